This is an optimization exercise on Yosys and OpenROAD, whose aim is small area and a short achievable clock period, not a production implementation. At most, simulation tests tie the RTL to the original design; equivalence was not proved. The runs stand in the order in which they began. Some may have run side by side, so a run need not build on the results above it, and the first need not be the original design. The series may have gaps, and a smaller design here may also do less where the tests do not look. For runs 5, 6, 14, 15, 20 and 21, only the layout was checked, not whether the RTL still works. Power and IR drop assume default switching activity.

[flow/run.sh]
#!/bin/bash
# synth_recipe.tcl (not shown) runs the flow's synth.tcl, then flattens the netlist and writes it again
# the make line also repeats each setting of config.mk as NAME=value (left out here)
make -C /OpenROAD-flow-scripts/flow DESIGN_CONFIG=/design/flow/config.mk WORK_HOME=/design/flow/orfs CLKGATE_MAP_FILE= SYNTH_SCRIPT=/design/flow/synth_recipe.tcl finish
[flow/config.mk]
export PLATFORM = sky130hd
export DESIGN_NAME = median_3x3
export DESIGN_NICKNAME = median_3x3
export VERILOG_FILES = /design/flow/design.v
export SDC_FILE = /design/flow/constraint.sdc
export NUM_CORES = 4
export LEC_CHECK = 0
export ABC_AREA = 1
export CAP_MARGIN = 20
export CORE_MARGIN = 2
export CORE_UTILIZATION = 60
export SETUP_SLACK_MARGIN = 2.8
export SLEW_MARGIN = 20
[flow/constraint.sdc]
create_clock -name core_clock -period 6.0 [get_ports {clk}]
set_input_delay 1.2000 -clock core_clock [delete_from_list [all_inputs] [get_ports {clk}]]
set_output_delay 1.2000 -clock core_clock [all_outputs]
set_load 0.01 [all_outputs]
[flow/design.v]
module find_min_max(
	input [8 - 1 : 0] a,
	input [8 - 1 : 0] b,
	output [8 - 1 : 0] min,
	output [8 - 1 : 0] max
);
	assign min = (a > b) ? b : a;
	assign max = (a > b) ? a : b;
endmodule
module find_min_mid_max(
	input [8 - 1 : 0] a,
	input [8 - 1 : 0] b,
	input [8 - 1 : 0] c,
	output [8 - 1 : 0] min,
	output [8 - 1 : 0] mid,
	output [8 - 1 : 0] max
);
	wire [8 - 1 : 0] ab_min;
	wire [8 - 1 : 0] ab_max;
	wire [8 - 1 : 0] mid_temp;
	find_min_max u1(.a(a), .b(b), .min(ab_min), .max(ab_max));
	find_min_max u2(.a(ab_max), .b(c), .min(mid_temp), .max(max));
	find_min_max u3(.a(ab_min), .b(mid_temp), .min(min), .max(mid));
endmodule
module median_3x3(
	input clk,
	input [8 - 1 : 0] i_p0, i_p1, i_p2,
	input [8 - 1 : 0] i_p3, i_p4, i_p5,
	input [8 - 1 : 0] i_p6, i_p7, i_p8,
	output reg [8 - 1 : 0] o_median
);
	wire m7_g0_1 = i_p0[7] | i_p1[7] | i_p2[7];
	wire m7_g0_2 = (i_p0[7] & i_p1[7]) | (i_p0[7] & i_p2[7]) | (i_p1[7] & i_p2[7]);
	wire m7_g0_3 = i_p0[7] & i_p1[7] & i_p2[7];
	wire m7_g1_1 = i_p3[7] | i_p4[7] | i_p5[7];
	wire m7_g1_2 = (i_p3[7] & i_p4[7]) | (i_p3[7] & i_p5[7]) | (i_p4[7] & i_p5[7]);
	wire m7_g1_3 = i_p3[7] & i_p4[7] & i_p5[7];
	wire m7_g2_1 = i_p6[7] | i_p7[7] | i_p8[7];
	wire m7_g2_2 = (i_p6[7] & i_p7[7]) | (i_p6[7] & i_p8[7]) | (i_p7[7] & i_p8[7]);
	wire m7_g2_3 = i_p6[7] & i_p7[7] & i_p8[7];
	wire m7_s2 = (m7_g1_2) | (m7_g0_1 & m7_g1_1) | (m7_g0_2);
	wire m7_s3 = (m7_g1_3) | (m7_g0_1 & m7_g1_2) | (m7_g0_2 & m7_g1_1) | (m7_g0_3);
	wire m7_s4 = (m7_g0_1 & m7_g1_3) | (m7_g0_2 & m7_g1_2) | (m7_g0_3 & m7_g1_1);
	wire m7_s5 = (m7_g0_2 & m7_g1_3) | (m7_g0_3 & m7_g1_2);
	wire m7 = m7_s5 | (m7_s4 & m7_g2_1) | (m7_s3 & m7_g2_2) | (m7_s2 & m7_g2_3);
	wire e6_0_0 = i_p0[7] | i_p0[6];
	wire e6_0_1 = (i_p0[6] & i_p0[7]);
	wire e6_1_0 = i_p1[7] | i_p1[6];
	wire e6_1_1 = (i_p1[6] & i_p1[7]);
	wire e6_2_0 = i_p2[7] | i_p2[6];
	wire e6_2_1 = (i_p2[6] & i_p2[7]);
	wire e6_3_0 = i_p3[7] | i_p3[6];
	wire e6_3_1 = (i_p3[6] & i_p3[7]);
	wire e6_4_0 = i_p4[7] | i_p4[6];
	wire e6_4_1 = (i_p4[6] & i_p4[7]);
	wire e6_5_0 = i_p5[7] | i_p5[6];
	wire e6_5_1 = (i_p5[6] & i_p5[7]);
	wire e6_6_0 = i_p6[7] | i_p6[6];
	wire e6_6_1 = (i_p6[6] & i_p6[7]);
	wire e6_7_0 = i_p7[7] | i_p7[6];
	wire e6_7_1 = (i_p7[6] & i_p7[7]);
	wire e6_8_0 = i_p8[7] | i_p8[6];
	wire e6_8_1 = (i_p8[6] & i_p8[7]);
	wire m6_0_g0_1 = e6_0_0 | e6_1_0 | e6_2_0;
	wire m6_0_g0_2 = (e6_0_0 & e6_1_0) | (e6_0_0 & e6_2_0) | (e6_1_0 & e6_2_0);
	wire m6_0_g0_3 = e6_0_0 & e6_1_0 & e6_2_0;
	wire m6_0_g1_1 = e6_3_0 | e6_4_0 | e6_5_0;
	wire m6_0_g1_2 = (e6_3_0 & e6_4_0) | (e6_3_0 & e6_5_0) | (e6_4_0 & e6_5_0);
	wire m6_0_g1_3 = e6_3_0 & e6_4_0 & e6_5_0;
	wire m6_0_g2_1 = e6_6_0 | e6_7_0 | e6_8_0;
	wire m6_0_g2_2 = (e6_6_0 & e6_7_0) | (e6_6_0 & e6_8_0) | (e6_7_0 & e6_8_0);
	wire m6_0_g2_3 = e6_6_0 & e6_7_0 & e6_8_0;
	wire m6_0_s2 = (m6_0_g1_2) | (m6_0_g0_1 & m6_0_g1_1) | (m6_0_g0_2);
	wire m6_0_s3 = (m6_0_g1_3) | (m6_0_g0_1 & m6_0_g1_2) | (m6_0_g0_2 & m6_0_g1_1) | (m6_0_g0_3);
	wire m6_0_s4 = (m6_0_g0_1 & m6_0_g1_3) | (m6_0_g0_2 & m6_0_g1_2) | (m6_0_g0_3 & m6_0_g1_1);
	wire m6_0_s5 = (m6_0_g0_2 & m6_0_g1_3) | (m6_0_g0_3 & m6_0_g1_2);
	wire m6_0 = m6_0_s5 | (m6_0_s4 & m6_0_g2_1) | (m6_0_s3 & m6_0_g2_2) | (m6_0_s2 & m6_0_g2_3);
	wire m6_1_g0_1 = e6_0_1 | e6_1_1 | e6_2_1;
	wire m6_1_g0_2 = (e6_0_1 & e6_1_1) | (e6_0_1 & e6_2_1) | (e6_1_1 & e6_2_1);
	wire m6_1_g0_3 = e6_0_1 & e6_1_1 & e6_2_1;
	wire m6_1_g1_1 = e6_3_1 | e6_4_1 | e6_5_1;
	wire m6_1_g1_2 = (e6_3_1 & e6_4_1) | (e6_3_1 & e6_5_1) | (e6_4_1 & e6_5_1);
	wire m6_1_g1_3 = e6_3_1 & e6_4_1 & e6_5_1;
	wire m6_1_g2_1 = e6_6_1 | e6_7_1 | e6_8_1;
	wire m6_1_g2_2 = (e6_6_1 & e6_7_1) | (e6_6_1 & e6_8_1) | (e6_7_1 & e6_8_1);
	wire m6_1_g2_3 = e6_6_1 & e6_7_1 & e6_8_1;
	wire m6_1_s2 = (m6_1_g1_2) | (m6_1_g0_1 & m6_1_g1_1) | (m6_1_g0_2);
	wire m6_1_s3 = (m6_1_g1_3) | (m6_1_g0_1 & m6_1_g1_2) | (m6_1_g0_2 & m6_1_g1_1) | (m6_1_g0_3);
	wire m6_1_s4 = (m6_1_g0_1 & m6_1_g1_3) | (m6_1_g0_2 & m6_1_g1_2) | (m6_1_g0_3 & m6_1_g1_1);
	wire m6_1_s5 = (m6_1_g0_2 & m6_1_g1_3) | (m6_1_g0_3 & m6_1_g1_2);
	wire m6_1 = m6_1_s5 | (m6_1_s4 & m6_1_g2_1) | (m6_1_s3 & m6_1_g2_2) | (m6_1_s2 & m6_1_g2_3);
	wire m6 = ~m7 ? m6_0 : m6_1;
	wire lt7_0 = (~i_p0[7] & m7);
	wire gt7_0 = (i_p0[7] & ~m7);
	wire lt7_1 = (~i_p1[7] & m7);
	wire gt7_1 = (i_p1[7] & ~m7);
	wire lt7_2 = (~i_p2[7] & m7);
	wire gt7_2 = (i_p2[7] & ~m7);
	wire lt7_3 = (~i_p3[7] & m7);
	wire gt7_3 = (i_p3[7] & ~m7);
	wire lt7_4 = (~i_p4[7] & m7);
	wire gt7_4 = (i_p4[7] & ~m7);
	wire lt7_5 = (~i_p5[7] & m7);
	wire gt7_5 = (i_p5[7] & ~m7);
	wire lt7_6 = (~i_p6[7] & m7);
	wire gt7_6 = (i_p6[7] & ~m7);
	wire lt7_7 = (~i_p7[7] & m7);
	wire gt7_7 = (i_p7[7] & ~m7);
	wire lt7_8 = (~i_p8[7] & m7);
	wire gt7_8 = (i_p8[7] & ~m7);
	wire e6_0 = m7 ? e6_0_1 : e6_0_0;
	wire e6_1 = m7 ? e6_1_1 : e6_1_0;
	wire e6_2 = m7 ? e6_2_1 : e6_2_0;
	wire e6_3 = m7 ? e6_3_1 : e6_3_0;
	wire e6_4 = m7 ? e6_4_1 : e6_4_0;
	wire e6_5 = m7 ? e6_5_1 : e6_5_0;
	wire e6_6 = m7 ? e6_6_1 : e6_6_0;
	wire e6_7 = m7 ? e6_7_1 : e6_7_0;
	wire e6_8 = m7 ? e6_8_1 : e6_8_0;
	wire lt6_0 = lt7_0 | (~e6_0 & m6);
	wire gt6_0 = gt7_0 | (e6_0 & ~m6);
	wire lt6_1 = lt7_1 | (~e6_1 & m6);
	wire gt6_1 = gt7_1 | (e6_1 & ~m6);
	wire lt6_2 = lt7_2 | (~e6_2 & m6);
	wire gt6_2 = gt7_2 | (e6_2 & ~m6);
	wire lt6_3 = lt7_3 | (~e6_3 & m6);
	wire gt6_3 = gt7_3 | (e6_3 & ~m6);
	wire lt6_4 = lt7_4 | (~e6_4 & m6);
	wire gt6_4 = gt7_4 | (e6_4 & ~m6);
	wire lt6_5 = lt7_5 | (~e6_5 & m6);
	wire gt6_5 = gt7_5 | (e6_5 & ~m6);
	wire lt6_6 = lt7_6 | (~e6_6 & m6);
	wire gt6_6 = gt7_6 | (e6_6 & ~m6);
	wire lt6_7 = lt7_7 | (~e6_7 & m6);
	wire gt6_7 = gt7_7 | (e6_7 & ~m6);
	wire lt6_8 = lt7_8 | (~e6_8 & m6);
	wire gt6_8 = gt7_8 | (e6_8 & ~m6);
	reg [5:0] s1_p0;
	reg [5:0] s1_p1;
	reg [5:0] s1_p2;
	reg [5:0] s1_p3;
	reg [5:0] s1_p4;
	reg [5:0] s1_p5;
	reg [5:0] s1_p6;
	reg [5:0] s1_p7;
	reg [5:0] s1_p8;
	reg s1_m7;
	reg s1_m6;
	wire m5_g0_1 = s1_p0[5] | s1_p1[5] | s1_p2[5];
	wire m5_g0_2 = (s1_p0[5] & s1_p1[5]) | (s1_p0[5] & s1_p2[5]) | (s1_p1[5] & s1_p2[5]);
	wire m5_g0_3 = s1_p0[5] & s1_p1[5] & s1_p2[5];
	wire m5_g1_1 = s1_p3[5] | s1_p4[5] | s1_p5[5];
	wire m5_g1_2 = (s1_p3[5] & s1_p4[5]) | (s1_p3[5] & s1_p5[5]) | (s1_p4[5] & s1_p5[5]);
	wire m5_g1_3 = s1_p3[5] & s1_p4[5] & s1_p5[5];
	wire m5_g2_1 = s1_p6[5] | s1_p7[5] | s1_p8[5];
	wire m5_g2_2 = (s1_p6[5] & s1_p7[5]) | (s1_p6[5] & s1_p8[5]) | (s1_p7[5] & s1_p8[5]);
	wire m5_g2_3 = s1_p6[5] & s1_p7[5] & s1_p8[5];
	wire m5_s2 = (m5_g1_2) | (m5_g0_1 & m5_g1_1) | (m5_g0_2);
	wire m5_s3 = (m5_g1_3) | (m5_g0_1 & m5_g1_2) | (m5_g0_2 & m5_g1_1) | (m5_g0_3);
	wire m5_s4 = (m5_g0_1 & m5_g1_3) | (m5_g0_2 & m5_g1_2) | (m5_g0_3 & m5_g1_1);
	wire m5_s5 = (m5_g0_2 & m5_g1_3) | (m5_g0_3 & m5_g1_2);
	wire m5 = m5_s5 | (m5_s4 & m5_g2_1) | (m5_s3 & m5_g2_2) | (m5_s2 & m5_g2_3);
	wire e4_0_0 = s1_p0[5] | s1_p0[4];
	wire e4_0_1 = (s1_p0[4] & s1_p0[5]);
	wire e4_1_0 = s1_p1[5] | s1_p1[4];
	wire e4_1_1 = (s1_p1[4] & s1_p1[5]);
	wire e4_2_0 = s1_p2[5] | s1_p2[4];
	wire e4_2_1 = (s1_p2[4] & s1_p2[5]);
	wire e4_3_0 = s1_p3[5] | s1_p3[4];
	wire e4_3_1 = (s1_p3[4] & s1_p3[5]);
	wire e4_4_0 = s1_p4[5] | s1_p4[4];
	wire e4_4_1 = (s1_p4[4] & s1_p4[5]);
	wire e4_5_0 = s1_p5[5] | s1_p5[4];
	wire e4_5_1 = (s1_p5[4] & s1_p5[5]);
	wire e4_6_0 = s1_p6[5] | s1_p6[4];
	wire e4_6_1 = (s1_p6[4] & s1_p6[5]);
	wire e4_7_0 = s1_p7[5] | s1_p7[4];
	wire e4_7_1 = (s1_p7[4] & s1_p7[5]);
	wire e4_8_0 = s1_p8[5] | s1_p8[4];
	wire e4_8_1 = (s1_p8[4] & s1_p8[5]);
	wire m4_0_g0_1 = e4_0_0 | e4_1_0 | e4_2_0;
	wire m4_0_g0_2 = (e4_0_0 & e4_1_0) | (e4_0_0 & e4_2_0) | (e4_1_0 & e4_2_0);
	wire m4_0_g0_3 = e4_0_0 & e4_1_0 & e4_2_0;
	wire m4_0_g1_1 = e4_3_0 | e4_4_0 | e4_5_0;
	wire m4_0_g1_2 = (e4_3_0 & e4_4_0) | (e4_3_0 & e4_5_0) | (e4_4_0 & e4_5_0);
	wire m4_0_g1_3 = e4_3_0 & e4_4_0 & e4_5_0;
	wire m4_0_g2_1 = e4_6_0 | e4_7_0 | e4_8_0;
	wire m4_0_g2_2 = (e4_6_0 & e4_7_0) | (e4_6_0 & e4_8_0) | (e4_7_0 & e4_8_0);
	wire m4_0_g2_3 = e4_6_0 & e4_7_0 & e4_8_0;
	wire m4_0_s2 = (m4_0_g1_2) | (m4_0_g0_1 & m4_0_g1_1) | (m4_0_g0_2);
	wire m4_0_s3 = (m4_0_g1_3) | (m4_0_g0_1 & m4_0_g1_2) | (m4_0_g0_2 & m4_0_g1_1) | (m4_0_g0_3);
	wire m4_0_s4 = (m4_0_g0_1 & m4_0_g1_3) | (m4_0_g0_2 & m4_0_g1_2) | (m4_0_g0_3 & m4_0_g1_1);
	wire m4_0_s5 = (m4_0_g0_2 & m4_0_g1_3) | (m4_0_g0_3 & m4_0_g1_2);
	wire m4_0 = m4_0_s5 | (m4_0_s4 & m4_0_g2_1) | (m4_0_s3 & m4_0_g2_2) | (m4_0_s2 & m4_0_g2_3);
	wire m4_1_g0_1 = e4_0_1 | e4_1_1 | e4_2_1;
	wire m4_1_g0_2 = (e4_0_1 & e4_1_1) | (e4_0_1 & e4_2_1) | (e4_1_1 & e4_2_1);
	wire m4_1_g0_3 = e4_0_1 & e4_1_1 & e4_2_1;
	wire m4_1_g1_1 = e4_3_1 | e4_4_1 | e4_5_1;
	wire m4_1_g1_2 = (e4_3_1 & e4_4_1) | (e4_3_1 & e4_5_1) | (e4_4_1 & e4_5_1);
	wire m4_1_g1_3 = e4_3_1 & e4_4_1 & e4_5_1;
	wire m4_1_g2_1 = e4_6_1 | e4_7_1 | e4_8_1;
	wire m4_1_g2_2 = (e4_6_1 & e4_7_1) | (e4_6_1 & e4_8_1) | (e4_7_1 & e4_8_1);
	wire m4_1_g2_3 = e4_6_1 & e4_7_1 & e4_8_1;
	wire m4_1_s2 = (m4_1_g1_2) | (m4_1_g0_1 & m4_1_g1_1) | (m4_1_g0_2);
	wire m4_1_s3 = (m4_1_g1_3) | (m4_1_g0_1 & m4_1_g1_2) | (m4_1_g0_2 & m4_1_g1_1) | (m4_1_g0_3);
	wire m4_1_s4 = (m4_1_g0_1 & m4_1_g1_3) | (m4_1_g0_2 & m4_1_g1_2) | (m4_1_g0_3 & m4_1_g1_1);
	wire m4_1_s5 = (m4_1_g0_2 & m4_1_g1_3) | (m4_1_g0_3 & m4_1_g1_2);
	wire m4_1 = m4_1_s5 | (m4_1_s4 & m4_1_g2_1) | (m4_1_s3 & m4_1_g2_2) | (m4_1_s2 & m4_1_g2_3);
	wire m4 = ~m5 ? m4_0 : m4_1;
	wire lt5_0 = (~s1_p0[5] & m5);
	wire gt5_0 = (s1_p0[5] & ~m5);
	wire lt5_1 = (~s1_p1[5] & m5);
	wire gt5_1 = (s1_p1[5] & ~m5);
	wire lt5_2 = (~s1_p2[5] & m5);
	wire gt5_2 = (s1_p2[5] & ~m5);
	wire lt5_3 = (~s1_p3[5] & m5);
	wire gt5_3 = (s1_p3[5] & ~m5);
	wire lt5_4 = (~s1_p4[5] & m5);
	wire gt5_4 = (s1_p4[5] & ~m5);
	wire lt5_5 = (~s1_p5[5] & m5);
	wire gt5_5 = (s1_p5[5] & ~m5);
	wire lt5_6 = (~s1_p6[5] & m5);
	wire gt5_6 = (s1_p6[5] & ~m5);
	wire lt5_7 = (~s1_p7[5] & m5);
	wire gt5_7 = (s1_p7[5] & ~m5);
	wire lt5_8 = (~s1_p8[5] & m5);
	wire gt5_8 = (s1_p8[5] & ~m5);
	wire e4_0 = m5 ? e4_0_1 : e4_0_0;
	wire e4_1 = m5 ? e4_1_1 : e4_1_0;
	wire e4_2 = m5 ? e4_2_1 : e4_2_0;
	wire e4_3 = m5 ? e4_3_1 : e4_3_0;
	wire e4_4 = m5 ? e4_4_1 : e4_4_0;
	wire e4_5 = m5 ? e4_5_1 : e4_5_0;
	wire e4_6 = m5 ? e4_6_1 : e4_6_0;
	wire e4_7 = m5 ? e4_7_1 : e4_7_0;
	wire e4_8 = m5 ? e4_8_1 : e4_8_0;
	wire e3_0_0 = e4_0 | (s1_p0[3] & ~lt5_0);
	wire e3_0_1 = gt5_0 | ((s1_p0[3] & ~lt5_0) & e4_0);
	wire e3_1_0 = e4_1 | (s1_p1[3] & ~lt5_1);
	wire e3_1_1 = gt5_1 | ((s1_p1[3] & ~lt5_1) & e4_1);
	wire e3_2_0 = e4_2 | (s1_p2[3] & ~lt5_2);
	wire e3_2_1 = gt5_2 | ((s1_p2[3] & ~lt5_2) & e4_2);
	wire e3_3_0 = e4_3 | (s1_p3[3] & ~lt5_3);
	wire e3_3_1 = gt5_3 | ((s1_p3[3] & ~lt5_3) & e4_3);
	wire e3_4_0 = e4_4 | (s1_p4[3] & ~lt5_4);
	wire e3_4_1 = gt5_4 | ((s1_p4[3] & ~lt5_4) & e4_4);
	wire e3_5_0 = e4_5 | (s1_p5[3] & ~lt5_5);
	wire e3_5_1 = gt5_5 | ((s1_p5[3] & ~lt5_5) & e4_5);
	wire e3_6_0 = e4_6 | (s1_p6[3] & ~lt5_6);
	wire e3_6_1 = gt5_6 | ((s1_p6[3] & ~lt5_6) & e4_6);
	wire e3_7_0 = e4_7 | (s1_p7[3] & ~lt5_7);
	wire e3_7_1 = gt5_7 | ((s1_p7[3] & ~lt5_7) & e4_7);
	wire e3_8_0 = e4_8 | (s1_p8[3] & ~lt5_8);
	wire e3_8_1 = gt5_8 | ((s1_p8[3] & ~lt5_8) & e4_8);
	wire m3_0_g0_1 = e3_0_0 | e3_1_0 | e3_2_0;
	wire m3_0_g0_2 = (e3_0_0 & e3_1_0) | (e3_0_0 & e3_2_0) | (e3_1_0 & e3_2_0);
	wire m3_0_g0_3 = e3_0_0 & e3_1_0 & e3_2_0;
	wire m3_0_g1_1 = e3_3_0 | e3_4_0 | e3_5_0;
	wire m3_0_g1_2 = (e3_3_0 & e3_4_0) | (e3_3_0 & e3_5_0) | (e3_4_0 & e3_5_0);
	wire m3_0_g1_3 = e3_3_0 & e3_4_0 & e3_5_0;
	wire m3_0_g2_1 = e3_6_0 | e3_7_0 | e3_8_0;
	wire m3_0_g2_2 = (e3_6_0 & e3_7_0) | (e3_6_0 & e3_8_0) | (e3_7_0 & e3_8_0);
	wire m3_0_g2_3 = e3_6_0 & e3_7_0 & e3_8_0;
	wire m3_0_s2 = (m3_0_g1_2) | (m3_0_g0_1 & m3_0_g1_1) | (m3_0_g0_2);
	wire m3_0_s3 = (m3_0_g1_3) | (m3_0_g0_1 & m3_0_g1_2) | (m3_0_g0_2 & m3_0_g1_1) | (m3_0_g0_3);
	wire m3_0_s4 = (m3_0_g0_1 & m3_0_g1_3) | (m3_0_g0_2 & m3_0_g1_2) | (m3_0_g0_3 & m3_0_g1_1);
	wire m3_0_s5 = (m3_0_g0_2 & m3_0_g1_3) | (m3_0_g0_3 & m3_0_g1_2);
	wire m3_0 = m3_0_s5 | (m3_0_s4 & m3_0_g2_1) | (m3_0_s3 & m3_0_g2_2) | (m3_0_s2 & m3_0_g2_3);
	wire m3_1_g0_1 = e3_0_1 | e3_1_1 | e3_2_1;
	wire m3_1_g0_2 = (e3_0_1 & e3_1_1) | (e3_0_1 & e3_2_1) | (e3_1_1 & e3_2_1);
	wire m3_1_g0_3 = e3_0_1 & e3_1_1 & e3_2_1;
	wire m3_1_g1_1 = e3_3_1 | e3_4_1 | e3_5_1;
	wire m3_1_g1_2 = (e3_3_1 & e3_4_1) | (e3_3_1 & e3_5_1) | (e3_4_1 & e3_5_1);
	wire m3_1_g1_3 = e3_3_1 & e3_4_1 & e3_5_1;
	wire m3_1_g2_1 = e3_6_1 | e3_7_1 | e3_8_1;
	wire m3_1_g2_2 = (e3_6_1 & e3_7_1) | (e3_6_1 & e3_8_1) | (e3_7_1 & e3_8_1);
	wire m3_1_g2_3 = e3_6_1 & e3_7_1 & e3_8_1;
	wire m3_1_s2 = (m3_1_g1_2) | (m3_1_g0_1 & m3_1_g1_1) | (m3_1_g0_2);
	wire m3_1_s3 = (m3_1_g1_3) | (m3_1_g0_1 & m3_1_g1_2) | (m3_1_g0_2 & m3_1_g1_1) | (m3_1_g0_3);
	wire m3_1_s4 = (m3_1_g0_1 & m3_1_g1_3) | (m3_1_g0_2 & m3_1_g1_2) | (m3_1_g0_3 & m3_1_g1_1);
	wire m3_1_s5 = (m3_1_g0_2 & m3_1_g1_3) | (m3_1_g0_3 & m3_1_g1_2);
	wire m3_1 = m3_1_s5 | (m3_1_s4 & m3_1_g2_1) | (m3_1_s3 & m3_1_g2_2) | (m3_1_s2 & m3_1_g2_3);
	wire m3 = ~m4 ? m3_0 : m3_1;
	wire lt4_0 = lt5_0 | (~e4_0 & m4);
	wire gt4_0 = gt5_0 | (e4_0 & ~m4);
	wire lt4_1 = lt5_1 | (~e4_1 & m4);
	wire gt4_1 = gt5_1 | (e4_1 & ~m4);
	wire lt4_2 = lt5_2 | (~e4_2 & m4);
	wire gt4_2 = gt5_2 | (e4_2 & ~m4);
	wire lt4_3 = lt5_3 | (~e4_3 & m4);
	wire gt4_3 = gt5_3 | (e4_3 & ~m4);
	wire lt4_4 = lt5_4 | (~e4_4 & m4);
	wire gt4_4 = gt5_4 | (e4_4 & ~m4);
	wire lt4_5 = lt5_5 | (~e4_5 & m4);
	wire gt4_5 = gt5_5 | (e4_5 & ~m4);
	wire lt4_6 = lt5_6 | (~e4_6 & m4);
	wire gt4_6 = gt5_6 | (e4_6 & ~m4);
	wire lt4_7 = lt5_7 | (~e4_7 & m4);
	wire gt4_7 = gt5_7 | (e4_7 & ~m4);
	wire lt4_8 = lt5_8 | (~e4_8 & m4);
	wire gt4_8 = gt5_8 | (e4_8 & ~m4);
	wire e3_0 = m4 ? e3_0_1 : e3_0_0;
	wire e3_1 = m4 ? e3_1_1 : e3_1_0;
	wire e3_2 = m4 ? e3_2_1 : e3_2_0;
	wire e3_3 = m4 ? e3_3_1 : e3_3_0;
	wire e3_4 = m4 ? e3_4_1 : e3_4_0;
	wire e3_5 = m4 ? e3_5_1 : e3_5_0;
	wire e3_6 = m4 ? e3_6_1 : e3_6_0;
	wire e3_7 = m4 ? e3_7_1 : e3_7_0;
	wire e3_8 = m4 ? e3_8_1 : e3_8_0;
	wire lt3_0 = lt4_0 | (~e3_0 & m3);
	wire gt3_0 = gt4_0 | (e3_0 & ~m3);
	wire lt3_1 = lt4_1 | (~e3_1 & m3);
	wire gt3_1 = gt4_1 | (e3_1 & ~m3);
	wire lt3_2 = lt4_2 | (~e3_2 & m3);
	wire gt3_2 = gt4_2 | (e3_2 & ~m3);
	wire lt3_3 = lt4_3 | (~e3_3 & m3);
	wire gt3_3 = gt4_3 | (e3_3 & ~m3);
	wire lt3_4 = lt4_4 | (~e3_4 & m3);
	wire gt3_4 = gt4_4 | (e3_4 & ~m3);
	wire lt3_5 = lt4_5 | (~e3_5 & m3);
	wire gt3_5 = gt4_5 | (e3_5 & ~m3);
	wire lt3_6 = lt4_6 | (~e3_6 & m3);
	wire gt3_6 = gt4_6 | (e3_6 & ~m3);
	wire lt3_7 = lt4_7 | (~e3_7 & m3);
	wire gt3_7 = gt4_7 | (e3_7 & ~m3);
	wire lt3_8 = lt4_8 | (~e3_8 & m3);
	wire gt3_8 = gt4_8 | (e3_8 & ~m3);
	reg [2:0] s2_p0;
	reg [2:0] s2_p1;
	reg [2:0] s2_p2;
	reg [2:0] s2_p3;
	reg [2:0] s2_p4;
	reg [2:0] s2_p5;
	reg [2:0] s2_p6;
	reg [2:0] s2_p7;
	reg [2:0] s2_p8;
	reg s2_m7;
	reg s2_m6;
	reg s2_m5;
	reg s2_m4;
	reg s2_m3;
	wire m2_g0_1 = s2_p0[2] | s2_p1[2] | s2_p2[2];
	wire m2_g0_2 = (s2_p0[2] & s2_p1[2]) | (s2_p0[2] & s2_p2[2]) | (s2_p1[2] & s2_p2[2]);
	wire m2_g0_3 = s2_p0[2] & s2_p1[2] & s2_p2[2];
	wire m2_g1_1 = s2_p3[2] | s2_p4[2] | s2_p5[2];
	wire m2_g1_2 = (s2_p3[2] & s2_p4[2]) | (s2_p3[2] & s2_p5[2]) | (s2_p4[2] & s2_p5[2]);
	wire m2_g1_3 = s2_p3[2] & s2_p4[2] & s2_p5[2];
	wire m2_g2_1 = s2_p6[2] | s2_p7[2] | s2_p8[2];
	wire m2_g2_2 = (s2_p6[2] & s2_p7[2]) | (s2_p6[2] & s2_p8[2]) | (s2_p7[2] & s2_p8[2]);
	wire m2_g2_3 = s2_p6[2] & s2_p7[2] & s2_p8[2];
	wire m2_s2 = (m2_g1_2) | (m2_g0_1 & m2_g1_1) | (m2_g0_2);
	wire m2_s3 = (m2_g1_3) | (m2_g0_1 & m2_g1_2) | (m2_g0_2 & m2_g1_1) | (m2_g0_3);
	wire m2_s4 = (m2_g0_1 & m2_g1_3) | (m2_g0_2 & m2_g1_2) | (m2_g0_3 & m2_g1_1);
	wire m2_s5 = (m2_g0_2 & m2_g1_3) | (m2_g0_3 & m2_g1_2);
	wire m2 = m2_s5 | (m2_s4 & m2_g2_1) | (m2_s3 & m2_g2_2) | (m2_s2 & m2_g2_3);
	wire e1_0_0 = s2_p0[2] | s2_p0[1];
	wire e1_0_1 = (s2_p0[1] & s2_p0[2]);
	wire e1_1_0 = s2_p1[2] | s2_p1[1];
	wire e1_1_1 = (s2_p1[1] & s2_p1[2]);
	wire e1_2_0 = s2_p2[2] | s2_p2[1];
	wire e1_2_1 = (s2_p2[1] & s2_p2[2]);
	wire e1_3_0 = s2_p3[2] | s2_p3[1];
	wire e1_3_1 = (s2_p3[1] & s2_p3[2]);
	wire e1_4_0 = s2_p4[2] | s2_p4[1];
	wire e1_4_1 = (s2_p4[1] & s2_p4[2]);
	wire e1_5_0 = s2_p5[2] | s2_p5[1];
	wire e1_5_1 = (s2_p5[1] & s2_p5[2]);
	wire e1_6_0 = s2_p6[2] | s2_p6[1];
	wire e1_6_1 = (s2_p6[1] & s2_p6[2]);
	wire e1_7_0 = s2_p7[2] | s2_p7[1];
	wire e1_7_1 = (s2_p7[1] & s2_p7[2]);
	wire e1_8_0 = s2_p8[2] | s2_p8[1];
	wire e1_8_1 = (s2_p8[1] & s2_p8[2]);
	wire m1_0_g0_1 = e1_0_0 | e1_1_0 | e1_2_0;
	wire m1_0_g0_2 = (e1_0_0 & e1_1_0) | (e1_0_0 & e1_2_0) | (e1_1_0 & e1_2_0);
	wire m1_0_g0_3 = e1_0_0 & e1_1_0 & e1_2_0;
	wire m1_0_g1_1 = e1_3_0 | e1_4_0 | e1_5_0;
	wire m1_0_g1_2 = (e1_3_0 & e1_4_0) | (e1_3_0 & e1_5_0) | (e1_4_0 & e1_5_0);
	wire m1_0_g1_3 = e1_3_0 & e1_4_0 & e1_5_0;
	wire m1_0_g2_1 = e1_6_0 | e1_7_0 | e1_8_0;
	wire m1_0_g2_2 = (e1_6_0 & e1_7_0) | (e1_6_0 & e1_8_0) | (e1_7_0 & e1_8_0);
	wire m1_0_g2_3 = e1_6_0 & e1_7_0 & e1_8_0;
	wire m1_0_s2 = (m1_0_g1_2) | (m1_0_g0_1 & m1_0_g1_1) | (m1_0_g0_2);
	wire m1_0_s3 = (m1_0_g1_3) | (m1_0_g0_1 & m1_0_g1_2) | (m1_0_g0_2 & m1_0_g1_1) | (m1_0_g0_3);
	wire m1_0_s4 = (m1_0_g0_1 & m1_0_g1_3) | (m1_0_g0_2 & m1_0_g1_2) | (m1_0_g0_3 & m1_0_g1_1);
	wire m1_0_s5 = (m1_0_g0_2 & m1_0_g1_3) | (m1_0_g0_3 & m1_0_g1_2);
	wire m1_0 = m1_0_s5 | (m1_0_s4 & m1_0_g2_1) | (m1_0_s3 & m1_0_g2_2) | (m1_0_s2 & m1_0_g2_3);
	wire m1_1_g0_1 = e1_0_1 | e1_1_1 | e1_2_1;
	wire m1_1_g0_2 = (e1_0_1 & e1_1_1) | (e1_0_1 & e1_2_1) | (e1_1_1 & e1_2_1);
	wire m1_1_g0_3 = e1_0_1 & e1_1_1 & e1_2_1;
	wire m1_1_g1_1 = e1_3_1 | e1_4_1 | e1_5_1;
	wire m1_1_g1_2 = (e1_3_1 & e1_4_1) | (e1_3_1 & e1_5_1) | (e1_4_1 & e1_5_1);
	wire m1_1_g1_3 = e1_3_1 & e1_4_1 & e1_5_1;
	wire m1_1_g2_1 = e1_6_1 | e1_7_1 | e1_8_1;
	wire m1_1_g2_2 = (e1_6_1 & e1_7_1) | (e1_6_1 & e1_8_1) | (e1_7_1 & e1_8_1);
	wire m1_1_g2_3 = e1_6_1 & e1_7_1 & e1_8_1;
	wire m1_1_s2 = (m1_1_g1_2) | (m1_1_g0_1 & m1_1_g1_1) | (m1_1_g0_2);
	wire m1_1_s3 = (m1_1_g1_3) | (m1_1_g0_1 & m1_1_g1_2) | (m1_1_g0_2 & m1_1_g1_1) | (m1_1_g0_3);
	wire m1_1_s4 = (m1_1_g0_1 & m1_1_g1_3) | (m1_1_g0_2 & m1_1_g1_2) | (m1_1_g0_3 & m1_1_g1_1);
	wire m1_1_s5 = (m1_1_g0_2 & m1_1_g1_3) | (m1_1_g0_3 & m1_1_g1_2);
	wire m1_1 = m1_1_s5 | (m1_1_s4 & m1_1_g2_1) | (m1_1_s3 & m1_1_g2_2) | (m1_1_s2 & m1_1_g2_3);
	wire m1 = ~m2 ? m1_0 : m1_1;
	wire lt2_0 = (~s2_p0[2] & m2);
	wire gt2_0 = (s2_p0[2] & ~m2);
	wire lt2_1 = (~s2_p1[2] & m2);
	wire gt2_1 = (s2_p1[2] & ~m2);
	wire lt2_2 = (~s2_p2[2] & m2);
	wire gt2_2 = (s2_p2[2] & ~m2);
	wire lt2_3 = (~s2_p3[2] & m2);
	wire gt2_3 = (s2_p3[2] & ~m2);
	wire lt2_4 = (~s2_p4[2] & m2);
	wire gt2_4 = (s2_p4[2] & ~m2);
	wire lt2_5 = (~s2_p5[2] & m2);
	wire gt2_5 = (s2_p5[2] & ~m2);
	wire lt2_6 = (~s2_p6[2] & m2);
	wire gt2_6 = (s2_p6[2] & ~m2);
	wire lt2_7 = (~s2_p7[2] & m2);
	wire gt2_7 = (s2_p7[2] & ~m2);
	wire lt2_8 = (~s2_p8[2] & m2);
	wire gt2_8 = (s2_p8[2] & ~m2);
	wire e1_0 = m2 ? e1_0_1 : e1_0_0;
	wire e1_1 = m2 ? e1_1_1 : e1_1_0;
	wire e1_2 = m2 ? e1_2_1 : e1_2_0;
	wire e1_3 = m2 ? e1_3_1 : e1_3_0;
	wire e1_4 = m2 ? e1_4_1 : e1_4_0;
	wire e1_5 = m2 ? e1_5_1 : e1_5_0;
	wire e1_6 = m2 ? e1_6_1 : e1_6_0;
	wire e1_7 = m2 ? e1_7_1 : e1_7_0;
	wire e1_8 = m2 ? e1_8_1 : e1_8_0;
	wire e0_0_0 = e1_0 | (s2_p0[0] & ~lt2_0);
	wire e0_0_1 = gt2_0 | ((s2_p0[0] & ~lt2_0) & e1_0);
	wire e0_1_0 = e1_1 | (s2_p1[0] & ~lt2_1);
	wire e0_1_1 = gt2_1 | ((s2_p1[0] & ~lt2_1) & e1_1);
	wire e0_2_0 = e1_2 | (s2_p2[0] & ~lt2_2);
	wire e0_2_1 = gt2_2 | ((s2_p2[0] & ~lt2_2) & e1_2);
	wire e0_3_0 = e1_3 | (s2_p3[0] & ~lt2_3);
	wire e0_3_1 = gt2_3 | ((s2_p3[0] & ~lt2_3) & e1_3);
	wire e0_4_0 = e1_4 | (s2_p4[0] & ~lt2_4);
	wire e0_4_1 = gt2_4 | ((s2_p4[0] & ~lt2_4) & e1_4);
	wire e0_5_0 = e1_5 | (s2_p5[0] & ~lt2_5);
	wire e0_5_1 = gt2_5 | ((s2_p5[0] & ~lt2_5) & e1_5);
	wire e0_6_0 = e1_6 | (s2_p6[0] & ~lt2_6);
	wire e0_6_1 = gt2_6 | ((s2_p6[0] & ~lt2_6) & e1_6);
	wire e0_7_0 = e1_7 | (s2_p7[0] & ~lt2_7);
	wire e0_7_1 = gt2_7 | ((s2_p7[0] & ~lt2_7) & e1_7);
	wire e0_8_0 = e1_8 | (s2_p8[0] & ~lt2_8);
	wire e0_8_1 = gt2_8 | ((s2_p8[0] & ~lt2_8) & e1_8);
	wire m0_0_g0_1 = e0_0_0 | e0_1_0 | e0_2_0;
	wire m0_0_g0_2 = (e0_0_0 & e0_1_0) | (e0_0_0 & e0_2_0) | (e0_1_0 & e0_2_0);
	wire m0_0_g0_3 = e0_0_0 & e0_1_0 & e0_2_0;
	wire m0_0_g1_1 = e0_3_0 | e0_4_0 | e0_5_0;
	wire m0_0_g1_2 = (e0_3_0 & e0_4_0) | (e0_3_0 & e0_5_0) | (e0_4_0 & e0_5_0);
	wire m0_0_g1_3 = e0_3_0 & e0_4_0 & e0_5_0;
	wire m0_0_g2_1 = e0_6_0 | e0_7_0 | e0_8_0;
	wire m0_0_g2_2 = (e0_6_0 & e0_7_0) | (e0_6_0 & e0_8_0) | (e0_7_0 & e0_8_0);
	wire m0_0_g2_3 = e0_6_0 & e0_7_0 & e0_8_0;
	wire m0_0_s2 = (m0_0_g1_2) | (m0_0_g0_1 & m0_0_g1_1) | (m0_0_g0_2);
	wire m0_0_s3 = (m0_0_g1_3) | (m0_0_g0_1 & m0_0_g1_2) | (m0_0_g0_2 & m0_0_g1_1) | (m0_0_g0_3);
	wire m0_0_s4 = (m0_0_g0_1 & m0_0_g1_3) | (m0_0_g0_2 & m0_0_g1_2) | (m0_0_g0_3 & m0_0_g1_1);
	wire m0_0_s5 = (m0_0_g0_2 & m0_0_g1_3) | (m0_0_g0_3 & m0_0_g1_2);
	wire m0_0 = m0_0_s5 | (m0_0_s4 & m0_0_g2_1) | (m0_0_s3 & m0_0_g2_2) | (m0_0_s2 & m0_0_g2_3);
	wire m0_1_g0_1 = e0_0_1 | e0_1_1 | e0_2_1;
	wire m0_1_g0_2 = (e0_0_1 & e0_1_1) | (e0_0_1 & e0_2_1) | (e0_1_1 & e0_2_1);
	wire m0_1_g0_3 = e0_0_1 & e0_1_1 & e0_2_1;
	wire m0_1_g1_1 = e0_3_1 | e0_4_1 | e0_5_1;
	wire m0_1_g1_2 = (e0_3_1 & e0_4_1) | (e0_3_1 & e0_5_1) | (e0_4_1 & e0_5_1);
	wire m0_1_g1_3 = e0_3_1 & e0_4_1 & e0_5_1;
	wire m0_1_g2_1 = e0_6_1 | e0_7_1 | e0_8_1;
	wire m0_1_g2_2 = (e0_6_1 & e0_7_1) | (e0_6_1 & e0_8_1) | (e0_7_1 & e0_8_1);
	wire m0_1_g2_3 = e0_6_1 & e0_7_1 & e0_8_1;
	wire m0_1_s2 = (m0_1_g1_2) | (m0_1_g0_1 & m0_1_g1_1) | (m0_1_g0_2);
	wire m0_1_s3 = (m0_1_g1_3) | (m0_1_g0_1 & m0_1_g1_2) | (m0_1_g0_2 & m0_1_g1_1) | (m0_1_g0_3);
	wire m0_1_s4 = (m0_1_g0_1 & m0_1_g1_3) | (m0_1_g0_2 & m0_1_g1_2) | (m0_1_g0_3 & m0_1_g1_1);
	wire m0_1_s5 = (m0_1_g0_2 & m0_1_g1_3) | (m0_1_g0_3 & m0_1_g1_2);
	wire m0_1 = m0_1_s5 | (m0_1_s4 & m0_1_g2_1) | (m0_1_s3 & m0_1_g2_2) | (m0_1_s2 & m0_1_g2_3);
	wire m0 = ~m1 ? m0_0 : m0_1;
	wire lt1_0 = lt2_0 | (~e1_0 & m1);
	wire gt1_0 = gt2_0 | (e1_0 & ~m1);
	wire lt1_1 = lt2_1 | (~e1_1 & m1);
	wire gt1_1 = gt2_1 | (e1_1 & ~m1);
	wire lt1_2 = lt2_2 | (~e1_2 & m1);
	wire gt1_2 = gt2_2 | (e1_2 & ~m1);
	wire lt1_3 = lt2_3 | (~e1_3 & m1);
	wire gt1_3 = gt2_3 | (e1_3 & ~m1);
	wire lt1_4 = lt2_4 | (~e1_4 & m1);
	wire gt1_4 = gt2_4 | (e1_4 & ~m1);
	wire lt1_5 = lt2_5 | (~e1_5 & m1);
	wire gt1_5 = gt2_5 | (e1_5 & ~m1);
	wire lt1_6 = lt2_6 | (~e1_6 & m1);
	wire gt1_6 = gt2_6 | (e1_6 & ~m1);
	wire lt1_7 = lt2_7 | (~e1_7 & m1);
	wire gt1_7 = gt2_7 | (e1_7 & ~m1);
	wire lt1_8 = lt2_8 | (~e1_8 & m1);
	wire gt1_8 = gt2_8 | (e1_8 & ~m1);
	wire e0_0 = m1 ? e0_0_1 : e0_0_0;
	wire e0_1 = m1 ? e0_1_1 : e0_1_0;
	wire e0_2 = m1 ? e0_2_1 : e0_2_0;
	wire e0_3 = m1 ? e0_3_1 : e0_3_0;
	wire e0_4 = m1 ? e0_4_1 : e0_4_0;
	wire e0_5 = m1 ? e0_5_1 : e0_5_0;
	wire e0_6 = m1 ? e0_6_1 : e0_6_0;
	wire e0_7 = m1 ? e0_7_1 : e0_7_0;
	wire e0_8 = m1 ? e0_8_1 : e0_8_0;
	always @(posedge clk) begin
		s1_p0 <= {6{gt6_0}} | (i_p0[5:0] & ~{6{lt6_0}});
		s1_p1 <= {6{gt6_1}} | (i_p1[5:0] & ~{6{lt6_1}});
		s1_p2 <= {6{gt6_2}} | (i_p2[5:0] & ~{6{lt6_2}});
		s1_p3 <= {6{gt6_3}} | (i_p3[5:0] & ~{6{lt6_3}});
		s1_p4 <= {6{gt6_4}} | (i_p4[5:0] & ~{6{lt6_4}});
		s1_p5 <= {6{gt6_5}} | (i_p5[5:0] & ~{6{lt6_5}});
		s1_p6 <= {6{gt6_6}} | (i_p6[5:0] & ~{6{lt6_6}});
		s1_p7 <= {6{gt6_7}} | (i_p7[5:0] & ~{6{lt6_7}});
		s1_p8 <= {6{gt6_8}} | (i_p8[5:0] & ~{6{lt6_8}});
		s1_m7 <= m7;
		s1_m6 <= m6;
		s2_p0 <= {3{gt3_0}} | (s1_p0[2:0] & ~{3{lt3_0}});
		s2_p1 <= {3{gt3_1}} | (s1_p1[2:0] & ~{3{lt3_1}});
		s2_p2 <= {3{gt3_2}} | (s1_p2[2:0] & ~{3{lt3_2}});
		s2_p3 <= {3{gt3_3}} | (s1_p3[2:0] & ~{3{lt3_3}});
		s2_p4 <= {3{gt3_4}} | (s1_p4[2:0] & ~{3{lt3_4}});
		s2_p5 <= {3{gt3_5}} | (s1_p5[2:0] & ~{3{lt3_5}});
		s2_p6 <= {3{gt3_6}} | (s1_p6[2:0] & ~{3{lt3_6}});
		s2_p7 <= {3{gt3_7}} | (s1_p7[2:0] & ~{3{lt3_7}});
		s2_p8 <= {3{gt3_8}} | (s1_p8[2:0] & ~{3{lt3_8}});
		s2_m7 <= s1_m7;
		s2_m6 <= s1_m6;
		s2_m5 <= m5;
		s2_m4 <= m4;
		s2_m3 <= m3;
		o_median <= {s2_m7, s2_m6, s2_m5, s2_m4, s2_m3, m2, m1, m0};
	end
endmodule
==> out/metrics.yaml, run 1 <==
outcome:
  status: "no timing/DRC/antenna violations"
floorplan:
  die_w_um: 107
  die_area_sq_mm: 0.0114
  initial_core_util_pct: 61.5
  ioPinCount: 81
  core-area_sq_mm: 0.0103
  dieHeight_um: 107
  rows: 37
worst_setup_path:
  crit_family: "compound AO/OA/AOI/OAI gates"
  critPathArrivalTime_ns: 3.44
  path_class: "in2reg"
  worst_path_max_delay_cell: "dlygate4sd2_1"
  cp-startpoint: "i_p2[7]"
  crit_chain: "dlygate4sd2_1 -> inv_2 -> nand2_1 -> a211o_1 -> a41oi_1 -> nand3_2 -> buf_1 -> o21ai_0 -> o22ai_2 -> o21ai_0"
  cp-start-kind: "input pin"
  endpoint_kind: "register"
  cpMostUsedCell: "o21ai_0"
  r2r_start: "s1_p0[5]"
  crit_path_max_fanout: 6
  crit_path_max_incr_delay_ns: 0.32
  cp_num_buf_inv: 3
  required_ns: 6.27
drt:
  num_vias: 6890
  drc_errors: 0
  wl_um: 17600
  drt_iter0_markers: 418
  drt.antenna.violating_nets: 0
  via_per_inst: 5.47
  routedWlPerCell_um: 14.0
  dr.pass1.iters: 5
sta:
  timing.final.crit_share_pct: 52.8
  setup_violations: 0
  report.final.slew_viol_count: 0
  final_hold_viol_count: 0
  worst-slew-pin-transition_ns: 0.455
  fin_tns_setup_ns: 0
  slew_headroom_pct: 69.4
  fin_skew_ns: 0.0132
  rsz0062_at_grt: "yes"
  finalCriticalPeriod_ns: 3.17
  fmax_mhz: 316
placed_design:
  dp_cells: 1225
  globalplace.congestion: 0.941
  portBuffers: 80
  dp_hpwl_um: 12800
power:
  p_leak_nw: 3.99
  power_density_mw_per_mm2: 572
  ir_drop_mv: 0.355
  total_power_w: 0.00457
global_route:
  grtUsageTotal_pct: 30.1
  antenna_found_initial: 0
  grt_pass1_wl_um: 27800
  grt_overflow: 0
  grt_pass1_vias: 6308
  grt_max_degree: 25
logic_synthesis:
  synthDistinctLibCells: 46
  yosys_most_used_dff: "dfxtp_1"
  async_flop_share_pct: 0
  ys_seq_elements: 96
  synth.avg_cell_area_sq_um: 6.19
  synth_area_leaders: "dfxtp_1, nand2_1, inv_1"
  synth-seq-area-share_pct: 30.4
  synthDominantCellAreaShare_pct: 30.4
  syn_nets: 1094
  syn_inst: 1021
  syn_area_sq_mm: 0.00632
  ys_warn_count: 1
  synth_area_leader_cell: "dfxtp_1"
  synth_most_common_cell: "nand2_1"
  synth_edf_count: 0
  netlist_top_cells_count: "nand2_1, inv_1, nor2_1, dfxtp_1, o21ai_0"
finish:
  final_util_pct: 77.6
  final_cells: 1259
  layout-drive-gt1-share_pct: 13.4
  num-nets-final: 1192
  antenna_cells: 0
  area_growth_pct: 26.2
worst_hold_path:
  hp-start: "s2_m6"
  hold_path_class: "reg2reg"
clocking:
  clkLatencyLatePin_ns: 0.37
  htreeDepth: 3
  cts_buffer_depth: 2
  cts_buffers: 9
  clock_sinks: 96
  clkSlewWorstSetupHoldPaths_ns: 0.10
  ctsHoldBuffers: 0
  tritoncts: "yes"
  root_buffer: "clkbuf_8"
flow_run:
  maxCapViolCount: 0
-- worst paths after layout --
check | end | slack, ns | cells past startpoint
worst max-delay path | s1_p3[1] | 2.83 | 10
worst min-delay path | o_median[6] | 0.32 | 0
worst max register to register | s2_p2[1] | 2.97 | 17
worst min register to register | o_median[6] | 0.32 | 0
-- placed cells by master, fill, tap and decap left out, types with 16 or more instances in the layout --
master	Yosys	routed
a21oi_1	26	20
nor2_1	118	104
inv_1	161	157
clkdlybuf4s50_1	0	67
nand3_1	81	77
nand2_1	270	265
o21ai_1	8	22
nand2_2	12	16
o21ai_0	94	77
dfxtp_1	96	96
-- through the flow --
| stage | hold slack [ns] | setup slack (ns) | instance area [sq um] |
|---|---|---|---|
| after floorplan | 0.310 | 3.04 | 6320 |
| after global placement | 0.310 | 1.96 | 7220 |
| after detailed placement | 0.314 | 1.76 | 7220 |
| after CTS | 0.321 | 2.84 | 7700 |
| after global routing | 0.326 | 2.65 | 7980 |
| final | 0.319 | 2.83 | 7980 |
-- report_power, final --
part,switching [W],total [W],internal (W)
logic,0.00193,0.00295,0.00102
registers,0.000181,0.00106,0.000878
clock network,0.000236,0.000556,0.000320
total,0.00235,0.00457,0.00222
-- cell families after synthesis --
group           synth area share [%]
compound gates                  21.9
fa+ha+maj                      0.317
buf+inv                         11.4
flops                           30.4
simple gates                    36.0
-- worst register-to-register path: stages, from the launching register on --
cell and delay (ns):
dfxtp_1 0.41, inv_2 0.09, nand3_1 0.17, nand2_1 0.12
nand3_2 0.08, a21oi_4 0.29, nand3_2 0.27, buf_4 0.22
o21ai_1 0.11, inv_1 0.08, nand2_1 0.12, nand2_1 0.08
nor2_1 0.09, nand2_1 0.09, nand4_4 0.23, nand2_8 0.17
a21oi_4 0.20, nand2_1 0.09
-- final cells by class --
type | count | area (sq um)
Multi-Input combinational cell | 744 | 4030
Clock buffer | 9 | 124
Clock inverter | 6 | 138
Inverter | 173 | 671
Tap cell | 136 | 170
Timing Repair Buffer | 95 | 926
Sequential cell | 96 | 1920
Fill cell | 823 | 2300
-- repair_timing --
action / 4_1_cts / 5_1_grt
setup buffers: 5 / 10
gates resized for setup: 47 / 71
cloned: 2 / 2
pin swaps: 5 / 19
setup endpoints to repair: 83 / 83
-- flip-flops by register name, indices dropped and copies added (netlist names), 6 cells and up --
name,flops
o_median,8
s1_p4,6
s1_p7,6
s1_p0,6
s1_p1,6
s1_p5,6
s1_p6,6
s1_p8,6
s1_p2,6
s1_p3,6
-- per-layer routing --
metal / track usage (%) / routed length [um] / vias up
met5: 0 / 0 / -
met4: 11.5 / 574 / 0
met3: 4.19 / 890 / 50
met2: 53.6 / 8620 / 213
met1: 36.8 / 7560 / 3116
li1: - / - / 3511
==> inputs of run 2 (changes only) <==
==> flow/flow/run.sh (new file) <==
#!/bin/bash
# The standard layout (standard.sh, ORFS from synthesis to the final
# layout), with the smallest buffer on the ports instead of ORFS's default
# choice. Each tool's output is in orfs/logs; standard.sh's own output in
# standard.log.
export BUFFER_PORTS_ARGS="-buffer_cell sky130_fd_sc_hd__buf_1"
bash standard.sh > standard.log 2>&1
==> flow/standard.sh (new file) <==
#!/bin/bash
# synth_recipe.tcl (not shown) runs the flow's synth.tcl, then flattens the netlist and writes it again
# the make line also repeats each setting of config.mk as NAME=value (left out here)
make -C /OpenROAD-flow-scripts/flow DESIGN_CONFIG=/design/flow/config.mk WORK_HOME=/design/flow/orfs CLKGATE_MAP_FILE= SYNTH_SCRIPT=/design/flow/synth_recipe.tcl "${@:-finish}"
--- a/flow/config.mk
+++ b/flow/config.mk
@@ -10,4 +10,4 @@
 export CORE_MARGIN = 2
-export CORE_UTILIZATION = 60
-export SETUP_SLACK_MARGIN = 2.8
+export CORE_UTILIZATION = 50
+export SETUP_SLACK_MARGIN = 3.4
 export SLEW_MARGIN = 20
removed: flow/run.sh
==> run 2 against run 1 <==
Compared with the run above: clock skew shrank 0.0042 ns; worst setup slack gained 0.35 ns; count of clock-buffer cells in the layout grew 1; via count grew 4.5%; register-to-register slack gained 0.21 ns; routed wire length grew 15%; sequential share of layout area shrank 2.5 points.
==> out/metrics.yaml, run 2 <==
worst_setup_path:
  r2r_start: "s1_p1[5]"  # was s1_p0[5]
  worst_path_max_delay_cell: "dfxtp_4"  # was dlygate4sd2_1
  cp-start-kind: "register"  # was input pin
  required_ns: 6.23  # was 6.27 ns
  path_class: "reg2reg"  # was in2reg
  crit_path_max_incr_delay_ns: 0.39  # was 0.32 ns
  crit_family: "simple AND/OR/NAND/NOR gates"  # was compound AO/OA/AOI/OAI gates
  critPathArrivalTime_ns: 3.05  # was 3.44 ns
  crit_path_max_fanout: 8  # was 6
  cp-startpoint: "s1_p1[5]"  # was i_p2[7]
  reg2reg_setup_slack_ns: 3.18  # was 2.97 ns
  rr_endpoint: "s2_p4[1]"  # was s2_p2[1]
  cp_num_buf_inv: 4  # was 3
  crit_chain: "nand2_2 -> inv_2 -> nor2_2 -> nand3_2 -> a21oi_4 -> buf_6 -> nand4_1 -> nand2_2 -> inv_1 -> nand2_4 -> nor2_1 -> nand2_2 -> nand2_1 -> nand3_2 -> nand2_2 -> nand4_4 -> buf_12 -> nand2_8 -> a21oi_4 -> nand2_1"  # was dlygate4sd2_1 -> inv_2 -> nand2_1 -> a211o_1 -> a41oi_1 -> nand3_2 -> buf_1 -> o21ai_0 -> o22ai_2 -> o21ai_0
  rr_worst_depth: 20  # was 17
  endpoint_kind: "register"  # unchanged
  cpMostUsedCell: "nand2_2"  # was o21ai_0
drt:
  drc_errors: 0  # unchanged
  wl_um: 20300  # was 17600 um
  drt_iter0_markers: 520  # was 418
  via_per_inst: 5.37  # was 5.47
  routedWlPerCell_um: 15.2  # was 14.0 um
  drt.antenna.violating_nets: 0  # unchanged
  num_vias: 7200  # was 6890
  dr.pass1.iters: 6  # was 5
finish:
  mostFrequentLayoutCell: "nand2_1"  # unchanged
  num-nets-final: 1238  # was 1192
  area_growth_pct: 43.2  # was 26.2%
  largest_reg_flops: 8  # unchanged
  antenna_cells: 0  # unchanged
  final_cells: 1341  # was 1259
  layout-drive-gt1-share_pct: 31.8  # was 13.4%
  layout_common_cells: "nand2_1, inv_1, nor2_1"  # unchanged
  regMostFlops: "o_median"  # unchanged
  fillers: 1022  # was 823
logic_synthesis:
  synth-simple-area-share_pct: 36.0  # unchanged
  synth_xor_area_share_pct: 0  # unchanged
  synth.avg_cell_area_sq_um: 6.19  # unchanged
  synth-seq-area-share_pct: 30.4  # unchanged
  synth_edf_count: 0  # unchanged
  synthDistinctLibCells: 46  # unchanged
  yosys.area_share.adder_pct: 0.317  # unchanged
  syn_inst: 1021  # unchanged
  async_flop_share_pct: 0  # unchanged
  synthDominantCellAreaShare_pct: 30.4  # unchanged
  yosys_most_used_dff: "dfxtp_1"  # unchanged
  ys_seq_elements: 96  # unchanged
  synth_most_common_cell: "nand2_1"  # unchanged
  muxShareOfSynthArea_pct: 0  # unchanged
  synth-compound-area-share_pct: 21.9  # unchanged
  synth_top_family_by_area: "simple AND/OR/NAND/NOR gates"  # unchanged
  synth_area_leaders: "dfxtp_1, nand2_1, inv_1"  # unchanged
  ys_warn_count: 1  # unchanged
  syn_nets: 1094  # unchanged
  netlist_top_cells_count: "nand2_1, inv_1, nor2_1, dfxtp_1, o21ai_0"  # unchanged
  syn_area_sq_mm: 0.00632  # unchanged
  synth_area_leader_cell: "dfxtp_1"  # unchanged
sta:
  timing.final.crit_share_pct: 47.0  # was 52.8%
  fin_tns_setup_ns: 0  # unchanged
  report.final.slew_viol_count: 0  # unchanged
  slew_headroom_pct: 68.8  # was 69.4%
  finalCriticalPeriod_ns: 2.82  # was 3.17 ns
  fmax_mhz: 355  # was 316 MHz
  fin_skew_ns: 0.00901  # was 0.0132 ns
  final_hold_viol_count: 0  # unchanged
  setup_violations: 0  # unchanged
  rsz0062_at_grt: "yes"  # unchanged
  worst-slew-pin-transition_ns: 0.466  # was 0.455 ns
placed_design:
  dp_cells: 1261  # was 1225
  dp_hpwl_um: 13500  # was 12800 um
  globalplace.congestion: 0.974  # was 0.941
  portBuffers: 80  # unchanged
global_route:
  grt_pass1_vias: 6523  # was 6308
  grt_pass1_wl_um: 30300  # was 27800 um
  grt_max_degree: 19  # was 25
  grtUsageTotal_pct: 28.9  # was 30.1%
  antenna_found_initial: 0  # unchanged
  grt_overflow: 0  # unchanged
worst_hold_path:
  hp-start: "s2_m5"  # was s2_m6
  whs_path_depth: 0  # unchanged
  holdPathEnd: "o_median[5]"  # was o_median[6]
  hold_path_class: "reg2reg"  # unchanged
floorplan:
  initial_core_util_pct: 50.7  # was 61.5%
  die_area_sq_mm: 0.0136  # was 0.0114 sq mm
  ioPinCount: 81  # unchanged
  core-area_sq_mm: 0.0125  # was 0.0103 sq mm
  rows: 41  # was 37
  dieHeight_um: 116  # was 107 um
  die_w_um: 116  # was 107 um
clocking:
  clkSlewWorstSetupHoldPaths_ns: 0.06  # was 0.10 ns
  root_buffer: "clkbuf_16"  # was clkbuf_8
  clkLatencyLatePin_ns: 0.35  # was 0.37 ns
  cts_buffer_depth: 2  # unchanged
  tritoncts: "yes"  # unchanged
  cts_buffers: 9  # unchanged
  htreeDepth: 3  # unchanged
  clock_sinks: 96  # unchanged
flow_run:
  maxCapViolCount: 0  # unchanged
outcome:
  status: "no timing/DRC/antenna violations"  # unchanged
run 2: cell count changes in the layout (fill, tap and decap cells not counted), sizes merged:
cell           previous run  this run
bufinv                    4         1
clkdlybuf4s50            67         0
inv                     172       171
clkinv                    2         3
buf                      15       133
clkinvlp                  1         4
nand3                    89        93
nand2                   288       290
clkbuf                   14        11
dlymetal6s2s              7         0
dlygate4sd2               1         0
run 2: worst max-delay path by stage:
stage               endpoint  slack [ns]  cells past startpoint
global placement    s1_p2[5]        2.39                      9
global route        s2_p4[1]        3.03                     19
finish              s2_p4[1]        3.18                     20
detailed placement  s1_p2[5]        2.41                      9
CTS                 s2_p8[2]        3.24                     19
floorplan           s1_p5[0]        3.27                      9
run 2: layout make-up:
cell class              instances  area (sq um)  share of cell area (%)
clock inverters                 5          58.8                   0.650
clock buffers                  10           229                    2.53
well taps                     172           215                    2.38
repair buffers                134           885                    9.77
repair inverters                1          8.76                  0.0968
flip-flops and latches         96          1950                    21.5
multi-input cells             750          5020                    55.5
inverters                     173           687                    7.59
run 2: through the flow:
| step | instance area, sq um | utilization, % | hold slack, ns | setup WS [ns] |
|---|---|---|---|---|
| 2_1_floorplan | 6490 | - | 0.310 | 3.27 |
| 3_3_place_gp | 6910 | 55.4 | 0.311 | 2.39 |
| 3_5_place_dp | 6910 | 55.4 | 0.314 | 2.41 |
| 4_1_cts | 8130 | 65.3 | 0.328 | 3.24 |
| 5_1_grt | 9050 | 72.6 | 0.334 | 3.03 |
| 6_report | 9050 | 72.6 | 0.326 | 3.18 |
run 2: cell families after synthesis:
logic type | Yosys count
simple gates | 523
compound gates | 215
buf+inv | 185
flops | 96
fa+ha+maj | 2
run 2: metal layers:
layer  share of wire, %  global-route usage (%)  vias up
li1                   -                       -     3643
met1                 42                    33.8     3200
met2                 47                    50.4      276
met3                4.7                    4.51       81
met4                6.1                    16.4        0
met5                  0                       0        -
run 2: what timing repair did:
item | CTS | global route
gates cloned | 10 | 1
setup buffers | 28 | 26
endpoints found under the setup margin | 85 | 84
endpoints found under the hold margin | 0 | 0
pin swaps | 48 | 86
hold buffers | 0 | 0
resized for setup | 202 | 198
Power of run 2 is not shown: the default activity estimate is doubtful for this run.
==> inputs of run 3 (changes only) <==
--- a/flow/config.mk
+++ b/flow/config.mk
@@ -11,3 +11,3 @@
 export CORE_UTILIZATION = 50
-export SETUP_SLACK_MARGIN = 3.4
+export SETUP_SLACK_MARGIN = 3.0
 export SLEW_MARGIN = 20
==> run 3 against run 2 <==
Compared with the run above: still clean; hold slack improved by 0.0010 ns; synthesized cell count did not move; die area stayed put; sequential share of layout area increased by 2.8 points; final cell count is 2.4% lower; clock skew shrank 0.0014 ns; flip-flop and latch count did not move; routed wire length down 11%; critical path type unchanged; critical endpoint is now s2_p1[0]; largest cell class unchanged.
==> out/metrics.yaml, run 3 <==
drt:
  wl_um: 18100  # was 20300 um
  drt_iter0_markers: 503  # was 520
  via_per_inst: 5.14  # was 5.37
  routedWlPerCell_um: 13.9  # was 15.2 um
  dr.pass1.iters: 5  # was 6
  drc_errors: 0  # unchanged
  num_vias: 6725  # was 7200
  drt.antenna.violating_nets: 0  # unchanged
placed_design:
  portBuffers: 80  # unchanged
  dp_hpwl_um: 13600  # was 13500 um
  globalplace.congestion: 0.894  # was 0.974
logic_synthesis:
  synth_area_leader_cell: "dfxtp_1"  # unchanged
  synthDominantCellAreaShare_pct: 30.4  # unchanged
  async_flop_share_pct: 0  # unchanged
  ys_warn_count: 1  # unchanged
  synth_most_common_cell: "nand2_1"  # unchanged
  synth.avg_cell_area_sq_um: 6.19  # unchanged
  syn_area_sq_mm: 0.00632  # unchanged
  netlist_top_cells_count: "nand2_1, inv_1, nor2_1, dfxtp_1, o21ai_0"  # unchanged
  synthDistinctLibCells: 46  # unchanged
  ys_seq_elements: 96  # unchanged
  synth_edf_count: 0  # unchanged
  syn_nets: 1094  # unchanged
  yosys_most_used_dff: "dfxtp_1"  # unchanged
  synth-seq-area-share_pct: 30.4  # unchanged
  syn_inst: 1021  # unchanged
  synth_area_leaders: "dfxtp_1, nand2_1, inv_1"  # unchanged
finish:
  regMostFlops: "o_median"  # unchanged
  num-nets-final: 1205  # was 1238
  area_growth_pct: 26.4  # was 43.2%
  layout_common_cells: "nand2_1, inv_1, nor2_1"  # unchanged
  antenna_cells: 0  # unchanged
  mostFrequentLayoutCell: "nand2_1"  # unchanged
  layout-drive-gt1-share_pct: 18.8  # was 31.8%
  largest_reg_flops: 8  # unchanged
worst_setup_path:
  r2r_start: "s1_p0[5]"  # was s1_p1[5]
  reg2reg_setup_slack_ns: 3.10  # was 3.18 ns
  crit_path_max_incr_delay_ns: 0.39  # about the same
  crit_path_max_fanout: 8  # unchanged
  path_class: "reg2reg"  # unchanged
  crit_chain: "nand2_4 -> nand2_2 -> nor2_2 -> nand3_2 -> a21oi_4 -> nand3_4 -> buf_6 -> nand2_2 -> nand3_2 -> nand2_2 -> inv_4 -> nand2_4 -> nand2_4 -> nand3_2 -> nand2_1 -> nand2_1 -> inv_2 -> nand3_4 -> nand2_4 -> a21oi_4 -> nand2_1"  # was nand2_2 -> inv_2 -> nor2_2 -> nand3_2 -> a21oi_4 -> buf_6 -> nand4_1 -> nand2_2 -> inv_1 -> nand2_4 -> nor2_1 -> nand2_2 -> nand2_1 -> nand3_2 -> nand2_2 -> nand4_4 -> buf_12 -> nand2_8 -> a21oi_4 -> nand2_1
  required_ns: 6.25  # was 6.23 ns
  critPathArrivalTime_ns: 3.15  # was 3.05 ns
  cp-start-kind: "register"  # unchanged
  worst_path_max_delay_cell: "dfxtp_4"  # unchanged
  endpoint_kind: "register"  # unchanged
  cpMostUsedCell: "nand2_4"  # was nand2_2
  crit_family: "simple AND/OR/NAND/NOR gates"  # unchanged
  rr_worst_depth: 21  # was 20
  rr_endpoint: "s2_p1[0]"  # was s2_p4[1]
  cp_num_buf_inv: 3  # was 4
sta:
  final_hold_viol_count: 0  # unchanged
  fin_tns_setup_ns: 0  # unchanged
  fmax_mhz: 344  # was 355 MHz
  rsz0062_at_grt: "yes"  # unchanged
  finalCriticalPeriod_ns: 2.90  # was 2.82 ns
  report.final.slew_viol_count: 0  # unchanged
  slew_headroom_pct: 66.6  # was 68.8%
  fin_skew_ns: 0.00757  # was 0.00901 ns
  timing.final.crit_share_pct: 48.4  # was 47.0%
  setup_violations: 0  # unchanged
  worst-slew-pin-transition_ns: 0.496  # was 0.466 ns
floorplan:
  rows: 41  # unchanged
  dieHeight_um: 116  # unchanged
  die_w_um: 116  # unchanged
  initial_core_util_pct: 50.7  # unchanged
  die_area_sq_mm: 0.0136  # unchanged
  core-area_sq_mm: 0.0125  # unchanged
  ioPinCount: 81  # unchanged
worst_hold_path:
  holdPathEnd: "o_median[3]"  # was o_median[5]
  whs_path_depth: 0  # unchanged
  hold_path_class: "reg2reg"  # unchanged
  hp-start: "s2_m3"  # was s2_m5
clocking:
  cts_buffers: 9  # unchanged
  clkLatencyLatePin_ns: 0.36  # was 0.35 ns
  clkSlewWorstSetupHoldPaths_ns: 0.07  # was 0.06 ns
  root_buffer: "clkbuf_16"  # unchanged
  clock_sinks: 96  # unchanged
  tritoncts: "yes"  # unchanged
  cts_buffer_depth: 2  # unchanged
  htreeDepth: 3  # unchanged
  ctsHoldBuffers: 0  # unchanged
flow_run:
  maxCapViolCount: 0  # unchanged
global_route:
  grt_pass1_vias: 5792  # was 6523
  grt_max_degree: 25  # was 19
  antenna_found_initial: 0  # unchanged
  grt_pass1_wl_um: 26500  # was 30300 um
  grt_overflow: 0  # unchanged
  grtUsageTotal_pct: 25.2  # was 28.9%
outcome:
  status: "no timing/DRC/antenna violations"  # unchanged
run 3: changes by cell type in the layout (fill, tap and decap cells not counted), moves of 17 or more:
cell	change
o21ai_0	+59
nand2_1	+39
o21ai_1	-35
o21ai_2	-25
buf_4	-22
nand2_2	-22
inv_1	+17
run 3: worst register-to-register path: stages (launching register included):
cell,delay [ns]
dfxtp_4,0.39
nand2_4,0.09
nand2_2,0.05
nor2_2,0.11
nand3_2,0.10
a21oi_4,0.29
nand3_4,0.26
buf_6,0.19
nand2_2,0.07
nand3_2,0.07
nand2_2,0.12
inv_4,0.07
nand2_4,0.08
nand2_4,0.05
nand3_2,0.07
nand2_1,0.05
nand2_1,0.08
inv_2,0.05
nand3_4,0.19
nand2_4,0.17
a21oi_4,0.17
nand2_1,0.08
run 3: metrics by stage:
| stage | cell area (sq um) | utilization (%) | cells | hold WS (ns) | setup WS [ns] |
|---|---|---|---|---|---|
| 6_report | 7990 | 64.1 | 1309 | 0.327 | 3.10 |
| 3_5_place_dp | 6770 | 54.3 | 1261 | 0.312 | 2.12 |
| 2_1_floorplan | 6320 | - | 1021 | 0.310 | 3.04 |
| 4_1_cts | 7260 | 58.2 | 1284 | 0.328 | 3.02 |
| 3_3_place_gp | 6770 | 54.3 | 1261 | 0.312 | 2.25 |
| 5_1_grt | 7990 | 64.1 | 1309 | 0.336 | 2.88 |
run 3: worst max-delay path by stage:
stage	start	end	slack, ns	cells past startpoint
2_1_floorplan	i_p1[7]	s1_p0[0]	3.04	11
3_3_place_gp	i_p3[7]	s1_p1[1]	2.25	10
3_5_place_dp	i_p0[7]	s1_p1[4]	2.12	10
4_1_cts	s1_p4[5]	s2_p3[0]	3.02	17
5_1_grt	s1_p3[5]	s2_p4[0]	2.88	22
6_report	s1_p0[5]	s2_p1[0]	3.10	21
run 3: routing by layer:
metal,wire length (um),track usage [%]
met2,8840,43.3
met5,0,0
met3,579,3.06
met1,8110,31.8
met4,616,11.4
run 3: cells by family after synthesis:
logic type,Yosys count,share of synthesized area (%)
adder cells (fa/ha/maj),2,0.317
AO/OA/AOI/OAI,215,21.9
AND/OR/NAND/NOR,523,36.0
buffers and inverters,185,11.4
flip-flops,96,30.4
run 3: layout make-up:
type / count / area (sq um)
inverter: 173 / 671
sequential: 96 / 1940
timing repair buffer: 108 / 581
timing repair inverter: 1 / 6.26
clock inverter: 6 / 61.3
tap: 172 / 215
clock buffer: 10 / 239
fill: 1229 / 4470
multi-input combinational: 743 / 4280
run 3: what timing repair did:
| item | 4_1_cts | 5_1_grt |
|---|---|---|
| gates cloned | 0 | 4 |
| pin swaps | 3 | 21 |
| setup buffers | 7 | 21 |
| endpoints found under the setup margin | 83 | 83 |
| gates resized for setup | 26 | 147 |
Power of run 3 is not shown: the default activity estimate is doubtful for this run.
==> inputs of run 4 (changes only) <==
--- a/flow/config.mk
+++ b/flow/config.mk
@@ -11,3 +11,3 @@
 export CORE_UTILIZATION = 50
-export SETUP_SLACK_MARGIN = 3.0
+export SETUP_SLACK_MARGIN = 2.7
 export SLEW_MARGIN = 20
==> run 4 against run 3 <==
Compared with the run above: still clean; critical path depth fell by 10; final cell count fell by 1.9%; die area did not move; via count fell by 4.0%; sequential share of layout area rose by 2.2 points; maximum frequency fell by 4.6%; cell area fell by 9.2%.
==> out/metrics.yaml, run 4 <==
logic_synthesis:
  syn_inst: 1021  # unchanged
  synthDistinctLibCells: 46  # unchanged
  ys_warn_count: 1  # unchanged
  yosys_most_used_dff: "dfxtp_1"  # unchanged
  synth_area_leader_cell: "dfxtp_1"  # unchanged
  synth_area_leaders: "dfxtp_1, nand2_1, inv_1"  # unchanged
  synthDominantCellAreaShare_pct: 30.4  # unchanged
  synth_most_common_cell: "nand2_1"  # unchanged
  ys_seq_elements: 96  # unchanged
  async_flop_share_pct: 0  # unchanged
  syn_nets: 1094  # unchanged
  synth.avg_cell_area_sq_um: 6.19  # unchanged
  syn_area_sq_mm: 0.00632  # unchanged
  netlist_top_cells_count: "nand2_1, inv_1, nor2_1, dfxtp_1, o21ai_0"  # unchanged
  synth-seq-area-share_pct: 30.4  # unchanged
  synth_edf_count: 0  # unchanged
finish:
  largest_reg_flops: 8  # unchanged
  area_growth_pct: 14.8  # was 26.4%
  mostFrequentLayoutCell: "nand2_1"  # unchanged
  layout-drive-gt1-share_pct: 8.90  # was 18.8%
  antenna_cells: 0  # unchanged
  layout_common_cells: "nand2_1, inv_1, nor2_1"  # unchanged
  regMostFlops: "o_median"  # unchanged
  num-nets-final: 1180  # was 1205
floorplan:
  dieHeight_um: 116  # unchanged
  initial_core_util_pct: 50.7  # unchanged
  rows: 41  # unchanged
  die_w_um: 116  # unchanged
  core-area_sq_mm: 0.0125  # unchanged
  die_area_sq_mm: 0.0136  # unchanged
  ioPinCount: 81  # unchanged
worst_setup_path:
  critPathArrivalTime_ns: 3.26  # was 3.15 ns
  required_ns: 6.21  # was 6.25 ns
  rr_endpoint: "s2_p3[0]"  # was s2_p1[0]
  crit_path_max_fanout: 19  # was 8
  reg2reg_setup_slack_ns: 3.01  # was 3.10 ns
  crit_chain: "buf_1 -> nor2_1 -> a21oi_1 -> a221oi_1 -> o21ai_0 -> nand2_1 -> nand3_2 -> nand3_2 -> nand2_8 -> a22oi_2 -> o21ai_0"  # was nand2_4 -> nand2_2 -> nor2_2 -> nand3_2 -> a21oi_4 -> nand3_4 -> buf_6 -> nand2_2 -> nand3_2 -> nand2_2 -> inv_4 -> nand2_4 -> nand2_4 -> nand3_2 -> nand2_1 -> nand2_1 -> inv_2 -> nand3_4 -> nand2_4 -> a21oi_4 -> nand2_1
  path_class: "in2reg"  # was reg2reg
  crit_end: "s1_p1[4]"  # was s2_p1[0]
  endpoint_kind: "register"  # unchanged
  worst_path_max_delay_cell: "a22oi_2"  # was dfxtp_4
  path_depth: 11  # was 21
  cp-start-kind: "input pin"  # was register
  rr_worst_depth: 19  # was 21
  cp-startpoint: "i_p4[7]"  # was s1_p0[5]
  crit_family: "compound AO/OA/AOI/OAI gates"  # was simple AND/OR/NAND/NOR gates
  cp_num_buf_inv: 1  # was 3
  r2r_start: "s1_p1[5]"  # was s1_p0[5]
  crit_path_max_incr_delay_ns: 0.31  # was 0.39 ns
clocking:
  root_buffer: "clkbuf_16"  # unchanged
  ctsHoldBuffers: 0  # unchanged
  clock_sinks: 96  # unchanged
  clkSlewWorstSetupHoldPaths_ns: 0.07  # about the same
  cts_buffer_depth: 2  # unchanged
  tritoncts: "yes"  # unchanged
  cts_buffers: 9  # unchanged
  clkLatencyLatePin_ns: 0.35  # was 0.36 ns
  htreeDepth: 3  # unchanged
sta:
  finalCriticalPeriod_ns: 3.05  # was 2.90 ns
  hold-worst-slack_ns: 0.327  # about the same
  rsz0062_at_grt: "no"  # was yes
  timing.final.crit_share_pct: 50.8  # was 48.4%
  report.final.slew_viol_count: 0  # unchanged
  slew_headroom_pct: 68.6  # was 66.6%
  fin_skew_ns: 0.00862  # was 0.00757 ns
  final_hold_viol_count: 0  # unchanged
  setup_violations: 0  # unchanged
  worst-slew-pin-transition_ns: 0.466  # was 0.496 ns
  fmax_mhz: 328  # was 344 MHz
  fin_tns_setup_ns: 0  # unchanged
global_route:
  grt_overflow: 0  # unchanged
  grt_pass1_vias: 5727  # was 5792
  grt_max_degree: 25  # unchanged
  grt_pass1_wl_um: 26300  # was 26500 um
  antenna_found_initial: 0  # unchanged
  grtUsageTotal_pct: 25.0  # was 25.2%
drt:
  met3_length_um: 472  # was 579 um
  drc_errors: 0  # unchanged
  via_per_inst: 5.03  # was 5.14
  wl_um: 16500  # was 18100 um
  wl_met2_um: 7760  # was 8840 um
  drt_iter0_markers: 365  # was 503
  routed.top_layer: "met4"  # unchanged
  num_vias: 6457  # was 6725
  routedWlPerCell_um: 12.8  # was 13.9 um
  drt.antenna.violating_nets: 0  # unchanged
  met1_length_um: 7770  # was 8110 um
  dr.pass1.iters: 5  # unchanged
worst_hold_path:
  whs_path_depth: 0  # unchanged
  hold_path_class: "reg2reg"  # unchanged
flow_run:
  maxCapViolCount: 0  # unchanged
placed_design:
  portBuffers: 80  # unchanged
  globalplace.congestion: 0.894  # unchanged
  dp_hpwl_um: 13600  # unchanged
outcome:
  status: "no timing/DRC/antenna violations"  # unchanged
run 4: layer usage:
metal	global-route usage, %	up-vias
li1	-	3494
met1	31.6	2813
met2	43.1	121
met3	3.01	29
met4	10.5	0
met5	0	-
run 4: how the worst min path moves through the flow:
stage,start,endpoint
floorplan,s2_m3,o_median[3]
global placement,s2_m7,o_median[7]
detailed placement,s2_m3,o_median[3]
CTS,s2_m3,o_median[3]
global route,s2_m7,o_median[7]
finish,s2_m3,o_median[3]
run 4: cells by family (layout without fill, tap and decap cells):
logic type | after synthesis | in the layout | synth area share [%]
AND/OR/NAND/NOR | 523 | 523 | 36.0
AO/OA/AOI/OAI | 215 | 215 | 21.9
buffers and inverters | 185 | 276 | 11.4
flip-flops | 96 | 96 | 30.4
adder cells (fa/ha/maj) | 2 | 2 | 0.317
run 4: worst reg2reg max path, delay by kind of cell, from the launching register on:
kind	cells	cell delay, ns
buffers and inverters	2	0.30
AND/OR/NAND/NOR	14	1.67
AO/OA/AOI/OAI	3	0.52
flip-flops	1	0.39
run 4: through the flow:
stage	instance area [sq um]	std cells	util [%]	setup slack (ns)
floorplan	6320	1021	-	3.04
global placement	6770	1261	54.3	2.25
detailed placement	6770	1261	54.3	2.12
CTS	7090	1277	56.9	2.71
global route	7260	1284	58.2	2.70
finish	7260	1284	58.2	2.95
run 4: area by class of cell:
class                           count  area [sq um]
Tap cell                          172           215
Fill cell                        1302          5210
Multi-Input combinational cell    740          3810
Clock buffer                       10           239
Sequential cell                    96          1920
Clock inverter                      6          61.3
Timing Repair Buffer               87           353
Inverter                          173           661
run 4: timing repair:
item,4_1_cts,5_1_grt
setup endpoints to repair,82,83
pin swaps,0,3
gates resized for setup,6,24
setup buffers,0,7
Power of run 4 is not shown: the default activity estimate is doubtful for this run.
==> inputs of run 5 (changes only) <==
==> flow/design.v (replaced) <==
module find_min_max(
	input [8 - 1 : 0] a,
	input [8 - 1 : 0] b,
	output [8 - 1 : 0] min,
	output [8 - 1 : 0] max
);
	assign min = (a > b) ? b : a;
	assign max = (a > b) ? a : b;
endmodule
module find_min_mid_max(
	input [8 - 1 : 0] a,
	input [8 - 1 : 0] b,
	input [8 - 1 : 0] c,
	output [8 - 1 : 0] min,
	output [8 - 1 : 0] mid,
	output [8 - 1 : 0] max
);
	wire [8 - 1 : 0] ab_min;
	wire [8 - 1 : 0] ab_max;
	wire [8 - 1 : 0] mid_temp;
	find_min_max u1(.a(a), .b(b), .min(ab_min), .max(ab_max));
	find_min_max u2(.a(ab_max), .b(c), .min(mid_temp), .max(max));
	find_min_max u3(.a(ab_min), .b(mid_temp), .min(min), .max(mid));
endmodule
module median_3x3(
	input clk,
	input [8 - 1 : 0] i_p0, i_p1, i_p2,
	input [8 - 1 : 0] i_p3, i_p4, i_p5,
	input [8 - 1 : 0] i_p6, i_p7, i_p8,
	output reg [8 - 1 : 0] o_median
);
	wire m7_g0_1 = i_p0[7] | i_p1[7] | i_p2[7];
	wire m7_g0_2 = (i_p0[7] & i_p1[7]) | (i_p0[7] & i_p2[7]) | (i_p1[7] & i_p2[7]);
	wire m7_g0_3 = i_p0[7] & i_p1[7] & i_p2[7];
	wire m7_g1_1 = i_p3[7] | i_p4[7] | i_p5[7];
	wire m7_g1_2 = (i_p3[7] & i_p4[7]) | (i_p3[7] & i_p5[7]) | (i_p4[7] & i_p5[7]);
	wire m7_g1_3 = i_p3[7] & i_p4[7] & i_p5[7];
	wire m7_g2_1 = i_p6[7] | i_p7[7] | i_p8[7];
	wire m7_g2_2 = (i_p6[7] & i_p7[7]) | (i_p6[7] & i_p8[7]) | (i_p7[7] & i_p8[7]);
	wire m7_g2_3 = i_p6[7] & i_p7[7] & i_p8[7];
	wire m7_s2 = (m7_g1_2) | (m7_g0_1 & m7_g1_1) | (m7_g0_2);
	wire m7_s3 = (m7_g1_3) | (m7_g0_1 & m7_g1_2) | (m7_g0_2 & m7_g1_1) | (m7_g0_3);
	wire m7_s4 = (m7_g0_1 & m7_g1_3) | (m7_g0_2 & m7_g1_2) | (m7_g0_3 & m7_g1_1);
	wire m7_s5 = (m7_g0_2 & m7_g1_3) | (m7_g0_3 & m7_g1_2);
	wire m7 = m7_s5 | (m7_s4 & m7_g2_1) | (m7_s3 & m7_g2_2) | (m7_s2 & m7_g2_3);
	wire e6_0_0 = i_p0[7] | i_p0[6];
	wire e6_0_1 = (i_p0[6] & i_p0[7]);
	wire e6_1_0 = i_p1[7] | i_p1[6];
	wire e6_1_1 = (i_p1[6] & i_p1[7]);
	wire e6_2_0 = i_p2[7] | i_p2[6];
	wire e6_2_1 = (i_p2[6] & i_p2[7]);
	wire e6_3_0 = i_p3[7] | i_p3[6];
	wire e6_3_1 = (i_p3[6] & i_p3[7]);
	wire e6_4_0 = i_p4[7] | i_p4[6];
	wire e6_4_1 = (i_p4[6] & i_p4[7]);
	wire e6_5_0 = i_p5[7] | i_p5[6];
	wire e6_5_1 = (i_p5[6] & i_p5[7]);
	wire e6_6_0 = i_p6[7] | i_p6[6];
	wire e6_6_1 = (i_p6[6] & i_p6[7]);
	wire e6_7_0 = i_p7[7] | i_p7[6];
	wire e6_7_1 = (i_p7[6] & i_p7[7]);
	wire e6_8_0 = i_p8[7] | i_p8[6];
	wire e6_8_1 = (i_p8[6] & i_p8[7]);
	wire m6_0_g0_1 = e6_0_0 | e6_1_0 | e6_2_0;
	wire m6_0_g0_2 = (e6_0_0 & e6_1_0) | (e6_0_0 & e6_2_0) | (e6_1_0 & e6_2_0);
	wire m6_0_g0_3 = e6_0_0 & e6_1_0 & e6_2_0;
	wire m6_0_g1_1 = e6_3_0 | e6_4_0 | e6_5_0;
	wire m6_0_g1_2 = (e6_3_0 & e6_4_0) | (e6_3_0 & e6_5_0) | (e6_4_0 & e6_5_0);
	wire m6_0_g1_3 = e6_3_0 & e6_4_0 & e6_5_0;
	wire m6_0_g2_1 = e6_6_0 | e6_7_0 | e6_8_0;
	wire m6_0_g2_2 = (e6_6_0 & e6_7_0) | (e6_6_0 & e6_8_0) | (e6_7_0 & e6_8_0);
	wire m6_0_g2_3 = e6_6_0 & e6_7_0 & e6_8_0;
	wire m6_0_s2 = (m6_0_g1_2) | (m6_0_g0_1 & m6_0_g1_1) | (m6_0_g0_2);
	wire m6_0_s3 = (m6_0_g1_3) | (m6_0_g0_1 & m6_0_g1_2) | (m6_0_g0_2 & m6_0_g1_1) | (m6_0_g0_3);
	wire m6_0_s4 = (m6_0_g0_1 & m6_0_g1_3) | (m6_0_g0_2 & m6_0_g1_2) | (m6_0_g0_3 & m6_0_g1_1);
	wire m6_0_s5 = (m6_0_g0_2 & m6_0_g1_3) | (m6_0_g0_3 & m6_0_g1_2);
	wire m6_0 = m6_0_s5 | (m6_0_s4 & m6_0_g2_1) | (m6_0_s3 & m6_0_g2_2) | (m6_0_s2 & m6_0_g2_3);
	wire m6_1_g0_1 = e6_0_1 | e6_1_1 | e6_2_1;
	wire m6_1_g0_2 = (e6_0_1 & e6_1_1) | (e6_0_1 & e6_2_1) | (e6_1_1 & e6_2_1);
	wire m6_1_g0_3 = e6_0_1 & e6_1_1 & e6_2_1;
	wire m6_1_g1_1 = e6_3_1 | e6_4_1 | e6_5_1;
	wire m6_1_g1_2 = (e6_3_1 & e6_4_1) | (e6_3_1 & e6_5_1) | (e6_4_1 & e6_5_1);
	wire m6_1_g1_3 = e6_3_1 & e6_4_1 & e6_5_1;
	wire m6_1_g2_1 = e6_6_1 | e6_7_1 | e6_8_1;
	wire m6_1_g2_2 = (e6_6_1 & e6_7_1) | (e6_6_1 & e6_8_1) | (e6_7_1 & e6_8_1);
	wire m6_1_g2_3 = e6_6_1 & e6_7_1 & e6_8_1;
	wire m6_1_s2 = (m6_1_g1_2) | (m6_1_g0_1 & m6_1_g1_1) | (m6_1_g0_2);
	wire m6_1_s3 = (m6_1_g1_3) | (m6_1_g0_1 & m6_1_g1_2) | (m6_1_g0_2 & m6_1_g1_1) | (m6_1_g0_3);
	wire m6_1_s4 = (m6_1_g0_1 & m6_1_g1_3) | (m6_1_g0_2 & m6_1_g1_2) | (m6_1_g0_3 & m6_1_g1_1);
	wire m6_1_s5 = (m6_1_g0_2 & m6_1_g1_3) | (m6_1_g0_3 & m6_1_g1_2);
	wire m6_1 = m6_1_s5 | (m6_1_s4 & m6_1_g2_1) | (m6_1_s3 & m6_1_g2_2) | (m6_1_s2 & m6_1_g2_3);
	wire m6 = ~m7 ? m6_0 : m6_1;
	wire lt7_0 = (~i_p0[7] & m7);
	wire gt7_0 = (i_p0[7] & ~m7);
	wire lt7_1 = (~i_p1[7] & m7);
	wire gt7_1 = (i_p1[7] & ~m7);
	wire lt7_2 = (~i_p2[7] & m7);
	wire gt7_2 = (i_p2[7] & ~m7);
	wire lt7_3 = (~i_p3[7] & m7);
	wire gt7_3 = (i_p3[7] & ~m7);
	wire lt7_4 = (~i_p4[7] & m7);
	wire gt7_4 = (i_p4[7] & ~m7);
	wire lt7_5 = (~i_p5[7] & m7);
	wire gt7_5 = (i_p5[7] & ~m7);
	wire lt7_6 = (~i_p6[7] & m7);
	wire gt7_6 = (i_p6[7] & ~m7);
	wire lt7_7 = (~i_p7[7] & m7);
	wire gt7_7 = (i_p7[7] & ~m7);
	wire lt7_8 = (~i_p8[7] & m7);
	wire gt7_8 = (i_p8[7] & ~m7);
	wire e6_0 = m7 ? e6_0_1 : e6_0_0;
	wire e6_1 = m7 ? e6_1_1 : e6_1_0;
	wire e6_2 = m7 ? e6_2_1 : e6_2_0;
	wire e6_3 = m7 ? e6_3_1 : e6_3_0;
	wire e6_4 = m7 ? e6_4_1 : e6_4_0;
	wire e6_5 = m7 ? e6_5_1 : e6_5_0;
	wire e6_6 = m7 ? e6_6_1 : e6_6_0;
	wire e6_7 = m7 ? e6_7_1 : e6_7_0;
	wire e6_8 = m7 ? e6_8_1 : e6_8_0;
	wire lt6_0 = lt7_0 | (~e6_0 & m6);
	wire gt6_0 = gt7_0 | (e6_0 & ~m6);
	wire lt6_1 = lt7_1 | (~e6_1 & m6);
	wire gt6_1 = gt7_1 | (e6_1 & ~m6);
	wire lt6_2 = lt7_2 | (~e6_2 & m6);
	wire gt6_2 = gt7_2 | (e6_2 & ~m6);
	wire lt6_3 = lt7_3 | (~e6_3 & m6);
	wire gt6_3 = gt7_3 | (e6_3 & ~m6);
	wire lt6_4 = lt7_4 | (~e6_4 & m6);
	wire gt6_4 = gt7_4 | (e6_4 & ~m6);
	wire lt6_5 = lt7_5 | (~e6_5 & m6);
	wire gt6_5 = gt7_5 | (e6_5 & ~m6);
	wire lt6_6 = lt7_6 | (~e6_6 & m6);
	wire gt6_6 = gt7_6 | (e6_6 & ~m6);
	wire lt6_7 = lt7_7 | (~e6_7 & m6);
	wire gt6_7 = gt7_7 | (e6_7 & ~m6);
	wire lt6_8 = lt7_8 | (~e6_8 & m6);
	wire gt6_8 = gt7_8 | (e6_8 & ~m6);
	reg [5:0] s1_p0;
	reg [5:0] s1_p1;
	reg [5:0] s1_p2;
	reg [5:0] s1_p3;
	reg [5:0] s1_p4;
	reg [5:0] s1_p5;
	reg [5:0] s1_p6;
	reg [5:0] s1_p7;
	reg [5:0] s1_p8;
	reg s1_m7;
	reg s1_m6;
	wire m5_g0_1 = s1_p0[5] | s1_p1[5] | s1_p2[5];
	wire m5_g0_2 = (s1_p0[5] & s1_p1[5]) | (s1_p0[5] & s1_p2[5]) | (s1_p1[5] & s1_p2[5]);
	wire m5_g0_3 = s1_p0[5] & s1_p1[5] & s1_p2[5];
	wire m5_g1_1 = s1_p3[5] | s1_p4[5] | s1_p5[5];
	wire m5_g1_2 = (s1_p3[5] & s1_p4[5]) | (s1_p3[5] & s1_p5[5]) | (s1_p4[5] & s1_p5[5]);
	wire m5_g1_3 = s1_p3[5] & s1_p4[5] & s1_p5[5];
	wire m5_g2_1 = s1_p6[5] | s1_p7[5] | s1_p8[5];
	wire m5_g2_2 = (s1_p6[5] & s1_p7[5]) | (s1_p6[5] & s1_p8[5]) | (s1_p7[5] & s1_p8[5]);
	wire m5_g2_3 = s1_p6[5] & s1_p7[5] & s1_p8[5];
	wire m5_s2 = (m5_g1_2) | (m5_g0_1 & m5_g1_1) | (m5_g0_2);
	wire m5_s3 = (m5_g1_3) | (m5_g0_1 & m5_g1_2) | (m5_g0_2 & m5_g1_1) | (m5_g0_3);
	wire m5_s4 = (m5_g0_1 & m5_g1_3) | (m5_g0_2 & m5_g1_2) | (m5_g0_3 & m5_g1_1);
	wire m5_s5 = (m5_g0_2 & m5_g1_3) | (m5_g0_3 & m5_g1_2);
	wire m5 = m5_s5 | (m5_s4 & m5_g2_1) | (m5_s3 & m5_g2_2) | (m5_s2 & m5_g2_3);
	wire lt5_0 = (~s1_p0[5] & m5);
	wire gt5_0 = (s1_p0[5] & ~m5);
	wire lt5_1 = (~s1_p1[5] & m5);
	wire gt5_1 = (s1_p1[5] & ~m5);
	wire lt5_2 = (~s1_p2[5] & m5);
	wire gt5_2 = (s1_p2[5] & ~m5);
	wire lt5_3 = (~s1_p3[5] & m5);
	wire gt5_3 = (s1_p3[5] & ~m5);
	wire lt5_4 = (~s1_p4[5] & m5);
	wire gt5_4 = (s1_p4[5] & ~m5);
	wire lt5_5 = (~s1_p5[5] & m5);
	wire gt5_5 = (s1_p5[5] & ~m5);
	wire lt5_6 = (~s1_p6[5] & m5);
	wire gt5_6 = (s1_p6[5] & ~m5);
	wire lt5_7 = (~s1_p7[5] & m5);
	wire gt5_7 = (s1_p7[5] & ~m5);
	wire lt5_8 = (~s1_p8[5] & m5);
	wire gt5_8 = (s1_p8[5] & ~m5);
	wire e4_0 = gt5_0 | (s1_p0[4] & ~lt5_0);
	wire e4_1 = gt5_1 | (s1_p1[4] & ~lt5_1);
	wire e4_2 = gt5_2 | (s1_p2[4] & ~lt5_2);
	wire e4_3 = gt5_3 | (s1_p3[4] & ~lt5_3);
	wire e4_4 = gt5_4 | (s1_p4[4] & ~lt5_4);
	wire e4_5 = gt5_5 | (s1_p5[4] & ~lt5_5);
	wire e4_6 = gt5_6 | (s1_p6[4] & ~lt5_6);
	wire e4_7 = gt5_7 | (s1_p7[4] & ~lt5_7);
	wire e4_8 = gt5_8 | (s1_p8[4] & ~lt5_8);
	wire m4_g0_1 = e4_0 | e4_1 | e4_2;
	wire m4_g0_2 = (e4_0 & e4_1) | (e4_0 & e4_2) | (e4_1 & e4_2);
	wire m4_g0_3 = e4_0 & e4_1 & e4_2;
	wire m4_g1_1 = e4_3 | e4_4 | e4_5;
	wire m4_g1_2 = (e4_3 & e4_4) | (e4_3 & e4_5) | (e4_4 & e4_5);
	wire m4_g1_3 = e4_3 & e4_4 & e4_5;
	wire m4_g2_1 = e4_6 | e4_7 | e4_8;
	wire m4_g2_2 = (e4_6 & e4_7) | (e4_6 & e4_8) | (e4_7 & e4_8);
	wire m4_g2_3 = e4_6 & e4_7 & e4_8;
	wire m4_s2 = (m4_g1_2) | (m4_g0_1 & m4_g1_1) | (m4_g0_2);
	wire m4_s3 = (m4_g1_3) | (m4_g0_1 & m4_g1_2) | (m4_g0_2 & m4_g1_1) | (m4_g0_3);
	wire m4_s4 = (m4_g0_1 & m4_g1_3) | (m4_g0_2 & m4_g1_2) | (m4_g0_3 & m4_g1_1);
	wire m4_s5 = (m4_g0_2 & m4_g1_3) | (m4_g0_3 & m4_g1_2);
	wire m4 = m4_s5 | (m4_s4 & m4_g2_1) | (m4_s3 & m4_g2_2) | (m4_s2 & m4_g2_3);
	wire lt4_0 = lt5_0 | (~e4_0 & m4);
	wire gt4_0 = gt5_0 | (e4_0 & ~m4);
	wire lt4_1 = lt5_1 | (~e4_1 & m4);
	wire gt4_1 = gt5_1 | (e4_1 & ~m4);
	wire lt4_2 = lt5_2 | (~e4_2 & m4);
	wire gt4_2 = gt5_2 | (e4_2 & ~m4);
	wire lt4_3 = lt5_3 | (~e4_3 & m4);
	wire gt4_3 = gt5_3 | (e4_3 & ~m4);
	wire lt4_4 = lt5_4 | (~e4_4 & m4);
	wire gt4_4 = gt5_4 | (e4_4 & ~m4);
	wire lt4_5 = lt5_5 | (~e4_5 & m4);
	wire gt4_5 = gt5_5 | (e4_5 & ~m4);
	wire lt4_6 = lt5_6 | (~e4_6 & m4);
	wire gt4_6 = gt5_6 | (e4_6 & ~m4);
	wire lt4_7 = lt5_7 | (~e4_7 & m4);
	wire gt4_7 = gt5_7 | (e4_7 & ~m4);
	wire lt4_8 = lt5_8 | (~e4_8 & m4);
	wire gt4_8 = gt5_8 | (e4_8 & ~m4);
	wire e3_0 = gt4_0 | (s1_p0[3] & ~lt4_0);
	wire e3_1 = gt4_1 | (s1_p1[3] & ~lt4_1);
	wire e3_2 = gt4_2 | (s1_p2[3] & ~lt4_2);
	wire e3_3 = gt4_3 | (s1_p3[3] & ~lt4_3);
	wire e3_4 = gt4_4 | (s1_p4[3] & ~lt4_4);
	wire e3_5 = gt4_5 | (s1_p5[3] & ~lt4_5);
	wire e3_6 = gt4_6 | (s1_p6[3] & ~lt4_6);
	wire e3_7 = gt4_7 | (s1_p7[3] & ~lt4_7);
	wire e3_8 = gt4_8 | (s1_p8[3] & ~lt4_8);
	wire m3_g0_1 = e3_0 | e3_1 | e3_2;
	wire m3_g0_2 = (e3_0 & e3_1) | (e3_0 & e3_2) | (e3_1 & e3_2);
	wire m3_g0_3 = e3_0 & e3_1 & e3_2;
	wire m3_g1_1 = e3_3 | e3_4 | e3_5;
	wire m3_g1_2 = (e3_3 & e3_4) | (e3_3 & e3_5) | (e3_4 & e3_5);
	wire m3_g1_3 = e3_3 & e3_4 & e3_5;
	wire m3_g2_1 = e3_6 | e3_7 | e3_8;
	wire m3_g2_2 = (e3_6 & e3_7) | (e3_6 & e3_8) | (e3_7 & e3_8);
	wire m3_g2_3 = e3_6 & e3_7 & e3_8;
	wire m3_s2 = (m3_g1_2) | (m3_g0_1 & m3_g1_1) | (m3_g0_2);
	wire m3_s3 = (m3_g1_3) | (m3_g0_1 & m3_g1_2) | (m3_g0_2 & m3_g1_1) | (m3_g0_3);
	wire m3_s4 = (m3_g0_1 & m3_g1_3) | (m3_g0_2 & m3_g1_2) | (m3_g0_3 & m3_g1_1);
	wire m3_s5 = (m3_g0_2 & m3_g1_3) | (m3_g0_3 & m3_g1_2);
	wire m3 = m3_s5 | (m3_s4 & m3_g2_1) | (m3_s3 & m3_g2_2) | (m3_s2 & m3_g2_3);
	wire lt3_0 = lt4_0 | (~e3_0 & m3);
	wire gt3_0 = gt4_0 | (e3_0 & ~m3);
	wire lt3_1 = lt4_1 | (~e3_1 & m3);
	wire gt3_1 = gt4_1 | (e3_1 & ~m3);
	wire lt3_2 = lt4_2 | (~e3_2 & m3);
	wire gt3_2 = gt4_2 | (e3_2 & ~m3);
	wire lt3_3 = lt4_3 | (~e3_3 & m3);
	wire gt3_3 = gt4_3 | (e3_3 & ~m3);
	wire lt3_4 = lt4_4 | (~e3_4 & m3);
	wire gt3_4 = gt4_4 | (e3_4 & ~m3);
	wire lt3_5 = lt4_5 | (~e3_5 & m3);
	wire gt3_5 = gt4_5 | (e3_5 & ~m3);
	wire lt3_6 = lt4_6 | (~e3_6 & m3);
	wire gt3_6 = gt4_6 | (e3_6 & ~m3);
	wire lt3_7 = lt4_7 | (~e3_7 & m3);
	wire gt3_7 = gt4_7 | (e3_7 & ~m3);
	wire lt3_8 = lt4_8 | (~e3_8 & m3);
	wire gt3_8 = gt4_8 | (e3_8 & ~m3);
	reg [2:0] s2_p0;
	reg [2:0] s2_p1;
	reg [2:0] s2_p2;
	reg [2:0] s2_p3;
	reg [2:0] s2_p4;
	reg [2:0] s2_p5;
	reg [2:0] s2_p6;
	reg [2:0] s2_p7;
	reg [2:0] s2_p8;
	reg s2_m7;
	reg s2_m6;
	reg s2_m5;
	reg s2_m4;
	reg s2_m3;
	wire m2_g0_1 = s2_p0[2] | s2_p1[2] | s2_p2[2];
	wire m2_g0_2 = (s2_p0[2] & s2_p1[2]) | (s2_p0[2] & s2_p2[2]) | (s2_p1[2] & s2_p2[2]);
	wire m2_g0_3 = s2_p0[2] & s2_p1[2] & s2_p2[2];
	wire m2_g1_1 = s2_p3[2] | s2_p4[2] | s2_p5[2];
	wire m2_g1_2 = (s2_p3[2] & s2_p4[2]) | (s2_p3[2] & s2_p5[2]) | (s2_p4[2] & s2_p5[2]);
	wire m2_g1_3 = s2_p3[2] & s2_p4[2] & s2_p5[2];
	wire m2_g2_1 = s2_p6[2] | s2_p7[2] | s2_p8[2];
	wire m2_g2_2 = (s2_p6[2] & s2_p7[2]) | (s2_p6[2] & s2_p8[2]) | (s2_p7[2] & s2_p8[2]);
	wire m2_g2_3 = s2_p6[2] & s2_p7[2] & s2_p8[2];
	wire m2_s2 = (m2_g1_2) | (m2_g0_1 & m2_g1_1) | (m2_g0_2);
	wire m2_s3 = (m2_g1_3) | (m2_g0_1 & m2_g1_2) | (m2_g0_2 & m2_g1_1) | (m2_g0_3);
	wire m2_s4 = (m2_g0_1 & m2_g1_3) | (m2_g0_2 & m2_g1_2) | (m2_g0_3 & m2_g1_1);
	wire m2_s5 = (m2_g0_2 & m2_g1_3) | (m2_g0_3 & m2_g1_2);
	wire m2 = m2_s5 | (m2_s4 & m2_g2_1) | (m2_s3 & m2_g2_2) | (m2_s2 & m2_g2_3);
	wire lt2_0 = (~s2_p0[2] & m2);
	wire gt2_0 = (s2_p0[2] & ~m2);
	wire lt2_1 = (~s2_p1[2] & m2);
	wire gt2_1 = (s2_p1[2] & ~m2);
	wire lt2_2 = (~s2_p2[2] & m2);
	wire gt2_2 = (s2_p2[2] & ~m2);
	wire lt2_3 = (~s2_p3[2] & m2);
	wire gt2_3 = (s2_p3[2] & ~m2);
	wire lt2_4 = (~s2_p4[2] & m2);
	wire gt2_4 = (s2_p4[2] & ~m2);
	wire lt2_5 = (~s2_p5[2] & m2);
	wire gt2_5 = (s2_p5[2] & ~m2);
	wire lt2_6 = (~s2_p6[2] & m2);
	wire gt2_6 = (s2_p6[2] & ~m2);
	wire lt2_7 = (~s2_p7[2] & m2);
	wire gt2_7 = (s2_p7[2] & ~m2);
	wire lt2_8 = (~s2_p8[2] & m2);
	wire gt2_8 = (s2_p8[2] & ~m2);
	wire e1_0 = gt2_0 | (s2_p0[1] & ~lt2_0);
	wire e1_1 = gt2_1 | (s2_p1[1] & ~lt2_1);
	wire e1_2 = gt2_2 | (s2_p2[1] & ~lt2_2);
	wire e1_3 = gt2_3 | (s2_p3[1] & ~lt2_3);
	wire e1_4 = gt2_4 | (s2_p4[1] & ~lt2_4);
	wire e1_5 = gt2_5 | (s2_p5[1] & ~lt2_5);
	wire e1_6 = gt2_6 | (s2_p6[1] & ~lt2_6);
	wire e1_7 = gt2_7 | (s2_p7[1] & ~lt2_7);
	wire e1_8 = gt2_8 | (s2_p8[1] & ~lt2_8);
	wire m1_g0_1 = e1_0 | e1_1 | e1_2;
	wire m1_g0_2 = (e1_0 & e1_1) | (e1_0 & e1_2) | (e1_1 & e1_2);
	wire m1_g0_3 = e1_0 & e1_1 & e1_2;
	wire m1_g1_1 = e1_3 | e1_4 | e1_5;
	wire m1_g1_2 = (e1_3 & e1_4) | (e1_3 & e1_5) | (e1_4 & e1_5);
	wire m1_g1_3 = e1_3 & e1_4 & e1_5;
	wire m1_g2_1 = e1_6 | e1_7 | e1_8;
	wire m1_g2_2 = (e1_6 & e1_7) | (e1_6 & e1_8) | (e1_7 & e1_8);
	wire m1_g2_3 = e1_6 & e1_7 & e1_8;
	wire m1_s2 = (m1_g1_2) | (m1_g0_1 & m1_g1_1) | (m1_g0_2);
	wire m1_s3 = (m1_g1_3) | (m1_g0_1 & m1_g1_2) | (m1_g0_2 & m1_g1_1) | (m1_g0_3);
	wire m1_s4 = (m1_g0_1 & m1_g1_3) | (m1_g0_2 & m1_g1_2) | (m1_g0_3 & m1_g1_1);
	wire m1_s5 = (m1_g0_2 & m1_g1_3) | (m1_g0_3 & m1_g1_2);
	wire m1 = m1_s5 | (m1_s4 & m1_g2_1) | (m1_s3 & m1_g2_2) | (m1_s2 & m1_g2_3);
	wire lt1_0 = lt2_0 | (~e1_0 & m1);
	wire gt1_0 = gt2_0 | (e1_0 & ~m1);
	wire lt1_1 = lt2_1 | (~e1_1 & m1);
	wire gt1_1 = gt2_1 | (e1_1 & ~m1);
	wire lt1_2 = lt2_2 | (~e1_2 & m1);
	wire gt1_2 = gt2_2 | (e1_2 & ~m1);
	wire lt1_3 = lt2_3 | (~e1_3 & m1);
	wire gt1_3 = gt2_3 | (e1_3 & ~m1);
	wire lt1_4 = lt2_4 | (~e1_4 & m1);
	wire gt1_4 = gt2_4 | (e1_4 & ~m1);
	wire lt1_5 = lt2_5 | (~e1_5 & m1);
	wire gt1_5 = gt2_5 | (e1_5 & ~m1);
	wire lt1_6 = lt2_6 | (~e1_6 & m1);
	wire gt1_6 = gt2_6 | (e1_6 & ~m1);
	wire lt1_7 = lt2_7 | (~e1_7 & m1);
	wire gt1_7 = gt2_7 | (e1_7 & ~m1);
	wire lt1_8 = lt2_8 | (~e1_8 & m1);
	wire gt1_8 = gt2_8 | (e1_8 & ~m1);
	wire e0_0 = gt1_0 | (s2_p0[0] & ~lt1_0);
	wire e0_1 = gt1_1 | (s2_p1[0] & ~lt1_1);
	wire e0_2 = gt1_2 | (s2_p2[0] & ~lt1_2);
	wire e0_3 = gt1_3 | (s2_p3[0] & ~lt1_3);
	wire e0_4 = gt1_4 | (s2_p4[0] & ~lt1_4);
	wire e0_5 = gt1_5 | (s2_p5[0] & ~lt1_5);
	wire e0_6 = gt1_6 | (s2_p6[0] & ~lt1_6);
	wire e0_7 = gt1_7 | (s2_p7[0] & ~lt1_7);
	wire e0_8 = gt1_8 | (s2_p8[0] & ~lt1_8);
	wire m0_g0_1 = e0_0 | e0_1 | e0_2;
	wire m0_g0_2 = (e0_0 & e0_1) | (e0_0 & e0_2) | (e0_1 & e0_2);
	wire m0_g0_3 = e0_0 & e0_1 & e0_2;
	wire m0_g1_1 = e0_3 | e0_4 | e0_5;
	wire m0_g1_2 = (e0_3 & e0_4) | (e0_3 & e0_5) | (e0_4 & e0_5);
	wire m0_g1_3 = e0_3 & e0_4 & e0_5;
	wire m0_g2_1 = e0_6 | e0_7 | e0_8;
	wire m0_g2_2 = (e0_6 & e0_7) | (e0_6 & e0_8) | (e0_7 & e0_8);
	wire m0_g2_3 = e0_6 & e0_7 & e0_8;
	wire m0_s2 = (m0_g1_2) | (m0_g0_1 & m0_g1_1) | (m0_g0_2);
	wire m0_s3 = (m0_g1_3) | (m0_g0_1 & m0_g1_2) | (m0_g0_2 & m0_g1_1) | (m0_g0_3);
	wire m0_s4 = (m0_g0_1 & m0_g1_3) | (m0_g0_2 & m0_g1_2) | (m0_g0_3 & m0_g1_1);
	wire m0_s5 = (m0_g0_2 & m0_g1_3) | (m0_g0_3 & m0_g1_2);
	wire m0 = m0_s5 | (m0_s4 & m0_g2_1) | (m0_s3 & m0_g2_2) | (m0_s2 & m0_g2_3);
	always @(posedge clk) begin
		s1_p0 <= {6{gt6_0}} | (i_p0[5:0] & ~{6{lt6_0}});
		s1_p1 <= {6{gt6_1}} | (i_p1[5:0] & ~{6{lt6_1}});
		s1_p2 <= {6{gt6_2}} | (i_p2[5:0] & ~{6{lt6_2}});
		s1_p3 <= {6{gt6_3}} | (i_p3[5:0] & ~{6{lt6_3}});
		s1_p4 <= {6{gt6_4}} | (i_p4[5:0] & ~{6{lt6_4}});
		s1_p5 <= {6{gt6_5}} | (i_p5[5:0] & ~{6{lt6_5}});
		s1_p6 <= {6{gt6_6}} | (i_p6[5:0] & ~{6{lt6_6}});
		s1_p7 <= {6{gt6_7}} | (i_p7[5:0] & ~{6{lt6_7}});
		s1_p8 <= {6{gt6_8}} | (i_p8[5:0] & ~{6{lt6_8}});
		s1_m7 <= m7;
		s1_m6 <= m6;
		s2_p0 <= {3{gt3_0}} | (s1_p0[2:0] & ~{3{lt3_0}});
		s2_p1 <= {3{gt3_1}} | (s1_p1[2:0] & ~{3{lt3_1}});
		s2_p2 <= {3{gt3_2}} | (s1_p2[2:0] & ~{3{lt3_2}});
		s2_p3 <= {3{gt3_3}} | (s1_p3[2:0] & ~{3{lt3_3}});
		s2_p4 <= {3{gt3_4}} | (s1_p4[2:0] & ~{3{lt3_4}});
		s2_p5 <= {3{gt3_5}} | (s1_p5[2:0] & ~{3{lt3_5}});
		s2_p6 <= {3{gt3_6}} | (s1_p6[2:0] & ~{3{lt3_6}});
		s2_p7 <= {3{gt3_7}} | (s1_p7[2:0] & ~{3{lt3_7}});
		s2_p8 <= {3{gt3_8}} | (s1_p8[2:0] & ~{3{lt3_8}});
		s2_m7 <= s1_m7;
		s2_m6 <= s1_m6;
		s2_m5 <= m5;
		s2_m4 <= m4;
		s2_m3 <= m3;
		o_median <= {s2_m7, s2_m6, s2_m5, s2_m4, s2_m3, m2, m1, m0};
	end
endmodule
--- a/flow/config.mk
+++ b/flow/config.mk
@@ -10,3 +10,3 @@
 export CORE_MARGIN = 2
-export CORE_UTILIZATION = 50
+export CORE_UTILIZATION = 55
 export SETUP_SLACK_MARGIN = 2.7
==> run 5 against run 4 <==
Compared with the run above: count of clock-buffer cells in the layout is the same; routed wire length rose by 7.7%; global-route usage up 2.5 points.
==> out/metrics.yaml, run 5 <==
sta:
  worst_slack_ns: 2.25  # was 2.95 ns
  finalCriticalPeriod_ns: 3.75  # was 3.05 ns
  fin_tns_setup_ns: 0  # unchanged
  final_hold_viol_count: 0  # unchanged
  fmax_mhz: 267  # was 328 MHz
  worst-slew-pin-transition_ns: 0.555  # was 0.466 ns
  report.final.slew_viol_count: 0  # unchanged
  slew_headroom_pct: 62.6  # was 68.6%
  rsz0062_at_grt: "yes"  # was no
  fin_skew_ns: 0.0164  # was 0.00862 ns
  timing.final.crit_share_pct: 62.5  # was 50.8%
  setup_violations: 0  # unchanged
drt:
  drt_iter0_markers: 525  # was 365
  dr.pass1.iters: 6  # was 5
  drt.antenna.violating_nets: 0  # unchanged
  num_vias: 6549  # was 6457
  drc_errors: 0  # unchanged
  wl_um: 17700  # was 16500 um
  routedWlPerCell_um: 14.7  # was 12.8 um
  via_per_inst: 5.42  # was 5.03
clocking:
  clkSlewWorstSetupHoldPaths_ns: 0.09  # was 0.07 ns
  htreeDepth: 3  # unchanged
  clkLatencyLatePin_ns: 0.38  # was 0.35 ns
  ctsHoldBuffers: 0  # unchanged
  root_buffer: "clkbuf_8"  # was clkbuf_16
  cts_buffers: 9  # unchanged
  clock_sinks: 96  # unchanged
  tritoncts: "yes"  # unchanged
  cts_buffer_depth: 2  # unchanged
placed_design:
  dp_cells: 1127  # was 1261
  dpl_cell_area_sq_mm: 0.00609  # was 0.00677 sq mm
  globalplace.congestion: 0.929  # was 0.894
  dp_slack_ns: 1.77  # was 2.12 ns
  dp_hpwl_um: 11200  # was 13600 um
  portBuffers: 80  # unchanged
logic_synthesis:
  synth_most_common_cell: "nand2_1"  # unchanged
  synth.avg_cell_area_sq_um: 6.17  # was 6.19 sq um
  synth_area_leaders: "dfxtp_1, nand2_1, inv_1"  # unchanged
  ys_seq_elements: 96  # unchanged
  synthDistinctLibCells: 41  # was 46
  muxShareOfSynthArea_pct: 0  # unchanged
  async_flop_share_pct: 0  # unchanged
  ys_warn_count: 1  # unchanged
  syn_area_sq_mm: 0.00566  # was 0.00632 sq mm
  syn_inst: 918  # was 1021
  netlist_top_cells_count: "nand2_1, inv_1, o21ai_0, dfxtp_1, nor2_1"  # was nand2_1, inv_1, nor2_1, dfxtp_1, o21ai_0
  synth-seq-area-share_pct: 33.9  # was 30.4%
  synthDominantCellAreaShare_pct: 33.9  # was 30.4%
  syn_nets: 991  # was 1094
  synth-simple-area-share_pct: 37.5  # was 36.0%
  synth_top_family_by_area: "simple AND/OR/NAND/NOR gates"  # unchanged
  yosys.area_share.adder_pct: 0  # was 0.317%
  synth-compound-area-share_pct: 16.9  # was 21.9%
  synth_area_leader_cell: "dfxtp_1"  # unchanged
  synth_xor_area_share_pct: 0  # unchanged
  yosys_most_used_dff: "dfxtp_1"  # unchanged
  synth_edf_count: 0  # unchanged
global_route:
  grt_pass1_wl_um: 24800  # was 26300 um
  grtUsageTotal_pct: 27.5  # was 25.0%
  grt_pass1_vias: 5617  # was 5727
  grt_max_degree: 21  # was 25
  antenna_found_initial: 0  # unchanged
  grt_overflow: 0  # unchanged
worst_setup_path:
  cpMostUsedCell: "nand2_2"
  rr_worst_depth: 30  # was 19
  crit_path_max_incr_delay_ns: 0.37  # was 0.31 ns
  required_ns: 6.33  # was 6.21 ns
  path_class: "reg2reg"  # was in2reg
  cp_num_buf_inv: 6  # was 1
  path_depth: 30  # was 11
  worst_path_max_delay_cell: "dfxtp_4"  # was a22oi_2
  critPathArrivalTime_ns: 4.08  # was 3.26 ns
  crit_family: "simple AND/OR/NAND/NOR gates"  # was compound AO/OA/AOI/OAI gates
  cp-start-kind: "register"  # was input pin
  endpoint_kind: "register"  # unchanged
  crit_path_max_fanout: 7  # was 19
floorplan:
  die_w_um: 105  # was 116 um
  rows: 37  # was 41
  dieHeight_um: 105  # was 116 um
  ioPinCount: 81  # unchanged
  die_area_sq_mm: 0.0111  # was 0.0136 sq mm
  initial_core_util_pct: 55.9  # was 50.7%
  core-area_sq_mm: 0.0101  # was 0.0125 sq mm
finish:
  layout-drive-gt1-share_pct: 31.0  # was 8.90%
  num-nets-final: 1141  # was 1180
  final_cells: 1208  # was 1284
  antenna_cells: 0  # unchanged
  design_area_sq_mm: 0.00797  # was 0.00726 sq mm
  mostFrequentLayoutCell: "nand2_1"  # unchanged
  layout_common_cells: "nand2_1, inv_1, o21ai_0"  # was nand2_1, inv_1, nor2_1
  largest_reg_flops: 8  # unchanged
  regMostFlops: "o_median"  # unchanged
  area_growth_pct: 40.7  # was 14.8%
worst_hold_path:
  whs_path_depth: 0  # unchanged
  hold_path_class: "reg2reg"  # unchanged
flow_run:
  maxCapViolCount: 0  # unchanged
outcome:
  status: "no timing/DRC/antenna violations"  # unchanged
run 5: changes by cell type after synthesis, sizes merged, moves of 3 or more:
cell / before / now
o21ai: 106 / 111
o31ai: 4 / 0
inv: 171 / 162
nand3: 88 / 81
o21a: 13 / 4
a31oi: 7 / 1
nor3: 6 / 2
clkbuf: 6 / 3
nor2: 121 / 88
o21bai: 1 / 6
a21oi: 36 / 23
a22oi: 14 / 1
run 5: kinds of logic (layout without fill, tap and decap cells):
group	after synthesis	after routing
and+or+nand+nor	484	487
buffers and inverters	170	321
AOI/OAI and AO/OA	168	168
DFF	96	96
run 5: path summary, 6_finish.rpt:
kind | from | endpoint | slack [ns]
min | s2_m4 | o_median[4] | 0.33
max reg2reg | s1_p3[5] | s2_p0[1] | 2.25
min reg2reg | s2_m4 | o_median[4] | 0.33
max | s1_p3[5] | s2_p0[1] | 2.25
run 5: area by class of cell:
cell class / instances / area, sq um
Clock buffer: 10 / 138
Tap cell: 136 / 170
Inverter: 162 / 639
Sequential cell: 96 / 1970
Multi-Input combinational cell: 655 / 4050
Clock inverter: 5 / 78.8
Timing Repair Buffer: 144 / 923
Fill cell: 698 / 2170
run 5: timing repair:
item / CTS / global route
pin swaps: 27 / 77
gates cloned: 4 / 4
gates resized for setup: 123 / 198
setup endpoints to repair: 84 / 83
buffers inserted: 30 / 28
run 5: metrics by stage:
stage          hold WS [ns]  util (%)
2_1_floorplan         0.310         -
3_3_place_gp          0.313      60.1
3_5_place_dp          0.314      60.1
4_1_cts               0.335      69.0
5_1_grt               0.338      78.6
6_report              0.333      78.6
run 5: layer usage:
metal  vias up  GRT usage (%)  routed length, um
li1       3247              -                  -
met2       259           49.8               9110
met5         -              0                  0
met4         0           12.3                724
met3        67           3.22                859
met1      2976           32.3               7030
Power of run 5 is left out: the tool's default activity adds up to more than one toggle a clock period on the data nets, which glitch-free logic cannot reach.
==> inputs of run 6 (changes only) <==
--- a/flow/design.v
+++ b/flow/design.v
@@ -162,2 +162,49 @@
 	wire m5 = m5_s5 | (m5_s4 & m5_g2_1) | (m5_s3 & m5_g2_2) | (m5_s2 & m5_g2_3);
+	wire e4_0_0 = s1_p0[5] | s1_p0[4];
+	wire e4_0_1 = (s1_p0[4] & s1_p0[5]);
+	wire e4_1_0 = s1_p1[5] | s1_p1[4];
+	wire e4_1_1 = (s1_p1[4] & s1_p1[5]);
+	wire e4_2_0 = s1_p2[5] | s1_p2[4];
+	wire e4_2_1 = (s1_p2[4] & s1_p2[5]);
+	wire e4_3_0 = s1_p3[5] | s1_p3[4];
+	wire e4_3_1 = (s1_p3[4] & s1_p3[5]);
+	wire e4_4_0 = s1_p4[5] | s1_p4[4];
+	wire e4_4_1 = (s1_p4[4] & s1_p4[5]);
+	wire e4_5_0 = s1_p5[5] | s1_p5[4];
+	wire e4_5_1 = (s1_p5[4] & s1_p5[5]);
+	wire e4_6_0 = s1_p6[5] | s1_p6[4];
+	wire e4_6_1 = (s1_p6[4] & s1_p6[5]);
+	wire e4_7_0 = s1_p7[5] | s1_p7[4];
+	wire e4_7_1 = (s1_p7[4] & s1_p7[5]);
+	wire e4_8_0 = s1_p8[5] | s1_p8[4];
+	wire e4_8_1 = (s1_p8[4] & s1_p8[5]);
+	wire m4_0_g0_1 = e4_0_0 | e4_1_0 | e4_2_0;
+	wire m4_0_g0_2 = (e4_0_0 & e4_1_0) | (e4_0_0 & e4_2_0) | (e4_1_0 & e4_2_0);
+	wire m4_0_g0_3 = e4_0_0 & e4_1_0 & e4_2_0;
+	wire m4_0_g1_1 = e4_3_0 | e4_4_0 | e4_5_0;
+	wire m4_0_g1_2 = (e4_3_0 & e4_4_0) | (e4_3_0 & e4_5_0) | (e4_4_0 & e4_5_0);
+	wire m4_0_g1_3 = e4_3_0 & e4_4_0 & e4_5_0;
+	wire m4_0_g2_1 = e4_6_0 | e4_7_0 | e4_8_0;
+	wire m4_0_g2_2 = (e4_6_0 & e4_7_0) | (e4_6_0 & e4_8_0) | (e4_7_0 & e4_8_0);
+	wire m4_0_g2_3 = e4_6_0 & e4_7_0 & e4_8_0;
+	wire m4_0_s2 = (m4_0_g1_2) | (m4_0_g0_1 & m4_0_g1_1) | (m4_0_g0_2);
+	wire m4_0_s3 = (m4_0_g1_3) | (m4_0_g0_1 & m4_0_g1_2) | (m4_0_g0_2 & m4_0_g1_1) | (m4_0_g0_3);
+	wire m4_0_s4 = (m4_0_g0_1 & m4_0_g1_3) | (m4_0_g0_2 & m4_0_g1_2) | (m4_0_g0_3 & m4_0_g1_1);
+	wire m4_0_s5 = (m4_0_g0_2 & m4_0_g1_3) | (m4_0_g0_3 & m4_0_g1_2);
+	wire m4_0 = m4_0_s5 | (m4_0_s4 & m4_0_g2_1) | (m4_0_s3 & m4_0_g2_2) | (m4_0_s2 & m4_0_g2_3);
+	wire m4_1_g0_1 = e4_0_1 | e4_1_1 | e4_2_1;
+	wire m4_1_g0_2 = (e4_0_1 & e4_1_1) | (e4_0_1 & e4_2_1) | (e4_1_1 & e4_2_1);
+	wire m4_1_g0_3 = e4_0_1 & e4_1_1 & e4_2_1;
+	wire m4_1_g1_1 = e4_3_1 | e4_4_1 | e4_5_1;
+	wire m4_1_g1_2 = (e4_3_1 & e4_4_1) | (e4_3_1 & e4_5_1) | (e4_4_1 & e4_5_1);
+	wire m4_1_g1_3 = e4_3_1 & e4_4_1 & e4_5_1;
+	wire m4_1_g2_1 = e4_6_1 | e4_7_1 | e4_8_1;
+	wire m4_1_g2_2 = (e4_6_1 & e4_7_1) | (e4_6_1 & e4_8_1) | (e4_7_1 & e4_8_1);
+	wire m4_1_g2_3 = e4_6_1 & e4_7_1 & e4_8_1;
+	wire m4_1_s2 = (m4_1_g1_2) | (m4_1_g0_1 & m4_1_g1_1) | (m4_1_g0_2);
+	wire m4_1_s3 = (m4_1_g1_3) | (m4_1_g0_1 & m4_1_g1_2) | (m4_1_g0_2 & m4_1_g1_1) | (m4_1_g0_3);
+	wire m4_1_s4 = (m4_1_g0_1 & m4_1_g1_3) | (m4_1_g0_2 & m4_1_g1_2) | (m4_1_g0_3 & m4_1_g1_1);
+	wire m4_1_s5 = (m4_1_g0_2 & m4_1_g1_3) | (m4_1_g0_3 & m4_1_g1_2);
+	wire m4_1 = m4_1_s5 | (m4_1_s4 & m4_1_g2_1) | (m4_1_s3 & m4_1_g2_2) | (m4_1_s2 & m4_1_g2_3);
+	wire m4 = ~m5 ? m4_0 : m4_1;
 	wire lt5_0 = (~s1_p0[5] & m5);
@@ -180,25 +227,58 @@
 	wire gt5_8 = (s1_p8[5] & ~m5);
-	wire e4_0 = gt5_0 | (s1_p0[4] & ~lt5_0);
-	wire e4_1 = gt5_1 | (s1_p1[4] & ~lt5_1);
-	wire e4_2 = gt5_2 | (s1_p2[4] & ~lt5_2);
-	wire e4_3 = gt5_3 | (s1_p3[4] & ~lt5_3);
-	wire e4_4 = gt5_4 | (s1_p4[4] & ~lt5_4);
-	wire e4_5 = gt5_5 | (s1_p5[4] & ~lt5_5);
-	wire e4_6 = gt5_6 | (s1_p6[4] & ~lt5_6);
-	wire e4_7 = gt5_7 | (s1_p7[4] & ~lt5_7);
-	wire e4_8 = gt5_8 | (s1_p8[4] & ~lt5_8);
-	wire m4_g0_1 = e4_0 | e4_1 | e4_2;
-	wire m4_g0_2 = (e4_0 & e4_1) | (e4_0 & e4_2) | (e4_1 & e4_2);
-	wire m4_g0_3 = e4_0 & e4_1 & e4_2;
-	wire m4_g1_1 = e4_3 | e4_4 | e4_5;
-	wire m4_g1_2 = (e4_3 & e4_4) | (e4_3 & e4_5) | (e4_4 & e4_5);
-	wire m4_g1_3 = e4_3 & e4_4 & e4_5;
-	wire m4_g2_1 = e4_6 | e4_7 | e4_8;
-	wire m4_g2_2 = (e4_6 & e4_7) | (e4_6 & e4_8) | (e4_7 & e4_8);
-	wire m4_g2_3 = e4_6 & e4_7 & e4_8;
-	wire m4_s2 = (m4_g1_2) | (m4_g0_1 & m4_g1_1) | (m4_g0_2);
-	wire m4_s3 = (m4_g1_3) | (m4_g0_1 & m4_g1_2) | (m4_g0_2 & m4_g1_1) | (m4_g0_3);
-	wire m4_s4 = (m4_g0_1 & m4_g1_3) | (m4_g0_2 & m4_g1_2) | (m4_g0_3 & m4_g1_1);
-	wire m4_s5 = (m4_g0_2 & m4_g1_3) | (m4_g0_3 & m4_g1_2);
-	wire m4 = m4_s5 | (m4_s4 & m4_g2_1) | (m4_s3 & m4_g2_2) | (m4_s2 & m4_g2_3);
+	wire e4_0 = m5 ? e4_0_1 : e4_0_0;
+	wire e4_1 = m5 ? e4_1_1 : e4_1_0;
+	wire e4_2 = m5 ? e4_2_1 : e4_2_0;
+	wire e4_3 = m5 ? e4_3_1 : e4_3_0;
+	wire e4_4 = m5 ? e4_4_1 : e4_4_0;
+	wire e4_5 = m5 ? e4_5_1 : e4_5_0;
+	wire e4_6 = m5 ? e4_6_1 : e4_6_0;
+	wire e4_7 = m5 ? e4_7_1 : e4_7_0;
+	wire e4_8 = m5 ? e4_8_1 : e4_8_0;
+	wire e3_0_0 = e4_0 | (s1_p0[3] & ~lt5_0);
+	wire e3_0_1 = gt5_0 | ((s1_p0[3] & ~lt5_0) & e4_0);
+	wire e3_1_0 = e4_1 | (s1_p1[3] & ~lt5_1);
+	wire e3_1_1 = gt5_1 | ((s1_p1[3] & ~lt5_1) & e4_1);
+	wire e3_2_0 = e4_2 | (s1_p2[3] & ~lt5_2);
+	wire e3_2_1 = gt5_2 | ((s1_p2[3] & ~lt5_2) & e4_2);
+	wire e3_3_0 = e4_3 | (s1_p3[3] & ~lt5_3);
+	wire e3_3_1 = gt5_3 | ((s1_p3[3] & ~lt5_3) & e4_3);
+	wire e3_4_0 = e4_4 | (s1_p4[3] & ~lt5_4);
+	wire e3_4_1 = gt5_4 | ((s1_p4[3] & ~lt5_4) & e4_4);
+	wire e3_5_0 = e4_5 | (s1_p5[3] & ~lt5_5);
+	wire e3_5_1 = gt5_5 | ((s1_p5[3] & ~lt5_5) & e4_5);
+	wire e3_6_0 = e4_6 | (s1_p6[3] & ~lt5_6);
+	wire e3_6_1 = gt5_6 | ((s1_p6[3] & ~lt5_6) & e4_6);
+	wire e3_7_0 = e4_7 | (s1_p7[3] & ~lt5_7);
+	wire e3_7_1 = gt5_7 | ((s1_p7[3] & ~lt5_7) & e4_7);
+	wire e3_8_0 = e4_8 | (s1_p8[3] & ~lt5_8);
+	wire e3_8_1 = gt5_8 | ((s1_p8[3] & ~lt5_8) & e4_8);
+	wire m3_0_g0_1 = e3_0_0 | e3_1_0 | e3_2_0;
+	wire m3_0_g0_2 = (e3_0_0 & e3_1_0) | (e3_0_0 & e3_2_0) | (e3_1_0 & e3_2_0);
+	wire m3_0_g0_3 = e3_0_0 & e3_1_0 & e3_2_0;
+	wire m3_0_g1_1 = e3_3_0 | e3_4_0 | e3_5_0;
+	wire m3_0_g1_2 = (e3_3_0 & e3_4_0) | (e3_3_0 & e3_5_0) | (e3_4_0 & e3_5_0);
+	wire m3_0_g1_3 = e3_3_0 & e3_4_0 & e3_5_0;
+	wire m3_0_g2_1 = e3_6_0 | e3_7_0 | e3_8_0;
+	wire m3_0_g2_2 = (e3_6_0 & e3_7_0) | (e3_6_0 & e3_8_0) | (e3_7_0 & e3_8_0);
+	wire m3_0_g2_3 = e3_6_0 & e3_7_0 & e3_8_0;
+	wire m3_0_s2 = (m3_0_g1_2) | (m3_0_g0_1 & m3_0_g1_1) | (m3_0_g0_2);
+	wire m3_0_s3 = (m3_0_g1_3) | (m3_0_g0_1 & m3_0_g1_2) | (m3_0_g0_2 & m3_0_g1_1) | (m3_0_g0_3);
+	wire m3_0_s4 = (m3_0_g0_1 & m3_0_g1_3) | (m3_0_g0_2 & m3_0_g1_2) | (m3_0_g0_3 & m3_0_g1_1);
+	wire m3_0_s5 = (m3_0_g0_2 & m3_0_g1_3) | (m3_0_g0_3 & m3_0_g1_2);
+	wire m3_0 = m3_0_s5 | (m3_0_s4 & m3_0_g2_1) | (m3_0_s3 & m3_0_g2_2) | (m3_0_s2 & m3_0_g2_3);
+	wire m3_1_g0_1 = e3_0_1 | e3_1_1 | e3_2_1;
+	wire m3_1_g0_2 = (e3_0_1 & e3_1_1) | (e3_0_1 & e3_2_1) | (e3_1_1 & e3_2_1);
+	wire m3_1_g0_3 = e3_0_1 & e3_1_1 & e3_2_1;
+	wire m3_1_g1_1 = e3_3_1 | e3_4_1 | e3_5_1;
+	wire m3_1_g1_2 = (e3_3_1 & e3_4_1) | (e3_3_1 & e3_5_1) | (e3_4_1 & e3_5_1);
+	wire m3_1_g1_3 = e3_3_1 & e3_4_1 & e3_5_1;
+	wire m3_1_g2_1 = e3_6_1 | e3_7_1 | e3_8_1;
+	wire m3_1_g2_2 = (e3_6_1 & e3_7_1) | (e3_6_1 & e3_8_1) | (e3_7_1 & e3_8_1);
+	wire m3_1_g2_3 = e3_6_1 & e3_7_1 & e3_8_1;
+	wire m3_1_s2 = (m3_1_g1_2) | (m3_1_g0_1 & m3_1_g1_1) | (m3_1_g0_2);
+	wire m3_1_s3 = (m3_1_g1_3) | (m3_1_g0_1 & m3_1_g1_2) | (m3_1_g0_2 & m3_1_g1_1) | (m3_1_g0_3);
+	wire m3_1_s4 = (m3_1_g0_1 & m3_1_g1_3) | (m3_1_g0_2 & m3_1_g1_2) | (m3_1_g0_3 & m3_1_g1_1);
+	wire m3_1_s5 = (m3_1_g0_2 & m3_1_g1_3) | (m3_1_g0_3 & m3_1_g1_2);
+	wire m3_1 = m3_1_s5 | (m3_1_s4 & m3_1_g2_1) | (m3_1_s3 & m3_1_g2_2) | (m3_1_s2 & m3_1_g2_3);
+	wire m3 = ~m4 ? m3_0 : m3_1;
 	wire lt4_0 = lt5_0 | (~e4_0 & m4);
@@ -221,25 +301,11 @@
 	wire gt4_8 = gt5_8 | (e4_8 & ~m4);
-	wire e3_0 = gt4_0 | (s1_p0[3] & ~lt4_0);
-	wire e3_1 = gt4_1 | (s1_p1[3] & ~lt4_1);
-	wire e3_2 = gt4_2 | (s1_p2[3] & ~lt4_2);
-	wire e3_3 = gt4_3 | (s1_p3[3] & ~lt4_3);
-	wire e3_4 = gt4_4 | (s1_p4[3] & ~lt4_4);
-	wire e3_5 = gt4_5 | (s1_p5[3] & ~lt4_5);
-	wire e3_6 = gt4_6 | (s1_p6[3] & ~lt4_6);
-	wire e3_7 = gt4_7 | (s1_p7[3] & ~lt4_7);
-	wire e3_8 = gt4_8 | (s1_p8[3] & ~lt4_8);
-	wire m3_g0_1 = e3_0 | e3_1 | e3_2;
-	wire m3_g0_2 = (e3_0 & e3_1) | (e3_0 & e3_2) | (e3_1 & e3_2);
-	wire m3_g0_3 = e3_0 & e3_1 & e3_2;
-	wire m3_g1_1 = e3_3 | e3_4 | e3_5;
-	wire m3_g1_2 = (e3_3 & e3_4) | (e3_3 & e3_5) | (e3_4 & e3_5);
-	wire m3_g1_3 = e3_3 & e3_4 & e3_5;
-	wire m3_g2_1 = e3_6 | e3_7 | e3_8;
-	wire m3_g2_2 = (e3_6 & e3_7) | (e3_6 & e3_8) | (e3_7 & e3_8);
-	wire m3_g2_3 = e3_6 & e3_7 & e3_8;
-	wire m3_s2 = (m3_g1_2) | (m3_g0_1 & m3_g1_1) | (m3_g0_2);
-	wire m3_s3 = (m3_g1_3) | (m3_g0_1 & m3_g1_2) | (m3_g0_2 & m3_g1_1) | (m3_g0_3);
-	wire m3_s4 = (m3_g0_1 & m3_g1_3) | (m3_g0_2 & m3_g1_2) | (m3_g0_3 & m3_g1_1);
-	wire m3_s5 = (m3_g0_2 & m3_g1_3) | (m3_g0_3 & m3_g1_2);
-	wire m3 = m3_s5 | (m3_s4 & m3_g2_1) | (m3_s3 & m3_g2_2) | (m3_s2 & m3_g2_3);
+	wire e3_0 = m4 ? e3_0_1 : e3_0_0;
+	wire e3_1 = m4 ? e3_1_1 : e3_1_0;
+	wire e3_2 = m4 ? e3_2_1 : e3_2_0;
+	wire e3_3 = m4 ? e3_3_1 : e3_3_0;
+	wire e3_4 = m4 ? e3_4_1 : e3_4_0;
+	wire e3_5 = m4 ? e3_5_1 : e3_5_0;
+	wire e3_6 = m4 ? e3_6_1 : e3_6_0;
+	wire e3_7 = m4 ? e3_7_1 : e3_7_0;
+	wire e3_8 = m4 ? e3_8_1 : e3_8_0;
 	wire lt3_0 = lt4_0 | (~e3_0 & m3);
@@ -290,2 +356,49 @@
 	wire m2 = m2_s5 | (m2_s4 & m2_g2_1) | (m2_s3 & m2_g2_2) | (m2_s2 & m2_g2_3);
+	wire e1_0_0 = s2_p0[2] | s2_p0[1];
+	wire e1_0_1 = (s2_p0[1] & s2_p0[2]);
+	wire e1_1_0 = s2_p1[2] | s2_p1[1];
+	wire e1_1_1 = (s2_p1[1] & s2_p1[2]);
+	wire e1_2_0 = s2_p2[2] | s2_p2[1];
+	wire e1_2_1 = (s2_p2[1] & s2_p2[2]);
+	wire e1_3_0 = s2_p3[2] | s2_p3[1];
+	wire e1_3_1 = (s2_p3[1] & s2_p3[2]);
+	wire e1_4_0 = s2_p4[2] | s2_p4[1];
+	wire e1_4_1 = (s2_p4[1] & s2_p4[2]);
+	wire e1_5_0 = s2_p5[2] | s2_p5[1];
+	wire e1_5_1 = (s2_p5[1] & s2_p5[2]);
+	wire e1_6_0 = s2_p6[2] | s2_p6[1];
+	wire e1_6_1 = (s2_p6[1] & s2_p6[2]);
+	wire e1_7_0 = s2_p7[2] | s2_p7[1];
+	wire e1_7_1 = (s2_p7[1] & s2_p7[2]);
+	wire e1_8_0 = s2_p8[2] | s2_p8[1];
+	wire e1_8_1 = (s2_p8[1] & s2_p8[2]);
+	wire m1_0_g0_1 = e1_0_0 | e1_1_0 | e1_2_0;
+	wire m1_0_g0_2 = (e1_0_0 & e1_1_0) | (e1_0_0 & e1_2_0) | (e1_1_0 & e1_2_0);
+	wire m1_0_g0_3 = e1_0_0 & e1_1_0 & e1_2_0;
+	wire m1_0_g1_1 = e1_3_0 | e1_4_0 | e1_5_0;
+	wire m1_0_g1_2 = (e1_3_0 & e1_4_0) | (e1_3_0 & e1_5_0) | (e1_4_0 & e1_5_0);
+	wire m1_0_g1_3 = e1_3_0 & e1_4_0 & e1_5_0;
+	wire m1_0_g2_1 = e1_6_0 | e1_7_0 | e1_8_0;
+	wire m1_0_g2_2 = (e1_6_0 & e1_7_0) | (e1_6_0 & e1_8_0) | (e1_7_0 & e1_8_0);
+	wire m1_0_g2_3 = e1_6_0 & e1_7_0 & e1_8_0;
+	wire m1_0_s2 = (m1_0_g1_2) | (m1_0_g0_1 & m1_0_g1_1) | (m1_0_g0_2);
+	wire m1_0_s3 = (m1_0_g1_3) | (m1_0_g0_1 & m1_0_g1_2) | (m1_0_g0_2 & m1_0_g1_1) | (m1_0_g0_3);
+	wire m1_0_s4 = (m1_0_g0_1 & m1_0_g1_3) | (m1_0_g0_2 & m1_0_g1_2) | (m1_0_g0_3 & m1_0_g1_1);
+	wire m1_0_s5 = (m1_0_g0_2 & m1_0_g1_3) | (m1_0_g0_3 & m1_0_g1_2);
+	wire m1_0 = m1_0_s5 | (m1_0_s4 & m1_0_g2_1) | (m1_0_s3 & m1_0_g2_2) | (m1_0_s2 & m1_0_g2_3);
+	wire m1_1_g0_1 = e1_0_1 | e1_1_1 | e1_2_1;
+	wire m1_1_g0_2 = (e1_0_1 & e1_1_1) | (e1_0_1 & e1_2_1) | (e1_1_1 & e1_2_1);
+	wire m1_1_g0_3 = e1_0_1 & e1_1_1 & e1_2_1;
+	wire m1_1_g1_1 = e1_3_1 | e1_4_1 | e1_5_1;
+	wire m1_1_g1_2 = (e1_3_1 & e1_4_1) | (e1_3_1 & e1_5_1) | (e1_4_1 & e1_5_1);
+	wire m1_1_g1_3 = e1_3_1 & e1_4_1 & e1_5_1;
+	wire m1_1_g2_1 = e1_6_1 | e1_7_1 | e1_8_1;
+	wire m1_1_g2_2 = (e1_6_1 & e1_7_1) | (e1_6_1 & e1_8_1) | (e1_7_1 & e1_8_1);
+	wire m1_1_g2_3 = e1_6_1 & e1_7_1 & e1_8_1;
+	wire m1_1_s2 = (m1_1_g1_2) | (m1_1_g0_1 & m1_1_g1_1) | (m1_1_g0_2);
+	wire m1_1_s3 = (m1_1_g1_3) | (m1_1_g0_1 & m1_1_g1_2) | (m1_1_g0_2 & m1_1_g1_1) | (m1_1_g0_3);
+	wire m1_1_s4 = (m1_1_g0_1 & m1_1_g1_3) | (m1_1_g0_2 & m1_1_g1_2) | (m1_1_g0_3 & m1_1_g1_1);
+	wire m1_1_s5 = (m1_1_g0_2 & m1_1_g1_3) | (m1_1_g0_3 & m1_1_g1_2);
+	wire m1_1 = m1_1_s5 | (m1_1_s4 & m1_1_g2_1) | (m1_1_s3 & m1_1_g2_2) | (m1_1_s2 & m1_1_g2_3);
+	wire m1 = ~m2 ? m1_0 : m1_1;
 	wire lt2_0 = (~s2_p0[2] & m2);
@@ -308,25 +421,11 @@
 	wire gt2_8 = (s2_p8[2] & ~m2);
-	wire e1_0 = gt2_0 | (s2_p0[1] & ~lt2_0);
-	wire e1_1 = gt2_1 | (s2_p1[1] & ~lt2_1);
-	wire e1_2 = gt2_2 | (s2_p2[1] & ~lt2_2);
-	wire e1_3 = gt2_3 | (s2_p3[1] & ~lt2_3);
-	wire e1_4 = gt2_4 | (s2_p4[1] & ~lt2_4);
-	wire e1_5 = gt2_5 | (s2_p5[1] & ~lt2_5);
-	wire e1_6 = gt2_6 | (s2_p6[1] & ~lt2_6);
-	wire e1_7 = gt2_7 | (s2_p7[1] & ~lt2_7);
-	wire e1_8 = gt2_8 | (s2_p8[1] & ~lt2_8);
-	wire m1_g0_1 = e1_0 | e1_1 | e1_2;
-	wire m1_g0_2 = (e1_0 & e1_1) | (e1_0 & e1_2) | (e1_1 & e1_2);
-	wire m1_g0_3 = e1_0 & e1_1 & e1_2;
-	wire m1_g1_1 = e1_3 | e1_4 | e1_5;
-	wire m1_g1_2 = (e1_3 & e1_4) | (e1_3 & e1_5) | (e1_4 & e1_5);
-	wire m1_g1_3 = e1_3 & e1_4 & e1_5;
-	wire m1_g2_1 = e1_6 | e1_7 | e1_8;
-	wire m1_g2_2 = (e1_6 & e1_7) | (e1_6 & e1_8) | (e1_7 & e1_8);
-	wire m1_g2_3 = e1_6 & e1_7 & e1_8;
-	wire m1_s2 = (m1_g1_2) | (m1_g0_1 & m1_g1_1) | (m1_g0_2);
-	wire m1_s3 = (m1_g1_3) | (m1_g0_1 & m1_g1_2) | (m1_g0_2 & m1_g1_1) | (m1_g0_3);
-	wire m1_s4 = (m1_g0_1 & m1_g1_3) | (m1_g0_2 & m1_g1_2) | (m1_g0_3 & m1_g1_1);
-	wire m1_s5 = (m1_g0_2 & m1_g1_3) | (m1_g0_3 & m1_g1_2);
-	wire m1 = m1_s5 | (m1_s4 & m1_g2_1) | (m1_s3 & m1_g2_2) | (m1_s2 & m1_g2_3);
+	wire e1_0 = m2 ? e1_0_1 : e1_0_0;
+	wire e1_1 = m2 ? e1_1_1 : e1_1_0;
+	wire e1_2 = m2 ? e1_2_1 : e1_2_0;
+	wire e1_3 = m2 ? e1_3_1 : e1_3_0;
+	wire e1_4 = m2 ? e1_4_1 : e1_4_0;
+	wire e1_5 = m2 ? e1_5_1 : e1_5_0;
+	wire e1_6 = m2 ? e1_6_1 : e1_6_0;
+	wire e1_7 = m2 ? e1_7_1 : e1_7_0;
+	wire e1_8 = m2 ? e1_8_1 : e1_8_0;
 	wire lt1_0 = lt2_0 | (~e1_0 & m1);
--- a/flow/config.mk
+++ b/flow/config.mk
@@ -11,3 +11,3 @@
 export CORE_UTILIZATION = 55
-export SETUP_SLACK_MARGIN = 2.7
+export SETUP_SLACK_MARGIN = 3.0
 export SLEW_MARGIN = 20
==> run 6 against run 5 <==
Compared with the run above: still clean on timing, DRC and antenna; count of clock-buffer cells in the layout is the same; global-route usage decreased by 0.42 points; flip-flop and latch count stayed put; routed wire length rose by 1.0%; cell area down 5.0%; hold slack worse by 0.0049 ns; die area grew 9.2%; clock skew is 0.0079 ns lower; sequential share of layout area up 0.98 points; maximum frequency up 19%; critical endpoint is now s1_p2[1]; highest routed layer unchanged.
==> out/metrics.yaml, run 6 <==
drt:
  met3_length_um: 1110  # was 859 um
  wl_met2_um: 8600  # was 9110 um
  wl_um: 17900  # was 17700 um
  drc_errors: 0  # unchanged
  drt_iter0_markers: 509  # was 525
  drt.antenna.violating_nets: 0  # unchanged
  dr.pass1.iters: 5  # was 6
  routedWlPerCell_um: 14.2  # was 14.7 um
  met1_length_um: 7660  # was 7030 um
  num_vias: 6753  # was 6549
  via_per_inst: 5.35  # was 5.42
  routed.top_layer: "met4"  # unchanged
sta:
  worst_slack_ns: 2.84  # was 2.25 ns
  setup_violations: 0  # unchanged
  final_hold_viol_count: 0  # unchanged
  fin_skew_ns: 0.00854  # was 0.0164 ns
  timing.final.crit_share_pct: 52.7  # was 62.5%
  fin_tns_setup_ns: 0  # unchanged
  fmax_mhz: 316  # was 267 MHz
  rsz0062_at_grt: "yes"  # unchanged
  report.final.slew_viol_count: 0  # unchanged
  slew_headroom_pct: 63.7  # was 62.6%
  worst-slew-pin-transition_ns: 0.538  # was 0.555 ns
  finalCriticalPeriod_ns: 3.16  # was 3.75 ns
logic_synthesis:
  synth.avg_cell_area_sq_um: 6.16  # was 6.17 sq um
  synthDominantCellAreaShare_pct: 31.0  # was 33.9%
  synth-compound-area-share_pct: 22.2  # was 16.9%
  ys_warn_count: 1  # unchanged
  yosys.area_share.adder_pct: 0.161  # was 0%
  async_flop_share_pct: 0  # unchanged
  synth-seq-area-share_pct: 31.0  # was 33.9%
  syn_inst: 1007  # was 918
  synth_area_leaders: "dfxtp_1, nand2_1, inv_1"  # unchanged
  muxShareOfSynthArea_pct: 0  # unchanged
  synthDistinctLibCells: 43  # was 41
  yosys_most_used_dff: "dfxtp_1"  # unchanged
  synth_most_common_cell: "nand2_1"  # unchanged
  syn_area_sq_mm: 0.00621  # was 0.00566 sq mm
  synth_xor_area_share_pct: 0  # unchanged
  synth_area_leader_cell: "dfxtp_1"  # unchanged
  synth_edf_count: 0  # unchanged
  ys_seq_elements: 96  # unchanged
  syn_nets: 1080  # was 991
  netlist_top_cells_count: "nand2_1, inv_1, o21ai_0, nor2_1, dfxtp_1"  # was nand2_1, inv_1, o21ai_0, dfxtp_1, nor2_1
  synth-simple-area-share_pct: 35.3  # was 37.5%
  synth_top_family_by_area: "simple AND/OR/NAND/NOR gates"  # unchanged
worst_setup_path:
  worst_path_max_delay_cell: "a221o_1"  # was dfxtp_4
  path_depth: 11  # was 30
  crit_path_max_fanout: 6  # was 7
  crit_chain: "clkbuf_2 -> nor2_4 -> nand2_1 -> a221o_1 -> o21ai_2 -> nand3_2 -> nand4_1 -> buf_4 -> nand2_2 -> a22oi_2 -> o21ai_1"
  path_class: "in2reg"  # was reg2reg
  rr_endpoint: "s2_p1[0]"  # was s2_p0[1]
  crit_path_max_incr_delay_ns: 0.38  # was 0.37 ns
  required_ns: 6.21  # was 6.33 ns
  crit_family: "compound AO/OA/AOI/OAI gates"  # was simple AND/OR/NAND/NOR gates
  r2r_start: "s1_p1[5]"  # was s1_p3[5]
  endpoint_kind: "register"  # unchanged
  reg2reg_setup_slack_ns: 3.15  # was 2.25 ns
  cp_num_buf_inv: 2  # was 6
  rr_worst_depth: 20  # was 30
  critPathArrivalTime_ns: 3.37  # was 4.08 ns
  cp-start-kind: "input pin"  # was register
floorplan:
  core-area_sq_mm: 0.0109  # was 0.0101 sq mm
  initial_core_util_pct: 56.8  # was 55.9%
  die_area_sq_mm: 0.0121  # was 0.0111 sq mm
  die_w_um: 110  # was 105 um
  rows: 38  # was 37
  ioPinCount: 81  # unchanged
  dieHeight_um: 110  # was 105 um
global_route:
  antenna_found_initial: 0  # unchanged
  grtUsageTotal_pct: 27.0  # was 27.5%
  grt_pass1_vias: 5550  # was 5617
  grt_overflow: 0  # unchanged
  grt_pass1_wl_um: 25400  # was 24800 um
  grt_max_degree: 33  # was 21
flow_run:
  maxCapViolCount: 0  # unchanged
finish:
  antenna_cells: 0  # unchanged
  largest_reg_flops: 8  # unchanged
  layout-drive-gt1-share_pct: 16.7  # was 31.0%
  layout_common_cells: "nand2_1, inv_1, o21ai_0"  # unchanged
  regMostFlops: "o_median"  # unchanged
  num-nets-final: 1190  # was 1141
  fillers: 985  # was 698
  mostFrequentLayoutCell: "nand2_1"  # unchanged
  area_growth_pct: 22.0  # was 40.7%
  final_util_pct: 69.2  # was 78.6%
  final-seq-area_sq_mm: 0.00194  # was 0.00197 sq mm
  multi_input_area_sq_mm: 0.00400  # was 0.00405 sq mm
worst_hold_path:
  whs_path_depth: 0  # unchanged
  hp-start: "s2_m3"  # was s2_m4
  hold_path_class: "reg2reg"  # unchanged
  holdPathEnd: "o_median[3]"  # was o_median[4]
clocking:
  clkSlewWorstSetupHoldPaths_ns: 0.07  # was 0.09 ns
  clock_sinks: 96  # unchanged
  tritoncts: "yes"  # unchanged
  ctsHoldBuffers: 0  # unchanged
  htreeDepth: 3  # unchanged
  clkLatencyLatePin_ns: 0.35  # was 0.38 ns
  root_buffer: "clkbuf_16"  # was clkbuf_8
  cts_buffer_depth: 2  # unchanged
  cts_buffers: 9  # unchanged
placed_design:
  dp_slack_ns: 2.26  # was 1.77 ns
  globalplace.congestion: 0.888  # was 0.929
  portBuffers: 80  # unchanged
  dp_hpwl_um: 12900  # was 11200 um
outcome:
  status: "no timing/DRC/antenna violations"  # unchanged
-- run 6: changes by cell type after synthesis, moves of 6 or more --
cell | previous run | this run
a21oi_4 | 2 | 10
a22oi_1 | 1 | 9
and2_1 | 6 | 0
inv_2 | 8 | 17
nand2_1 | 260 | 279
nand2_2 | 24 | 14
nand3_1 | 74 | 83
nor2_1 | 84 | 97
o21ai_1 | 3 | 17
o22ai_1 | 11 | 21
-- run 6: cell type report --
cell class              count  area share, %
flip-flops and latches     96           25.6
multi-input cells         738           52.8
clock inverters             6          0.628
inverters                 169           8.68
well taps                 140           2.31
clock buffers              10           3.16
repair buffers            102           6.64
repair inverters            1         0.0992
-- run 6: worst max path at each step --
stage                 start       end
floorplan           i_p1[7]  s1_p0[0]
global placement    i_p4[7]  s1_p3[1]
detailed placement  i_p4[7]  s1_p4[3]
CTS                 i_p4[7]  s1_p4[3]
global route        i_p0[7]  s1_p2[1]
finish              i_p1[7]  s1_p2[1]
-- run 6: metal layers --
layer | up-vias | track usage, %
met5 | - | 0
met4 | 0 | 9.82
met3 | 38 | 3.82
met2 | 243 | 45.7
met1 | 2964 | 35.1
li1 | 3508 | -
-- run 6: cells by family (layout without fill, tap and decap cells) --
family                   after synthesis  in the layout
AND/OR/NAND/NOR                      506            513
AO/OA/AOI/OAI                        224            224
buffers and inverters                180            288
flip-flops                            96             96
adder cells (fa/ha/maj)                1              1
-- run 6: through the flow --
stage | hold slack (ns) | instances | instance area (sq um)
floorplan | 0.310 | 1007 | 6210
global placement | 0.310 | 1217 | 6620
detailed placement | 0.313 | 1217 | 6620
CTS | 0.329 | 1237 | 7000
global route | 0.344 | 1262 | 7570
finish | 0.328 | 1262 | 7570
-- run 6: worst register-to-register path: cells and delay by family, from the launching register on --
kind	cells	cell delay, ns
and+or+nand+nor	14	1.54
buffers and inverters	4	0.37
AOI/OAI and AO/OA	2	0.45
DFF	1	0.38
-- run 6: what timing repair did --
| action | 4_1_cts | 5_1_grt |
|---|---|---|
| pin swaps | 1 | 20 |
| setup endpoints to repair | 57 | 83 |
| gates cloned | 1 | 7 |
| resized for setup | 17 | 113 |
| setup buffers | 3 | 18 |
Power of run 6 is not shown: the default activity estimate is doubtful for this run.
==> inputs of run 7 (changes only) <==
==> flow/design.v (replaced) <==
module find_min_max(
	input [8 - 1 : 0] a,
	input [8 - 1 : 0] b,
	output [8 - 1 : 0] min,
	output [8 - 1 : 0] max
);
	assign min = (a > b) ? b : a;
	assign max = (a > b) ? a : b;
endmodule
module find_min_mid_max(
	input [8 - 1 : 0] a,
	input [8 - 1 : 0] b,
	input [8 - 1 : 0] c,
	output [8 - 1 : 0] min,
	output [8 - 1 : 0] mid,
	output [8 - 1 : 0] max
);
	wire [8 - 1 : 0] ab_min;
	wire [8 - 1 : 0] ab_max;
	wire [8 - 1 : 0] mid_temp;
	find_min_max u1(.a(a), .b(b), .min(ab_min), .max(ab_max));
	find_min_max u2(.a(ab_max), .b(c), .min(mid_temp), .max(max));
	find_min_max u3(.a(ab_min), .b(mid_temp), .min(min), .max(mid));
endmodule
module median_3x3(
	input clk,
	input [8 - 1 : 0] i_p0, i_p1, i_p2,
	input [8 - 1 : 0] i_p3, i_p4, i_p5,
	input [8 - 1 : 0] i_p6, i_p7, i_p8,
	output reg [8 - 1 : 0] o_median
);
	wire m7_r0_lo = i_p0[7] & i_p1[7] & i_p2[7];
	wire m7_r0_md = (i_p0[7] & i_p1[7]) | (i_p0[7] & i_p2[7]) | (i_p1[7] & i_p2[7]);
	wire m7_r0_hi = i_p0[7] | i_p1[7] | i_p2[7];
	wire m7_r1_lo = i_p3[7] & i_p4[7] & i_p5[7];
	wire m7_r1_md = (i_p3[7] & i_p4[7]) | (i_p3[7] & i_p5[7]) | (i_p4[7] & i_p5[7]);
	wire m7_r1_hi = i_p3[7] | i_p4[7] | i_p5[7];
	wire m7_r2_lo = i_p6[7] & i_p7[7] & i_p8[7];
	wire m7_r2_md = (i_p6[7] & i_p7[7]) | (i_p6[7] & i_p8[7]) | (i_p7[7] & i_p8[7]);
	wire m7_r2_hi = i_p6[7] | i_p7[7] | i_p8[7];
	wire m7_a = m7_r0_lo | m7_r1_lo | m7_r2_lo;
	wire m7_b = (m7_r0_md & m7_r1_md) | (m7_r0_md & m7_r2_md) | (m7_r1_md & m7_r2_md);
	wire m7_c = m7_r0_hi & m7_r1_hi & m7_r2_hi;
	wire m7 = (m7_a & m7_b) | (m7_a & m7_c) | (m7_b & m7_c);
	wire e6_0_0 = i_p0[7] | i_p0[6];
	wire e6_0_1 = (i_p0[6] & i_p0[7]);
	wire e6_1_0 = i_p1[7] | i_p1[6];
	wire e6_1_1 = (i_p1[6] & i_p1[7]);
	wire e6_2_0 = i_p2[7] | i_p2[6];
	wire e6_2_1 = (i_p2[6] & i_p2[7]);
	wire e6_3_0 = i_p3[7] | i_p3[6];
	wire e6_3_1 = (i_p3[6] & i_p3[7]);
	wire e6_4_0 = i_p4[7] | i_p4[6];
	wire e6_4_1 = (i_p4[6] & i_p4[7]);
	wire e6_5_0 = i_p5[7] | i_p5[6];
	wire e6_5_1 = (i_p5[6] & i_p5[7]);
	wire e6_6_0 = i_p6[7] | i_p6[6];
	wire e6_6_1 = (i_p6[6] & i_p6[7]);
	wire e6_7_0 = i_p7[7] | i_p7[6];
	wire e6_7_1 = (i_p7[6] & i_p7[7]);
	wire e6_8_0 = i_p8[7] | i_p8[6];
	wire e6_8_1 = (i_p8[6] & i_p8[7]);
	wire m6_0_r0_lo = e6_0_0 & e6_1_0 & e6_2_0;
	wire m6_0_r0_md = (e6_0_0 & e6_1_0) | (e6_0_0 & e6_2_0) | (e6_1_0 & e6_2_0);
	wire m6_0_r0_hi = e6_0_0 | e6_1_0 | e6_2_0;
	wire m6_0_r1_lo = e6_3_0 & e6_4_0 & e6_5_0;
	wire m6_0_r1_md = (e6_3_0 & e6_4_0) | (e6_3_0 & e6_5_0) | (e6_4_0 & e6_5_0);
	wire m6_0_r1_hi = e6_3_0 | e6_4_0 | e6_5_0;
	wire m6_0_r2_lo = e6_6_0 & e6_7_0 & e6_8_0;
	wire m6_0_r2_md = (e6_6_0 & e6_7_0) | (e6_6_0 & e6_8_0) | (e6_7_0 & e6_8_0);
	wire m6_0_r2_hi = e6_6_0 | e6_7_0 | e6_8_0;
	wire m6_0_a = m6_0_r0_lo | m6_0_r1_lo | m6_0_r2_lo;
	wire m6_0_b = (m6_0_r0_md & m6_0_r1_md) | (m6_0_r0_md & m6_0_r2_md) | (m6_0_r1_md & m6_0_r2_md);
	wire m6_0_c = m6_0_r0_hi & m6_0_r1_hi & m6_0_r2_hi;
	wire m6_0 = (m6_0_a & m6_0_b) | (m6_0_a & m6_0_c) | (m6_0_b & m6_0_c);
	wire m6_1_r0_lo = e6_0_1 & e6_1_1 & e6_2_1;
	wire m6_1_r0_md = (e6_0_1 & e6_1_1) | (e6_0_1 & e6_2_1) | (e6_1_1 & e6_2_1);
	wire m6_1_r0_hi = e6_0_1 | e6_1_1 | e6_2_1;
	wire m6_1_r1_lo = e6_3_1 & e6_4_1 & e6_5_1;
	wire m6_1_r1_md = (e6_3_1 & e6_4_1) | (e6_3_1 & e6_5_1) | (e6_4_1 & e6_5_1);
	wire m6_1_r1_hi = e6_3_1 | e6_4_1 | e6_5_1;
	wire m6_1_r2_lo = e6_6_1 & e6_7_1 & e6_8_1;
	wire m6_1_r2_md = (e6_6_1 & e6_7_1) | (e6_6_1 & e6_8_1) | (e6_7_1 & e6_8_1);
	wire m6_1_r2_hi = e6_6_1 | e6_7_1 | e6_8_1;
	wire m6_1_a = m6_1_r0_lo | m6_1_r1_lo | m6_1_r2_lo;
	wire m6_1_b = (m6_1_r0_md & m6_1_r1_md) | (m6_1_r0_md & m6_1_r2_md) | (m6_1_r1_md & m6_1_r2_md);
	wire m6_1_c = m6_1_r0_hi & m6_1_r1_hi & m6_1_r2_hi;
	wire m6_1 = (m6_1_a & m6_1_b) | (m6_1_a & m6_1_c) | (m6_1_b & m6_1_c);
	wire m6 = ~m7 ? m6_0 : m6_1;
	wire lt7_0 = (~i_p0[7] & m7);
	wire gt7_0 = (i_p0[7] & ~m7);
	wire lt7_1 = (~i_p1[7] & m7);
	wire gt7_1 = (i_p1[7] & ~m7);
	wire lt7_2 = (~i_p2[7] & m7);
	wire gt7_2 = (i_p2[7] & ~m7);
	wire lt7_3 = (~i_p3[7] & m7);
	wire gt7_3 = (i_p3[7] & ~m7);
	wire lt7_4 = (~i_p4[7] & m7);
	wire gt7_4 = (i_p4[7] & ~m7);
	wire lt7_5 = (~i_p5[7] & m7);
	wire gt7_5 = (i_p5[7] & ~m7);
	wire lt7_6 = (~i_p6[7] & m7);
	wire gt7_6 = (i_p6[7] & ~m7);
	wire lt7_7 = (~i_p7[7] & m7);
	wire gt7_7 = (i_p7[7] & ~m7);
	wire lt7_8 = (~i_p8[7] & m7);
	wire gt7_8 = (i_p8[7] & ~m7);
	wire e6_0 = m7 ? e6_0_1 : e6_0_0;
	wire e6_1 = m7 ? e6_1_1 : e6_1_0;
	wire e6_2 = m7 ? e6_2_1 : e6_2_0;
	wire e6_3 = m7 ? e6_3_1 : e6_3_0;
	wire e6_4 = m7 ? e6_4_1 : e6_4_0;
	wire e6_5 = m7 ? e6_5_1 : e6_5_0;
	wire e6_6 = m7 ? e6_6_1 : e6_6_0;
	wire e6_7 = m7 ? e6_7_1 : e6_7_0;
	wire e6_8 = m7 ? e6_8_1 : e6_8_0;
	wire lt6_0 = lt7_0 | (~e6_0 & m6);
	wire gt6_0 = gt7_0 | (e6_0 & ~m6);
	wire lt6_1 = lt7_1 | (~e6_1 & m6);
	wire gt6_1 = gt7_1 | (e6_1 & ~m6);
	wire lt6_2 = lt7_2 | (~e6_2 & m6);
	wire gt6_2 = gt7_2 | (e6_2 & ~m6);
	wire lt6_3 = lt7_3 | (~e6_3 & m6);
	wire gt6_3 = gt7_3 | (e6_3 & ~m6);
	wire lt6_4 = lt7_4 | (~e6_4 & m6);
	wire gt6_4 = gt7_4 | (e6_4 & ~m6);
	wire lt6_5 = lt7_5 | (~e6_5 & m6);
	wire gt6_5 = gt7_5 | (e6_5 & ~m6);
	wire lt6_6 = lt7_6 | (~e6_6 & m6);
	wire gt6_6 = gt7_6 | (e6_6 & ~m6);
	wire lt6_7 = lt7_7 | (~e6_7 & m6);
	wire gt6_7 = gt7_7 | (e6_7 & ~m6);
	wire lt6_8 = lt7_8 | (~e6_8 & m6);
	wire gt6_8 = gt7_8 | (e6_8 & ~m6);
	reg [5:0] s1_p0;
	reg [5:0] s1_p1;
	reg [5:0] s1_p2;
	reg [5:0] s1_p3;
	reg [5:0] s1_p4;
	reg [5:0] s1_p5;
	reg [5:0] s1_p6;
	reg [5:0] s1_p7;
	reg [5:0] s1_p8;
	reg s1_m7;
	reg s1_m6;
	wire m5_r0_lo = s1_p0[5] & s1_p1[5] & s1_p2[5];
	wire m5_r0_md = (s1_p0[5] & s1_p1[5]) | (s1_p0[5] & s1_p2[5]) | (s1_p1[5] & s1_p2[5]);
	wire m5_r0_hi = s1_p0[5] | s1_p1[5] | s1_p2[5];
	wire m5_r1_lo = s1_p3[5] & s1_p4[5] & s1_p5[5];
	wire m5_r1_md = (s1_p3[5] & s1_p4[5]) | (s1_p3[5] & s1_p5[5]) | (s1_p4[5] & s1_p5[5]);
	wire m5_r1_hi = s1_p3[5] | s1_p4[5] | s1_p5[5];
	wire m5_r2_lo = s1_p6[5] & s1_p7[5] & s1_p8[5];
	wire m5_r2_md = (s1_p6[5] & s1_p7[5]) | (s1_p6[5] & s1_p8[5]) | (s1_p7[5] & s1_p8[5]);
	wire m5_r2_hi = s1_p6[5] | s1_p7[5] | s1_p8[5];
	wire m5_a = m5_r0_lo | m5_r1_lo | m5_r2_lo;
	wire m5_b = (m5_r0_md & m5_r1_md) | (m5_r0_md & m5_r2_md) | (m5_r1_md & m5_r2_md);
	wire m5_c = m5_r0_hi & m5_r1_hi & m5_r2_hi;
	wire m5 = (m5_a & m5_b) | (m5_a & m5_c) | (m5_b & m5_c);
	wire e4_0_0 = s1_p0[5] | s1_p0[4];
	wire e4_0_1 = (s1_p0[4] & s1_p0[5]);
	wire e4_1_0 = s1_p1[5] | s1_p1[4];
	wire e4_1_1 = (s1_p1[4] & s1_p1[5]);
	wire e4_2_0 = s1_p2[5] | s1_p2[4];
	wire e4_2_1 = (s1_p2[4] & s1_p2[5]);
	wire e4_3_0 = s1_p3[5] | s1_p3[4];
	wire e4_3_1 = (s1_p3[4] & s1_p3[5]);
	wire e4_4_0 = s1_p4[5] | s1_p4[4];
	wire e4_4_1 = (s1_p4[4] & s1_p4[5]);
	wire e4_5_0 = s1_p5[5] | s1_p5[4];
	wire e4_5_1 = (s1_p5[4] & s1_p5[5]);
	wire e4_6_0 = s1_p6[5] | s1_p6[4];
	wire e4_6_1 = (s1_p6[4] & s1_p6[5]);
	wire e4_7_0 = s1_p7[5] | s1_p7[4];
	wire e4_7_1 = (s1_p7[4] & s1_p7[5]);
	wire e4_8_0 = s1_p8[5] | s1_p8[4];
	wire e4_8_1 = (s1_p8[4] & s1_p8[5]);
	wire m4_0_r0_lo = e4_0_0 & e4_1_0 & e4_2_0;
	wire m4_0_r0_md = (e4_0_0 & e4_1_0) | (e4_0_0 & e4_2_0) | (e4_1_0 & e4_2_0);
	wire m4_0_r0_hi = e4_0_0 | e4_1_0 | e4_2_0;
	wire m4_0_r1_lo = e4_3_0 & e4_4_0 & e4_5_0;
	wire m4_0_r1_md = (e4_3_0 & e4_4_0) | (e4_3_0 & e4_5_0) | (e4_4_0 & e4_5_0);
	wire m4_0_r1_hi = e4_3_0 | e4_4_0 | e4_5_0;
	wire m4_0_r2_lo = e4_6_0 & e4_7_0 & e4_8_0;
	wire m4_0_r2_md = (e4_6_0 & e4_7_0) | (e4_6_0 & e4_8_0) | (e4_7_0 & e4_8_0);
	wire m4_0_r2_hi = e4_6_0 | e4_7_0 | e4_8_0;
	wire m4_0_a = m4_0_r0_lo | m4_0_r1_lo | m4_0_r2_lo;
	wire m4_0_b = (m4_0_r0_md & m4_0_r1_md) | (m4_0_r0_md & m4_0_r2_md) | (m4_0_r1_md & m4_0_r2_md);
	wire m4_0_c = m4_0_r0_hi & m4_0_r1_hi & m4_0_r2_hi;
	wire m4_0 = (m4_0_a & m4_0_b) | (m4_0_a & m4_0_c) | (m4_0_b & m4_0_c);
	wire m4_1_r0_lo = e4_0_1 & e4_1_1 & e4_2_1;
	wire m4_1_r0_md = (e4_0_1 & e4_1_1) | (e4_0_1 & e4_2_1) | (e4_1_1 & e4_2_1);
	wire m4_1_r0_hi = e4_0_1 | e4_1_1 | e4_2_1;
	wire m4_1_r1_lo = e4_3_1 & e4_4_1 & e4_5_1;
	wire m4_1_r1_md = (e4_3_1 & e4_4_1) | (e4_3_1 & e4_5_1) | (e4_4_1 & e4_5_1);
	wire m4_1_r1_hi = e4_3_1 | e4_4_1 | e4_5_1;
	wire m4_1_r2_lo = e4_6_1 & e4_7_1 & e4_8_1;
	wire m4_1_r2_md = (e4_6_1 & e4_7_1) | (e4_6_1 & e4_8_1) | (e4_7_1 & e4_8_1);
	wire m4_1_r2_hi = e4_6_1 | e4_7_1 | e4_8_1;
	wire m4_1_a = m4_1_r0_lo | m4_1_r1_lo | m4_1_r2_lo;
	wire m4_1_b = (m4_1_r0_md & m4_1_r1_md) | (m4_1_r0_md & m4_1_r2_md) | (m4_1_r1_md & m4_1_r2_md);
	wire m4_1_c = m4_1_r0_hi & m4_1_r1_hi & m4_1_r2_hi;
	wire m4_1 = (m4_1_a & m4_1_b) | (m4_1_a & m4_1_c) | (m4_1_b & m4_1_c);
	wire m4 = ~m5 ? m4_0 : m4_1;
	wire lt5_0 = (~s1_p0[5] & m5);
	wire gt5_0 = (s1_p0[5] & ~m5);
	wire lt5_1 = (~s1_p1[5] & m5);
	wire gt5_1 = (s1_p1[5] & ~m5);
	wire lt5_2 = (~s1_p2[5] & m5);
	wire gt5_2 = (s1_p2[5] & ~m5);
	wire lt5_3 = (~s1_p3[5] & m5);
	wire gt5_3 = (s1_p3[5] & ~m5);
	wire lt5_4 = (~s1_p4[5] & m5);
	wire gt5_4 = (s1_p4[5] & ~m5);
	wire lt5_5 = (~s1_p5[5] & m5);
	wire gt5_5 = (s1_p5[5] & ~m5);
	wire lt5_6 = (~s1_p6[5] & m5);
	wire gt5_6 = (s1_p6[5] & ~m5);
	wire lt5_7 = (~s1_p7[5] & m5);
	wire gt5_7 = (s1_p7[5] & ~m5);
	wire lt5_8 = (~s1_p8[5] & m5);
	wire gt5_8 = (s1_p8[5] & ~m5);
	wire e4_0 = m5 ? e4_0_1 : e4_0_0;
	wire e4_1 = m5 ? e4_1_1 : e4_1_0;
	wire e4_2 = m5 ? e4_2_1 : e4_2_0;
	wire e4_3 = m5 ? e4_3_1 : e4_3_0;
	wire e4_4 = m5 ? e4_4_1 : e4_4_0;
	wire e4_5 = m5 ? e4_5_1 : e4_5_0;
	wire e4_6 = m5 ? e4_6_1 : e4_6_0;
	wire e4_7 = m5 ? e4_7_1 : e4_7_0;
	wire e4_8 = m5 ? e4_8_1 : e4_8_0;
	wire e3_0_0 = e4_0 | (s1_p0[3] & ~lt5_0);
	wire e3_0_1 = gt5_0 | ((s1_p0[3] & ~lt5_0) & e4_0);
	wire e3_1_0 = e4_1 | (s1_p1[3] & ~lt5_1);
	wire e3_1_1 = gt5_1 | ((s1_p1[3] & ~lt5_1) & e4_1);
	wire e3_2_0 = e4_2 | (s1_p2[3] & ~lt5_2);
	wire e3_2_1 = gt5_2 | ((s1_p2[3] & ~lt5_2) & e4_2);
	wire e3_3_0 = e4_3 | (s1_p3[3] & ~lt5_3);
	wire e3_3_1 = gt5_3 | ((s1_p3[3] & ~lt5_3) & e4_3);
	wire e3_4_0 = e4_4 | (s1_p4[3] & ~lt5_4);
	wire e3_4_1 = gt5_4 | ((s1_p4[3] & ~lt5_4) & e4_4);
	wire e3_5_0 = e4_5 | (s1_p5[3] & ~lt5_5);
	wire e3_5_1 = gt5_5 | ((s1_p5[3] & ~lt5_5) & e4_5);
	wire e3_6_0 = e4_6 | (s1_p6[3] & ~lt5_6);
	wire e3_6_1 = gt5_6 | ((s1_p6[3] & ~lt5_6) & e4_6);
	wire e3_7_0 = e4_7 | (s1_p7[3] & ~lt5_7);
	wire e3_7_1 = gt5_7 | ((s1_p7[3] & ~lt5_7) & e4_7);
	wire e3_8_0 = e4_8 | (s1_p8[3] & ~lt5_8);
	wire e3_8_1 = gt5_8 | ((s1_p8[3] & ~lt5_8) & e4_8);
	wire m3_0_r0_lo = e3_0_0 & e3_1_0 & e3_2_0;
	wire m3_0_r0_md = (e3_0_0 & e3_1_0) | (e3_0_0 & e3_2_0) | (e3_1_0 & e3_2_0);
	wire m3_0_r0_hi = e3_0_0 | e3_1_0 | e3_2_0;
	wire m3_0_r1_lo = e3_3_0 & e3_4_0 & e3_5_0;
	wire m3_0_r1_md = (e3_3_0 & e3_4_0) | (e3_3_0 & e3_5_0) | (e3_4_0 & e3_5_0);
	wire m3_0_r1_hi = e3_3_0 | e3_4_0 | e3_5_0;
	wire m3_0_r2_lo = e3_6_0 & e3_7_0 & e3_8_0;
	wire m3_0_r2_md = (e3_6_0 & e3_7_0) | (e3_6_0 & e3_8_0) | (e3_7_0 & e3_8_0);
	wire m3_0_r2_hi = e3_6_0 | e3_7_0 | e3_8_0;
	wire m3_0_a = m3_0_r0_lo | m3_0_r1_lo | m3_0_r2_lo;
	wire m3_0_b = (m3_0_r0_md & m3_0_r1_md) | (m3_0_r0_md & m3_0_r2_md) | (m3_0_r1_md & m3_0_r2_md);
	wire m3_0_c = m3_0_r0_hi & m3_0_r1_hi & m3_0_r2_hi;
	wire m3_0 = (m3_0_a & m3_0_b) | (m3_0_a & m3_0_c) | (m3_0_b & m3_0_c);
	wire m3_1_r0_lo = e3_0_1 & e3_1_1 & e3_2_1;
	wire m3_1_r0_md = (e3_0_1 & e3_1_1) | (e3_0_1 & e3_2_1) | (e3_1_1 & e3_2_1);
	wire m3_1_r0_hi = e3_0_1 | e3_1_1 | e3_2_1;
	wire m3_1_r1_lo = e3_3_1 & e3_4_1 & e3_5_1;
	wire m3_1_r1_md = (e3_3_1 & e3_4_1) | (e3_3_1 & e3_5_1) | (e3_4_1 & e3_5_1);
	wire m3_1_r1_hi = e3_3_1 | e3_4_1 | e3_5_1;
	wire m3_1_r2_lo = e3_6_1 & e3_7_1 & e3_8_1;
	wire m3_1_r2_md = (e3_6_1 & e3_7_1) | (e3_6_1 & e3_8_1) | (e3_7_1 & e3_8_1);
	wire m3_1_r2_hi = e3_6_1 | e3_7_1 | e3_8_1;
	wire m3_1_a = m3_1_r0_lo | m3_1_r1_lo | m3_1_r2_lo;
	wire m3_1_b = (m3_1_r0_md & m3_1_r1_md) | (m3_1_r0_md & m3_1_r2_md) | (m3_1_r1_md & m3_1_r2_md);
	wire m3_1_c = m3_1_r0_hi & m3_1_r1_hi & m3_1_r2_hi;
	wire m3_1 = (m3_1_a & m3_1_b) | (m3_1_a & m3_1_c) | (m3_1_b & m3_1_c);
	wire m3 = ~m4 ? m3_0 : m3_1;
	wire lt4_0 = lt5_0 | (~e4_0 & m4);
	wire gt4_0 = gt5_0 | (e4_0 & ~m4);
	wire lt4_1 = lt5_1 | (~e4_1 & m4);
	wire gt4_1 = gt5_1 | (e4_1 & ~m4);
	wire lt4_2 = lt5_2 | (~e4_2 & m4);
	wire gt4_2 = gt5_2 | (e4_2 & ~m4);
	wire lt4_3 = lt5_3 | (~e4_3 & m4);
	wire gt4_3 = gt5_3 | (e4_3 & ~m4);
	wire lt4_4 = lt5_4 | (~e4_4 & m4);
	wire gt4_4 = gt5_4 | (e4_4 & ~m4);
	wire lt4_5 = lt5_5 | (~e4_5 & m4);
	wire gt4_5 = gt5_5 | (e4_5 & ~m4);
	wire lt4_6 = lt5_6 | (~e4_6 & m4);
	wire gt4_6 = gt5_6 | (e4_6 & ~m4);
	wire lt4_7 = lt5_7 | (~e4_7 & m4);
	wire gt4_7 = gt5_7 | (e4_7 & ~m4);
	wire lt4_8 = lt5_8 | (~e4_8 & m4);
	wire gt4_8 = gt5_8 | (e4_8 & ~m4);
	wire e3_0 = m4 ? e3_0_1 : e3_0_0;
	wire e3_1 = m4 ? e3_1_1 : e3_1_0;
	wire e3_2 = m4 ? e3_2_1 : e3_2_0;
	wire e3_3 = m4 ? e3_3_1 : e3_3_0;
	wire e3_4 = m4 ? e3_4_1 : e3_4_0;
	wire e3_5 = m4 ? e3_5_1 : e3_5_0;
	wire e3_6 = m4 ? e3_6_1 : e3_6_0;
	wire e3_7 = m4 ? e3_7_1 : e3_7_0;
	wire e3_8 = m4 ? e3_8_1 : e3_8_0;
	wire lt3_0 = lt4_0 | (~e3_0 & m3);
	wire gt3_0 = gt4_0 | (e3_0 & ~m3);
	wire lt3_1 = lt4_1 | (~e3_1 & m3);
	wire gt3_1 = gt4_1 | (e3_1 & ~m3);
	wire lt3_2 = lt4_2 | (~e3_2 & m3);
	wire gt3_2 = gt4_2 | (e3_2 & ~m3);
	wire lt3_3 = lt4_3 | (~e3_3 & m3);
	wire gt3_3 = gt4_3 | (e3_3 & ~m3);
	wire lt3_4 = lt4_4 | (~e3_4 & m3);
	wire gt3_4 = gt4_4 | (e3_4 & ~m3);
	wire lt3_5 = lt4_5 | (~e3_5 & m3);
	wire gt3_5 = gt4_5 | (e3_5 & ~m3);
	wire lt3_6 = lt4_6 | (~e3_6 & m3);
	wire gt3_6 = gt4_6 | (e3_6 & ~m3);
	wire lt3_7 = lt4_7 | (~e3_7 & m3);
	wire gt3_7 = gt4_7 | (e3_7 & ~m3);
	wire lt3_8 = lt4_8 | (~e3_8 & m3);
	wire gt3_8 = gt4_8 | (e3_8 & ~m3);
	reg [2:0] s2_p0;
	reg [2:0] s2_p1;
	reg [2:0] s2_p2;
	reg [2:0] s2_p3;
	reg [2:0] s2_p4;
	reg [2:0] s2_p5;
	reg [2:0] s2_p6;
	reg [2:0] s2_p7;
	reg [2:0] s2_p8;
	reg s2_m7;
	reg s2_m6;
	reg s2_m5;
	reg s2_m4;
	reg s2_m3;
	wire m2_r0_lo = s2_p0[2] & s2_p1[2] & s2_p2[2];
	wire m2_r0_md = (s2_p0[2] & s2_p1[2]) | (s2_p0[2] & s2_p2[2]) | (s2_p1[2] & s2_p2[2]);
	wire m2_r0_hi = s2_p0[2] | s2_p1[2] | s2_p2[2];
	wire m2_r1_lo = s2_p3[2] & s2_p4[2] & s2_p5[2];
	wire m2_r1_md = (s2_p3[2] & s2_p4[2]) | (s2_p3[2] & s2_p5[2]) | (s2_p4[2] & s2_p5[2]);
	wire m2_r1_hi = s2_p3[2] | s2_p4[2] | s2_p5[2];
	wire m2_r2_lo = s2_p6[2] & s2_p7[2] & s2_p8[2];
	wire m2_r2_md = (s2_p6[2] & s2_p7[2]) | (s2_p6[2] & s2_p8[2]) | (s2_p7[2] & s2_p8[2]);
	wire m2_r2_hi = s2_p6[2] | s2_p7[2] | s2_p8[2];
	wire m2_a = m2_r0_lo | m2_r1_lo | m2_r2_lo;
	wire m2_b = (m2_r0_md & m2_r1_md) | (m2_r0_md & m2_r2_md) | (m2_r1_md & m2_r2_md);
	wire m2_c = m2_r0_hi & m2_r1_hi & m2_r2_hi;
	wire m2 = (m2_a & m2_b) | (m2_a & m2_c) | (m2_b & m2_c);
	wire e1_0_0 = s2_p0[2] | s2_p0[1];
	wire e1_0_1 = (s2_p0[1] & s2_p0[2]);
	wire e1_1_0 = s2_p1[2] | s2_p1[1];
	wire e1_1_1 = (s2_p1[1] & s2_p1[2]);
	wire e1_2_0 = s2_p2[2] | s2_p2[1];
	wire e1_2_1 = (s2_p2[1] & s2_p2[2]);
	wire e1_3_0 = s2_p3[2] | s2_p3[1];
	wire e1_3_1 = (s2_p3[1] & s2_p3[2]);
	wire e1_4_0 = s2_p4[2] | s2_p4[1];
	wire e1_4_1 = (s2_p4[1] & s2_p4[2]);
	wire e1_5_0 = s2_p5[2] | s2_p5[1];
	wire e1_5_1 = (s2_p5[1] & s2_p5[2]);
	wire e1_6_0 = s2_p6[2] | s2_p6[1];
	wire e1_6_1 = (s2_p6[1] & s2_p6[2]);
	wire e1_7_0 = s2_p7[2] | s2_p7[1];
	wire e1_7_1 = (s2_p7[1] & s2_p7[2]);
	wire e1_8_0 = s2_p8[2] | s2_p8[1];
	wire e1_8_1 = (s2_p8[1] & s2_p8[2]);
	wire m1_0_r0_lo = e1_0_0 & e1_1_0 & e1_2_0;
	wire m1_0_r0_md = (e1_0_0 & e1_1_0) | (e1_0_0 & e1_2_0) | (e1_1_0 & e1_2_0);
	wire m1_0_r0_hi = e1_0_0 | e1_1_0 | e1_2_0;
	wire m1_0_r1_lo = e1_3_0 & e1_4_0 & e1_5_0;
	wire m1_0_r1_md = (e1_3_0 & e1_4_0) | (e1_3_0 & e1_5_0) | (e1_4_0 & e1_5_0);
	wire m1_0_r1_hi = e1_3_0 | e1_4_0 | e1_5_0;
	wire m1_0_r2_lo = e1_6_0 & e1_7_0 & e1_8_0;
	wire m1_0_r2_md = (e1_6_0 & e1_7_0) | (e1_6_0 & e1_8_0) | (e1_7_0 & e1_8_0);
	wire m1_0_r2_hi = e1_6_0 | e1_7_0 | e1_8_0;
	wire m1_0_a = m1_0_r0_lo | m1_0_r1_lo | m1_0_r2_lo;
	wire m1_0_b = (m1_0_r0_md & m1_0_r1_md) | (m1_0_r0_md & m1_0_r2_md) | (m1_0_r1_md & m1_0_r2_md);
	wire m1_0_c = m1_0_r0_hi & m1_0_r1_hi & m1_0_r2_hi;
	wire m1_0 = (m1_0_a & m1_0_b) | (m1_0_a & m1_0_c) | (m1_0_b & m1_0_c);
	wire m1_1_r0_lo = e1_0_1 & e1_1_1 & e1_2_1;
	wire m1_1_r0_md = (e1_0_1 & e1_1_1) | (e1_0_1 & e1_2_1) | (e1_1_1 & e1_2_1);
	wire m1_1_r0_hi = e1_0_1 | e1_1_1 | e1_2_1;
	wire m1_1_r1_lo = e1_3_1 & e1_4_1 & e1_5_1;
	wire m1_1_r1_md = (e1_3_1 & e1_4_1) | (e1_3_1 & e1_5_1) | (e1_4_1 & e1_5_1);
	wire m1_1_r1_hi = e1_3_1 | e1_4_1 | e1_5_1;
	wire m1_1_r2_lo = e1_6_1 & e1_7_1 & e1_8_1;
	wire m1_1_r2_md = (e1_6_1 & e1_7_1) | (e1_6_1 & e1_8_1) | (e1_7_1 & e1_8_1);
	wire m1_1_r2_hi = e1_6_1 | e1_7_1 | e1_8_1;
	wire m1_1_a = m1_1_r0_lo | m1_1_r1_lo | m1_1_r2_lo;
	wire m1_1_b = (m1_1_r0_md & m1_1_r1_md) | (m1_1_r0_md & m1_1_r2_md) | (m1_1_r1_md & m1_1_r2_md);
	wire m1_1_c = m1_1_r0_hi & m1_1_r1_hi & m1_1_r2_hi;
	wire m1_1 = (m1_1_a & m1_1_b) | (m1_1_a & m1_1_c) | (m1_1_b & m1_1_c);
	wire m1 = ~m2 ? m1_0 : m1_1;
	wire lt2_0 = (~s2_p0[2] & m2);
	wire gt2_0 = (s2_p0[2] & ~m2);
	wire lt2_1 = (~s2_p1[2] & m2);
	wire gt2_1 = (s2_p1[2] & ~m2);
	wire lt2_2 = (~s2_p2[2] & m2);
	wire gt2_2 = (s2_p2[2] & ~m2);
	wire lt2_3 = (~s2_p3[2] & m2);
	wire gt2_3 = (s2_p3[2] & ~m2);
	wire lt2_4 = (~s2_p4[2] & m2);
	wire gt2_4 = (s2_p4[2] & ~m2);
	wire lt2_5 = (~s2_p5[2] & m2);
	wire gt2_5 = (s2_p5[2] & ~m2);
	wire lt2_6 = (~s2_p6[2] & m2);
	wire gt2_6 = (s2_p6[2] & ~m2);
	wire lt2_7 = (~s2_p7[2] & m2);
	wire gt2_7 = (s2_p7[2] & ~m2);
	wire lt2_8 = (~s2_p8[2] & m2);
	wire gt2_8 = (s2_p8[2] & ~m2);
	wire e1_0 = m2 ? e1_0_1 : e1_0_0;
	wire e1_1 = m2 ? e1_1_1 : e1_1_0;
	wire e1_2 = m2 ? e1_2_1 : e1_2_0;
	wire e1_3 = m2 ? e1_3_1 : e1_3_0;
	wire e1_4 = m2 ? e1_4_1 : e1_4_0;
	wire e1_5 = m2 ? e1_5_1 : e1_5_0;
	wire e1_6 = m2 ? e1_6_1 : e1_6_0;
	wire e1_7 = m2 ? e1_7_1 : e1_7_0;
	wire e1_8 = m2 ? e1_8_1 : e1_8_0;
	wire e0_0_0 = e1_0 | (s2_p0[0] & ~lt2_0);
	wire e0_0_1 = gt2_0 | ((s2_p0[0] & ~lt2_0) & e1_0);
	wire e0_1_0 = e1_1 | (s2_p1[0] & ~lt2_1);
	wire e0_1_1 = gt2_1 | ((s2_p1[0] & ~lt2_1) & e1_1);
	wire e0_2_0 = e1_2 | (s2_p2[0] & ~lt2_2);
	wire e0_2_1 = gt2_2 | ((s2_p2[0] & ~lt2_2) & e1_2);
	wire e0_3_0 = e1_3 | (s2_p3[0] & ~lt2_3);
	wire e0_3_1 = gt2_3 | ((s2_p3[0] & ~lt2_3) & e1_3);
	wire e0_4_0 = e1_4 | (s2_p4[0] & ~lt2_4);
	wire e0_4_1 = gt2_4 | ((s2_p4[0] & ~lt2_4) & e1_4);
	wire e0_5_0 = e1_5 | (s2_p5[0] & ~lt2_5);
	wire e0_5_1 = gt2_5 | ((s2_p5[0] & ~lt2_5) & e1_5);
	wire e0_6_0 = e1_6 | (s2_p6[0] & ~lt2_6);
	wire e0_6_1 = gt2_6 | ((s2_p6[0] & ~lt2_6) & e1_6);
	wire e0_7_0 = e1_7 | (s2_p7[0] & ~lt2_7);
	wire e0_7_1 = gt2_7 | ((s2_p7[0] & ~lt2_7) & e1_7);
	wire e0_8_0 = e1_8 | (s2_p8[0] & ~lt2_8);
	wire e0_8_1 = gt2_8 | ((s2_p8[0] & ~lt2_8) & e1_8);
	wire m0_0_r0_lo = e0_0_0 & e0_1_0 & e0_2_0;
	wire m0_0_r0_md = (e0_0_0 & e0_1_0) | (e0_0_0 & e0_2_0) | (e0_1_0 & e0_2_0);
	wire m0_0_r0_hi = e0_0_0 | e0_1_0 | e0_2_0;
	wire m0_0_r1_lo = e0_3_0 & e0_4_0 & e0_5_0;
	wire m0_0_r1_md = (e0_3_0 & e0_4_0) | (e0_3_0 & e0_5_0) | (e0_4_0 & e0_5_0);
	wire m0_0_r1_hi = e0_3_0 | e0_4_0 | e0_5_0;
	wire m0_0_r2_lo = e0_6_0 & e0_7_0 & e0_8_0;
	wire m0_0_r2_md = (e0_6_0 & e0_7_0) | (e0_6_0 & e0_8_0) | (e0_7_0 & e0_8_0);
	wire m0_0_r2_hi = e0_6_0 | e0_7_0 | e0_8_0;
	wire m0_0_a = m0_0_r0_lo | m0_0_r1_lo | m0_0_r2_lo;
	wire m0_0_b = (m0_0_r0_md & m0_0_r1_md) | (m0_0_r0_md & m0_0_r2_md) | (m0_0_r1_md & m0_0_r2_md);
	wire m0_0_c = m0_0_r0_hi & m0_0_r1_hi & m0_0_r2_hi;
	wire m0_0 = (m0_0_a & m0_0_b) | (m0_0_a & m0_0_c) | (m0_0_b & m0_0_c);
	wire m0_1_r0_lo = e0_0_1 & e0_1_1 & e0_2_1;
	wire m0_1_r0_md = (e0_0_1 & e0_1_1) | (e0_0_1 & e0_2_1) | (e0_1_1 & e0_2_1);
	wire m0_1_r0_hi = e0_0_1 | e0_1_1 | e0_2_1;
	wire m0_1_r1_lo = e0_3_1 & e0_4_1 & e0_5_1;
	wire m0_1_r1_md = (e0_3_1 & e0_4_1) | (e0_3_1 & e0_5_1) | (e0_4_1 & e0_5_1);
	wire m0_1_r1_hi = e0_3_1 | e0_4_1 | e0_5_1;
	wire m0_1_r2_lo = e0_6_1 & e0_7_1 & e0_8_1;
	wire m0_1_r2_md = (e0_6_1 & e0_7_1) | (e0_6_1 & e0_8_1) | (e0_7_1 & e0_8_1);
	wire m0_1_r2_hi = e0_6_1 | e0_7_1 | e0_8_1;
	wire m0_1_a = m0_1_r0_lo | m0_1_r1_lo | m0_1_r2_lo;
	wire m0_1_b = (m0_1_r0_md & m0_1_r1_md) | (m0_1_r0_md & m0_1_r2_md) | (m0_1_r1_md & m0_1_r2_md);
	wire m0_1_c = m0_1_r0_hi & m0_1_r1_hi & m0_1_r2_hi;
	wire m0_1 = (m0_1_a & m0_1_b) | (m0_1_a & m0_1_c) | (m0_1_b & m0_1_c);
	wire m0 = ~m1 ? m0_0 : m0_1;
	wire lt1_0 = lt2_0 | (~e1_0 & m1);
	wire gt1_0 = gt2_0 | (e1_0 & ~m1);
	wire lt1_1 = lt2_1 | (~e1_1 & m1);
	wire gt1_1 = gt2_1 | (e1_1 & ~m1);
	wire lt1_2 = lt2_2 | (~e1_2 & m1);
	wire gt1_2 = gt2_2 | (e1_2 & ~m1);
	wire lt1_3 = lt2_3 | (~e1_3 & m1);
	wire gt1_3 = gt2_3 | (e1_3 & ~m1);
	wire lt1_4 = lt2_4 | (~e1_4 & m1);
	wire gt1_4 = gt2_4 | (e1_4 & ~m1);
	wire lt1_5 = lt2_5 | (~e1_5 & m1);
	wire gt1_5 = gt2_5 | (e1_5 & ~m1);
	wire lt1_6 = lt2_6 | (~e1_6 & m1);
	wire gt1_6 = gt2_6 | (e1_6 & ~m1);
	wire lt1_7 = lt2_7 | (~e1_7 & m1);
	wire gt1_7 = gt2_7 | (e1_7 & ~m1);
	wire lt1_8 = lt2_8 | (~e1_8 & m1);
	wire gt1_8 = gt2_8 | (e1_8 & ~m1);
	wire e0_0 = m1 ? e0_0_1 : e0_0_0;
	wire e0_1 = m1 ? e0_1_1 : e0_1_0;
	wire e0_2 = m1 ? e0_2_1 : e0_2_0;
	wire e0_3 = m1 ? e0_3_1 : e0_3_0;
	wire e0_4 = m1 ? e0_4_1 : e0_4_0;
	wire e0_5 = m1 ? e0_5_1 : e0_5_0;
	wire e0_6 = m1 ? e0_6_1 : e0_6_0;
	wire e0_7 = m1 ? e0_7_1 : e0_7_0;
	wire e0_8 = m1 ? e0_8_1 : e0_8_0;
	always @(posedge clk) begin
		s1_p0 <= {6{gt6_0}} | (i_p0[5:0] & ~{6{lt6_0}});
		s1_p1 <= {6{gt6_1}} | (i_p1[5:0] & ~{6{lt6_1}});
		s1_p2 <= {6{gt6_2}} | (i_p2[5:0] & ~{6{lt6_2}});
		s1_p3 <= {6{gt6_3}} | (i_p3[5:0] & ~{6{lt6_3}});
		s1_p4 <= {6{gt6_4}} | (i_p4[5:0] & ~{6{lt6_4}});
		s1_p5 <= {6{gt6_5}} | (i_p5[5:0] & ~{6{lt6_5}});
		s1_p6 <= {6{gt6_6}} | (i_p6[5:0] & ~{6{lt6_6}});
		s1_p7 <= {6{gt6_7}} | (i_p7[5:0] & ~{6{lt6_7}});
		s1_p8 <= {6{gt6_8}} | (i_p8[5:0] & ~{6{lt6_8}});
		s1_m7 <= m7;
		s1_m6 <= m6;
		s2_p0 <= {3{gt3_0}} | (s1_p0[2:0] & ~{3{lt3_0}});
		s2_p1 <= {3{gt3_1}} | (s1_p1[2:0] & ~{3{lt3_1}});
		s2_p2 <= {3{gt3_2}} | (s1_p2[2:0] & ~{3{lt3_2}});
		s2_p3 <= {3{gt3_3}} | (s1_p3[2:0] & ~{3{lt3_3}});
		s2_p4 <= {3{gt3_4}} | (s1_p4[2:0] & ~{3{lt3_4}});
		s2_p5 <= {3{gt3_5}} | (s1_p5[2:0] & ~{3{lt3_5}});
		s2_p6 <= {3{gt3_6}} | (s1_p6[2:0] & ~{3{lt3_6}});
		s2_p7 <= {3{gt3_7}} | (s1_p7[2:0] & ~{3{lt3_7}});
		s2_p8 <= {3{gt3_8}} | (s1_p8[2:0] & ~{3{lt3_8}});
		s2_m7 <= s1_m7;
		s2_m6 <= s1_m6;
		s2_m5 <= m5;
		s2_m4 <= m4;
		s2_m3 <= m3;
		o_median <= {s2_m7, s2_m6, s2_m5, s2_m4, s2_m3, m2, m1, m0};
	end
endmodule
--- a/flow/config.mk
+++ b/flow/config.mk
@@ -10,3 +10,3 @@
 export CORE_MARGIN = 2
-export CORE_UTILIZATION = 55
+export CORE_UTILIZATION = 60
 export SETUP_SLACK_MARGIN = 3.0
==> run 7 against run 6 <==
Compared with the run above: register-to-register slack gained 0.12 ns; hold slack lost 0.0013 ns; clock skew grew 0.012 ns; final cell count shrank 4.7%; still clean; critical path depth shrank 1.
==> out/metrics.yaml, run 7 <==
power:
  power_density_mw_per_mm2: 587
  switchingPower_w: 0.00211
  ir_drop_mv: 0.278
  power_frac_comb_pct: 63.9
  p_leak_nw: 3.60
  clockPowerShare_pct: 10.8
  seqPwrFrac_pct: 25.3
  p_sw_share_pct: 51.6
  power.internal_w: 0.00198
logic_synthesis:
  synth-seq-area-share_pct: 31.5  # was 31.0%
  syn_nets: 1048  # was 1080
  syn_area_sq_mm: 0.00611  # was 0.00621 sq mm
  syn_inst: 975  # was 1007
  synth_area_leaders: "dfxtp_1, nand2_1, inv_1"  # unchanged
  synth_edf_count: 0  # unchanged
  synthDistinctLibCells: 45  # was 43
  yosys_most_used_dff: "dfxtp_1"  # unchanged
  synth_area_leader_cell: "dfxtp_1"  # unchanged
  ys_seq_elements: 96  # unchanged
  synth.avg_cell_area_sq_um: 6.26  # was 6.16 sq um
  ys_warn_count: 1  # unchanged
  async_flop_share_pct: 0  # unchanged
  synth_most_common_cell: "nand2_1"  # unchanged
  netlist_top_cells_count: "nand2_1, inv_1, o21ai_0, dfxtp_1, nand3_1"  # was nand2_1, inv_1, o21ai_0, nor2_1, dfxtp_1
  synthDominantCellAreaShare_pct: 31.5  # was 31.0%
finish:
  mostFrequentLayoutCell: "nand2_1"  # unchanged
  fillers: 900  # was 985
  num-nets-final: 1139  # was 1190
  final-seq-area_sq_mm: 0.00193  # was 0.00194 sq mm
  antenna_cells: 0  # unchanged
  largest_reg_flops: 8  # unchanged
  regMostFlops: "o_median"  # unchanged
  layout_common_cells: "nand2_1, inv_1, dfxtp_1"  # was nand2_1, inv_1, o21ai_0
  multi_input_area_sq_mm: 0.00360  # was 0.00400 sq mm
  area_growth_pct: 14.0  # was 22.0%
  layout-drive-gt1-share_pct: 12.8  # was 16.7%
drt:
  wl_um: 15300  # was 17900 um
  dr.pass1.iters: 5  # unchanged
  via_per_inst: 5.17  # was 5.35
  num_vias: 6218  # was 6753
  drt_iter0_markers: 516  # was 509
  routedWlPerCell_um: 12.7  # was 14.2 um
  drc_errors: 0  # unchanged
  drt.antenna.violating_nets: 0  # unchanged
clocking:
  cts_buffer_depth: 2  # unchanged
  cts_buffers: 9  # unchanged
  root_buffer: "clkbuf_8"  # was clkbuf_16
  clkSlewWorstSetupHoldPaths_ns: 0.09  # was 0.07 ns
  tritoncts: "yes"  # unchanged
  clock_sinks: 96  # unchanged
  htreeDepth: 3  # unchanged
  clkLatencyLatePin_ns: 0.37  # was 0.35 ns
worst_hold_path:
  hold_path_class: "reg2reg"  # unchanged
  holdPathEnd: "s2_m7"  # was o_median[3]
  hp-start: "s1_m7"  # was s2_m3
  whs_path_depth: 0  # unchanged
global_route:
  grt_max_degree: 38  # was 33
  grt_overflow: 0  # unchanged
  grt_pass1_vias: 5409  # was 5550
  top_usage_layer: "met2"  # unchanged
  met1_usage_pct: 37.0  # was 35.1%
  grt_pass1_wl_um: 24800  # was 25400 um
  antenna_found_initial: 0  # unchanged
  grtUsageTotal_pct: 28.1  # was 27.0%
  met3_usage_pct: 4.93  # was 3.82%
  grt_util_met2_pct: 46.9  # was 45.7%
floorplan:
  die_w_um: 105  # was 110 um
  rows: 36  # was 38
  ioPinCount: 81  # unchanged
  die_area_sq_mm: 0.0110  # was 0.0121 sq mm
  initial_core_util_pct: 62.2  # was 56.8%
  dieHeight_um: 105  # was 110 um
  core-area_sq_mm: 0.00982  # was 0.0109 sq mm
placed_design:
  dp_hpwl_um: 11800  # was 12900 um
  globalplace.congestion: 0.923  # was 0.888
  portBuffers: 80  # unchanged
worst_setup_path:
  worst_path_max_delay_cell: "maj3_1"  # was a221o_1
  path_class: "in2reg"  # unchanged
  crit_path_max_incr_delay_ns: 0.38  # about the same
  cpMostUsedCell: "maj3_1"
  crit_chain: "clkbuf_2 -> nand2_1 -> maj3_1 -> maj3_1 -> maj3_1 -> o21ai_4 -> buf_6 -> nand2_1 -> o21ai_4 -> o21ai_0"  # was clkbuf_2 -> nor2_4 -> nand2_1 -> a221o_1 -> o21ai_2 -> nand3_2 -> nand4_1 -> buf_4 -> nand2_2 -> a22oi_2 -> o21ai_1
  cp_num_buf_inv: 2  # unchanged
  rr_endpoint: "s2_p8[2]"  # was s2_p1[0]
  cp-start-kind: "input pin"  # unchanged
  cp-startpoint: "i_p6[7]"  # was i_p1[7]
  rr_worst_depth: 16  # was 20
  reg2reg_setup_slack_ns: 3.27  # was 3.15 ns
  crit_family: "adder cells"  # was compound AO/OA/AOI/OAI gates
  r2r_start: "s1_p0[5]"  # was s1_p1[5]
  path_depth: 10  # was 11
  critPathArrivalTime_ns: 3.17  # was 3.37 ns
  endpoint_kind: "register"  # unchanged
  crit_path_max_fanout: 6  # unchanged
  required_ns: 6.24  # was 6.21 ns
sta:
  fin_tns_setup_ns: 0  # unchanged
  fmax_mhz: 341  # was 316 MHz
  fin_skew_ns: 0.0203  # was 0.00854 ns
  report.final.slew_viol_count: 0  # unchanged
  finalCriticalPeriod_ns: 2.93  # was 3.16 ns
  setup_violations: 0  # unchanged
  hold-worst-slack_ns: 0.327  # was 0.328 ns
  rsz0062_at_grt: "no"  # was yes
  final_hold_viol_count: 0  # unchanged
  slew_headroom_pct: 59.0  # was 63.7%
  worst-slew-pin-transition_ns: 0.610  # was 0.538 ns
  timing.final.crit_share_pct: 48.9  # was 52.7%
outcome:
  status: "no timing/DRC/antenna violations"  # unchanged
flow_run:
  maxCapViolCount: 0  # unchanged
==> run 7: cell type report <==
type	count	area share (%)
Tap cell	133	2.39
Timing Repair Buffer	92	6.02
Clock buffer	11	2.17
Sequential cell	96	27.7
Clock inverter	4	0.755
Inverter	171	9.31
Multi-Input combinational cell	696	51.7
==> run 7: worst max path at each step <==
stage	slack (ns)	endpoint
finish	3.07	s1_p1[5]
global route	2.98	s1_p3[5]
CTS	2.93	s1_p2[2]
detailed placement	1.79	s1_p2[2]
global placement	1.93	s1_p1[2]
floorplan	3.03	s1_p3[0]
==> run 7: repair_timing <==
item,4_1_cts,5_1_grt
endpoints found under the hold margin,0,0
setup endpoints to repair,82,82
gates resized for setup,21,42
pin swaps,1,3
setup buffers,4,8
cloned,0,1
hold buffers,0,0
==> run 7: power groups by stage <==
stage          Sequential, W  Combinational [W]  Clock, W
4_1_cts              0.00103            0.00252  0.000446
6_report             0.00103            0.00261  0.000442
5_1_grt              0.00106            0.00300  0.000476
3_3_place_gp         0.00104            0.00246         0
2_1_floorplan       0.000998            0.00204         0
3_5_place_dp         0.00105            0.00248         0
==> run 7: cells by family (layout without fill, tap and decap cells) <==
group | Yosys count | in the layout | synth area share [%]
fa+ha+maj | 8 | 8 | 1.33
buf+inv | 184 | 278 | 11.8
compound gates | 196 | 196 | 18.6
simple gates | 491 | 492 | 36.8
flops | 96 | 96 | 31.5
==> run 7: worst register-to-register path, cell delays in order (launching register included) <==
cell and delay, ns:
dfxtp_2 0.36, o21ai_0 0.31, nand2_1 0.10, nand2_1 0.11, nand2_4 0.13, nand2_8 0.21, inv_4 0.06, a21oi_1 0.15
o21ai_2 0.13, nand2_4 0.21, inv_2 0.09, a21oi_2 0.16, nand2_4 0.16, nand2_8 0.20, nand2_4 0.08, nand3_1 0.08
nand2_1 0.10
==> run 7: metal layers <==
| layer | up-vias | part of all wire (%) |
|---|---|---|
| met4 | 0 | 2.7 |
| li1 | 3306 | - |
| met1 | 2669 | 45 |
| met3 | 31 | 6.6 |
| met5 | - | 0 |
| met2 | 212 | 46 |
==> run 7: per-stage QoR <==
step                      power, W  util, %  setup slack, ns  cell area (sq um)  std cells
final                      0.00409     70.9             3.07               6960       1203
after floorplan            0.00303        -             3.03               6110        975
after global placement     0.00350     66.2             1.93               6500       1175
after detailed placement   0.00353     66.2             1.79               6500       1175
after CTS                  0.00400     69.0             2.93               6780       1194
after global routing       0.00454     70.9             2.98               6960       1203
==> inputs of run 8 (changes only) <==
--- a/flow/config.mk
+++ b/flow/config.mk
@@ -11,2 +11,3 @@
 export CORE_UTILIZATION = 60
+export CTS_BUF_LIST = sky130_fd_sc_hd__clkbuf_8
 export SETUP_SLACK_MARGIN = 3.0
==> run 8 against run 7 <==
Compared with the run above: still clean; total power unchanged; synthesized area unchanged; utilization is the same; first-iteration DRC count is the same; cell area unchanged; hold slack did not move; non-clock buffer count did not move; routed wire length did not move; global-route usage did not move; clock power is essentially flat; count of clock-buffer cells in the layout unchanged; critical path depth stayed put; highest routed layer unchanged.
==> out/metrics.yaml, run 8 <==
power:
  ir_drop_mv: 0.278  # unchanged
  power_density_mw_per_mm2: 587  # unchanged
  p_leak_nw: 3.60  # unchanged
logic_synthesis:
  ys_warn_count: 1  # unchanged
  synth-seq-area-share_pct: 31.5  # unchanged
  async_flop_share_pct: 0  # unchanged
  netlist_top_cells_count: "nand2_1, inv_1, o21ai_0, dfxtp_1, nand3_1"  # unchanged
  yosys_most_used_dff: "dfxtp_1"  # unchanged
  synth_edf_count: 0  # unchanged
  synth_most_common_cell: "nand2_1"  # unchanged
  synth_area_leaders: "dfxtp_1, nand2_1, inv_1"  # unchanged
  synth.avg_cell_area_sq_um: 6.26  # unchanged
  ys_seq_elements: 96  # unchanged
  synthDominantCellAreaShare_pct: 31.5  # unchanged
  synth_area_leader_cell: "dfxtp_1"  # unchanged
  syn_nets: 1048  # unchanged
  syn_inst: 975  # unchanged
  synthDistinctLibCells: 45  # unchanged
  syn_area_sq_mm: 0.00611  # unchanged
worst_setup_path:
  endpoint_kind: "register"  # unchanged
  cp_num_buf_inv: 2  # unchanged
  critPathArrivalTime_ns: 3.17  # about the same
  crit_path_max_incr_delay_ns: 0.38  # about the same
  cp-start-kind: "input pin"  # unchanged
  cpMostUsedCell: "maj3_1"  # unchanged
  crit_chain: "clkbuf_2 -> nand2_1 -> maj3_1 -> maj3_1 -> maj3_1 -> o21ai_4 -> buf_6 -> nand2_1 -> o21ai_4 -> o21ai_0"  # unchanged
  worst_path_max_delay_cell: "maj3_1"  # unchanged
  r2r_start: "s1_p0[5]"  # unchanged
  cp-startpoint: "i_p6[7]"  # unchanged
  path_class: "in2reg"  # unchanged
  required_ns: 6.24  # about the same
  crit_path_max_fanout: 6  # unchanged
  crit_family: "adder cells"  # unchanged
worst_hold_path:
  hold_path_class: "reg2reg"  # unchanged
  hp-start: "s1_m7"  # unchanged
clocking:
  clkSlewWorstSetupHoldPaths_ns: 0.09  # about the same
  clock_sinks: 96  # unchanged
  root_buffer: "clkbuf_8"  # unchanged
  cts_buffers: 9  # unchanged
  htreeDepth: 3  # unchanged
  ctsHoldBuffers: 0  # unchanged
  clkLatencyLatePin_ns: 0.37  # about the same
  tritoncts: "yes"  # unchanged
  cts_buffer_depth: 2  # unchanged
sta:
  fmax_mhz: 341  # unchanged
  hold-worst-slack_ns: 0.327  # unchanged
  rsz0062_at_grt: "no"  # unchanged
  slew_headroom_pct: 59.0  # unchanged
  setup_violations: 0  # unchanged
  final_hold_viol_count: 0  # unchanged
  report.final.slew_viol_count: 0  # unchanged
  fin_skew_ns: 0.0203  # unchanged
  worst-slew-pin-transition_ns: 0.610  # unchanged
  fin_tns_setup_ns: 0  # unchanged
  finalCriticalPeriod_ns: 2.93  # unchanged
  timing.final.crit_share_pct: 48.9  # unchanged
drt:
  wl_um: 15300  # unchanged
  num_vias: 6218  # unchanged
  routedWlPerCell_um: 12.7  # unchanged
  drt.antenna.violating_nets: 0  # unchanged
  drt_iter0_markers: 516  # unchanged
  drc_errors: 0  # unchanged
  dr.pass1.iters: 5  # unchanged
  via_per_inst: 5.17  # unchanged
floorplan:
  die_w_um: 105  # unchanged
  initial_core_util_pct: 62.2  # unchanged
  rows: 36  # unchanged
  dieHeight_um: 105  # unchanged
  core-area_sq_mm: 0.00982  # unchanged
  ioPinCount: 81  # unchanged
  die_area_sq_mm: 0.0110  # unchanged
finish:
  area_growth_pct: 14.0  # unchanged
  num-nets-final: 1139  # unchanged
  antenna_cells: 0  # unchanged
  layout-drive-gt1-share_pct: 12.8  # unchanged
  layout_common_cells: "nand2_1, inv_1, dfxtp_1"  # unchanged
  largest_reg_flops: 8  # unchanged
  regMostFlops: "o_median"  # unchanged
  fillers: 900  # unchanged
  mostFrequentLayoutCell: "nand2_1"  # unchanged
  final_util_pct: 70.9  # unchanged
global_route:
  grtUsageTotal_pct: 28.1  # unchanged
  antenna_found_initial: 0  # unchanged
  grt_pass1_vias: 5409  # unchanged
  grt_max_degree: 38  # unchanged
  grt_pass1_wl_um: 24800  # unchanged
  grt_overflow: 0  # unchanged
flow_run:
  maxCapViolCount: 0  # unchanged
placed_design:
  portBuffers: 80  # unchanged
  dp_hpwl_um: 11800  # unchanged
  globalplace.congestion: 0.923  # unchanged
outcome:
  status: "no timing/DRC/antenna violations"  # unchanged
==> run 8: cell counts after synthesis <==
Identical to the previous run, type by type.
==> run 8: cell families (layout without fill, tap and decap cells) <==
kind of cell / after synthesis / count (layout) / share of synthesized area (%)
AO/OA/AOI/OAI: 196 / 196 / 18.6
AND/OR/NAND/NOR: 491 / 492 / 36.8
flip-flops: 96 / 96 / 31.5
adder cells (fa/ha/maj): 8 / 8 / 1.33
buffers and inverters: 184 / 278 / 11.8
==> run 8: timing repair <==
action                                 CTS  global route
buffers inserted                         4             8
pin swaps                                1             3
resized for setup                       21            42
setup endpoints to repair               82            82
endpoints found under the hold margin    0             0
cloned                                   0             1
==> run 8: worst reg2reg max path, cell delays in order, from the launching register on <==
cell     delay (ns)
dfxtp_2        0.36
o21ai_0        0.31
nand2_1        0.10
nand2_1        0.11
nand2_4        0.13
nand2_8        0.21
inv_4          0.06
a21oi_1        0.15
o21ai_2        0.13
nand2_4        0.21
inv_2          0.09
a21oi_2        0.16
nand2_4        0.16
nand2_8        0.20
nand2_4        0.08
nand3_1        0.08
nand2_1        0.10
==> run 8: metrics by stage <==
| step | setup slack [ns] | std cells | area, sq um | power [W] |
|---|---|---|---|---|
| final | 3.07 | 1203 | 6960 | 0.00409 |
| after global routing | 2.98 | 1203 | 6960 | 0.00454 |
| after CTS | 2.93 | 1194 | 6780 | 0.00400 |
| after detailed placement | 1.79 | 1175 | 6500 | 0.00353 |
| after global placement | 1.93 | 1175 | 6500 | 0.00350 |
| after floorplan | 3.03 | 975 | 6110 | 0.00303 |
==> run 8: path summary, 6_finish.rpt <==
check	depth (start not counted)	slack, ns	to
setup / recovery	10	3.07	s1_p1[5]
setup reg to reg	16	3.27	s2_p8[2]
hold / removal	0	0.33	s2_m7
hold reg to reg	0	0.33	s2_m7
==> run 8: cell type report <==
class	count	area (sq um)	share of cell area, %
clock inverters	4	52.6	0.755
well taps	133	166	2.39
repair buffers	92	419	6.02
multi-input cells	696	3600	51.7
flip-flops and latches	96	1930	27.7
clock buffers	11	151	2.17
inverters	171	648	9.31
==> run 8: per-layer routing <==
metal,global-route usage (%),wire (um)
met1,37.0,6930
met3,4.93,1010
met5,0,0
met4,8.67,407
met2,46.9,6990
==> run 8: where the power goes <==
| part | switching, W | leakage (nW) | total (W) | internal, W |
|---|---|---|---|---|
| clock | 0.000227 | 0.106 | 0.000442 | 0.000215 |
| sequential | 0.000163 | 0.808 | 0.00103 | 0.000870 |
| combinational | 0.00172 | 2.69 | 0.00261 | 0.000893 |
==> inputs of run 9 (changes only) <==
--- a/flow/config.mk
+++ b/flow/config.mk
@@ -12,3 +12,3 @@
 export CTS_BUF_LIST = sky130_fd_sc_hd__clkbuf_8
-export SETUP_SLACK_MARGIN = 3.0
+export SETUP_SLACK_MARGIN = 3.4
 export SLEW_MARGIN = 20
==> run 9 against run 8 <==
Compared with the run above: still clean; via count is 15% higher; routed wire length increased by 38%; register-to-register slack improved by 0.09 ns; synthesized cell count stayed put; cell area rose by 15%; flip-flop and latch count did not move; utilization increased by 11 points; non-clock buffer count grew 17; count of clock-buffer cells in the layout is 2 lower; die area stayed put; critical path type unchanged.
==> out/metrics.yaml, run 9 <==
outcome:
  status: "no timing/DRC/antenna violations"  # unchanged
worst_setup_path:
  required_ns: 6.25  # was 6.24 ns
  crit_path_max_fanout: 6  # unchanged
  path_class: "in2reg"  # unchanged
  crit_path_max_incr_delay_ns: 0.32  # was 0.38 ns
  endpoint_kind: "register"  # unchanged
  worst_path_max_delay_cell: "o21ai_4"  # was maj3_1
  cp-start-kind: "input pin"  # unchanged
  crit_chain: "buf_12 -> nor2_4 -> inv_2 -> nor2_2 -> inv_1 -> o22ai_1 -> a31oi_1 -> nand2_1 -> o21ai_1 -> o22ai_2 -> o21ai_4 -> buf_8 -> nand2_4 -> o21ai_4 -> o21ai_1"  # was clkbuf_2 -> nand2_1 -> maj3_1 -> maj3_1 -> maj3_1 -> o21ai_4 -> buf_6 -> nand2_1 -> o21ai_4 -> o21ai_0
  critPathArrivalTime_ns: 3.12  # was 3.17 ns
finish:
  layout-drive-gt1-share_pct: 25.7  # was 12.8%
  num-nets-final: 1164  # was 1139
  largest_reg_flops: 8  # unchanged
  layout_common_cells: "nand2_1, inv_1, dfxtp_1"  # unchanged
  fillers: 683  # was 900
  antenna_cells: 0  # unchanged
  area_growth_pct: 31.4  # was 14.0%
  regMostFlops: "o_median"  # unchanged
  mostFrequentLayoutCell: "nand2_1"  # unchanged
global_route:
  grt_util_met2_pct: 50.3  # was 46.9%
  top_usage_layer: "met2"  # unchanged
  grtUsageTotal_pct: 30.0  # was 28.1%
  grt_pass1_vias: 5734  # was 5409
  antenna_found_initial: 0  # unchanged
  met3_usage_pct: 5.30  # was 4.93%
  met1_usage_pct: 39.3  # was 37.0%
  grt_max_degree: 23  # was 38
  grt_overflow: 0  # unchanged
  grt_pass1_wl_um: 26500  # was 24800 um
clocking:
  clkSlewWorstSetupHoldPaths_ns: 0.09  # about the same
  clock_sinks: 96  # unchanged
  tritoncts: "yes"  # unchanged
  cts_buffers: 9  # unchanged
  root_buffer: "clkbuf_8"  # unchanged
  clkLatencyLatePin_ns: 0.38  # was 0.37 ns
  cts_buffer_depth: 2  # unchanged
  ctsHoldBuffers: 0  # unchanged
  htreeDepth: 3  # unchanged
drt:
  routedWlPerCell_um: 17.2  # was 12.7 um
  wl_um: 21100  # was 15300 um
  drt.antenna.violating_nets: 0  # unchanged
  dr.pass1.iters: 8  # was 5
  via_per_inst: 5.81  # was 5.17
  num_vias: 7146  # was 6218
  drc_errors: 0  # unchanged
  drt_iter0_markers: 791  # was 516
logic_synthesis:
  synthDominantCellAreaShare_pct: 31.5  # unchanged
  synth_area_leader_cell: "dfxtp_1"  # unchanged
  synth_most_common_cell: "nand2_1"  # unchanged
  syn_area_sq_mm: 0.00611  # unchanged
  ys_seq_elements: 96  # unchanged
  async_flop_share_pct: 0  # unchanged
  synthDistinctLibCells: 45  # unchanged
  syn_nets: 1048  # unchanged
  syn_inst: 975  # unchanged
  synth_edf_count: 0  # unchanged
  yosys_most_used_dff: "dfxtp_1"  # unchanged
  ys_warn_count: 1  # unchanged
  synth_area_leaders: "dfxtp_1, nand2_1, inv_1"  # unchanged
  synth-seq-area-share_pct: 31.5  # unchanged
  netlist_top_cells_count: "nand2_1, inv_1, o21ai_0, dfxtp_1, nand3_1"  # unchanged
  synth.avg_cell_area_sq_um: 6.26  # unchanged
sta:
  setup_violations: 0  # unchanged
  final_hold_viol_count: 0  # unchanged
  worst-slew-pin-transition_ns: 0.456  # was 0.610 ns
  report.final.slew_viol_count: 0  # unchanged
  finalCriticalPeriod_ns: 2.88  # was 2.93 ns
  fin_tns_setup_ns: 0  # unchanged
  fin_skew_ns: 0.0180  # was 0.0203 ns
  timing.final.crit_share_pct: 47.9  # was 48.9%
  rsz0062_at_grt: "yes"  # was no
  fmax_mhz: 348  # was 341 MHz
  slew_headroom_pct: 69.3  # was 59.0%
floorplan:
  ioPinCount: 81  # unchanged
  rows: 36  # unchanged
  die_area_sq_mm: 0.0110  # unchanged
  dieHeight_um: 105  # unchanged
  core-area_sq_mm: 0.00982  # unchanged
  initial_core_util_pct: 62.2  # unchanged
  die_w_um: 105  # unchanged
placed_design:
  dp_hpwl_um: 12200  # was 11800 um
  portBuffers: 80  # unchanged
  globalplace.congestion: 0.929  # was 0.923
worst_hold_path:
  hold_path_class: "reg2reg"  # unchanged
flow_run:
  maxCapViolCount: 0  # unchanged
## run 9: cell counts after synthesis
Identical to the previous run, type by type.
## run 9: path summary, 6_finish.rpt
path,start,depth (start not counted),end,slack [ns]
max,i_p0[7],15,s1_p7[3],3.12
min,s2_m4,0,o_median[4],0.33
max reg2reg,s1_p1[5],19,s2_p4[0],3.36
min reg2reg,s2_m4,0,o_median[4],0.33
## run 9: layout make-up
cell class	count	area (sq um)	share of cell area (%)
clock buffer	9	124	1.54
inverter	171	662	8.25
tap	133	166	2.07
multi-input combinational	704	4290	53.5
sequential	96	1960	24.4
timing repair buffer	109	754	9.40
clock inverter	7	72.6	0.904
## run 9: routing by layer
metal  vias up  share of wire (%)
li1       3375                  -
met4         0                5.1
met1      3194                 39
met3       110                8.9
met5         -                  0
met2       467                 47
## run 9: cells by family (layout without fill, tap and decap cells)
group,after synthesis,count (layout),share of synthesized area (%)
adder cells (fa/ha/maj),8,8,1.33
flip-flops,96,96,31.5
AND/OR/NAND/NOR,491,500,36.8
AO/OA/AOI/OAI,196,196,18.6
buffers and inverters,184,296,11.8
## run 9: worst max-delay path, delay by kind of cell
kind	cells	cell delay [ns]
AOI/OAI and AO/OA	7	1.21
and+or+nand+nor	4	0.27
buffers and inverters	4	0.43
## run 9: repair_timing
action / 4_1_cts / 5_1_grt
endpoints found under the setup margin: 84 / 82
setup buffers: 12 / 16
endpoints found under the hold margin: 0 / 0
cloned: 2 / 8
pin swaps: 9 / 45
resized for setup: 91 / 232
## run 9: stage by stage
| step | utilization, % | setup WS (ns) | cells | area [sq um] | hold slack (ns) |
|---|---|---|---|---|---|
| final | 81.8 | 3.12 | 1229 | 8030 | 0.333 |
| after global routing | 81.8 | 3.10 | 1229 | 8030 | 0.333 |
| after CTS | 72.2 | 3.40 | 1205 | 7090 | 0.321 |
| after detailed placement | 66.8 | 2.32 | 1175 | 6560 | 0.312 |
| after global placement | 66.8 | 2.38 | 1175 | 6560 | 0.311 |
| after floorplan | - | 3.22 | 975 | 6170 | 0.310 |
Power of run 9 is not shown: the default activity estimate is doubtful for this run.
==> inputs of run 10 (changes only) <==
--- a/flow/config.mk
+++ b/flow/config.mk
@@ -12,3 +12,3 @@
 export CTS_BUF_LIST = sky130_fd_sc_hd__clkbuf_8
-export SETUP_SLACK_MARGIN = 3.4
+export SETUP_SLACK_MARGIN = 3.3
 export SLEW_MARGIN = 20
==> run 10 against run 9 <==
Compared with the run above: clock skew fell by 0.0067 ns; still clean on timing, DRC and antenna; utilization fell by 6.0 points; highest routed layer unchanged; critical path depth fell by 2; global-route usage fell by 0.43 points; cell area fell by 7.3%; via count fell by 9.2%; synthesized cell count did not move.
==> out/metrics.yaml, run 10 <==
worst_setup_path:
  cp-start-kind: "input pin"  # unchanged
  crit_chain: "buf_8 -> nand2_4 -> inv_2 -> a221oi_2 -> inv_1 -> or2_4 -> nand2_8 -> clkinv_8 -> o21ai_4 -> buf_6 -> nand2_4 -> o21ai_4 -> o21ai_1"  # was buf_12 -> nor2_4 -> inv_2 -> nor2_2 -> inv_1 -> o22ai_1 -> a31oi_1 -> nand2_1 -> o21ai_1 -> o22ai_2 -> o21ai_4 -> buf_8 -> nand2_4 -> o21ai_4 -> o21ai_1
  crit_path_max_incr_delay_ns: 0.29  # was 0.32 ns
  required_ns: 6.24  # was 6.25 ns
  critPathArrivalTime_ns: 3.01  # was 3.12 ns
  crit_family: "compound AO/OA/AOI/OAI gates"  # unchanged
  cp_num_buf_inv: 5  # was 4
  path_class: "in2reg"  # unchanged
  crit_path_max_fanout: 7  # was 6
  worst_path_max_delay_cell: "or2_4"  # was o21ai_4
  endpoint_kind: "register"  # unchanged
floorplan:
  die_area_sq_mm: 0.0110  # unchanged
  ioPinCount: 81  # unchanged
  dieHeight_um: 105  # unchanged
  rows: 36  # unchanged
  die_w_um: 105  # unchanged
  initial_core_util_pct: 62.2  # unchanged
  core-area_sq_mm: 0.00982  # unchanged
logic_synthesis:
  netlist_top_cells_count: "nand2_1, inv_1, o21ai_0, dfxtp_1, nand3_1"  # unchanged
  synth_most_common_cell: "nand2_1"  # unchanged
  synthDominantCellAreaShare_pct: 31.5  # unchanged
  yosys_most_used_dff: "dfxtp_1"  # unchanged
  synth_area_leader_cell: "dfxtp_1"  # unchanged
  async_flop_share_pct: 0  # unchanged
  syn_inst: 975  # unchanged
  syn_area_sq_mm: 0.00611  # unchanged
  synthDistinctLibCells: 45  # unchanged
  synth.avg_cell_area_sq_um: 6.26  # unchanged
  ys_seq_elements: 96  # unchanged
  ys_warn_count: 1  # unchanged
  synth_edf_count: 0  # unchanged
  syn_nets: 1048  # unchanged
  synth-seq-area-share_pct: 31.5  # unchanged
  synth_area_leaders: "dfxtp_1, nand2_1, inv_1"  # unchanged
placed_design:
  dpl_cell_area_sq_mm: 0.00656  # unchanged
  portBuffers: 80  # unchanged
  globalplace.congestion: 0.929  # unchanged
  dp_hpwl_um: 12200  # unchanged
finish:
  largest_reg_flops: 8  # unchanged
  mostFrequentLayoutCell: "nand2_1"  # unchanged
  area_growth_pct: 21.9  # was 31.4%
  layout_common_cells: "nand2_1, inv_1, nand3_1, dfxtp_1, nor2_1"  # was nand2_1, inv_1, dfxtp_1
  fillers: 850  # was 683
  regMostFlops: "o_median"  # unchanged
  num-nets-final: 1147  # was 1164
  layout-drive-gt1-share_pct: 18.7  # was 25.7%
  antenna_cells: 0  # unchanged
  final-seq-area_sq_mm: 0.00195  # was 0.00196 sq mm
  design_area_sq_mm: 0.00744  # was 0.00803 sq mm
  multi_input_area_sq_mm: 0.00393  # was 0.00429 sq mm
sta:
  fmax_mhz: 361  # was 348 MHz
  slew_headroom_pct: 66.1  # was 69.3%
  fin_skew_ns: 0.0112  # was 0.0180 ns
  worst-slew-pin-transition_ns: 0.503  # was 0.456 ns
  setup_violations: 0  # unchanged
  rsz0062_at_grt: "yes"  # unchanged
  fin_tns_setup_ns: 0  # unchanged
  finalCriticalPeriod_ns: 2.77  # was 2.88 ns
  final_hold_viol_count: 0  # unchanged
  timing.final.crit_share_pct: 46.2  # was 47.9%
  report.final.slew_viol_count: 0  # unchanged
global_route:
  antenna_found_initial: 0  # unchanged
  grt_pass1_wl_um: 26100  # was 26500 um
  grt_overflow: 0  # unchanged
  grtUsageTotal_pct: 29.5  # was 30.0%
  grt_max_degree: 23  # unchanged
  grt_pass1_vias: 5614  # was 5734
drt:
  routedWlPerCell_um: 14.3  # was 17.2 um
  drt.antenna.violating_nets: 0  # unchanged
  num_vias: 6487  # was 7146
  wl_um: 17400  # was 21100 um
  drc_errors: 0  # unchanged
  dr.pass1.iters: 5  # was 8
  via_per_inst: 5.35  # was 5.81
  drt_iter0_markers: 612  # was 791
clocking:
  htreeDepth: 3  # unchanged
  cts_buffers: 9  # unchanged
  root_buffer: "clkbuf_8"  # unchanged
  tritoncts: "yes"  # unchanged
  clkSlewWorstSetupHoldPaths_ns: 0.08  # was 0.09 ns
  clkLatencyLatePin_ns: 0.36  # was 0.38 ns
  cts_buffer_depth: 2  # unchanged
  clock_sinks: 96  # unchanged
outcome:
  status: "no timing/DRC/antenna violations"  # unchanged
flow_run:
  maxCapViolCount: 0  # unchanged
worst_hold_path:
  hold_path_class: "reg2reg"  # unchanged
-- run 10: repair_timing --
action / CTS / global route
hold buffers: 0 / 0
resized for setup: 56 / 135
gates cloned: 1 / 4
pin swaps: 5 / 16
endpoints found under the hold margin: 0 / 0
setup buffers: 9 / 7
endpoints found under the setup margin: 83 / 83
-- run 10: final timing paths --
kind                      end  slack [ns]  depth (start not counted)  startpoint
setup / recovery     s1_p2[0]        3.23                         13     i_p6[7]
hold / removal    o_median[4]        0.33                          0       s2_m4
setup reg to reg     s2_p4[0]        3.39                         20    s1_p0[5]
hold reg to reg   o_median[4]        0.33                          0       s2_m4
-- run 10: worst reg2reg max path, delay by kind of cell, from the launching register on --
kind          cells  cell delay [ns]
simple gates     19             2.10
buf+inv           1             0.05
flops             1             0.41
-- run 10: logic make-up (layout without fill, tap and decap cells) --
kind of cell,count (synthesis),in the layout,share of synthesized area (%)
buffers and inverters,184,283,11.8
AO/OA/AOI/OAI,196,196,18.6
adder cells (fa/ha/maj),8,8,1.33
flip-flops,96,96,31.5
AND/OR/NAND/NOR,491,496,36.8
-- run 10: area by class of cell --
type                       instances  share of cell area [%]
timing repair buffer              96                    7.26
sequential                        96                    26.1
clock buffer                       9                    1.66
tap                              133                    2.24
multi-input combinational        700                    52.8
inverter                         171                    8.89
clock inverter                     7                   0.975
-- run 10: per-stage QoR --
step	cells	setup slack (ns)	hold WS, ns	utilization, %
5_1_grt	1212	3.17	0.341	75.8
3_5_place_dp	1175	2.32	0.312	66.8
2_1_floorplan	975	3.22	0.310	-
3_3_place_gp	1175	2.38	0.311	66.8
4_1_cts	1201	3.30	0.321	71.0
6_report	1212	3.23	0.332	75.8
-- run 10: routing by layer --
metal	track usage [%]	wire length, um	up-vias
met2	49.2	8220	265
met1	40.0	7550	2859
met3	3.81	1160	42
met4	8.86	442	0
li1	-	-	3321
met5	0	0	-
Power of run 10 is not shown: the default activity estimate is doubtful for this run.
==> inputs of run 11 (changes only) <==
--- a/flow/config.mk
+++ b/flow/config.mk
@@ -12,3 +12,3 @@
 export CTS_BUF_LIST = sky130_fd_sc_hd__clkbuf_8
-export SETUP_SLACK_MARGIN = 3.3
+export SETUP_SLACK_MARGIN = 3.2
 export SLEW_MARGIN = 20
==> run 11 against run 10 <==
Compared with the run above: first-iteration DRC count shrank 19%; clock skew shrank 0.0027 ns; routed wire length shrank 4.4%; critical path type unchanged; count of clock-buffer cells in the layout is the same; die area is the same.
==> out/metrics.yaml, run 11 <==
finish:
  antenna_cells: 0  # unchanged
  layout-drive-gt1-share_pct: 14.7  # was 18.7%
  regMostFlops: "o_median"  # unchanged
  multi_input_area_sq_mm: 0.00369  # was 0.00393 sq mm
  mostFrequentLayoutCell: "nand2_1"  # unchanged
  final_util_pct: 72.0  # was 75.8%
  area_growth_pct: 15.8  # was 21.9%
  fillers: 887  # was 850
  num-nets-final: 1145  # was 1147
  layout_common_cells: "nand2_1, inv_1, nand3_1"  # was nand2_1, inv_1, nand3_1, dfxtp_1, nor2_1
  largest_reg_flops: 8  # unchanged
  final-seq-area_sq_mm: 0.00194  # was 0.00195 sq mm
drt:
  num_vias: 6399  # was 6487
  routedWlPerCell_um: 13.7  # was 14.3 um
  via_per_inst: 5.29  # was 5.35
  drt.antenna.violating_nets: 0  # unchanged
  wl_um: 16600  # was 17400 um
  drt_iter0_markers: 496  # was 612
  dr.pass1.iters: 5  # unchanged
  drc_errors: 0  # unchanged
global_route:
  grt_pass1_vias: 5717  # was 5614
  grt_pass1_wl_um: 26300  # was 26100 um
  antenna_found_initial: 0  # unchanged
  grt_max_degree: 38  # was 23
  grtUsageTotal_pct: 30.1  # was 29.5%
  grt_overflow: 0  # unchanged
clocking:
  root_buffer: "clkbuf_8"  # unchanged
  tritoncts: "yes"  # unchanged
  clkSlewWorstSetupHoldPaths_ns: 0.09  # was 0.08 ns
  htreeDepth: 3  # unchanged
  cts_buffer_depth: 2  # unchanged
  clock_sinks: 96  # unchanged
  cts_buffers: 9  # unchanged
  clkLatencyLatePin_ns: 0.38  # was 0.36 ns
logic_synthesis:
  async_flop_share_pct: 0  # unchanged
  yosys_most_used_dff: "dfxtp_1"  # unchanged
  synth_area_leaders: "dfxtp_1, nand2_1, inv_1"  # unchanged
  muxShareOfSynthArea_pct: 0  # unchanged
  synth-compound-area-share_pct: 18.6  # unchanged
  synth_xor_area_share_pct: 0  # unchanged
  syn_nets: 1048  # unchanged
  yosys.area_share.adder_pct: 1.33  # unchanged
  synthDominantCellAreaShare_pct: 31.5  # unchanged
  synth_area_leader_cell: "dfxtp_1"  # unchanged
  synth-simple-area-share_pct: 36.8  # unchanged
  netlist_top_cells_count: "nand2_1, inv_1, o21ai_0, dfxtp_1, nand3_1"  # unchanged
  ys_seq_elements: 96  # unchanged
  syn_inst: 975  # unchanged
  syn_area_sq_mm: 0.00611  # unchanged
  synth.avg_cell_area_sq_um: 6.26  # unchanged
  synth_edf_count: 0  # unchanged
  synth_top_family_by_area: "simple AND/OR/NAND/NOR gates"  # unchanged
  ys_warn_count: 1  # unchanged
  synth_most_common_cell: "nand2_1"  # unchanged
  synth-seq-area-share_pct: 31.5  # unchanged
  synthDistinctLibCells: 45  # unchanged
worst_setup_path:
  required_ns: 6.26  # was 6.24 ns
  crit_family: "adder cells"  # was compound AO/OA/AOI/OAI gates
  endpoint_kind: "register"  # unchanged
  cpMostUsedCell: "maj3_2"
  path_class: "in2reg"  # unchanged
  crit_chain: "buf_2 -> nand2_2 -> maj3_2 -> maj3_2 -> maj3_2 -> o21ai_4 -> buf_4 -> o21ai_1 -> inv_2 -> o21ai_0"  # was buf_8 -> nand2_4 -> inv_2 -> a221oi_2 -> inv_1 -> or2_4 -> nand2_8 -> clkinv_8 -> o21ai_4 -> buf_6 -> nand2_4 -> o21ai_4 -> o21ai_1
  crit_path_max_fanout: 6  # was 7
  critPathArrivalTime_ns: 3.00  # was 3.01 ns
  worst_path_max_delay_cell: "maj3_2"  # was or2_4
  crit_path_max_incr_delay_ns: 0.35  # was 0.29 ns
  cp_num_buf_inv: 3  # was 5
  cp-start-kind: "input pin"  # unchanged
sta:
  finalCriticalPeriod_ns: 2.74  # was 2.77 ns
  report.final.slew_viol_count: 0  # unchanged
  timing.final.crit_share_pct: 45.6  # was 46.2%
  slew_headroom_pct: 63.5  # was 66.1%
  rsz0062_at_grt: "yes"  # unchanged
  fmax_mhz: 365  # was 361 MHz
  worst_slack_ns: 3.26  # was 3.23 ns
  fin_tns_setup_ns: 0  # unchanged
  fin_skew_ns: 0.00856  # was 0.0112 ns
  final_hold_viol_count: 0  # unchanged
  setup_violations: 0  # unchanged
  worst-slew-pin-transition_ns: 0.543  # was 0.503 ns
floorplan:
  initial_core_util_pct: 62.2  # unchanged
  dieHeight_um: 105  # unchanged
  core-area_sq_mm: 0.00982  # unchanged
  die_w_um: 105  # unchanged
  ioPinCount: 81  # unchanged
  die_area_sq_mm: 0.0110  # unchanged
  rows: 36  # unchanged
worst_hold_path:
  hold_path_class: "reg2reg"  # unchanged
flow_run:
  maxCapViolCount: 0  # unchanged
placed_design:
  portBuffers: 80  # unchanged
  dp_hpwl_um: 12700  # was 12200 um
  dp_slack_ns: 2.29  # was 2.32 ns
  globalplace.congestion: 0.923  # was 0.929
outcome:
  status: "no timing/DRC/antenna violations"  # unchanged
## run 11: kinds of logic (layout without fill, tap and decap cells)
logic type / after synthesis / after routing
and+or+nand+nor: 491 / 495
AOI/OAI and AO/OA: 196 / 197
buffers and inverters: 184 / 280
DFF: 96 / 96
adders and majority gates: 8 / 8
## run 11: worst reg2reg max path, delay by kind of cell, from the launching register on
kind	cells	cell delay, ns
simple gates	5	1.03
flops	1	0.39
compound gates	3	0.91
fa+ha+maj	1	0.31
## run 11: area by class of cell
type / instances / area share (%)
Sequential cell: 96 / 27.4
Tap cell: 133 / 2.35
Clock buffer: 9 / 1.75
Timing Repair Buffer: 94 / 6.23
Multi-Input combinational cell: 700 / 52.2
Inverter: 171 / 9.18
Clock inverter: 6 / 0.849
## run 11: through the flow
step	area, sq um	hold WS [ns]	std cells
2_1_floorplan	6130	0.310	975
3_3_place_gp	6520	0.312	1175
3_5_place_dp	6520	0.316	1175
6_report	7070	0.335	1209
5_1_grt	7070	0.342	1209
4_1_cts	6860	0.336	1200
## run 11: worst paths after layout
check,startpoint,endpoint,slack (ns),cells past startpoint
worst min-delay path,s2_m6,o_median[6],0.33,0
worst min register to register,s2_m6,o_median[6],0.33,0
worst max register to register,s1_p6[5],s2_p7[0],3.31,9
worst max-delay path,i_p7[7],s1_p2[4],3.26,10
## run 11: repair_timing
action / in CTS / in global routing
buffers inserted: 9 / 5
gates resized for setup: 29 / 63
gates cloned: 1 / 4
pin swaps: 3 / 8
setup endpoints to repair: 83 / 83
hold buffers: 0 / 0
## run 11: per-layer routing
| metal | global-route usage (%) | vias to the layer above | part of all wire (%) |
|---|---|---|---|
| li1 | - | 3321 | - |
| met1 | 38.6 | 2818 | 43 |
| met2 | 50.6 | 229 | 47 |
| met3 | 6.74 | 31 | 7.8 |
| met4 | 8.95 | 0 | 2.1 |
| met5 | 0 | - | 0 |
Power of run 11 is not shown: the default activity estimate is doubtful for this run.
==> inputs of run 12 (changes only) <==
--- a/flow/config.mk
+++ b/flow/config.mk
@@ -12,2 +12,3 @@
 export CTS_BUF_LIST = sky130_fd_sc_hd__clkbuf_8
+export GPL_TIMING_DRIVEN = 1
 export SETUP_SLACK_MARGIN = 3.2
==> run 12 against run 11 <==
Compared with the run above: critical path depth is the same; maximum frequency stayed put; hold slack did not move; die area unchanged; global-route usage unchanged; sequential share of layout area unchanged; via count unchanged; synthesized cell count is the same; utilization unchanged; cell area is the same; highest routed layer unchanged.
==> out/metrics.yaml, run 12 <==
outcome:
  status: "no timing/DRC/antenna violations"  # unchanged
logic_synthesis:
  synth_area_leaders: "dfxtp_1, nand2_1, inv_1"  # unchanged
  synth-seq-area-share_pct: 31.5  # unchanged
  synth_area_leader_cell: "dfxtp_1"  # unchanged
  ys_seq_elements: 96  # unchanged
  syn_inst: 975  # unchanged
  synth.avg_cell_area_sq_um: 6.26  # unchanged
  yosys_most_used_dff: "dfxtp_1"  # unchanged
  syn_nets: 1048  # unchanged
  synthDominantCellAreaShare_pct: 31.5  # unchanged
  synth_edf_count: 0  # unchanged
  netlist_top_cells_count: "nand2_1, inv_1, o21ai_0, dfxtp_1, nand3_1"  # unchanged
  syn_area_sq_mm: 0.00611  # unchanged
  synthDistinctLibCells: 45  # unchanged
  async_flop_share_pct: 0  # unchanged
  synth_most_common_cell: "nand2_1"  # unchanged
  ys_warn_count: 1  # unchanged
global_route:
  grt_max_degree: 38  # unchanged
  grt_overflow: 0  # unchanged
  grt_pass1_vias: 5717  # unchanged
  grt_pass1_wl_um: 26300  # unchanged
  antenna_found_initial: 0  # unchanged
  grtUsageTotal_pct: 30.1  # unchanged
drt:
  dr.pass1.iters: 5  # unchanged
  drc_errors: 0  # unchanged
  drt_iter0_markers: 496  # unchanged
  wl_met2_um: 7810  # unchanged
  wl_um: 16600  # unchanged
  num_vias: 6399  # unchanged
  met1_length_um: 7150  # unchanged
  via_per_inst: 5.29  # unchanged
  met3_length_um: 1300  # unchanged
  routed.top_layer: "met4"  # unchanged
  drt.antenna.violating_nets: 0  # unchanged
  routedWlPerCell_um: 13.7  # unchanged
worst_setup_path:
  path_class: "in2reg"  # unchanged
  critPathArrivalTime_ns: 3.00  # about the same
  endpoint_kind: "register"  # unchanged
  cp-start-kind: "input pin"  # unchanged
  required_ns: 6.26  # about the same
  crit_path_max_fanout: 6  # unchanged
finish:
  layout_common_cells: "nand2_1, inv_1, nand3_1"  # unchanged
  antenna_cells: 0  # unchanged
  regMostFlops: "o_median"  # unchanged
  num-nets-final: 1145  # unchanged
  mostFrequentLayoutCell: "nand2_1"  # unchanged
  largest_reg_flops: 8  # unchanged
  multi_input_area_sq_mm: 0.00369  # unchanged
  layout-drive-gt1-share_pct: 14.7  # unchanged
  fillers: 887  # unchanged
  final-seq-area_sq_mm: 0.00194  # unchanged
  area_growth_pct: 15.8  # unchanged
clocking:
  cts_buffer_depth: 2  # unchanged
  root_buffer: "clkbuf_8"  # unchanged
  clkSlewWorstSetupHoldPaths_ns: 0.09  # about the same
  ctsHoldBuffers: 0  # unchanged
  clkLatencyLatePin_ns: 0.38  # about the same
  tritoncts: "yes"  # unchanged
  htreeDepth: 3  # unchanged
  cts_buffers: 9  # unchanged
  clock_sinks: 96  # unchanged
sta:
  timing.final.crit_share_pct: 45.6  # unchanged
  slew_headroom_pct: 63.5  # unchanged
  fmax_mhz: 365  # unchanged
  final_hold_viol_count: 0  # unchanged
  fin_skew_ns: 0.00856  # unchanged
  rsz0062_at_grt: "yes"  # unchanged
  finalCriticalPeriod_ns: 2.74  # unchanged
  worst-slew-pin-transition_ns: 0.543  # unchanged
  fin_tns_setup_ns: 0  # unchanged
  report.final.slew_viol_count: 0  # unchanged
  setup_violations: 0  # unchanged
floorplan:
  die_area_sq_mm: 0.0110  # unchanged
  initial_core_util_pct: 62.2  # unchanged
  core-area_sq_mm: 0.00982  # unchanged
  die_w_um: 105  # unchanged
  rows: 36  # unchanged
  ioPinCount: 81  # unchanged
  dieHeight_um: 105  # unchanged
placed_design:
  dp_hpwl_um: 12700  # unchanged
  globalplace.congestion: 0.923  # unchanged
  portBuffers: 80  # unchanged
worst_hold_path:
  hold_path_class: "reg2reg"  # unchanged
flow_run:
  maxCapViolCount: 0  # unchanged
[run 12: cell counts after synthesis]
Identical to the previous run, type by type.
[run 12: timing repair]
action,4_1_cts,5_1_grt
pin swaps,3,8
resized for setup,29,63
gates cloned,1,4
setup endpoints to repair,83,83
buffers inserted,9,5
[run 12: final timing paths]
kind | startpoint | to | slack [ns] | cells after the start
hold reg to reg | s2_m6 | o_median[6] | 0.33 | 0
hold / removal | s2_m6 | o_median[6] | 0.33 | 0
setup reg to reg | s1_p6[5] | s2_p7[0] | 3.31 | 9
setup / recovery | i_p7[7] | s1_p2[4] | 3.26 | 10
[run 12: through the flow]
stage | hold WS [ns] | std cells | util [%] | instance area (sq um) | setup slack [ns]
2_1_floorplan | 0.310 | 975 | - | 6130 | 3.20
3_3_place_gp | 0.312 | 1175 | 66.4 | 6520 | 2.35
3_5_place_dp | 0.316 | 1175 | 66.4 | 6520 | 2.29
4_1_cts | 0.336 | 1200 | 69.9 | 6860 | 3.21
5_1_grt | 0.342 | 1209 | 72.0 | 7070 | 3.17
6_report | 0.335 | 1209 | 72.0 | 7070 | 3.26
[run 12: cell families after synthesis]
kind of cell,Yosys count,synth area share (%)
AOI/OAI and AO/OA,196,18.6
adders and majority gates,8,1.33
buffers and inverters,184,11.8
and+or+nand+nor,491,36.8
DFF,96,31.5
[run 12: final cells by class]
class | count | share of cell area [%]
Clock buffer | 9 | 1.75
Clock inverter | 6 | 0.849
Inverter | 171 | 9.18
Multi-Input combinational cell | 700 | 52.2
Sequential cell | 96 | 27.4
Tap cell | 133 | 2.35
Timing Repair Buffer | 94 | 6.23
[run 12: layer usage]
metal	global-route usage, %	vias up
li1	-	3321
met1	38.6	2818
met2	50.6	229
met3	6.74	31
met4	8.95	0
met5	0	-
[run 12: critical path, stage by stage]
cell and delay [ns]:
buf_2 0.15, nand2_2 0.10, maj3_2 0.31, maj3_2 0.30, maj3_2 0.35, o21ai_4 0.12
buf_4 0.16, o21ai_1 0.06, inv_2 0.12, o21ai_0 0.11
Power of run 12 is not shown: the default activity estimate is doubtful for this run.
==> inputs of run 13 (changes only) <==
--- a/flow/config.mk
+++ b/flow/config.mk
@@ -12,4 +12,3 @@
 export CTS_BUF_LIST = sky130_fd_sc_hd__clkbuf_8
-export GPL_TIMING_DRIVEN = 1
-export SETUP_SLACK_MARGIN = 3.2
+export SETUP_SLACK_MARGIN = 3.1
 export SLEW_MARGIN = 20
==> run 13 against run 12 <==
Compared with the run above: still clean; first-iteration DRC count decreased by 2.4%; die area unchanged; register-to-register slack got worse by 0.05 ns; critical endpoint is now s1_p1[4]; highest routed layer unchanged.
==> out/metrics.yaml, run 13 <==
floorplan:
  rows: 36  # unchanged
  ioPinCount: 81  # unchanged
  core-area_sq_mm: 0.00982  # unchanged
  die_w_um: 105  # unchanged
  initial_core_util_pct: 62.2  # unchanged
  dieHeight_um: 105  # unchanged
  die_area_sq_mm: 0.0110  # unchanged
sta:
  fin_tns_setup_ns: 0  # unchanged
  final_hold_viol_count: 0  # unchanged
  report.final.slew_viol_count: 0  # unchanged
  worst-slew-pin-transition_ns: 0.550  # was 0.543 ns
  finalCriticalPeriod_ns: 2.87  # was 2.74 ns
  fin_skew_ns: 0.00925  # was 0.00856 ns
  slew_headroom_pct: 63.0  # was 63.5%
  timing.final.crit_share_pct: 47.9  # was 45.6%
  setup_violations: 0  # unchanged
  rsz0062_at_grt: "yes"  # unchanged
  fmax_mhz: 348  # was 365 MHz
worst_setup_path:
  critPathArrivalTime_ns: 3.11  # was 3.00 ns
  crit_path_max_fanout: 8  # was 6
  endpoint_kind: "register"  # unchanged
  required_ns: 6.23  # was 6.26 ns
  cp-start-kind: "input pin"  # unchanged
  r2r_start: "s1_p4[5]"  # was s1_p6[5]
  path_class: "in2reg"  # unchanged
  cp-startpoint: "i_p6[7]"  # was i_p7[7]
clocking:
  clock_sinks: 96  # unchanged
  tritoncts: "yes"  # unchanged
  cts_buffers: 9  # unchanged
  htreeDepth: 3  # unchanged
  clkSlewWorstSetupHoldPaths_ns: 0.08  # was 0.09 ns
  clkLatencyLatePin_ns: 0.36  # was 0.38 ns
  ctsHoldBuffers: 0  # unchanged
  root_buffer: "clkbuf_8"  # unchanged
  cts_buffer_depth: 2  # unchanged
logic_synthesis:
  syn_area_sq_mm: 0.00611  # unchanged
  ys_seq_elements: 96  # unchanged
  synth_area_leaders: "dfxtp_1, nand2_1, inv_1"  # unchanged
  synth_xor_area_share_pct: 0  # unchanged
  syn_nets: 1048  # unchanged
  ys_warn_count: 1  # unchanged
  synth_top_family_by_area: "simple AND/OR/NAND/NOR gates"  # unchanged
  synth_most_common_cell: "nand2_1"  # unchanged
  synth_edf_count: 0  # unchanged
  synthDominantCellAreaShare_pct: 31.5  # unchanged
  muxShareOfSynthArea_pct: 0  # unchanged
  synthDistinctLibCells: 45  # unchanged
  synth_area_leader_cell: "dfxtp_1"  # unchanged
  synth-seq-area-share_pct: 31.5  # unchanged
  synth-simple-area-share_pct: 36.8  # unchanged
  yosys.area_share.adder_pct: 1.33  # unchanged
  netlist_top_cells_count: "nand2_1, inv_1, o21ai_0, dfxtp_1, nand3_1"  # unchanged
  yosys_most_used_dff: "dfxtp_1"  # unchanged
  synth.avg_cell_area_sq_um: 6.26  # unchanged
  synth-compound-area-share_pct: 18.6  # unchanged
  async_flop_share_pct: 0  # unchanged
  syn_inst: 975  # unchanged
global_route:
  grt_pass1_vias: 5488  # was 5717
  grt_pass1_wl_um: 25500  # was 26300 um
  grt_overflow: 0  # unchanged
  met1_usage_pct: 38.6  # about the same
  met3_usage_pct: 2.93  # was 6.74%
  top_usage_layer: "met2"  # unchanged
  grt_max_degree: 38  # unchanged
  grt_util_met2_pct: 48.9  # was 50.6%
  grtUsageTotal_pct: 28.7  # was 30.1%
  antenna_found_initial: 0  # unchanged
outcome:
  status: "no timing/DRC/antenna violations"  # unchanged
placed_design:
  globalplace.congestion: 0.947  # was 0.923
  dp_hpwl_um: 11900  # was 12700 um
  portBuffers: 80  # unchanged
finish:
  regMostFlops: "o_median"  # unchanged
  mostFrequentLayoutCell: "nand2_1"  # unchanged
  area_growth_pct: 16.1  # was 15.8%
  layout-drive-gt1-share_pct: 14.3  # was 14.7%
  antenna_cells: 0  # unchanged
  num-nets-final: 1143  # was 1145
  largest_reg_flops: 8  # unchanged
  layout_common_cells: "nand2_1, inv_1, nand3_1, dfxtp_1, o21ai_0"  # was nand2_1, inv_1, nand3_1
drt:
  routedWlPerCell_um: 13.2  # was 13.7 um
  drt.antenna.violating_nets: 0  # unchanged
  drc_errors: 0  # unchanged
  wl_um: 16000  # was 16600 um
  drt_iter0_markers: 484  # was 496
  via_per_inst: 5.21  # was 5.29
  num_vias: 6279  # was 6399
  dr.pass1.iters: 5  # unchanged
worst_hold_path:
  hp-start: "s2_m3"  # was s2_m6
  hold_path_class: "reg2reg"  # unchanged
flow_run:
  maxCapViolCount: 0  # unchanged
-- run 13: kinds of logic (layout without fill, tap and decap cells) --
| group | after synthesis | count (layout) |
|---|---|---|
| and+or+nand+nor | 491 | 492 |
| DFF | 96 | 96 |
| buffers and inverters | 184 | 281 |
| AOI/OAI and AO/OA | 196 | 196 |
| adders and majority gates | 8 | 8 |
-- run 13: metrics by stage --
step | util, % | area (sq um) | worst slack [ns] | hold WS [ns] | std cells
final | 72.2 | 7090 | 3.13 | 0.332 | 1206
after global routing | 72.2 | 7090 | 3.01 | 0.343 | 1206
after CTS | 70.1 | 6890 | 3.10 | 0.333 | 1198
after detailed placement | 66.3 | 6510 | 1.98 | 0.312 | 1175
after global placement | 66.3 | 6510 | 2.10 | 0.310 | 1175
after floorplan | - | 6120 | 3.11 | 0.310 | 975
-- run 13: area by class of cell --
| class | count | area [sq um] |
|---|---|---|
| clock inverter | 5 | 98.8 |
| fill | 870 | 2730 |
| clock buffer | 9 | 124 |
| tap | 133 | 166 |
| inverter | 171 | 648 |
| sequential | 96 | 1930 |
| timing repair buffer | 96 | 497 |
| multi-input combinational | 696 | 3630 |
-- run 13: path summary, 6_finish.rpt --
check        slack [ns]           to  cells after the start
max                3.13     s1_p1[4]                     13
min                0.33  o_median[3]                      0
max reg2reg        3.26     s2_p8[0]                     20
min reg2reg        0.33  o_median[3]                      0
-- run 13: per-layer routing --
metal	wire length, um	up-vias
met2	7440	208
met5	0	-
met1	7280	2739
met3	953	25
li1	-	3307
met4	282	0
-- run 13: worst max-delay path, cell delays in order --
cell and delay [ns]:
clkbuf_4 0.15, nand2_2 0.07, inv_1 0.05, a221oi_2 0.27, inv_1 0.10, or2_4 0.26
nand2_8 0.10, clkinvlp_4 0.12, o21ai_4 0.24, buf_12 0.15, nand2_1 0.06, o21ai_2 0.17
o21ai_0 0.13
-- run 13: timing repair --
item                                    CTS  global route
endpoints found under the hold margin     0             0
resized for setup                        31            61
cloned                                    0             2
endpoints found under the setup margin   82            82
setup buffers                             9             6
pin swaps                                 2             6
Power of run 13 is not shown: the default activity estimate is doubtful for this run.
==> inputs of run 14 (changes only) <==
--- a/flow/design.v
+++ b/flow/design.v
@@ -302,2 +302,47 @@
 	wire e3_8 = m4 ? e3_8_1 : e3_8_0;
+	wire e2_0_0 = e3_0 | (s1_p0[2] & ~lt4_0);
+	wire e2_0_1 = gt4_0 | ((s1_p0[2] & ~lt4_0) & e3_0);
+	wire e2_1_0 = e3_1 | (s1_p1[2] & ~lt4_1);
+	wire e2_1_1 = gt4_1 | ((s1_p1[2] & ~lt4_1) & e3_1);
+	wire e2_2_0 = e3_2 | (s1_p2[2] & ~lt4_2);
+	wire e2_2_1 = gt4_2 | ((s1_p2[2] & ~lt4_2) & e3_2);
+	wire e2_3_0 = e3_3 | (s1_p3[2] & ~lt4_3);
+	wire e2_3_1 = gt4_3 | ((s1_p3[2] & ~lt4_3) & e3_3);
+	wire e2_4_0 = e3_4 | (s1_p4[2] & ~lt4_4);
+	wire e2_4_1 = gt4_4 | ((s1_p4[2] & ~lt4_4) & e3_4);
+	wire e2_5_0 = e3_5 | (s1_p5[2] & ~lt4_5);
+	wire e2_5_1 = gt4_5 | ((s1_p5[2] & ~lt4_5) & e3_5);
+	wire e2_6_0 = e3_6 | (s1_p6[2] & ~lt4_6);
+	wire e2_6_1 = gt4_6 | ((s1_p6[2] & ~lt4_6) & e3_6);
+	wire e2_7_0 = e3_7 | (s1_p7[2] & ~lt4_7);
+	wire e2_7_1 = gt4_7 | ((s1_p7[2] & ~lt4_7) & e3_7);
+	wire e2_8_0 = e3_8 | (s1_p8[2] & ~lt4_8);
+	wire e2_8_1 = gt4_8 | ((s1_p8[2] & ~lt4_8) & e3_8);
+	wire m2_0_r0_lo = e2_0_0 & e2_1_0 & e2_2_0;
+	wire m2_0_r0_md = (e2_0_0 & e2_1_0) | (e2_0_0 & e2_2_0) | (e2_1_0 & e2_2_0);
+	wire m2_0_r0_hi = e2_0_0 | e2_1_0 | e2_2_0;
+	wire m2_0_r1_lo = e2_3_0 & e2_4_0 & e2_5_0;
+	wire m2_0_r1_md = (e2_3_0 & e2_4_0) | (e2_3_0 & e2_5_0) | (e2_4_0 & e2_5_0);
+	wire m2_0_r1_hi = e2_3_0 | e2_4_0 | e2_5_0;
+	wire m2_0_r2_lo = e2_6_0 & e2_7_0 & e2_8_0;
+	wire m2_0_r2_md = (e2_6_0 & e2_7_0) | (e2_6_0 & e2_8_0) | (e2_7_0 & e2_8_0);
+	wire m2_0_r2_hi = e2_6_0 | e2_7_0 | e2_8_0;
+	wire m2_0_a = m2_0_r0_lo | m2_0_r1_lo | m2_0_r2_lo;
+	wire m2_0_b = (m2_0_r0_md & m2_0_r1_md) | (m2_0_r0_md & m2_0_r2_md) | (m2_0_r1_md & m2_0_r2_md);
+	wire m2_0_c = m2_0_r0_hi & m2_0_r1_hi & m2_0_r2_hi;
+	wire m2_0 = (m2_0_a & m2_0_b) | (m2_0_a & m2_0_c) | (m2_0_b & m2_0_c);
+	wire m2_1_r0_lo = e2_0_1 & e2_1_1 & e2_2_1;
+	wire m2_1_r0_md = (e2_0_1 & e2_1_1) | (e2_0_1 & e2_2_1) | (e2_1_1 & e2_2_1);
+	wire m2_1_r0_hi = e2_0_1 | e2_1_1 | e2_2_1;
+	wire m2_1_r1_lo = e2_3_1 & e2_4_1 & e2_5_1;
+	wire m2_1_r1_md = (e2_3_1 & e2_4_1) | (e2_3_1 & e2_5_1) | (e2_4_1 & e2_5_1);
+	wire m2_1_r1_hi = e2_3_1 | e2_4_1 | e2_5_1;
+	wire m2_1_r2_lo = e2_6_1 & e2_7_1 & e2_8_1;
+	wire m2_1_r2_md = (e2_6_1 & e2_7_1) | (e2_6_1 & e2_8_1) | (e2_7_1 & e2_8_1);
+	wire m2_1_r2_hi = e2_6_1 | e2_7_1 | e2_8_1;
+	wire m2_1_a = m2_1_r0_lo | m2_1_r1_lo | m2_1_r2_lo;
+	wire m2_1_b = (m2_1_r0_md & m2_1_r1_md) | (m2_1_r0_md & m2_1_r2_md) | (m2_1_r1_md & m2_1_r2_md);
+	wire m2_1_c = m2_1_r0_hi & m2_1_r1_hi & m2_1_r2_hi;
+	wire m2_1 = (m2_1_a & m2_1_b) | (m2_1_a & m2_1_c) | (m2_1_b & m2_1_c);
+	wire m2 = ~m3 ? m2_0 : m2_1;
 	wire lt3_0 = lt4_0 | (~e3_0 & m3);
@@ -320,11 +365,38 @@
 	wire gt3_8 = gt4_8 | (e3_8 & ~m3);
-	reg [2:0] s2_p0;
-	reg [2:0] s2_p1;
-	reg [2:0] s2_p2;
-	reg [2:0] s2_p3;
-	reg [2:0] s2_p4;
-	reg [2:0] s2_p5;
-	reg [2:0] s2_p6;
-	reg [2:0] s2_p7;
-	reg [2:0] s2_p8;
+	wire e2_0 = m3 ? e2_0_1 : e2_0_0;
+	wire e2_1 = m3 ? e2_1_1 : e2_1_0;
+	wire e2_2 = m3 ? e2_2_1 : e2_2_0;
+	wire e2_3 = m3 ? e2_3_1 : e2_3_0;
+	wire e2_4 = m3 ? e2_4_1 : e2_4_0;
+	wire e2_5 = m3 ? e2_5_1 : e2_5_0;
+	wire e2_6 = m3 ? e2_6_1 : e2_6_0;
+	wire e2_7 = m3 ? e2_7_1 : e2_7_0;
+	wire e2_8 = m3 ? e2_8_1 : e2_8_0;
+	wire lt2_0 = lt3_0 | (~e2_0 & m2);
+	wire gt2_0 = gt3_0 | (e2_0 & ~m2);
+	wire lt2_1 = lt3_1 | (~e2_1 & m2);
+	wire gt2_1 = gt3_1 | (e2_1 & ~m2);
+	wire lt2_2 = lt3_2 | (~e2_2 & m2);
+	wire gt2_2 = gt3_2 | (e2_2 & ~m2);
+	wire lt2_3 = lt3_3 | (~e2_3 & m2);
+	wire gt2_3 = gt3_3 | (e2_3 & ~m2);
+	wire lt2_4 = lt3_4 | (~e2_4 & m2);
+	wire gt2_4 = gt3_4 | (e2_4 & ~m2);
+	wire lt2_5 = lt3_5 | (~e2_5 & m2);
+	wire gt2_5 = gt3_5 | (e2_5 & ~m2);
+	wire lt2_6 = lt3_6 | (~e2_6 & m2);
+	wire gt2_6 = gt3_6 | (e2_6 & ~m2);
+	wire lt2_7 = lt3_7 | (~e2_7 & m2);
+	wire gt2_7 = gt3_7 | (e2_7 & ~m2);
+	wire lt2_8 = lt3_8 | (~e2_8 & m2);
+	wire gt2_8 = gt3_8 | (e2_8 & ~m2);
+	reg [1:0] s2_p0;
+	reg [1:0] s2_p1;
+	reg [1:0] s2_p2;
+	reg [1:0] s2_p3;
+	reg [1:0] s2_p4;
+	reg [1:0] s2_p5;
+	reg [1:0] s2_p6;
+	reg [1:0] s2_p7;
+	reg [1:0] s2_p8;
 	reg s2_m7;
@@ -334,105 +406,34 @@
 	reg s2_m3;
-	wire m2_r0_lo = s2_p0[2] & s2_p1[2] & s2_p2[2];
-	wire m2_r0_md = (s2_p0[2] & s2_p1[2]) | (s2_p0[2] & s2_p2[2]) | (s2_p1[2] & s2_p2[2]);
-	wire m2_r0_hi = s2_p0[2] | s2_p1[2] | s2_p2[2];
-	wire m2_r1_lo = s2_p3[2] & s2_p4[2] & s2_p5[2];
-	wire m2_r1_md = (s2_p3[2] & s2_p4[2]) | (s2_p3[2] & s2_p5[2]) | (s2_p4[2] & s2_p5[2]);
-	wire m2_r1_hi = s2_p3[2] | s2_p4[2] | s2_p5[2];
-	wire m2_r2_lo = s2_p6[2] & s2_p7[2] & s2_p8[2];
-	wire m2_r2_md = (s2_p6[2] & s2_p7[2]) | (s2_p6[2] & s2_p8[2]) | (s2_p7[2] & s2_p8[2]);
-	wire m2_r2_hi = s2_p6[2] | s2_p7[2] | s2_p8[2];
-	wire m2_a = m2_r0_lo | m2_r1_lo | m2_r2_lo;
-	wire m2_b = (m2_r0_md & m2_r1_md) | (m2_r0_md & m2_r2_md) | (m2_r1_md & m2_r2_md);
-	wire m2_c = m2_r0_hi & m2_r1_hi & m2_r2_hi;
-	wire m2 = (m2_a & m2_b) | (m2_a & m2_c) | (m2_b & m2_c);
-	wire e1_0_0 = s2_p0[2] | s2_p0[1];
-	wire e1_0_1 = (s2_p0[1] & s2_p0[2]);
-	wire e1_1_0 = s2_p1[2] | s2_p1[1];
-	wire e1_1_1 = (s2_p1[1] & s2_p1[2]);
-	wire e1_2_0 = s2_p2[2] | s2_p2[1];
-	wire e1_2_1 = (s2_p2[1] & s2_p2[2]);
-	wire e1_3_0 = s2_p3[2] | s2_p3[1];
-	wire e1_3_1 = (s2_p3[1] & s2_p3[2]);
-	wire e1_4_0 = s2_p4[2] | s2_p4[1];
-	wire e1_4_1 = (s2_p4[1] & s2_p4[2]);
-	wire e1_5_0 = s2_p5[2] | s2_p5[1];
-	wire e1_5_1 = (s2_p5[1] & s2_p5[2]);
-	wire e1_6_0 = s2_p6[2] | s2_p6[1];
-	wire e1_6_1 = (s2_p6[1] & s2_p6[2]);
-	wire e1_7_0 = s2_p7[2] | s2_p7[1];
-	wire e1_7_1 = (s2_p7[1] & s2_p7[2]);
-	wire e1_8_0 = s2_p8[2] | s2_p8[1];
-	wire e1_8_1 = (s2_p8[1] & s2_p8[2]);
-	wire m1_0_r0_lo = e1_0_0 & e1_1_0 & e1_2_0;
-	wire m1_0_r0_md = (e1_0_0 & e1_1_0) | (e1_0_0 & e1_2_0) | (e1_1_0 & e1_2_0);
-	wire m1_0_r0_hi = e1_0_0 | e1_1_0 | e1_2_0;
-	wire m1_0_r1_lo = e1_3_0 & e1_4_0 & e1_5_0;
-	wire m1_0_r1_md = (e1_3_0 & e1_4_0) | (e1_3_0 & e1_5_0) | (e1_4_0 & e1_5_0);
-	wire m1_0_r1_hi = e1_3_0 | e1_4_0 | e1_5_0;
-	wire m1_0_r2_lo = e1_6_0 & e1_7_0 & e1_8_0;
-	wire m1_0_r2_md = (e1_6_0 & e1_7_0) | (e1_6_0 & e1_8_0) | (e1_7_0 & e1_8_0);
-	wire m1_0_r2_hi = e1_6_0 | e1_7_0 | e1_8_0;
-	wire m1_0_a = m1_0_r0_lo | m1_0_r1_lo | m1_0_r2_lo;
-	wire m1_0_b = (m1_0_r0_md & m1_0_r1_md) | (m1_0_r0_md & m1_0_r2_md) | (m1_0_r1_md & m1_0_r2_md);
-	wire m1_0_c = m1_0_r0_hi & m1_0_r1_hi & m1_0_r2_hi;
-	wire m1_0 = (m1_0_a & m1_0_b) | (m1_0_a & m1_0_c) | (m1_0_b & m1_0_c);
-	wire m1_1_r0_lo = e1_0_1 & e1_1_1 & e1_2_1;
-	wire m1_1_r0_md = (e1_0_1 & e1_1_1) | (e1_0_1 & e1_2_1) | (e1_1_1 & e1_2_1);
-	wire m1_1_r0_hi = e1_0_1 | e1_1_1 | e1_2_1;
-	wire m1_1_r1_lo = e1_3_1 & e1_4_1 & e1_5_1;
-	wire m1_1_r1_md = (e1_3_1 & e1_4_1) | (e1_3_1 & e1_5_1) | (e1_4_1 & e1_5_1);
-	wire m1_1_r1_hi = e1_3_1 | e1_4_1 | e1_5_1;
-	wire m1_1_r2_lo = e1_6_1 & e1_7_1 & e1_8_1;
-	wire m1_1_r2_md = (e1_6_1 & e1_7_1) | (e1_6_1 & e1_8_1) | (e1_7_1 & e1_8_1);
-	wire m1_1_r2_hi = e1_6_1 | e1_7_1 | e1_8_1;
-	wire m1_1_a = m1_1_r0_lo | m1_1_r1_lo | m1_1_r2_lo;
-	wire m1_1_b = (m1_1_r0_md & m1_1_r1_md) | (m1_1_r0_md & m1_1_r2_md) | (m1_1_r1_md & m1_1_r2_md);
-	wire m1_1_c = m1_1_r0_hi & m1_1_r1_hi & m1_1_r2_hi;
-	wire m1_1 = (m1_1_a & m1_1_b) | (m1_1_a & m1_1_c) | (m1_1_b & m1_1_c);
-	wire m1 = ~m2 ? m1_0 : m1_1;
-	wire lt2_0 = (~s2_p0[2] & m2);
-	wire gt2_0 = (s2_p0[2] & ~m2);
-	wire lt2_1 = (~s2_p1[2] & m2);
-	wire gt2_1 = (s2_p1[2] & ~m2);
-	wire lt2_2 = (~s2_p2[2] & m2);
-	wire gt2_2 = (s2_p2[2] & ~m2);
-	wire lt2_3 = (~s2_p3[2] & m2);
-	wire gt2_3 = (s2_p3[2] & ~m2);
-	wire lt2_4 = (~s2_p4[2] & m2);
-	wire gt2_4 = (s2_p4[2] & ~m2);
-	wire lt2_5 = (~s2_p5[2] & m2);
-	wire gt2_5 = (s2_p5[2] & ~m2);
-	wire lt2_6 = (~s2_p6[2] & m2);
-	wire gt2_6 = (s2_p6[2] & ~m2);
-	wire lt2_7 = (~s2_p7[2] & m2);
-	wire gt2_7 = (s2_p7[2] & ~m2);
-	wire lt2_8 = (~s2_p8[2] & m2);
-	wire gt2_8 = (s2_p8[2] & ~m2);
-	wire e1_0 = m2 ? e1_0_1 : e1_0_0;
-	wire e1_1 = m2 ? e1_1_1 : e1_1_0;
-	wire e1_2 = m2 ? e1_2_1 : e1_2_0;
-	wire e1_3 = m2 ? e1_3_1 : e1_3_0;
-	wire e1_4 = m2 ? e1_4_1 : e1_4_0;
-	wire e1_5 = m2 ? e1_5_1 : e1_5_0;
-	wire e1_6 = m2 ? e1_6_1 : e1_6_0;
-	wire e1_7 = m2 ? e1_7_1 : e1_7_0;
-	wire e1_8 = m2 ? e1_8_1 : e1_8_0;
-	wire e0_0_0 = e1_0 | (s2_p0[0] & ~lt2_0);
-	wire e0_0_1 = gt2_0 | ((s2_p0[0] & ~lt2_0) & e1_0);
-	wire e0_1_0 = e1_1 | (s2_p1[0] & ~lt2_1);
-	wire e0_1_1 = gt2_1 | ((s2_p1[0] & ~lt2_1) & e1_1);
-	wire e0_2_0 = e1_2 | (s2_p2[0] & ~lt2_2);
-	wire e0_2_1 = gt2_2 | ((s2_p2[0] & ~lt2_2) & e1_2);
-	wire e0_3_0 = e1_3 | (s2_p3[0] & ~lt2_3);
-	wire e0_3_1 = gt2_3 | ((s2_p3[0] & ~lt2_3) & e1_3);
-	wire e0_4_0 = e1_4 | (s2_p4[0] & ~lt2_4);
-	wire e0_4_1 = gt2_4 | ((s2_p4[0] & ~lt2_4) & e1_4);
-	wire e0_5_0 = e1_5 | (s2_p5[0] & ~lt2_5);
-	wire e0_5_1 = gt2_5 | ((s2_p5[0] & ~lt2_5) & e1_5);
-	wire e0_6_0 = e1_6 | (s2_p6[0] & ~lt2_6);
-	wire e0_6_1 = gt2_6 | ((s2_p6[0] & ~lt2_6) & e1_6);
-	wire e0_7_0 = e1_7 | (s2_p7[0] & ~lt2_7);
-	wire e0_7_1 = gt2_7 | ((s2_p7[0] & ~lt2_7) & e1_7);
-	wire e0_8_0 = e1_8 | (s2_p8[0] & ~lt2_8);
-	wire e0_8_1 = gt2_8 | ((s2_p8[0] & ~lt2_8) & e1_8);
+	reg s2_m2;
+	wire m1_r0_lo = s2_p0[1] & s2_p1[1] & s2_p2[1];
+	wire m1_r0_md = (s2_p0[1] & s2_p1[1]) | (s2_p0[1] & s2_p2[1]) | (s2_p1[1] & s2_p2[1]);
+	wire m1_r0_hi = s2_p0[1] | s2_p1[1] | s2_p2[1];
+	wire m1_r1_lo = s2_p3[1] & s2_p4[1] & s2_p5[1];
+	wire m1_r1_md = (s2_p3[1] & s2_p4[1]) | (s2_p3[1] & s2_p5[1]) | (s2_p4[1] & s2_p5[1]);
+	wire m1_r1_hi = s2_p3[1] | s2_p4[1] | s2_p5[1];
+	wire m1_r2_lo = s2_p6[1] & s2_p7[1] & s2_p8[1];
+	wire m1_r2_md = (s2_p6[1] & s2_p7[1]) | (s2_p6[1] & s2_p8[1]) | (s2_p7[1] & s2_p8[1]);
+	wire m1_r2_hi = s2_p6[1] | s2_p7[1] | s2_p8[1];
+	wire m1_a = m1_r0_lo | m1_r1_lo | m1_r2_lo;
+	wire m1_b = (m1_r0_md & m1_r1_md) | (m1_r0_md & m1_r2_md) | (m1_r1_md & m1_r2_md);
+	wire m1_c = m1_r0_hi & m1_r1_hi & m1_r2_hi;
+	wire m1 = (m1_a & m1_b) | (m1_a & m1_c) | (m1_b & m1_c);
+	wire e0_0_0 = s2_p0[1] | s2_p0[0];
+	wire e0_0_1 = (s2_p0[0] & s2_p0[1]);
+	wire e0_1_0 = s2_p1[1] | s2_p1[0];
+	wire e0_1_1 = (s2_p1[0] & s2_p1[1]);
+	wire e0_2_0 = s2_p2[1] | s2_p2[0];
+	wire e0_2_1 = (s2_p2[0] & s2_p2[1]);
+	wire e0_3_0 = s2_p3[1] | s2_p3[0];
+	wire e0_3_1 = (s2_p3[0] & s2_p3[1]);
+	wire e0_4_0 = s2_p4[1] | s2_p4[0];
+	wire e0_4_1 = (s2_p4[0] & s2_p4[1]);
+	wire e0_5_0 = s2_p5[1] | s2_p5[0];
+	wire e0_5_1 = (s2_p5[0] & s2_p5[1]);
+	wire e0_6_0 = s2_p6[1] | s2_p6[0];
+	wire e0_6_1 = (s2_p6[0] & s2_p6[1]);
+	wire e0_7_0 = s2_p7[1] | s2_p7[0];
+	wire e0_7_1 = (s2_p7[0] & s2_p7[1]);
+	wire e0_8_0 = s2_p8[1] | s2_p8[0];
+	wire e0_8_1 = (s2_p8[0] & s2_p8[1]);
 	wire m0_0_r0_lo = e0_0_0 & e0_1_0 & e0_2_0;
@@ -464,20 +465,20 @@
 	wire m0 = ~m1 ? m0_0 : m0_1;
-	wire lt1_0 = lt2_0 | (~e1_0 & m1);
-	wire gt1_0 = gt2_0 | (e1_0 & ~m1);
-	wire lt1_1 = lt2_1 | (~e1_1 & m1);
-	wire gt1_1 = gt2_1 | (e1_1 & ~m1);
-	wire lt1_2 = lt2_2 | (~e1_2 & m1);
-	wire gt1_2 = gt2_2 | (e1_2 & ~m1);
-	wire lt1_3 = lt2_3 | (~e1_3 & m1);
-	wire gt1_3 = gt2_3 | (e1_3 & ~m1);
-	wire lt1_4 = lt2_4 | (~e1_4 & m1);
-	wire gt1_4 = gt2_4 | (e1_4 & ~m1);
-	wire lt1_5 = lt2_5 | (~e1_5 & m1);
-	wire gt1_5 = gt2_5 | (e1_5 & ~m1);
-	wire lt1_6 = lt2_6 | (~e1_6 & m1);
-	wire gt1_6 = gt2_6 | (e1_6 & ~m1);
-	wire lt1_7 = lt2_7 | (~e1_7 & m1);
-	wire gt1_7 = gt2_7 | (e1_7 & ~m1);
-	wire lt1_8 = lt2_8 | (~e1_8 & m1);
-	wire gt1_8 = gt2_8 | (e1_8 & ~m1);
+	wire lt1_0 = (~s2_p0[1] & m1);
+	wire gt1_0 = (s2_p0[1] & ~m1);
+	wire lt1_1 = (~s2_p1[1] & m1);
+	wire gt1_1 = (s2_p1[1] & ~m1);
+	wire lt1_2 = (~s2_p2[1] & m1);
+	wire gt1_2 = (s2_p2[1] & ~m1);
+	wire lt1_3 = (~s2_p3[1] & m1);
+	wire gt1_3 = (s2_p3[1] & ~m1);
+	wire lt1_4 = (~s2_p4[1] & m1);
+	wire gt1_4 = (s2_p4[1] & ~m1);
+	wire lt1_5 = (~s2_p5[1] & m1);
+	wire gt1_5 = (s2_p5[1] & ~m1);
+	wire lt1_6 = (~s2_p6[1] & m1);
+	wire gt1_6 = (s2_p6[1] & ~m1);
+	wire lt1_7 = (~s2_p7[1] & m1);
+	wire gt1_7 = (s2_p7[1] & ~m1);
+	wire lt1_8 = (~s2_p8[1] & m1);
+	wire gt1_8 = (s2_p8[1] & ~m1);
 	wire e0_0 = m1 ? e0_0_1 : e0_0_0;
@@ -503,11 +504,11 @@
 		s1_m6 <= m6;
-		s2_p0 <= {3{gt3_0}} | (s1_p0[2:0] & ~{3{lt3_0}});
-		s2_p1 <= {3{gt3_1}} | (s1_p1[2:0] & ~{3{lt3_1}});
-		s2_p2 <= {3{gt3_2}} | (s1_p2[2:0] & ~{3{lt3_2}});
-		s2_p3 <= {3{gt3_3}} | (s1_p3[2:0] & ~{3{lt3_3}});
-		s2_p4 <= {3{gt3_4}} | (s1_p4[2:0] & ~{3{lt3_4}});
-		s2_p5 <= {3{gt3_5}} | (s1_p5[2:0] & ~{3{lt3_5}});
-		s2_p6 <= {3{gt3_6}} | (s1_p6[2:0] & ~{3{lt3_6}});
-		s2_p7 <= {3{gt3_7}} | (s1_p7[2:0] & ~{3{lt3_7}});
-		s2_p8 <= {3{gt3_8}} | (s1_p8[2:0] & ~{3{lt3_8}});
+		s2_p0 <= {2{gt2_0}} | (s1_p0[1:0] & ~{2{lt2_0}});
+		s2_p1 <= {2{gt2_1}} | (s1_p1[1:0] & ~{2{lt2_1}});
+		s2_p2 <= {2{gt2_2}} | (s1_p2[1:0] & ~{2{lt2_2}});
+		s2_p3 <= {2{gt2_3}} | (s1_p3[1:0] & ~{2{lt2_3}});
+		s2_p4 <= {2{gt2_4}} | (s1_p4[1:0] & ~{2{lt2_4}});
+		s2_p5 <= {2{gt2_5}} | (s1_p5[1:0] & ~{2{lt2_5}});
+		s2_p6 <= {2{gt2_6}} | (s1_p6[1:0] & ~{2{lt2_6}});
+		s2_p7 <= {2{gt2_7}} | (s1_p7[1:0] & ~{2{lt2_7}});
+		s2_p8 <= {2{gt2_8}} | (s1_p8[1:0] & ~{2{lt2_8}});
 		s2_m7 <= s1_m7;
@@ -517,3 +518,4 @@
 		s2_m3 <= m3;
-		o_median <= {s2_m7, s2_m6, s2_m5, s2_m4, s2_m3, m2, m1, m0};
+		s2_m2 <= m2;
+		o_median <= {s2_m7, s2_m6, s2_m5, s2_m4, s2_m3, s2_m2, m1, m0};
 	end
--- a/flow/config.mk
+++ b/flow/config.mk
@@ -12,3 +12,3 @@
 export CTS_BUF_LIST = sky130_fd_sc_hd__clkbuf_8
-export SETUP_SLACK_MARGIN = 3.1
+export SETUP_SLACK_MARGIN = 3.2
 export SLEW_MARGIN = 20
==> run 14 against run 13 <==
Compared with the run above: still clean on timing, DRC and antenna; critical path depth is 10 higher; hold slack worse by 0.0019 ns; non-clock buffer count is 27 higher; first-iteration DRC count is 4.5% higher; die area is 3.0% lower; critical path type is now reg2reg; critical endpoint is now s2_p3[0]; highest routed layer unchanged.
==> out/metrics.yaml, run 14 <==
outcome:
  status: "no timing/DRC/antenna violations"  # unchanged
global_route:
  antenna_found_initial: 0  # unchanged
  grtUsageTotal_pct: 33.0  # was 28.7%
  met3_usage_pct: 5.11  # was 2.93%
  grt_util_met2_pct: 55.3  # was 48.9%
  met1_usage_pct: 42.7  # was 38.6%
  grt_pass1_wl_um: 27000  # was 25500 um
  top_usage_layer: "met2"  # unchanged
  grt_max_degree: 22  # was 38
  grt_overflow: 0  # unchanged
  grt_pass1_vias: 5807  # was 5488
logic_synthesis:
  synth.avg_cell_area_sq_um: 5.81  # was 6.26 sq um
  synth-simple-area-share_pct: 36.6  # was 36.8%
  synth-seq-area-share_pct: 29.8  # was 31.5%
  async_flop_share_pct: 0  # unchanged
  synth-compound-area-share_pct: 18.4  # was 18.6%
  syn_inst: 1018  # was 975
  synth_xor_area_share_pct: 0  # unchanged
  synthDominantCellAreaShare_pct: 29.8  # was 31.5%
  netlist_top_cells_count: "nand2_1, inv_1, o21ai_0, nand3_1, dfxtp_1"  # was nand2_1, inv_1, o21ai_0, dfxtp_1, nand3_1
  muxShareOfSynthArea_pct: 0  # unchanged
  yosys.area_share.adder_pct: 1.69  # was 1.33%
  yosys_most_used_dff: "dfxtp_1"  # unchanged
  syn_nets: 1091  # was 1048
  synth_area_leaders: "dfxtp_1, nand2_1, inv_1"  # unchanged
  synth_most_common_cell: "nand2_1"  # unchanged
  syn_area_sq_mm: 0.00592  # was 0.00611 sq mm
  ys_seq_elements: 88  # was 96
  synth_top_family_by_area: "simple AND/OR/NAND/NOR gates"  # unchanged
  synth_edf_count: 0  # unchanged
  synthDistinctLibCells: 36  # was 45
  synth_area_leader_cell: "dfxtp_1"  # unchanged
  ys_warn_count: 1  # unchanged
worst_setup_path:
  required_ns: 6.30  # was 6.23 ns
  critPathArrivalTime_ns: 3.41  # was 3.11 ns
  endpoint_kind: "register"  # unchanged
  crit_path_max_fanout: 6  # was 8
  cp-start-kind: "register"  # was input pin
  reg2reg_setup_slack_ns: 2.90  # was 3.26 ns
  path_class: "reg2reg"  # was in2reg
clocking:
  clock_sinks: 88  # was 96
  htreeDepth: 3  # unchanged
  root_buffer: "clkbuf_8"  # unchanged
  clkLatencyLatePin_ns: 0.36  # about the same
  cts_buffers: 9  # unchanged
  ctsHoldBuffers: 0  # unchanged
  cts_buffer_depth: 2  # unchanged
  clkSlewWorstSetupHoldPaths_ns: 0.08  # about the same
  tritoncts: "yes"  # unchanged
flow_run:
  maxCapViolCount: 0  # unchanged
sta:
  final_hold_viol_count: 0  # unchanged
  report.final.slew_viol_count: 0  # unchanged
  setup_violations: 0  # unchanged
  fin_skew_ns: 0.0167  # was 0.00925 ns
  rsz0062_at_grt: "yes"  # unchanged
  finalCriticalPeriod_ns: 3.10  # was 2.87 ns
  slew_headroom_pct: 71.4  # was 63.0%
  fin_tns_setup_ns: 0  # unchanged
  timing.final.crit_share_pct: 51.7  # was 47.9%
  fmax_mhz: 322  # was 348 MHz
  worst-slew-pin-transition_ns: 0.429  # was 0.550 ns
drt:
  dr.pass1.iters: 8  # was 5
  num_vias: 7152  # was 6279
  drt_iter0_markers: 506  # was 484
  drc_errors: 0  # unchanged
  wl_um: 19300  # was 16000 um
  drt.antenna.violating_nets: 0  # unchanged
  routedWlPerCell_um: 15.1  # was 13.2 um
  via_per_inst: 5.57  # was 5.21
worst_hold_path:
  hold_path_class: "reg2reg"  # unchanged
finish:
  antenna_cells: 0  # unchanged
  layout-drive-gt1-share_pct: 24.8  # was 14.3%
  final-seq-area_sq_mm: 0.00180  # was 0.00193 sq mm
  area_growth_pct: 31.7  # was 16.1%
  mostFrequentLayoutCell: "nand2_1"  # unchanged
  num-nets-final: 1222  # was 1143
  multi_input_area_sq_mm: 0.00421  # was 0.00363 sq mm
  fillers: 715  # was 870
  regMostFlops: "o_median"  # unchanged
  layout_common_cells: "nand2_1, inv_1, nand3_1"  # was nand2_1, inv_1, nand3_1, dfxtp_1, o21ai_0
  largest_reg_flops: 8  # unchanged
floorplan:
  dieHeight_um: 103  # was 105 um
  die_area_sq_mm: 0.0107  # was 0.0110 sq mm
  die_w_um: 103  # was 105 um
  core-area_sq_mm: 0.00968  # was 0.00982 sq mm
  rows: 36  # unchanged
  ioPinCount: 81  # unchanged
  initial_core_util_pct: 61.1  # was 62.2%
placed_design:
  globalplace.congestion: 0.955  # was 0.947
  portBuffers: 80  # unchanged
  dp_hpwl_um: 13200  # was 11900 um
[run 14: worst max-delay path: stages, from the launching register on]
cell,delay (ns)
dfxtp_4,0.38
nand2_1,0.12
inv_1,0.13
nand3_1,0.11
nand2_1,0.07
nor2_1,0.04
or2_1,0.24
nand3_4,0.15
nand2_8,0.10
buf_8,0.16
o21ai_4,0.16
buf_6,0.12
nor2_1,0.04
nor2_2,0.17
nand3_2,0.15
nand2_1,0.12
nor2_1,0.04
nand2_1,0.10
nand3_4,0.15
nand2_8,0.15
nand2_8,0.10
nand2_4,0.09
nand3_2,0.07
nand2_2,0.09
[run 14: metal layers]
metal	part of all wire, %	routed length (um)	vias up
met5	0	0	-
met4	5.0	964	0
met3	8.9	1720	90
met2	47	9090	373
met1	39	7570	3193
li1	-	-	3496
[run 14: stage by stage]
stage / std cells / setup slack (ns) / instance area, sq um / utilization [%] / hold WS [ns]
floorplan: 1018 / 3.20 / 5950 / - / 0.310
global placement: 1219 / 1.86 / 6340 / 65.5 / 0.310
detailed placement: 1219 / 1.87 / 6340 / 65.5 / 0.312
CTS: 1248 / 3.10 / 6960 / 71.9 / 0.331
global route: 1284 / 2.69 / 7800 / 80.5 / 0.335
finish: 1284 / 2.90 / 7800 / 80.5 / 0.330
[run 14: area by class of cell]
cell class	instances	share of cell area [%]
clock inverters	3	0.273
flip-flops and latches	88	23.1
multi-input cells	732	54.0
clock buffers	10	1.77
well taps	133	2.13
inverters	195	9.71
repair buffers	123	8.95
[run 14: kinds of logic after synthesis]
| kind of cell | Yosys count |
|---|---|
| buffers and inverters | 207 |
| adders and majority gates | 10 |
| AOI/OAI and AO/OA | 193 |
| DFF | 88 |
| and+or+nand+nor | 520 |
[run 14: worst paths after layout]
| check | end | start | cells past startpoint |
|---|---|---|---|
| max | s2_p3[0] | s1_p2[5] | 23 |
| min | o_median[5] | s2_m5 | 0 |
| max reg2reg | s2_p3[0] | s1_p2[5] | 23 |
| min reg2reg | o_median[5] | s2_m5 | 0 |
[run 14: repair_timing]
action | CTS | global route
resized for setup | 101 | 174
gates cloned | 5 | 4
endpoints found under the setup margin | 74 | 73
pin swaps | 15 | 52
setup buffers | 11 | 32
Power of run 14 is not shown: the default activity estimate is doubtful for this run.
==> inputs of run 15 (changes only) <==
--- a/flow/design.v
+++ b/flow/design.v
@@ -135,21 +135,39 @@
 	reg [5:0] s1_p0;
+	reg s1_p0_lt, s1_p0_gt;
 	reg [5:0] s1_p1;
+	reg s1_p1_lt, s1_p1_gt;
 	reg [5:0] s1_p2;
+	reg s1_p2_lt, s1_p2_gt;
 	reg [5:0] s1_p3;
+	reg s1_p3_lt, s1_p3_gt;
 	reg [5:0] s1_p4;
+	reg s1_p4_lt, s1_p4_gt;
 	reg [5:0] s1_p5;
+	reg s1_p5_lt, s1_p5_gt;
 	reg [5:0] s1_p6;
+	reg s1_p6_lt, s1_p6_gt;
 	reg [5:0] s1_p7;
+	reg s1_p7_lt, s1_p7_gt;
 	reg [5:0] s1_p8;
+	reg s1_p8_lt, s1_p8_gt;
 	reg s1_m7;
 	reg s1_m6;
-	wire m5_r0_lo = s1_p0[5] & s1_p1[5] & s1_p2[5];
-	wire m5_r0_md = (s1_p0[5] & s1_p1[5]) | (s1_p0[5] & s1_p2[5]) | (s1_p1[5] & s1_p2[5]);
-	wire m5_r0_hi = s1_p0[5] | s1_p1[5] | s1_p2[5];
-	wire m5_r1_lo = s1_p3[5] & s1_p4[5] & s1_p5[5];
-	wire m5_r1_md = (s1_p3[5] & s1_p4[5]) | (s1_p3[5] & s1_p5[5]) | (s1_p4[5] & s1_p5[5]);
-	wire m5_r1_hi = s1_p3[5] | s1_p4[5] | s1_p5[5];
-	wire m5_r2_lo = s1_p6[5] & s1_p7[5] & s1_p8[5];
-	wire m5_r2_md = (s1_p6[5] & s1_p7[5]) | (s1_p6[5] & s1_p8[5]) | (s1_p7[5] & s1_p8[5]);
-	wire m5_r2_hi = s1_p6[5] | s1_p7[5] | s1_p8[5];
+	wire e5_0 = s1_p0_gt | (s1_p0[5] & ~s1_p0_lt);
+	wire e5_1 = s1_p1_gt | (s1_p1[5] & ~s1_p1_lt);
+	wire e5_2 = s1_p2_gt | (s1_p2[5] & ~s1_p2_lt);
+	wire e5_3 = s1_p3_gt | (s1_p3[5] & ~s1_p3_lt);
+	wire e5_4 = s1_p4_gt | (s1_p4[5] & ~s1_p4_lt);
+	wire e5_5 = s1_p5_gt | (s1_p5[5] & ~s1_p5_lt);
+	wire e5_6 = s1_p6_gt | (s1_p6[5] & ~s1_p6_lt);
+	wire e5_7 = s1_p7_gt | (s1_p7[5] & ~s1_p7_lt);
+	wire e5_8 = s1_p8_gt | (s1_p8[5] & ~s1_p8_lt);
+	wire m5_r0_lo = e5_0 & e5_1 & e5_2;
+	wire m5_r0_md = (e5_0 & e5_1) | (e5_0 & e5_2) | (e5_1 & e5_2);
+	wire m5_r0_hi = e5_0 | e5_1 | e5_2;
+	wire m5_r1_lo = e5_3 & e5_4 & e5_5;
+	wire m5_r1_md = (e5_3 & e5_4) | (e5_3 & e5_5) | (e5_4 & e5_5);
+	wire m5_r1_hi = e5_3 | e5_4 | e5_5;
+	wire m5_r2_lo = e5_6 & e5_7 & e5_8;
+	wire m5_r2_md = (e5_6 & e5_7) | (e5_6 & e5_8) | (e5_7 & e5_8);
+	wire m5_r2_hi = e5_6 | e5_7 | e5_8;
 	wire m5_a = m5_r0_lo | m5_r1_lo | m5_r2_lo;
@@ -158,20 +176,20 @@
 	wire m5 = (m5_a & m5_b) | (m5_a & m5_c) | (m5_b & m5_c);
-	wire e4_0_0 = s1_p0[5] | s1_p0[4];
-	wire e4_0_1 = (s1_p0[4] & s1_p0[5]);
-	wire e4_1_0 = s1_p1[5] | s1_p1[4];
-	wire e4_1_1 = (s1_p1[4] & s1_p1[5]);
-	wire e4_2_0 = s1_p2[5] | s1_p2[4];
-	wire e4_2_1 = (s1_p2[4] & s1_p2[5]);
-	wire e4_3_0 = s1_p3[5] | s1_p3[4];
-	wire e4_3_1 = (s1_p3[4] & s1_p3[5]);
-	wire e4_4_0 = s1_p4[5] | s1_p4[4];
-	wire e4_4_1 = (s1_p4[4] & s1_p4[5]);
-	wire e4_5_0 = s1_p5[5] | s1_p5[4];
-	wire e4_5_1 = (s1_p5[4] & s1_p5[5]);
-	wire e4_6_0 = s1_p6[5] | s1_p6[4];
-	wire e4_6_1 = (s1_p6[4] & s1_p6[5]);
-	wire e4_7_0 = s1_p7[5] | s1_p7[4];
-	wire e4_7_1 = (s1_p7[4] & s1_p7[5]);
-	wire e4_8_0 = s1_p8[5] | s1_p8[4];
-	wire e4_8_1 = (s1_p8[4] & s1_p8[5]);
+	wire e4_0_0 = e5_0 | (s1_p0[4] & ~s1_p0_lt);
+	wire e4_0_1 = s1_p0_gt | ((s1_p0[4] & ~s1_p0_lt) & e5_0);
+	wire e4_1_0 = e5_1 | (s1_p1[4] & ~s1_p1_lt);
+	wire e4_1_1 = s1_p1_gt | ((s1_p1[4] & ~s1_p1_lt) & e5_1);
+	wire e4_2_0 = e5_2 | (s1_p2[4] & ~s1_p2_lt);
+	wire e4_2_1 = s1_p2_gt | ((s1_p2[4] & ~s1_p2_lt) & e5_2);
+	wire e4_3_0 = e5_3 | (s1_p3[4] & ~s1_p3_lt);
+	wire e4_3_1 = s1_p3_gt | ((s1_p3[4] & ~s1_p3_lt) & e5_3);
+	wire e4_4_0 = e5_4 | (s1_p4[4] & ~s1_p4_lt);
+	wire e4_4_1 = s1_p4_gt | ((s1_p4[4] & ~s1_p4_lt) & e5_4);
+	wire e4_5_0 = e5_5 | (s1_p5[4] & ~s1_p5_lt);
+	wire e4_5_1 = s1_p5_gt | ((s1_p5[4] & ~s1_p5_lt) & e5_5);
+	wire e4_6_0 = e5_6 | (s1_p6[4] & ~s1_p6_lt);
+	wire e4_6_1 = s1_p6_gt | ((s1_p6[4] & ~s1_p6_lt) & e5_6);
+	wire e4_7_0 = e5_7 | (s1_p7[4] & ~s1_p7_lt);
+	wire e4_7_1 = s1_p7_gt | ((s1_p7[4] & ~s1_p7_lt) & e5_7);
+	wire e4_8_0 = e5_8 | (s1_p8[4] & ~s1_p8_lt);
+	wire e4_8_1 = s1_p8_gt | ((s1_p8[4] & ~s1_p8_lt) & e5_8);
 	wire m4_0_r0_lo = e4_0_0 & e4_1_0 & e4_2_0;
@@ -203,20 +221,20 @@
 	wire m4 = ~m5 ? m4_0 : m4_1;
-	wire lt5_0 = (~s1_p0[5] & m5);
-	wire gt5_0 = (s1_p0[5] & ~m5);
-	wire lt5_1 = (~s1_p1[5] & m5);
-	wire gt5_1 = (s1_p1[5] & ~m5);
-	wire lt5_2 = (~s1_p2[5] & m5);
-	wire gt5_2 = (s1_p2[5] & ~m5);
-	wire lt5_3 = (~s1_p3[5] & m5);
-	wire gt5_3 = (s1_p3[5] & ~m5);
-	wire lt5_4 = (~s1_p4[5] & m5);
-	wire gt5_4 = (s1_p4[5] & ~m5);
-	wire lt5_5 = (~s1_p5[5] & m5);
-	wire gt5_5 = (s1_p5[5] & ~m5);
-	wire lt5_6 = (~s1_p6[5] & m5);
-	wire gt5_6 = (s1_p6[5] & ~m5);
-	wire lt5_7 = (~s1_p7[5] & m5);
-	wire gt5_7 = (s1_p7[5] & ~m5);
-	wire lt5_8 = (~s1_p8[5] & m5);
-	wire gt5_8 = (s1_p8[5] & ~m5);
+	wire lt5_0 = s1_p0_lt | (~e5_0 & m5);
+	wire gt5_0 = s1_p0_gt | (e5_0 & ~m5);
+	wire lt5_1 = s1_p1_lt | (~e5_1 & m5);
+	wire gt5_1 = s1_p1_gt | (e5_1 & ~m5);
+	wire lt5_2 = s1_p2_lt | (~e5_2 & m5);
+	wire gt5_2 = s1_p2_gt | (e5_2 & ~m5);
+	wire lt5_3 = s1_p3_lt | (~e5_3 & m5);
+	wire gt5_3 = s1_p3_gt | (e5_3 & ~m5);
+	wire lt5_4 = s1_p4_lt | (~e5_4 & m5);
+	wire gt5_4 = s1_p4_gt | (e5_4 & ~m5);
+	wire lt5_5 = s1_p5_lt | (~e5_5 & m5);
+	wire gt5_5 = s1_p5_gt | (e5_5 & ~m5);
+	wire lt5_6 = s1_p6_lt | (~e5_6 & m5);
+	wire gt5_6 = s1_p6_gt | (e5_6 & ~m5);
+	wire lt5_7 = s1_p7_lt | (~e5_7 & m5);
+	wire gt5_7 = s1_p7_gt | (e5_7 & ~m5);
+	wire lt5_8 = s1_p8_lt | (~e5_8 & m5);
+	wire gt5_8 = s1_p8_gt | (e5_8 & ~m5);
 	wire e4_0 = m5 ? e4_0_1 : e4_0_0;
@@ -302,47 +320,2 @@
 	wire e3_8 = m4 ? e3_8_1 : e3_8_0;
-	wire e2_0_0 = e3_0 | (s1_p0[2] & ~lt4_0);
-	wire e2_0_1 = gt4_0 | ((s1_p0[2] & ~lt4_0) & e3_0);
-	wire e2_1_0 = e3_1 | (s1_p1[2] & ~lt4_1);
-	wire e2_1_1 = gt4_1 | ((s1_p1[2] & ~lt4_1) & e3_1);
-	wire e2_2_0 = e3_2 | (s1_p2[2] & ~lt4_2);
-	wire e2_2_1 = gt4_2 | ((s1_p2[2] & ~lt4_2) & e3_2);
-	wire e2_3_0 = e3_3 | (s1_p3[2] & ~lt4_3);
-	wire e2_3_1 = gt4_3 | ((s1_p3[2] & ~lt4_3) & e3_3);
-	wire e2_4_0 = e3_4 | (s1_p4[2] & ~lt4_4);
-	wire e2_4_1 = gt4_4 | ((s1_p4[2] & ~lt4_4) & e3_4);
-	wire e2_5_0 = e3_5 | (s1_p5[2] & ~lt4_5);
-	wire e2_5_1 = gt4_5 | ((s1_p5[2] & ~lt4_5) & e3_5);
-	wire e2_6_0 = e3_6 | (s1_p6[2] & ~lt4_6);
-	wire e2_6_1 = gt4_6 | ((s1_p6[2] & ~lt4_6) & e3_6);
-	wire e2_7_0 = e3_7 | (s1_p7[2] & ~lt4_7);
-	wire e2_7_1 = gt4_7 | ((s1_p7[2] & ~lt4_7) & e3_7);
-	wire e2_8_0 = e3_8 | (s1_p8[2] & ~lt4_8);
-	wire e2_8_1 = gt4_8 | ((s1_p8[2] & ~lt4_8) & e3_8);
-	wire m2_0_r0_lo = e2_0_0 & e2_1_0 & e2_2_0;
-	wire m2_0_r0_md = (e2_0_0 & e2_1_0) | (e2_0_0 & e2_2_0) | (e2_1_0 & e2_2_0);
-	wire m2_0_r0_hi = e2_0_0 | e2_1_0 | e2_2_0;
-	wire m2_0_r1_lo = e2_3_0 & e2_4_0 & e2_5_0;
-	wire m2_0_r1_md = (e2_3_0 & e2_4_0) | (e2_3_0 & e2_5_0) | (e2_4_0 & e2_5_0);
-	wire m2_0_r1_hi = e2_3_0 | e2_4_0 | e2_5_0;
-	wire m2_0_r2_lo = e2_6_0 & e2_7_0 & e2_8_0;
-	wire m2_0_r2_md = (e2_6_0 & e2_7_0) | (e2_6_0 & e2_8_0) | (e2_7_0 & e2_8_0);
-	wire m2_0_r2_hi = e2_6_0 | e2_7_0 | e2_8_0;
-	wire m2_0_a = m2_0_r0_lo | m2_0_r1_lo | m2_0_r2_lo;
-	wire m2_0_b = (m2_0_r0_md & m2_0_r1_md) | (m2_0_r0_md & m2_0_r2_md) | (m2_0_r1_md & m2_0_r2_md);
-	wire m2_0_c = m2_0_r0_hi & m2_0_r1_hi & m2_0_r2_hi;
-	wire m2_0 = (m2_0_a & m2_0_b) | (m2_0_a & m2_0_c) | (m2_0_b & m2_0_c);
-	wire m2_1_r0_lo = e2_0_1 & e2_1_1 & e2_2_1;
-	wire m2_1_r0_md = (e2_0_1 & e2_1_1) | (e2_0_1 & e2_2_1) | (e2_1_1 & e2_2_1);
-	wire m2_1_r0_hi = e2_0_1 | e2_1_1 | e2_2_1;
-	wire m2_1_r1_lo = e2_3_1 & e2_4_1 & e2_5_1;
-	wire m2_1_r1_md = (e2_3_1 & e2_4_1) | (e2_3_1 & e2_5_1) | (e2_4_1 & e2_5_1);
-	wire m2_1_r1_hi = e2_3_1 | e2_4_1 | e2_5_1;
-	wire m2_1_r2_lo = e2_6_1 & e2_7_1 & e2_8_1;
-	wire m2_1_r2_md = (e2_6_1 & e2_7_1) | (e2_6_1 & e2_8_1) | (e2_7_1 & e2_8_1);
-	wire m2_1_r2_hi = e2_6_1 | e2_7_1 | e2_8_1;
-	wire m2_1_a = m2_1_r0_lo | m2_1_r1_lo | m2_1_r2_lo;
-	wire m2_1_b = (m2_1_r0_md & m2_1_r1_md) | (m2_1_r0_md & m2_1_r2_md) | (m2_1_r1_md & m2_1_r2_md);
-	wire m2_1_c = m2_1_r0_hi & m2_1_r1_hi & m2_1_r2_hi;
-	wire m2_1 = (m2_1_a & m2_1_b) | (m2_1_a & m2_1_c) | (m2_1_b & m2_1_c);
-	wire m2 = ~m3 ? m2_0 : m2_1;
 	wire lt3_0 = lt4_0 | (~e3_0 & m3);
@@ -365,38 +338,11 @@
 	wire gt3_8 = gt4_8 | (e3_8 & ~m3);
-	wire e2_0 = m3 ? e2_0_1 : e2_0_0;
-	wire e2_1 = m3 ? e2_1_1 : e2_1_0;
-	wire e2_2 = m3 ? e2_2_1 : e2_2_0;
-	wire e2_3 = m3 ? e2_3_1 : e2_3_0;
-	wire e2_4 = m3 ? e2_4_1 : e2_4_0;
-	wire e2_5 = m3 ? e2_5_1 : e2_5_0;
-	wire e2_6 = m3 ? e2_6_1 : e2_6_0;
-	wire e2_7 = m3 ? e2_7_1 : e2_7_0;
-	wire e2_8 = m3 ? e2_8_1 : e2_8_0;
-	wire lt2_0 = lt3_0 | (~e2_0 & m2);
-	wire gt2_0 = gt3_0 | (e2_0 & ~m2);
-	wire lt2_1 = lt3_1 | (~e2_1 & m2);
-	wire gt2_1 = gt3_1 | (e2_1 & ~m2);
-	wire lt2_2 = lt3_2 | (~e2_2 & m2);
-	wire gt2_2 = gt3_2 | (e2_2 & ~m2);
-	wire lt2_3 = lt3_3 | (~e2_3 & m2);
-	wire gt2_3 = gt3_3 | (e2_3 & ~m2);
-	wire lt2_4 = lt3_4 | (~e2_4 & m2);
-	wire gt2_4 = gt3_4 | (e2_4 & ~m2);
-	wire lt2_5 = lt3_5 | (~e2_5 & m2);
-	wire gt2_5 = gt3_5 | (e2_5 & ~m2);
-	wire lt2_6 = lt3_6 | (~e2_6 & m2);
-	wire gt2_6 = gt3_6 | (e2_6 & ~m2);
-	wire lt2_7 = lt3_7 | (~e2_7 & m2);
-	wire gt2_7 = gt3_7 | (e2_7 & ~m2);
-	wire lt2_8 = lt3_8 | (~e2_8 & m2);
-	wire gt2_8 = gt3_8 | (e2_8 & ~m2);
-	reg [1:0] s2_p0;
-	reg [1:0] s2_p1;
-	reg [1:0] s2_p2;
-	reg [1:0] s2_p3;
-	reg [1:0] s2_p4;
-	reg [1:0] s2_p5;
-	reg [1:0] s2_p6;
-	reg [1:0] s2_p7;
-	reg [1:0] s2_p8;
+	reg [2:0] s2_p0;
+	reg [2:0] s2_p1;
+	reg [2:0] s2_p2;
+	reg [2:0] s2_p3;
+	reg [2:0] s2_p4;
+	reg [2:0] s2_p5;
+	reg [2:0] s2_p6;
+	reg [2:0] s2_p7;
+	reg [2:0] s2_p8;
 	reg s2_m7;
@@ -406,34 +352,105 @@
 	reg s2_m3;
-	reg s2_m2;
-	wire m1_r0_lo = s2_p0[1] & s2_p1[1] & s2_p2[1];
-	wire m1_r0_md = (s2_p0[1] & s2_p1[1]) | (s2_p0[1] & s2_p2[1]) | (s2_p1[1] & s2_p2[1]);
-	wire m1_r0_hi = s2_p0[1] | s2_p1[1] | s2_p2[1];
-	wire m1_r1_lo = s2_p3[1] & s2_p4[1] & s2_p5[1];
-	wire m1_r1_md = (s2_p3[1] & s2_p4[1]) | (s2_p3[1] & s2_p5[1]) | (s2_p4[1] & s2_p5[1]);
-	wire m1_r1_hi = s2_p3[1] | s2_p4[1] | s2_p5[1];
-	wire m1_r2_lo = s2_p6[1] & s2_p7[1] & s2_p8[1];
-	wire m1_r2_md = (s2_p6[1] & s2_p7[1]) | (s2_p6[1] & s2_p8[1]) | (s2_p7[1] & s2_p8[1]);
-	wire m1_r2_hi = s2_p6[1] | s2_p7[1] | s2_p8[1];
-	wire m1_a = m1_r0_lo | m1_r1_lo | m1_r2_lo;
-	wire m1_b = (m1_r0_md & m1_r1_md) | (m1_r0_md & m1_r2_md) | (m1_r1_md & m1_r2_md);
-	wire m1_c = m1_r0_hi & m1_r1_hi & m1_r2_hi;
-	wire m1 = (m1_a & m1_b) | (m1_a & m1_c) | (m1_b & m1_c);
-	wire e0_0_0 = s2_p0[1] | s2_p0[0];
-	wire e0_0_1 = (s2_p0[0] & s2_p0[1]);
-	wire e0_1_0 = s2_p1[1] | s2_p1[0];
-	wire e0_1_1 = (s2_p1[0] & s2_p1[1]);
-	wire e0_2_0 = s2_p2[1] | s2_p2[0];
-	wire e0_2_1 = (s2_p2[0] & s2_p2[1]);
-	wire e0_3_0 = s2_p3[1] | s2_p3[0];
-	wire e0_3_1 = (s2_p3[0] & s2_p3[1]);
-	wire e0_4_0 = s2_p4[1] | s2_p4[0];
-	wire e0_4_1 = (s2_p4[0] & s2_p4[1]);
-	wire e0_5_0 = s2_p5[1] | s2_p5[0];
-	wire e0_5_1 = (s2_p5[0] & s2_p5[1]);
-	wire e0_6_0 = s2_p6[1] | s2_p6[0];
-	wire e0_6_1 = (s2_p6[0] & s2_p6[1]);
-	wire e0_7_0 = s2_p7[1] | s2_p7[0];
-	wire e0_7_1 = (s2_p7[0] & s2_p7[1]);
-	wire e0_8_0 = s2_p8[1] | s2_p8[0];
-	wire e0_8_1 = (s2_p8[0] & s2_p8[1]);
+	wire m2_r0_lo = s2_p0[2] & s2_p1[2] & s2_p2[2];
+	wire m2_r0_md = (s2_p0[2] & s2_p1[2]) | (s2_p0[2] & s2_p2[2]) | (s2_p1[2] & s2_p2[2]);
+	wire m2_r0_hi = s2_p0[2] | s2_p1[2] | s2_p2[2];
+	wire m2_r1_lo = s2_p3[2] & s2_p4[2] & s2_p5[2];
+	wire m2_r1_md = (s2_p3[2] & s2_p4[2]) | (s2_p3[2] & s2_p5[2]) | (s2_p4[2] & s2_p5[2]);
+	wire m2_r1_hi = s2_p3[2] | s2_p4[2] | s2_p5[2];
+	wire m2_r2_lo = s2_p6[2] & s2_p7[2] & s2_p8[2];
+	wire m2_r2_md = (s2_p6[2] & s2_p7[2]) | (s2_p6[2] & s2_p8[2]) | (s2_p7[2] & s2_p8[2]);
+	wire m2_r2_hi = s2_p6[2] | s2_p7[2] | s2_p8[2];
+	wire m2_a = m2_r0_lo | m2_r1_lo | m2_r2_lo;
+	wire m2_b = (m2_r0_md & m2_r1_md) | (m2_r0_md & m2_r2_md) | (m2_r1_md & m2_r2_md);
+	wire m2_c = m2_r0_hi & m2_r1_hi & m2_r2_hi;
+	wire m2 = (m2_a & m2_b) | (m2_a & m2_c) | (m2_b & m2_c);
+	wire e1_0_0 = s2_p0[2] | s2_p0[1];
+	wire e1_0_1 = (s2_p0[1] & s2_p0[2]);
+	wire e1_1_0 = s2_p1[2] | s2_p1[1];
+	wire e1_1_1 = (s2_p1[1] & s2_p1[2]);
+	wire e1_2_0 = s2_p2[2] | s2_p2[1];
+	wire e1_2_1 = (s2_p2[1] & s2_p2[2]);
+	wire e1_3_0 = s2_p3[2] | s2_p3[1];
+	wire e1_3_1 = (s2_p3[1] & s2_p3[2]);
+	wire e1_4_0 = s2_p4[2] | s2_p4[1];
+	wire e1_4_1 = (s2_p4[1] & s2_p4[2]);
+	wire e1_5_0 = s2_p5[2] | s2_p5[1];
+	wire e1_5_1 = (s2_p5[1] & s2_p5[2]);
+	wire e1_6_0 = s2_p6[2] | s2_p6[1];
+	wire e1_6_1 = (s2_p6[1] & s2_p6[2]);
+	wire e1_7_0 = s2_p7[2] | s2_p7[1];
+	wire e1_7_1 = (s2_p7[1] & s2_p7[2]);
+	wire e1_8_0 = s2_p8[2] | s2_p8[1];
+	wire e1_8_1 = (s2_p8[1] & s2_p8[2]);
+	wire m1_0_r0_lo = e1_0_0 & e1_1_0 & e1_2_0;
+	wire m1_0_r0_md = (e1_0_0 & e1_1_0) | (e1_0_0 & e1_2_0) | (e1_1_0 & e1_2_0);
+	wire m1_0_r0_hi = e1_0_0 | e1_1_0 | e1_2_0;
+	wire m1_0_r1_lo = e1_3_0 & e1_4_0 & e1_5_0;
+	wire m1_0_r1_md = (e1_3_0 & e1_4_0) | (e1_3_0 & e1_5_0) | (e1_4_0 & e1_5_0);
+	wire m1_0_r1_hi = e1_3_0 | e1_4_0 | e1_5_0;
+	wire m1_0_r2_lo = e1_6_0 & e1_7_0 & e1_8_0;
+	wire m1_0_r2_md = (e1_6_0 & e1_7_0) | (e1_6_0 & e1_8_0) | (e1_7_0 & e1_8_0);
+	wire m1_0_r2_hi = e1_6_0 | e1_7_0 | e1_8_0;
+	wire m1_0_a = m1_0_r0_lo | m1_0_r1_lo | m1_0_r2_lo;
+	wire m1_0_b = (m1_0_r0_md & m1_0_r1_md) | (m1_0_r0_md & m1_0_r2_md) | (m1_0_r1_md & m1_0_r2_md);
+	wire m1_0_c = m1_0_r0_hi & m1_0_r1_hi & m1_0_r2_hi;
+	wire m1_0 = (m1_0_a & m1_0_b) | (m1_0_a & m1_0_c) | (m1_0_b & m1_0_c);
+	wire m1_1_r0_lo = e1_0_1 & e1_1_1 & e1_2_1;
+	wire m1_1_r0_md = (e1_0_1 & e1_1_1) | (e1_0_1 & e1_2_1) | (e1_1_1 & e1_2_1);
+	wire m1_1_r0_hi = e1_0_1 | e1_1_1 | e1_2_1;
+	wire m1_1_r1_lo = e1_3_1 & e1_4_1 & e1_5_1;
+	wire m1_1_r1_md = (e1_3_1 & e1_4_1) | (e1_3_1 & e1_5_1) | (e1_4_1 & e1_5_1);
+	wire m1_1_r1_hi = e1_3_1 | e1_4_1 | e1_5_1;
+	wire m1_1_r2_lo = e1_6_1 & e1_7_1 & e1_8_1;
+	wire m1_1_r2_md = (e1_6_1 & e1_7_1) | (e1_6_1 & e1_8_1) | (e1_7_1 & e1_8_1);
+	wire m1_1_r2_hi = e1_6_1 | e1_7_1 | e1_8_1;
+	wire m1_1_a = m1_1_r0_lo | m1_1_r1_lo | m1_1_r2_lo;
+	wire m1_1_b = (m1_1_r0_md & m1_1_r1_md) | (m1_1_r0_md & m1_1_r2_md) | (m1_1_r1_md & m1_1_r2_md);
+	wire m1_1_c = m1_1_r0_hi & m1_1_r1_hi & m1_1_r2_hi;
+	wire m1_1 = (m1_1_a & m1_1_b) | (m1_1_a & m1_1_c) | (m1_1_b & m1_1_c);
+	wire m1 = ~m2 ? m1_0 : m1_1;
+	wire lt2_0 = (~s2_p0[2] & m2);
+	wire gt2_0 = (s2_p0[2] & ~m2);
+	wire lt2_1 = (~s2_p1[2] & m2);
+	wire gt2_1 = (s2_p1[2] & ~m2);
+	wire lt2_2 = (~s2_p2[2] & m2);
+	wire gt2_2 = (s2_p2[2] & ~m2);
+	wire lt2_3 = (~s2_p3[2] & m2);
+	wire gt2_3 = (s2_p3[2] & ~m2);
+	wire lt2_4 = (~s2_p4[2] & m2);
+	wire gt2_4 = (s2_p4[2] & ~m2);
+	wire lt2_5 = (~s2_p5[2] & m2);
+	wire gt2_5 = (s2_p5[2] & ~m2);
+	wire lt2_6 = (~s2_p6[2] & m2);
+	wire gt2_6 = (s2_p6[2] & ~m2);
+	wire lt2_7 = (~s2_p7[2] & m2);
+	wire gt2_7 = (s2_p7[2] & ~m2);
+	wire lt2_8 = (~s2_p8[2] & m2);
+	wire gt2_8 = (s2_p8[2] & ~m2);
+	wire e1_0 = m2 ? e1_0_1 : e1_0_0;
+	wire e1_1 = m2 ? e1_1_1 : e1_1_0;
+	wire e1_2 = m2 ? e1_2_1 : e1_2_0;
+	wire e1_3 = m2 ? e1_3_1 : e1_3_0;
+	wire e1_4 = m2 ? e1_4_1 : e1_4_0;
+	wire e1_5 = m2 ? e1_5_1 : e1_5_0;
+	wire e1_6 = m2 ? e1_6_1 : e1_6_0;
+	wire e1_7 = m2 ? e1_7_1 : e1_7_0;
+	wire e1_8 = m2 ? e1_8_1 : e1_8_0;
+	wire e0_0_0 = e1_0 | (s2_p0[0] & ~lt2_0);
+	wire e0_0_1 = gt2_0 | ((s2_p0[0] & ~lt2_0) & e1_0);
+	wire e0_1_0 = e1_1 | (s2_p1[0] & ~lt2_1);
+	wire e0_1_1 = gt2_1 | ((s2_p1[0] & ~lt2_1) & e1_1);
+	wire e0_2_0 = e1_2 | (s2_p2[0] & ~lt2_2);
+	wire e0_2_1 = gt2_2 | ((s2_p2[0] & ~lt2_2) & e1_2);
+	wire e0_3_0 = e1_3 | (s2_p3[0] & ~lt2_3);
+	wire e0_3_1 = gt2_3 | ((s2_p3[0] & ~lt2_3) & e1_3);
+	wire e0_4_0 = e1_4 | (s2_p4[0] & ~lt2_4);
+	wire e0_4_1 = gt2_4 | ((s2_p4[0] & ~lt2_4) & e1_4);
+	wire e0_5_0 = e1_5 | (s2_p5[0] & ~lt2_5);
+	wire e0_5_1 = gt2_5 | ((s2_p5[0] & ~lt2_5) & e1_5);
+	wire e0_6_0 = e1_6 | (s2_p6[0] & ~lt2_6);
+	wire e0_6_1 = gt2_6 | ((s2_p6[0] & ~lt2_6) & e1_6);
+	wire e0_7_0 = e1_7 | (s2_p7[0] & ~lt2_7);
+	wire e0_7_1 = gt2_7 | ((s2_p7[0] & ~lt2_7) & e1_7);
+	wire e0_8_0 = e1_8 | (s2_p8[0] & ~lt2_8);
+	wire e0_8_1 = gt2_8 | ((s2_p8[0] & ~lt2_8) & e1_8);
 	wire m0_0_r0_lo = e0_0_0 & e0_1_0 & e0_2_0;
@@ -465,20 +482,20 @@
 	wire m0 = ~m1 ? m0_0 : m0_1;
-	wire lt1_0 = (~s2_p0[1] & m1);
-	wire gt1_0 = (s2_p0[1] & ~m1);
-	wire lt1_1 = (~s2_p1[1] & m1);
-	wire gt1_1 = (s2_p1[1] & ~m1);
-	wire lt1_2 = (~s2_p2[1] & m1);
-	wire gt1_2 = (s2_p2[1] & ~m1);
-	wire lt1_3 = (~s2_p3[1] & m1);
-	wire gt1_3 = (s2_p3[1] & ~m1);
-	wire lt1_4 = (~s2_p4[1] & m1);
-	wire gt1_4 = (s2_p4[1] & ~m1);
-	wire lt1_5 = (~s2_p5[1] & m1);
-	wire gt1_5 = (s2_p5[1] & ~m1);
-	wire lt1_6 = (~s2_p6[1] & m1);
-	wire gt1_6 = (s2_p6[1] & ~m1);
-	wire lt1_7 = (~s2_p7[1] & m1);
-	wire gt1_7 = (s2_p7[1] & ~m1);
-	wire lt1_8 = (~s2_p8[1] & m1);
-	wire gt1_8 = (s2_p8[1] & ~m1);
+	wire lt1_0 = lt2_0 | (~e1_0 & m1);
+	wire gt1_0 = gt2_0 | (e1_0 & ~m1);
+	wire lt1_1 = lt2_1 | (~e1_1 & m1);
+	wire gt1_1 = gt2_1 | (e1_1 & ~m1);
+	wire lt1_2 = lt2_2 | (~e1_2 & m1);
+	wire gt1_2 = gt2_2 | (e1_2 & ~m1);
+	wire lt1_3 = lt2_3 | (~e1_3 & m1);
+	wire gt1_3 = gt2_3 | (e1_3 & ~m1);
+	wire lt1_4 = lt2_4 | (~e1_4 & m1);
+	wire gt1_4 = gt2_4 | (e1_4 & ~m1);
+	wire lt1_5 = lt2_5 | (~e1_5 & m1);
+	wire gt1_5 = gt2_5 | (e1_5 & ~m1);
+	wire lt1_6 = lt2_6 | (~e1_6 & m1);
+	wire gt1_6 = gt2_6 | (e1_6 & ~m1);
+	wire lt1_7 = lt2_7 | (~e1_7 & m1);
+	wire gt1_7 = gt2_7 | (e1_7 & ~m1);
+	wire lt1_8 = lt2_8 | (~e1_8 & m1);
+	wire gt1_8 = gt2_8 | (e1_8 & ~m1);
 	wire e0_0 = m1 ? e0_0_1 : e0_0_0;
@@ -493,22 +510,22 @@
 	always @(posedge clk) begin
-		s1_p0 <= {6{gt6_0}} | (i_p0[5:0] & ~{6{lt6_0}});
-		s1_p1 <= {6{gt6_1}} | (i_p1[5:0] & ~{6{lt6_1}});
-		s1_p2 <= {6{gt6_2}} | (i_p2[5:0] & ~{6{lt6_2}});
-		s1_p3 <= {6{gt6_3}} | (i_p3[5:0] & ~{6{lt6_3}});
-		s1_p4 <= {6{gt6_4}} | (i_p4[5:0] & ~{6{lt6_4}});
-		s1_p5 <= {6{gt6_5}} | (i_p5[5:0] & ~{6{lt6_5}});
-		s1_p6 <= {6{gt6_6}} | (i_p6[5:0] & ~{6{lt6_6}});
-		s1_p7 <= {6{gt6_7}} | (i_p7[5:0] & ~{6{lt6_7}});
-		s1_p8 <= {6{gt6_8}} | (i_p8[5:0] & ~{6{lt6_8}});
+		s1_p0 <= i_p0[5:0]; s1_p0_lt <= lt6_0; s1_p0_gt <= gt6_0;
+		s1_p1 <= i_p1[5:0]; s1_p1_lt <= lt6_1; s1_p1_gt <= gt6_1;
+		s1_p2 <= i_p2[5:0]; s1_p2_lt <= lt6_2; s1_p2_gt <= gt6_2;
+		s1_p3 <= i_p3[5:0]; s1_p3_lt <= lt6_3; s1_p3_gt <= gt6_3;
+		s1_p4 <= i_p4[5:0]; s1_p4_lt <= lt6_4; s1_p4_gt <= gt6_4;
+		s1_p5 <= i_p5[5:0]; s1_p5_lt <= lt6_5; s1_p5_gt <= gt6_5;
+		s1_p6 <= i_p6[5:0]; s1_p6_lt <= lt6_6; s1_p6_gt <= gt6_6;
+		s1_p7 <= i_p7[5:0]; s1_p7_lt <= lt6_7; s1_p7_gt <= gt6_7;
+		s1_p8 <= i_p8[5:0]; s1_p8_lt <= lt6_8; s1_p8_gt <= gt6_8;
 		s1_m7 <= m7;
 		s1_m6 <= m6;
-		s2_p0 <= {2{gt2_0}} | (s1_p0[1:0] & ~{2{lt2_0}});
-		s2_p1 <= {2{gt2_1}} | (s1_p1[1:0] & ~{2{lt2_1}});
-		s2_p2 <= {2{gt2_2}} | (s1_p2[1:0] & ~{2{lt2_2}});
-		s2_p3 <= {2{gt2_3}} | (s1_p3[1:0] & ~{2{lt2_3}});
-		s2_p4 <= {2{gt2_4}} | (s1_p4[1:0] & ~{2{lt2_4}});
-		s2_p5 <= {2{gt2_5}} | (s1_p5[1:0] & ~{2{lt2_5}});
-		s2_p6 <= {2{gt2_6}} | (s1_p6[1:0] & ~{2{lt2_6}});
-		s2_p7 <= {2{gt2_7}} | (s1_p7[1:0] & ~{2{lt2_7}});
-		s2_p8 <= {2{gt2_8}} | (s1_p8[1:0] & ~{2{lt2_8}});
+		s2_p0 <= {3{gt3_0}} | (s1_p0[2:0] & ~{3{lt3_0}});
+		s2_p1 <= {3{gt3_1}} | (s1_p1[2:0] & ~{3{lt3_1}});
+		s2_p2 <= {3{gt3_2}} | (s1_p2[2:0] & ~{3{lt3_2}});
+		s2_p3 <= {3{gt3_3}} | (s1_p3[2:0] & ~{3{lt3_3}});
+		s2_p4 <= {3{gt3_4}} | (s1_p4[2:0] & ~{3{lt3_4}});
+		s2_p5 <= {3{gt3_5}} | (s1_p5[2:0] & ~{3{lt3_5}});
+		s2_p6 <= {3{gt3_6}} | (s1_p6[2:0] & ~{3{lt3_6}});
+		s2_p7 <= {3{gt3_7}} | (s1_p7[2:0] & ~{3{lt3_7}});
+		s2_p8 <= {3{gt3_8}} | (s1_p8[2:0] & ~{3{lt3_8}});
 		s2_m7 <= s1_m7;
@@ -518,4 +535,3 @@
 		s2_m3 <= m3;
-		s2_m2 <= m2;
-		o_median <= {s2_m7, s2_m6, s2_m5, s2_m4, s2_m3, s2_m2, m1, m0};
+		o_median <= {s2_m7, s2_m6, s2_m5, s2_m4, s2_m3, m2, m1, m0};
 	end
==> run 15 against run 14 <==
Compared with the run above: still clean; cell area is 1.9% higher; count of clock-buffer cells in the layout rose by 9; first-iteration DRC count is 31% higher; via count shrank 2.8%; register-to-register slack gained 0.12 ns; synthesized cell count shrank 12%; maximum frequency increased by 4.2%; flip-flop and latch count increased by 26; die area increased by 0.44%; utilization up 1.5 points; global-route usage grew 0.21 points; critical endpoint is now s2_p7[1]; largest cell class unchanged.
==> out/metrics.yaml, run 15 <==
logic_synthesis:
  synth.avg_cell_area_sq_um: 6.62  # was 5.81 sq um
  synth_area_leaders: "dfxtp_1, nand2_1, nand3_1"  # was dfxtp_1, nand2_1, inv_1
  synthDistinctLibCells: 40  # was 36
  synth_edf_count: 0  # unchanged
  yosys.area_share.adder_pct: 1.51  # was 1.69%
  ys_warn_count: 1  # unchanged
  muxShareOfSynthArea_pct: 0  # unchanged
  syn_area_sq_mm: 0.00595  # was 0.00592 sq mm
  async_flop_share_pct: 0  # unchanged
  netlist_top_cells_count: "nand2_1, inv_1, dfxtp_1, nand3_1, nor2_1"  # was nand2_1, inv_1, o21ai_0, nand3_1, dfxtp_1
  synth-seq-area-share_pct: 38.4  # was 29.8%
  synth_most_common_cell: "nand2_1"  # unchanged
  ys_seq_elements: 114  # was 88
  synth-simple-area-share_pct: 33.4  # was 36.6%
  synth_area_leader_cell: "dfxtp_1"  # unchanged
  synth_top_family_by_area: "simple AND/OR/NAND/NOR gates"  # unchanged
  synthDominantCellAreaShare_pct: 38.4  # was 29.8%
  synth-compound-area-share_pct: 16.7  # was 18.4%
  syn_nets: 971  # was 1091
  yosys_most_used_dff: "dfxtp_1"  # unchanged
  synth_xor_area_share_pct: 0  # unchanged
  syn_inst: 898  # was 1018
power:
  switchingPower_w: 0.00227
  power_density_mw_per_mm2: 570
  ir_drop_mv: 0.388
  p_sw_share_pct: 50.0
  power_frac_comb_pct: 59.4
  total_power_w: 0.00453
  clockPowerShare_pct: 16.8
  p_leak_nw: 3.85
  power.internal_w: 0.00226
  seqPwrFrac_pct: 23.9
placed_design:
  portBuffers: 80  # unchanged
  globalplace.congestion: 0.990  # was 0.955
  dp_hpwl_um: 12400  # was 13200 um
finish:
  fillers: 609  # was 715
  largest_reg_flops: 8  # unchanged
  regMostFlops: "o_median"  # unchanged
  multi_input_area_sq_mm: 0.00381  # was 0.00421 sq mm
  area_growth_pct: 33.6  # was 31.7%
  mostFrequentLayoutCell: "nand2_1"  # unchanged
  num-nets-final: 1113  # was 1222
  layout_common_cells: "nand2_1, inv_1, dfxtp_1"  # was nand2_1, inv_1, nand3_1
  layout-drive-gt1-share_pct: 25.4  # was 24.8%
  antenna_cells: 0  # unchanged
  final-seq-area_sq_mm: 0.00231  # was 0.00180 sq mm
sta:
  rsz0062_at_grt: "yes"  # unchanged
  slew_headroom_pct: 61.2  # was 71.4%
  timing.final.crit_share_pct: 49.7  # was 51.7%
  final_hold_viol_count: 0  # unchanged
  finalCriticalPeriod_ns: 2.98  # was 3.10 ns
  fmax_mhz: 336  # was 322 MHz
  worst-slew-pin-transition_ns: 0.581  # was 0.429 ns
  setup_violations: 0  # unchanged
  fin_tns_setup_ns: 0  # unchanged
  fin_skew_ns: 0.0156  # was 0.0167 ns
  report.final.slew_viol_count: 0  # unchanged
clocking:
  tritoncts: "yes"  # unchanged
  clkLatencyLatePin_ns: 0.45  # was 0.36 ns
  clkSlewWorstSetupHoldPaths_ns: 0.08  # about the same
  ctsHoldBuffers: 0  # unchanged
  root_buffer: "clkbuf_8"  # unchanged
  cts_buffers: 17  # was 9
  clock_sinks: 114  # was 88
  htreeDepth: 4  # was 3
  cts_buffer_depth: 2  # unchanged
drt:
  routedWlPerCell_um: 17.2  # was 15.1 um
  drt.antenna.violating_nets: 0  # unchanged
  wl_um: 20500  # was 19300 um
  drc_errors: 0  # unchanged
  via_per_inst: 5.86  # was 5.57
  drt_iter0_markers: 662  # was 506
  num_vias: 6955  # was 7152
  dr.pass1.iters: 9  # was 8
worst_setup_path:
  cp-start-kind: "register"  # unchanged
  endpoint_kind: "register"  # unchanged
  required_ns: 6.39  # was 6.30 ns
  critPathArrivalTime_ns: 3.37  # was 3.41 ns
  crit_path_max_fanout: 8  # was 6
  path_class: "reg2reg"  # unchanged
outcome:
  status: "no timing/DRC/antenna violations"  # unchanged
floorplan:
  core-area_sq_mm: 0.00968  # unchanged
  die_area_sq_mm: 0.0107  # about the same
  dieHeight_um: 104  # was 103 um
  die_w_um: 104  # was 103 um
  initial_core_util_pct: 61.4  # was 61.1%
  ioPinCount: 81  # unchanged
  rows: 36  # unchanged
global_route:
  grt_max_degree: 33  # was 22
  grt_pass1_wl_um: 28200  # was 27000 um
  grt_overflow: 0  # unchanged
  grt_pass1_vias: 5952  # was 5807
  grtUsageTotal_pct: 33.2  # was 33.0%
  antenna_found_initial: 0  # unchanged
flow_run:
  maxCapViolCount: 0  # unchanged
worst_hold_path:
  hold_path_class: "reg2reg"  # unchanged
==> run 15: cell count changes after synthesis, sizes merged, moves of 15 or more <==
cell and change:
a21oi +17, dfxtp +26, inv -56, nand2 -48, nor2 -15, o21ai -59
==> run 15: critical path, stage by stage (launching register included) <==
cell	delay, ns
dfxtp_2	0.33
inv_2	0.07
nand2_2	0.06
nand2_4	0.13
nand3_4	0.12
nand3_4	0.13
buf_12	0.12
nand2_8	0.07
nand2_8	0.12
nand2_8	0.13
o21ai_4	0.25
nor2_1	0.08
nor2_1	0.18
nand3_1	0.14
nand2_1	0.11
nor2_2	0.04
nor2_1	0.13
nor2_2	0.08
nand2_4	0.17
nand2_8	0.13
nand2_4	0.11
nand3_1	0.08
nand2_1	0.09
==> run 15: layer usage <==
metal  wire length [um]  up-vias  GRT usage, %  share of wire, %
met2               9380      485          51.6                46
met3               2200       95          9.00                11
met5                  0        -             0                 0
met1               8110     3151          44.3                40
met4                765        0          12.6               3.7
li1                   -     3224             -                 -
==> run 15: through the flow <==
| stage | setup WS (ns) | utilization (%) | std cells | hold slack [ns] | area (sq um) |
|---|---|---|---|---|---|
| 2_1_floorplan | 3.21 | - | 898 | 0.310 | 5960 |
| 3_3_place_gp | 2.45 | 65.6 | 1101 | 0.313 | 6350 |
| 3_5_place_dp | 2.44 | 65.6 | 1101 | 0.319 | 6350 |
| 4_1_cts | 3.17 | 74.0 | 1154 | 0.332 | 7170 |
| 5_1_grt | 2.90 | 82.0 | 1186 | 0.334 | 7940 |
| 6_report | 3.02 | 82.0 | 1186 | 0.330 | 7940 |
==> run 15: power groups by stage <==
stage / Sequential (W) / Combinational, W / Clock [W]
floorplan: 0.00104 / 0.00155 / 0
global placement: 0.00107 / 0.00187 / 0
detailed placement: 0.00107 / 0.00194 / 0
CTS: 0.00106 / 0.00217 / 0.000760
global route: 0.00109 / 0.00293 / 0.000794
finish: 0.00108 / 0.00269 / 0.000758
==> run 15: kinds of logic after synthesis <==
| kind of cell | after synthesis |
|---|---|
| AO/OA/AOI/OAI | 169 |
| adder cells (fa/ha/maj) | 9 |
| buffers and inverters | 151 |
| flip-flops | 114 |
| AND/OR/NAND/NOR | 455 |
==> run 15: worst paths after layout <==
path	startpoint	end	slack (ns)	cells past startpoint
setup / recovery	s1_p5_lt	s2_p7[1]	3.02	22
hold / removal	s2_m7	o_median[7]	0.33	0
setup reg to reg	s1_p5_lt	s2_p7[1]	3.02	22
hold reg to reg	s2_m7	o_median[7]	0.33	0
==> run 15: cell type report <==
| type | instances | area share, % |
|---|---|---|
| clock buffers | 19 | 3.29 |
| clock inverters | 13 | 2.02 |
| inverters | 141 | 6.99 |
| multi-input cells | 640 | 47.9 |
| flip-flops and latches | 114 | 29.1 |
| well taps | 133 | 2.10 |
| repair buffers | 125 | 8.51 |
| repair inverters | 1 | 0.0945 |
==> run 15: timing repair <==
item | 4_1_cts | 5_1_grt
endpoints found under the setup margin | 41 | 41
resized for setup | 61 | 137
pin swaps | 21 | 45
gates cloned | 6 | 2
setup buffers | 15 | 30
==> inputs of run 16 (changes only) <==
==> flow/design.v: back to that of run 7 <==
--- a/flow/config.mk
+++ b/flow/config.mk
@@ -12,3 +12,3 @@
 export CTS_BUF_LIST = sky130_fd_sc_hd__clkbuf_8
-export SETUP_SLACK_MARGIN = 3.2
+export SETUP_SLACK_MARGIN = 3.25
 export SLEW_MARGIN = 20
==> run 16 against run 15 <==
Compared with the run above: still clean; first-iteration DRC count is 29% lower; flip-flop and latch count shrank 18; hold slack about the same; register-to-register slack improved by 0.27 ns; synthesized cell count rose by 8.6%; global-route usage is 4.2 points lower; count of clock-buffer cells in the layout down 10; critical path depth shrank 11; routed wire length down 19%; sequential share of layout area decreased by 2.1 points; utilization is 8.6 points lower; non-clock buffer count down 34; largest cell class unchanged.
==> out/metrics.yaml, run 16 <==
outcome:
  status: "no timing/DRC/antenna violations"  # unchanged
finish:
  layout_common_cells: "nand2_1, inv_1, dfxtp_1"  # unchanged
  area_growth_pct: 18.1  # was 33.6%
  layout-drive-gt1-share_pct: 16.1  # was 25.4%
  mostFrequentLayoutCell: "nand2_1"  # unchanged
  largest_reg_flops: 8  # unchanged
  antenna_cells: 0  # unchanged
  regMostFlops: "o_median"  # unchanged
  num-nets-final: 1142  # was 1113
floorplan:
  rows: 36  # unchanged
  die_w_um: 105  # was 104 um
  die_area_sq_mm: 0.0110  # was 0.0107 sq mm
  core-area_sq_mm: 0.00982  # was 0.00968 sq mm
  dieHeight_um: 105  # was 104 um
  initial_core_util_pct: 62.2  # was 61.4%
  ioPinCount: 81  # unchanged
logic_synthesis:
  synth-seq-area-share_pct: 31.5  # was 38.4%
  async_flop_share_pct: 0  # unchanged
  synth_area_leaders: "dfxtp_1, nand2_1, inv_1"  # was dfxtp_1, nand2_1, nand3_1
  synthDistinctLibCells: 45  # was 40
  synth.avg_cell_area_sq_um: 6.26  # was 6.62 sq um
  netlist_top_cells_count: "nand2_1, inv_1, o21ai_0, dfxtp_1, nand3_1"  # was nand2_1, inv_1, dfxtp_1, nand3_1, nor2_1
  ys_seq_elements: 96  # was 114
  synth_most_common_cell: "nand2_1"  # unchanged
  synthDominantCellAreaShare_pct: 31.5  # was 38.4%
  yosys_most_used_dff: "dfxtp_1"  # unchanged
  synth_area_leader_cell: "dfxtp_1"  # unchanged
  syn_area_sq_mm: 0.00611  # was 0.00595 sq mm
  syn_inst: 975  # was 898
  syn_nets: 1048  # was 971
  synth_edf_count: 0  # unchanged
  ys_warn_count: 1  # unchanged
drt:
  num_vias: 6343  # was 6955
  wl_um: 16500  # was 20500 um
  routedWlPerCell_um: 13.7  # was 17.2 um
  dr.pass1.iters: 7  # was 9
  drt.antenna.violating_nets: 0  # unchanged
  via_per_inst: 5.26  # was 5.86
  drc_errors: 0  # unchanged
  drt_iter0_markers: 469  # was 662
sta:
  report.final.slew_viol_count: 0  # unchanged
  slew_headroom_pct: 56.4  # was 61.2%
  timing.final.crit_share_pct: 45.2  # was 49.7%
  setup_violations: 0  # unchanged
  fmax_mhz: 369  # was 336 MHz
  fin_tns_setup_ns: 0  # unchanged
  worst_slack_ns: 3.29  # was 3.02 ns
  fin_skew_ns: 0.0106  # was 0.0156 ns
  finalCriticalPeriod_ns: 2.71  # was 2.98 ns
  worst-slew-pin-transition_ns: 0.654  # was 0.581 ns
  rsz0062_at_grt: "yes"  # unchanged
  final_hold_viol_count: 0  # unchanged
worst_setup_path:
  crit_path_max_incr_delay_ns: 0.41  # was 0.33 ns
  cpMostUsedCell: "nand2_4"  # was nand2_8
  cp-start-kind: "register"  # unchanged
  required_ns: 6.31  # was 6.39 ns
  endpoint_kind: "register"  # unchanged
  rr_worst_depth: 11  # was 22
  reg2reg_setup_slack_ns: 3.29  # was 3.02 ns
  path_class: "reg2reg"  # unchanged
  crit_chain: "or2_2 -> nor2_1 -> a21oi_1 -> maj3_2 -> o21ai_2 -> nand2_4 -> o21ai_0 -> inv_1 -> nand2_4 -> nand3_1 -> nand2_1"  # was inv_2 -> nand2_2 -> nand2_4 -> nand3_4 -> nand3_4 -> buf_12 -> nand2_8 -> nand2_8 -> nand2_8 -> o21ai_4 -> nor2_1 -> nor2_1 -> nand3_1 -> nand2_1 -> nor2_2 -> nor2_1 -> nor2_2 -> nand2_4 -> nand2_8 -> nand2_4 -> nand3_1 -> nand2_1
  crit_path_max_fanout: 10  # was 8
  r2r_start: "s1_p4[5]"  # was s1_p5_lt
  worst_path_max_delay_cell: "o21ai_0"  # was dfxtp_2
  rr_endpoint: "s2_p6[0]"  # was s2_p7[1]
  critPathArrivalTime_ns: 3.02  # was 3.37 ns
worst_hold_path:
  hp-start: "s2_m7"  # unchanged
  holdPathEnd: "o_median[7]"  # unchanged
  whs_path_depth: 0  # unchanged
  hold_path_class: "reg2reg"  # unchanged
global_route:
  grt_overflow: 0  # unchanged
  antenna_found_initial: 0  # unchanged
  grtUsageTotal_pct: 29.0  # was 33.2%
  grt_max_degree: 38  # was 33
  grt_pass1_vias: 5568  # was 5952
  grt_pass1_wl_um: 25700  # was 28200 um
clocking:
  clkLatencyLatePin_ns: 0.37  # was 0.45 ns
  cts_buffers: 9  # was 17
  tritoncts: "yes"  # unchanged
  cts_buffer_depth: 2  # unchanged
  clkSlewWorstSetupHoldPaths_ns: 0.10  # was 0.08 ns
  clock_sinks: 96  # was 114
  root_buffer: "clkbuf_8"  # unchanged
  htreeDepth: 3  # was 4
placed_design:
  portBuffers: 80  # unchanged
  dp_slack_ns: 2.32  # was 2.44 ns
  globalplace.congestion: 0.929  # was 0.990
  dp_hpwl_um: 12200  # was 12400 um
flow_run:
  maxCapViolCount: 0  # unchanged
[run 16: critical path, delay by kind of cell (launching register included)]
| kind | cells | cell delay (ns) |
|---|---|---|
| AO/OA/AOI/OAI | 3 | 0.81 |
| flip-flops | 1 | 0.38 |
| AND/OR/NAND/NOR | 6 | 1.02 |
| adder cells (fa/ha/maj) | 1 | 0.33 |
| buffers and inverters | 1 | 0.13 |
[run 16: stage by stage]
step           hold WS, ns  utilization, %  std cells  area (sq um)
4_1_cts              0.321            70.6       1198          6930
2_1_floorplan        0.310               -        975          6170
3_5_place_dp         0.312            66.8       1175          6560
6_report             0.330            73.4       1207          7210
5_1_grt              0.319            73.4       1207          7210
3_3_place_gp         0.311            66.8       1175          6560
[run 16: area by class of cell]
type                       count  area [sq um]
multi-input combinational    700          3800
fill                         902          2610
sequential                    96          1940
inverter                     171           649
timing repair buffer          91           454
tap                          133           166
clock buffer                   9           124
clock inverter                 7          72.6
[run 16: how the worst max path moves through the flow]
stage                     cells after the start  endpoint  slack (ns)     start
after CTS                                    20  s2_p7[1]        3.26  s1_p1[5]
after detailed placement                     12  s1_p2[4]        2.32   i_p6[7]
after floorplan                               9  s1_p3[0]        3.22   i_p8[6]
final                                        11  s2_p6[0]        3.29  s1_p4[5]
after global placement                       12  s1_p2[4]        2.38   i_p6[7]
after global routing                         15  s1_p1[5]        3.18   i_p0[6]
[run 16: repair_timing]
action / in CTS / in global routing
setup buffers: 7 / 4
hold buffers: 0 / 0
gates resized for setup: 47 / 98
cloned: 0 / 5
setup endpoints to repair: 83 / 83
pin swaps: 4 / 9
[run 16: kinds of logic after synthesis]
group | after synthesis | share of synthesized area (%)
compound gates | 196 | 18.6
fa+ha+maj | 8 | 1.33
buf+inv | 184 | 11.8
flops | 96 | 31.5
simple gates | 491 | 36.8
[run 16: per-layer routing]
layer	vias up	track usage, %	wire, um
li1	3304	-	-
met1	2763	39.1	7490
met2	249	48.0	7600
met3	27	3.87	1090
met4	0	9.43	363
met5	-	0	0
Power of run 16 is not shown: the default activity estimate is doubtful for this run.
==> inputs of run 17 (changes only) <==
--- a/flow/config.mk
+++ b/flow/config.mk
@@ -10,5 +10,5 @@
 export CORE_MARGIN = 2
-export CORE_UTILIZATION = 60
+export CORE_UTILIZATION = 65
 export CTS_BUF_LIST = sky130_fd_sc_hd__clkbuf_8
-export SETUP_SLACK_MARGIN = 3.25
+export SETUP_SLACK_MARGIN = 3.2
 export SLEW_MARGIN = 20
==> run 17 against run 16 <==
Compared with the run above: sequential share of layout area hardly changed; die area is 7.4% lower; global-route usage is 2.6 points higher; worst setup slack worse by 0.18 ns; first-iteration DRC count is 23% lower; clock skew is 0.0022 ns higher; critical endpoint is now s1_p4[0].
==> out/metrics.yaml, run 17 <==
outcome:
  status: "no timing/DRC/antenna violations"  # unchanged
floorplan:
  rows: 35  # was 36
  ioPinCount: 81  # unchanged
  initial_core_util_pct: 66.4  # was 62.2%
  dieHeight_um: 101  # was 105 um
  die_w_um: 101  # was 105 um
  die_area_sq_mm: 0.0102  # was 0.0110 sq mm
  core-area_sq_mm: 0.00920  # was 0.00982 sq mm
flow_run:
  maxCapViolCount: 0  # unchanged
power:
  power_density_mw_per_mm2: 584
  ir_drop_mv: 0.280
  p_leak_nw: 3.72
worst_setup_path:
  critPathArrivalTime_ns: 3.13  # was 3.02 ns
  crit_path_max_incr_delay_ns: 0.29  # was 0.41 ns
  crit_path_max_fanout: 8  # was 10
  path_class: "in2reg"  # was reg2reg
  crit_family: "compound AO/OA/AOI/OAI gates"  # was simple AND/OR/NAND/NOR gates
  worst_path_max_delay_cell: "or2_4"  # was o21ai_0
  path_depth: 13  # was 11
  required_ns: 6.24  # was 6.31 ns
  crit_chain: "buf_6 -> inv_1 -> nand2_1 -> o22ai_1 -> a31oi_1 -> or2_4 -> nand2_8 -> clkinv_8 -> o21ai_4 -> clkbuf_16 -> nand2_1 -> o21ai_2 -> o21ai_0"  # was or2_2 -> nor2_1 -> a21oi_1 -> maj3_2 -> o21ai_2 -> nand2_4 -> o21ai_0 -> inv_1 -> nand2_4 -> nand3_1 -> nand2_1
  endpoint_kind: "register"  # unchanged
  cp-start-kind: "input pin"  # was register
  cpMostUsedCell: "nand2_1"  # was nand2_4
  rr_worst_depth: 12  # was 11
  cp_num_buf_inv: 4  # was 1
logic_synthesis:
  synthDominantCellAreaShare_pct: 31.5  # unchanged
  syn_inst: 975  # unchanged
  synth_area_leader_cell: "dfxtp_1"  # unchanged
  async_flop_share_pct: 0  # unchanged
  synth_edf_count: 0  # unchanged
  synth-seq-area-share_pct: 31.5  # unchanged
  syn_nets: 1048  # unchanged
  synth.avg_cell_area_sq_um: 6.26  # unchanged
  ys_seq_elements: 96  # unchanged
  ys_warn_count: 1  # unchanged
  netlist_top_cells_count: "nand2_1, inv_1, o21ai_0, dfxtp_1, nand3_1"  # unchanged
  yosys_most_used_dff: "dfxtp_1"  # unchanged
  syn_area_sq_mm: 0.00611  # unchanged
  synth_area_leaders: "dfxtp_1, nand2_1, inv_1"  # unchanged
  synth_most_common_cell: "nand2_1"  # unchanged
  synthDistinctLibCells: 45  # unchanged
finish:
  final-seq-area_sq_mm: 0.00193  # was 0.00194 sq mm
  design_area_sq_mm: 0.00719  # was 0.00721 sq mm
  area_growth_pct: 17.8  # was 18.1%
  multi_input_area_sq_mm: 0.00367  # was 0.00380 sq mm
  largest_reg_flops: 8  # unchanged
  antenna_cells: 0  # unchanged
  fillers: 758  # was 902
  final_util_pct: 78.2  # was 73.4%
  mostFrequentLayoutCell: "nand2_1"  # unchanged
  final_cells: 1189  # was 1207
  num-nets-final: 1146  # was 1142
  layout_common_cells: "nand2_1, inv_1, nand3_1"  # was nand2_1, inv_1, dfxtp_1
  layout-drive-gt1-share_pct: 15.9  # was 16.1%
  regMostFlops: "o_median"  # unchanged
drt:
  drt.antenna.violating_nets: 0  # unchanged
  num_vias: 6588  # was 6343
  drc_errors: 0  # unchanged
  drt_iter0_markers: 360  # was 469
  via_per_inst: 5.54  # was 5.26
  wl_um: 17100  # was 16500 um
  routedWlPerCell_um: 14.4  # was 13.7 um
  dr.pass1.iters: 5  # was 7
global_route:
  met3_usage_pct: 5.48  # was 3.87%
  grt_overflow: 0  # unchanged
  grt_max_degree: 23  # was 38
  grt_pass1_vias: 5555  # was 5568
  antenna_found_initial: 0  # unchanged
  grt_pass1_wl_um: 25200  # was 25700 um
  grt_util_met2_pct: 53.2  # was 48.0%
  top_usage_layer: "met2"  # unchanged
  grtUsageTotal_pct: 31.6  # was 29.0%
  met1_usage_pct: 41.2  # was 39.1%
clocking:
  htreeDepth: 3  # unchanged
  clkLatencyLatePin_ns: 0.37  # about the same
  cts_buffers: 9  # unchanged
  clock_sinks: 96  # unchanged
  cts_buffer_depth: 2  # unchanged
  clkSlewWorstSetupHoldPaths_ns: 0.09  # was 0.10 ns
  tritoncts: "yes"  # unchanged
  root_buffer: "clkbuf_8"  # unchanged
sta:
  finalCriticalPeriod_ns: 2.89  # was 2.71 ns
  slew_headroom_pct: 64.2  # was 56.4%
  hold-worst-slack_ns: 0.320  # was 0.330 ns
  setup_violations: 0  # unchanged
  worst-slew-pin-transition_ns: 0.532  # was 0.654 ns
  rsz0062_at_grt: "yes"  # unchanged
  timing.final.crit_share_pct: 48.2  # was 45.2%
  report.final.slew_viol_count: 0  # unchanged
  fmax_mhz: 346  # was 369 MHz
  final_hold_viol_count: 0  # unchanged
  fin_tns_setup_ns: 0  # unchanged
  fin_skew_ns: 0.0129  # was 0.0106 ns
placed_design:
  portBuffers: 80  # unchanged
  dpl_cell_area_sq_mm: 0.00649  # was 0.00656 sq mm
  globalplace.congestion: 0.951  # was 0.929
  dp_hpwl_um: 12100  # was 12200 um
  dp_cells: 1153  # was 1175
worst_hold_path:
  whs_path_depth: 0  # unchanged
  hold_path_class: "reg2reg"  # unchanged
[run 17: cell counts after synthesis]
No cell type changed its count.
[run 17: area by class of cell]
type                    instances  share of cell area [%]
clock buffers                  11                    2.11
clock inverters                 5                    1.18
inverters                     171                    9.13
multi-input cells             696                    51.0
flip-flops and latches         96                    26.9
well taps                     111                    1.93
repair buffers                 99                    7.79
[run 17: final timing paths]
kind                  to     start  slack, ns
max             s1_p4[0]   i_p7[7]       3.11
min          o_median[7]     s2_m7       0.32
max reg2reg     s2_p8[1]  s1_p6[5]       3.28
min reg2reg  o_median[7]     s2_m7       0.32
[run 17: kinds of logic after synthesis]
| kind of cell | count (synthesis) | synth area share [%] |
|---|---|---|
| flip-flops | 96 | 31.5 |
| AND/OR/NAND/NOR | 491 | 36.8 |
| buffers and inverters | 184 | 11.8 |
| AO/OA/AOI/OAI | 196 | 18.6 |
| adder cells (fa/ha/maj) | 8 | 1.33 |
[run 17: what timing repair did]
item	in CTS	in global routing
cloned	1	2
pin swaps	4	8
setup buffers	7	10
resized for setup	24	82
hold buffers	0	0
endpoints found under the setup margin	82	83
[run 17: layer usage]
metal / wire length [um] / vias to the layer above
li1: - / 3326
met1: 7080 / 2898
met5: 0 / -
met2: 8070 / 299
met3: 1380 / 65
met4: 607 / 0
[run 17: through the flow]
step / power, W / setup WS, ns
2_1_floorplan: 0.00304 / 3.20
6_report: 0.00420 / 3.11
3_3_place_gp: 0.00351 / 2.35
5_1_grt: 0.00461 / 3.05
4_1_cts: 0.00408 / 3.18
3_5_place_dp: 0.00355 / 2.29
[run 17: power by group]
| part | leakage [nW] | total, W | switching, W | internal (W) |
|---|---|---|---|---|
| clock network | 0.117 | 0.000483 | 0.000223 | 0.000260 |
| logic | 2.80 | 0.00266 | 0.00176 | 0.000908 |
| registers | 0.807 | 0.00106 | 0.000184 | 0.000872 |
==> inputs of run 18 (changes only) <==
--- a/flow/config.mk
+++ b/flow/config.mk
@@ -10,5 +10,5 @@
 export CORE_MARGIN = 2
-export CORE_UTILIZATION = 65
+export CORE_UTILIZATION = 60
 export CTS_BUF_LIST = sky130_fd_sc_hd__clkbuf_8
-export SETUP_SLACK_MARGIN = 3.2
+export SETUP_SLACK_MARGIN = 3.15
 export SLEW_MARGIN = 20
==> run 18 against run 17 <==
Compared with the run above: critical endpoint is now s1_p1[5]; worst setup slack better by 0.11 ns; routed wire length shrank 6.6%; largest cell class unchanged; critical path depth down 3; hold slack better by 0.014 ns; via count fell by 4.2%; global-route usage shrank 2.5 points; clock skew fell by 0.0040 ns; first-iteration DRC count up 46%; sequential share of layout area increased by 0.45 points; non-clock buffer count down 2; register-to-register slack about the same; final cell count rose by 1.9%.
==> out/metrics.yaml, run 18 <==
finish:
  num-nets-final: 1147  # was 1146
  largest_reg_flops: 8  # unchanged
  regMostFlops: "o_median"  # unchanged
  layout-drive-gt1-share_pct: 14.7  # was 15.9%
  multi_input_area_sq_mm: 0.00369  # was 0.00367 sq mm
  antenna_cells: 0  # unchanged
  fillers: 878  # was 758
  final-seq-area_sq_mm: 0.00194  # was 0.00193 sq mm
  layout_common_cells: "nand2_1, inv_1, o21ai_0"  # was nand2_1, inv_1, nand3_1
  area_growth_pct: 16.1  # was 17.8%
  mostFrequentLayoutCell: "nand2_1"  # unchanged
worst_setup_path:
  r2r_start: "s1_p1[5]"  # was s1_p6[5]
  critPathArrivalTime_ns: 3.04  # was 3.13 ns
  crit_chain: "clkbuf_4 -> nand2_2 -> maj3_2 -> maj3_1 -> maj3_2 -> o21ai_4 -> buf_4 -> nand2_1 -> o21ai_4 -> o21ai_0"  # was buf_6 -> inv_1 -> nand2_1 -> o22ai_1 -> a31oi_1 -> or2_4 -> nand2_8 -> clkinv_8 -> o21ai_4 -> clkbuf_16 -> nand2_1 -> o21ai_2 -> o21ai_0
  path_class: "in2reg"  # unchanged
  crit_path_max_incr_delay_ns: 0.33  # was 0.29 ns
  required_ns: 6.26  # was 6.24 ns
  reg2reg_setup_slack_ns: 3.29  # was 3.28 ns
  worst_path_max_delay_cell: "maj3_1"  # was or2_4
  cp-start-kind: "input pin"  # unchanged
  endpoint_kind: "register"  # unchanged
  crit_path_max_fanout: 7  # was 8
  cp-startpoint: "i_p8[7]"  # was i_p7[7]
logic_synthesis:
  synth.avg_cell_area_sq_um: 6.26  # unchanged
  synth-simple-area-share_pct: 36.8  # unchanged
  muxShareOfSynthArea_pct: 0  # unchanged
  yosys_most_used_dff: "dfxtp_1"  # unchanged
  syn_area_sq_mm: 0.00611  # unchanged
  ys_warn_count: 1  # unchanged
  synth_edf_count: 0  # unchanged
  syn_nets: 1048  # unchanged
  netlist_top_cells_count: "nand2_1, inv_1, o21ai_0, dfxtp_1, nand3_1"  # unchanged
  synthDistinctLibCells: 45  # unchanged
  async_flop_share_pct: 0  # unchanged
  synth_xor_area_share_pct: 0  # unchanged
  synth-seq-area-share_pct: 31.5  # unchanged
  yosys.area_share.adder_pct: 1.33  # unchanged
  synth_area_leaders: "dfxtp_1, nand2_1, inv_1"  # unchanged
  synth_top_family_by_area: "simple AND/OR/NAND/NOR gates"  # unchanged
  synth-compound-area-share_pct: 18.6  # unchanged
  ys_seq_elements: 96  # unchanged
  synth_area_leader_cell: "dfxtp_1"  # unchanged
  syn_inst: 975  # unchanged
  synthDominantCellAreaShare_pct: 31.5  # unchanged
  synth_most_common_cell: "nand2_1"  # unchanged
sta:
  fmax_mhz: 359  # was 346 MHz
  worst-slew-pin-transition_ns: 0.524  # was 0.532 ns
  final_hold_viol_count: 0  # unchanged
  slew_headroom_pct: 64.7  # was 64.2%
  timing.final.crit_share_pct: 46.4  # was 48.2%
  finalCriticalPeriod_ns: 2.78  # was 2.89 ns
  report.final.slew_viol_count: 0  # unchanged
  rsz0062_at_grt: "yes"  # unchanged
  fin_tns_setup_ns: 0  # unchanged
  setup_violations: 0  # unchanged
  fin_skew_ns: 0.00887  # was 0.0129 ns
drt:
  routedWlPerCell_um: 13.2  # was 14.4 um
  drt_iter0_markers: 525  # was 360
  drc_errors: 0  # unchanged
  wl_um: 16000  # was 17100 um
  via_per_inst: 5.21  # was 5.54
  dr.pass1.iters: 7  # was 5
  drt.antenna.violating_nets: 0  # unchanged
  num_vias: 6309  # was 6588
floorplan:
  core-area_sq_mm: 0.00982  # was 0.00920 sq mm
  ioPinCount: 81  # unchanged
  die_w_um: 105  # was 101 um
  dieHeight_um: 105  # was 101 um
  initial_core_util_pct: 62.2  # was 66.4%
  die_area_sq_mm: 0.0110  # was 0.0102 sq mm
  rows: 36  # was 35
global_route:
  grt_pass1_vias: 5526  # was 5555
  grt_max_degree: 23  # unchanged
  grt_pass1_wl_um: 25700  # was 25200 um
  antenna_found_initial: 0  # unchanged
  grtUsageTotal_pct: 29.1  # was 31.6%
  grt_overflow: 0  # unchanged
placed_design:
  dp_hpwl_um: 11800  # was 12100 um
  portBuffers: 80  # unchanged
  globalplace.congestion: 0.915  # was 0.951
clocking:
  root_buffer: "clkbuf_8"  # unchanged
  ctsHoldBuffers: 0  # unchanged
  cts_buffers: 9  # unchanged
  tritoncts: "yes"  # unchanged
  htreeDepth: 3  # unchanged
  clkLatencyLatePin_ns: 0.38  # was 0.37 ns
  cts_buffer_depth: 2  # unchanged
  clock_sinks: 96  # unchanged
  clkSlewWorstSetupHoldPaths_ns: 0.09  # about the same
worst_hold_path:
  hp-start: "s2_m3"  # was s2_m7
  hold_path_class: "reg2reg"  # unchanged
outcome:
  status: "no timing/DRC/antenna violations"  # unchanged
flow_run:
  maxCapViolCount: 0  # unchanged
run 18: cell counts after synthesis:
Identical to the previous run, type by type.
run 18: what timing repair did:
item	4_1_cts	5_1_grt
pin swaps	4	9
endpoints found under the setup margin	82	82
buffers inserted	11	6
resized for setup	28	52
gates cloned	1	3
run 18: layout make-up:
type	count	area share, %
clock inverter	5	0.476
timing repair buffer	97	6.67
clock buffer	10	1.94
inverter	171	9.14
multi-input combinational	699	52.1
tap	133	2.35
sequential	96	27.3
run 18: metal layers:
layer | global-route usage (%) | share of wire [%]
met1 | 38.8 | 45
met2 | 48.9 | 46
met3 | 4.93 | 6.6
met4 | 7.24 | 1.8
met5 | 0 | 0
run 18: kinds of logic (layout without fill, tap and decap cells):
kind of cell,count (synthesis),in the layout
buffers and inverters,184,283
AO/OA/AOI/OAI,196,196
adder cells (fa/ha/maj),8,8
flip-flops,96,96
AND/OR/NAND/NOR,491,495
run 18: worst max-delay path: cells and delay by family:
| kind | cells | cell delay, ns |
|---|---|---|
| AOI/OAI and AO/OA | 3 | 0.36 |
| adders and majority gates | 3 | 0.97 |
| buffers and inverters | 2 | 0.33 |
| and+or+nand+nor | 2 | 0.18 |
run 18: stage by stage:
stage                     cell area, sq um  util (%)  setup WS [ns]  cells  hold slack [ns]
final                                 7090      72.2           3.22   1211            0.333
after global routing                  7090      72.2           3.09   1211            0.348
after CTS                             6850      69.8           3.16   1202            0.335
after detailed placement              6520      66.4           2.14   1175            0.314
after global placement                6520      66.4           2.28   1175            0.310
after floorplan                       6130         -           3.16    975            0.310
run 18: worst paths after layout:
kind | cells past startpoint | end
setup / recovery | 10 | s1_p1[5]
hold / removal | 0 | o_median[3]
hold reg to reg | 0 | o_median[3]
setup reg to reg | 13 | s2_p8[1]
Power of run 18 is not shown: the default activity estimate is doubtful for this run.
==> inputs of run 19 (changes only) <==
--- a/flow/config.mk
+++ b/flow/config.mk
@@ -10,5 +10,5 @@
 export CORE_MARGIN = 2
-export CORE_UTILIZATION = 60
+export CORE_UTILIZATION = 55
 export CTS_BUF_LIST = sky130_fd_sc_hd__clkbuf_8
-export SETUP_SLACK_MARGIN = 3.15
+export SETUP_SLACK_MARGIN = 3.2
 export SLEW_MARGIN = 20
==> run 19 against run 18 <==
Compared with the run above: maximum frequency up 2.0%; sequential share of layout area about the same; first-iteration DRC count down 21%; critical endpoint is now s1_p8[1]; utilization down 6.5 points; worst setup slack better by 0.056 ns; flip-flop and latch count unchanged; cell area up 0.53%; via count down 1.2%; highest routed layer unchanged.
==> out/metrics.yaml, run 19 <==
logic_synthesis:
  synthDominantCellAreaShare_pct: 31.5  # unchanged
  netlist_top_cells_count: "nand2_1, inv_1, o21ai_0, dfxtp_1, nand3_1"  # unchanged
  synthDistinctLibCells: 45  # unchanged
  synth-seq-area-share_pct: 31.5  # unchanged
  async_flop_share_pct: 0  # unchanged
  synth_area_leader_cell: "dfxtp_1"  # unchanged
  syn_inst: 975  # unchanged
  synth_edf_count: 0  # unchanged
  synth_most_common_cell: "nand2_1"  # unchanged
  ys_seq_elements: 96  # unchanged
  ys_warn_count: 1  # unchanged
  yosys_most_used_dff: "dfxtp_1"  # unchanged
  synth_area_leaders: "dfxtp_1, nand2_1, inv_1"  # unchanged
  syn_nets: 1048  # unchanged
  synth.avg_cell_area_sq_um: 6.26  # unchanged
  syn_area_sq_mm: 0.00611  # unchanged
worst_setup_path:
  cp-start-kind: "input pin"  # unchanged
  rr_worst_depth: 9  # was 13
  path_class: "in2reg"  # unchanged
  endpoint_kind: "register"  # unchanged
  r2r_start: "s1_p1[5]"  # unchanged
  critPathArrivalTime_ns: 2.97  # was 3.04 ns
  required_ns: 6.24  # was 6.26 ns
  crit_path_max_fanout: 6  # was 7
  cp-startpoint: "i_p7[7]"  # was i_p8[7]
drt:
  drt_iter0_markers: 413  # was 525
  drc_errors: 0  # unchanged
  dr.pass1.iters: 5  # was 7
  routedWlPerCell_um: 13.5  # was 13.2 um
  num_vias: 6231  # was 6309
  drt.antenna.violating_nets: 0  # unchanged
  wl_um: 16300  # was 16000 um
  via_per_inst: 5.14  # was 5.21
placed_design:
  globalplace.congestion: 0.929  # was 0.915
  portBuffers: 80  # unchanged
  dp_slack_ns: 2.28  # was 2.14 ns
  dp_hpwl_um: 12800  # was 11800 um
clocking:
  clkLatencyLatePin_ns: 0.38  # about the same
  clock_sinks: 96  # unchanged
  cts_buffer_depth: 2  # unchanged
  root_buffer: "clkbuf_8"  # unchanged
  ctsHoldBuffers: 0  # unchanged
  htreeDepth: 3  # unchanged
  cts_buffers: 9  # unchanged
  tritoncts: "yes"  # unchanged
  clkSlewWorstSetupHoldPaths_ns: 0.09  # about the same
finish:
  layout-drive-gt1-share_pct: 15.5  # was 14.7%
  area_growth_pct: 16.7  # was 16.1%
  num-nets-final: 1140  # was 1147
  largest_reg_flops: 8  # unchanged
  layout_common_cells: "nand2_1, inv_1, nand3_1"  # was nand2_1, inv_1, o21ai_0
  fillers: 1055  # was 878
  multi_input_area_sq_mm: 0.00374  # was 0.00369 sq mm
  regMostFlops: "o_median"  # unchanged
  final-seq-area_sq_mm: 0.00195  # was 0.00194 sq mm
  final_util_pct: 65.8  # was 72.2%
  mostFrequentLayoutCell: "nand2_1"  # unchanged
  antenna_cells: 0  # unchanged
outcome:
  status: "no timing/DRC/antenna violations"  # unchanged
floorplan:
  die_w_um: 109  # was 105 um
  die_area_sq_mm: 0.0120  # was 0.0110 sq mm
  ioPinCount: 81  # unchanged
  initial_core_util_pct: 56.3  # was 62.2%
  core-area_sq_mm: 0.0108  # was 0.00982 sq mm
  rows: 38  # was 36
  dieHeight_um: 109  # was 105 um
global_route:
  antenna_found_initial: 0  # unchanged
  grtUsageTotal_pct: 27.8  # was 29.1%
  grt_pass1_vias: 5382  # was 5526
  grt_overflow: 0  # unchanged
  grt_pass1_wl_um: 25600  # was 25700 um
  grt_max_degree: 23  # unchanged
sta:
  rsz0062_at_grt: "yes"  # unchanged
  slew_headroom_pct: 59.6  # was 64.7%
  timing.final.crit_share_pct: 45.5  # was 46.4%
  report.final.slew_viol_count: 0  # unchanged
  final_hold_viol_count: 0  # unchanged
  worst_slack_ns: 3.27  # was 3.22 ns
  fin_skew_ns: 0.0180  # was 0.00887 ns
  finalCriticalPeriod_ns: 2.73  # was 2.78 ns
  fin_tns_setup_ns: 0  # unchanged
  fmax_mhz: 367  # was 359 MHz
  worst-slew-pin-transition_ns: 0.599  # was 0.524 ns
  setup_violations: 0  # unchanged
worst_hold_path:
  whs_path_depth: 0  # unchanged
  hold_path_class: "reg2reg"  # unchanged
  hp-start: "s1_m7"  # was s2_m3
flow_run:
  maxCapViolCount: 0  # unchanged
run 19: changes by cell type in the layout (fill, tap and decap cells not counted), moves of 4 or more:
cell,before,now
buf_4,13,7
o21ai_0,90,79
o21ai_1,8,18
inv_6,1,5
a21boi_0,11,7
a21boi_1,1,5
nor2_1,73,69
run 19: repair_timing:
| action | CTS | global route |
|---|---|---|
| gates cloned | 2 | 2 |
| pin swaps | 3 | 9 |
| setup buffers | 6 | 4 |
| gates resized for setup | 37 | 74 |
| setup endpoints to repair | 83 | 83 |
run 19: cell families after synthesis:
logic type      count (synthesis)  synth area share (%)
simple gates                  491                  36.8
fa+ha+maj                       8                  1.33
buf+inv                       184                  11.8
compound gates                196                  18.6
flops                          96                  31.5
run 19: layout make-up:
cell class | count | area share (%)
sequential | 96 | 27.3
inverter | 171 | 9.11
tap | 140 | 2.46
timing repair buffer | 90 | 6.04
multi-input combinational | 699 | 52.5
clock inverter | 6 | 0.684
clock buffer | 10 | 1.93
run 19: final timing paths:
kind,end,slack (ns)
worst max register to register,s2_p7[0],3.31
worst min-delay path,s2_m7,0.33
worst max-delay path,s1_p8[1],3.27
worst min register to register,s2_m7,0.33
run 19: metrics by stage:
| stage | hold WS [ns] | std cells | instance area (sq um) |
|---|---|---|---|
| 6_report | 0.334 | 1212 | 7130 |
| 5_1_grt | 0.346 | 1212 | 7130 |
| 4_1_cts | 0.333 | 1206 | 6870 |
| 3_5_place_dp | 0.312 | 1182 | 6530 |
| 3_3_place_gp | 0.311 | 1182 | 6530 |
| 2_1_floorplan | 0.310 | 975 | 6130 |
run 19: metal layers:
| metal | vias to the layer above | share of wire (%) | global-route usage (%) |
|---|---|---|---|
| met5 | - | 0 | 0 |
| met4 | 0 | 2.6 | 9.86 |
| met3 | 30 | 5.8 | 4.09 |
| met2 | 187 | 44 | 43.4 |
| met1 | 2703 | 48 | 39.0 |
| li1 | 3311 | - | - |
run 19: critical path: stages:
cell	delay, ns
clkbuf_4	0.15
nand2_2	0.09
maj3_2	0.31
maj3_2	0.29
maj3_2	0.37
o21ai_4	0.12
buf_4	0.15
nand2_1	0.07
o21ai_4	0.12
o21ai_0	0.10
Power of run 19 is not shown: the default activity estimate is doubtful for this run.
==> inputs of run 20 (changes only) <==
--- a/flow/design.v
+++ b/flow/design.v
@@ -88,3 +88,2 @@
 	wire m6_1 = (m6_1_a & m6_1_b) | (m6_1_a & m6_1_c) | (m6_1_b & m6_1_c);
-	wire m6 = ~m7 ? m6_0 : m6_1;
 	wire lt7_0 = (~i_p0[7] & m7);
@@ -107,71 +106,105 @@
 	wire gt7_8 = (i_p8[7] & ~m7);
-	wire e6_0 = m7 ? e6_0_1 : e6_0_0;
-	wire e6_1 = m7 ? e6_1_1 : e6_1_0;
-	wire e6_2 = m7 ? e6_2_1 : e6_2_0;
-	wire e6_3 = m7 ? e6_3_1 : e6_3_0;
-	wire e6_4 = m7 ? e6_4_1 : e6_4_0;
-	wire e6_5 = m7 ? e6_5_1 : e6_5_0;
-	wire e6_6 = m7 ? e6_6_1 : e6_6_0;
-	wire e6_7 = m7 ? e6_7_1 : e6_7_0;
-	wire e6_8 = m7 ? e6_8_1 : e6_8_0;
-	wire lt6_0 = lt7_0 | (~e6_0 & m6);
-	wire gt6_0 = gt7_0 | (e6_0 & ~m6);
-	wire lt6_1 = lt7_1 | (~e6_1 & m6);
-	wire gt6_1 = gt7_1 | (e6_1 & ~m6);
-	wire lt6_2 = lt7_2 | (~e6_2 & m6);
-	wire gt6_2 = gt7_2 | (e6_2 & ~m6);
-	wire lt6_3 = lt7_3 | (~e6_3 & m6);
-	wire gt6_3 = gt7_3 | (e6_3 & ~m6);
-	wire lt6_4 = lt7_4 | (~e6_4 & m6);
-	wire gt6_4 = gt7_4 | (e6_4 & ~m6);
-	wire lt6_5 = lt7_5 | (~e6_5 & m6);
-	wire gt6_5 = gt7_5 | (e6_5 & ~m6);
-	wire lt6_6 = lt7_6 | (~e6_6 & m6);
-	wire gt6_6 = gt7_6 | (e6_6 & ~m6);
-	wire lt6_7 = lt7_7 | (~e6_7 & m6);
-	wire gt6_7 = gt7_7 | (e6_7 & ~m6);
-	wire lt6_8 = lt7_8 | (~e6_8 & m6);
-	wire gt6_8 = gt7_8 | (e6_8 & ~m6);
-	reg [5:0] s1_p0;
-	reg [5:0] s1_p1;
-	reg [5:0] s1_p2;
-	reg [5:0] s1_p3;
-	reg [5:0] s1_p4;
-	reg [5:0] s1_p5;
-	reg [5:0] s1_p6;
-	reg [5:0] s1_p7;
-	reg [5:0] s1_p8;
+	reg [6:0] s1_p0;
+	reg [6:0] s1_p1;
+	reg [6:0] s1_p2;
+	reg [6:0] s1_p3;
+	reg [6:0] s1_p4;
+	reg [6:0] s1_p5;
+	reg [6:0] s1_p6;
+	reg [6:0] s1_p7;
+	reg [6:0] s1_p8;
 	reg s1_m7;
-	reg s1_m6;
-	wire m5_r0_lo = s1_p0[5] & s1_p1[5] & s1_p2[5];
-	wire m5_r0_md = (s1_p0[5] & s1_p1[5]) | (s1_p0[5] & s1_p2[5]) | (s1_p1[5] & s1_p2[5]);
-	wire m5_r0_hi = s1_p0[5] | s1_p1[5] | s1_p2[5];
-	wire m5_r1_lo = s1_p3[5] & s1_p4[5] & s1_p5[5];
-	wire m5_r1_md = (s1_p3[5] & s1_p4[5]) | (s1_p3[5] & s1_p5[5]) | (s1_p4[5] & s1_p5[5]);
-	wire m5_r1_hi = s1_p3[5] | s1_p4[5] | s1_p5[5];
-	wire m5_r2_lo = s1_p6[5] & s1_p7[5] & s1_p8[5];
-	wire m5_r2_md = (s1_p6[5] & s1_p7[5]) | (s1_p6[5] & s1_p8[5]) | (s1_p7[5] & s1_p8[5]);
-	wire m5_r2_hi = s1_p6[5] | s1_p7[5] | s1_p8[5];
-	wire m5_a = m5_r0_lo | m5_r1_lo | m5_r2_lo;
-	wire m5_b = (m5_r0_md & m5_r1_md) | (m5_r0_md & m5_r2_md) | (m5_r1_md & m5_r2_md);
-	wire m5_c = m5_r0_hi & m5_r1_hi & m5_r2_hi;
-	wire m5 = (m5_a & m5_b) | (m5_a & m5_c) | (m5_b & m5_c);
-	wire e4_0_0 = s1_p0[5] | s1_p0[4];
-	wire e4_0_1 = (s1_p0[4] & s1_p0[5]);
-	wire e4_1_0 = s1_p1[5] | s1_p1[4];
-	wire e4_1_1 = (s1_p1[4] & s1_p1[5]);
-	wire e4_2_0 = s1_p2[5] | s1_p2[4];
-	wire e4_2_1 = (s1_p2[4] & s1_p2[5]);
-	wire e4_3_0 = s1_p3[5] | s1_p3[4];
-	wire e4_3_1 = (s1_p3[4] & s1_p3[5]);
-	wire e4_4_0 = s1_p4[5] | s1_p4[4];
-	wire e4_4_1 = (s1_p4[4] & s1_p4[5]);
-	wire e4_5_0 = s1_p5[5] | s1_p5[4];
-	wire e4_5_1 = (s1_p5[4] & s1_p5[5]);
-	wire e4_6_0 = s1_p6[5] | s1_p6[4];
-	wire e4_6_1 = (s1_p6[4] & s1_p6[5]);
-	wire e4_7_0 = s1_p7[5] | s1_p7[4];
-	wire e4_7_1 = (s1_p7[4] & s1_p7[5]);
-	wire e4_8_0 = s1_p8[5] | s1_p8[4];
-	wire e4_8_1 = (s1_p8[4] & s1_p8[5]);
+	reg s1_m6_0;
+	reg s1_m6_1;
+	wire m6 = s1_m7 ? s1_m6_1 : s1_m6_0;
+	wire e5_0_0 = s1_p0[6] | s1_p0[5];
+	wire e5_0_1 = (s1_p0[5] & s1_p0[6]);
+	wire e5_1_0 = s1_p1[6] | s1_p1[5];
+	wire e5_1_1 = (s1_p1[5] & s1_p1[6]);
+	wire e5_2_0 = s1_p2[6] | s1_p2[5];
+	wire e5_2_1 = (s1_p2[5] & s1_p2[6]);
+	wire e5_3_0 = s1_p3[6] | s1_p3[5];
+	wire e5_3_1 = (s1_p3[5] & s1_p3[6]);
+	wire e5_4_0 = s1_p4[6] | s1_p4[5];
+	wire e5_4_1 = (s1_p4[5] & s1_p4[6]);
+	wire e5_5_0 = s1_p5[6] | s1_p5[5];
+	wire e5_5_1 = (s1_p5[5] & s1_p5[6]);
+	wire e5_6_0 = s1_p6[6] | s1_p6[5];
+	wire e5_6_1 = (s1_p6[5] & s1_p6[6]);
+	wire e5_7_0 = s1_p7[6] | s1_p7[5];
+	wire e5_7_1 = (s1_p7[5] & s1_p7[6]);
+	wire e5_8_0 = s1_p8[6] | s1_p8[5];
+	wire e5_8_1 = (s1_p8[5] & s1_p8[6]);
+	wire m5_0_r0_lo = e5_0_0 & e5_1_0 & e5_2_0;
+	wire m5_0_r0_md = (e5_0_0 & e5_1_0) | (e5_0_0 & e5_2_0) | (e5_1_0 & e5_2_0);
+	wire m5_0_r0_hi = e5_0_0 | e5_1_0 | e5_2_0;
+	wire m5_0_r1_lo = e5_3_0 & e5_4_0 & e5_5_0;
+	wire m5_0_r1_md = (e5_3_0 & e5_4_0) | (e5_3_0 & e5_5_0) | (e5_4_0 & e5_5_0);
+	wire m5_0_r1_hi = e5_3_0 | e5_4_0 | e5_5_0;
+	wire m5_0_r2_lo = e5_6_0 & e5_7_0 & e5_8_0;
+	wire m5_0_r2_md = (e5_6_0 & e5_7_0) | (e5_6_0 & e5_8_0) | (e5_7_0 & e5_8_0);
+	wire m5_0_r2_hi = e5_6_0 | e5_7_0 | e5_8_0;
+	wire m5_0_a = m5_0_r0_lo | m5_0_r1_lo | m5_0_r2_lo;
+	wire m5_0_b = (m5_0_r0_md & m5_0_r1_md) | (m5_0_r0_md & m5_0_r2_md) | (m5_0_r1_md & m5_0_r2_md);
+	wire m5_0_c = m5_0_r0_hi & m5_0_r1_hi & m5_0_r2_hi;
+	wire m5_0 = (m5_0_a & m5_0_b) | (m5_0_a & m5_0_c) | (m5_0_b & m5_0_c);
+	wire m5_1_r0_lo = e5_0_1 & e5_1_1 & e5_2_1;
+	wire m5_1_r0_md = (e5_0_1 & e5_1_1) | (e5_0_1 & e5_2_1) | (e5_1_1 & e5_2_1);
+	wire m5_1_r0_hi = e5_0_1 | e5_1_1 | e5_2_1;
+	wire m5_1_r1_lo = e5_3_1 & e5_4_1 & e5_5_1;
+	wire m5_1_r1_md = (e5_3_1 & e5_4_1) | (e5_3_1 & e5_5_1) | (e5_4_1 & e5_5_1);
+	wire m5_1_r1_hi = e5_3_1 | e5_4_1 | e5_5_1;
+	wire m5_1_r2_lo = e5_6_1 & e5_7_1 & e5_8_1;
+	wire m5_1_r2_md = (e5_6_1 & e5_7_1) | (e5_6_1 & e5_8_1) | (e5_7_1 & e5_8_1);
+	wire m5_1_r2_hi = e5_6_1 | e5_7_1 | e5_8_1;
+	wire m5_1_a = m5_1_r0_lo | m5_1_r1_lo | m5_1_r2_lo;
+	wire m5_1_b = (m5_1_r0_md & m5_1_r1_md) | (m5_1_r0_md & m5_1_r2_md) | (m5_1_r1_md & m5_1_r2_md);
+	wire m5_1_c = m5_1_r0_hi & m5_1_r1_hi & m5_1_r2_hi;
+	wire m5_1 = (m5_1_a & m5_1_b) | (m5_1_a & m5_1_c) | (m5_1_b & m5_1_c);
+	wire m5 = ~m6 ? m5_0 : m5_1;
+	wire lt6_0 = (~s1_p0[6] & m6);
+	wire gt6_0 = (s1_p0[6] & ~m6);
+	wire lt6_1 = (~s1_p1[6] & m6);
+	wire gt6_1 = (s1_p1[6] & ~m6);
+	wire lt6_2 = (~s1_p2[6] & m6);
+	wire gt6_2 = (s1_p2[6] & ~m6);
+	wire lt6_3 = (~s1_p3[6] & m6);
+	wire gt6_3 = (s1_p3[6] & ~m6);
+	wire lt6_4 = (~s1_p4[6] & m6);
+	wire gt6_4 = (s1_p4[6] & ~m6);
+	wire lt6_5 = (~s1_p5[6] & m6);
+	wire gt6_5 = (s1_p5[6] & ~m6);
+	wire lt6_6 = (~s1_p6[6] & m6);
+	wire gt6_6 = (s1_p6[6] & ~m6);
+	wire lt6_7 = (~s1_p7[6] & m6);
+	wire gt6_7 = (s1_p7[6] & ~m6);
+	wire lt6_8 = (~s1_p8[6] & m6);
+	wire gt6_8 = (s1_p8[6] & ~m6);
+	wire e5_0 = m6 ? e5_0_1 : e5_0_0;
+	wire e5_1 = m6 ? e5_1_1 : e5_1_0;
+	wire e5_2 = m6 ? e5_2_1 : e5_2_0;
+	wire e5_3 = m6 ? e5_3_1 : e5_3_0;
+	wire e5_4 = m6 ? e5_4_1 : e5_4_0;
+	wire e5_5 = m6 ? e5_5_1 : e5_5_0;
+	wire e5_6 = m6 ? e5_6_1 : e5_6_0;
+	wire e5_7 = m6 ? e5_7_1 : e5_7_0;
+	wire e5_8 = m6 ? e5_8_1 : e5_8_0;
+	wire e4_0_0 = e5_0 | (s1_p0[4] & ~lt6_0);
+	wire e4_0_1 = gt6_0 | ((s1_p0[4] & ~lt6_0) & e5_0);
+	wire e4_1_0 = e5_1 | (s1_p1[4] & ~lt6_1);
+	wire e4_1_1 = gt6_1 | ((s1_p1[4] & ~lt6_1) & e5_1);
+	wire e4_2_0 = e5_2 | (s1_p2[4] & ~lt6_2);
+	wire e4_2_1 = gt6_2 | ((s1_p2[4] & ~lt6_2) & e5_2);
+	wire e4_3_0 = e5_3 | (s1_p3[4] & ~lt6_3);
+	wire e4_3_1 = gt6_3 | ((s1_p3[4] & ~lt6_3) & e5_3);
+	wire e4_4_0 = e5_4 | (s1_p4[4] & ~lt6_4);
+	wire e4_4_1 = gt6_4 | ((s1_p4[4] & ~lt6_4) & e5_4);
+	wire e4_5_0 = e5_5 | (s1_p5[4] & ~lt6_5);
+	wire e4_5_1 = gt6_5 | ((s1_p5[4] & ~lt6_5) & e5_5);
+	wire e4_6_0 = e5_6 | (s1_p6[4] & ~lt6_6);
+	wire e4_6_1 = gt6_6 | ((s1_p6[4] & ~lt6_6) & e5_6);
+	wire e4_7_0 = e5_7 | (s1_p7[4] & ~lt6_7);
+	wire e4_7_1 = gt6_7 | ((s1_p7[4] & ~lt6_7) & e5_7);
+	wire e4_8_0 = e5_8 | (s1_p8[4] & ~lt6_8);
+	wire e4_8_1 = gt6_8 | ((s1_p8[4] & ~lt6_8) & e5_8);
 	wire m4_0_r0_lo = e4_0_0 & e4_1_0 & e4_2_0;
@@ -203,20 +236,20 @@
 	wire m4 = ~m5 ? m4_0 : m4_1;
-	wire lt5_0 = (~s1_p0[5] & m5);
-	wire gt5_0 = (s1_p0[5] & ~m5);
-	wire lt5_1 = (~s1_p1[5] & m5);
-	wire gt5_1 = (s1_p1[5] & ~m5);
-	wire lt5_2 = (~s1_p2[5] & m5);
-	wire gt5_2 = (s1_p2[5] & ~m5);
-	wire lt5_3 = (~s1_p3[5] & m5);
-	wire gt5_3 = (s1_p3[5] & ~m5);
-	wire lt5_4 = (~s1_p4[5] & m5);
-	wire gt5_4 = (s1_p4[5] & ~m5);
-	wire lt5_5 = (~s1_p5[5] & m5);
-	wire gt5_5 = (s1_p5[5] & ~m5);
-	wire lt5_6 = (~s1_p6[5] & m5);
-	wire gt5_6 = (s1_p6[5] & ~m5);
-	wire lt5_7 = (~s1_p7[5] & m5);
-	wire gt5_7 = (s1_p7[5] & ~m5);
-	wire lt5_8 = (~s1_p8[5] & m5);
-	wire gt5_8 = (s1_p8[5] & ~m5);
+	wire lt5_0 = lt6_0 | (~e5_0 & m5);
+	wire gt5_0 = gt6_0 | (e5_0 & ~m5);
+	wire lt5_1 = lt6_1 | (~e5_1 & m5);
+	wire gt5_1 = gt6_1 | (e5_1 & ~m5);
+	wire lt5_2 = lt6_2 | (~e5_2 & m5);
+	wire gt5_2 = gt6_2 | (e5_2 & ~m5);
+	wire lt5_3 = lt6_3 | (~e5_3 & m5);
+	wire gt5_3 = gt6_3 | (e5_3 & ~m5);
+	wire lt5_4 = lt6_4 | (~e5_4 & m5);
+	wire gt5_4 = gt6_4 | (e5_4 & ~m5);
+	wire lt5_5 = lt6_5 | (~e5_5 & m5);
+	wire gt5_5 = gt6_5 | (e5_5 & ~m5);
+	wire lt5_6 = lt6_6 | (~e5_6 & m5);
+	wire gt5_6 = gt6_6 | (e5_6 & ~m5);
+	wire lt5_7 = lt6_7 | (~e5_7 & m5);
+	wire gt5_7 = gt6_7 | (e5_7 & ~m5);
+	wire lt5_8 = lt6_8 | (~e5_8 & m5);
+	wire gt5_8 = gt6_8 | (e5_8 & ~m5);
 	wire e4_0 = m5 ? e4_0_1 : e4_0_0;
@@ -492,13 +525,14 @@
 	always @(posedge clk) begin
-		s1_p0 <= {6{gt6_0}} | (i_p0[5:0] & ~{6{lt6_0}});
-		s1_p1 <= {6{gt6_1}} | (i_p1[5:0] & ~{6{lt6_1}});
-		s1_p2 <= {6{gt6_2}} | (i_p2[5:0] & ~{6{lt6_2}});
-		s1_p3 <= {6{gt6_3}} | (i_p3[5:0] & ~{6{lt6_3}});
-		s1_p4 <= {6{gt6_4}} | (i_p4[5:0] & ~{6{lt6_4}});
-		s1_p5 <= {6{gt6_5}} | (i_p5[5:0] & ~{6{lt6_5}});
-		s1_p6 <= {6{gt6_6}} | (i_p6[5:0] & ~{6{lt6_6}});
-		s1_p7 <= {6{gt6_7}} | (i_p7[5:0] & ~{6{lt6_7}});
-		s1_p8 <= {6{gt6_8}} | (i_p8[5:0] & ~{6{lt6_8}});
+		s1_p0 <= {7{gt7_0}} | (i_p0[6:0] & ~{7{lt7_0}});
+		s1_p1 <= {7{gt7_1}} | (i_p1[6:0] & ~{7{lt7_1}});
+		s1_p2 <= {7{gt7_2}} | (i_p2[6:0] & ~{7{lt7_2}});
+		s1_p3 <= {7{gt7_3}} | (i_p3[6:0] & ~{7{lt7_3}});
+		s1_p4 <= {7{gt7_4}} | (i_p4[6:0] & ~{7{lt7_4}});
+		s1_p5 <= {7{gt7_5}} | (i_p5[6:0] & ~{7{lt7_5}});
+		s1_p6 <= {7{gt7_6}} | (i_p6[6:0] & ~{7{lt7_6}});
+		s1_p7 <= {7{gt7_7}} | (i_p7[6:0] & ~{7{lt7_7}});
+		s1_p8 <= {7{gt7_8}} | (i_p8[6:0] & ~{7{lt7_8}});
 		s1_m7 <= m7;
-		s1_m6 <= m6;
+		s1_m6_0 <= m6_0;
+		s1_m6_1 <= m6_1;
 		s2_p0 <= {3{gt3_0}} | (s1_p0[2:0] & ~{3{lt3_0}});
@@ -513,3 +547,3 @@
 		s2_m7 <= s1_m7;
-		s2_m6 <= s1_m6;
+		s2_m6 <= m6;
 		s2_m5 <= m5;
--- a/flow/config.mk
+++ b/flow/config.mk
@@ -12,3 +12,3 @@
 export CTS_BUF_LIST = sky130_fd_sc_hd__clkbuf_8
-export SETUP_SLACK_MARGIN = 3.2
+export SETUP_SLACK_MARGIN = 3.35
 export SLEW_MARGIN = 20
==> run 20 against run 19 <==
Compared with the run above: maximum frequency fell by 7.2%; still clean; synthesized cell count up 11%; largest cell class unchanged; cell area up 25%.
==> out/metrics.yaml, run 20 <==
drt:
  met1_length_um: 9390  # was 7840 um
  num_vias: 7761  # was 6231
  drt_iter0_markers: 635  # was 413
  routedWlPerCell_um: 16.5  # was 13.5 um
  routed.top_layer: "met4"  # unchanged
  dr.pass1.iters: 5  # unchanged
  wl_met2_um: 10300  # was 7130 um
  wl_um: 22400  # was 16300 um
  drc_errors: 0  # unchanged
  drt.antenna.violating_nets: 0  # unchanged
  via_per_inst: 5.69  # was 5.14
  met3_length_um: 1870  # was 941 um
power:
  power_density_mw_per_mm2: 435
  power.internal_w: 0.00189
  p_leak_nw: 4.34
  p_sw_share_pct: 51.2
  seqPwrFrac_pct: 26.7
  ir_drop_mv: 0.168
  power_frac_comb_pct: 61.6
  clockPowerShare_pct: 11.8
  switchingPower_w: 0.00198
placed_design:
  dp_hpwl_um: 14300  # was 12800 um
  portBuffers: 80  # unchanged
  globalplace.congestion: 0.938  # was 0.929
worst_setup_path:
  crit_path_max_fanout: 16  # was 6
  crit_chain: "nand2_2 -> nand2_8 -> clkinv_8 -> nand2_1 -> nand2_1 -> a21oi_2 -> nor2_1 -> o21ai_1 -> nand2_1 -> nand3_1 -> o211ai_1 -> nand2_2 -> nand2_4 -> clkinv_8 -> o21a_4 -> nand2_8 -> nand2_8 -> nand2_4 -> nand3_2 -> nand2_1"  # was clkbuf_4 -> nand2_2 -> maj3_2 -> maj3_2 -> maj3_2 -> o21ai_4 -> buf_4 -> nand2_1 -> o21ai_4 -> o21ai_0
  reg2reg_setup_slack_ns: 3.06  # was 3.31 ns
  rr_worst_depth: 20  # was 9
  r2r_start: "s1_m7"  # was s1_p1[5]
  critPathArrivalTime_ns: 3.24  # was 2.97 ns
  endpoint_kind: "register"  # unchanged
  worst_path_max_delay_cell: "dfxtp_2"  # was maj3_2
  crit_end: "s2_p8[0]"  # was s1_p8[1]
  crit_path_max_incr_delay_ns: 0.36  # was 0.37 ns
  cp-startpoint: "s1_m7"  # was i_p7[7]
  rr_endpoint: "s2_p8[0]"  # was s2_p7[0]
  required_ns: 6.30  # was 6.24 ns
  cpMostUsedCell: "nand2_1"  # was maj3_2
  cp-start-kind: "register"  # was input pin
  path_class: "reg2reg"  # was in2reg
floorplan:
  rows: 40  # was 38
  initial_core_util_pct: 55.8  # was 56.3%
  dieHeight_um: 114  # was 109 um
  core-area_sq_mm: 0.0119  # was 0.0108 sq mm
  ioPinCount: 81  # unchanged
  die_w_um: 114  # was 109 um
  die_area_sq_mm: 0.0129  # was 0.0120 sq mm
clocking:
  cts_buffer_depth: 2  # unchanged
  clock_sinks: 106  # was 96
  tritoncts: "yes"  # unchanged
  root_buffer: "clkbuf_8"  # unchanged
  clkLatencyLatePin_ns: 0.40  # was 0.38 ns
  htreeDepth: 3  # unchanged
  cts_buffers: 9  # unchanged
  clkSlewWorstSetupHoldPaths_ns: 0.11  # was 0.09 ns
sta:
  timing.final.crit_share_pct: 49.0  # was 45.5%
  slew_headroom_pct: 61.0  # was 59.6%
  final_hold_viol_count: 0  # unchanged
  fin_skew_ns: 0.0202  # was 0.0180 ns
  worst-slew-pin-transition_ns: 0.579  # was 0.599 ns
  fin_tns_setup_ns: 0  # unchanged
  report.final.slew_viol_count: 0  # unchanged
  hold-worst-slack_ns: 0.337  # was 0.334 ns
  rsz0062_at_grt: "yes"  # unchanged
  finalCriticalPeriod_ns: 2.94  # was 2.73 ns
  fmax_mhz: 340  # was 367 MHz
  setup_violations: 0  # unchanged
logic_synthesis:
  synth_area_leader_cell: "dfxtp_1"  # unchanged
  yosys_most_used_dff: "dfxtp_1"  # unchanged
  synth.avg_cell_area_sq_um: 6.10  # was 6.26 sq um
  synthDominantCellAreaShare_pct: 32.1  # was 31.5%
  syn_inst: 1085  # was 975
  ys_seq_elements: 106  # was 96
  synth_area_leaders: "dfxtp_1, nand2_1, o21ai_0"  # was dfxtp_1, nand2_1, inv_1
  netlist_top_cells_count: "nand2_1, o21ai_0, inv_1, dfxtp_1, nor2_1"  # was nand2_1, inv_1, o21ai_0, dfxtp_1, nand3_1
  async_flop_share_pct: 0  # unchanged
  syn_nets: 1158  # was 1048
  synthDistinctLibCells: 45  # unchanged
  synth_edf_count: 0  # unchanged
  ys_warn_count: 1  # unchanged
  syn_area_sq_mm: 0.00662  # was 0.00611 sq mm
  synth_most_common_cell: "nand2_1"  # unchanged
  synth-seq-area-share_pct: 32.1  # was 31.5%
global_route:
  grtUsageTotal_pct: 31.9  # was 27.8%
  grt_overflow: 0  # unchanged
  grt_pass1_wl_um: 32700  # was 25600 um
  grt_pass1_vias: 6720  # was 5382
  grt_max_degree: 64  # was 23
  antenna_found_initial: 0  # unchanged
finish:
  mostFrequentLayoutCell: "nand2_1"  # unchanged
  layout-drive-gt1-share_pct: 30.7  # was 15.5%
  multi_input_area_sq_mm: 0.00507  # was 0.00374 sq mm
  layout_common_cells: "nand2_1, inv_1, o21ai_0"  # was nand2_1, inv_1, nand3_1
  fillers: 944  # was 1055
  area_growth_pct: 34.6  # was 16.7%
  regMostFlops: "o_median"  # unchanged
  num-nets-final: 1284  # was 1140
  final-seq-area_sq_mm: 0.00220  # was 0.00195 sq mm
  largest_reg_flops: 8  # unchanged
  antenna_cells: 0  # unchanged
flow_run:
  maxCapViolCount: 0  # unchanged
worst_hold_path:
  hold_path_class: "reg2reg"  # unchanged
outcome:
  status: "no timing/DRC/antenna violations"  # unchanged
-- run 20: area by class of cell --
| cell class | instances | share of cell area, % |
|---|---|---|
| Inverter | 130 | 5.89 |
| Sequential cell | 106 | 24.7 |
| Timing Repair inverter | 1 | 0.0984 |
| Tap cell | 147 | 2.07 |
| Clock buffer | 9 | 1.39 |
| Multi-Input combinational cell | 835 | 56.9 |
| Timing Repair Buffer | 128 | 7.95 |
| Clock inverter | 7 | 0.998 |
-- run 20: stage by stage --
stage	worst slack (ns)	total power (W)	instance area [sq um]	util [%]	std cells
floorplan	3.36	0.00228	6630	-	1085
global placement	2.68	0.00262	6970	58.8	1289
detailed placement	2.70	0.00262	6970	58.8	1289
CTS	3.27	0.00341	8000	67.4	1338
global route	2.90	0.00414	8900	75.1	1363
finish	3.06	0.00388	8900	75.1	1363
-- run 20: kinds of logic (layout without fill, tap and decap cells) --
kind of cell	count (synthesis)	after routing	synth area share [%]
AND/OR/NAND/NOR	606	616	39.5
AO/OA/AOI/OAI	212	212	17.9
adder cells (fa/ha/maj)	7	7	1.06
flip-flops	106	106	32.1
buffers and inverters	154	275	9.45
-- run 20: power groups by stage --
stage	combinational [W]	sequential [W]	clock (W)
floorplan	0.00130	0.000977	0
global placement	0.00160	0.00101	0
detailed placement	0.00160	0.00101	0
CTS	0.00194	0.00101	0.000464
global route	0.00260	0.00105	0.000488
finish	0.00239	0.00103	0.000456
-- run 20: worst min-delay path by stage --
stage	slack, ns	depth (start not counted)	start	endpoint
after floorplan	0.31	0	s2_m3	o_median[3]
after global placement	0.31	0	s2_m7	o_median[7]
after detailed placement	0.31	0	s2_m7	o_median[7]
after CTS	0.34	0	s2_m7	o_median[7]
after global routing	0.34	0	s2_m3	o_median[3]
final	0.34	0	s2_m5	o_median[5]
-- run 20: critical path: cells and delay by family, from the launching register on --
family	cells	cell delay (ns)
AND/OR/NAND/NOR	14	1.50
AO/OA/AOI/OAI	4	0.74
flip-flops	1	0.36
buffers and inverters	2	0.22
-- run 20: what timing repair did --
action	in CTS	in global routing
hold buffers	0	0
gates resized for setup	152	221
pin swaps	38	75
cloned	10	1
setup endpoints to repair	83	84
setup buffers	23	24
-- run 20: per-layer routing --
| layer | vias up | track usage (%) |
|---|---|---|
| met5 | - | 0 |
| met4 | 0 | 9.92 |
| met3 | 109 | 4.84 |
| met2 | 421 | 52.8 |
| met1 | 3449 | 43.1 |
| li1 | 3782 | - |
==> inputs of run 21 (changes only) <==
--- a/flow/design.v
+++ b/flow/design.v
@@ -88,2 +88,3 @@
 	wire m6_1 = (m6_1_a & m6_1_b) | (m6_1_a & m6_1_c) | (m6_1_b & m6_1_c);
+	wire m6 = ~m7 ? m6_0 : m6_1;
 	wire lt7_0 = (~i_p0[7] & m7);
@@ -106,105 +107,71 @@
 	wire gt7_8 = (i_p8[7] & ~m7);
-	reg [6:0] s1_p0;
-	reg [6:0] s1_p1;
-	reg [6:0] s1_p2;
-	reg [6:0] s1_p3;
-	reg [6:0] s1_p4;
-	reg [6:0] s1_p5;
-	reg [6:0] s1_p6;
-	reg [6:0] s1_p7;
-	reg [6:0] s1_p8;
+	wire e6_0 = m7 ? e6_0_1 : e6_0_0;
+	wire e6_1 = m7 ? e6_1_1 : e6_1_0;
+	wire e6_2 = m7 ? e6_2_1 : e6_2_0;
+	wire e6_3 = m7 ? e6_3_1 : e6_3_0;
+	wire e6_4 = m7 ? e6_4_1 : e6_4_0;
+	wire e6_5 = m7 ? e6_5_1 : e6_5_0;
+	wire e6_6 = m7 ? e6_6_1 : e6_6_0;
+	wire e6_7 = m7 ? e6_7_1 : e6_7_0;
+	wire e6_8 = m7 ? e6_8_1 : e6_8_0;
+	wire lt6_0 = lt7_0 | (~e6_0 & m6);
+	wire gt6_0 = gt7_0 | (e6_0 & ~m6);
+	wire lt6_1 = lt7_1 | (~e6_1 & m6);
+	wire gt6_1 = gt7_1 | (e6_1 & ~m6);
+	wire lt6_2 = lt7_2 | (~e6_2 & m6);
+	wire gt6_2 = gt7_2 | (e6_2 & ~m6);
+	wire lt6_3 = lt7_3 | (~e6_3 & m6);
+	wire gt6_3 = gt7_3 | (e6_3 & ~m6);
+	wire lt6_4 = lt7_4 | (~e6_4 & m6);
+	wire gt6_4 = gt7_4 | (e6_4 & ~m6);
+	wire lt6_5 = lt7_5 | (~e6_5 & m6);
+	wire gt6_5 = gt7_5 | (e6_5 & ~m6);
+	wire lt6_6 = lt7_6 | (~e6_6 & m6);
+	wire gt6_6 = gt7_6 | (e6_6 & ~m6);
+	wire lt6_7 = lt7_7 | (~e6_7 & m6);
+	wire gt6_7 = gt7_7 | (e6_7 & ~m6);
+	wire lt6_8 = lt7_8 | (~e6_8 & m6);
+	wire gt6_8 = gt7_8 | (e6_8 & ~m6);
+	reg [5:0] s1_p0;
+	reg [5:0] s1_p1;
+	reg [5:0] s1_p2;
+	reg [5:0] s1_p3;
+	reg [5:0] s1_p4;
+	reg [5:0] s1_p5;
+	reg [5:0] s1_p6;
+	reg [5:0] s1_p7;
+	reg [5:0] s1_p8;
 	reg s1_m7;
-	reg s1_m6_0;
-	reg s1_m6_1;
-	wire m6 = s1_m7 ? s1_m6_1 : s1_m6_0;
-	wire e5_0_0 = s1_p0[6] | s1_p0[5];
-	wire e5_0_1 = (s1_p0[5] & s1_p0[6]);
-	wire e5_1_0 = s1_p1[6] | s1_p1[5];
-	wire e5_1_1 = (s1_p1[5] & s1_p1[6]);
-	wire e5_2_0 = s1_p2[6] | s1_p2[5];
-	wire e5_2_1 = (s1_p2[5] & s1_p2[6]);
-	wire e5_3_0 = s1_p3[6] | s1_p3[5];
-	wire e5_3_1 = (s1_p3[5] & s1_p3[6]);
-	wire e5_4_0 = s1_p4[6] | s1_p4[5];
-	wire e5_4_1 = (s1_p4[5] & s1_p4[6]);
-	wire e5_5_0 = s1_p5[6] | s1_p5[5];
-	wire e5_5_1 = (s1_p5[5] & s1_p5[6]);
-	wire e5_6_0 = s1_p6[6] | s1_p6[5];
-	wire e5_6_1 = (s1_p6[5] & s1_p6[6]);
-	wire e5_7_0 = s1_p7[6] | s1_p7[5];
-	wire e5_7_1 = (s1_p7[5] & s1_p7[6]);
-	wire e5_8_0 = s1_p8[6] | s1_p8[5];
-	wire e5_8_1 = (s1_p8[5] & s1_p8[6]);
-	wire m5_0_r0_lo = e5_0_0 & e5_1_0 & e5_2_0;
-	wire m5_0_r0_md = (e5_0_0 & e5_1_0) | (e5_0_0 & e5_2_0) | (e5_1_0 & e5_2_0);
-	wire m5_0_r0_hi = e5_0_0 | e5_1_0 | e5_2_0;
-	wire m5_0_r1_lo = e5_3_0 & e5_4_0 & e5_5_0;
-	wire m5_0_r1_md = (e5_3_0 & e5_4_0) | (e5_3_0 & e5_5_0) | (e5_4_0 & e5_5_0);
-	wire m5_0_r1_hi = e5_3_0 | e5_4_0 | e5_5_0;
-	wire m5_0_r2_lo = e5_6_0 & e5_7_0 & e5_8_0;
-	wire m5_0_r2_md = (e5_6_0 & e5_7_0) | (e5_6_0 & e5_8_0) | (e5_7_0 & e5_8_0);
-	wire m5_0_r2_hi = e5_6_0 | e5_7_0 | e5_8_0;
-	wire m5_0_a = m5_0_r0_lo | m5_0_r1_lo | m5_0_r2_lo;
-	wire m5_0_b = (m5_0_r0_md & m5_0_r1_md) | (m5_0_r0_md & m5_0_r2_md) | (m5_0_r1_md & m5_0_r2_md);
-	wire m5_0_c = m5_0_r0_hi & m5_0_r1_hi & m5_0_r2_hi;
-	wire m5_0 = (m5_0_a & m5_0_b) | (m5_0_a & m5_0_c) | (m5_0_b & m5_0_c);
-	wire m5_1_r0_lo = e5_0_1 & e5_1_1 & e5_2_1;
-	wire m5_1_r0_md = (e5_0_1 & e5_1_1) | (e5_0_1 & e5_2_1) | (e5_1_1 & e5_2_1);
-	wire m5_1_r0_hi = e5_0_1 | e5_1_1 | e5_2_1;
-	wire m5_1_r1_lo = e5_3_1 & e5_4_1 & e5_5_1;
-	wire m5_1_r1_md = (e5_3_1 & e5_4_1) | (e5_3_1 & e5_5_1) | (e5_4_1 & e5_5_1);
-	wire m5_1_r1_hi = e5_3_1 | e5_4_1 | e5_5_1;
-	wire m5_1_r2_lo = e5_6_1 & e5_7_1 & e5_8_1;
-	wire m5_1_r2_md = (e5_6_1 & e5_7_1) | (e5_6_1 & e5_8_1) | (e5_7_1 & e5_8_1);
-	wire m5_1_r2_hi = e5_6_1 | e5_7_1 | e5_8_1;
-	wire m5_1_a = m5_1_r0_lo | m5_1_r1_lo | m5_1_r2_lo;
-	wire m5_1_b = (m5_1_r0_md & m5_1_r1_md) | (m5_1_r0_md & m5_1_r2_md) | (m5_1_r1_md & m5_1_r2_md);
-	wire m5_1_c = m5_1_r0_hi & m5_1_r1_hi & m5_1_r2_hi;
-	wire m5_1 = (m5_1_a & m5_1_b) | (m5_1_a & m5_1_c) | (m5_1_b & m5_1_c);
-	wire m5 = ~m6 ? m5_0 : m5_1;
-	wire lt6_0 = (~s1_p0[6] & m6);
-	wire gt6_0 = (s1_p0[6] & ~m6);
-	wire lt6_1 = (~s1_p1[6] & m6);
-	wire gt6_1 = (s1_p1[6] & ~m6);
-	wire lt6_2 = (~s1_p2[6] & m6);
-	wire gt6_2 = (s1_p2[6] & ~m6);
-	wire lt6_3 = (~s1_p3[6] & m6);
-	wire gt6_3 = (s1_p3[6] & ~m6);
-	wire lt6_4 = (~s1_p4[6] & m6);
-	wire gt6_4 = (s1_p4[6] & ~m6);
-	wire lt6_5 = (~s1_p5[6] & m6);
-	wire gt6_5 = (s1_p5[6] & ~m6);
-	wire lt6_6 = (~s1_p6[6] & m6);
-	wire gt6_6 = (s1_p6[6] & ~m6);
-	wire lt6_7 = (~s1_p7[6] & m6);
-	wire gt6_7 = (s1_p7[6] & ~m6);
-	wire lt6_8 = (~s1_p8[6] & m6);
-	wire gt6_8 = (s1_p8[6] & ~m6);
-	wire e5_0 = m6 ? e5_0_1 : e5_0_0;
-	wire e5_1 = m6 ? e5_1_1 : e5_1_0;
-	wire e5_2 = m6 ? e5_2_1 : e5_2_0;
-	wire e5_3 = m6 ? e5_3_1 : e5_3_0;
-	wire e5_4 = m6 ? e5_4_1 : e5_4_0;
-	wire e5_5 = m6 ? e5_5_1 : e5_5_0;
-	wire e5_6 = m6 ? e5_6_1 : e5_6_0;
-	wire e5_7 = m6 ? e5_7_1 : e5_7_0;
-	wire e5_8 = m6 ? e5_8_1 : e5_8_0;
-	wire e4_0_0 = e5_0 | (s1_p0[4] & ~lt6_0);
-	wire e4_0_1 = gt6_0 | ((s1_p0[4] & ~lt6_0) & e5_0);
-	wire e4_1_0 = e5_1 | (s1_p1[4] & ~lt6_1);
-	wire e4_1_1 = gt6_1 | ((s1_p1[4] & ~lt6_1) & e5_1);
-	wire e4_2_0 = e5_2 | (s1_p2[4] & ~lt6_2);
-	wire e4_2_1 = gt6_2 | ((s1_p2[4] & ~lt6_2) & e5_2);
-	wire e4_3_0 = e5_3 | (s1_p3[4] & ~lt6_3);
-	wire e4_3_1 = gt6_3 | ((s1_p3[4] & ~lt6_3) & e5_3);
-	wire e4_4_0 = e5_4 | (s1_p4[4] & ~lt6_4);
-	wire e4_4_1 = gt6_4 | ((s1_p4[4] & ~lt6_4) & e5_4);
-	wire e4_5_0 = e5_5 | (s1_p5[4] & ~lt6_5);
-	wire e4_5_1 = gt6_5 | ((s1_p5[4] & ~lt6_5) & e5_5);
-	wire e4_6_0 = e5_6 | (s1_p6[4] & ~lt6_6);
-	wire e4_6_1 = gt6_6 | ((s1_p6[4] & ~lt6_6) & e5_6);
-	wire e4_7_0 = e5_7 | (s1_p7[4] & ~lt6_7);
-	wire e4_7_1 = gt6_7 | ((s1_p7[4] & ~lt6_7) & e5_7);
-	wire e4_8_0 = e5_8 | (s1_p8[4] & ~lt6_8);
-	wire e4_8_1 = gt6_8 | ((s1_p8[4] & ~lt6_8) & e5_8);
+	reg s1_m6;
+	wire m5_r0_lo = s1_p0[5] & s1_p1[5] & s1_p2[5];
+	wire m5_r0_md = (s1_p0[5] & s1_p1[5]) | (s1_p0[5] & s1_p2[5]) | (s1_p1[5] & s1_p2[5]);
+	wire m5_r0_hi = s1_p0[5] | s1_p1[5] | s1_p2[5];
+	wire m5_r1_lo = s1_p3[5] & s1_p4[5] & s1_p5[5];
+	wire m5_r1_md = (s1_p3[5] & s1_p4[5]) | (s1_p3[5] & s1_p5[5]) | (s1_p4[5] & s1_p5[5]);
+	wire m5_r1_hi = s1_p3[5] | s1_p4[5] | s1_p5[5];
+	wire m5_r2_lo = s1_p6[5] & s1_p7[5] & s1_p8[5];
+	wire m5_r2_md = (s1_p6[5] & s1_p7[5]) | (s1_p6[5] & s1_p8[5]) | (s1_p7[5] & s1_p8[5]);
+	wire m5_r2_hi = s1_p6[5] | s1_p7[5] | s1_p8[5];
+	wire m5_a = m5_r0_lo | m5_r1_lo | m5_r2_lo;
+	wire m5_b = (m5_r0_md & m5_r1_md) | (m5_r0_md & m5_r2_md) | (m5_r1_md & m5_r2_md);
+	wire m5_c = m5_r0_hi & m5_r1_hi & m5_r2_hi;
+	wire m5 = (m5_a & m5_b) | (m5_a & m5_c) | (m5_b & m5_c);
+	wire e4_0_0 = s1_p0[5] | s1_p0[4];
+	wire e4_0_1 = (s1_p0[4] & s1_p0[5]);
+	wire e4_1_0 = s1_p1[5] | s1_p1[4];
+	wire e4_1_1 = (s1_p1[4] & s1_p1[5]);
+	wire e4_2_0 = s1_p2[5] | s1_p2[4];
+	wire e4_2_1 = (s1_p2[4] & s1_p2[5]);
+	wire e4_3_0 = s1_p3[5] | s1_p3[4];
+	wire e4_3_1 = (s1_p3[4] & s1_p3[5]);
+	wire e4_4_0 = s1_p4[5] | s1_p4[4];
+	wire e4_4_1 = (s1_p4[4] & s1_p4[5]);
+	wire e4_5_0 = s1_p5[5] | s1_p5[4];
+	wire e4_5_1 = (s1_p5[4] & s1_p5[5]);
+	wire e4_6_0 = s1_p6[5] | s1_p6[4];
+	wire e4_6_1 = (s1_p6[4] & s1_p6[5]);
+	wire e4_7_0 = s1_p7[5] | s1_p7[4];
+	wire e4_7_1 = (s1_p7[4] & s1_p7[5]);
+	wire e4_8_0 = s1_p8[5] | s1_p8[4];
+	wire e4_8_1 = (s1_p8[4] & s1_p8[5]);
 	wire m4_0_r0_lo = e4_0_0 & e4_1_0 & e4_2_0;
@@ -236,20 +203,20 @@
 	wire m4 = ~m5 ? m4_0 : m4_1;
-	wire lt5_0 = lt6_0 | (~e5_0 & m5);
-	wire gt5_0 = gt6_0 | (e5_0 & ~m5);
-	wire lt5_1 = lt6_1 | (~e5_1 & m5);
-	wire gt5_1 = gt6_1 | (e5_1 & ~m5);
-	wire lt5_2 = lt6_2 | (~e5_2 & m5);
-	wire gt5_2 = gt6_2 | (e5_2 & ~m5);
-	wire lt5_3 = lt6_3 | (~e5_3 & m5);
-	wire gt5_3 = gt6_3 | (e5_3 & ~m5);
-	wire lt5_4 = lt6_4 | (~e5_4 & m5);
-	wire gt5_4 = gt6_4 | (e5_4 & ~m5);
-	wire lt5_5 = lt6_5 | (~e5_5 & m5);
-	wire gt5_5 = gt6_5 | (e5_5 & ~m5);
-	wire lt5_6 = lt6_6 | (~e5_6 & m5);
-	wire gt5_6 = gt6_6 | (e5_6 & ~m5);
-	wire lt5_7 = lt6_7 | (~e5_7 & m5);
-	wire gt5_7 = gt6_7 | (e5_7 & ~m5);
-	wire lt5_8 = lt6_8 | (~e5_8 & m5);
-	wire gt5_8 = gt6_8 | (e5_8 & ~m5);
+	wire lt5_0 = (~s1_p0[5] & m5);
+	wire gt5_0 = (s1_p0[5] & ~m5);
+	wire lt5_1 = (~s1_p1[5] & m5);
+	wire gt5_1 = (s1_p1[5] & ~m5);
+	wire lt5_2 = (~s1_p2[5] & m5);
+	wire gt5_2 = (s1_p2[5] & ~m5);
+	wire lt5_3 = (~s1_p3[5] & m5);
+	wire gt5_3 = (s1_p3[5] & ~m5);
+	wire lt5_4 = (~s1_p4[5] & m5);
+	wire gt5_4 = (s1_p4[5] & ~m5);
+	wire lt5_5 = (~s1_p5[5] & m5);
+	wire gt5_5 = (s1_p5[5] & ~m5);
+	wire lt5_6 = (~s1_p6[5] & m5);
+	wire gt5_6 = (s1_p6[5] & ~m5);
+	wire lt5_7 = (~s1_p7[5] & m5);
+	wire gt5_7 = (s1_p7[5] & ~m5);
+	wire lt5_8 = (~s1_p8[5] & m5);
+	wire gt5_8 = (s1_p8[5] & ~m5);
 	wire e4_0 = m5 ? e4_0_1 : e4_0_0;
@@ -335,2 +302,46 @@
 	wire e3_8 = m4 ? e3_8_1 : e3_8_0;
+	wire e2_0_0 = e3_0 | (s1_p0[2] & ~lt4_0);
+	wire e2_0_1 = gt4_0 | ((s1_p0[2] & ~lt4_0) & e3_0);
+	wire e2_1_0 = e3_1 | (s1_p1[2] & ~lt4_1);
+	wire e2_1_1 = gt4_1 | ((s1_p1[2] & ~lt4_1) & e3_1);
+	wire e2_2_0 = e3_2 | (s1_p2[2] & ~lt4_2);
+	wire e2_2_1 = gt4_2 | ((s1_p2[2] & ~lt4_2) & e3_2);
+	wire e2_3_0 = e3_3 | (s1_p3[2] & ~lt4_3);
+	wire e2_3_1 = gt4_3 | ((s1_p3[2] & ~lt4_3) & e3_3);
+	wire e2_4_0 = e3_4 | (s1_p4[2] & ~lt4_4);
+	wire e2_4_1 = gt4_4 | ((s1_p4[2] & ~lt4_4) & e3_4);
+	wire e2_5_0 = e3_5 | (s1_p5[2] & ~lt4_5);
+	wire e2_5_1 = gt4_5 | ((s1_p5[2] & ~lt4_5) & e3_5);
+	wire e2_6_0 = e3_6 | (s1_p6[2] & ~lt4_6);
+	wire e2_6_1 = gt4_6 | ((s1_p6[2] & ~lt4_6) & e3_6);
+	wire e2_7_0 = e3_7 | (s1_p7[2] & ~lt4_7);
+	wire e2_7_1 = gt4_7 | ((s1_p7[2] & ~lt4_7) & e3_7);
+	wire e2_8_0 = e3_8 | (s1_p8[2] & ~lt4_8);
+	wire e2_8_1 = gt4_8 | ((s1_p8[2] & ~lt4_8) & e3_8);
+	wire m2_0_r0_lo = e2_0_0 & e2_1_0 & e2_2_0;
+	wire m2_0_r0_md = (e2_0_0 & e2_1_0) | (e2_0_0 & e2_2_0) | (e2_1_0 & e2_2_0);
+	wire m2_0_r0_hi = e2_0_0 | e2_1_0 | e2_2_0;
+	wire m2_0_r1_lo = e2_3_0 & e2_4_0 & e2_5_0;
+	wire m2_0_r1_md = (e2_3_0 & e2_4_0) | (e2_3_0 & e2_5_0) | (e2_4_0 & e2_5_0);
+	wire m2_0_r1_hi = e2_3_0 | e2_4_0 | e2_5_0;
+	wire m2_0_r2_lo = e2_6_0 & e2_7_0 & e2_8_0;
+	wire m2_0_r2_md = (e2_6_0 & e2_7_0) | (e2_6_0 & e2_8_0) | (e2_7_0 & e2_8_0);
+	wire m2_0_r2_hi = e2_6_0 | e2_7_0 | e2_8_0;
+	wire m2_0_a = m2_0_r0_lo | m2_0_r1_lo | m2_0_r2_lo;
+	wire m2_0_b = (m2_0_r0_md & m2_0_r1_md) | (m2_0_r0_md & m2_0_r2_md) | (m2_0_r1_md & m2_0_r2_md);
+	wire m2_0_c = m2_0_r0_hi & m2_0_r1_hi & m2_0_r2_hi;
+	wire m2_0 = (m2_0_a & m2_0_b) | (m2_0_a & m2_0_c) | (m2_0_b & m2_0_c);
+	wire m2_1_r0_lo = e2_0_1 & e2_1_1 & e2_2_1;
+	wire m2_1_r0_md = (e2_0_1 & e2_1_1) | (e2_0_1 & e2_2_1) | (e2_1_1 & e2_2_1);
+	wire m2_1_r0_hi = e2_0_1 | e2_1_1 | e2_2_1;
+	wire m2_1_r1_lo = e2_3_1 & e2_4_1 & e2_5_1;
+	wire m2_1_r1_md = (e2_3_1 & e2_4_1) | (e2_3_1 & e2_5_1) | (e2_4_1 & e2_5_1);
+	wire m2_1_r1_hi = e2_3_1 | e2_4_1 | e2_5_1;
+	wire m2_1_r2_lo = e2_6_1 & e2_7_1 & e2_8_1;
+	wire m2_1_r2_md = (e2_6_1 & e2_7_1) | (e2_6_1 & e2_8_1) | (e2_7_1 & e2_8_1);
+	wire m2_1_r2_hi = e2_6_1 | e2_7_1 | e2_8_1;
+	wire m2_1_a = m2_1_r0_lo | m2_1_r1_lo | m2_1_r2_lo;
+	wire m2_1_b = (m2_1_r0_md & m2_1_r1_md) | (m2_1_r0_md & m2_1_r2_md) | (m2_1_r1_md & m2_1_r2_md);
+	wire m2_1_c = m2_1_r0_hi & m2_1_r1_hi & m2_1_r2_hi;
+	wire m2_1 = (m2_1_a & m2_1_b) | (m2_1_a & m2_1_c) | (m2_1_b & m2_1_c);
 	wire lt3_0 = lt4_0 | (~e3_0 & m3);
@@ -367,15 +378,5 @@
 	reg s2_m3;
-	wire m2_r0_lo = s2_p0[2] & s2_p1[2] & s2_p2[2];
-	wire m2_r0_md = (s2_p0[2] & s2_p1[2]) | (s2_p0[2] & s2_p2[2]) | (s2_p1[2] & s2_p2[2]);
-	wire m2_r0_hi = s2_p0[2] | s2_p1[2] | s2_p2[2];
-	wire m2_r1_lo = s2_p3[2] & s2_p4[2] & s2_p5[2];
-	wire m2_r1_md = (s2_p3[2] & s2_p4[2]) | (s2_p3[2] & s2_p5[2]) | (s2_p4[2] & s2_p5[2]);
-	wire m2_r1_hi = s2_p3[2] | s2_p4[2] | s2_p5[2];
-	wire m2_r2_lo = s2_p6[2] & s2_p7[2] & s2_p8[2];
-	wire m2_r2_md = (s2_p6[2] & s2_p7[2]) | (s2_p6[2] & s2_p8[2]) | (s2_p7[2] & s2_p8[2]);
-	wire m2_r2_hi = s2_p6[2] | s2_p7[2] | s2_p8[2];
-	wire m2_a = m2_r0_lo | m2_r1_lo | m2_r2_lo;
-	wire m2_b = (m2_r0_md & m2_r1_md) | (m2_r0_md & m2_r2_md) | (m2_r1_md & m2_r2_md);
-	wire m2_c = m2_r0_hi & m2_r1_hi & m2_r2_hi;
-	wire m2 = (m2_a & m2_b) | (m2_a & m2_c) | (m2_b & m2_c);
+	reg s2_m2_0;
+	reg s2_m2_1;
+	wire m2 = s2_m3 ? s2_m2_1 : s2_m2_0;
 	wire e1_0_0 = s2_p0[2] | s2_p0[1];
@@ -525,14 +526,13 @@
 	always @(posedge clk) begin
-		s1_p0 <= {7{gt7_0}} | (i_p0[6:0] & ~{7{lt7_0}});
-		s1_p1 <= {7{gt7_1}} | (i_p1[6:0] & ~{7{lt7_1}});
-		s1_p2 <= {7{gt7_2}} | (i_p2[6:0] & ~{7{lt7_2}});
-		s1_p3 <= {7{gt7_3}} | (i_p3[6:0] & ~{7{lt7_3}});
-		s1_p4 <= {7{gt7_4}} | (i_p4[6:0] & ~{7{lt7_4}});
-		s1_p5 <= {7{gt7_5}} | (i_p5[6:0] & ~{7{lt7_5}});
-		s1_p6 <= {7{gt7_6}} | (i_p6[6:0] & ~{7{lt7_6}});
-		s1_p7 <= {7{gt7_7}} | (i_p7[6:0] & ~{7{lt7_7}});
-		s1_p8 <= {7{gt7_8}} | (i_p8[6:0] & ~{7{lt7_8}});
+		s1_p0 <= {6{gt6_0}} | (i_p0[5:0] & ~{6{lt6_0}});
+		s1_p1 <= {6{gt6_1}} | (i_p1[5:0] & ~{6{lt6_1}});
+		s1_p2 <= {6{gt6_2}} | (i_p2[5:0] & ~{6{lt6_2}});
+		s1_p3 <= {6{gt6_3}} | (i_p3[5:0] & ~{6{lt6_3}});
+		s1_p4 <= {6{gt6_4}} | (i_p4[5:0] & ~{6{lt6_4}});
+		s1_p5 <= {6{gt6_5}} | (i_p5[5:0] & ~{6{lt6_5}});
+		s1_p6 <= {6{gt6_6}} | (i_p6[5:0] & ~{6{lt6_6}});
+		s1_p7 <= {6{gt6_7}} | (i_p7[5:0] & ~{6{lt6_7}});
+		s1_p8 <= {6{gt6_8}} | (i_p8[5:0] & ~{6{lt6_8}});
 		s1_m7 <= m7;
-		s1_m6_0 <= m6_0;
-		s1_m6_1 <= m6_1;
+		s1_m6 <= m6;
 		s2_p0 <= {3{gt3_0}} | (s1_p0[2:0] & ~{3{lt3_0}});
@@ -547,3 +547,3 @@
 		s2_m7 <= s1_m7;
-		s2_m6 <= m6;
+		s2_m6 <= s1_m6;
 		s2_m5 <= m5;
@@ -551,2 +551,4 @@
 		s2_m3 <= m3;
+		s2_m2_0 <= m2_0;
+		s2_m2_1 <= m2_1;
 		o_median <= {s2_m7, s2_m6, s2_m5, s2_m4, s2_m3, m2, m1, m0};
--- a/flow/config.mk
+++ b/flow/config.mk
@@ -12,3 +12,3 @@
 export CTS_BUF_LIST = sky130_fd_sc_hd__clkbuf_8
-export SETUP_SLACK_MARGIN = 3.35
+export SETUP_SLACK_MARGIN = 3.3
 export SLEW_MARGIN = 20
==> run 21 against run 20 <==
Compared with the run above: still clean on timing, DRC and antenna; register-to-register slack gained 0.09 ns; flip-flop and latch count shrank 8; via count grew 0.48%; cell area rose by 4.2%; synthesized cell count is 1.0% lower; non-clock buffer count up 12; maximum frequency rose by 3.3%; die area decreased by 0.84%; synthesized area decreased by 0.87%; highest routed layer unchanged.
==> out/metrics.yaml, run 21 <==
worst_setup_path:
  rr_worst_depth: 19  # was 20
  critPathArrivalTime_ns: 3.12  # was 3.24 ns
  cp-start-kind: "register"  # unchanged
  crit_path_max_fanout: 7  # was 16
  path_class: "reg2reg"  # unchanged
  endpoint_kind: "register"  # unchanged
  required_ns: 6.28  # was 6.30 ns
finish:
  layout_common_cells: "nand2_1, inv_1, dfxtp_1"  # was nand2_1, inv_1, o21ai_0
  regMostFlops: "o_median"  # unchanged
  num-nets-final: 1304  # was 1284
  largest_reg_flops: 8  # unchanged
  mostFrequentLayoutCell: "nand2_1"  # unchanged
  layout-drive-gt1-share_pct: 32.8  # was 30.7%
  area_growth_pct: 41.4  # was 34.6%
  antenna_cells: 0  # unchanged
logic_synthesis:
  synthDominantCellAreaShare_pct: 29.9  # was 32.1%
  yosys_most_used_dff: "dfxtp_1"  # unchanged
  syn_nets: 1147  # was 1158
  synth_area_leader_cell: "dfxtp_1"  # unchanged
  synth.avg_cell_area_sq_um: 6.11  # was 6.10 sq um
  netlist_top_cells_count: "nand2_1, inv_1, dfxtp_1, o21ai_0, nor2_1"  # was nand2_1, o21ai_0, inv_1, dfxtp_1, nor2_1
  synth_edf_count: 0  # unchanged
  synth_most_common_cell: "nand2_1"  # unchanged
  ys_seq_elements: 98  # was 106
  synth_area_leaders: "dfxtp_1, nand2_1, inv_1"  # was dfxtp_1, nand2_1, o21ai_0
  synthDistinctLibCells: 43  # was 45
  synth-seq-area-share_pct: 29.9  # was 32.1%
  async_flop_share_pct: 0  # unchanged
  syn_inst: 1074  # was 1085
  syn_area_sq_mm: 0.00656  # was 0.00662 sq mm
  ys_warn_count: 1  # unchanged
floorplan:
  rows: 39  # was 40
  ioPinCount: 81  # unchanged
  die_w_um: 113  # was 114 um
  dieHeight_um: 113  # was 114 um
  core-area_sq_mm: 0.0115  # was 0.0119 sq mm
  initial_core_util_pct: 57.0  # was 55.8%
  die_area_sq_mm: 0.0128  # was 0.0129 sq mm
sta:
  final_hold_viol_count: 0  # unchanged
  timing.final.crit_share_pct: 47.4  # was 49.0%
  report.final.slew_viol_count: 0  # unchanged
  fin_skew_ns: 0.0228  # was 0.0202 ns
  worst-slew-pin-transition_ns: 0.512  # was 0.579 ns
  setup_violations: 0  # unchanged
  finalCriticalPeriod_ns: 2.84  # was 2.94 ns
  rsz0062_at_grt: "yes"  # unchanged
  fmax_mhz: 352  # was 340 MHz
  slew_headroom_pct: 65.6  # was 61.0%
  fin_tns_setup_ns: 0  # unchanged
clocking:
  tritoncts: "yes"  # unchanged
  root_buffer: "clkbuf_8"  # unchanged
  clkLatencyLatePin_ns: 0.40  # about the same
  cts_buffers: 9  # unchanged
  clock_sinks: 98  # was 106
  clkSlewWorstSetupHoldPaths_ns: 0.09  # was 0.11 ns
  htreeDepth: 3  # unchanged
  cts_buffer_depth: 2  # unchanged
flow_run:
  maxCapViolCount: 0  # unchanged
placed_design:
  dp_hpwl_um: 14200  # was 14300 um
  globalplace.congestion: 0.972  # was 0.938
  portBuffers: 80  # unchanged
global_route:
  grt_pass1_vias: 6372  # was 6720
  grt_overflow: 0  # unchanged
  antenna_found_initial: 0  # unchanged
  grt_max_degree: 22  # was 64
  grt_pass1_wl_um: 30700  # was 32700 um
  grtUsageTotal_pct: 30.3  # was 31.9%
drt:
  wl_um: 23700  # was 22400 um
  drt_iter0_markers: 805  # was 635
  met3_length_um: 2100  # was 1870 um
  drt.antenna.violating_nets: 0  # unchanged
  met1_length_um: 9210  # was 9390 um
  routed.top_layer: "met4"  # unchanged
  wl_met2_um: 11000  # was 10300 um
  via_per_inst: 5.65  # was 5.69
  routedWlPerCell_um: 17.2  # was 16.5 um
  dr.pass1.iters: 18  # was 5
  drc_errors: 0  # unchanged
  num_vias: 7798  # was 7761
worst_hold_path:
  whs_path_depth: 0  # unchanged
  hold_path_class: "reg2reg"  # unchanged
outcome:
  status: "no timing/DRC/antenna violations"  # unchanged
run 21: final timing paths:
kind             from  endpoint  slack, ns
max          s1_p8[5]  s2_p4[0]       3.16
min             s1_m7     s2_m7       0.34
max reg2reg  s1_p8[5]  s2_p4[0]       3.16
min reg2reg     s1_m7     s2_m7       0.34
run 21: layout make-up:
class,count,area [sq um]
clock buffers,10,138
clock inverters,6,66.3
fillers,805,2240
inverters,200,805
multi-input cells,780,5090
flip-flops and latches,98,2000
well taps,143,179
repair buffers,140,988
repair inverters,2,13.8
run 21: worst max-delay path, cell delays in order, from the launching register on:
cell,delay (ns)
dfxtp_4,0.40
buf_4,0.15
nand2_4,0.10
nand2_4,0.06
nor2_4,0.16
nand2_8,0.11
buf_12,0.16
nand2_8,0.12
nand3_4,0.19
nand2_8,0.16
buf_4,0.15
inv_6,0.05
buf_4,0.14
nor2_4,0.13
buf_6,0.13
nand2_8,0.10
nand2_8,0.15
nand2_4,0.08
nand3_1,0.11
nand2_1,0.08
run 21: logic make-up (layout without fill, tap and decap cells):
kind of cell	count (synthesis)	after routing	share of synthesized area, %
AND/OR/NAND/NOR	563	575	38.5
AO/OA/AOI/OAI	198	198	18.1
buffers and inverters	208	358	12.5
adder cells (fa/ha/maj)	7	7	1.07
flip-flops	98	98	29.9
run 21: layer usage:
metal	GRT usage [%]	up-vias
li1	-	3754
met1	39.9	3433
met2	49.3	478
met3	5.68	133
met4	12.0	0
met5	0	-
run 21: timing repair:
item / in CTS / in global routing
endpoints found under the setup margin: 85 / 85
hold endpoints to repair: 0 / 0
resized for setup: 86 / 337
cloned: 6 / 10
hold buffers: 0 / 0
pin swaps: 13 / 56
setup buffers: 20 / 38
run 21: stage by stage:
stage | instance area (sq um) | utilization, % | cells | hold WS [ns] | worst slack (ns)
after floorplan | 6620 | - | 1074 | 0.310 | 3.20
after global placement | 7030 | 61.0 | 1289 | 0.311 | 2.32
after detailed placement | 7030 | 61.0 | 1289 | 0.312 | 2.23
after CTS | 7700 | 66.9 | 1331 | 0.339 | 3.29
after global routing | 9280 | 80.6 | 1379 | 0.347 | 3.09
final | 9280 | 80.6 | 1379 | 0.336 | 3.16
Power of run 21 is not shown: the default activity estimate is doubtful for this run.
==> inputs of run 22 (changes only) <==
==> flow/design.v: back to that of run 7 <==
--- a/flow/config.mk
+++ b/flow/config.mk
@@ -10,5 +10,5 @@
 export CORE_MARGIN = 2
-export CORE_UTILIZATION = 55
+export CORE_UTILIZATION = 50
 export CTS_BUF_LIST = sky130_fd_sc_hd__clkbuf_8
-export SETUP_SLACK_MARGIN = 3.3
+export SETUP_SLACK_MARGIN = 3.2
 export SLEW_MARGIN = 20
==> run 22 against run 21 <==
Compared with the run above: still clean; highest routed layer unchanged; synthesized area down 6.9%; clock skew down 0.0076 ns; utilization down 21 points; cell area down 23%.
==> out/metrics.yaml, run 22 <==
sta:
  worst-slew-pin-transition_ns: 0.594  # was 0.512 ns
  final_hold_viol_count: 0  # unchanged
  report.final.slew_viol_count: 0  # unchanged
  fmax_mhz: 361  # was 352 MHz
  finalCriticalPeriod_ns: 2.77  # was 2.84 ns
  setup_violations: 0  # unchanged
  timing.final.crit_share_pct: 46.2  # was 47.4%
  rsz0062_at_grt: "no"  # was yes
  slew_headroom_pct: 60.0  # was 65.6%
  fin_tns_setup_ns: 0  # unchanged
  fin_skew_ns: 0.0151  # was 0.0228 ns
drt:
  dr.pass1.iters: 5  # was 18
  drt.antenna.violating_nets: 0  # unchanged
  wl_um: 16700  # was 23700 um
  num_vias: 6247  # was 7798
  routedWlPerCell_um: 13.6  # was 17.2 um
  via_per_inst: 5.10  # was 5.65
  drc_errors: 0  # unchanged
  drt_iter0_markers: 426  # was 805
floorplan:
  dieHeight_um: 115  # was 113 um
  ioPinCount: 81  # unchanged
  rows: 40  # was 39
  die_area_sq_mm: 0.0131  # was 0.0128 sq mm
  core-area_sq_mm: 0.0120  # was 0.0115 sq mm
  die_w_um: 115  # was 113 um
  initial_core_util_pct: 51.1  # was 57.0%
logic_synthesis:
  syn_nets: 1048  # was 1147
  yosys_most_used_dff: "dfxtp_1"  # unchanged
  synth_edf_count: 0  # unchanged
  synth_most_common_cell: "nand2_1"  # unchanged
  ys_seq_elements: 96  # was 98
  synth_area_leader_cell: "dfxtp_1"  # unchanged
  async_flop_share_pct: 0  # unchanged
  netlist_top_cells_count: "nand2_1, inv_1, o21ai_0, dfxtp_1, nand3_1"  # was nand2_1, inv_1, dfxtp_1, o21ai_0, nor2_1
  syn_area_sq_mm: 0.00611  # was 0.00656 sq mm
  synth.avg_cell_area_sq_um: 6.26  # was 6.11 sq um
  synth-seq-area-share_pct: 31.5  # was 29.9%
  syn_inst: 975  # was 1074
  synthDominantCellAreaShare_pct: 31.5  # was 29.9%
  synth_area_leaders: "dfxtp_1, nand2_1, inv_1"  # unchanged
  synthDistinctLibCells: 45  # was 43
  ys_warn_count: 1  # unchanged
finish:
  layout_common_cells: "nand2_1, inv_1, dfxtp_1"  # unchanged
  layout-drive-gt1-share_pct: 15.1  # was 32.8%
  fillers: 1241  # was 805
  num-nets-final: 1146  # was 1304
  mostFrequentLayoutCell: "nand2_1"  # unchanged
  largest_reg_flops: 8  # unchanged
  regMostFlops: "o_median"  # unchanged
  area_growth_pct: 17.2  # was 41.4%
  antenna_cells: 0  # unchanged
clocking:
  root_buffer: "clkbuf_8"  # unchanged
  tritoncts: "yes"  # unchanged
  clkSlewWorstSetupHoldPaths_ns: 0.10  # was 0.09 ns
  htreeDepth: 3  # unchanged
  clock_sinks: 96  # was 98
  clkLatencyLatePin_ns: 0.38  # was 0.40 ns
  cts_buffers: 9  # unchanged
  cts_buffer_depth: 2  # unchanged
worst_setup_path:
  worst_path_max_delay_cell: "maj3_2"  # was dfxtp_4
  cp-start-kind: "input pin"  # was register
  crit_path_max_fanout: 7  # unchanged
  path_class: "in2reg"  # was reg2reg
  required_ns: 6.26  # was 6.28 ns
  reg2reg_setup_slack_ns: 3.38  # was 3.16 ns
  crit_path_max_incr_delay_ns: 0.34  # was 0.40 ns
  crit_chain: "buf_2 -> nand2_2 -> maj3_2 -> maj3_2 -> maj3_2 -> o21ai_4 -> clkbuf_16 -> o22ai_1 -> inv_2 -> o21ai_0"  # was buf_4 -> nand2_4 -> nand2_4 -> nor2_4 -> nand2_8 -> buf_12 -> nand2_8 -> nand3_4 -> nand2_8 -> buf_4 -> inv_6 -> buf_4 -> nor2_4 -> buf_6 -> nand2_8 -> nand2_8 -> nand2_4 -> nand3_1 -> nand2_1
  critPathArrivalTime_ns: 3.03  # was 3.12 ns
  cpMostUsedCell: "maj3_2"  # was nand2_8
  endpoint_kind: "register"  # unchanged
flow_run:
  maxCapViolCount: 0  # unchanged
global_route:
  grt_pass1_wl_um: 26000  # was 30700 um
  grt_pass1_vias: 5482  # was 6372
  grtUsageTotal_pct: 25.4  # was 30.3%
  antenna_found_initial: 0  # unchanged
  grt_util_met2_pct: 42.2  # was 49.3%
  top_usage_layer: "met2"  # unchanged
  met3_usage_pct: 3.44  # was 5.68%
  met1_usage_pct: 34.6  # was 39.9%
  grt_overflow: 0  # unchanged
  grt_max_degree: 23  # was 22
placed_design:
  dp_hpwl_um: 13100  # was 14200 um
  globalplace.congestion: 0.903  # was 0.972
  portBuffers: 80  # unchanged
worst_hold_path:
  hold_path_class: "reg2reg"  # unchanged
outcome:
  status: "no timing/DRC/antenna violations"  # unchanged
==> run 22: cell type report <==
class | count | area, sq um | share of cell area (%)
inverters | 171 | 647 | 9.04
clock buffers | 9 | 124 | 1.73
flip-flops and latches | 96 | 1940 | 27.1
repair buffers | 96 | 492 | 6.87
multi-input cells | 699 | 3720 | 52.0
well taps | 147 | 184 | 2.57
clock inverters | 7 | 48.8 | 0.682
==> run 22: worst paths after layout <==
path | start | end | depth (start not counted)
max | i_p7[7] | s1_p7[3] | 10
min | s2_m3 | o_median[3] | 0
max reg2reg | s1_p0[5] | s2_p0[2] | 10
min reg2reg | s2_m3 | o_median[3] | 0
==> run 22: cells by family after synthesis <==
group / count (synthesis) / share of synthesized area, %
simple gates: 491 / 36.8
flops: 96 / 31.5
compound gates: 196 / 18.6
buf+inv: 184 / 11.8
fa+ha+maj: 8 / 1.33
==> run 22: metrics by stage <==
step           utilization, %  cells  cell area (sq um)  setup WS (ns)  hold WS, ns
3_3_place_gp             54.7   1189               6540           2.33        0.311
2_1_floorplan               -    975               6130           3.20        0.310
5_1_grt                  59.8   1225               7160           3.16        0.340
4_1_cts                  57.2   1208               6840           3.17        0.328
6_report                 59.8   1225               7160           3.23        0.327
3_5_place_dp             54.7   1189               6540           2.28        0.314
==> run 22: repair_timing <==
action | in CTS | in global routing
resized for setup | 38 | 61
pin swaps | 2 | 8
cloned | 1 | 4
endpoints found under the setup margin | 83 | 83
setup buffers | 2 | 13
hold buffers | 0 | 0
==> run 22: worst max-delay path, delay by kind of cell <==
family / cells / cell delay, ns
adders and majority gates: 3 / 0.96
buffers and inverters: 3 / 0.47
AOI/OAI and AO/OA: 3 / 0.30
and+or+nand+nor: 1 / 0.10
==> run 22: routing by layer <==
metal / part of all wire [%] / vias to the layer above
li1: - / 3318
met1: 47 / 2733
met2: 46 / 177
met3: 5.5 / 19
met4: 1.4 / 0
met5: 0 / -
Power of run 22 is not shown: the default activity estimate is doubtful for this run.
==> inputs of run 23 (changes only) <==
--- a/flow/config.mk
+++ b/flow/config.mk
@@ -10,5 +10,5 @@
 export CORE_MARGIN = 2
-export CORE_UTILIZATION = 50
+export CORE_UTILIZATION = 55
 export CTS_BUF_LIST = sky130_fd_sc_hd__clkbuf_8
-export SETUP_SLACK_MARGIN = 3.2
+export SETUP_SLACK_MARGIN = 3.25
 export SLEW_MARGIN = 20
==> run 23 against run 22 <==
Compared with the run above: still clean on timing, DRC and antenna; final cell count fell by 0.98%; critical path depth up 3; die area shrank 8.8%; maximum frequency up 1.3%; synthesized cell count unchanged; highest routed layer unchanged.
==> out/metrics.yaml, run 23 <==
outcome:
  status: "no timing/DRC/antenna violations"  # unchanged
worst_setup_path:
  crit_path_max_incr_delay_ns: 0.27  # was 0.34 ns
  critPathArrivalTime_ns: 2.99  # was 3.03 ns
  crit_path_max_fanout: 13  # was 7
  crit_chain: "clkbuf_4 -> nand2_1 -> inv_1 -> a221oi_2 -> inv_1 -> or2_4 -> nand2_8 -> inv_6 -> o21ai_4 -> buf_4 -> nand2_1 -> o21ai_2 -> o21ai_1"  # was buf_2 -> nand2_2 -> maj3_2 -> maj3_2 -> maj3_2 -> o21ai_4 -> clkbuf_16 -> o22ai_1 -> inv_2 -> o21ai_0
  path_class: "in2reg"  # unchanged
  endpoint_kind: "register"  # unchanged
  cp_num_buf_inv: 5  # was 3
  crit_family: "compound AO/OA/AOI/OAI gates"  # was adder cells
  worst_path_max_delay_cell: "a221oi_2"  # was maj3_2
  cp-start-kind: "input pin"  # unchanged
  required_ns: 6.25  # was 6.26 ns
drt:
  met3_length_um: 887  # was 915 um
  num_vias: 6184  # was 6247
  drc_errors: 0  # unchanged
  drt_iter0_markers: 387  # was 426
  met1_length_um: 7630  # was 7820 um
  via_per_inst: 5.10  # about the same
  wl_um: 16300  # was 16700 um
  routedWlPerCell_um: 13.5  # was 13.6 um
  routed.top_layer: "met4"  # unchanged
  dr.pass1.iters: 7  # was 5
  wl_met2_um: 7520  # was 7730 um
  drt.antenna.violating_nets: 0  # unchanged
floorplan:
  die_area_sq_mm: 0.0120  # was 0.0131 sq mm
  core-area_sq_mm: 0.0108  # was 0.0120 sq mm
  die_w_um: 109  # was 115 um
  rows: 38  # was 40
  initial_core_util_pct: 56.3  # was 51.1%
  dieHeight_um: 109  # was 115 um
  ioPinCount: 81  # unchanged
clocking:
  clkSlewWorstSetupHoldPaths_ns: 0.09  # was 0.10 ns
  htreeDepth: 3  # unchanged
  cts_buffers: 9  # unchanged
  clkLatencyLatePin_ns: 0.37  # was 0.38 ns
  root_buffer: "clkbuf_8"  # unchanged
  tritoncts: "yes"  # unchanged
  cts_buffer_depth: 2  # unchanged
  clock_sinks: 96  # unchanged
flow_run:
  maxCapViolCount: 0  # unchanged
placed_design:
  portBuffers: 80  # unchanged
  dpl_cell_area_sq_mm: 0.00657  # was 0.00654 sq mm
  globalplace.congestion: 0.901  # was 0.903
  dp_cells: 1182  # was 1189
  dp_hpwl_um: 12500  # was 13100 um
logic_synthesis:
  synth.avg_cell_area_sq_um: 6.26  # unchanged
  ys_warn_count: 1  # unchanged
  synthDistinctLibCells: 45  # unchanged
  synth_area_leader_cell: "dfxtp_1"  # unchanged
  syn_inst: 975  # unchanged
  synth_edf_count: 0  # unchanged
  synth_most_common_cell: "nand2_1"  # unchanged
  syn_nets: 1048  # unchanged
  synth-seq-area-share_pct: 31.5  # unchanged
  synth_area_leaders: "dfxtp_1, nand2_1, inv_1"  # unchanged
  synthDominantCellAreaShare_pct: 31.5  # unchanged
  netlist_top_cells_count: "nand2_1, inv_1, o21ai_0, dfxtp_1, nand3_1"  # unchanged
  async_flop_share_pct: 0  # unchanged
  ys_seq_elements: 96  # unchanged
  syn_area_sq_mm: 0.00611  # unchanged
  yosys_most_used_dff: "dfxtp_1"  # unchanged
finish:
  largest_reg_flops: 8  # unchanged
  design_area_sq_mm: 0.00718  # was 0.00716 sq mm
  area_growth_pct: 17.6  # was 17.2%
  regMostFlops: "o_median"  # unchanged
  num-nets-final: 1141  # was 1146
  mostFrequentLayoutCell: "nand2_1"  # unchanged
  layout_common_cells: "nand2_1, inv_1, nand3_1"  # was nand2_1, inv_1, dfxtp_1
  layout-drive-gt1-share_pct: 15.6  # was 15.1%
  antenna_cells: 0  # unchanged
  final_util_pct: 66.3  # was 59.8%
  final_cells: 1213  # was 1225
sta:
  timing.final.crit_share_pct: 45.6  # was 46.2%
  fmax_mhz: 365  # was 361 MHz
  fin_tns_setup_ns: 0  # unchanged
  setup_violations: 0  # unchanged
  hold-worst-slack_ns: 0.334  # was 0.327 ns
  finalCriticalPeriod_ns: 2.74  # was 2.77 ns
  report.final.slew_viol_count: 0  # unchanged
  worst-slew-pin-transition_ns: 0.491  # was 0.594 ns
  final_hold_viol_count: 0  # unchanged
  fin_skew_ns: 0.0101  # was 0.0151 ns
  slew_headroom_pct: 67.2  # was 60.0%
  rsz0062_at_grt: "yes"  # was no
global_route:
  grt_overflow: 0  # unchanged
  grt_max_degree: 23  # unchanged
  grt_pass1_wl_um: 25600  # was 26000 um
  antenna_found_initial: 0  # unchanged
  grt_pass1_vias: 5374  # was 5482
  grtUsageTotal_pct: 27.7  # was 25.4%
power:
  switchingPower_w: 0.00218
  p_leak_nw: 3.65
  seqPwrFrac_pct: 25.5
  ir_drop_mv: 0.334
  p_sw_share_pct: 52.4
  power_density_mw_per_mm2: 577
  power_frac_comb_pct: 65.3
  clockPowerShare_pct: 9.2
  power.internal_w: 0.00197
worst_hold_path:
  hold_path_class: "reg2reg"  # unchanged
run 23: power by group through the flow:
stage / clock network [W] / registers, W / logic (W)
6_report: 0.000381 / 0.00106 / 0.00271
5_1_grt: 0.000416 / 0.00109 / 0.00309
2_1_floorplan: 0 / 0.000998 / 0.00204
4_1_cts: 0.000390 / 0.00105 / 0.00258
3_3_place_gp: 0 / 0.00106 / 0.00248
3_5_place_dp: 0 / 0.00106 / 0.00251
run 23: what timing repair did:
action,CTS,global route
hold buffers,0,0
pin swaps,3,6
endpoints found under the setup margin,83,83
resized for setup,45,81
buffers inserted,3,9
gates cloned,2,1
run 23: kinds of logic after synthesis:
family	synth area share, %
flip-flops	31.5
AO/OA/AOI/OAI	18.6
buffers and inverters	11.8
AND/OR/NAND/NOR	36.8
adder cells (fa/ha/maj)	1.33
run 23: per-stage QoR:
stage	setup slack [ns]	power (W)
2_1_floorplan	3.22	0.00304
3_3_place_gp	2.38	0.00354
3_5_place_dp	2.31	0.00357
4_1_cts	3.24	0.00402
5_1_grt	3.21	0.00459
6_report	3.26	0.00415
run 23: routing by layer:
layer	vias up	global-route usage (%)
li1	3308	-
met1	2675	38.0
met2	175	45.2
met3	26	4.21
met4	0	8.05
met5	-	0
run 23: final timing paths:
| path | depth (start not counted) | slack, ns | to | from |
|---|---|---|---|---|
| max | 13 | 3.26 | s1_p3[1] | i_p6[7] |
| max reg2reg | 13 | 3.39 | s2_p8[0] | s1_p1[5] |
| min | 0 | 0.33 | o_median[3] | s2_m3 |
| min reg2reg | 0 | 0.33 | o_median[3] | s2_m3 |
run 23: cell type report:
cell class	count	area [sq um]
multi-input combinational	697	3790
fill	1030	3660
sequential	96	1940
inverter	171	649
timing repair buffer	93	454
tap	140	175
clock buffer	10	138
clock inverter	6	36.3

separate check: timing with driven ports:
In the flow no input, the clock included, has a driving cell. The finished layouts below were timed again as built, in two steps.
Step 1 assumes that a clkbuf_16 drives the clock port and a buf_2 every other input.
Step 2 also shifts input and output timing later by t, the mid clock arrival at the registers, as if the neighbouring blocks saw the same clock.
Slacks: no drivers / after step 1 / after step 2; pairs: no drivers / after step 1.
| run | shift t [ns] | setup WS [ns] | clock arrival spread, ns | worst data-port slew with drivers (ns) | cell pins on the clock port's net |
|---|---|---|---|---|---|
| run 1 | 0.398 | 2.831 / 2.845 / 2.447 | 0.014 / 0.014 | 0.04 | 1 |
| run 2 | 0.388 | 3.183 / 3.183 / 2.827 | 0.009 / 0.009 | 0.06 | 1 |
| run 3 | 0.396 | 3.095 / 3.095 / 2.778 | 0.008 / 0.008 | 0.04 | 1 |
| run 4 | 0.391 | 2.954 / 2.976 / 2.585 | 0.009 / 0.009 | 0.04 | 1 |
| run 5 | 0.411 | 2.251 / 2.251 / 2.251 | 0.018 / 0.018 | 0.04 | 1 |
| run 6 | 0.386 | 2.838 / 2.852 / 2.466 | 0.009 / 0.010 | 0.06 | 1 |
| run 7 | 0.393 | 3.066 / 3.077 / 2.684 | 0.020 / 0.020 | 0.04 | 1 |
| run 8 | 0.393 | 3.066 / 3.077 / 2.684 | 0.020 / 0.020 | 0.04 | 1 |
| run 9 | 0.407 | 3.124 / 3.081 / 2.674 | 0.019 / 0.020 | 0.08 | 1 |
| run 10 | 0.396 | 3.229 / 3.228 / 2.832 | 0.013 / 0.013 | 0.05 | 1 |
| run 11 | 0.411 | 3.262 / 3.274 / 2.863 | 0.008 / 0.009 | 0.03 | 1 |
| run 12 | 0.411 | 3.262 / 3.274 / 2.863 | 0.008 / 0.009 | 0.03 | 1 |
| run 13 | 0.393 | 3.127 / 3.142 / 2.749 | 0.009 / 0.009 | 0.03 | 1 |
| run 14 | 0.390 | 2.896 / 2.896 / 2.896 | 0.017 / 0.017 | 0.04 | 1 |
| run 15 | 0.482 | 3.020 / 3.020 / 2.710 | 0.016 / 0.016 | 0.05 | 1 |
| run 16 | 0.401 | 3.289 / 3.289 / 2.909 | 0.011 / 0.011 | 0.04 | 1 |
| run 17 | 0.395 | 3.109 / 3.113 / 2.718 | 0.014 / 0.014 | 0.04 | 1 |
| run 18 | 0.406 | 3.217 / 3.230 / 2.823 | 0.009 / 0.009 | 0.03 | 1 |
| run 19 | 0.406 | 3.273 / 3.287 / 2.881 | 0.018 / 0.018 | 0.03 | 1 |
| run 20 | 0.422 | 3.062 / 3.062 / 3.049 | 0.020 / 0.020 | 0.05 | 1 |
| run 21 | 0.438 | 3.155 / 3.155 / 2.758 | 0.024 / 0.025 | 0.08 | 1 |
| run 22 | 0.404 | 3.227 / 3.242 / 2.837 | 0.015 / 0.015 | 0.03 | 1 |
| run 23 | 0.395 | 3.261 / 3.274 / 2.880 | 0.010 / 0.011 | 0.05 | 1 |
After both steps setup and hold are still met in every run listed. For run 9, which loses most, drivers alone change the setup slack by -0.043 ns; drivers and shift together by -0.450 ns.
